This is an optimization exercise on Yosys and OpenROAD, whose aim is small area, a short achievable clock period and few clock cycles per item, not a production implementation. RTL that was checked went through simulation tests only; none was proved equivalent to the original. Runs are listed by start time; runs that overlapped did not see each other's results, and the first one shown may already differ from the original design. The series may have gaps, and a smaller design here may also do less where the tests do not look. No functional check of the RTL was part of runs 2 to 14, 16, 23, 26, 32, 34 to 38, 54 to 56, 59 to 61, 65, 66, 77, 78 and 80 to 85. The clock port is modelled as an ideal driver; clocking choices that lean on that would not hold on a real chip. Power figures rest on the tool's default switching activity, not on a simulated workload.

`run.sh`:
```
#!/bin/bash
# synth_recipe.tcl (not shown) runs the flow's synth.tcl, then flattens the netlist and writes it again
# the make line also repeats each setting of config.mk as NAME=value (left out here)
make -C /OpenROAD-flow-scripts/flow DESIGN_CONFIG=/design/flow/config.mk WORK_HOME=/design/flow/orfs CLKGATE_MAP_FILE= SYNTH_SCRIPT=/design/flow/synth_recipe.tcl finish
```
`config.mk`:
```
export PLATFORM = sky130hd
export DESIGN_NAME = el2_exu_div_ctl
export DESIGN_NICKNAME = el2_exu_div_ctl
export VERILOG_FILES = /design/flow/design.v
export SDC_FILE = /design/flow/constraint.sdc
export NUM_CORES = 8
export LEC_CHECK = 0
export CAP_MARGIN = 40
export CORE_MARGIN = 2
export CORE_UTILIZATION = 40
export SETUP_SLACK_MARGIN = 1.0
export SLEW_MARGIN = 40
```
`constraint.sdc`:
```
create_clock -name core_clock -period 12.0 [get_ports {clk}]
set_input_delay 2.4000 -clock core_clock [delete_from_list [all_inputs] [get_ports {clk}]]
set_output_delay 2.4000 -clock core_clock [all_outputs]
set_load 0.01 [all_outputs]
```
`design.v`:
```
module rvdff #( parameter WIDTH=1, SHORT=0 )
   (
     input logic [WIDTH-1:0] din,
     input logic           clk,
     input logic                   rst_l,
     output logic [WIDTH-1:0] dout
     );
if (SHORT == 1) begin
   assign dout = din;
end
else begin
   always_ff @(posedge clk or negedge rst_l) begin
      if (rst_l == 0)
        dout[WIDTH-1:0] <= 0;
      else
        dout[WIDTH-1:0] <= din[WIDTH-1:0];
   end
end
endmodule
module rvdffs #( parameter WIDTH=1, SHORT=0 )
   (
     input logic [WIDTH-1:0] din,
     input logic             en,
     input logic           clk,
     input logic                   rst_l,
     output logic [WIDTH-1:0] dout
     );
if (SHORT == 1) begin : genblock
   assign dout = din;
end
else begin : genblock
   rvdff #(WIDTH) dffs (.din((en) ? din[WIDTH-1:0] : dout[WIDTH-1:0]), .*);
end
endmodule
module rvdffe #( parameter WIDTH=1, SHORT=0, OVERRIDE=0 )
   (
     input  logic [WIDTH-1:0] din,
     input  logic           en,
     input  logic           clk,
     input  logic           rst_l,
     input  logic             scan_mode,
     output logic [WIDTH-1:0] dout
     );
   rvdffs #(WIDTH) dff ( .* );
endmodule  
module rvtwoscomp #( parameter WIDTH=32 )
   (
     input logic [WIDTH-1:0] din,
     output logic [WIDTH-1:0] dout
     );
   logic [WIDTH-1:1]          dout_temp;    
   genvar                     i;
   for ( i = 1; i < WIDTH; i++ )  begin : flip_after_first_one
      assign dout_temp[i] = (|din[i-1:0]) ? ~din[i] : din[i];
   end : flip_after_first_one
   assign dout[WIDTH-1:0]  = { dout_temp[WIDTH-1:1], din[0] };
endmodule   
module el2_exu_div_ctl
  (
   input logic           clk,                        
   input logic           rst_l,                      
   input logic           dp_valid,                   
   input logic           dp_unsign,                  
   input logic           dp_rem,                     
   input logic  [31:0]   dividend,                   
   input logic  [31:0]   divisor,                    
   input logic           cancel,                     
   output logic          finish_dly,                 
   output logic [31:0]   out                         
  );
   logic [31:0]          out_raw;
   assign out[31:0] = {32{finish_dly}} & out_raw[31:0];      
        el2_exu_div_new_4bit_fullshortq         i_new_4bit_div_fullshortq       (
            .clk              ( clk                      ),    
            .rst_l            ( rst_l                    ),    
            .scan_mode        ( 1'b0                     ),    
            .cancel           ( cancel                   ),    
            .valid_in         ( dp_valid                 ),    
            .signed_in        (~dp_unsign                ),    
            .rem_in           ( dp_rem                   ),    
            .dividend_in      ( dividend[31:0]           ),    
            .divisor_in       ( divisor[31:0]            ),    
            .valid_out        ( finish_dly               ),    
            .data_out         ( out_raw[31:0]            ));   
endmodule  
module el2_exu_div_new_4bit_fullshortq
  (
   input  logic            clk,                        
   input  logic            rst_l,                      
   input  logic            scan_mode,                  
   input  logic            cancel,                     
   input  logic            valid_in,
   input  logic            signed_in,
   input  logic            rem_in,
   input  logic [31:0]     dividend_in,
   input  logic [31:0]     divisor_in,
   output logic            valid_out,
   output logic [31:0]     data_out
  );
   logic                   valid_ff_in, valid_ff;
   logic                   finish_raw, finish, finish_ff;
   logic                   running_state;
   logic                   misc_enable;
   logic         [2:0]     control_in, control_ff;
   logic                   dividend_sign_ff, divisor_sign_ff, rem_ff;
   logic                   count_enable;
   logic         [6:0]     count_in, count_ff;
   logic                   smallnum_case;
   logic         [3:0]     smallnum;
   logic                   a_enable, a_shift;
   logic        [31:0]     a_in, a_ff;
   logic                   b_enable, b_twos_comp;
   logic        [32:0]     b_in;
   logic        [37:0]     b_ff;
   logic        [31:0]     q_in, q_ff;
   logic                   rq_enable;
   logic                   r_sign_sel;
   logic                   r_restore_sel;
   logic                   r_adder01_sel, r_adder02_sel, r_adder03_sel;
   logic                   r_adder04_sel, r_adder05_sel, r_adder06_sel, r_adder07_sel;
   logic                   r_adder08_sel, r_adder09_sel, r_adder10_sel, r_adder11_sel;
   logic                   r_adder12_sel, r_adder13_sel, r_adder14_sel, r_adder15_sel;
   logic        [32:0]     r_in, r_ff;
   logic                   twos_comp_q_sel, twos_comp_b_sel;
   logic        [31:0]     twos_comp_in, twos_comp_out;
   logic        [15:1]     quotient_raw;
   logic         [3:0]     quotient_new;
   logic        [34:0]     adder01_out;
   logic        [35:0]     adder02_out;
   logic        [36:0]     adder03_out;
   logic        [37:0]     adder04_out;
   logic        [37:0]     adder05_out;
   logic        [37:0]     adder06_out;
   logic        [37:0]     adder07_out;
   logic        [37:0]     adder08_out;
   logic        [37:0]     adder09_out;
   logic        [37:0]     adder10_out;
   logic        [37:0]     adder11_out;
   logic        [37:0]     adder12_out;
   logic        [37:0]     adder13_out;
   logic        [37:0]     adder14_out;
   logic        [37:0]     adder15_out;
   logic        [64:0]     ar_shifted;
   logic         [5:0]     shortq;
   logic         [4:0]     shortq_shift;
   logic         [4:0]     shortq_decode;
   logic         [4:0]     shortq_shift_ff;
   logic                   shortq_enable;
   logic                   shortq_enable_ff;
   logic        [32:0]     shortq_dividend;
   logic                   by_zero_case;
   logic                   by_zero_case_ff;
   rvdffe #(19) i_misc_ff        (.*, .clk(clk), .en(misc_enable),     .din ({valid_ff_in, control_in[2:0], by_zero_case,    shortq_enable,    shortq_shift[4:0],    finish,    count_in[6:0]}),
                                                                       .dout({valid_ff,    control_ff[2:0], by_zero_case_ff, shortq_enable_ff, shortq_shift_ff[4:0], finish_ff, count_ff[6:0]}));
   rvdffe #(32) i_a_ff           (.*, .clk(clk), .en(a_enable),        .din(a_in[31:0]),           .dout(a_ff[31:0]));
   rvdffe #(33) i_b_ff           (.*, .clk(clk), .en(b_enable),        .din(b_in[32:0]),           .dout(b_ff[32:0]));
   rvdffe #(33) i_r_ff           (.*, .clk(clk), .en(rq_enable),       .din(r_in[32:0]),           .dout(r_ff[32:0]));
   rvdffe #(32) i_q_ff           (.*, .clk(clk), .en(rq_enable),       .din(q_in[31:0]),           .dout(q_ff[31:0]));
   assign valid_ff_in            =  valid_in  & ~cancel;
   assign control_in[2]          = (~valid_in & control_ff[2]) | (valid_in & signed_in  & dividend_in[31]);
   assign control_in[1]          = (~valid_in & control_ff[1]) | (valid_in & signed_in  &  divisor_in[31]);
   assign control_in[0]          = (~valid_in & control_ff[0]) | (valid_in & rem_in);
   assign dividend_sign_ff       =  control_ff[2];
   assign divisor_sign_ff        =  control_ff[1];
   assign rem_ff                 =  control_ff[0];
   assign by_zero_case           =  valid_ff & (b_ff[31:0] == 32'b0);
   assign misc_enable            =  valid_in | valid_ff | cancel | running_state | finish_ff;
   assign running_state          = (| count_ff[6:0]) | shortq_enable_ff;
   assign finish_raw             =   smallnum_case      |
                                     by_zero_case       |
                                    (count_ff[6:0] == 7'd32);
   assign finish                 =  finish_raw & ~cancel;
   assign count_enable           = (valid_ff | running_state) & ~finish & ~finish_ff & ~cancel & ~shortq_enable;
   assign count_in[6:0]          = {7{count_enable}} & (count_ff[6:0] + 7'd4 + {2'b0,shortq_shift_ff[4:0]});
   assign a_enable               =  valid_in | running_state;
   assign a_shift                =  running_state & ~shortq_enable_ff;
   assign ar_shifted[64:0]       = { {33{dividend_sign_ff}} , a_ff[31:0]} << {shortq_shift_ff[4:0]};
   assign a_in[31:0]             = ( {32{~a_shift & ~shortq_enable_ff}} &  dividend_in[31:0] ) |
                                   ( {32{ a_shift                    }} & {a_ff[27:0],4'b0}  ) |
                                   ( {32{            shortq_enable_ff}} &  ar_shifted[31:0]  );
   assign b_enable               =    valid_in | b_twos_comp;
   assign b_twos_comp            =    valid_ff & ~(dividend_sign_ff ^ divisor_sign_ff);
   assign b_in[32:0]             = ( {33{~b_twos_comp}} & { (signed_in & divisor_in[31]),divisor_in[31:0] } ) |
                                   ( {33{ b_twos_comp}} & {~divisor_sign_ff,twos_comp_out[31:0] } );
   assign rq_enable              =  valid_in | valid_ff | running_state;
   assign r_sign_sel             =  valid_ff      &  dividend_sign_ff & ~by_zero_case;
   assign r_restore_sel          =  running_state & (quotient_new[3:0] == 4'd00) & ~shortq_enable_ff;
   assign r_adder01_sel          =  running_state & (quotient_new[3:0] == 4'd01) & ~shortq_enable_ff;
   assign r_adder02_sel          =  running_state & (quotient_new[3:0] == 4'd02) & ~shortq_enable_ff;
   assign r_adder03_sel          =  running_state & (quotient_new[3:0] == 4'd03) & ~shortq_enable_ff;
   assign r_adder04_sel          =  running_state & (quotient_new[3:0] == 4'd04) & ~shortq_enable_ff;
   assign r_adder05_sel          =  running_state & (quotient_new[3:0] == 4'd05) & ~shortq_enable_ff;
   assign r_adder06_sel          =  running_state & (quotient_new[3:0] == 4'd06) & ~shortq_enable_ff;
   assign r_adder07_sel          =  running_state & (quotient_new[3:0] == 4'd07) & ~shortq_enable_ff;
   assign r_adder08_sel          =  running_state & (quotient_new[3:0] == 4'd08) & ~shortq_enable_ff;
   assign r_adder09_sel          =  running_state & (quotient_new[3:0] == 4'd09) & ~shortq_enable_ff;
   assign r_adder10_sel          =  running_state & (quotient_new[3:0] == 4'd10) & ~shortq_enable_ff;
   assign r_adder11_sel          =  running_state & (quotient_new[3:0] == 4'd11) & ~shortq_enable_ff;
   assign r_adder12_sel          =  running_state & (quotient_new[3:0] == 4'd12) & ~shortq_enable_ff;
   assign r_adder13_sel          =  running_state & (quotient_new[3:0] == 4'd13) & ~shortq_enable_ff;
   assign r_adder14_sel          =  running_state & (quotient_new[3:0] == 4'd14) & ~shortq_enable_ff;
   assign r_adder15_sel          =  running_state & (quotient_new[3:0] == 4'd15) & ~shortq_enable_ff;
   assign r_in[32:0]             = ( {33{r_sign_sel      }} & {33{1'b1}}               ) |
                                   ( {33{r_restore_sel   }} & {r_ff[28:0],a_ff[31:28]} ) |
                                   ( {33{r_adder01_sel   }} &  adder01_out[32:0]       ) |
                                   ( {33{r_adder02_sel   }} &  adder02_out[32:0]       ) |
                                   ( {33{r_adder03_sel   }} &  adder03_out[32:0]       ) |
                                   ( {33{r_adder04_sel   }} &  adder04_out[32:0]       ) |
                                   ( {33{r_adder05_sel   }} &  adder05_out[32:0]       ) |
                                   ( {33{r_adder06_sel   }} &  adder06_out[32:0]       ) |
                                   ( {33{r_adder07_sel   }} &  adder07_out[32:0]       ) |
                                   ( {33{r_adder08_sel   }} &  adder08_out[32:0]       ) |
                                   ( {33{r_adder09_sel   }} &  adder09_out[32:0]       ) |
                                   ( {33{r_adder10_sel   }} &  adder10_out[32:0]       ) |
                                   ( {33{r_adder11_sel   }} &  adder11_out[32:0]       ) |
                                   ( {33{r_adder12_sel   }} &  adder12_out[32:0]       ) |
                                   ( {33{r_adder13_sel   }} &  adder13_out[32:0]       ) |
                                   ( {33{r_adder14_sel   }} &  adder14_out[32:0]       ) |
                                   ( {33{r_adder15_sel   }} &  adder15_out[32:0]       ) |
                                   ( {33{shortq_enable_ff}} &  ar_shifted[64:32]       ) |
                                   ( {33{by_zero_case    }} & {1'b0,a_ff[31:0]}        );
   assign q_in[31:0]             = ( {32{~valid_ff     }} & {q_ff[27:0], quotient_new[3:0]} ) |
                                   ( {32{ smallnum_case}} & {28'b0     , smallnum[3:0]}     ) |
                                   ( {32{ by_zero_case }} & {32{1'b1}}                      );
   assign b_ff[37:33]            = {b_ff[32],b_ff[32],b_ff[32],b_ff[32],b_ff[32]};
   assign adder01_out[34:0]      = {         r_ff[30:0],a_ff[31:28]}  +                                                                   b_ff[34:0];
   assign adder02_out[35:0]      = {         r_ff[31:0],a_ff[31:28]}  +                                             {b_ff[34:0],1'b0};
   assign adder03_out[36:0]      = {         r_ff[32:0],a_ff[31:28]}  +                                             {b_ff[35:0],1'b0}  +  b_ff[36:0];
   assign adder04_out[37:0]      = {r_ff[32],r_ff[32:0],a_ff[31:28]}  +                       {b_ff[35:0],2'b0};
   assign adder05_out[37:0]      = {r_ff[32],r_ff[32:0],a_ff[31:28]}  +                       {b_ff[35:0],2'b0}  +                        b_ff[37:0];
   assign adder06_out[37:0]      = {r_ff[32],r_ff[32:0],a_ff[31:28]}  +                       {b_ff[35:0],2'b0}  +  {b_ff[36:0],1'b0};
   assign adder07_out[37:0]      = {r_ff[32],r_ff[32:0],a_ff[31:28]}  +                       {b_ff[35:0],2'b0}  +  {b_ff[36:0],1'b0}  +  b_ff[37:0];
   assign adder08_out[37:0]      = {r_ff[32],r_ff[32:0],a_ff[31:28]}  +  {b_ff[34:0],3'b0};
   assign adder09_out[37:0]      = {r_ff[32],r_ff[32:0],a_ff[31:28]}  +  {b_ff[34:0],3'b0} +                                              b_ff[37:0];
   assign adder10_out[37:0]      = {r_ff[32],r_ff[32:0],a_ff[31:28]}  +  {b_ff[34:0],3'b0} +                        {b_ff[36:0],1'b0};
   assign adder11_out[37:0]      = {r_ff[32],r_ff[32:0],a_ff[31:28]}  +  {b_ff[34:0],3'b0} +                        {b_ff[36:0],1'b0}  +  b_ff[37:0];
   assign adder12_out[37:0]      = {r_ff[32],r_ff[32:0],a_ff[31:28]}  +  {b_ff[34:0],3'b0} +  {b_ff[35:0],2'b0};
   assign adder13_out[37:0]      = {r_ff[32],r_ff[32:0],a_ff[31:28]}  +  {b_ff[34:0],3'b0} +  {b_ff[35:0],2'b0}  +                        b_ff[37:0];
   assign adder14_out[37:0]      = {r_ff[32],r_ff[32:0],a_ff[31:28]}  +  {b_ff[34:0],3'b0} +  {b_ff[35:0],2'b0}  +  {b_ff[36:0],1'b0};
   assign adder15_out[37:0]      = {r_ff[32],r_ff[32:0],a_ff[31:28]}  +  {b_ff[34:0],3'b0} +  {b_ff[35:0],2'b0}  +  {b_ff[36:0],1'b0}  +  b_ff[37:0];
   assign quotient_raw[01]       = (~adder01_out[34] ^ dividend_sign_ff) | ( (a_ff[27:0] == 28'b0) & (adder01_out[34:0] == 35'b0) );
   assign quotient_raw[02]       = (~adder02_out[35] ^ dividend_sign_ff) | ( (a_ff[27:0] == 28'b0) & (adder02_out[35:0] == 36'b0) );
   assign quotient_raw[03]       = (~adder03_out[36] ^ dividend_sign_ff) | ( (a_ff[27:0] == 28'b0) & (adder03_out[36:0] == 37'b0) );
   assign quotient_raw[04]       = (~adder04_out[37] ^ dividend_sign_ff) | ( (a_ff[27:0] == 28'b0) & (adder04_out[37:0] == 38'b0) );
   assign quotient_raw[05]       = (~adder05_out[37] ^ dividend_sign_ff) | ( (a_ff[27:0] == 28'b0) & (adder05_out[37:0] == 38'b0) );
   assign quotient_raw[06]       = (~adder06_out[37] ^ dividend_sign_ff) | ( (a_ff[27:0] == 28'b0) & (adder06_out[37:0] == 38'b0) );
   assign quotient_raw[07]       = (~adder07_out[37] ^ dividend_sign_ff) | ( (a_ff[27:0] == 28'b0) & (adder07_out[37:0] == 38'b0) );
   assign quotient_raw[08]       = (~adder08_out[37] ^ dividend_sign_ff) | ( (a_ff[27:0] == 28'b0) & (adder08_out[37:0] == 38'b0) );
   assign quotient_raw[09]       = (~adder09_out[37] ^ dividend_sign_ff) | ( (a_ff[27:0] == 28'b0) & (adder09_out[37:0] == 38'b0) );
   assign quotient_raw[10]       = (~adder10_out[37] ^ dividend_sign_ff) | ( (a_ff[27:0] == 28'b0) & (adder10_out[37:0] == 38'b0) );
   assign quotient_raw[11]       = (~adder11_out[37] ^ dividend_sign_ff) | ( (a_ff[27:0] == 28'b0) & (adder11_out[37:0] == 38'b0) );
   assign quotient_raw[12]       = (~adder12_out[37] ^ dividend_sign_ff) | ( (a_ff[27:0] == 28'b0) & (adder12_out[37:0] == 38'b0) );
   assign quotient_raw[13]       = (~adder13_out[37] ^ dividend_sign_ff) | ( (a_ff[27:0] == 28'b0) & (adder13_out[37:0] == 38'b0) );
   assign quotient_raw[14]       = (~adder14_out[37] ^ dividend_sign_ff) | ( (a_ff[27:0] == 28'b0) & (adder14_out[37:0] == 38'b0) );
   assign quotient_raw[15]       = (~adder15_out[37] ^ dividend_sign_ff) | ( (a_ff[27:0] == 28'b0) & (adder15_out[37:0] == 38'b0) );
   assign quotient_new[0]        = ( quotient_raw[15:01] == 15'b000_0000_0000_0001 ) |   
                                   ( quotient_raw[15:03] == 13'b000_0000_0000_01   ) |   
                                   ( quotient_raw[15:05] == 11'b000_0000_0001      ) |   
                                   ( quotient_raw[15:07] ==  9'b000_0000_01        ) |   
                                   ( quotient_raw[15:09] ==  7'b000_0001           ) |   
                                   ( quotient_raw[15:11] ==  5'b000_01             ) |   
                                   ( quotient_raw[15:13] ==  3'b001                ) |   
                                   ( quotient_raw[   15] ==  1'b1                  );    
   assign quotient_new[1]        = ( quotient_raw[15:02] == 14'b000_0000_0000_001  ) |   
                                   ( quotient_raw[15:03] == 13'b000_0000_0000_01   ) |   
                                   ( quotient_raw[15:06] == 10'b000_0000_001       ) |   
                                   ( quotient_raw[15:07] ==  9'b000_0000_01        ) |   
                                   ( quotient_raw[15:10] ==  6'b000_001            ) |   
                                   ( quotient_raw[15:11] ==  5'b000_01             ) |   
                                   ( quotient_raw[15:14] ==  2'b01                 ) |   
                                   ( quotient_raw[   15] ==  1'b1                  );    
   assign quotient_new[2]        = ( quotient_raw[15:04] == 12'b000_0000_0000_1    ) |   
                                   ( quotient_raw[15:05] == 11'b000_0000_0001      ) |   
                                   ( quotient_raw[15:06] == 10'b000_0000_001       ) |   
                                   ( quotient_raw[15:07] ==  9'b000_0000_01        ) |   
                                   ( quotient_raw[15:12] ==  4'b000_1              ) |   
                                   ( quotient_raw[15:13] ==  3'b001                ) |   
                                   ( quotient_raw[15:14] ==  2'b01                 ) |   
                                   ( quotient_raw[   15] ==  1'b1                  );    
   assign quotient_new[3]        = ( quotient_raw[15:08] ==  8'b000_0000_1         ) |   
                                   ( quotient_raw[15:09] ==  7'b000_0001           ) |   
                                   ( quotient_raw[15:10] ==  6'b000_001            ) |   
                                   ( quotient_raw[15:11] ==  5'b000_01             ) |   
                                   ( quotient_raw[15:12] ==  4'b000_1              ) |   
                                   ( quotient_raw[15:13] ==  3'b001                ) |   
                                   ( quotient_raw[15:14] ==  2'b01                 ) |   
                                   ( quotient_raw[   15] ==  1'b1                  );    
   assign twos_comp_b_sel        =  valid_ff           & ~(dividend_sign_ff ^ divisor_sign_ff);
   assign twos_comp_q_sel        = ~valid_ff & ~rem_ff &  (dividend_sign_ff ^ divisor_sign_ff) & ~by_zero_case_ff;
   assign twos_comp_in[31:0]     = ( {32{twos_comp_q_sel}} & q_ff[31:0] ) |
                                   ( {32{twos_comp_b_sel}} & b_ff[31:0] );
   rvtwoscomp #(32) i_twos_comp  (.din(twos_comp_in[31:0]), .dout(twos_comp_out[31:0]));
   assign valid_out              =  finish_ff & ~cancel;
   assign data_out[31:0]         = ( {32{~rem_ff & ~twos_comp_q_sel}} & q_ff[31:0]          ) |
                                   ( {32{ rem_ff                   }} & r_ff[31:0]          ) |
                                   ( {32{           twos_comp_q_sel}} & twos_comp_out[31:0] );
   assign smallnum_case          = ( (a_ff[31:4]  == 28'b0) & (b_ff[31:4] == 28'b0) & ~by_zero_case & ~rem_ff & valid_ff & ~cancel) |
                                   ( (a_ff[31:0]  == 32'b0) &                         ~by_zero_case & ~rem_ff & valid_ff & ~cancel);
   assign smallnum[3]            = ( a_ff[3] &                                  ~b_ff[3] & ~b_ff[2] & ~b_ff[1]           );
   assign smallnum[2]            = ( a_ff[3] &                                  ~b_ff[3] & ~b_ff[2] &            ~b_ff[0]) |
                                   (            a_ff[2] &                       ~b_ff[3] & ~b_ff[2] & ~b_ff[1]           ) |
                                   ( a_ff[3] &  a_ff[2] &                       ~b_ff[3] & ~b_ff[2]                      );
   assign smallnum[1]            = (            a_ff[2] &                       ~b_ff[3] & ~b_ff[2] &            ~b_ff[0]) |
                                   (                       a_ff[1] &            ~b_ff[3] & ~b_ff[2] & ~b_ff[1]           ) |
                                   ( a_ff[3] &                                  ~b_ff[3] &            ~b_ff[1] & ~b_ff[0]) |
                                   ( a_ff[3] & ~a_ff[2] &                       ~b_ff[3] & ~b_ff[2] &  b_ff[1] &  b_ff[0]) |
                                   (~a_ff[3] &  a_ff[2] &  a_ff[1] &            ~b_ff[3] & ~b_ff[2]                      ) |
                                   ( a_ff[3] &  a_ff[2] &                       ~b_ff[3] &                       ~b_ff[0]) |
                                   ( a_ff[3] &  a_ff[2] &                       ~b_ff[3] &  b_ff[2] & ~b_ff[1]           ) |
                                   ( a_ff[3] &             a_ff[1] &            ~b_ff[3] &            ~b_ff[1]           ) |
                                   ( a_ff[3] &  a_ff[2] &  a_ff[1] &            ~b_ff[3] &  b_ff[2]                      );
   assign smallnum[0]            = (            a_ff[2] &  a_ff[1] &  a_ff[0] & ~b_ff[3] &            ~b_ff[1]           ) |
                                   ( a_ff[3] & ~a_ff[2] &             a_ff[0] & ~b_ff[3] &             b_ff[1] &  b_ff[0]) |
                                   (            a_ff[2] &                       ~b_ff[3] &            ~b_ff[1] & ~b_ff[0]) |
                                   (                       a_ff[1] &            ~b_ff[3] & ~b_ff[2] &            ~b_ff[0]) |
                                   (                                  a_ff[0] & ~b_ff[3] & ~b_ff[2] & ~b_ff[1]           ) |
                                   (~a_ff[3] &  a_ff[2] & ~a_ff[1] &            ~b_ff[3] & ~b_ff[2] &  b_ff[1] &  b_ff[0]) |
                                   (~a_ff[3] &  a_ff[2] &  a_ff[1] &            ~b_ff[3] &                       ~b_ff[0]) |
                                   ( a_ff[3] &                                             ~b_ff[2] & ~b_ff[1] & ~b_ff[0]) |
                                   ( a_ff[3] & ~a_ff[2] &                       ~b_ff[3] &  b_ff[2] &  b_ff[1]           ) |
                                   (~a_ff[3] &  a_ff[2] &  a_ff[1] &            ~b_ff[3] &  b_ff[2] & ~b_ff[1]           ) |
                                   (~a_ff[3] &  a_ff[2] &             a_ff[0] & ~b_ff[3] &            ~b_ff[1]           ) |
                                   ( a_ff[3] & ~a_ff[2] & ~a_ff[1] &            ~b_ff[3] &  b_ff[2] &             b_ff[0]) |
                                   (           ~a_ff[2] &  a_ff[1] &  a_ff[0] & ~b_ff[3] & ~b_ff[2]                      ) |
                                   ( a_ff[3] &  a_ff[2] &                                             ~b_ff[1] & ~b_ff[0]) |
                                   ( a_ff[3] &             a_ff[1] &                       ~b_ff[2] &            ~b_ff[0]) |
                                   (~a_ff[3] &  a_ff[2] &  a_ff[1] &  a_ff[0] & ~b_ff[3] &  b_ff[2]                      ) |
                                   ( a_ff[3] &  a_ff[2] &                        b_ff[3] & ~b_ff[2]                      ) |
                                   ( a_ff[3] &             a_ff[1] &             b_ff[3] & ~b_ff[2] & ~b_ff[1]           ) |
                                   ( a_ff[3] &                        a_ff[0] &            ~b_ff[2] & ~b_ff[1]           ) |
                                   ( a_ff[3] &            ~a_ff[1] &            ~b_ff[3] &  b_ff[2] &  b_ff[1] &  b_ff[0]) |
                                   ( a_ff[3] &  a_ff[2] &  a_ff[1] &             b_ff[3] &                       ~b_ff[0]) |
                                   ( a_ff[3] &  a_ff[2] &  a_ff[1] &             b_ff[3] &            ~b_ff[1]           ) |
                                   ( a_ff[3] &  a_ff[2] &             a_ff[0] &  b_ff[3] &            ~b_ff[1]           ) |
                                   ( a_ff[3] & ~a_ff[2] &  a_ff[1] &            ~b_ff[3] &             b_ff[1]           ) |
                                   ( a_ff[3] &             a_ff[1] &  a_ff[0] &            ~b_ff[2]                      ) |
                                   ( a_ff[3] &  a_ff[2] &  a_ff[1] &  a_ff[0] &  b_ff[3]                                 );
   assign shortq_dividend[32:0]   = {dividend_sign_ff,a_ff[31:0]};
   logic [5:0]  dw_a_enc;
   logic [5:0]  dw_b_enc;
   logic [6:0]  dw_shortq_raw;
   el2_exu_div_cls i_a_cls  (
       .operand  ( shortq_dividend[32:0]  ),
       .cls      ( dw_a_enc[4:0]          ));
   el2_exu_div_cls i_b_cls  (
       .operand  ( b_ff[32:0]             ),
       .cls      ( dw_b_enc[4:0]          ));
   assign dw_a_enc[5]             =  1'b0;
   assign dw_b_enc[5]             =  1'b0;
   assign dw_shortq_raw[6:0]      =  {1'b0,dw_b_enc[5:0]} - {1'b0,dw_a_enc[5:0]} + 7'd1;
   assign shortq[5:0]             =  dw_shortq_raw[6]  ?  6'd0  :  dw_shortq_raw[5:0];
   assign shortq_enable           =  valid_ff & ~shortq[5] & ~(shortq[4:2] ==  3'b111) & ~cancel;
   assign shortq_decode[4:0]      = ( {5{shortq[4:0] == 5'd31}} & 5'd00) |
                                    ( {5{shortq[4:0] == 5'd30}} & 5'd00) |
                                    ( {5{shortq[4:0] == 5'd29}} & 5'd00) |
                                    ( {5{shortq[4:0] == 5'd28}} & 5'd00) |
                                    ( {5{shortq[4:0] == 5'd27}} & 5'd04) |
                                    ( {5{shortq[4:0] == 5'd26}} & 5'd04) |
                                    ( {5{shortq[4:0] == 5'd25}} & 5'd04) |
                                    ( {5{shortq[4:0] == 5'd24}} & 5'd04) |
                                    ( {5{shortq[4:0] == 5'd23}} & 5'd08) |
                                    ( {5{shortq[4:0] == 5'd22}} & 5'd08) |
                                    ( {5{shortq[4:0] == 5'd21}} & 5'd08) |
                                    ( {5{shortq[4:0] == 5'd20}} & 5'd08) |
                                    ( {5{shortq[4:0] == 5'd19}} & 5'd12) |
                                    ( {5{shortq[4:0] == 5'd18}} & 5'd12) |
                                    ( {5{shortq[4:0] == 5'd17}} & 5'd12) |
                                    ( {5{shortq[4:0] == 5'd16}} & 5'd12) |
                                    ( {5{shortq[4:0] == 5'd15}} & 5'd16) |
                                    ( {5{shortq[4:0] == 5'd14}} & 5'd16) |
                                    ( {5{shortq[4:0] == 5'd13}} & 5'd16) |
                                    ( {5{shortq[4:0] == 5'd12}} & 5'd16) |
                                    ( {5{shortq[4:0] == 5'd11}} & 5'd20) |
                                    ( {5{shortq[4:0] == 5'd10}} & 5'd20) |
                                    ( {5{shortq[4:0] == 5'd09}} & 5'd20) |
                                    ( {5{shortq[4:0] == 5'd08}} & 5'd20) |
                                    ( {5{shortq[4:0] == 5'd07}} & 5'd24) |
                                    ( {5{shortq[4:0] == 5'd06}} & 5'd24) |
                                    ( {5{shortq[4:0] == 5'd05}} & 5'd24) |
                                    ( {5{shortq[4:0] == 5'd04}} & 5'd24) |
                                    ( {5{shortq[4:0] == 5'd03}} & 5'd28) |
                                    ( {5{shortq[4:0] == 5'd02}} & 5'd28) |
                                    ( {5{shortq[4:0] == 5'd01}} & 5'd28) |
                                    ( {5{shortq[4:0] == 5'd00}} & 5'd28);
   assign shortq_shift[4:0]       = ~shortq_enable     ?  5'd0  :  shortq_decode[4:0];
endmodule  
module el2_exu_div_cls
  (
   input  logic [32:0] operand,
   output logic [4:0]  cls                   
   );
   logic [4:0]   cls_zeros;
   logic [4:0]   cls_ones;
assign cls_zeros[4:0]             = ({5{operand[31]    ==  {           1'b1} }} & 5'd00) |
                                    ({5{operand[31:30] ==  {{ 1{1'b0}},1'b1} }} & 5'd01) |
                                    ({5{operand[31:29] ==  {{ 2{1'b0}},1'b1} }} & 5'd02) |
                                    ({5{operand[31:28] ==  {{ 3{1'b0}},1'b1} }} & 5'd03) |
                                    ({5{operand[31:27] ==  {{ 4{1'b0}},1'b1} }} & 5'd04) |
                                    ({5{operand[31:26] ==  {{ 5{1'b0}},1'b1} }} & 5'd05) |
                                    ({5{operand[31:25] ==  {{ 6{1'b0}},1'b1} }} & 5'd06) |
                                    ({5{operand[31:24] ==  {{ 7{1'b0}},1'b1} }} & 5'd07) |
                                    ({5{operand[31:23] ==  {{ 8{1'b0}},1'b1} }} & 5'd08) |
                                    ({5{operand[31:22] ==  {{ 9{1'b0}},1'b1} }} & 5'd09) |
                                    ({5{operand[31:21] ==  {{10{1'b0}},1'b1} }} & 5'd10) |
                                    ({5{operand[31:20] ==  {{11{1'b0}},1'b1} }} & 5'd11) |
                                    ({5{operand[31:19] ==  {{12{1'b0}},1'b1} }} & 5'd12) |
                                    ({5{operand[31:18] ==  {{13{1'b0}},1'b1} }} & 5'd13) |
                                    ({5{operand[31:17] ==  {{14{1'b0}},1'b1} }} & 5'd14) |
                                    ({5{operand[31:16] ==  {{15{1'b0}},1'b1} }} & 5'd15) |
                                    ({5{operand[31:15] ==  {{16{1'b0}},1'b1} }} & 5'd16) |
                                    ({5{operand[31:14] ==  {{17{1'b0}},1'b1} }} & 5'd17) |
                                    ({5{operand[31:13] ==  {{18{1'b0}},1'b1} }} & 5'd18) |
                                    ({5{operand[31:12] ==  {{19{1'b0}},1'b1} }} & 5'd19) |
                                    ({5{operand[31:11] ==  {{20{1'b0}},1'b1} }} & 5'd20) |
                                    ({5{operand[31:10] ==  {{21{1'b0}},1'b1} }} & 5'd21) |
                                    ({5{operand[31:09] ==  {{22{1'b0}},1'b1} }} & 5'd22) |
                                    ({5{operand[31:08] ==  {{23{1'b0}},1'b1} }} & 5'd23) |
                                    ({5{operand[31:07] ==  {{24{1'b0}},1'b1} }} & 5'd24) |
                                    ({5{operand[31:06] ==  {{25{1'b0}},1'b1} }} & 5'd25) |
                                    ({5{operand[31:05] ==  {{26{1'b0}},1'b1} }} & 5'd26) |
                                    ({5{operand[31:04] ==  {{27{1'b0}},1'b1} }} & 5'd27) |
                                    ({5{operand[31:03] ==  {{28{1'b0}},1'b1} }} & 5'd28) |
                                    ({5{operand[31:02] ==  {{29{1'b0}},1'b1} }} & 5'd29) |
                                    ({5{operand[31:01] ==  {{30{1'b0}},1'b1} }} & 5'd30) |
                                    ({5{operand[31:00] ==  {{31{1'b0}},1'b1} }} & 5'd31) |
                                    ({5{operand[31:00] ==  {{32{1'b0}}     } }} & 5'd00);     
assign cls_ones[4:0]              = ({5{operand[31:30] ==  {{ 1{1'b1}},1'b0} }} & 5'd00) |
                                    ({5{operand[31:29] ==  {{ 2{1'b1}},1'b0} }} & 5'd01) |
                                    ({5{operand[31:28] ==  {{ 3{1'b1}},1'b0} }} & 5'd02) |
                                    ({5{operand[31:27] ==  {{ 4{1'b1}},1'b0} }} & 5'd03) |
                                    ({5{operand[31:26] ==  {{ 5{1'b1}},1'b0} }} & 5'd04) |
                                    ({5{operand[31:25] ==  {{ 6{1'b1}},1'b0} }} & 5'd05) |
                                    ({5{operand[31:24] ==  {{ 7{1'b1}},1'b0} }} & 5'd06) |
                                    ({5{operand[31:23] ==  {{ 8{1'b1}},1'b0} }} & 5'd07) |
                                    ({5{operand[31:22] ==  {{ 9{1'b1}},1'b0} }} & 5'd08) |
                                    ({5{operand[31:21] ==  {{10{1'b1}},1'b0} }} & 5'd09) |
                                    ({5{operand[31:20] ==  {{11{1'b1}},1'b0} }} & 5'd10) |
                                    ({5{operand[31:19] ==  {{12{1'b1}},1'b0} }} & 5'd11) |
                                    ({5{operand[31:18] ==  {{13{1'b1}},1'b0} }} & 5'd12) |
                                    ({5{operand[31:17] ==  {{14{1'b1}},1'b0} }} & 5'd13) |
                                    ({5{operand[31:16] ==  {{15{1'b1}},1'b0} }} & 5'd14) |
                                    ({5{operand[31:15] ==  {{16{1'b1}},1'b0} }} & 5'd15) |
                                    ({5{operand[31:14] ==  {{17{1'b1}},1'b0} }} & 5'd16) |
                                    ({5{operand[31:13] ==  {{18{1'b1}},1'b0} }} & 5'd17) |
                                    ({5{operand[31:12] ==  {{19{1'b1}},1'b0} }} & 5'd18) |
                                    ({5{operand[31:11] ==  {{20{1'b1}},1'b0} }} & 5'd19) |
                                    ({5{operand[31:10] ==  {{21{1'b1}},1'b0} }} & 5'd20) |
                                    ({5{operand[31:09] ==  {{22{1'b1}},1'b0} }} & 5'd21) |
                                    ({5{operand[31:08] ==  {{23{1'b1}},1'b0} }} & 5'd22) |
                                    ({5{operand[31:07] ==  {{24{1'b1}},1'b0} }} & 5'd23) |
                                    ({5{operand[31:06] ==  {{25{1'b1}},1'b0} }} & 5'd24) |
                                    ({5{operand[31:05] ==  {{26{1'b1}},1'b0} }} & 5'd25) |
                                    ({5{operand[31:04] ==  {{27{1'b1}},1'b0} }} & 5'd26) |
                                    ({5{operand[31:03] ==  {{28{1'b1}},1'b0} }} & 5'd27) |
                                    ({5{operand[31:02] ==  {{29{1'b1}},1'b0} }} & 5'd28) |
                                    ({5{operand[31:01] ==  {{30{1'b1}},1'b0} }} & 5'd29) |
                                    ({5{operand[31:00] ==  {{31{1'b1}},1'b0} }} & 5'd30) |
                                    ({5{operand[31:00] ==  {{32{1'b1}}     } }} & 5'd31);
assign cls[4:0]                   =  operand[32]  ?  cls_ones[4:0]  :  cls_zeros[4:0];
endmodule  
```
==> qor.txt, run 1 <==
=====================================================================================
Met2 Resource Use GR                                                           74.41%
Layout cell share with drive strength beyond 1                                 13.13%
Gate count of the mapped netlist                                                7,489
Core ar.                                                                 127,700 sq um
Shortest period the worst path allows                                        10.93 ns
Total global-route track usage                                                 55.38%
Setup slack of the worst register-to-register path                            1.07 ns
Post-route cell area                                                     59,800 sq um
Post-Synth XOR/XNOR Area                                                       7.008%
Setup Total Neg Slack                                                            0 ns
Mux share of post-synthesis cell area                                          2.884%
Root Buffer Master                                                          clkbuf_16
Remaining Overflow, GRT                                                             0
Global-route wire length before repair                                     512,900 um
Clk buf depth                                                                       2
Number of max-capacitance violations reported                                       0
Pre-CTS setup slack                                                         0.1757 ns
Critical path startpoint category                                                flop
Netlist area before placement                                            51,510 sq um
Die Footprint                                                            131,600 sq um
Number of synthesized flops with an enable pin                                      0
Setup repair after global routing missed its margin                              true
Number of placed I/O pins                                                         103
Share of synthesized registers carrying an async set or reset                  100.0%
TritonCTS Sinks                                                                   147
Average footprint of a synthesized cell                                   6.878 sq um
Result of the run                                            timing/DRC/antenna clean
Worst Setup Slack, final                                                     1.065 ns
Starting density of the core                                                   40.34%
Clock-pin slew of the registers on the worst-case setup and hold paths        0.08 ns
Top Usage Layer GRT                                                              met2
Slew @ Worst Pin                                                             1.052 ns
Sequential-to-total area share from yosys stat                                 7.142%
Via count of the first global-routing pass                                     63.61k
Signal arrival time at the worst endpoint                                    11.32 ns
Average routed wire per standard cell                                        40.15 um
Synth Warn #                                                                        3
DIE HEIGHT                                                                   362.8 um
Std-Cell Rows                                                                     131
Number of antenna violations at the first check in global routing                  79
Clock network latency to the later pin of the worst-skew pair                 0.55 ns
Top_reg_cell synth                                                            dfrtp_1
Estimated wirelength of the detail-placed design                           310,300 um
Slowest CP cell                                                              a222oi_1
Routability congestion estimate                                                 1.240
DP Area                                                                  57,590 sq um
Achievable frequency                                                        91.45 MHz
Max transition margin                                                          28.07%
Final ANT Viol Nets                                                                 0
Depth of the CTS H-tree                                                             4
Layout area overhead                                                           16.10%
Cts bufs inserted                                                                  17
Cts hold-fix bufs                                                                   0
Number of unique standard cell types used by synthesis                            116
TritonCTS clock tree                                                             done
Vias per std cell                                                               7.585
GR Util met3                                                                   24.04%
Number of hold violations in the final report                                       0
Number of cells traversed by the worst register-to-register path                   37
Fraction of the mapped netlist area in adder cells                             14.49%
Flop and latch count out of synthesis                                             147
Path type of the worst setup path                                             reg2reg
Class of the tightest hold or removal check                                   reg2reg
Pin count of the biggest net entering global routing                               67
Number of buffers added on ports                                                  102
Number of DRC violations after detailed-routing iteration 0                    12.42k
Final Max Tran Viols                                                                0
Worst EP required                                                            12.38 ns
GR Util met1                                                                   66.12%
Largest clock skew in the final design                                     0.02963 ns
Hold Crit Depth                                                                     1
Hold Slack                                                                  0.5145 ns
Maximum single-stage delay on the critical path                               0.55 ns
DRC errors left                                                                     0
Main combinational cell family by area after synthesis                   compound AO/OA/AOI/OAI gates
Final wirelength                                                           382,100 um
Final setup fails                                                                   0
CP endpoint kind                                                                 flop
Via total after detailed routing                                               72.17k
Area fraction in compound gates after synthesis                                38.30%
Dominant cell type by count on the critical path                                buf_4
Simple-gate share of the synthesized area                                      25.40%
Number of optimization iterations in the first detailed-route pass                 12
Nets                                                                            8,410
Ratio of final minimum period to clock period                                  91.12%
Largest fanout on the critical path                                                 8
Width of the die                                                             362.8 um
=====================================================================================
==> layout make-up <==
cell class                 instances  area, sq um
multi-input combinational       6705        46730
fill                           12990        67890
clock buffer                      17        425.4
timing repair buffer             679         5653
tap                             1662         2079
clock inverter                    15        202.7
sequential                       147         3704
inverter                         220        825.8
antenna                           70        175.2
==> per-stage QoR <==
step / utilization, % / instances
floorplan: - / 7489
global route: 46.71 / 9451
CTS: 45.81 / 9406
finish: 46.83 / 9515
global placement: 44.83 / 9356
detailed placement: 45.11 / 9369
==> per-layer routing <==
metal,share of wire [%],vias to the layer above
li1,-,29520
met1,35,34180
met2,37,6481
met3,16,1930
met4,11,58
met5,0.17,-
==> layout by cell type (no fill, tap or decap), types with 98 or more instances in the layout <==
cell / n
o21ai_0: 462
nor4_1: 98
a21o_1: 176
nand2_1: 772
a211oi_1: 120
a21oi_1: 734
buf_4: 544
o211ai_1: 118
nand4_1: 136
o21a_1: 117
nand3_1: 174
dfrtp_1: 127
ha_1: 496
xnor2_1: 184
inv_1: 214
a31oi_1: 104
mux2i_1: 116
clkdlybuf4s50_1: 100
nor2_1: 683
xor2_1: 176
nor3_1: 193
==> cell families (layout without fill, tap and decap cells) <==
| logic type | Yosys count | count (layout) |
|---|---|---|
| compound gates | 2907 | 2907 |
| simple gates | 2674 | 2675 |
| buf+inv | 638 | 931 |
| fa+ha+maj | 570 | 570 |
| xor+xnor | 409 | 409 |
| flops | 147 | 147 |
| mux | 144 | 144 |
| other cells | 0 | 70 |
==> sequential cells by signal, indices dropped and copies added (netlist names), named ones only <==
register and count:
i_new_4bit_div_fullshortq.i_a_ff.dff.genblock.dffs.dout 32, i_new_4bit_div_fullshortq.i_b_ff.dff.genblock.dffs.dout 33, i_new_4bit_div_fullshortq.i_misc_ff.dff.genblock.dffs.dout 16, i_new_4bit_div_fullshortq.i_q_ff.dff.genblock.dffs.dout 32, i_new_4bit_div_fullshortq.i_r_ff.dff.genblock.dffs.dout 33
==> worst max-delay path, delay by kind of cell, from the launching register on <==
kind                     cells  cell delay (ns)
multiplexers                 1             0.41
XOR/XNOR                     2             0.49
AO/OA/AOI/OAI               15             4.16
flip-flops                   1             0.49
adder cells (fa/ha/maj)      4             1.74
AND/OR/NAND/NOR             10             2.53
buffers and inverters        5             0.95
==> cells in the mapped netlist (147+ instances only) <==
master / number / area (sq um)
nand2_1: 778 / 2920
o21ai_0: 497 / 2487
a21oi_1: 754 / 3774
dfrtp_1: 147 / 3679
ha_1: 526 / 6581
xnor2_1: 213 / 1866
xor2_1: 194 / 1699
nor3_1: 206 / 1031
inv_1: 217 / 814.5
nor2_1: 693 / 2601
a21o_1: 177 / 1329
nand3_1: 175 / 875.8
clkbuf_1: 346 / 1299
==> repair_timing <==
action,in CTS,in global routing
buffers inserted,4,37
cloned,1,1
setup endpoints to repair,34,35
pin swaps,5,37
gates resized for setup,41,166
==> worst max path at each step <==
| stage | slack [ns] | cells after the start | to | start |
|---|---|---|---|---|
| 3_5_place_dp | 0.18 | 43 | flop | flop |
| 4_1_cts | 1.02 | 44 | flop | flop |
| 5_1_grt | 0.86 | 43 | flop | flop |
| 3_3_place_gp | -0.15 | 42 | flop | flop |
| 6_report | 1.07 | 37 | flop | flop |
| 2_1_floorplan | 2.18 | 42 | flop | flop |
Testbench counts, summed over its fixed seeds: cycles 20,136, items 3,200.
Power of run 1 is not shown: default switching activity piles up to over one toggle a cycle in this logic, so the estimate is an artifact.
==> run 2, diff against run 1 <==
==> design.v (replaced) <==
module el2_exu_div_ctl
  (
   input logic           clk,                        
   input logic           rst_l,                      
   input logic           dp_valid,                   
   input logic           dp_unsign,                  
   input logic           dp_rem,                     
   input logic  [31:0]   dividend,                   
   input logic  [31:0]   divisor,                    
   input logic           cancel,                     
   output logic          finish_dly,                 
   output logic [31:0]   out                         
  );
   function automatic logic [5:0] clz32 (input logic [31:0] x);
      clz32 = 6'd32;
      for (int i = 0; i < 32; i++)
         if (x[i]) clz32 = 31 - i;
   endfunction
   logic        sv_ff;                  
   logic        it_ff;                  
   logic        fin_ff;                 
   logic [3:0]  cnt_ff;                 
   logic        busy;
   logic [31:0] r_ff;                   
   logic [31:0] q_ff;                   
   logic [32:0] b_ff;                   
   logic        rem_ff, negq_ff, negr_ff;
   logic        sa, sb;
   logic [31:0] abs_a, abs_b;
   assign busy  = sv_ff | it_ff;
   assign sa    = ~dp_unsign & dividend[31];
   assign sb    = ~dp_unsign & divisor[31];
   assign abs_a = sa ? -dividend : dividend;
   assign abs_b = sb ? -divisor  : divisor;
   logic [5:0]  clza, clzb;
   logic [6:0]  sdiff;
   logic        bzero, early;
   logic [4:0]  tsh;
   logic [32:0] b_al;
   assign clza  = clz32(r_ff);
   assign clzb  = clz32(b_ff[31:0]);
   assign bzero = clzb[5];
   assign sdiff = {1'b0,clzb} - {1'b0,clza};
   assign early = sdiff[6];                               
   assign tsh   = bzero ? 5'd31 : {sdiff[4:1],1'b1};
   assign b_al  = {1'b0,b_ff[31:0]} << tsh;
   logic [33:0] d1;
   logic [32:0] d2;
   logic        q1, q2;
   logic [31:0] r1, r2;
   assign d1 = {2'b0,r_ff} - {1'b0,b_ff};
   assign q1 = it_ff & ~d1[33];
   assign r1 = q1 ? d1[31:0] : r_ff;
   assign d2 = {1'b0,r1} - {1'b0,b_ff[32:1]};
   assign q2 = it_ff & ~d2[32];
   assign r2 = q2 ? d2[31:0] : r1;
   always_ff @(posedge clk or negedge rst_l) begin
      if (!rst_l) begin
         sv_ff  <= 1'b0;
         it_ff  <= 1'b0;
         fin_ff <= 1'b0;
      end
      else begin
         sv_ff  <= dp_valid & ~cancel;
         it_ff  <= ~cancel & ((sv_ff & ~early) | (it_ff & (cnt_ff != 4'd0)));
         fin_ff <= ~cancel & it_ff & (cnt_ff == 4'd0);
      end
   end
   always_ff @(posedge clk) begin
      cnt_ff <= sv_ff ? tsh[4:1] : cnt_ff - 4'd1;
      q_ff   <= it_ff ? {q_ff[29:0], q1, q2} : 32'b0;
      r_ff   <= busy ? r2 : abs_a;
      b_ff   <= sv_ff ? b_al : it_ff ? {2'b0, b_ff[32:2]} : {1'b0, abs_b};
      if (!busy) begin
         rem_ff  <= dp_rem;
         negr_ff <= sa;
         negq_ff <= sa ^ sb;
      end
      else if (sv_ff & bzero)
         negq_ff <= 1'b0;
   end
   logic [31:0] res;
   logic        negres;
   assign res        = rem_ff ? r_ff : q_ff;
   assign negres     = rem_ff ? negr_ff : negq_ff;
   assign out        = negres ? -res : res;
   assign finish_dly = ~cancel & (fin_ff | (sv_ff & early));
endmodule  
==> run 2 against run 1 <==
Compared with the run above: setup slack better by 3.4 ns; cell count is 79% lower; global-route usage fell by 31 points; final area decreased by 78%; via count fell by 84%; register-to-register slack improved by 3.4 ns; non-clock buffer count shrank 564; still clean; synthesized cell count is 79% lower; routed wire length is 90% lower; flip-flop and latch count down 40; fmax increased by 45%; clock skew fell by 0.012 ns.
==> qor.txt, run 2 <==
==========================================================================
Final ANT Viol Nets                                                      0   unchanged
Pin count of the biggest net entering global routing                    96   was 67
Gate count of the mapped netlist                                     1,552   was 7,489
Path type of the worst setup path                                  reg2reg   unchanged
GR Util met3                                                        3.155%   was 24.04%
Number of unique standard cell types used by synthesis                  91   was 116
Worst EP required                                                 12.29 ns   was 12.38 ns
Width of the die                                                  175.1 um   was 362.8 um
Number of placed I/O pins                                              103   unchanged
Pre-CTS setup slack                                               4.627 ns   was 0.1757 ns
TritonCTS Sinks                                                        107   was 147
Remaining Overflow, GRT                                                  0   unchanged
Non-clock buffer area fraction after layout                         8.478%   was 9.454%
Top Usage Layer GRT                                                   met2   unchanged
Std-Cell Rows                                                           62   was 131
Clock buf/inv share                                                 2.340%   was 1.050%
Via total after detailed routing                                    11.79k   was 72.17k
Number of DRC violations after detailed-routing iteration 0            957   was 12.42k
Number of buffers added on ports                                       102   unchanged
Result of the run                                 timing/DRC/antenna clean   unchanged
Largest cell class by area                                    multi-input gates   unchanged
Final wirelength                                                 37,620 um   was 382,100 um
Achievable frequency                                             133.0 MHz   was 91.45 MHz
==========================================================================
[run 2: cell types whose count changed after synthesis, sizes merged, moves of 143 or more]
cell    before  now
inv        218   74
o21ai      518  113
ha         526   73
a21oi      756  160
nor2       696  156
dfrtp      147    3
nor3       212   41
clkbuf     347   39
a21o       177   29
nand2      778  101
nand3      175   19
xnor2      213   70
[run 2: kinds of logic (layout without fill, tap and decap cells)]
group           Yosys count  count (layout)  synth area share (%)
simple gates            483             483                 20.73
compound gates          505             505                 27.66
mux                      99              99                 9.257
flops                   107             107                 18.69
xor+xnor                140             140                 10.48
buf+inv                 142             206                 4.874
fa+ha+maj                76              76                 8.316
[run 2: worst paths after layout]
| kind | endpoint | slack, ns | depth (start not counted) | startpoint |
|---|---|---|---|---|
| min reg2reg | q_ff[29] | 0.47 | 1 | q_ff[27] |
| max reg2reg | r_ff[26] | 4.48 | 26 | b_ff[1] |
| min | q_ff[29] | 0.47 | 1 | q_ff[27] |
| max | r_ff[26] | 4.48 | 26 | b_ff[1] |
| min in group asynchronous | sv_ff | 2.20 | 1 | rst_l |
| max in group asynchronous | it_ff | 9.65 | 1 | rst_l |
Power of run 2 is left out for the same reason.
==> run 3, diff against run 2 <==
--- a/config.mk
+++ b/config.mk
@@ -8,5 +8,5 @@
 export CAP_MARGIN = 40
 export CORE_MARGIN = 2
 export CORE_UTILIZATION = 40
-export SETUP_SLACK_MARGIN = 1.0
+export SETUP_SLACK_MARGIN = 5
 export SLEW_MARGIN = 40
==> run 3 against run 2 <==
Compared with the run above: highest routed layer unchanged; core utilization rose by 0.57 points; hold slack better by 0.00058 ns; non-clock buffer count rose by 4; routed wire length up 1.5%; cell count is 0.25% higher; largest cell class unchanged; area after synthesis is the same; register-to-register slack improved by 0.83 ns; count of clock-buffer cells in the layout unchanged; critical path depth stayed put.
==> qor.txt, run 3 <==
===================================================================
Result of the run                          timing/DRC/antenna clean   unchanged
Path type of the worst setup path                           reg2reg   unchanged
Total global-route track usage                               24.32%   was 24.29%
Buf/Inv on CP                                                     6   was 5
Post-synth top cells                                   160 x a21oi_1, 155 x nor2_1, 108 x o21ai_0   unchanged
Via count of the first global-routing pass                   10.99k   was 10.98k
Signal arrival time at the worst endpoint                   6.96 ns   was 7.80 ns
Largest area contributor in the synthesized netlist         dfxtp_1   unchanged
Via total after detailed routing                             11.82k   was 11.79k
GR Util met1                                                 33.75%   was 33.76%
Critical path startpoint category                              flop   unchanged
Final non-filler cell total                                   2,005   was 2,000
CP endpoint kind                                               flop   unchanged
Setup Total Neg Slack                                          0 ns   unchanged
Non-clock buffer area fraction after layout                  8.866%   was 8.478%
Cts bufs inserted                                                 9   unchanged
Die Footprint                                          30,650 sq um   unchanged
TritonCTS clock tree                                           done   unchanged
Ratio of final minimum period to clock period                55.73%   was 62.64%
TritonCTS Sinks                                                 107   unchanged
Layout cell share with drive strength beyond 1               7.588%   was 5.941%
Estimated wirelength of the detail-placed design          29,720 um   unchanged
Setup repair after global routing missed its margin           false   unchanged
Non-clock buffer count in the final layout                      119   was 115
Top_reg_cell synth                                          dfxtp_1   unchanged
Netlist area before placement                          11,700 sq um   unchanged
Final wirelength                                          38,190 um   was 37,620 um
Flip-flop and latch share of the layout cell area            16.24%   was 16.37%
Number of placed I/O pins                                       103   unchanged
Startpoint of the lowest-slack hold path                   q_ff[27]   unchanged
Hold Slack                                                0.4679 ns   was 0.4673 ns
Most area-consuming cells after synthesis              dfxtp_1 17%, ha_1 7.8%, a21oi_1 6.8%   unchanged
DRC errors left                                                   0   unchanged
Number of flip-flops under the largest register name             33   unchanged
===================================================================
run 3: cell count changes in the layout (fill, tap and decap cells not counted), moves of 2 or more:
cell / before / now
nor3_1: 41 / 39
dfxtp_2: 0 / 5
mux2i_1: 70 / 68
nor3_2: 0 / 2
a21oi_1: 160 / 157
inv_1: 71 / 69
a21oi_2: 0 / 3
mux2i_2: 0 / 2
dfxtp_1: 101 / 95
run 3: worst max-delay path by stage:
stage / startpoint / to / slack [ns]
floorplan: rem_ff / out[28] / 5.01
global placement: b_ff[2] / r_ff[25] / 4.83
detailed placement: b_ff[2] / r_ff[21] / 4.63
CTS: rem_ff / out[30] / 5.01
global route: b_ff[8] / r_ff[16] / 4.99
finish: b_ff[8] / r_ff[16] / 5.31
run 3: cells by family after synthesis:
group	count (synthesis)	synth area share, %
xor gates and xnor gates	140	10.48
muxes	99	9.257
and+or+nand+nor	483	20.73
DFF	107	18.69
adders and majority gates	76	8.316
AOI/OAI and AO/OA	505	27.66
buffers and inverters	142	4.874
run 3: repair_timing:
item                                    4_1_cts  5_1_grt
setup buffers                                 0        3
endpoints found under the setup margin       22       37
cloned                                        0        2
resized for setup                             9       31
pin swaps                                     0       12
Power of run 3 is left out for the same reason.
==> run 4, diff against run 3 <==
==> flow/run.sh (new file) <==
#!/bin/bash
set -euo pipefail
MARGIN=${MARGIN:-6.5}
sed -E "s/SETUP_SLACK_MARGIN=[^ ]+/SETUP_SLACK_MARGIN=${MARGIN}/" standard.sh > standard_margin.sh
bash standard_margin.sh > flow.log 2>&1
==> standard.sh (new file) <==
#!/bin/bash
# synth_recipe.tcl (not shown) runs the flow's synth.tcl, then flattens the netlist and writes it again
# the make line also repeats each setting of config.mk as NAME=value (left out here)
make -C /OpenROAD-flow-scripts/flow DESIGN_CONFIG=/design/flow/config.mk WORK_HOME=/design/flow/orfs CLKGATE_MAP_FILE= SYNTH_SCRIPT=/design/flow/synth_recipe.tcl "${@:-finish}"
removed: run.sh
==> run 4 against run 3 <==
Compared with the run above: critical path depth fell by 9; flip-flop and latch count did not move; core utilization rose by 6.3 points; die area did not move; setup slack improved by 0.66 ns; count of clock-buffer cells in the layout did not move; first-iteration DRC count rose by 16%; fmax rose by 11%; critical endpoint is now finish_dly; largest cell class unchanged; highest routed layer unchanged.
==> qor.txt, run 4 <==
===========================================================================
Result of the run                                  timing/DRC/antenna clean   unchanged
Multi-input gates                                                     1,304   unchanged
Cts hold-fix bufs                                                         0   unchanged
Met2 Resource Use GR                                                 42.97%   was 39.16%
Via total after detailed routing                                     12.51k   was 11.82k
Depth of the CTS H-tree                                                   3   unchanged
Layout cell share with drive strength beyond 1                       19.58%   was 7.588%
Largest fanout on the critical path                                       3   was 40
Post-Synth XOR/XNOR Area                                             10.48%   unchanged
Number of placed I/O pins                                               103   unchanged
Fillers                                                               2,740   was 2,889
Gate count of the mapped netlist                                      1,552   unchanged
Number of flip-flops under the largest register name                     33   unchanged
Setup Total Neg Slack                                                  0 ns   unchanged
DIE HEIGHT                                                         175.1 um   unchanged
Path type of the worst setup path                                   reg2out   was reg2reg
Fraction of the mapped netlist area in adder cells                   8.316%   unchanged
Average routed wire per standard cell                              19.79 um   was 19.04 um
Nets                                                                  1,847   was 1,762
Simple-gate share of the synthesized area                            20.73%   unchanged
Hold Crit Depth                                                           1   unchanged
Max transition margin                                                34.65%   was 37.03%
Mux share of post-synthesis cell area                                9.257%   unchanged
Slowest CP cell                                                        fa_2   was or4b_1
Worst EP required                                                   9.60 ns   was 12.27 ns
Final wirelength                                                  41,350 um   was 38,190 um
Flop and latch count out of synthesis                                   107   unchanged
Cts bufs inserted                                                         9   unchanged
Biggest regs                                                   b_ff x33, q_ff x32, r_ff x32   unchanged
Library cell with the highest instance count after synthesis        a21oi_1   unchanged
Ratio of final minimum period to clock period                        50.22%   was 55.73%
DRC errors left                                                           0   unchanged
Via count of the first global-routing pass                           11.96k   was 10.99k
Pre-CTS setup slack                                                4.976 ns   was 4.627 ns
===========================================================================
[run 4: cell counts after synthesis]
Identical to the previous run, type by type.
[run 4: final timing paths]
check / startpoint / end / slack [ns]
hold / removal: q_ff[27] / q_ff[29] / 0.47
min in group asynchronous: rst_l / sv_ff / 2.20
hold reg to reg: q_ff[27] / q_ff[29] / 0.47
max in group asynchronous: rst_l / it_ff / 9.64
setup / recovery: r_ff[0] / finish_dly / 5.97
setup reg to reg: b_ff[6] / r_ff[27] / 6.03
[run 4: worst max-delay path: cells and delay by family, from the launching register on]
| family | cells | cell delay, ns |
|---|---|---|
| simple gates | 3 | 0.37 |
| fa+ha+maj | 1 | 0.44 |
| compound gates | 12 | 1.94 |
| buf+inv | 1 | 0.13 |
| flops | 1 | 0.37 |
[run 4: cell families (layout without fill, tap and decap cells)]
logic type / count (synthesis) / count (layout)
AO/OA/AOI/OAI: 505 / 505
AND/OR/NAND/NOR: 483 / 484
buffers and inverters: 142 / 295
XOR/XNOR: 140 / 140
flip-flops: 107 / 107
multiplexers: 99 / 99
adder cells (fa/ha/maj): 76 / 76
Power of run 4 is left out for the same reason.
==> run 5, diff against run 4 <==
==> design.v (replaced) <==
module el2_exu_div_ctl
  (
   input logic           clk,                        
   input logic           rst_l,                      
   input logic           dp_valid,                   
   input logic           dp_unsign,                  
   input logic           dp_rem,                     
   input logic  [31:0]   dividend,                   
   input logic  [31:0]   divisor,                    
   input logic           cancel,                     
   output logic          finish_dly,                 
   output logic [31:0]   out                         
  );
   function automatic logic [5:0] clz32 (input logic [31:0] x);
      clz32 = 6'd32;
      for (int i = 0; i < 32; i++)
         if (x[i]) clz32 = 31 - i;
   endfunction
   logic        sv_ff;                  
   logic        it_ff;                  
   logic        fin_ff;                 
   logic [3:0]  cnt_ff;                 
   logic        busy, ans;
   logic [31:0] r_ff;                   
   logic [31:0] q_ff;                   
   logic [32:0] b_ff;                   
   logic        rem_ff, neg_ff;         
   assign busy  = sv_ff | it_ff;
   assign ans   = sv_ff | fin_ff;       
   logic        sa, sb, bz;
   logic [31:0] neg_in, neg_out;
   logic        neg_s;
   assign sa      = ~dp_unsign & dividend[31];
   assign sb      = ~dp_unsign & divisor[31];
   assign bz      = (divisor == 32'b0);
   assign neg_in  = ans ? (rem_ff ? r_ff : q_ff) : dividend;
   assign neg_s   = ans ? neg_ff : sa;
   assign neg_out = neg_s ? -neg_in : neg_in;
   logic [33:0] d1;
   logic [32:0] d2;
   logic        q1, q2;
   logic [31:0] r1, r2;
   assign d1 = {2'b0,r_ff} - {1'b0,b_ff};
   assign q1 = it_ff & ~d1[33];
   assign r1 = q1 ? d1[31:0] : r_ff;
   assign d2 = {1'b0,r1} - {1'b0,b_ff[32:1]};
   assign q2 = it_ff & ~d2[32];
   assign r2 = q2 ? d2[31:0] : r1;
   logic        early;
   logic [5:0]  clza, clzb;
   logic [5:0]  sdiff;
   logic        bzero;
   logic [3:0]  m;
   logic [4:0]  rot;
   logic [32:0] b_r1, b_rot;
   assign early = d1[33];
   assign clza  = clz32(r_ff);
   assign clzb  = clz32(b_ff[31:0]);
   assign bzero = clzb[5];
   assign sdiff = clzb - clza;                            
   assign m     = (bzero | ~sv_ff) ? 4'hf : sdiff[4:1];
   assign b_r1  = {b_ff[31:0], b_ff[32]};
   assign b_rot = ({b_r1, b_r1} << {m, 1'b0}) >> 33;
   always_ff @(posedge clk or negedge rst_l) begin
      if (!rst_l) begin
         sv_ff  <= 1'b0;
         it_ff  <= 1'b0;
         fin_ff <= 1'b0;
      end
      else begin
         sv_ff  <= dp_valid & ~cancel;
         it_ff  <= ~cancel & ((sv_ff & ~early) | (it_ff & (cnt_ff != 4'd0)));
         fin_ff <= ~cancel & it_ff & (cnt_ff == 4'd0);
      end
   end
   always_ff @(posedge clk) begin
      cnt_ff <= sv_ff ? m : cnt_ff - 4'd1;
      q_ff   <= it_ff ? {q_ff[29:0], q1, q2} : 32'b0;
      r_ff   <= busy ? r2 : neg_out;
      b_ff   <= busy ? b_rot : {1'b0, sb ? -divisor : divisor};
      if (!busy) begin
         rem_ff <= dp_rem;
         neg_ff <= dp_rem ? sa : (sa ^ sb) & ~bz;
      end
   end
   assign out        = neg_out;
   assign finish_dly = ~cancel & (fin_ff | (sv_ff & early));
endmodule  
==> run.sh (new file) <==
#!/bin/bash
# synth_recipe.tcl (not shown) runs the flow's synth.tcl, then flattens the netlist and writes it again
# the make line also repeats each setting of config.mk as NAME=value (left out here)
make -C /OpenROAD-flow-scripts/flow DESIGN_CONFIG=/design/flow/config.mk WORK_HOME=/design/flow/orfs CLKGATE_MAP_FILE= SYNTH_SCRIPT=/design/flow/synth_recipe.tcl finish
removed: flow/run.sh
removed: standard.sh
==> run 5 against run 4 <==
Compared with the run above: still clean on timing, DRC and antenna; cell count decreased by 1.5%; hold slack got worse by 0.013 ns; flip-flop and latch count decreased by 1; setup slack got worse by 0.93 ns; count of clock-buffer cells in the layout unchanged; critical path depth decreased by 9; global-route usage increased by 2.1 points; first-iteration DRC count decreased by 7.6%.
==> qor.txt, run 5 <==
=================================================================================
Slowest CP cell                                                      clkdlybuf4s50_1   was fa_2
Register with the highest flop count                                         b_ff   unchanged
Setup slack of the worst register-to-register path                        5.43 ns   was 6.03 ns
Post-synth top cells                                                 123 x nor2_1, 120 x nand2_1, 114 x a21oi_1   was 160 x a21oi_1, 155 x nor2_1, 108 x o21ai_0
DP Area                                                              13,430 sq um   was 13,150 sq um
Largest clock skew in the final design                                 0.01371 ns   was 0.007423 ns
Number of cells traversed by the worst register-to-register path               21   was 27
Signal arrival time at the worst endpoint                                 4.56 ns   was 3.63 ns
Vias per std cell                                                           6.152   was 5.988
Library cell with the highest instance count after synthesis               nor2_1   was a21oi_1
Buf/Inv on CP                                                                   3   was 1
Share of synthesized registers carrying an async set or reset              2.830%   was 2.804%
Met1 Wirelength                                                         19,710 um   was 18,260 um
Non-clock buffer area fraction after layout                                10.83%   was 14.04%
Pre-CTS setup slack                                                      4.090 ns   was 4.976 ns
CP endpoint kind                                                      output port   unchanged
Worst Setup Slack, final                                                 5.045 ns   was 5.974 ns
Via total after detailed routing                                           12.67k   was 12.51k
DRC errors left                                                                 0   unchanged
Setup repair after global routing missed its margin                         false   was true
Commonest cells after routing, fill and taps aside                   123 x nor2_1, 117 x nand2_1, 114 x a21oi_1, 101 x dfxtp_1, 81 x mux2i_1   was 149 x nor2_1, 134 x a21oi_1, 96 x nand2_1, 85 x clkdlybuf4s50_1, 84 x o21ai_0
Instance count on the critical path                                             8   was 17
Routability congestion estimate                                            0.9955   was 0.9248
Number of buffers added on ports                                              102   unchanged
DIE HEIGHT                                                               178.1 um   was 175.1 um
Met2 wirelength from detailed routing                                   20,940 um   was 19,070 um
Number of antenna violations at the first check in global routing               1   was 0
Number of optimization iterations in the first detailed-route pass              6   unchanged
TritonCTS clock tree                                                         done   unchanged
Die Footprint                                                        31,710 sq um   was 30,650 sq um
Starting density of the core                                               40.79%   was 40.67%
Largest cell class by area                                           multi-input gates   unchanged
Multi-input gates                                                           1,306   was 1,304
Result of the run                                        timing/DRC/antenna clean   unchanged
=================================================================================
-- run 5: changes by cell type in the layout (fill, tap and decap cells not counted), sizes merged, moves of 19 or more --
cell	change
nand2	+19
mux2	+23
nor2	-31
o21ai	-25
mux2i	+28
a31oi	+21
a21oi	-43
buf	-29
xor2	-26
-- run 5: cell families (layout without fill, tap and decap cells) --
group	after synthesis	count (layout)	share of synthesized area [%]
fa+ha+maj	73	73	7.722
compound gates	492	492	27.20
buf+inv	150	257	5.440
flops	106	106	17.80
simple gates	478	478	19.66
xor+xnor	108	108	7.804
mux	155	155	14.38
-- run 5: how the worst max path moves through the flow --
stage | startpoint | end
CTS | dividend[6] | out[27]
detailed placement | dividend[2] | out[27]
global placement | dividend[2] | out[27]
global route | dividend[8] | out[25]
finish | dividend[6] | out[11]
floorplan | dividend[2] | out[27]
-- run 5: timing repair --
item | 4_1_cts | 5_1_grt
hold endpoints to repair | 0 | 0
buffers inserted | 31 | 18
gates resized for setup | 57 | 44
setup endpoints to repair | 39 | 28
pin swaps | 21 | 13
Power of run 5 is not shown: the default activity estimate is doubtful for this run.
==> run 6, diff against run 5 <==
--- a/design.v
+++ b/design.v
@@ -20,22 +20,17 @@
    logic        it_ff;                  
    logic        fin_ff;                 
    logic [3:0]  cnt_ff;                 
-   logic        busy, ans;
+   logic        busy;
    logic [31:0] r_ff;                   
    logic [31:0] q_ff;                   
    logic [32:0] b_ff;                   
    logic        rem_ff, neg_ff;         
    assign busy  = sv_ff | it_ff;
-   assign ans   = sv_ff | fin_ff;       
    logic        sa, sb, bz;
-   logic [31:0] neg_in, neg_out;
-   logic        neg_s;
+   logic [31:0] res;
    assign sa      = ~dp_unsign & dividend[31];
    assign sb      = ~dp_unsign & divisor[31];
    assign bz      = (divisor == 32'b0);
-   assign neg_in  = ans ? (rem_ff ? r_ff : q_ff) : dividend;
-   assign neg_s   = ans ? neg_ff : sa;
-   assign neg_out = neg_s ? -neg_in : neg_in;
    logic [33:0] d1;
    logic [32:0] d2;
    logic        q1, q2;
@@ -76,13 +71,14 @@
    always_ff @(posedge clk) begin
       cnt_ff <= sv_ff ? m : cnt_ff - 4'd1;
       q_ff   <= it_ff ? {q_ff[29:0], q1, q2} : 32'b0;
-      r_ff   <= busy ? r2 : neg_out;
+      r_ff   <= busy ? r2 : (sa ? -dividend : dividend);
       b_ff   <= busy ? b_rot : {1'b0, sb ? -divisor : divisor};
       if (!busy) begin
          rem_ff <= dp_rem;
          neg_ff <= dp_rem ? sa : (sa ^ sb) & ~bz;
       end
    end
-   assign out        = neg_out;
+   assign res        = rem_ff ? r_ff : q_ff;
+   assign out        = neg_ff ? -res : res;
    assign finish_dly = ~cancel & (fin_ff | (sv_ff & early));
 endmodule  
==> run 6 against run 5 <==
Compared with the run above: still clean on timing, DRC and antenna; synthesized cell count up 4.0%; register-to-register slack worse by 0.05 ns; first-iteration DRC count down 8.4%; critical path type is now reg2out; largest cell class unchanged.
==> qor.txt, run 6 <==
=================================================================================
Result of the run                                        timing/DRC/antenna clean   unchanged
Max layer used                                                               met4   unchanged
Routability congestion estimate                                            0.9379   was 0.9955
Number of flip-flops under the largest register name                           33   unchanged
Worst Setup Slack, final                                                 5.228 ns   was 5.045 ns
Destination of the worst hold path                                       q_ff[31]   was q_ff[27]
GR Util met1                                                               32.89%   was 36.17%
Number of hold violations in the final report                                   0   unchanged
Mux share of post-synthesis cell area                                      12.94%   was 14.38%
Slew @ Worst Pin                                                        0.8371 ns   was 0.8537 ns
Number of synthesized flops with an enable pin                                  2   unchanged
Top_reg_cell synth                                                        dfxtp_1   unchanged
Synth Warn #                                                                    1   unchanged
Commonest cells after routing, fill and taps aside                   155 x nor2_1, 142 x a21oi_1, 126 x mux2i_1, 117 x nand2_1, 102 x clkdlybuf4s50_1   was 123 x nor2_1, 117 x nand2_1, 114 x a21oi_1, 101 x dfxtp_1, 81 x mux2i_1
Startpoint of the lowest-slack register-to-register path                  r_ff[1]   was b_ff[19]
Achievable frequency                                                    147.7 MHz   was 143.8 MHz
Total global-route track usage                                             25.15%   was 28.02%
Final ANT Viol Nets                                                             0   unchanged
Hold Crit Depth                                                                 1   unchanged
Reg-to-reg critical path endpoint                                         r_ff[4]   was r_ff[30]
Largest fanout on the critical path                                            41   was 3
Final Max Tran Viols                                                            0   unchanged
Starting density of the core                                               40.32%   was 40.79%
Post CTS Setup Buffer Count                                                     0   was 31
Remaining Overflow, GRT                                                         0   unchanged
Pin count of the biggest net entering global routing                           83   was 57
DIE HEIGHT                                                               179.1 um   was 178.1 um
Path type of the worst setup path                                         reg2out   was in2out
Area fraction in compound gates after synthesis                            25.43%   was 27.20%
Via total after detailed routing                                           12.43k   was 12.67k
Gate count of the mapped netlist                                            1,624   was 1,562
Share of synthesized registers carrying an async set or reset              2.830%   unchanged
Number of optimization iterations in the first detailed-route pass              5   was 6
Shortest period the worst path allows                                    6.772 ns   was 6.955 ns
=================================================================================
-- run 6: cell count changes after synthesis, moves of 9 or more --
cell      change
o22ai_1      -19
a21oi_1      +29
mux2_2       -21
nand3_1       -9
a221oi_1     +26
nor2_1       +33
xor2_1       +21
nor3_1       +19
mux4_2        -9
or3_1        +11
a31oi_1      -20
a221o_1      -11
mux2i_1      +30
-- run 6: worst max-delay path by stage --
stage | start | slack [ns] | end | cells past startpoint
after floorplan | rem_ff | 5.13 | out[30] | 17
after global placement | rem_ff | 5.13 | out[30] | 12
after detailed placement | r_ff[1] | 4.98 | r_ff[30] | 23
after CTS | rem_ff | 4.99 | out[30] | 12
after global routing | rem_ff | 5.00 | out[30] | 12
final | rem_ff | 5.23 | out[31] | 11
-- run 6: cell type report --
| class | count | area share, % |
|---|---|---|
| Clock inverter | 6 | 0.2777 |
| Multi-Input combinational cell | 1372 | 68.41 |
| Sequential cell | 106 | 15.45 |
| Timing Repair inverter | 1 | 0.05375 |
| Inverter | 76 | 2.069 |
| Clock buffer | 10 | 1.711 |
| Timing Repair Buffer | 119 | 8.474 |
| Tap cell | 396 | 3.547 |
Power of run 6 is not shown: the default activity estimate is doubtful for this run.
--- run 7: outline of the changes from run 6 ---
design.v: 84 -> 822 lines; modules unchanged: 0
  el2_exu_div_ctl: edited, 84 -> 822 lines, shown in part
==> module el2_exu_div_ctl as of run 7, first 16 of 822 lines <==
module el2_exu_div_ctl
  (
   input logic           clk,                        
   input logic           rst_l,                      
   input logic           dp_valid,                   
   input logic           dp_unsign,                  
   input logic           dp_rem,                     
   input logic  [31:0]   dividend,                   
   input logic  [31:0]   divisor,                    
   input logic           cancel,                     
   output logic          finish_dly,                 
   output logic [31:0]   out                         
  );
   logic        sv_ff;                  
   logic        it_ff;                  
   logic        fin_ff;                 
removed: run.sh
==> flow/run.sh (new file) <==
#!/bin/bash
set -euo pipefail
MARGIN=${MARGIN:-6.5}
sed -E "s/SETUP_SLACK_MARGIN=[^ ]+/SETUP_SLACK_MARGIN=${MARGIN}/" standard.sh > standard_margin.sh
bash standard_margin.sh > flow.log 2>&1
==> standard.sh (new file) <==
#!/bin/bash
# synth_recipe.tcl (not shown) runs the flow's synth.tcl, then flattens the netlist and writes it again
# the make line also repeats each setting of config.mk as NAME=value (left out here)
make -C /OpenROAD-flow-scripts/flow DESIGN_CONFIG=/design/flow/config.mk WORK_HOME=/design/flow/orfs CLKGATE_MAP_FILE= SYNTH_SCRIPT=/design/flow/synth_recipe.tcl "${@:-finish}"
==> run 7 against run 6 <==
Compared with the run above: critical endpoint unchanged; via count fell by 1.4%; area after synthesis fell by 8.3%; still clean on timing, DRC and antenna; setup slack improved by 0.42 ns; first-iteration DRC count fell by 3.4%.
==> qor.txt, run 7 <==
=================================================================================
Result of the run                                        timing/DRC/antenna clean   unchanged
Number of flip-flops under the largest register name                           33   unchanged
Cts hold-fix bufs                                                               0   unchanged
Number of hold violations in the final report                                   0   unchanged
Met3 wire length                                                          2629 um   was 2245 um
Number of placed I/O pins                                                     103   unchanged
Layout area overhead                                                       33.49%   was 13.85%
Main combinational cell family by area after synthesis               compound AO/OA/AOI/OAI gates   unchanged
Number of DRC violations after detailed-routing iteration 0                   969   was 1,003
Number of gates given a new drive strength after cts                          144   was 2
First element of the critical path                                        q_ff[2]   was rem_ff
Total global-route track usage                                             28.06%   was 25.15%
Area fraction in compound gates after synthesis                            29.46%   was 25.43%
Buf/Inv on CP                                                                   2   unchanged
Via total after detailed routing                                           12.25k   was 12.43k
Average routed wire per standard cell                                    21.50 um   was 19.69 um
Mux share of post-synthesis cell area                                      6.443%   was 12.94%
Pin count of the biggest net entering global routing                           57   was 83
Number of optimization iterations in the first detailed-route pass              5   unchanged
Largest fanout on the critical path                                             5   was 41
Clock network latency to the later pin of the worst-skew pair             0.38 ns   was 0.37 ns
Depth of the CTS H-tree                                                         3   unchanged
Final ANT Viol Nets                                                             0   unchanged
Root Buffer Master                                                      clkbuf_16   unchanged
CP endpoint kind                                                      output port   unchanged
Number of unique standard cell types used by synthesis                         82   was 84
Number of antenna violations at the first check in global routing               0   unchanged
Fraction of the mapped netlist area in adder cells                         9.302%   was 7.731%
Post-Synth XOR/XNOR Area                                                   9.970%   was 9.709%
Most common library cell in the layout ignoring fill and taps              nor2_1   unchanged
Largest clock skew in the final design                                 0.02062 ns   was 0.006562 ns
Ratio of final minimum period to clock period                              52.97%   was 56.44%
Dominant cell type by count on the critical path                            or4_4   was o21ai_1
GR Util met1                                                               36.72%   was 32.89%
=================================================================================
==> run 7: changes by cell type in the layout (fill, tap and decap cells not counted), moves of 16 or more <==
cell,change
inv_2,+19
and2_1,-25
inv_1,-18
mux2i_1,-79
dfxtp_2,+32
nor3_1,-18
ha_1,-22
clkdlybuf4s50_1,-16
dfxtp_1,-35
nor2_1,-37
buf_4,+59
xor2_1,-24
a21oi_1,-44
==> run 7: stage by stage <==
stage	instances	setup slack, ns	hold WS (ns)	utilization (%)	instance area [sq um]
global placement	1906	5.090	0.4826	45.54	12620
global route	2019	5.531	0.5377	54.18	15010
floorplan	1482	6.257	0.4546	-	11290
detailed placement	1907	5.037	0.4822	45.66	12650
finish	2019	5.643	0.4960	54.18	15010
CTS	1982	5.633	0.4975	50.32	13940
==> run 7: area by class of cell <==
type	count	area, sq um	area share (%)
tap	378	473.0	3.151
timing repair buffer	211	2212	14.74
clock inverter	6	57.56	0.3834
sequential	106	2208	14.71
inverter	77	291.5	1.942
multi-input combinational	1231	9539	63.55
clock buffer	10	229.0	1.525
Power of run 7 is not shown: the default activity estimate is doubtful for this run.
## Run 8: large edit since run 7, in outline
design.v: 822 -> 1046 lines; modules unchanged: 0
  el2_exu_div_ctl: edited, 822 -> 1046 lines, not shown
removed: flow/run.sh
removed: standard.sh
==> run.sh (new file) <==
#!/bin/bash
# synth_recipe.tcl (not shown) runs the flow's synth.tcl, then flattens the netlist and writes it again
# the make line also repeats each setting of config.mk as NAME=value (left out here)
make -C /OpenROAD-flow-scripts/flow DESIGN_CONFIG=/design/flow/config.mk WORK_HOME=/design/flow/orfs CLKGATE_MAP_FILE= SYNTH_SCRIPT=/design/flow/synth_recipe.tcl finish
==> run 8 against run 7 <==
Compared with the run above: still clean; die area rose by 2.8%; hold slack barely moved; first-iteration DRC count is 17% lower; final area is 11% lower; area after synthesis rose by 2.9%; clock skew shrank 0.0080 ns; register-to-register slack got worse by 0.92 ns; non-clock buffer count shrank 89; critical path depth is the same; via count down 3.7%; sequential share of layout area up 1.5 points; count of clock-buffer cells in the layout did not move.
==> qor.txt, run 8 <==
=====================================================================================
Number of hold violations in the final report                                       0   unchanged
TritonCTS Sinks                                                                   106   unchanged
Setup slack of the worst register-to-register path                            5.43 ns   was 6.35 ns
Clock network latency to the later pin of the worst-skew pair                 0.37 ns   was 0.38 ns
Slowest CP cell                                                                 or4_4   unchanged
Fillers                                                                         2,898   was 2,592
Final non-filler cell total                                                     1,986   was 2,019
Hold Crit Depth                                                                     1   unchanged
Clock-pin slew of the registers on the worst-case setup and hold paths        0.09 ns   about the same
Ratio of final minimum period to clock period                                  57.10%   was 52.97%
Share of the synthesized area in the top cell type                             17.48%   was 17.98%
Number of max-capacitance violations reported                                       0   unchanged
GR Util met3                                                                   2.450%   was 2.508%
Average routed wire per standard cell                                        19.94 um   was 21.50 um
Layout cell share with drive strength beyond 1                                 7.428%   was 22.12%
Startpoint of the lowest-slack register-to-register path                      b_ff[8]   was b_ff[10]
Area occupied by registers                                                 2157 sq um   was 2208 sq um
Sequential-to-total area share from yosys stat                                 18.65%   was 19.18%
Shortest period the worst path allows                                        6.852 ns   was 6.357 ns
Post-route cell area                                                     13,320 sq um   was 15,010 sq um
Mux share of post-synthesis cell area                                          10.05%   was 6.443%
Final wirelength                                                            39,590 um   was 43,410 um
Cell class contributing the biggest share of worst-path delay            simple AND/OR/NAND/NOR gates   unchanged
Critical path startpoint category                                                flop   unchanged
Result of the run                                            timing/DRC/antenna clean   unchanged
Final Max Tran Viols                                                                0   unchanged
Number of cells traversed by the worst register-to-register path                   21   was 26
Reg-to-reg critical path endpoint                                            q_ff[30]   was q_ff[17]
Via total after detailed routing                                               11.79k   was 12.25k
Estimated wirelength of the detail-placed design                            31,840 um   was 31,550 um
Std-Cell Rows                                                                      62   was 61
Layout area overhead                                                           15.17%   was 33.49%
Gate count of the mapped netlist                                                1,537   was 1,482
Max transition margin                                                          41.66%   was 34.27%
=====================================================================================
## run 8: changes by cell type after synthesis, sizes merged, moves of 14 or more
cell and change:
a21oi +29, xor2 +21, o21ai +14, nor3 -31
mux2 +16, mux4 +15, a221oi -14, nand2 +37
a211oi -27, o22ai +25
## run 8: timing repair
| action | CTS | global route |
|---|---|---|
| pin swaps | 0 | 0 |
| resized for setup | 5 | 6 |
| endpoints found under the setup margin | 4 | 4 |
| setup buffers | 0 | 0 |
## run 8: routing by layer
metal | vias up | share of wire (%)
met2 | 405 | 44
met5 | - | 0
met1 | 5492 | 47
met3 | 61 | 5.5
met4 | 0 | 3.7
li1 | 5835 | -
## run 8: cell families after synthesis
| family | Yosys count |
|---|---|
| AO/OA/AOI/OAI | 514 |
| XOR/XNOR | 143 |
| adder cells (fa/ha/maj) | 71 |
| buffers and inverters | 141 |
| flip-flops | 106 |
| multiplexers | 93 |
| AND/OR/NAND/NOR | 469 |
## run 8: final cells by class
cell class / count / area share, %
clock buffer: 10 / 1.794
clock inverter: 6 / 0.4884
inverter: 68 / 1.916
multi-input combinational: 1290 / 67.19
sequential: 106 / 16.19
tap: 384 / 3.607
timing repair buffer: 122 / 8.811
Power of run 8 is not shown: the default activity estimate is doubtful for this run.
==> run 9, diff against run 8 <==
==> flow/run.sh (new file) <==
#!/bin/bash
set -euo pipefail
MARGIN=${MARGIN:-6.5}
sed -E "s/SETUP_SLACK_MARGIN=[^ ]+/SETUP_SLACK_MARGIN=${MARGIN}/" standard.sh > standard_margin.sh
bash standard_margin.sh > flow.log 2>&1
==> standard.sh (new file) <==
#!/bin/bash
# synth_recipe.tcl (not shown) runs the flow's synth.tcl, then flattens the netlist and writes it again
# the make line also repeats each setting of config.mk as NAME=value (left out here)
make -C /OpenROAD-flow-scripts/flow DESIGN_CONFIG=/design/flow/config.mk WORK_HOME=/design/flow/orfs CLKGATE_MAP_FILE= SYNTH_SCRIPT=/design/flow/synth_recipe.tcl "${@:-finish}"
removed: run.sh
==> run 9 against run 8 <==
Compared with the run above: still clean on timing, DRC and antenna; cell count up 2.0%; global-route usage up 1.1 points; non-clock buffer count grew 40.
==> qor.txt, run 9 <==
===========================================================================
Met3 wire length                                                    2537 um   was 2164 um
Sequential-to-total area share from yosys stat                       18.65%   unchanged
DIE HEIGHT                                                         174.0 um   unchanged
Main combinational cell family by area after synthesis         compound AO/OA/AOI/OAI gates   unchanged
Routability congestion estimate                                      0.9363   was 0.9383
Final wirelength                                                  42,260 um   was 39,590 um
Via total after detailed routing                                     12.15k   was 11.79k
Layout cell share with drive strength beyond 1                       18.21%   was 7.428%
Multi-input gate area                                            9633 sq um   was 8950 sq um
Reg-to-reg critical path endpoint                                   q_ff[9]   was q_ff[30]
Via count of the first global-routing pass                           11.38k   was 11.01k
Number of buffers added on ports                                        102   unchanged
Most area-consuming cells after synthesis                      dfxtp_1 17%, ha_1 7.4%, a21oi_1 6.3%   unchanged
Number of flip-flops under the largest register name                     33   unchanged
Met2 wirelength from detailed routing                             18,990 um   was 17,310 um
Commonest cells after routing, fill and taps aside             152 x nand2_1, 136 x a21oi_1, 124 x nor2_1, 93 x o21ai_0   was 155 x nand2_1, 145 x a21oi_1, 128 x nor2_1, 112 x o21ai_0, 101 x dfxtp_1
GR Util met3                                                         3.325%   was 2.450%
Instance count on the critical path                                      11   unchanged
Timing endpoint of the critical path                                out[31]   was out[30]
Result of the run                                  timing/DRC/antenna clean   unchanged
Max layer used                                                         met4   unchanged
Biggest regs                                                   b_ff x33, q_ff x32, r_ff x32   unchanged
Number of placed instances, taps included                             1,970   unchanged
Slew @ Worst Pin                                                  0.8372 ns   was 0.8671 ns
Met2 Resource Use GR                                                 42.81%   was 41.02%
CP endpoint kind                                                output port   unchanged
Largest fanout on the critical path                                       4   was 8
Die Footprint                                                  30,290 sq um   unchanged
Number of max-capacitance violations reported                             0   unchanged
Max transition margin                                                43.67%   was 41.66%
Worst Setup Slack, final                                           5.214 ns   was 5.148 ns
Library cell with the highest instance count after synthesis        nand2_1   unchanged
Buf/Inv on CP                                                             1   unchanged
Gate count of the mapped netlist                                      1,537   unchanged
===========================================================================
==> run 9: kinds of logic after synthesis <==
kind of cell,count (synthesis)
compound gates,514
xor+xnor,143
fa+ha+maj,71
buf+inv,141
flops,106
mux,93
simple gates,469
==> run 9: repair_timing <==
action,in CTS,in global routing
endpoints found under the setup margin,89,118
pin swaps,22,26
gates resized for setup,158,109
cloned,2,4
buffers inserted,18,16
hold buffers,0,0
endpoints found under the hold margin,0,0
==> run 9: area by class of cell <==
class                      instances  area share [%]
clock buffer                       9           1.565
sequential                       106           15.20
multi-input combinational       1290           66.96
inverter                          68           1.774
clock inverter                     7          0.4523
tap                              384           3.340
timing repair buffer             162           10.71
==> run 9: how the worst min path moves through the flow <==
stage	to	from	slack [ns]
4_1_cts	cnt_ff[0]	cnt_ff[0]	0.50
6_report	cnt_ff[0]	cnt_ff[0]	0.50
3_5_place_dp	cnt_ff[0]	cnt_ff[0]	0.49
2_1_floorplan	cnt_ff[0]	cnt_ff[0]	0.45
3_3_place_gp	cnt_ff[0]	cnt_ff[0]	0.48
5_1_grt	cnt_ff[0]	cnt_ff[0]	0.55
Power of run 9 is not shown: the default activity estimate is doubtful for this run.
--- run 10: outline of the changes from run 9 ---
design.v: 1046 -> 662 lines; modules unchanged: 0
  el2_exu_div_ctl: edited, 1046 -> 76 lines, not shown
  div_cneg_in: new, 113 lines, not shown
  div_cneg_out: new, 113 lines, not shown
  div_step34: new, 143 lines, not shown
  div_step33: new, 140 lines, not shown
  div_clz32: new, 77 lines, not shown
removed: flow/run.sh
removed: standard.sh
==> run.sh (new file) <==
#!/bin/bash
# synth_recipe.tcl (not shown) runs the flow's synth.tcl, then flattens the netlist and writes it again
# the make line also repeats each setting of config.mk as NAME=value (left out here)
make -C /OpenROAD-flow-scripts/flow DESIGN_CONFIG=/design/flow/config.mk WORK_HOME=/design/flow/orfs CLKGATE_MAP_FILE= SYNTH_SCRIPT=/design/flow/synth_recipe.tcl finish
--- a/config.mk
+++ b/config.mk
@@ -10,3 +10,5 @@
 export CORE_UTILIZATION = 40
 export SETUP_SLACK_MARGIN = 5
 export SLEW_MARGIN = 40
+export SYNTH_HIERARCHICAL = 1
+export SYNTH_MINIMUM_KEEP_SIZE = 0
==> run 10 against run 9 <==
Compared with the run above: cell count grew 2.7%; register-to-register slack lost 0.91 ns; setup slack gained 0.44 ns; final area shrank 1.1%; fmax grew 6.9%; flip-flop and latch count is the same.
==> qor.txt, run 10 <==
=============================================================
GR Util met1                                           32.46%   was 35.15%
Number of placed instances, taps included               2,065   was 1,970
Buf/Inv on CP                                               4   was 1
Num sequential                                            106   unchanged
Non-clock buffer count in the final layout                120   was 162
Std-Cell Rows                                              65   was 62
Depth of the CTS H-tree                                     3   unchanged
Nets                                                    1,824   was 1,778
Starting density of the core                           40.38%   was 40.41%
Average routed wire per standard cell                18.87 um   was 20.86 um
Layout area overhead                                   12.27%   was 24.38%
Ratio of final minimum period to clock period          52.88%   was 56.55%
TritonCTS Sinks                                           106   unchanged
Fillers                                                 3,154   was 2,792
Number of hold violations in the final report               0   unchanged
Global-route wire length before repair              62,230 um   was 63,270 um
Remaining Overflow, GRT                                     0   unchanged
Met2 Resource Use GR                                   36.66%   was 42.81%
Synth Warn #                                                7   was 1
Achievable frequency                                157.6 MHz   was 147.4 MHz
Total global-route track usage                         23.33%   was 26.56%
Layout cell share with drive strength beyond 1         10.30%   was 18.21%
Routability congestion estimate                        0.9041   was 0.9363
Width of the die                                     182.0 um   was 174.0 um
Result of the run                    timing/DRC/antenna clean   unchanged
GR Util met3                                           2.507%   was 3.325%
Number of well-tap cells placed                           402   was 384
Max transition margin                                  40.14%   was 43.67%
Nonclk inv count                                          111   was 68
Vias per std cell                                       5.837   was 5.996
Slew @ Worst Pin                                    0.8752 ns   was 0.8372 ns
TritonCTS clock tree                                     done   unchanged
Register with the highest flop count                     b_ff   unchanged
Class of the tightest hold or removal check           reg2reg   unchanged
=============================================================
[run 10: worst paths after layout]
check                      startpoint   endpoint  slack [ns]  cells past startpoint
max in group asynchronous       rst_l      sv_ff        9.64                      1
min reg2reg                 cnt_ff[0]  cnt_ff[0]        0.47                      1
min                         cnt_ff[0]  cnt_ff[0]        0.47                      1
min in group asynchronous       rst_l     fin_ff        2.21                      1
max reg2reg                  b_ff[11]   q_ff[31]        5.65                     26
max                          b_ff[11]   q_ff[31]        5.65                     26
[run 10: layer usage]
metal | wire length (um) | part of all wire (%) | vias to the layer above
met5 | 0 | 0 | -
met4 | 1561 | 4.0 | 0
met3 | 2066 | 5.3 | 74
met2 | 16870 | 43 | 411
met1 | 18770 | 48 | 5634
li1 | - | - | 6028
[run 10: per-stage QoR]
stage	hold slack (ns)	cell area, sq um	setup WS, ns
floorplan	0.4309	12690	6.692
global placement	0.4487	13900	5.668
detailed placement	0.4640	13930	5.508
CTS	0.4754	14220	5.505
global route	0.5236	14230	5.047
finish	0.4692	14230	5.655
Power of run 10 is not shown: the default activity estimate is doubtful for this run.
==> run 11: too many edits to list; what changed since run 10 <==
design.v: 662 -> 886 lines; modules unchanged: 4
  div_step34: edited, 143 -> 259 lines, not shown
  div_step33: edited, 140 -> 248 lines, not shown
removed: run.sh
==> flow/run.sh (new file) <==
#!/bin/bash
set -euo pipefail
MARGIN=${MARGIN:-6.5}
sed -E "s/SETUP_SLACK_MARGIN=[^ ]+/SETUP_SLACK_MARGIN=${MARGIN}/" standard.sh > standard_margin.sh
bash standard_margin.sh > flow.log 2>&1
==> standard.sh (new file) <==
#!/bin/bash
# synth_recipe.tcl (not shown) runs the flow's synth.tcl, then flattens the netlist and writes it again
# the make line also repeats each setting of config.mk as NAME=value (left out here)
make -C /OpenROAD-flow-scripts/flow DESIGN_CONFIG=/design/flow/config.mk WORK_HOME=/design/flow/orfs CLKGATE_MAP_FILE= SYNTH_SCRIPT=/design/flow/synth_recipe.tcl "${@:-finish}"
==> run 11 against run 10 <==
Compared with the run above: register-to-register slack better by 1.0 ns; area after synthesis up 8.4%; fmax up 18%; sequential share of layout area down 1.2 points; hold slack about the same; global-route usage up 2.4 points; count of clock-buffer cells in the layout up 1.
==> qor.txt, run 11 <==
=====================================================================================
Result of the run                                            timing/DRC/antenna clean   unchanged
Root Buffer Master                                                          clkbuf_16   unchanged
Final setup fails                                                                   0   unchanged
Layout cell share with drive strength beyond 1                                 15.59%   was 10.30%
Via count of the first global-routing pass                                     12.97k   was 11.41k
Number of cells traversed by the worst register-to-register path                   25   was 26
Cts hold-fix bufs                                                                   0   unchanged
Final ANT Viol Nets                                                                 0   unchanged
Slowest CP cell                                                                  fa_2   was dfxtp_1
TritonCTS Sinks                                                                   106   unchanged
Vias per std cell                                                               6.008   was 5.837
Max transition margin                                                          47.44%   was 40.14%
Setup Total Neg Slack                                                            0 ns   unchanged
Number of hold violations in the final report                                       0   unchanged
Width of the die                                                             189.4 um   was 182.0 um
Average footprint of a synthesized cell                                   7.709 sq um   was 7.754 sq um
Hold Slack                                                                  0.4695 ns   was 0.4692 ns
Core ar.                                                                 33,700 sq um   was 31,390 sq um
Reg-to-reg critical path endpoint                                            q_ff[25]   was q_ff[31]
Clock-pin slew of the registers on the worst-case setup and hold paths        0.08 ns   was 0.09 ns
Final cell utilization of the core                                             46.83%   was 45.34%
Slew @ Worst Pin                                                            0.7875 ns   was 0.8752 ns
Path type of the worst setup path                                             reg2out   was reg2reg
Via total after detailed routing                                               13.72k   was 12.15k
Estimated wirelength of the detail-placed design                            36,290 um   was 30,160 um
Starting density of the core                                                   40.79%   was 40.38%
Number of DRC violations after detailed-routing iteration 0                     1,234   was 1,013
Number of placed instances, taps included                                       2,256   was 2,065
Synth Warn #                                                                        7   unchanged
Remaining Overflow, GRT                                                             0   unchanged
Total global-route track usage                                                 25.70%   was 23.33%
First element of the critical path                                            r_ff[0]   was b_ff[11]
Met3 wire length                                                              2703 um   was 2066 um
Number of placed I/O pins                                                         103   unchanged
=====================================================================================
==> run 11: how the worst min path moves through the flow <==
stage,start,to,slack (ns),cells past startpoint
2_1_floorplan,cnt_ff[0],cnt_ff[0],0.43,1
3_3_place_gp,cnt_ff[0],cnt_ff[0],0.45,1
3_5_place_dp,cnt_ff[0],cnt_ff[0],0.47,1
4_1_cts,cnt_ff[0],cnt_ff[0],0.47,1
5_1_grt,cnt_ff[0],cnt_ff[0],0.50,1
6_report,cnt_ff[0],cnt_ff[0],0.47,1
==> run 11: final cells by class <==
| type | instances | share of cell area [%] |
|---|---|---|
| Multi-Input combinational cell | 1468 | 69.34 |
| Clock buffer | 11 | 1.673 |
| Timing Repair Buffer | 136 | 8.618 |
| Clock inverter | 5 | 0.2696 |
| Sequential cell | 106 | 13.95 |
| Tap cell | 448 | 3.552 |
| Inverter | 109 | 2.593 |
==> run 11: what timing repair did <==
| action | CTS | global route |
|---|---|---|
| cloned | 0 | 2 |
| pin swaps | 6 | 12 |
| setup endpoints to repair | 65 | 65 |
| endpoints found under the hold margin | 0 | 0 |
| resized for setup | 50 | 35 |
| buffers inserted | 4 | 5 |
Power of run 11 is not shown: the default activity estimate is doubtful for this run.
==> run 12, diff against run 11 <==
==> run.sh (new file) <==
#!/bin/bash
# synth_recipe.tcl (not shown) runs the flow's synth.tcl, then flattens the netlist and writes it again
# the make line also repeats each setting of config.mk as NAME=value (left out here)
make -C /OpenROAD-flow-scripts/flow DESIGN_CONFIG=/design/flow/config.mk WORK_HOME=/design/flow/orfs CLKGATE_MAP_FILE= SYNTH_SCRIPT=/design/flow/synth_recipe.tcl finish
removed: flow/run.sh
removed: standard.sh
==> run 12 against run 11 <==
Compared with the run above: die area unchanged; via count down 0.34%; routed wire length down 2.3%; count of clock-buffer cells in the layout unchanged; critical path depth up 8; global-route usage down 0.13 points; area after synthesis unchanged; register-to-register slack worse by 1.1 ns; core utilization down 1.2 points; non-clock buffer count down 11; clock skew up 0.0045 ns; flip-flop and latch count unchanged.
==> qor.txt, run 12 <==
============================================================================
Result of the run                                   timing/DRC/antenna clean   unchanged
Root Buffer Master                                                 clkbuf_16   unchanged
Gate count of the mapped netlist                                       1,783   unchanged
TritonCTS clock tree                                                    done   unchanged
Setup slack of the worst register-to-register path                   5.56 ns   was 6.70 ns
Via total after detailed routing                                      13.67k   was 13.72k
Final ANT Viol Nets                                                        0   unchanged
Most common library cell in the layout ignoring fill and taps        nand2_1   unchanged
Worst EP required                                                   12.26 ns   was 9.60 ns
Nets                                                                   1,963   was 1,974
Top Usage Layer GRT                                                     met2   unchanged
Cts bufs inserted                                                          9   unchanged
Average routed wire per standard cell                               20.44 um   was 20.81 um
Ratio of final minimum period to clock period                         53.69%   was 44.83%
Clock network latency to the later pin of the worst-skew pair        0.39 ns   was 0.38 ns
DIE HEIGHT                                                          189.4 um   unchanged
Final Max Tran Viols                                                       0   unchanged
Commonest cells after routing, fill and taps aside              259 x nand2_1, 130 x xnor2_1, 109 x inv_1, 102 x clkdlybuf4s50_1, 101 x dfxtp_1   was 259 x nand2_1, 130 x xnor2_1, 108 x inv_1, 100 x clkdlybuf4s50_1, 92 x o21ai_0
First element of the critical path                                   b_ff[1]   was r_ff[0]
Cell class contributing the biggest share of worst-path delay   compound AO/OA/AOI/OAI gates   unchanged
Met2 Resource Use GR                                                  41.45%   was 41.72%
Layout area overhead                                                  11.89%   was 14.81%
Met2 wirelength from detailed routing                              20,990 um   was 21,340 um
Routability congestion estimate                                       0.9597   unchanged
Max layer used                                                          met4   unchanged
Signal arrival time at the worst endpoint                            6.70 ns   was 2.98 ns
Layout cell share with drive strength beyond 1                        12.23%   was 15.59%
Number of gates given a new drive strength after cts                       0   was 50
GR Util met1                                                          35.98%   was 35.83%
Number of buffers added on ports                                         102   unchanged
Number of hold violations in the final report                              0   unchanged
Met1 Wirelength                                                    22,170 um   was 22,520 um
Class of the tightest hold or removal check                          reg2reg   unchanged
TritonCTS Sinks                                                          106   unchanged
============================================================================
run 12: layout make-up:
class,count,area [sq um]
clock buffer,11,264.0
tap,448,560.5
inverter,109,409.1
timing repair buffer,125,1220
clock inverter,5,42.54
sequential,106,2157
multi-input combinational,1468,10730
fill,3395,18320
run 12: worst min path at each step:
stage	cells after the start	end	slack, ns	startpoint
4_1_cts	1	cnt_ff[0]	0.47	cnt_ff[0]
2_1_floorplan	1	cnt_ff[0]	0.43	cnt_ff[0]
5_1_grt	1	cnt_ff[0]	0.50	cnt_ff[0]
6_report	1	cnt_ff[0]	0.47	cnt_ff[0]
3_5_place_dp	1	cnt_ff[0]	0.47	cnt_ff[0]
3_3_place_gp	1	cnt_ff[0]	0.45	cnt_ff[0]
run 12: through the flow:
stage	util, %	setup WS, ns	instance area [sq um]	std cells	hold WS (ns)
6_report	45.64	5.558	15380	2272	0.4747
3_3_place_gp	44.53	5.897	15010	2252	0.4507
4_1_cts	45.64	5.643	15380	2272	0.4726
2_1_floorplan	-	6.956	13760	1787	0.4309
3_5_place_dp	44.73	5.691	15070	2256	0.4662
5_1_grt	45.64	5.018	15380	2272	0.5009
Power of run 12 is not shown: the default activity estimate is doubtful for this run.
==> run 13, diff against run 12 <==
==> design.v: back to that of run 10 <==
==> flow/run.sh (new file) <==
#!/bin/bash
set -euo pipefail
MARGIN=${MARGIN:-6.5}
sed -E "s/SETUP_SLACK_MARGIN=[^ ]+/SETUP_SLACK_MARGIN=${MARGIN}/" standard.sh > standard_margin.sh
bash standard_margin.sh > flow.log 2>&1
==> standard.sh (new file) <==
#!/bin/bash
# synth_recipe.tcl (not shown) runs the flow's synth.tcl, then flattens the netlist and writes it again
# the make line also repeats each setting of config.mk as NAME=value (left out here)
make -C /OpenROAD-flow-scripts/flow DESIGN_CONFIG=/design/flow/config.mk WORK_HOME=/design/flow/orfs CLKGATE_MAP_FILE= SYNTH_SCRIPT=/design/flow/synth_recipe.tcl "${@:-finish}"
removed: run.sh
==> run 13 against run 12 <==
Compared with the run above: die area shrank 7.6%; critical endpoint is now finish_dly; still clean on timing, DRC and antenna; first-iteration DRC count down 4.9%; core utilization grew 2.5 points; fmax increased by 15%; critical path type is now reg2out.
==> qor.txt, run 13 <==
================================================================================
Largest fanout on the critical path                                            3   was 65
Startpoint of the lowest-slack register-to-register path                 r_ff[0]   was b_ff[1]
Most common library cell in the layout ignoring fill and taps            nand2_1   unchanged
Vias per std cell                                                          5.925   was 6.017
Maximum single-stage delay on the critical path                          0.34 ns   was 0.54 ns
Number of antenna violations at the first check in global routing              0   unchanged
Slowest CP cell                                                          dfxtp_2   was dfxtp_1
Starting density of the core                                              40.38%   was 40.79%
Gate count of the mapped netlist                                           1,635   was 1,783
Layout cell share with drive strength beyond 1                            16.61%   was 12.23%
DIE HEIGHT                                                              182.0 um   was 189.4 um
TritonCTS Sinks                                                              106   unchanged
# diodes                                                                       0   unchanged
Achievable frequency                                                   179.0 MHz   was 155.2 MHz
Std-Cell Rows                                                                 65   was 67
Layout area overhead                                                      19.12%   was 11.89%
Number of buffers added on ports                                             102   unchanged
Synth Warn #                                                                   7   unchanged
Commonest cells after routing, fill and taps aside                  264 x nand2_1, 124 x xnor2_1, 110 x inv_1, 101 x clkdlybuf4s50_1, 80 x dfxtp_1   was 259 x nand2_1, 130 x xnor2_1, 109 x inv_1, 102 x clkdlybuf4s50_1, 101 x dfxtp_1
Via total after detailed routing                                          12.59k   was 13.67k
Width of the die                                                        182.0 um   was 189.4 um
Ratio of final minimum period to clock period                             46.56%   was 53.69%
Average footprint of a synthesized cell                              7.754 sq um   was 7.709 sq um
Clock network latency to the later pin of the worst-skew pair            0.37 ns   was 0.39 ns
DRC errors left                                                                0   unchanged
Final cell utilization of the core                                        48.10%   was 45.64%
Register with the highest flop count                                        b_ff   unchanged
Global-route wire length before repair                                 63,710 um   was 73,260 um
Biggest regs                                                        b_ff x33, q_ff x32, r_ff x32   unchanged
Routability congestion estimate                                           0.9041   was 0.9597
Result of the run                                       timing/DRC/antenna clean   unchanged
Signal arrival time at the worst endpoint                                3.19 ns   was 6.70 ns
Core ar.                                                            31,390 sq um   was 33,700 sq um
Slew @ Worst Pin                                                       0.8649 ns   was 0.7953 ns
================================================================================
## run 13: layout make-up
type                    count  area [sq um]
flip-flops and latches    106          2216
fillers                  3097         16290
clock inverters             6         62.56
inverters                 111         416.7
multi-input cells        1326          9961
well taps                 402         503.0
clock buffers              10         229.0
repair buffers            163          1713
## run 13: worst max-delay path by stage
stage	start	endpoint	slack (ns)	depth (start not counted)
4_1_cts	r_ff[0]	finish_dly	6.42	14
3_3_place_gp	b_ff[11]	q_ff[0]	5.67	25
3_5_place_dp	b_ff[11]	q_ff[4]	5.51	25
6_report	r_ff[0]	finish_dly	6.41	15
2_1_floorplan	r_ff[0]	q_ff[22]	6.69	27
5_1_grt	r_ff[0]	finish_dly	6.26	15
## run 13: per-layer routing
metal	vias up	track usage, %	wire length, um
met4	0	10.68	1987
met1	5875	32.82	19020
met3	102	2.367	2353
li1	6117	-	-
met5	-	0	0
met2	491	38.12	19080
## run 13: repair_timing
action | CTS | global route
buffers inserted | 9 | 23
gates resized for setup | 44 | 114
endpoints found under the setup margin | 65 | 65
pin swaps | 14 | 22
gates cloned | 3 | 8
endpoints found under the hold margin | 0 | 0
Power of run 13 is not shown: the default activity estimate is doubtful for this run.
--- run 14: outline of the changes from run 13 ---
design.v: 662 -> 670 lines; modules unchanged: 4
  div_step34: edited, 143 -> 151 lines, not shown
  div_step33: edited, 140 -> 140 lines, not shown
==> run 14 against run 13 <==
Compared with the run above: final area rose by 5.5%; first-iteration DRC count fell by 6.4%; fmax fell by 0.21%; global-route usage rose by 0.22 points; critical endpoint is now q_ff[22]; largest cell class unchanged.
==> qor.txt, run 14 <==
=====================================================================================
TritonCTS clock tree                                                             done   unchanged
Cts bufs inserted                                                                   9   unchanged
Largest fanout on the critical path                                                 8   was 3
Result of the run                                            timing/DRC/antenna clean   unchanged
Worst EP required                                                            12.27 ns   was 9.60 ns
Routability congestion estimate                                                0.9129   was 0.9041
Path type of the worst setup path                                             reg2reg   was reg2out
Average footprint of a synthesized cell                                   8.095 sq um   was 7.754 sq um
Class of the tightest hold or removal check                                   reg2reg   unchanged
Gate count of the mapped netlist                                                1,601   was 1,635
Setup repair after global routing missed its margin                              true   unchanged
Biggest regs                                                             b_ff x33, q_ff x32, r_ff x32   unchanged
Core ar.                                                                 31,720 sq um   was 31,390 sq um
Achievable frequency                                                        178.6 MHz   was 179.0 MHz
Starting density of the core                                                   40.86%   was 40.38%
Number of placed instances, taps included                                       2,035   was 2,065
Global-route wire length before repair                                      64,460 um   was 63,710 um
Shortest period the worst path allows                                        5.599 ns   was 5.587 ns
Signal arrival time at the worst endpoint                                     5.87 ns   was 3.19 ns
Remaining Overflow, GRT                                                             0   unchanged
Pin count of the biggest net entering global routing                               77   unchanged
Maximum single-stage delay on the critical path                               0.43 ns   was 0.34 ns
Via count of the first global-routing pass                                     11.66k   was 11.59k
Via total after detailed routing                                               12.55k   was 12.59k
Cts hold-fix bufs                                                                   0   unchanged
Vias per std cell                                                               5.933   was 5.925
Met3 wire length                                                              2129 um   was 2353 um
Critical path startpoint category                                                flop   unchanged
# diodes                                                                            0   unchanged
Number of max-capacitance violations reported                                       0   unchanged
Worst Setup Slack, final                                                     6.401 ns   was 6.413 ns
Clock-pin slew of the registers on the worst-case setup and hold paths        0.09 ns   was 0.08 ns
Hold Slack                                                                  0.4777 ns   was 0.4736 ns
Number of antenna violations at the first check in global routing                   0   unchanged
=====================================================================================
-- run 14: layer usage --
layer  vias to the layer above  track usage (%)
li1                       6019                -
met1                      6016            33.07
met2                       432            39.18
met3                        82            2.437
met4                         0            9.216
met5                         -                0
-- run 14: worst paths after layout --
path | from | endpoint | slack [ns] | cells after the start
min reg2reg | cnt_ff[0] | cnt_ff[0] | 0.48 | 1
min | cnt_ff[0] | cnt_ff[0] | 0.48 | 1
min in group asynchronous | rst_l | it_ff | 2.21 | 1
max reg2reg | b_ff[17] | q_ff[22] | 6.40 | 24
max in group asynchronous | rst_l | fin_ff | 9.65 | 1
max | b_ff[17] | q_ff[22] | 6.40 | 24
-- run 14: what timing repair did --
item,4_1_cts,5_1_grt
buffers inserted,21,34
pin swaps,15,45
gates cloned,1,8
gates resized for setup,87,146
setup endpoints to repair,65,65
-- run 14: area by class of cell --
class / instances / area (sq um)
Sequential cell: 106 / 2242
Timing Repair Buffer: 185 / 1848
Clock buffer: 10 / 229.0
Multi-Input combinational cell: 1288 / 10600
Fill cell: 3001 / 15780
Clock inverter: 6 / 62.56
Tap cell: 402 / 503.0
Inverter: 118 / 447.9
Power of run 14 is not shown: the default activity estimate is doubtful for this run.
--- run 15: outline of the changes from run 14 ---
design.v: 670 -> 570 lines; modules unchanged: 4
  div_step34: edited, 151 -> 97 lines, not shown
  div_step33: edited, 140 -> 94 lines, not shown
==> run 15 against run 14 <==
Compared with the run above: core utilization fell by 3.6 points; highest routed layer unchanged; setup slack improved by 0.18 ns; global-route usage down 1.2 points; area after synthesis is 0.62% lower; routed wire length shrank 11%; count of clock-buffer cells in the layout decreased by 1; clock skew decreased by 0.0058 ns; via count shrank 5.4%; still clean; hold slack got worse by 0.0043 ns.
==> qor.txt, run 15 <==
=================================================================================
Clock network latency to the later pin of the worst-skew pair             0.36 ns   was 0.38 ns
Vias per std cell                                                           5.801   was 5.933
Number of max-capacitance violations reported                                   0   unchanged
Startpoint of the lowest-slack register-to-register path                  b_ff[3]   was b_ff[17]
Commonest cells after routing, fill and taps aside                   243 x nand2_1, 120 x inv_1, 108 x xnor2_1, 100 x clkdlybuf4s50_1   was 239 x nand2_1, 106 x inv_1, 105 x xnor2_1, 100 x clkdlybuf4s50_1, 73 x mux2i_1
Core ar.                                                             31,640 sq um   was 31,720 sq um
Met2 wirelength from detailed routing                                   17,490 um   was 20,770 um
Number of flip-flops under the largest register name                           33   unchanged
Number of buffers added on ports                                              102   unchanged
Met1 Wirelength                                                         18,710 um   was 19,700 um
Max layer used                                                               met4   unchanged
Gate count of the mapped netlist                                            1,582   was 1,601
Achievable frequency                                                    184.6 MHz   was 178.6 MHz
Nets                                                                        1,812   was 1,880
Result of the run                                        timing/DRC/antenna clean   unchanged
Hold Crit Depth                                                                 1   unchanged
Slew @ Worst Pin                                                        0.8305 ns   was 0.9431 ns
Register with the highest flop count                                         b_ff   unchanged
GR Util met1                                                               32.49%   was 33.07%
Via count of the first global-routing pass                                 11.11k   was 11.66k
Area occupied by registers                                             2198 sq um   was 2242 sq um
Top Usage Layer GRT                                                          met2   unchanged
Class of the tightest hold or removal check                               reg2reg   unchanged
Routability congestion estimate                                            0.8879   was 0.9129
Layout cell share with drive strength beyond 1                             15.63%   was 23.23%
Shortest period the worst path allows                                    5.416 ns   was 5.599 ns
Global-route wire length before repair                                  61,150 um   was 64,460 um
Final setup fails                                                               0   unchanged
Clk buf depth                                                                   2   unchanged
Startpoint of the lowest-slack hold path                                cnt_ff[0]   unchanged
Remaining Overflow, GRT                                                         0   unchanged
Fillers                                                                     3,122   was 3,001
Number of optimization iterations in the first detailed-route pass              5   was 6
Worst Setup Slack, final                                                 6.584 ns   was 6.401 ns
=================================================================================
run 15: worst max path at each step:
stage                 end  slack [ns]  startpoint
3_3_place_gp   finish_dly        6.09      cancel
5_1_grt          q_ff[15]        6.48     b_ff[3]
4_1_cts        finish_dly        6.50     r_ff[0]
3_5_place_dp   finish_dly        6.07      cancel
6_report       finish_dly        6.58      cancel
2_1_floorplan  finish_dly        7.03      cancel
run 15: what timing repair did:
| item | 4_1_cts | 5_1_grt |
|---|---|---|
| hold endpoints to repair | 0 | 0 |
| hold buffers | 0 | 0 |
| resized for setup | 18 | 43 |
| endpoints found under the setup margin | 65 | 65 |
| pin swaps | 3 | 14 |
| buffers inserted | 0 | 16 |
| gates cloned | 1 | 1 |
run 15: cell type report:
| type | count | area share, % |
|---|---|---|
| clock buffer | 9 | 1.528 |
| clock inverter | 6 | 0.3480 |
| inverter | 120 | 3.056 |
| multi-input combinational | 1267 | 67.59 |
| sequential | 106 | 14.91 |
| tap | 402 | 3.412 |
| timing repair buffer | 136 | 9.150 |
run 15: worst max-delay path, cell delays in order:
cell and delay [ns]:
dlygate4sd2_1 0.27, nor2_1 0.11, clkdlybuf4s15_1 0.24
Testbench counts for the RTL of run 15, summed over its fixed seeds: cycles 18,134, items 3,200.
Power of run 15 is not shown: the default activity estimate is doubtful for this run.
==> run 16, diff against run 15 <==
--- a/design.v
+++ b/design.v
@@ -90,98 +90,75 @@
    wire yy_po_l0_25 = x[25] | x[24];
    wire yy_po_l0_27 = x[27] | x[26];
    wire yy_po_l0_29 = x[29] | x[28];
-   wire yy_po_l1_2 = x[2] | yy_po_l0_1;
    wire yy_po_l1_3 = yy_po_l0_3 | yy_po_l0_1;
-   wire yy_po_l1_6 = x[6] | yy_po_l0_5;
    wire yy_po_l1_7 = yy_po_l0_7 | yy_po_l0_5;
-   wire yy_po_l1_10 = x[10] | yy_po_l0_9;
    wire yy_po_l1_11 = yy_po_l0_11 | yy_po_l0_9;
-   wire yy_po_l1_14 = x[14] | yy_po_l0_13;
    wire yy_po_l1_15 = yy_po_l0_15 | yy_po_l0_13;
-   wire yy_po_l1_18 = x[18] | yy_po_l0_17;
    wire yy_po_l1_19 = yy_po_l0_19 | yy_po_l0_17;
-   wire yy_po_l1_22 = x[22] | yy_po_l0_21;
    wire yy_po_l1_23 = yy_po_l0_23 | yy_po_l0_21;
-   wire yy_po_l1_26 = x[26] | yy_po_l0_25;
    wire yy_po_l1_27 = yy_po_l0_27 | yy_po_l0_25;
-   wire yy_po_l1_30 = x[30] | yy_po_l0_29;
-   wire yy_po_l2_4 = x[4] | yy_po_l1_3;
-   wire yy_po_l2_5 = yy_po_l0_5 | yy_po_l1_3;
-   wire yy_po_l2_6 = yy_po_l1_6 | yy_po_l1_3;
    wire yy_po_l2_7 = yy_po_l1_7 | yy_po_l1_3;
-   wire yy_po_l2_12 = x[12] | yy_po_l1_11;
-   wire yy_po_l2_13 = yy_po_l0_13 | yy_po_l1_11;
-   wire yy_po_l2_14 = yy_po_l1_14 | yy_po_l1_11;
    wire yy_po_l2_15 = yy_po_l1_15 | yy_po_l1_11;
-   wire yy_po_l2_20 = x[20] | yy_po_l1_19;
-   wire yy_po_l2_21 = yy_po_l0_21 | yy_po_l1_19;
-   wire yy_po_l2_22 = yy_po_l1_22 | yy_po_l1_19;
    wire yy_po_l2_23 = yy_po_l1_23 | yy_po_l1_19;
-   wire yy_po_l2_28 = x[28] | yy_po_l1_27;
-   wire yy_po_l2_29 = yy_po_l0_29 | yy_po_l1_27;
-   wire yy_po_l2_30 = yy_po_l1_30 | yy_po_l1_27;
-   wire yy_po_l3_8 = x[8] | yy_po_l2_7;
-   wire yy_po_l3_9 = yy_po_l0_9 | yy_po_l2_7;
-   wire yy_po_l3_10 = yy_po_l1_10 | yy_po_l2_7;
-   wire yy_po_l3_11 = yy_po_l1_11 | yy_po_l2_7;
-   wire yy_po_l3_12 = yy_po_l2_12 | yy_po_l2_7;
-   wire yy_po_l3_13 = yy_po_l2_13 | yy_po_l2_7;
-   wire yy_po_l3_14 = yy_po_l2_14 | yy_po_l2_7;
    wire yy_po_l3_15 = yy_po_l2_15 | yy_po_l2_7;
-   wire yy_po_l3_24 = x[24] | yy_po_l2_23;
-   wire yy_po_l3_25 = yy_po_l0_25 | yy_po_l2_23;
-   wire yy_po_l3_26 = yy_po_l1_26 | yy_po_l2_23;
-   wire yy_po_l3_27 = yy_po_l1_27 | yy_po_l2_23;
-   wire yy_po_l3_28 = yy_po_l2_28 | yy_po_l2_23;
-   wire yy_po_l3_29 = yy_po_l2_29 | yy_po_l2_23;
-   wire yy_po_l3_30 = yy_po_l2_30 | yy_po_l2_23;
-   wire yy_po_l4_16 = x[16] | yy_po_l3_15;
-   wire yy_po_l4_17 = yy_po_l0_17 | yy_po_l3_15;
-   wire yy_po_l4_18 = yy_po_l1_18 | yy_po_l3_15;
-   wire yy_po_l4_19 = yy_po_l1_19 | yy_po_l3_15;
-   wire yy_po_l4_20 = yy_po_l2_20 | yy_po_l3_15;
-   wire yy_po_l4_21 = yy_po_l2_21 | yy_po_l3_15;
-   wire yy_po_l4_22 = yy_po_l2_22 | yy_po_l3_15;
-   wire yy_po_l4_23 = yy_po_l2_23 | yy_po_l3_15;
-   wire yy_po_l4_24 = yy_po_l3_24 | yy_po_l3_15;
-   wire yy_po_l4_25 = yy_po_l3_25 | yy_po_l3_15;
-   wire yy_po_l4_26 = yy_po_l3_26 | yy_po_l3_15;
-   wire yy_po_l4_27 = yy_po_l3_27 | yy_po_l3_15;
-   wire yy_po_l4_28 = yy_po_l3_28 | yy_po_l3_15;
-   wire yy_po_l4_29 = yy_po_l3_29 | yy_po_l3_15;
-   wire yy_po_l4_30 = yy_po_l3_30 | yy_po_l3_15;
+   wire yy_po_l5_23 = yy_po_l2_23 | yy_po_l3_15;
+   wire yy_po_l6_11 = yy_po_l1_11 | yy_po_l2_7;
+   wire yy_po_l6_19 = yy_po_l1_19 | yy_po_l3_15;
+   wire yy_po_l6_27 = yy_po_l1_27 | yy_po_l5_23;
+   wire yy_po_l7_5 = yy_po_l0_5 | yy_po_l1_3;
+   wire yy_po_l7_9 = yy_po_l0_9 | yy_po_l2_7;
+   wire yy_po_l7_13 = yy_po_l0_13 | yy_po_l6_11;
+   wire yy_po_l7_17 = yy_po_l0_17 | yy_po_l3_15;
+   wire yy_po_l7_21 = yy_po_l0_21 | yy_po_l6_19;
+   wire yy_po_l7_25 = yy_po_l0_25 | yy_po_l5_23;
+   wire yy_po_l7_29 = yy_po_l0_29 | yy_po_l6_27;
+   wire yy_po_l8_2 = x[2] | yy_po_l0_1;
+   wire yy_po_l8_4 = x[4] | yy_po_l1_3;
+   wire yy_po_l8_6 = x[6] | yy_po_l7_5;
+   wire yy_po_l8_8 = x[8] | yy_po_l2_7;
+   wire yy_po_l8_10 = x[10] | yy_po_l7_9;
+   wire yy_po_l8_12 = x[12] | yy_po_l6_11;
+   wire yy_po_l8_14 = x[14] | yy_po_l7_13;
+   wire yy_po_l8_16 = x[16] | yy_po_l3_15;
+   wire yy_po_l8_18 = x[18] | yy_po_l7_17;
+   wire yy_po_l8_20 = x[20] | yy_po_l6_19;
+   wire yy_po_l8_22 = x[22] | yy_po_l7_21;
+   wire yy_po_l8_24 = x[24] | yy_po_l5_23;
+   wire yy_po_l8_26 = x[26] | yy_po_l7_25;
+   wire yy_po_l8_28 = x[28] | yy_po_l6_27;
+   wire yy_po_l8_30 = x[30] | yy_po_l7_29;
    wire [30:0] yy_po;
    assign yy_po[0] = x[0];
    assign yy_po[1] = yy_po_l0_1;
-   assign yy_po[2] = yy_po_l1_2;
+   assign yy_po[2] = yy_po_l8_2;
    assign yy_po[3] = yy_po_l1_3;
-   assign yy_po[4] = yy_po_l2_4;
-   assign yy_po[5] = yy_po_l2_5;
-   assign yy_po[6] = yy_po_l2_6;
+   assign yy_po[4] = yy_po_l8_4;
+   assign yy_po[5] = yy_po_l7_5;
+   assign yy_po[6] = yy_po_l8_6;
    assign yy_po[7] = yy_po_l2_7;
-   assign yy_po[8] = yy_po_l3_8;
-   assign yy_po[9] = yy_po_l3_9;
-   assign yy_po[10] = yy_po_l3_10;
-   assign yy_po[11] = yy_po_l3_11;
-   assign yy_po[12] = yy_po_l3_12;
-   assign yy_po[13] = yy_po_l3_13;
-   assign yy_po[14] = yy_po_l3_14;
+   assign yy_po[8] = yy_po_l8_8;
+   assign yy_po[9] = yy_po_l7_9;
+   assign yy_po[10] = yy_po_l8_10;
+   assign yy_po[11] = yy_po_l6_11;
+   assign yy_po[12] = yy_po_l8_12;
+   assign yy_po[13] = yy_po_l7_13;
+   assign yy_po[14] = yy_po_l8_14;
    assign yy_po[15] = yy_po_l3_15;
-   assign yy_po[16] = yy_po_l4_16;
-   assign yy_po[17] = yy_po_l4_17;
-   assign yy_po[18] = yy_po_l4_18;
-   assign yy_po[19] = yy_po_l4_19;
-   assign yy_po[20] = yy_po_l4_20;
-   assign yy_po[21] = yy_po_l4_21;
-   assign yy_po[22] = yy_po_l4_22;
-   assign yy_po[23] = yy_po_l4_23;
-   assign yy_po[24] = yy_po_l4_24;
-   assign yy_po[25] = yy_po_l4_25;
-   assign yy_po[26] = yy_po_l4_26;
-   assign yy_po[27] = yy_po_l4_27;
-   assign yy_po[28] = yy_po_l4_28;
-   assign yy_po[29] = yy_po_l4_29;
-   assign yy_po[30] = yy_po_l4_30;
+   assign yy_po[16] = yy_po_l8_16;
+   assign yy_po[17] = yy_po_l7_17;
+   assign yy_po[18] = yy_po_l8_18;
+   assign yy_po[19] = yy_po_l6_19;
+   assign yy_po[20] = yy_po_l8_20;
+   assign yy_po[21] = yy_po_l7_21;
+   assign yy_po[22] = yy_po_l8_22;
+   assign yy_po[23] = yy_po_l5_23;
+   assign yy_po[24] = yy_po_l8_24;
+   assign yy_po[25] = yy_po_l7_25;
+   assign yy_po[26] = yy_po_l8_26;
+   assign yy_po[27] = yy_po_l6_27;
+   assign yy_po[28] = yy_po_l8_28;
+   assign yy_po[29] = yy_po_l7_29;
+   assign yy_po[30] = yy_po_l8_30;
    wire [31:0] yy;
    assign yy[0] = x[0];
    assign yy[31:1] = x[31:1] ^ ({31{s}} & yy_po);
@@ -203,98 +180,75 @@
    wire yy_po_l0_25 = x[25] | x[24];
    wire yy_po_l0_27 = x[27] | x[26];
    wire yy_po_l0_29 = x[29] | x[28];
-   wire yy_po_l1_2 = x[2] | yy_po_l0_1;
    wire yy_po_l1_3 = yy_po_l0_3 | yy_po_l0_1;
-   wire yy_po_l1_6 = x[6] | yy_po_l0_5;
    wire yy_po_l1_7 = yy_po_l0_7 | yy_po_l0_5;
-   wire yy_po_l1_10 = x[10] | yy_po_l0_9;
    wire yy_po_l1_11 = yy_po_l0_11 | yy_po_l0_9;
-   wire yy_po_l1_14 = x[14] | yy_po_l0_13;
    wire yy_po_l1_15 = yy_po_l0_15 | yy_po_l0_13;
-   wire yy_po_l1_18 = x[18] | yy_po_l0_17;
    wire yy_po_l1_19 = yy_po_l0_19 | yy_po_l0_17;
-   wire yy_po_l1_22 = x[22] | yy_po_l0_21;
    wire yy_po_l1_23 = yy_po_l0_23 | yy_po_l0_21;
-   wire yy_po_l1_26 = x[26] | yy_po_l0_25;
    wire yy_po_l1_27 = yy_po_l0_27 | yy_po_l0_25;
-   wire yy_po_l1_30 = x[30] | yy_po_l0_29;
-   wire yy_po_l2_4 = x[4] | yy_po_l1_3;
-   wire yy_po_l2_5 = yy_po_l0_5 | yy_po_l1_3;
-   wire yy_po_l2_6 = yy_po_l1_6 | yy_po_l1_3;
    wire yy_po_l2_7 = yy_po_l1_7 | yy_po_l1_3;
-   wire yy_po_l2_12 = x[12] | yy_po_l1_11;
-   wire yy_po_l2_13 = yy_po_l0_13 | yy_po_l1_11;
-   wire yy_po_l2_14 = yy_po_l1_14 | yy_po_l1_11;
    wire yy_po_l2_15 = yy_po_l1_15 | yy_po_l1_11;
-   wire yy_po_l2_20 = x[20] | yy_po_l1_19;
-   wire yy_po_l2_21 = yy_po_l0_21 | yy_po_l1_19;
-   wire yy_po_l2_22 = yy_po_l1_22 | yy_po_l1_19;
    wire yy_po_l2_23 = yy_po_l1_23 | yy_po_l1_19;
-   wire yy_po_l2_28 = x[28] | yy_po_l1_27;
-   wire yy_po_l2_29 = yy_po_l0_29 | yy_po_l1_27;
-   wire yy_po_l2_30 = yy_po_l1_30 | yy_po_l1_27;
-   wire yy_po_l3_8 = x[8] | yy_po_l2_7;
-   wire yy_po_l3_9 = yy_po_l0_9 | yy_po_l2_7;
-   wire yy_po_l3_10 = yy_po_l1_10 | yy_po_l2_7;
-   wire yy_po_l3_11 = yy_po_l1_11 | yy_po_l2_7;
-   wire yy_po_l3_12 = yy_po_l2_12 | yy_po_l2_7;
-   wire yy_po_l3_13 = yy_po_l2_13 | yy_po_l2_7;
-   wire yy_po_l3_14 = yy_po_l2_14 | yy_po_l2_7;
    wire yy_po_l3_15 = yy_po_l2_15 | yy_po_l2_7;
-   wire yy_po_l3_24 = x[24] | yy_po_l2_23;
-   wire yy_po_l3_25 = yy_po_l0_25 | yy_po_l2_23;
-   wire yy_po_l3_26 = yy_po_l1_26 | yy_po_l2_23;
-   wire yy_po_l3_27 = yy_po_l1_27 | yy_po_l2_23;
-   wire yy_po_l3_28 = yy_po_l2_28 | yy_po_l2_23;
-   wire yy_po_l3_29 = yy_po_l2_29 | yy_po_l2_23;
-   wire yy_po_l3_30 = yy_po_l2_30 | yy_po_l2_23;
-   wire yy_po_l4_16 = x[16] | yy_po_l3_15;
-   wire yy_po_l4_17 = yy_po_l0_17 | yy_po_l3_15;
-   wire yy_po_l4_18 = yy_po_l1_18 | yy_po_l3_15;
-   wire yy_po_l4_19 = yy_po_l1_19 | yy_po_l3_15;
-   wire yy_po_l4_20 = yy_po_l2_20 | yy_po_l3_15;
-   wire yy_po_l4_21 = yy_po_l2_21 | yy_po_l3_15;
-   wire yy_po_l4_22 = yy_po_l2_22 | yy_po_l3_15;
-   wire yy_po_l4_23 = yy_po_l2_23 | yy_po_l3_15;
-   wire yy_po_l4_24 = yy_po_l3_24 | yy_po_l3_15;
-   wire yy_po_l4_25 = yy_po_l3_25 | yy_po_l3_15;
-   wire yy_po_l4_26 = yy_po_l3_26 | yy_po_l3_15;
-   wire yy_po_l4_27 = yy_po_l3_27 | yy_po_l3_15;
-   wire yy_po_l4_28 = yy_po_l3_28 | yy_po_l3_15;
-   wire yy_po_l4_29 = yy_po_l3_29 | yy_po_l3_15;
-   wire yy_po_l4_30 = yy_po_l3_30 | yy_po_l3_15;
+   wire yy_po_l5_23 = yy_po_l2_23 | yy_po_l3_15;
+   wire yy_po_l6_11 = yy_po_l1_11 | yy_po_l2_7;
+   wire yy_po_l6_19 = yy_po_l1_19 | yy_po_l3_15;
+   wire yy_po_l6_27 = yy_po_l1_27 | yy_po_l5_23;
+   wire yy_po_l7_5 = yy_po_l0_5 | yy_po_l1_3;
+   wire yy_po_l7_9 = yy_po_l0_9 | yy_po_l2_7;
+   wire yy_po_l7_13 = yy_po_l0_13 | yy_po_l6_11;
+   wire yy_po_l7_17 = yy_po_l0_17 | yy_po_l3_15;
+   wire yy_po_l7_21 = yy_po_l0_21 | yy_po_l6_19;
+   wire yy_po_l7_25 = yy_po_l0_25 | yy_po_l5_23;
+   wire yy_po_l7_29 = yy_po_l0_29 | yy_po_l6_27;
+   wire yy_po_l8_2 = x[2] | yy_po_l0_1;
+   wire yy_po_l8_4 = x[4] | yy_po_l1_3;
+   wire yy_po_l8_6 = x[6] | yy_po_l7_5;
+   wire yy_po_l8_8 = x[8] | yy_po_l2_7;
+   wire yy_po_l8_10 = x[10] | yy_po_l7_9;
+   wire yy_po_l8_12 = x[12] | yy_po_l6_11;
+   wire yy_po_l8_14 = x[14] | yy_po_l7_13;
+   wire yy_po_l8_16 = x[16] | yy_po_l3_15;
+   wire yy_po_l8_18 = x[18] | yy_po_l7_17;
+   wire yy_po_l8_20 = x[20] | yy_po_l6_19;
+   wire yy_po_l8_22 = x[22] | yy_po_l7_21;
+   wire yy_po_l8_24 = x[24] | yy_po_l5_23;
+   wire yy_po_l8_26 = x[26] | yy_po_l7_25;
+   wire yy_po_l8_28 = x[28] | yy_po_l6_27;
+   wire yy_po_l8_30 = x[30] | yy_po_l7_29;
    wire [30:0] yy_po;
    assign yy_po[0] = x[0];
    assign yy_po[1] = yy_po_l0_1;
-   assign yy_po[2] = yy_po_l1_2;
+   assign yy_po[2] = yy_po_l8_2;
    assign yy_po[3] = yy_po_l1_3;
-   assign yy_po[4] = yy_po_l2_4;
-   assign yy_po[5] = yy_po_l2_5;
-   assign yy_po[6] = yy_po_l2_6;
+   assign yy_po[4] = yy_po_l8_4;
+   assign yy_po[5] = yy_po_l7_5;
+   assign yy_po[6] = yy_po_l8_6;
    assign yy_po[7] = yy_po_l2_7;
-   assign yy_po[8] = yy_po_l3_8;
-   assign yy_po[9] = yy_po_l3_9;
-   assign yy_po[10] = yy_po_l3_10;
-   assign yy_po[11] = yy_po_l3_11;
-   assign yy_po[12] = yy_po_l3_12;
-   assign yy_po[13] = yy_po_l3_13;
-   assign yy_po[14] = yy_po_l3_14;
+   assign yy_po[8] = yy_po_l8_8;
+   assign yy_po[9] = yy_po_l7_9;
+   assign yy_po[10] = yy_po_l8_10;
+   assign yy_po[11] = yy_po_l6_11;
+   assign yy_po[12] = yy_po_l8_12;
+   assign yy_po[13] = yy_po_l7_13;
+   assign yy_po[14] = yy_po_l8_14;
    assign yy_po[15] = yy_po_l3_15;
-   assign yy_po[16] = yy_po_l4_16;
-   assign yy_po[17] = yy_po_l4_17;
-   assign yy_po[18] = yy_po_l4_18;
-   assign yy_po[19] = yy_po_l4_19;
-   assign yy_po[20] = yy_po_l4_20;
-   assign yy_po[21] = yy_po_l4_21;
-   assign yy_po[22] = yy_po_l4_22;
-   assign yy_po[23] = yy_po_l4_23;
-   assign yy_po[24] = yy_po_l4_24;
-   assign yy_po[25] = yy_po_l4_25;
-   assign yy_po[26] = yy_po_l4_26;
-   assign yy_po[27] = yy_po_l4_27;
-   assign yy_po[28] = yy_po_l4_28;
-   assign yy_po[29] = yy_po_l4_29;
-   assign yy_po[30] = yy_po_l4_30;
+   assign yy_po[16] = yy_po_l8_16;
+   assign yy_po[17] = yy_po_l7_17;
+   assign yy_po[18] = yy_po_l8_18;
+   assign yy_po[19] = yy_po_l6_19;
+   assign yy_po[20] = yy_po_l8_20;
+   assign yy_po[21] = yy_po_l7_21;
+   assign yy_po[22] = yy_po_l8_22;
+   assign yy_po[23] = yy_po_l5_23;
+   assign yy_po[24] = yy_po_l8_24;
+   assign yy_po[25] = yy_po_l7_25;
+   assign yy_po[26] = yy_po_l8_26;
+   assign yy_po[27] = yy_po_l6_27;
+   assign yy_po[28] = yy_po_l8_28;
+   assign yy_po[29] = yy_po_l7_29;
+   assign yy_po[30] = yy_po_l8_30;
    wire [31:0] yy;
    assign yy[0] = x[0];
    assign yy[31:1] = x[31:1] ^ ({31{s}} & yy_po);
==> run 16 against run 15 <==
Compared with the run above: area after synthesis up 0.73%; synthesized cell count down 0.38%; critical path type unchanged; via count up 0.88%; still clean on timing, DRC and antenna; largest cell class unchanged; critical path depth unchanged; global-route usage up 0.72 points; final area up 1.1%; clock skew up 0.0074 ns; fmax down 0.36%; non-clock buffer count up 5; count of clock-buffer cells in the layout up 1; sequential share of layout area down 0.098 points.
==> qor.txt, run 16 <==
============================================================================
Result of the run                                   timing/DRC/antenna clean   unchanged
Remaining Overflow, GRT                                                    0   unchanged
Critical path startpoint category                                  input pin   unchanged
Final ANT Viol Nets                                                        0   unchanged
Pre-CTS setup slack                                                 6.015 ns   was 6.074 ns
Via total after detailed routing                                      11.97k   was 11.87k
Class of the tightest hold or removal check                          reg2reg   unchanged
Hold Slack                                                         0.4710 ns   was 0.4734 ns
Commonest cells after routing, fill and taps aside              240 x nand2_1, 120 x inv_1, 109 x xnor2_1, 100 x clkdlybuf4s50_1, 78 x o21ai_0   was 243 x nand2_1, 120 x inv_1, 108 x xnor2_1, 100 x clkdlybuf4s50_1
Dominant cell type by count on the critical path                dlygate4sd2_1
Depth of the CTS H-tree                                                    3   unchanged
Layout area overhead                                                  14.82%   was 14.45%
Die Footprint                                                   33,890 sq um   was 33,650 sq um
Final setup fails                                                          0   unchanged
Most common library cell in the layout ignoring fill and taps        nand2_1   unchanged
Met2 Resource Use GR                                                  37.58%   was 36.30%
Post-route cell area                                            14,900 sq um   was 14,740 sq um
Average footprint of a synthesized cell                          8.232 sq um   was 8.141 sq um
Final wirelength                                                   40,910 um   was 39,310 um
Total global-route track usage                                        23.66%   was 22.93%
Largest fanout on the critical path                                        4   unchanged
Cts bufs inserted                                                          9   unchanged
Layout cell share with drive strength beyond 1                        16.84%   was 15.63%
Met3 wire length                                                     2175 um   was 1817 um
Number of flip-flops under the largest register name                      33   unchanged
Clock network latency to the later pin of the worst-skew pair        0.38 ns   was 0.36 ns
Cts hold-fix bufs                                                          0   unchanged
Setup Total Neg Slack                                                   0 ns   unchanged
DIE HEIGHT                                                          184.1 um   was 183.4 um
Biggest regs                                                    b_ff x33, q_ff x32, r_ff x32   unchanged
Clk buf depth                                                              2   unchanged
Register with the highest flop count                                    b_ff   unchanged
Starting density of the core                                          40.90%   was 40.71%
Worst EP required                                                    9.60 ns   about the same
============================================================================
[run 16: changes by cell type in the layout (fill, tap and decap cells not counted), sizes merged, moves of 6 or more]
cell   delta
buf       +6
nor3      +9
or2       -6
o41ai     -6
or4       -6
nor2      -6
[run 16: final timing paths]
kind / cells after the start / to / slack [ns] / from
setup / recovery: 3 / finish_dly / 6.56 / cancel
setup reg to reg: 24 / q_ff[29] / 6.71 / b_ff[1]
hold reg to reg: 1 / cnt_ff[0] / 0.47 / cnt_ff[0]
hold / removal: 1 / cnt_ff[0] / 0.47 / cnt_ff[0]
max in group asynchronous: 1 / fin_ff / 9.67 / rst_l
min in group asynchronous: 1 / sv_ff / 2.20 / rst_l
[run 16: metrics by stage]
step,cells,utilization [%]
final,2053,46.97
after global routing,2053,46.97
after CTS,2030,46.06
after detailed placement,2013,44.93
after global placement,2011,44.82
after floorplan,1580,-
[run 16: final cells by class]
cell class              count  area (sq um)  share of cell area, %
multi-input cells        1268         10080                  67.69
flip-flops and latches    106          2207                  14.82
repair buffers            141          1351                  9.071
well taps                 402         503.0                  3.376
inverters                 120         450.4                  3.024
clock buffers              10         250.2                  1.680
clock inverters             6         51.30                 0.3444
Power of run 16 is not shown: the default activity estimate is doubtful for this run.
==> run 17, diff against run 16 <==
==> design.v: back to that of run 15 <==
==> flow/run.sh (replaced) <==
#!/bin/bash
set -euo pipefail
MARGIN=${MARGIN:-6.8}
sed -E "s/SETUP_SLACK_MARGIN=[^ ]+/SETUP_SLACK_MARGIN=${MARGIN}/" standard.sh > standard_margin.sh
bash standard_margin.sh > flow.log 2>&1
==> run 17 against run 16 <==
Compared with the run above: flip-flop and latch count is the same; setup slack improved by 0.24 ns; critical endpoint unchanged; area after synthesis fell by 0.72%; non-clock buffer count fell by 5; still clean; clock skew is 0.0071 ns lower.
==> qor.txt, run 17 <==
=================================================================================
Via count of the first global-routing pass                                 11.14k   was 11.50k
Setup slack of the worst register-to-register path                        6.96 ns   was 6.71 ns
Number of placed instances, taps included                                   2,013   unchanged
Area occupied by registers                                             2243 sq um   was 2207 sq um
Signal arrival time at the worst endpoint                                 2.80 ns   was 3.04 ns
Most common library cell in the layout ignoring fill and taps             nand2_1   unchanged
Final non-filler cell total                                                 2,049   was 2,053
Number of optimization iterations in the first detailed-route pass              6   unchanged
First element of the critical path                                       b_ff[12]   was cancel
Root Buffer Master                                                      clkbuf_16   unchanged
Slowest CP cell                                                           dfxtp_2   was dlygate4sd2_1
Via total after detailed routing                                           11.99k   was 11.97k
Nonclk inv count                                                              120   unchanged
CP endpoint kind                                                      output port   unchanged
Biggest regs                                                         b_ff x33, q_ff x32, r_ff x32   unchanged
Num sequential                                                                106   unchanged
Average routed wire per standard cell                                    19.79 um   was 19.93 um
Non-clock buffer area fraction after layout                                9.022%   was 9.071%
Startpoint of the lowest-slack register-to-register path                 b_ff[12]   was b_ff[1]
Path type of the worst setup path                                         reg2out   was in2out
DRC errors left                                                                 0   unchanged
Max transition margin                                                      48.67%   was 45.70%
Result of the run                                        timing/DRC/antenna clean   unchanged
Post CTS Setup Buffer Count                                                     6   was 1
Post-route cell area                                                 14,980 sq um   was 14,900 sq um
Final setup fails                                                               0   unchanged
DIE HEIGHT                                                               183.4 um   was 184.1 um
Cts bufs inserted                                                               9   unchanged
Critical path startpoint category                                            flop   was input pin
Number of flip-flops under the largest register name                           33   unchanged
Remaining Overflow, GRT                                                         0   unchanged
Final Max Tran Viols                                                            0   unchanged
# diodes                                                                        0   unchanged
Clock buf/inv share                                                        1.846%   was 2.024%
=================================================================================
==> run 17: final timing paths <==
kind                              end  cells past startpoint
max in group asynchronous      fin_ff                      1
max                        finish_dly                     13
min                         cnt_ff[0]                      1
min in group asynchronous       sv_ff                      1
max reg2reg                  q_ff[26]                     22
min reg2reg                 cnt_ff[0]                      1
==> run 17: worst register-to-register path, stage by stage (launching register included) <==
cell	delay [ns]
dfxtp_2	0.54
inv_1	0.09
ha_1	0.31
nand4_1	0.15
inv_1	0.07
a21oi_2	0.26
a31oi_4	0.17
o41ai_4	0.31
buf_4	0.18
buf_4	0.10
bufbuf_16	0.31
mux2_4	0.33
ha_1	0.33
and4_2	0.27
a221oi_2	0.38
o21ai_4	0.16
a31oi_2	0.23
fa_1	0.43
inv_1	0.07
nand2_1	0.05
o21ai_1	0.11
nand2_1	0.07
nand2_1	0.07
==> run 17: per-layer routing <==
| metal | track usage, % | vias up | routed length (um) |
|---|---|---|---|
| met3 | 2.318 | 54 | 1771 |
| met5 | 0 | - | 0 |
| met2 | 36.71 | 373 | 18330 |
| li1 | - | 5849 | - |
| met4 | 7.936 | 0 | 1264 |
| met1 | 32.60 | 5714 | 19180 |
Testbench counts for the RTL of run 17, summed over its fixed seeds: cycles 18,134, items 3,200.
Power of run 17 is not shown: the default activity estimate is doubtful for this run.
==> run 18, diff against run 17 <==
==> flow/run.sh (replaced) <==
#!/bin/bash
set -euo pipefail
MARGIN=${MARGIN:-7.0}
sed -E "s/SETUP_SLACK_MARGIN=[^ ]+/SETUP_SLACK_MARGIN=${MARGIN}/" standard.sh > standard_margin.sh
bash standard_margin.sh > flow.log 2>&1
==> run 18 against run 17 <==
Compared with the run above: first-iteration DRC count is 18% higher; critical endpoint unchanged; flip-flop and latch count did not move; fmax grew 1.3%; non-clock buffer count rose by 50; still clean on timing, DRC and antenna; core utilization rose by 3.1 points; die area is the same; largest cell class unchanged; cell count up 2.8%.
==> qor.txt, run 18 <==
==========================================================================
DP Area                                                       14,140 sq um   unchanged
Number of placed I/O pins                                              103   unchanged
Number of placed instances, taps included                            2,013   unchanged
First element of the critical path                                  cancel   was b_ff[12]
DIE HEIGHT                                                        183.4 um   unchanged
Vias per std cell                                                    5.928   was 5.852
Slew @ Worst Pin                                                 0.7879 ns   was 0.7680 ns
Starting density of the core                                        40.71%   unchanged
Biggest regs                                                  b_ff x33, q_ff x32, r_ff x32   unchanged
Die Footprint                                                 33,650 sq um   unchanged
Number of max-capacitance violations reported                            0   unchanged
Signal arrival time at the worst endpoint                          2.73 ns   was 2.80 ns
Via total after detailed routing                                    12.48k   was 11.99k
Layout cell share with drive strength beyond 1                      24.18%   was 17.85%
Via count of the first global-routing pass                          11.39k   was 11.14k
Cts hold-fix bufs                                                        0   unchanged
Achievable frequency                                             195.0 MHz   was 192.5 MHz
DRC errors left                                                          0   unchanged
Register with the highest flop count                                  b_ff   unchanged
Estimated wirelength of the detail-placed design                 29,910 um   unchanged
Largest clock skew in the final design                          0.01046 ns   was 0.01273 ns
Result of the run                                 timing/DRC/antenna clean   unchanged
TritonCTS clock tree                                                  done   unchanged
Worst EP required                                                  9.60 ns   about the same
Hold Slack                                                       0.4714 ns   was 0.4733 ns
Cts bufs inserted                                                        9   unchanged
Number of DRC violations after detailed-routing iteration 0          1,021   was 864
Pre-CTS setup slack                                               6.074 ns   unchanged
Worst Setup Slack, final                                          6.871 ns   was 6.805 ns
Final wirelength                                                 42,850 um   was 40,540 um
Startpoint of the lowest-slack register-to-register path          b_ff[19]   was b_ff[12]
Setup slack of the worst register-to-register path                 7.11 ns   was 6.96 ns
Slowest CP cell                                                      buf_2   was dfxtp_2
Number of buffers added on ports                                       102   unchanged
==========================================================================
run 18: area by class of cell:
| type | instances | share of cell area [%] |
|---|---|---|
| timing repair buffer | 186 | 10.80 |
| tap | 402 | 3.154 |
| clock inverter | 6 | 0.3217 |
| sequential | 106 | 14.30 |
| multi-input combinational | 1277 | 67.19 |
| clock buffer | 9 | 1.412 |
| inverter | 120 | 2.825 |
run 18: worst paths after layout:
check | cells after the start | endpoint
worst max-delay path | 3 | finish_dly
worst min-delay path | 1 | cnt_ff[0]
worst max register to register | 25 | q_ff[24]
worst min register to register | 1 | cnt_ff[0]
max in group asynchronous | 1 | fin_ff
min in group asynchronous | 1 | sv_ff
run 18: routing by layer:
metal	wire, um	vias up	global-route usage, %
li1	-	5979	-
met1	19320	6007	33.39
met2	19730	415	38.31
met3	2172	83	2.338
met4	1629	0	8.480
met5	0	-	0
run 18: timing repair:
| action | CTS | global route |
|---|---|---|
| resized for setup | 110 | 145 |
| hold endpoints to repair | 0 | 0 |
| pin swaps | 23 | 41 |
| endpoints found under the setup margin | 95 | 90 |
| buffers inserted | 14 | 53 |
| cloned | 3 | 8 |
Power of run 18 is not shown: the default activity estimate is doubtful for this run.
==> run 19, diff against run 18 <==
==> flow/run.sh (replaced) <==
#!/bin/bash
set -euo pipefail
MARGIN=${MARGIN:-6.8}
sed -E "s/SETUP_SLACK_MARGIN=[^ ]+/SETUP_SLACK_MARGIN=${MARGIN}/" standard.sh > standard_margin.sh
bash standard_margin.sh > flow.log 2>&1
--- a/config.mk
+++ b/config.mk
@@ -7,7 +7,7 @@
 export LEC_CHECK = 0
 export CAP_MARGIN = 40
 export CORE_MARGIN = 2
-export CORE_UTILIZATION = 40
+export CORE_UTILIZATION = 60
 export SETUP_SLACK_MARGIN = 5
 export SLEW_MARGIN = 40
 export SYNTH_HIERARCHICAL = 1
==> run 19 against run 18 <==
Compared with the run above: clock skew increased by 0.0072 ns; setup slack worse by 0.087 ns; critical endpoint unchanged; still clean on timing, DRC and antenna; highest routed layer unchanged; non-clock buffer count is 52 lower; critical path depth is 11 higher; cell count down 8.8%.
==> qor.txt, run 19 <==
================================================================================
Result of the run                                       timing/DRC/antenna clean   unchanged
Setup Total Neg Slack                                                       0 ns   unchanged
CP endpoint kind                                                     output port   unchanged
Final ANT Viol Nets                                                            0   unchanged
Pin count of the biggest net entering global routing                          77   was 66
Clock network latency to the later pin of the worst-skew pair            0.37 ns   was 0.36 ns
Largest fanout on the critical path                                            3   was 4
Hold Crit Depth                                                                1   unchanged
Number of max-capacitance violations reported                                  0   unchanged
Starting density of the core                                              61.27%   was 40.71%
Core ar.                                                            21,020 sq um   was 31,640 sq um
Cell class contributing the biggest share of worst-path delay       compound AO/OA/AOI/OAI gates   was buffers and inverters
Top Usage Layer GRT                                                         met2   unchanged
Total global-route track usage                                            34.35%   was 23.89%
Startpoint of the lowest-slack register-to-register path                 b_ff[2]   was b_ff[19]
Destination of the worst hold path                                     cnt_ff[0]   unchanged
Layout area overhead                                                      15.12%   was 23.81%
Number of antenna violations at the first check in global routing              1   was 0
Global-route wire length before repair                                 60,860 um   was 63,400 um
Number of placed instances, taps included                                  1,887   was 2,013
Number of DRC violations after detailed-routing iteration 0                1,135   was 1,021
DP Area                                                             13,980 sq um   was 14,140 sq um
Worst EP required                                                        9.60 ns   about the same
Number of buffers added on ports                                             102   unchanged
Startpoint of the lowest-slack hold path                               cnt_ff[0]   unchanged
Register with the highest flop count                                        b_ff   unchanged
Via total after detailed routing                                          12.17k   was 12.48k
Biggest regs                                                        b_ff x33, q_ff x32, r_ff x32   unchanged
Layout cell share with drive strength beyond 1                            17.58%   was 24.18%
DIE HEIGHT                                                              150.5 um   was 183.4 um
Achievable frequency                                                   191.7 MHz   was 195.0 MHz
Synth Warn #                                                                   7   unchanged
Clk buf depth                                                                  2   unchanged
Slew @ Worst Pin                                                       0.7513 ns   was 0.7879 ns
================================================================================
==> run 19: cell count changes in the layout (fill, tap and decap cells not counted), sizes merged <==
cell	delta
clkinv	-1
clkdlybuf4s50	+9
and3	-7
o211ai	-1
dlymetal6s2s	-4
diode	+1
nand4	-1
inv	+1
buf	-53
clkbuf	+2
dlygate4sd2	-5
==> run 19: what timing repair did <==
item	in CTS	in global routing
pin swaps	6	24
resized for setup	55	70
gates cloned	1	1
endpoints found under the hold margin	0	0
setup endpoints to repair	65	80
setup buffers	3	11
==> run 19: layer usage <==
metal  part of all wire (%)  vias to the layer above
met3                    6.5                      107
met4                    5.8                        0
li1                       -                     5821
met2                     46                      501
met5                      0                        -
met1                     42                     5739
==> run 19: final cells by class <==
| class | count | area (sq um) |
|---|---|---|
| antenna | 1 | 2.502 |
| clock buffer | 10 | 239.0 |
| clock inverter | 6 | 47.55 |
| fill | 1720 | 6195 |
| inverter | 120 | 452.9 |
| multi-input combinational | 1268 | 10130 |
| sequential | 106 | 2250 |
| tap | 275 | 344.1 |
| timing repair buffer | 134 | 1356 |
Power of run 19 is not shown: the default activity estimate is doubtful for this run.
==> run 20, diff against run 19 <==
--- a/config.mk
+++ b/config.mk
@@ -7,7 +7,7 @@
 export LEC_CHECK = 0
 export CAP_MARGIN = 40
 export CORE_MARGIN = 2
-export CORE_UTILIZATION = 60
+export CORE_UTILIZATION = 25
 export SETUP_SLACK_MARGIN = 5
 export SLEW_MARGIN = 40
 export SYNTH_HIERARCHICAL = 1
==> run 20 against run 19 <==
Compared with the run above: still clean on timing, DRC and antenna; cell count grew 22%; hold slack lost 0.018 ns; critical path type is now in2out; die area grew 140%; flip-flop and latch count is the same; final area grew 4.3%; core utilization shrank 40 points; clock skew shrank 0.0011 ns; area after synthesis is the same; first-iteration DRC count grew 2.9%; global-route usage shrank 19 points; sequential share of layout area shrank 0.61 points.
==> qor.txt, run 20 <==
============================================================================
Reg-to-reg critical path endpoint                                   q_ff[26]   was q_ff[28]
Path type of the worst setup path                                     in2out   was reg2out
Vias per std cell                                                      5.271   was 6.338
Class of the tightest hold or removal check                          reg2reg   unchanged
# diodes                                                                   0   was 1
Estimated wirelength of the detail-placed design                   33,010 um   was 29,130 um
TritonCTS Sinks                                                          106   unchanged
Achievable frequency                                               192.0 MHz   was 191.7 MHz
Worst EP required                                                    9.60 ns   about the same
Gate count of the mapped netlist                                       1,582   unchanged
Startpoint of the lowest-slack hold path                           cnt_ff[0]   unchanged
Layout cell share with drive strength beyond 1                        19.02%   was 17.58%
Average routed wire per standard cell                               18.82 um   was 20.85 um
Clock network latency to the later pin of the worst-skew pair        0.38 ns   was 0.37 ns
Result of the run                                   timing/DRC/antenna clean   unchanged
Hold Crit Depth                                                            1   unchanged
Cts bufs inserted                                                          9   unchanged
Max layer used                                                          met4   unchanged
Width of the die                                                    231.0 um   was 150.5 um
Signal arrival time at the worst endpoint                            2.81 ns   was 2.82 ns
Number of max-capacitance violations reported                              0   unchanged
Slew @ Worst Pin                                                   0.8729 ns   was 0.7513 ns
Hold Slack                                                         0.4620 ns   was 0.4799 ns
============================================================================
[run 20: per-stage QoR]
step	setup slack [ns]	std cells
after detailed placement	6.082	2290
after global placement	6.088	2289
final	6.791	2336
after CTS	6.776	2312
after global routing	6.684	2336
after floorplan	7.031	1586
[run 20: worst max path at each step]
stage                            end  cells past startpoint  slack (ns)     from
after floorplan           finish_dly                      1        7.03   cancel
after CTS                 finish_dly                      3        6.78   cancel
after global placement    finish_dly                      3        6.09   cancel
after global routing        q_ff[26]                     25        6.68  b_ff[3]
after detailed placement  finish_dly                      3        6.08   cancel
final                     finish_dly                      3        6.79   cancel
[run 20: cell type report]
cell class | count | area (sq um)
clock buffers | 10 | 239.0
clock inverters | 6 | 56.30
fillers | 5425 | 35630
inverters | 120 | 452.9
multi-input cells | 1269 | 10190
flip-flops and latches | 106 | 2252
well taps | 680 | 850.8
repair buffers | 145 | 1428
[run 20: what timing repair did]
item,4_1_cts,5_1_grt
buffers inserted,6,21
resized for setup,60,101
pin swaps,12,20
cloned,0,3
hold buffers,0,0
endpoints found under the setup margin,69,92
[run 20: worst max-delay path, stage by stage]
cell,delay [ns]
clkdlybuf4s15_2,0.21
nor2_2,0.07
buf_2,0.13
Power of run 20 is not shown: the default activity estimate is doubtful for this run.
==> run 21, diff against run 20 <==
==> flow/run.sh (replaced) <==
#!/bin/bash
set -euo pipefail
MARGIN=${MARGIN:-6.8}
PORTBUF=${PORTBUF:-sky130_fd_sc_hd__buf_1}
sed -E -e "s/SETUP_SLACK_MARGIN=[^ ]+/SETUP_SLACK_MARGIN=${MARGIN}/" \
       -e "s/CLKGATE_MAP_FILE= /CLKGATE_MAP_FILE= 'BUFFER_PORTS_ARGS=-buffer_cell ${PORTBUF}' /" \
       standard.sh > standard_mod.sh
grep -q "BUFFER_PORTS_ARGS" standard_mod.sh
bash standard_mod.sh > flow.log 2>&1
--- a/config.mk
+++ b/config.mk
@@ -7,7 +7,7 @@
 export LEC_CHECK = 0
 export CAP_MARGIN = 40
 export CORE_MARGIN = 2
-export CORE_UTILIZATION = 25
+export CORE_UTILIZATION = 40
 export SETUP_SLACK_MARGIN = 5
 export SLEW_MARGIN = 40
 export SYNTH_HIERARCHICAL = 1
==> run 21 against run 20 <==
Compared with the run above: critical path type is now reg2out; cell count fell by 12%; hold slack better by 0.0051 ns; highest routed layer unchanged; setup slack improved by 0.011 ns; still clean; flip-flop and latch count unchanged; die area fell by 37%; clock skew decreased by 0.00067 ns.
==> qor.txt, run 21 <==
================================================================================
Buf/Inv on CP                                                                  4   was 2
Std-Cell Rows                                                                 65   was 83
Nonclk inv count                                                             120   unchanged
Reg-to-reg critical path endpoint                                       q_ff[26]   unchanged
Non-clock buffer area fraction after layout                               5.601%   was 9.230%
Startpoint of the lowest-slack register-to-register path                 r_ff[0]   was b_ff[3]
Layout area overhead                                                      12.21%   was 20.09%
Average routed wire per standard cell                                   19.73 um   was 18.82 um
Number of hold violations in the final report                                  0   unchanged
Die Footprint                                                       33,650 sq um   was 53,350 sq um
Fillers                                                                    3,150   was 5,425
Starting density of the core                                              40.71%   was 25.21%
Path type of the worst setup path                                        reg2out   was in2out
Routability congestion estimate                                           0.8993   was 0.9133
Final cell utilization of the core                                        45.68%   was 30.27%
Gate count of the mapped netlist                                           1,582   unchanged
Number of DRC violations after detailed-routing iteration 0                1,142   was 1,168
Largest clock skew in the final design                                0.01591 ns   was 0.01658 ns
Max transition margin                                                     47.85%   was 41.46%
Final ANT Viol Nets                                                            0   unchanged
Number of buffers added on ports                                             102   unchanged
Number of cells traversed by the worst register-to-register path              24   was 23
Share of cell area taken by multi-input logic gates                       70.30%   was 65.87%
Result of the run                                       timing/DRC/antenna clean   unchanged
Class of the tightest hold or removal check                              reg2reg   unchanged
Clkbuf count                                                                   9   was 10
Vias per std cell                                                          5.902   was 5.271
Number of antenna violations at the first check in global routing              1   was 0
Final Max Tran Viols                                                           0   unchanged
Achievable frequency                                                   192.4 MHz   was 192.0 MHz
Final wirelength                                                       40,710 um   was 43,980 um
Largest cell class by area                                          multi-input gates   unchanged
Root Buffer Master                                                     clkbuf_16   unchanged
# diodes                                                                       0   unchanged
================================================================================
==> run 21: worst max path at each step <==
stage                   from         end  slack, ns  cells past startpoint
global placement    b_ff[27]     q_ff[0]       6.03                     21
CTS                  b_ff[3]    q_ff[27]       6.81                     25
floorplan             cancel  finish_dly       7.03                      1
finish               r_ff[0]  finish_dly       6.80                     14
detailed placement  b_ff[27]    q_ff[27]       6.15                     24
global route         r_ff[0]  finish_dly       6.65                     14
==> run 21: what timing repair did <==
action / in CTS / in global routing
endpoints found under the setup margin: 65 / 66
gates resized for setup: 57 / 62
hold buffers: 0 / 0
cloned: 1 / 2
setup buffers: 18 / 13
pin swaps: 7 / 19
==> run 21: stage by stage <==
step	worst slack (ns)	hold WS [ns]
after floorplan	7.031	0.4309
after global placement	6.029	0.4509
after detailed placement	6.150	0.4555
after CTS	6.808	0.4694
after global routing	6.651	0.4841
final	6.802	0.4671
==> run 21: per-layer routing <==
layer  vias to the layer above  GRT usage, %
li1                       5867             -
met1                      5851         33.56
met2                       400         36.78
met3                        58         2.476
met4                         0         8.192
met5                         -             0
Power of run 21 is not shown: the default activity estimate is doubtful for this run.
==> run 22, diff against run 21 <==
--- a/config.mk
+++ b/config.mk
@@ -5,6 +5,7 @@
 export SDC_FILE = /design/flow/constraint.sdc
 export NUM_CORES = 8
 export LEC_CHECK = 0
+export ABC_AREA = 1
 export CAP_MARGIN = 40
 export CORE_MARGIN = 2
 export CORE_UTILIZATION = 40
==> run 22 against run 21 <==
Compared with the run above: critical path depth down 11; hold slack better by 0.074 ns; non-clock buffer count shrank 32; core utilization decreased by 2.2 points; routed wire length rose by 5.8%; register-to-register slack improved by 0.21 ns; global-route usage up 0.64 points; final area grew 1.4%; synthesized cell count rose by 48%; cell count increased by 37%; area after synthesis grew 6.6%; via count rose by 19%; largest cell class unchanged.
==> qor.txt, run 22 <==
================================================================================
Non-clock buffer area fraction after layout                               3.638%   was 5.601%
Average routed wire per standard cell                                   15.21 um   was 19.73 um
Layout cell share with drive strength beyond 1                            8.770%   was 18.30%
Nonclk inv count                                                             315   was 120
Number of cells traversed by the worst register-to-register path              36   was 24
DP Area                                                             14,190 sq um   was 13,510 sq um
Total global-route track usage                                            24.16%   was 23.52%
Estimated wirelength of the detail-placed design                       33,770 um   was 29,740 um
Largest fanout on the critical path                                            4   was 3
Gate count of the mapped netlist                                           2,343   was 1,582
Number of antenna violations at the first check in global routing              1   unchanged
Die Footprint                                                       35,810 sq um   was 33,650 sq um
Depth of the CTS H-tree                                                        3   unchanged
Post-route cell area                                                14,650 sq um   was 14,450 sq um
Met3 wire length                                                         2480 um   was 1874 um
Multi-input gate area                                                 9886 sq um   was 10,160 sq um
Worst Setup Slack, final                                                6.859 ns   was 6.802 ns
Num sequential                                                               106   unchanged
Clkbuf count                                                                  11   was 9
Result of the run                                       timing/DRC/antenna clean   unchanged
Via count of the first global-routing pass                                13.25k   was 11.40k
Hold Slack                                                             0.5408 ns   was 0.4671 ns
DRC errors left                                                                0   unchanged
================================================================================
run 22: cell count changes in the layout (fill, tap and decap cells not counted), sizes merged, moves of 50 or more:
| cell | delta |
|---|---|
| nor2 | +135 |
| a21oi | +50 |
| xnor2 | -88 |
| nand2 | +647 |
| nand3 | +227 |
| inv | +196 |
| mux2i | -79 |
run 22: worst min-delay path by stage:
stage | startpoint | end | slack, ns | depth (start not counted)
3_3_place_gp | cnt_ff[0] | cnt_ff[0] | 0.51 | 3
2_1_floorplan | cnt_ff[0] | cnt_ff[0] | 0.49 | 3
3_5_place_dp | cnt_ff[0] | cnt_ff[0] | 0.53 | 3
4_1_cts | q_ff[18] | q_ff[20] | 0.55 | 2
5_1_grt | q_ff[3] | q_ff[5] | 0.58 | 2
6_report | q_ff[18] | q_ff[20] | 0.54 | 2
run 22: power groups by stage:
stage	Combinational, mW	Clock (mW)	Sequential [mW]
after floorplan	2.02	0	0.592
after global placement	2.50	0	0.682
after detailed placement	2.52	0	0.683
after CTS	2.56	0.314	0.677
after global routing	2.96	0.328	0.707
final	2.59	0.308	0.687
run 22: critical path: stages:
cell and delay (ns):
clkbuf_2 0.11, nor2_1 0.09, buf_2 0.14
==> run 23, diff against run 22 <==
==> design.v: back to that of run 10 <==
--- a/config.mk
+++ b/config.mk
@@ -5,7 +5,6 @@
 export SDC_FILE = /design/flow/constraint.sdc
 export NUM_CORES = 8
 export LEC_CHECK = 0
-export ABC_AREA = 1
 export CAP_MARGIN = 40
 export CORE_MARGIN = 2
 export CORE_UTILIZATION = 40
==> run 23 against run 22 <==
Compared with the run above: still clean; core utilization increased by 6.3 points; flip-flop and latch count unchanged; setup slack got worse by 0.41 ns; critical endpoint unchanged; critical path type is now reg2out; count of clock-buffer cells in the layout decreased by 1.
==> qor.txt, run 23 <==
=====================================================================================
TritonCTS Sinks                                                                   106   unchanged
Final ANT Viol Nets                                                                 0   unchanged
Slew @ Worst Pin                                                            0.8077 ns   was 0.7786 ns
Via count of the first global-routing pass                                     12.39k   was 13.25k
Core ar.                                                                 31,390 sq um   was 33,700 sq um
Number of DRC violations after detailed-routing iteration 0                     1,179   was 1,312
Total global-route track usage                                                 26.13%   was 24.16%
Signal arrival time at the worst endpoint                                     3.15 ns   was 2.74 ns
Setup Total Neg Slack                                                            0 ns   unchanged
DP Area                                                                  13,300 sq um   was 14,190 sq um
Final wirelength                                                            44,230 um   was 43,060 um
Register with the highest flop count                                             b_ff   unchanged
Critical path startpoint category                                                flop   was input pin
Result of the run                                            timing/DRC/antenna clean   unchanged
Clock network latency to the later pin of the worst-skew pair                 0.38 ns   was 0.37 ns
Number of gates given a new drive strength after cts                              258   was 5
Met3 wire length                                                              2639 um   was 2480 um
Final non-filler cell total                                                     2,159   was 2,831
Root Buffer Master                                                          clkbuf_16   unchanged
First element of the critical path                                            b_ff[0]   was cancel
Timing endpoint of the critical path                                       finish_dly   unchanged
GR Util met3                                                                   2.447%   was 2.391%
Via total after detailed routing                                               12.97k   was 14.45k
Clock-pin slew of the registers on the worst-case setup and hold paths        0.09 ns   was 0.08 ns
Reg-to-reg critical path endpoint                                             q_ff[3]   was q_ff[30]
Setup slack of the worst register-to-register path                            6.50 ns   was 7.17 ns
Worst Setup Slack, final                                                     6.446 ns   was 6.859 ns
Layout cell share with drive strength beyond 1                                 23.28%   was 8.770%
Number of antenna violations at the first check in global routing                   0   was 1
Vias per std cell                                                               6.008   was 5.103
DRC errors left                                                                     0   unchanged
Met2 Resource Use GR                                                           43.48%   was 39.38%
Average routed wire per standard cell                                        20.48 um   was 15.21 um
Setup repair after global routing missed its margin                              true   unchanged
=====================================================================================
[run 23: cell types whose count changed in the layout (fill, tap and decap cells not counted), sizes merged, moves of 25 or more]
cell,previous run,this run
mux2i,0,72
nor4,4,35
inv,318,117
xnor2,22,125
buf,118,197
a21oi,106,64
a32oi,0,32
xor2,48,19
nand3,266,41
o31ai,0,33
nand2,891,267
or2,2,27
nor2,197,65
o221a,0,30
[run 23: area by class of cell]
| type | instances | area, sq um | share of cell area [%] |
|---|---|---|---|
| sequential | 106 | 2211 | 14.14 |
| multi-input combinational | 1326 | 10690 | 68.40 |
| clock inverter | 6 | 55.05 | 0.3521 |
| timing repair buffer | 198 | 1516 | 9.700 |
| tap | 402 | 503.0 | 3.217 |
| clock buffer | 10 | 239.0 | 1.529 |
| inverter | 111 | 416.7 | 2.665 |
[run 23: through the flow]
| step | util, % | hold WS (ns) |
|---|---|---|
| 3_5_place_dp | 42.35 | 0.4628 |
| 5_1_grt | 49.80 | 0.5203 |
| 4_1_cts | 48.38 | 0.4808 |
| 2_1_floorplan | - | 0.4309 |
| 6_report | 49.80 | 0.4807 |
| 3_3_place_gp | 42.24 | 0.4479 |
Power of run 23 is not shown: the default activity estimate is doubtful for this run.
==> run 24, diff against run 23 <==
==> design.v: back to that of run 15 <==
--- a/flow/run.sh
+++ b/flow/run.sh
@@ -1,6 +1,6 @@
 #!/bin/bash
 set -euo pipefail
-MARGIN=${MARGIN:-6.8}
+MARGIN=${MARGIN:-6.6}
 PORTBUF=${PORTBUF:-sky130_fd_sc_hd__buf_1}
 sed -E -e "s/SETUP_SLACK_MARGIN=[^ ]+/SETUP_SLACK_MARGIN=${MARGIN}/" \
        -e "s/CLKGATE_MAP_FILE= /CLKGATE_MAP_FILE= 'BUFFER_PORTS_ARGS=-buffer_cell ${PORTBUF}' /" \
--- a/config.mk
+++ b/config.mk
@@ -5,6 +5,7 @@
 export SDC_FILE = /design/flow/constraint.sdc
 export NUM_CORES = 8
 export LEC_CHECK = 0
+export ABC_AREA = 1
 export CAP_MARGIN = 40
 export CORE_MARGIN = 2
 export CORE_UTILIZATION = 40
==> run 24 against run 23 <==
Compared with the run above: cell count is 31% higher; first-iteration DRC count is 4.0% higher; area after synthesis is 8.3% higher; critical path type is now in2out; critical endpoint unchanged.
==> qor.txt, run 24 <==
================================================================================
TritonCTS clock tree                                                        done   unchanged
Num sequential                                                               106   unchanged
Cts bufs inserted                                                              9   unchanged
Average footprint of a synthesized cell                              5.858 sq um   was 7.754 sq um
TritonCTS Sinks                                                              106   unchanged
Maximum single-stage delay on the critical path                          0.17 ns   was 0.38 ns
Met2 Resource Use GR                                                      38.90%   was 43.48%
Final non-filler cell total                                                2,830   was 2,159
Number of DRC violations after detailed-routing iteration 0                1,226   was 1,179
Std-Cell Rows                                                                 67   was 65
Max layer used                                                              met5   was met4
Slew @ Worst Pin                                                       0.7743 ns   was 0.8077 ns
Number of antenna violations at the first check in global routing              1   was 0
Netlist area before placement                                       13,720 sq um   was 12,680 sq um
Result of the run                                       timing/DRC/antenna clean   unchanged
Routability congestion estimate                                           0.9345   was 0.9437
GR Util met3                                                              2.391%   was 2.447%
Remaining Overflow, GRT                                                        0   unchanged
Number of flip-flops under the largest register name                          33   unchanged
Largest cell class by area                                          multi-input gates   unchanged
Biggest regs                                                        b_ff x33, q_ff x32, r_ff x32   unchanged
Synth Warn #                                                                   7   unchanged
Number of well-tap cells placed                                              448   was 402
Via total after detailed routing                                          14.47k   was 12.97k
Max transition margin                                                     48.26%   was 45.66%
Number of hold violations in the final report                                  0   unchanged
Post-route cell area                                                14,590 sq um   was 15,630 sq um
Most common library cell in the layout ignoring fill and taps            nand2_1   unchanged
Number of buffers added on ports                                             102   unchanged
Setup slack of the worst register-to-register path                       7.08 ns   was 6.50 ns
Non-clock buffer area fraction after layout                               3.446%   was 9.700%
Total global-route track usage                                            23.99%   was 26.13%
Combinational Power                                                      2.58 mW
Critical path startpoint category                                      input pin   was flop
================================================================================
## run 24: cell count changes in the layout (fill, tap and decap cells not counted), moves of 32 or more
cell / change
a21oi_1: +53
nand3_1: +221
inv_1: +188
o31ai_1: -32
xnor2_1: -102
mux2i_1: -71
nand2_2: +35
nand2_1: +603
a32oi_1: -32
nor2_1: +87
buf_4: -51
## run 24: worst paths after layout
kind,cells past startpoint,start,endpoint
max,3,cancel,finish_dly
min,2,q_ff[18],q_ff[20]
max reg2reg,33,r_ff[0],q_ff[2]
min reg2reg,2,q_ff[18],q_ff[20]
max in group asynchronous,1,rst_l,it_ff
min in group asynchronous,1,rst_l,fin_ff
## run 24: through the flow
stage	setup slack (ns)	util (%)
final	6.794	43.31
after CTS	6.628	43.02
after detailed placement	6.614	42.10
after global routing	6.616	43.31
after floorplan	7.031	-
after global placement	6.427	42.09
## run 24: repair_timing
| item | CTS | global route |
|---|---|---|
| pin swaps | 0 | 2 |
| endpoints found under the setup margin | 3 | 65 |
| buffers inserted | 0 | 4 |
| resized for setup | 2 | 12 |
| cloned | 0 | 3 |
Testbench counts for the RTL of run 24, summed over its fixed seeds: cycles 18,134, items 3,200.
==> run 25, diff against run 24 <==
--- a/flow/run.sh
+++ b/flow/run.sh
@@ -1,6 +1,6 @@
 #!/bin/bash
 set -euo pipefail
-MARGIN=${MARGIN:-6.6}
+MARGIN=${MARGIN:-6.4}
 PORTBUF=${PORTBUF:-sky130_fd_sc_hd__buf_1}
 sed -E -e "s/SETUP_SLACK_MARGIN=[^ ]+/SETUP_SLACK_MARGIN=${MARGIN}/" \
        -e "s/CLKGATE_MAP_FILE= /CLKGATE_MAP_FILE= 'BUFFER_PORTS_ARGS=-buffer_cell ${PORTBUF}' /" \
==> run 25 against run 24 <==
Compared with the run above: still clean; cell count fell by 0.21%; first-iteration DRC count increased by 6.0%; routed wire length down 0.83%; non-clock buffer count decreased by 4; sequential power hardly changed.
==> qor.txt, run 25 <==
================================================================================
Result of the run                                       timing/DRC/antenna clean   unchanged
Total sequential power                                                    682 uW   was 683 uW
Netlist area before placement                                       13,720 sq um   unchanged
Cell class contributing the biggest share of worst-path delay       simple AND/OR/NAND/NOR gates   was buffers and inverters
Number of antenna violations at the first check in global routing              1   unchanged
Layout area overhead                                                      5.825%   was 6.336%
Shortest period the worst path allows                                   5.251 ns   was 5.206 ns
Met2 wirelength from detailed routing                                  18,880 um   was 19,220 um
Number of gates given a new drive strength after cts                           0   was 2
Commonest cells after routing, fill and taps aside                  833 x nand2_1, 298 x inv_1, 262 x nand3_1, 151 x nor2_1   unchanged
Nets                                                                       2,543   was 2,549
Hold Crit Depth                                                                2   unchanged
Global-route wire length before repair                                 69,620 um   was 69,630 um
GR Util met3                                                              2.391%   unchanged
Average footprint of a synthesized cell                              5.858 sq um   unchanged
Cts hold-fix bufs                                                              0   unchanged
Slew @ Worst Pin                                                       0.7678 ns   was 0.7743 ns
Remaining Overflow, GRT                                                        0   unchanged
# diodes                                                                       0   unchanged
Critical path startpoint category                                           flop   was input pin
Final ANT Viol Nets                                                            0   unchanged
Achievable frequency                                                   190.4 MHz   was 192.1 MHz
Number of flip-flops under the largest register name                          33   unchanged
Reg-to-reg critical path endpoint                                        q_ff[2]   unchanged
Met2 Resource Use GR                                                      38.87%   was 38.90%
Number of max-capacitance violations reported                                  0   unchanged
Final wirelength                                                       42,890 um   was 43,250 um
Top Usage Layer GRT                                                         met2   unchanged
Largest power group                                                 combinational logic   unchanged
Slowest CP cell                                                          dfxtp_1   was buf_1
Met3 wire length                                                         2455 um   was 2203 um
Signal arrival time at the worst endpoint                                2.85 ns   was 2.81 ns
Cts bufs inserted                                                              9   unchanged
TritonCTS Sinks                                                              106   unchanged
================================================================================
==> run 25: changes by cell type in the layout (fill, tap and decap cells not counted), moves of 3 or more <==
cell,previous run,this run
dfxtp_2,5,0
buf_4,14,10
dfxtp_1,96,101
nand2_4,16,13
==> run 25: area by class of cell <==
cell class / instances / area (sq um) / area share, %
Tap cell: 448 / 560.5 / 3.859
Inverter: 315 / 1191 / 8.201
Clock buffer: 11 / 252.7 / 1.740
Multi-Input combinational cell: 1826 / 9847 / 67.80
Clock inverter: 5 / 43.79 / 0.3015
Sequential cell: 106 / 2160 / 14.87
Timing Repair Buffer: 113 / 469.2 / 3.231
==> run 25: per-stage QoR <==
stage	power [mW]	utilization (%)	hold WS [ns]	setup WS (ns)	cells
3_3_place_gp	3.180	42.09	0.5126	6.427	2807
5_1_grt	3.948	43.10	0.5816	6.484	2824
3_5_place_dp	3.203	42.10	0.5322	6.614	2807
6_report	3.553	43.10	0.5423	6.749	2824
4_1_cts	3.525	42.98	0.5507	6.582	2823
2_1_floorplan	2.609	-	0.4918	7.031	2347
==> run 25: tightest hold or removal path: stages, from the launching register on <==
cell and delay (ns):
dfxtp_1 0.35, nand2_1 0.07, o211ai_1 0.07
==> run 26, diff against run 25 <==
==> design.v: back to that of run 11 <==
--- a/flow/run.sh
+++ b/flow/run.sh
@@ -1,6 +1,6 @@
 #!/bin/bash
 set -euo pipefail
-MARGIN=${MARGIN:-6.4}
+MARGIN=${MARGIN:-6.8}
 PORTBUF=${PORTBUF:-sky130_fd_sc_hd__buf_1}
 sed -E -e "s/SETUP_SLACK_MARGIN=[^ ]+/SETUP_SLACK_MARGIN=${MARGIN}/" \
        -e "s/CLKGATE_MAP_FILE= /CLKGATE_MAP_FILE= 'BUFFER_PORTS_ARGS=-buffer_cell ${PORTBUF}' /" \
==> run 26 against run 25 <==
Compared with the run above: register-to-register slack better by 0.21 ns; critical endpoint unchanged; critical path type is now in2out; setup slack better by 0.13 ns; flip-flop and latch count unchanged; still clean on timing, DRC and antenna; area after synthesis up 15%; count of clock-buffer cells in the layout unchanged; core utilization up 0.51 points; fmax up 2.6%; routed wire length up 44%; via count up 27%; synthesized cell count up 27%; final area up 17%; die area up 15%.
==> qor.txt, run 26 <==
===================================================================
Number of placed I/O pins                                       103   unchanged
Number of flip-flops under the largest register name             33   unchanged
Core ar.                                               38,830 sq um   was 33,700 sq um
Routability congestion estimate                               1.027   was 0.9345
Remaining Overflow, GRT                                           0   unchanged
CP endpoint kind                                        output port   unchanged
Final setup fails                                                 0   unchanged
Critical path startpoint category                         input pin   was flop
Average routed wire per standard cell                      17.43 um   was 15.19 um
DP Area                                                16,450 sq um   was 14,190 sq um
Average footprint of a synthesized cell                 5.323 sq um   was 5.858 sq um
Cts hold-fix bufs                                                 0   unchanged
Final cell utilization of the core                           43.60%   was 43.10%
Number of placed instances, taps included                     3,516   was 2,807
Class of the tightest hold or removal check                 reg2reg   unchanged
Signal arrival time at the worst endpoint                   2.72 ns   was 2.85 ns
Number of max-capacitance violations reported                     0   unchanged
Number of hold violations in the final report                     0   unchanged
Depth of the CTS H-tree                                           3   unchanged
Result of the run                          timing/DRC/antenna clean   unchanged
Die Footprint                                          41,130 sq um   was 35,810 sq um
Via total after detailed routing                             18.54k   was 14.56k
Number of gates given a new drive strength after cts              9   was 0
Vias per std cell                                             5.239   was 5.155
DIE HEIGHT                                                 202.8 um   was 189.2 um
Post CTS Setup Buffer Count                                       0   unchanged
Layout area overhead                                         7.091%   was 5.825%
Largest clock skew in the final design                   0.01491 ns   was 0.01319 ns
Width of the die                                           202.8 um   was 189.2 um
Biggest regs                                           b_ff x33, q_ff x32, r_ff x32   unchanged
Synth Warn #                                                      7   unchanged
Netlist area before placement                          15,810 sq um   was 13,720 sq um
Hold Slack                                                0.5353 ns   was 0.5423 ns
Post-route cell area                                   16,930 sq um   was 14,520 sq um
===================================================================
## run 26: area by class of cell
class / instances / area [sq um]
clock buffers: 11 / 252.7
clock inverters: 5 / 45.04
fillers: 4319 / 21900
inverters: 460 / 1732
multi-input cells: 2310 / 11460
flip-flops and latches: 106 / 2185
well taps: 518 / 648.1
repair buffers: 128 / 611.8
## run 26: path summary, 6_finish.rpt
kind                            slack, ns     start  cells past startpoint          to
min in group asynchronous            1.83     rst_l                      1       sv_ff
worst min register to register       0.54   q_ff[3]                      2     q_ff[5]
worst max-delay path                 6.88    cancel                      3  finish_dly
worst max register to register       7.17  b_ff[17]                     31     q_ff[9]
worst min-delay path                 0.54   q_ff[3]                      2     q_ff[5]
max in group asynchronous           10.01     rst_l                      1       it_ff
## run 26: per-layer routing
metal | vias to the layer above | part of all wire [%] | track usage (%)
li1 | 9273 | - | -
met1 | 8428 | 46 | 41.88
met2 | 738 | 42 | 43.74
met3 | 98 | 9.5 | 6.453
met4 | 0 | 3.1 | 9.046
met5 | - | 0 | 0
## run 26: critical path, stage by stage
cell,delay (ns)
clkbuf_2,0.11
nor2_1,0.08
buf_2,0.13
Power of run 26 is not shown: the default activity estimate is doubtful for this run.
==> run 27: too many edits to list; what changed since run 26 <==
design.v: 886 -> 574 lines; modules unchanged: 3
  el2_exu_div_ctl: edited, 76 -> 73 lines, not shown
  div_step34: edited, 259 -> 97 lines, not shown
  div_step33: edited, 248 -> 94 lines, not shown
  div_rot33: new, 7 lines
==> module div_rot33 as of run 27 <==
module div_rot33 (input logic [32:0] b, input logic [3:0] m, output logic [32:0] y);
   wire [32:0] b_r1  = {b[31:0], b[32]};
   wire [32:0] b_r2  = m[0] ? {b_r1[30:0], b_r1[32:31]} : b_r1;
   wire [32:0] b_r4  = m[1] ? {b_r2[28:0], b_r2[32:29]} : b_r2;
   wire [32:0] b_r8  = m[2] ? {b_r4[24:0], b_r4[32:25]} : b_r4;
   assign y          = m[3] ? {b_r8[16:0], b_r8[32:17]} : b_r8;
endmodule
==> run 27 against run 26 <==
Compared with the run above: still clean on timing, DRC and antenna; hold slack worse by 0.062 ns; core utilization down 0.68 points; fmax down 0.87%; critical path type unchanged; critical endpoint unchanged; largest cell class unchanged; highest routed layer unchanged.
==> qor.txt, run 27 <==
=====================================================================================
Width of the die                                                             190.3 um   was 202.8 um
Signal arrival time at the worst endpoint                                     2.76 ns   was 2.72 ns
Result of the run                                            timing/DRC/antenna clean   unchanged
Root Buffer Master                                                          clkbuf_16   unchanged
Cts hold-fix bufs                                                                   0   unchanged
Average routed wire per standard cell                                        14.13 um   was 17.43 um
Class of the tightest hold or removal check                                   reg2reg   unchanged
Startpoint of the lowest-slack register-to-register path                      r_ff[0]   was b_ff[17]
Cts bufs inserted                                                                   9   unchanged
Fillers                                                                         3,821   was 4,319
Global-route wire length before repair                                      67,390 um   was 93,760 um
Worst EP required                                                             9.60 ns   about the same
Clock-pin slew of the registers on the worst-case setup and hold paths        0.07 ns   was 0.08 ns
Met1 Wirelength                                                             19,790 um   was 28,180 um
Setup Total Neg Slack                                                            0 ns   unchanged
Buf/Inv on CP                                                                       2   unchanged
Gate count of the mapped netlist                                                2,409   was 2,970
Commonest cells after routing, fill and taps aside                       876 x nand2_1, 364 x inv_1, 281 x nand3_1, 166 x nor2_1, 102 x buf_1   was 1,178 x nand2_1, 441 x inv_1, 300 x nand3_1, 207 x nor2_1, 120 x a21oi_1
Shortest period the worst path allows                                        5.162 ns   was 5.117 ns
Clk buf depth                                                                       2   unchanged
Clock network latency to the later pin of the worst-skew pair                 0.38 ns   was 0.37 ns
Startpoint of the lowest-slack hold path                                    cnt_ff[0]   was q_ff[3]
Number of placed I/O pins                                                         103   unchanged
DP Area                                                                  14,360 sq um   was 16,450 sq um
Via total after detailed routing                                               14.17k   was 18.54k
Most common library cell in the layout ignoring fill and taps                 nand2_1   unchanged
Routability congestion estimate                                                0.9560   was 1.027
Largest power group                                                      combinational logic
Number of cells traversed by the worst register-to-register path                   29   was 31
Estimated wirelength of the detail-placed design                            32,410 um   was 50,620 um
Final cell utilization of the core                                             42.92%   was 43.60%
Average footprint of a synthesized cell                                   5.764 sq um   was 5.323 sq um
GR Util met3                                                                   1.619%   was 6.453%
Critical path startpoint category                                           input pin   unchanged
=====================================================================================
[run 27: repair_timing]
item | 4_1_cts | 5_1_grt
pin swaps | 1 | 1
resized for setup | 1 | 20
buffers inserted | 3 | 1
setup endpoints to repair | 2 | 65
cloned | 1 | 0
[run 27: worst max path at each step]
stage | from | end | slack, ns | cells past startpoint
after floorplan | cancel | finish_dly | 7.03 | 1
final | cancel | finish_dly | 6.84 | 3
after global routing | cancel | finish_dly | 6.81 | 3
after detailed placement | b_ff[6] | q_ff[2] | 6.79 | 32
after CTS | cancel | finish_dly | 6.83 | 3
after global placement | cancel | finish_dly | 6.81 | 3
[run 27: stage by stage]
| stage | cells | hold WS, ns |
|---|---|---|
| 2_1_floorplan | 2413 | 0.4356 |
| 3_3_place_gp | 2892 | 0.4714 |
| 3_5_place_dp | 2892 | 0.4648 |
| 4_1_cts | 2912 | 0.4741 |
| 5_1_grt | 2914 | 0.5208 |
| 6_report | 2914 | 0.4731 |
[run 27: layout make-up]
class                      count  area share (%)
sequential                   106           14.74
inverter                     381           9.744
clock buffer                  11           1.577
timing repair buffer         120           3.647
clock inverter                 5          0.2629
tap                          455           3.859
multi-input combinational   1836           66.17
Testbench counts for the RTL of run 27, summed over its fixed seeds: cycles 18,134, items 3,200.
==> run 28, diff against run 27 <==
--- a/config.mk
+++ b/config.mk
@@ -5,10 +5,11 @@
 export SDC_FILE = /design/flow/constraint.sdc
 export NUM_CORES = 8
 export LEC_CHECK = 0
-export ABC_AREA = 1
 export CAP_MARGIN = 40
 export CORE_MARGIN = 2
 export CORE_UTILIZATION = 40
+export CTS_CLUSTER_DIAMETER = 200
+export CTS_CLUSTER_SIZE = 50
 export SETUP_SLACK_MARGIN = 5
 export SLEW_MARGIN = 40
 export SYNTH_HIERARCHICAL = 1
==> run 28 against run 27 <==
Compared with the run above: still clean on timing, DRC and antenna; die area fell by 11%; register-to-register slack got worse by 0.33 ns; via count fell by 27%; global-route usage fell by 1.4 points.
==> qor.txt, run 28 <==
================================================================================
Number of antenna violations at the first check in global routing              0   unchanged
Largest fanout on the critical path                                            3   was 4
DIE HEIGHT                                                              179.8 um   was 190.3 um
Final non-filler cell total                                                1,768   was 2,914
Vias per std cell                                                          5.846   was 4.861
TritonCTS Sinks                                                              106   unchanged
Reg-to-reg critical path endpoint                                       q_ff[26]   was q_ff[2]
Register with the highest flop count                                        b_ff   unchanged
Estimated wirelength of the detail-placed design                       27,160 um   was 32,410 um
Startpoint of the lowest-slack register-to-register path                 r_ff[3]   was r_ff[0]
Final wirelength                                                       35,700 um   was 41,160 um
TritonCTS clock tree                                                        done   unchanged
Pin count of the biggest net entering global routing                          65   was 71
Depth of the CTS H-tree                                                        3   unchanged
Width of the die                                                        179.8 um   was 190.3 um
First element of the critical path                                       r_ff[0]   was cancel
Number of buffers added on ports                                             102   unchanged
Setup slack of the worst register-to-register path                       6.81 ns   was 7.14 ns
Worst Setup Slack, final                                                6.761 ns   was 6.838 ns
Final Max Tran Viols                                                           0   unchanged
Die Footprint                                                       32,310 sq um   was 36,220 sq um
Result of the run                                       timing/DRC/antenna clean   unchanged
Final cell utilization of the core                                        46.10%   was 42.92%
Hold Slack                                                             0.4825 ns   was 0.4731 ns
Critical path startpoint category                                           flop   was input pin
Max layer used                                                              met4   unchanged
Cts bufs inserted                                                              9   unchanged
Max transition margin                                                     42.21%   was 47.61%
Pre-CTS setup slack                                                     5.414 ns   was 6.789 ns
Setup repair after global routing missed its margin                         true   was false
Nets                                                                       1,539   was 2,626
Class of the tightest hold or removal check                              reg2reg   unchanged
Routability congestion estimate                                           0.8847   was 0.9560
Maximum single-stage delay on the critical path                          0.36 ns   was 0.15 ns
================================================================================
## run 28: cell type report
class / count / area [sq um]
Fill cell: 2874 / 16450
Inverter: 118 / 445.4
Clock buffer: 10 / 239.0
Timing Repair Buffer: 151 / 855.8
Clock inverter: 6 / 56.30
Sequential cell: 106 / 2271
Multi-Input combinational cell: 981 / 9701
Tap cell: 396 / 495.5
## run 28: repair_timing
action	CTS	global route
resized for setup	62	87
setup endpoints to repair	76	61
setup buffers	10	26
pin swaps	8	19
endpoints found under the hold margin	0	0
gates cloned	2	0
## run 28: worst min path at each step
| stage | end | slack, ns | depth (start not counted) |
|---|---|---|---|
| floorplan | cnt_ff[0] | 0.44 | 1 |
| global placement | cnt_ff[0] | 0.48 | 1 |
| detailed placement | cnt_ff[0] | 0.46 | 1 |
| CTS | cnt_ff[0] | 0.49 | 1 |
| global route | cnt_ff[0] | 0.51 | 1 |
| finish | cnt_ff[0] | 0.48 | 1 |
## run 28: routing by layer
metal  up-vias  global-route usage [%]
met5         -                       0
met4         0                   6.374
met3        63                   3.768
met2       301                   39.07
met1      5085                   26.68
li1       4887                       -
Power of run 28 is not shown: the default activity estimate is doubtful for this run.
==> run 29, diff against run 28 <==
--- a/config.mk
+++ b/config.mk
@@ -8,8 +8,7 @@
 export CAP_MARGIN = 40
 export CORE_MARGIN = 2
 export CORE_UTILIZATION = 40
-export CTS_CLUSTER_DIAMETER = 200
-export CTS_CLUSTER_SIZE = 50
+export GPL_TIMING_DRIVEN = 1
 export SETUP_SLACK_MARGIN = 5
 export SLEW_MARGIN = 40
 export SYNTH_HIERARCHICAL = 1
==> run 29 against run 28 <==
Compared with the run above: core utilization stayed put; fmax stayed put; setup slack stayed put; die area stayed put; sequential share of layout area stayed put; area after synthesis stayed put; largest cell class unchanged.
==> qor.txt, run 29 <==
=====================================================================================
Result of the run                                            timing/DRC/antenna clean   unchanged
Register with the highest flop count                                             b_ff   unchanged
Estimated wirelength of the detail-placed design                            27,160 um   unchanged
Class of the tightest hold or removal check                                   reg2reg   unchanged
Setup slack of the worst register-to-register path                            6.81 ns   about the same
Layout area overhead                                                           13.82%   unchanged
Average footprint of a synthesized cell                                   9.775 sq um   unchanged
Number of placed instances, taps included                                       1,714   unchanged
Worst EP required                                                             9.60 ns   about the same
Cts bufs inserted                                                                   9   unchanged
Final cell utilization of the core                                             46.10%   unchanged
Most common library cell in the layout ignoring fill and taps                   inv_1   unchanged
Largest clock skew in the final design                                     0.01175 ns   unchanged
DIE HEIGHT                                                                   179.8 um   unchanged
Number of gates given a new drive strength after cts                               62   unchanged
Instance count on the critical path                                                14   unchanged
Starting density of the core                                                   40.50%   unchanged
Area occupied by registers                                                 2271 sq um   unchanged
Slowest CP cell                                                                  fa_2   unchanged
Commonest cells after routing, fill and taps aside                       113 x inv_1, 108 x xnor2_1, 100 x buf_1, 84 x nand2_1, 62 x dfxtp_1   unchanged
TritonCTS clock tree                                                             done   unchanged
Total global-route track usage                                                 21.79%   unchanged
TritonCTS Sinks                                                                   106   unchanged
Depth of the CTS H-tree                                                             3   unchanged
Clk buf depth                                                                       2   unchanged
Routability congestion estimate                                                0.8847   unchanged
Number of flip-flops under the largest register name                               33   unchanged
Worst path cell trace                                                    inv_2, ha_4, fa_2, nand2b_4, a21oi_4, o211ai_1, buf_4, a31oi_4, nor3_2, o21ai_2, inv_1, a21oi_2, nor2_1, buf_2   unchanged
Number of buffers added on ports                                                  102   unchanged
Root Buffer Master                                                          clkbuf_16   unchanged
Multi-input gate area                                                      9701 sq um   unchanged
Destination of the worst hold path                                          cnt_ff[0]   unchanged
Clock-pin slew of the registers on the worst-case setup and hold paths        0.08 ns   about the same
Number of DRC violations after detailed-routing iteration 0                       874   unchanged
=====================================================================================
==> run 29: metal layers <==
layer	vias to the layer above	routed length, um	global-route usage [%]
met4	0	979	6.374
met1	5085	14500	26.68
met2	301	18180	39.07
li1	4887	-	-
met3	63	2037	3.768
met5	-	0	0
==> run 29: per-stage QoR <==
stage | hold slack [ns] | setup slack [ns]
detailed placement | 0.4636 | 5.414
CTS | 0.4881 | 6.801
global route | 0.5119 | 6.618
floorplan | 0.4422 | 6.991
global placement | 0.4758 | 5.507
finish | 0.4825 | 6.761
==> run 29: final cells by class <==
type                            instances  area share (%)
Clock buffer                           10           1.699
Multi-Input combinational cell        981           68.98
Timing Repair Buffer                  151           6.085
Clock inverter                          6          0.4004
Tap cell                              396           3.523
Sequential cell                       106           16.15
Inverter                              118           3.167
==> run 29: worst max path at each step <==
stage / start / to / slack [ns]
after floorplan: b_ff[27] / q_ff[27] / 6.99
after global placement: b_ff[23] / q_ff[3] / 5.51
after detailed placement: b_ff[23] / q_ff[12] / 5.41
after CTS: cancel / finish_dly / 6.80
after global routing: r_ff[0] / q_ff[27] / 6.62
final: r_ff[0] / finish_dly / 6.76
Power of run 29 is not shown: the default activity estimate is doubtful for this run.
==> run 30, diff against run 29 <==
--- a/flow/run.sh
+++ b/flow/run.sh
@@ -1,6 +1,6 @@
 #!/bin/bash
 set -euo pipefail
-MARGIN=${MARGIN:-6.8}
+MARGIN=${MARGIN:-6.7}
 PORTBUF=${PORTBUF:-sky130_fd_sc_hd__buf_1}
 sed -E -e "s/SETUP_SLACK_MARGIN=[^ ]+/SETUP_SLACK_MARGIN=${MARGIN}/" \
        -e "s/CLKGATE_MAP_FILE= /CLKGATE_MAP_FILE= 'BUFFER_PORTS_ARGS=-buffer_cell ${PORTBUF}' /" \
--- a/config.mk
+++ b/config.mk
@@ -8,7 +8,6 @@
 export CAP_MARGIN = 40
 export CORE_MARGIN = 2
 export CORE_UTILIZATION = 40
-export GPL_TIMING_DRIVEN = 1
 export SETUP_SLACK_MARGIN = 5
 export SLEW_MARGIN = 40
 export SYNTH_HIERARCHICAL = 1
==> run 30 against run 29 <==
Compared with the run above: non-clock buffer count rose by 5; via count rose by 0.68%; fmax fell by 0.63%; global-route usage fell by 0.23 points; clock skew barely moved; routed wire length rose by 0.37%; synthesized cell count did not move; critical path type unchanged.
==> qor.txt, run 30 <==
================================================================================
Multi-input gate area                                                 9668 sq um   was 9701 sq um
GR Util met1                                                              26.39%   was 26.68%
Class of the tightest hold or removal check                              reg2reg   unchanged
Met2 wirelength from detailed routing                                  18,460 um   was 18,180 um
Achievable frequency                                                   189.7 MHz   was 190.9 MHz
Power Clock                                                               307 uW
Clock network latency to the later pin of the worst-skew pair            0.37 ns   was 0.38 ns
Worst Setup Slack, final                                                6.728 ns   was 6.761 ns
Multi-input gates                                                            981   unchanged
Number of placed instances, taps included                                  1,714   unchanged
Number of gates given a new drive strength after cts                          50   was 62
Cts bufs inserted                                                              9   unchanged
Depth of the CTS H-tree                                                        3   unchanged
Reg-to-reg critical path endpoint                                       q_ff[30]   was q_ff[26]
Hold Slack                                                             0.4825 ns   about the same
Fillers                                                                    2,869   was 2,874
Root Buffer Master                                                     clkbuf_16   unchanged
Non-clock buffer count in the final layout                                   156   was 151
Non-clock buffer area fraction after layout                               6.342%   was 6.085%
Slew @ Worst Pin                                                       0.8691 ns   was 0.8647 ns
Layout cell share with drive strength beyond 1                            28.10%   was 28.50%
Estimated wirelength of the detail-placed design                       27,160 um   unchanged
Number of buffers added on ports                                             102   unchanged
DRC errors left                                                                0   unchanged
Pin count of the biggest net entering global routing                          65   unchanged
Remaining Overflow, GRT                                                        0   unchanged
DIE HEIGHT                                                              179.8 um   unchanged
Number of antenna violations at the first check in global routing              0   unchanged
Number of cells traversed by the worst register-to-register path              23   unchanged
First element of the critical path                                       r_ff[0]   unchanged
Setup repair after global routing missed its margin                         true   unchanged
Result of the run                                       timing/DRC/antenna clean   unchanged
Final non-filler cell total                                                1,773   was 1,768
Vias per std cell                                                          5.869   was 5.846
================================================================================
[run 30: cell count changes in the layout (fill, tap and decap cells not counted), moves of 2 or more]
cell / change
buf_4: +4
buf_6: +2
a21oi_2: -2
a21oi_1: +2
buf_12: -2
[run 30: critical path, stage by stage (launching register included)]
cell and delay, ns:
dfxtp_2 0.35, inv_2 0.06, ha_4 0.15, fa_2 0.36, nand2b_4 0.17, a21oi_4 0.16
o211ai_1 0.11, buf_4 0.16, a31oi_4 0.21, nor3_1 0.08, o21ai_2 0.26, inv_1 0.07
a21oi_1 0.15, nor2_1 0.06, buf_1 0.13
[run 30: how the worst min path moves through the flow]
stage | from | end | slack [ns] | depth (start not counted)
after detailed placement | cnt_ff[0] | cnt_ff[0] | 0.46 | 1
after global routing | cnt_ff[0] | cnt_ff[0] | 0.51 | 1
after global placement | cnt_ff[0] | cnt_ff[0] | 0.48 | 1
final | cnt_ff[0] | cnt_ff[0] | 0.48 | 1
after floorplan | cnt_ff[0] | cnt_ff[0] | 0.44 | 1
after CTS | cnt_ff[0] | cnt_ff[0] | 0.49 | 1
==> run 31, diff against run 30 <==
--- a/flow/run.sh
+++ b/flow/run.sh
@@ -1,6 +1,6 @@
 #!/bin/bash
 set -euo pipefail
-MARGIN=${MARGIN:-6.7}
+MARGIN=${MARGIN:-6.8}
 PORTBUF=${PORTBUF:-sky130_fd_sc_hd__buf_1}
 sed -E -e "s/SETUP_SLACK_MARGIN=[^ ]+/SETUP_SLACK_MARGIN=${MARGIN}/" \
        -e "s/CLKGATE_MAP_FILE= /CLKGATE_MAP_FILE= 'BUFFER_PORTS_ARGS=-buffer_cell ${PORTBUF}' /" \
==> run 31 against run 30 <==
Compared with the run above: core utilization is essentially flat; non-clock buffer count shrank 5; synthesized cell count is the same; die area is the same; first-iteration DRC count grew 6.1%; count of clock-buffer cells in the layout is the same; still clean; setup slack gained 0.033 ns; register-to-register slack gained 0.06 ns; flip-flop and latch count is the same; clock skew is essentially flat; hold slack is essentially flat; critical path depth is the same.
==> qor.txt, run 31 <==
=====================================================================================
Number of antenna violations at the first check in global routing                   0   unchanged
Result of the run                                            timing/DRC/antenna clean   unchanged
Max transition margin                                                          42.21%   was 41.91%
Number of optimization iterations in the first detailed-route pass                  5   unchanged
Via total after detailed routing                                               10.34k   was 10.41k
Average routed wire per standard cell                                        20.19 um   was 20.21 um
CP endpoint kind                                                          output port   unchanged
Depth of the CTS H-tree                                                             3   unchanged
DIE HEIGHT                                                                   179.8 um   unchanged
Final Max Tran Viols                                                                0   unchanged
DP Area                                                                  12,980 sq um   unchanged
Clock-pin slew of the registers on the worst-case setup and hold paths        0.08 ns   about the same
Largest cell class by area                                               multi-input gates   unchanged
Critical path startpoint category                                                flop   unchanged
Achievable frequency                                                        190.9 MHz   was 189.7 MHz
TritonCTS clock tree                                                             done   unchanged
Nonclk inv count                                                                  118   unchanged
Cts bufs inserted                                                                   9   unchanged
TritonCTS Sinks                                                                   106   unchanged
Maximum single-stage delay on the critical path                               0.36 ns   about the same
Area occupied by registers                                                 2271 sq um   unchanged
Final wirelength                                                            35,700 um   was 35,830 um
Number of placed I/O pins                                                         103   unchanged
Number of placed instances, taps included                                       1,714   unchanged
Cell class contributing the biggest share of worst-path delay            compound AO/OA/AOI/OAI gates   unchanged
Slew @ Worst Pin                                                            0.8647 ns   was 0.8691 ns
Via count of the first global-routing pass                                     10.05k   was 9,954
Final setup fails                                                                   0   unchanged
Worst path cell trace                                                    inv_2, ha_4, fa_2, nand2b_4, a21oi_4, o211ai_1, buf_4, a31oi_4, nor3_2, o21ai_2, inv_1, a21oi_2, nor2_1, buf_2   was inv_2, ha_4, fa_2, nand2b_4, a21oi_4, o211ai_1, buf_4, a31oi_4, nor3_1, o21ai_2, inv_1, a21oi_1, nor2_1, buf_1
Number of buffers added on ports                                                  102   unchanged
Clkbuf count                                                                       10   unchanged
Biggest regs                                                             b_ff x33, q_ff x32, r_ff x32   unchanged
Largest fanout on the critical path                                                 3   unchanged
Width of the die                                                             179.8 um   unchanged
=====================================================================================
run 31: cell count changes in the layout (fill, tap and decap cells not counted), moves of 2 or more:
cell     before  now
buf_12        1    3
buf_6         4    2
a21oi_2      11   13
a21oi_1      37   35
buf_4        43   39
run 31: layer usage:
metal	wire [um]	vias to the layer above	global-route usage, %	share of wire, %
met4	979	0	6.374	2.7
met5	0	-	0	0
met1	14500	5085	26.68	41
li1	-	4887	-	-
met3	2037	63	3.768	5.7
met2	18180	301	39.07	51
run 31: final timing paths:
check	start	endpoint	slack, ns	cells past startpoint
hold / removal	cnt_ff[0]	cnt_ff[0]	0.48	1
hold reg to reg	cnt_ff[0]	cnt_ff[0]	0.48	1
setup / recovery	r_ff[0]	finish_dly	6.76	14
setup reg to reg	r_ff[3]	q_ff[26]	6.81	23
min in group asynchronous	rst_l	it_ff	1.82	1
max in group asynchronous	rst_l	sv_ff	10.02	1
run 31: timing repair:
item | 4_1_cts | 5_1_grt
setup buffers | 10 | 26
resized for setup | 62 | 87
pin swaps | 8 | 19
setup endpoints to repair | 76 | 61
cloned | 2 | 0
Power of run 31 is not shown: the default activity estimate is doubtful for this run.
==> run 32, diff against run 31 <==
--- a/design.v
+++ b/design.v
@@ -72,117 +72,25 @@
    assign finish_dly = ~cancel & (fin_ff | (sv_ff & early));
 endmodule  
 module div_cneg_in (input logic s, input logic [31:0] x, output logic [31:0] y);
-   wire yy_po_l0_1 = x[1] | x[0];
-   wire yy_po_l0_3 = x[3] | x[2];
-   wire yy_po_l0_5 = x[5] | x[4];
-   wire yy_po_l0_7 = x[7] | x[6];
-   wire yy_po_l0_9 = x[9] | x[8];
-   wire yy_po_l0_11 = x[11] | x[10];
-   wire yy_po_l0_13 = x[13] | x[12];
-   wire yy_po_l0_15 = x[15] | x[14];
-   wire yy_po_l0_17 = x[17] | x[16];
-   wire yy_po_l0_19 = x[19] | x[18];
-   wire yy_po_l0_21 = x[21] | x[20];
-   wire yy_po_l0_23 = x[23] | x[22];
-   wire yy_po_l0_25 = x[25] | x[24];
-   wire yy_po_l0_27 = x[27] | x[26];
-   wire yy_po_l0_29 = x[29] | x[28];
-   wire yy_po_l1_2 = x[2] | yy_po_l0_1;
-   wire yy_po_l1_3 = yy_po_l0_3 | yy_po_l0_1;
-   wire yy_po_l1_6 = x[6] | yy_po_l0_5;
-   wire yy_po_l1_7 = yy_po_l0_7 | yy_po_l0_5;
-   wire yy_po_l1_10 = x[10] | yy_po_l0_9;
-   wire yy_po_l1_11 = yy_po_l0_11 | yy_po_l0_9;
-   wire yy_po_l1_14 = x[14] | yy_po_l0_13;
-   wire yy_po_l1_15 = yy_po_l0_15 | yy_po_l0_13;
-   wire yy_po_l1_18 = x[18] | yy_po_l0_17;
-   wire yy_po_l1_19 = yy_po_l0_19 | yy_po_l0_17;
-   wire yy_po_l1_22 = x[22] | yy_po_l0_21;
-   wire yy_po_l1_23 = yy_po_l0_23 | yy_po_l0_21;
-   wire yy_po_l1_26 = x[26] | yy_po_l0_25;
-   wire yy_po_l1_27 = yy_po_l0_27 | yy_po_l0_25;
-   wire yy_po_l1_30 = x[30] | yy_po_l0_29;
-   wire yy_po_l2_4 = x[4] | yy_po_l1_3;
-   wire yy_po_l2_5 = yy_po_l0_5 | yy_po_l1_3;
-   wire yy_po_l2_6 = yy_po_l1_6 | yy_po_l1_3;
-   wire yy_po_l2_7 = yy_po_l1_7 | yy_po_l1_3;
-   wire yy_po_l2_12 = x[12] | yy_po_l1_11;
-   wire yy_po_l2_13 = yy_po_l0_13 | yy_po_l1_11;
-   wire yy_po_l2_14 = yy_po_l1_14 | yy_po_l1_11;
-   wire yy_po_l2_15 = yy_po_l1_15 | yy_po_l1_11;
-   wire yy_po_l2_20 = x[20] | yy_po_l1_19;
-   wire yy_po_l2_21 = yy_po_l0_21 | yy_po_l1_19;
-   wire yy_po_l2_22 = yy_po_l1_22 | yy_po_l1_19;
-   wire yy_po_l2_23 = yy_po_l1_23 | yy_po_l1_19;
-   wire yy_po_l2_28 = x[28] | yy_po_l1_27;
-   wire yy_po_l2_29 = yy_po_l0_29 | yy_po_l1_27;
-   wire yy_po_l2_30 = yy_po_l1_30 | yy_po_l1_27;
-   wire yy_po_l3_8 = x[8] | yy_po_l2_7;
-   wire yy_po_l3_9 = yy_po_l0_9 | yy_po_l2_7;
-   wire yy_po_l3_10 = yy_po_l1_10 | yy_po_l2_7;
-   wire yy_po_l3_11 = yy_po_l1_11 | yy_po_l2_7;
-   wire yy_po_l3_12 = yy_po_l2_12 | yy_po_l2_7;
-   wire yy_po_l3_13 = yy_po_l2_13 | yy_po_l2_7;
-   wire yy_po_l3_14 = yy_po_l2_14 | yy_po_l2_7;
-   wire yy_po_l3_15 = yy_po_l2_15 | yy_po_l2_7;
-   wire yy_po_l3_24 = x[24] | yy_po_l2_23;
-   wire yy_po_l3_25 = yy_po_l0_25 | yy_po_l2_23;
-   wire yy_po_l3_26 = yy_po_l1_26 | yy_po_l2_23;
-   wire yy_po_l3_27 = yy_po_l1_27 | yy_po_l2_23;
-   wire yy_po_l3_28 = yy_po_l2_28 | yy_po_l2_23;
-   wire yy_po_l3_29 = yy_po_l2_29 | yy_po_l2_23;
-   wire yy_po_l3_30 = yy_po_l2_30 | yy_po_l2_23;
-   wire yy_po_l4_16 = x[16] | yy_po_l3_15;
-   wire yy_po_l4_17 = yy_po_l0_17 | yy_po_l3_15;
-   wire yy_po_l4_18 = yy_po_l1_18 | yy_po_l3_15;
-   wire yy_po_l4_19 = yy_po_l1_19 | yy_po_l3_15;
-   wire yy_po_l4_20 = yy_po_l2_20 | yy_po_l3_15;
-   wire yy_po_l4_21 = yy_po_l2_21 | yy_po_l3_15;
-   wire yy_po_l4_22 = yy_po_l2_22 | yy_po_l3_15;
-   wire yy_po_l4_23 = yy_po_l2_23 | yy_po_l3_15;
-   wire yy_po_l4_24 = yy_po_l3_24 | yy_po_l3_15;
-   wire yy_po_l4_25 = yy_po_l3_25 | yy_po_l3_15;
-   wire yy_po_l4_26 = yy_po_l3_26 | yy_po_l3_15;
-   wire yy_po_l4_27 = yy_po_l3_27 | yy_po_l3_15;
-   wire yy_po_l4_28 = yy_po_l3_28 | yy_po_l3_15;
-   wire yy_po_l4_29 = yy_po_l3_29 | yy_po_l3_15;
-   wire yy_po_l4_30 = yy_po_l3_30 | yy_po_l3_15;
-   wire [30:0] yy_po;
-   assign yy_po[0] = x[0];
-   assign yy_po[1] = yy_po_l0_1;
-   assign yy_po[2] = yy_po_l1_2;
-   assign yy_po[3] = yy_po_l1_3;
-   assign yy_po[4] = yy_po_l2_4;
-   assign yy_po[5] = yy_po_l2_5;
-   assign yy_po[6] = yy_po_l2_6;
-   assign yy_po[7] = yy_po_l2_7;
-   assign yy_po[8] = yy_po_l3_8;
-   assign yy_po[9] = yy_po_l3_9;
-   assign yy_po[10] = yy_po_l3_10;
-   assign yy_po[11] = yy_po_l3_11;
-   assign yy_po[12] = yy_po_l3_12;
-   assign yy_po[13] = yy_po_l3_13;
-   assign yy_po[14] = yy_po_l3_14;
-   assign yy_po[15] = yy_po_l3_15;
-   assign yy_po[16] = yy_po_l4_16;
-   assign yy_po[17] = yy_po_l4_17;
-   assign yy_po[18] = yy_po_l4_18;
-   assign yy_po[19] = yy_po_l4_19;
-   assign yy_po[20] = yy_po_l4_20;
-   assign yy_po[21] = yy_po_l4_21;
-   assign yy_po[22] = yy_po_l4_22;
-   assign yy_po[23] = yy_po_l4_23;
-   assign yy_po[24] = yy_po_l4_24;
-   assign yy_po[25] = yy_po_l4_25;
-   assign yy_po[26] = yy_po_l4_26;
-   assign yy_po[27] = yy_po_l4_27;
-   assign yy_po[28] = yy_po_l4_28;
-   assign yy_po[29] = yy_po_l4_29;
-   assign yy_po[30] = yy_po_l4_30;
-   wire [31:0] yy;
-   assign yy[0] = x[0];
-   assign yy[31:1] = x[31:1] ^ ({31{s}} & yy_po);
-   assign y = yy;
+   wire [4:0] p;
+   assign p[0] = 1'b0;
+   div_cneg_in_slice u_0 (.s(s), .pin(p[0]), .x(x[7:0]), .y(y[7:0]), .pout(p[1]));
+   div_cneg_in_slice u_1 (.s(s), .pin(p[1]), .x(x[15:8]), .y(y[15:8]), .pout(p[2]));
+   div_cneg_in_slice u_2 (.s(s), .pin(p[2]), .x(x[23:16]), .y(y[23:16]), .pout(p[3]));
+   div_cneg_in_slice u_3 (.s(s), .pin(p[3]), .x(x[31:24]), .y(y[31:24]), .pout(p[4]));
+endmodule
+module div_cneg_in_slice (input logic s, input logic pin, input logic [7:0] x, output logic [7:0] y, output logic pout);
+   wire [7:0] pre;
+   assign pre[0] = pin;
+   assign pre[1] = pre[0] | x[0];
+   assign pre[2] = pre[1] | x[1];
+   assign pre[3] = pre[2] | x[2];
+   assign pre[4] = pre[3] | x[3];
+   assign pre[5] = pre[4] | x[4];
+   assign pre[6] = pre[5] | x[5];
+   assign pre[7] = pre[6] | x[6];
+   assign y = x ^ ({8{s}} & pre);
+   assign pout = pin | (|x);
 endmodule
 module div_cneg_out (input logic s, input logic [31:0] x, output logic [31:0] y);
    wire yy_po_l0_1 = x[1] | x[0];
==> run 32 against run 31 <==
Compared with the run above: sequential share of layout area down 1.1 points; fmax down 17%; die area down 1.6%; routed wire length up 4.1%; area after synthesis down 1.6%; register-to-register slack worse by 0.06 ns; final area up 7.3%.
==> qor.txt, run 32 <==
=====================================================================================
Result of the run                                            timing/DRC/antenna clean   unchanged
Slowest CP cell                                                                 or4_4   was fa_2
Final cell utilization of the core                                             50.62%   was 46.10%
Worst EP required                                                            12.25 ns   was 9.60 ns
Achievable frequency                                                        158.4 MHz   was 190.9 MHz
DP Area                                                                  12,800 sq um   was 12,980 sq um
Power Clock                                                                    290 uW
DIE HEIGHT                                                                   178.3 um   was 179.8 um
Fillers                                                                         2,673   was 2,874
Clk buf depth                                                                       2   unchanged
Shortest period the worst path allows                                        6.314 ns   was 5.239 ns
Number of placed instances, taps included                                       1,702   was 1,714
Number of placed I/O pins                                                         103   unchanged
Root Buffer Master                                                          clkbuf_16   unchanged
Setup Total Neg Slack                                                            0 ns   unchanged
Worst Setup Slack, final                                                     5.686 ns   was 6.761 ns
Post-route total power                                                       4.356 mW
Total global-route track usage                                                 23.19%   was 21.79%
Vias per std cell                                                               5.829   was 5.846
Post CTS Setup Buffer Count                                                        48   was 10
Cell class contributing the biggest share of worst-path delay            simple AND/OR/NAND/NOR gates   was compound AO/OA/AOI/OAI gates
TritonCTS Sinks                                                                   106   unchanged
Area occupied by registers                                                 2262 sq um   was 2271 sq um
Starting density of the core                                                   40.79%   was 40.50%
Std-Cell Rows                                                                      63   was 64
Signal arrival time at the worst endpoint                                     6.57 ns   was 2.84 ns
Most common library cell in the layout ignoring fill and taps                   inv_1   unchanged
Number of gates given a new drive strength after cts                              177   was 62
Dominant cell type by count on the critical path                                or4_4
Number of DRC violations after detailed-routing iteration 0                       611   was 874
Nets                                                                            1,584   was 1,539
Largest clock skew in the final design                                     0.01025 ns   was 0.01175 ns
Clock-pin slew of the registers on the worst-case setup and hold paths        0.08 ns   about the same
Final wirelength                                                            37,150 um   was 35,700 um
=====================================================================================
[run 32: path summary, 6_finish.rpt]
check / to / cells past startpoint / startpoint / slack, ns
max: q_ff[27] / 14 / dividend[2] / 5.69
min reg2reg: cnt_ff[0] / 1 / cnt_ff[0] / 0.50
max reg2reg: q_ff[30] / 29 / r_ff[0] / 6.75
min: cnt_ff[0] / 1 / cnt_ff[0] / 0.50
min in group asynchronous: sv_ff / 1 / rst_l / 1.83
max in group asynchronous: it_ff / 1 / rst_l / 10.02
[run 32: layout make-up]
cell class | instances | share of cell area [%]
clock buffer | 12 | 1.568
clock inverter | 4 | 0.1825
timing repair buffer | 206 | 10.27
sequential | 106 | 15.00
inverter | 118 | 2.953
multi-input combinational | 971 | 66.79
tap | 390 | 3.235
[run 32: routing by layer]
metal	track usage, %	vias up	share of wire, %	routed length (um)
met5	0	-	0	0
met4	7.656	0	2.6	975
met3	3.922	81	5.6	2081
met2	40.50	343	51	18830
met1	29.01	5189	41	15260
li1	-	4920	-	-
==> run 33, diff against run 32 <==
--- a/design.v
+++ b/design.v
@@ -72,24 +72,24 @@
    assign finish_dly = ~cancel & (fin_ff | (sv_ff & early));
 endmodule  
 module div_cneg_in (input logic s, input logic [31:0] x, output logic [31:0] y);
-   wire [4:0] p;
+   wire [8:0] p;
    assign p[0] = 1'b0;
-   div_cneg_in_slice u_0 (.s(s), .pin(p[0]), .x(x[7:0]), .y(y[7:0]), .pout(p[1]));
-   div_cneg_in_slice u_1 (.s(s), .pin(p[1]), .x(x[15:8]), .y(y[15:8]), .pout(p[2]));
-   div_cneg_in_slice u_2 (.s(s), .pin(p[2]), .x(x[23:16]), .y(y[23:16]), .pout(p[3]));
-   div_cneg_in_slice u_3 (.s(s), .pin(p[3]), .x(x[31:24]), .y(y[31:24]), .pout(p[4]));
+   div_cneg_in_slice u_0 (.s(s), .pin(p[0]), .x(x[3:0]), .y(y[3:0]), .pout(p[1]));
+   div_cneg_in_slice u_1 (.s(s), .pin(p[1]), .x(x[7:4]), .y(y[7:4]), .pout(p[2]));
+   div_cneg_in_slice u_2 (.s(s), .pin(p[2]), .x(x[11:8]), .y(y[11:8]), .pout(p[3]));
+   div_cneg_in_slice u_3 (.s(s), .pin(p[3]), .x(x[15:12]), .y(y[15:12]), .pout(p[4]));
+   div_cneg_in_slice u_4 (.s(s), .pin(p[4]), .x(x[19:16]), .y(y[19:16]), .pout(p[5]));
+   div_cneg_in_slice u_5 (.s(s), .pin(p[5]), .x(x[23:20]), .y(y[23:20]), .pout(p[6]));
+   div_cneg_in_slice u_6 (.s(s), .pin(p[6]), .x(x[27:24]), .y(y[27:24]), .pout(p[7]));
+   div_cneg_in_slice u_7 (.s(s), .pin(p[7]), .x(x[31:28]), .y(y[31:28]), .pout(p[8]));
 endmodule
-module div_cneg_in_slice (input logic s, input logic pin, input logic [7:0] x, output logic [7:0] y, output logic pout);
-   wire [7:0] pre;
+module div_cneg_in_slice (input logic s, input logic pin, input logic [3:0] x, output logic [3:0] y, output logic pout);
+   wire [3:0] pre;
    assign pre[0] = pin;
    assign pre[1] = pre[0] | x[0];
    assign pre[2] = pre[1] | x[1];
    assign pre[3] = pre[2] | x[2];
-   assign pre[4] = pre[3] | x[3];
-   assign pre[5] = pre[4] | x[4];
-   assign pre[6] = pre[5] | x[5];
-   assign pre[7] = pre[6] | x[6];
-   assign y = x ^ ({8{s}} & pre);
+   assign y = x ^ ({4{s}} & pre);
    assign pout = pin | (|x);
 endmodule
 module div_cneg_out (input logic s, input logic [31:0] x, output logic [31:0] y);
==> run 33 against run 32 <==
Compared with the run above: flip-flop and latch count unchanged; total power down 3.3%; clock power is essentially flat; sequential share of layout area rose by 0.80 points; count of clock-buffer cells in the layout stayed put; synthesized cell count grew 0.96%; global-route usage fell by 1.6 points; register-to-register slack improved by 0.07 ns; combinational power decreased by 5%; non-clock buffer count is 21 lower; critical path type is now in2out; critical endpoint is now finish_dly.
==> qor.txt, run 33 <==
===============================================================================
Met3 wire length                                                        1750 um   was 2081 um
Met2 Resource Use GR                                                     37.19%   was 40.50%
Setup Total Neg Slack                                                      0 ns   unchanged
Number of cells traversed by the worst register-to-register path             23   was 29
Clock network latency to the later pin of the worst-skew pair           0.36 ns   was 0.37 ns
Achievable frequency                                                  192.8 MHz   was 158.4 MHz
Worst path cell trace                                              buf_1, nor2_1, buf_1   was buf_8, or4_4, or4_4, or3_4, or4_4, or3_4, or4_4, or3_4, buf_4, o21ai_2, xnor2_1, mux2i_1, o21ai_2, a221o_1
Number of buffers added on ports                                            102   unchanged
Result of the run                                      timing/DRC/antenna clean   unchanged
Number of DRC violations after detailed-routing iteration 0                 722   was 611
Worst EP required                                                       9.60 ns   was 12.25 ns
GR Util met3                                                             3.261%   was 3.922%
Number of max-capacitance violations reported                                 0   unchanged
Core ar.                                                           29,800 sq um   unchanged
Maximum single-stage delay on the critical path                         0.16 ns   was 0.53 ns
Number of flip-flops under the largest register name                         33   unchanged
Top Usage Layer GRT                                                        met2   unchanged
Cts hold-fix bufs                                                             0   unchanged
Synth Warn #                                                                  7   unchanged
Netlist area before placement                                      12,160 sq um   was 12,150 sq um
Register with the highest flop count                                       b_ff   unchanged
Root Buffer Master                                                    clkbuf_16   unchanged
Vias per std cell                                                         5.765   was 5.829
===============================================================================
-- run 33: layout make-up --
class	count	area share [%]
Multi-Input combinational cell	995	67.93
Clock buffer	12	1.716
Timing Repair Buffer	185	7.883
Inverter	118	3.101
Tap cell	390	3.397
Sequential cell	106	15.80
Clock inverter	3	0.1742
-- run 33: worst max-delay path, delay by kind of cell --
| kind | cells | cell delay (ns) |
|---|---|---|
| buf+inv | 2 | 0.28 |
| simple gates | 1 | 0.11 |
-- run 33: how the worst min path moves through the flow --
stage               from        end  slack (ns)  cells after the start
5_1_grt        cnt_ff[0]  cnt_ff[0]        0.55                      1
3_3_place_gp   cnt_ff[0]  cnt_ff[0]        0.47                      1
6_report       cnt_ff[0]  cnt_ff[0]        0.50                      1
2_1_floorplan  cnt_ff[0]  cnt_ff[0]        0.44                      1
4_1_cts        cnt_ff[0]  cnt_ff[0]        0.50                      1
3_5_place_dp   cnt_ff[0]  cnt_ff[0]        0.48                      1
-- run 33: report_power, final --
group,switching (mW),internal [mW]
Sequential,0.299,0.525
Combinational,1.55,1.54
Clock,0.141,0.147
Testbench counts for the RTL of run 33, summed over its fixed seeds: cycles 18,134, items 3,200.
==> run 34, diff against run 33 <==
--- a/design.v
+++ b/design.v
@@ -29,8 +29,9 @@
    div_cneg_in u_nega (.s(sa), .x(dividend), .y(abs_a));
    div_cneg_in u_negb (.s(sb), .x(divisor),  .y(abs_b));
    wire        q1, d1_co, q2, d2_co;
+   wire        en1;
    wire [31:0] r1, d2;
-   div_step34 u_s1 (.en(it_ff), .x({2'b0, r_ff}), .b({1'b0, b_ff}), .q(q1), .co(d1_co), .y(r1));
+   div_step34 u_s1 (.en(en1), .x({2'b0, r_ff}), .b({1'b0, b_ff}), .q(q1), .co(d1_co), .y(r1));
    div_step33 u_s2 (.en(it_ff), .x({1'b0, r1}), .b({1'b0, b_ff[32:1]}), .q(q2), .co(d2_co), .y(d2));
    wire [31:0] r2_n = busy ? r1 : abs_a;
    wire [31:0] r_next = q2 ? d2 : r2_n;
@@ -40,6 +41,8 @@
    div_clz32 u_clzb (.x(b_ff[31:0]), .n(clzb));
    wire [5:0]  sdiff = clzb - clza;                     
    wire        bzero = clzb[5];
+   wire        s0    = sv_ff & ~bzero & (clza == clzb);
+   assign      en1   = it_ff | s0;
    wire [3:0]  m     = (bzero | ~sv_ff) ? 4'hf : sdiff[4:1];
    wire [32:0] b_rot;
    div_rot33 u_rot (.b(b_ff), .m(m), .y(b_rot));
@@ -51,14 +54,14 @@
       end
       else begin
          sv_ff  <= dp_valid & ~cancel;
-         it_ff  <= ~cancel & ((sv_ff & ~early) | (it_ff & (cnt_ff != 4'd0)));
-         fin_ff <= ~cancel & last;
+         it_ff  <= ~cancel & ((sv_ff & ~early & ~s0) | (it_ff & (cnt_ff != 4'd0)));
+         fin_ff <= ~cancel & (last | (s0 & ~early));
       end
    end
    always_ff @(posedge clk) begin
       cnt_ff <= sv_ff ? m : cnt_ff - 4'd1;
       r_ff   <= r_next;
-      q_ff   <= it_ff ? ((last & rem_ff) ? r_next : {q_ff[29:0], q1, q2}) :
+      q_ff   <= (it_ff | s0) ? (((last | s0) & rem_ff) ? r_next : {q_ff[29:0], q1 & it_ff, q2 | s0}) :
                 sv_ff ? 32'b0 : (abs_a & {32{dp_rem}});
       b_ff   <= busy ? b_rot : {1'b0, abs_b};
       if (!busy) begin
@@ -72,25 +75,117 @@
    assign finish_dly = ~cancel & (fin_ff | (sv_ff & early));
 endmodule  
 module div_cneg_in (input logic s, input logic [31:0] x, output logic [31:0] y);
-   wire [8:0] p;
-   assign p[0] = 1'b0;
-   div_cneg_in_slice u_0 (.s(s), .pin(p[0]), .x(x[3:0]), .y(y[3:0]), .pout(p[1]));
-   div_cneg_in_slice u_1 (.s(s), .pin(p[1]), .x(x[7:4]), .y(y[7:4]), .pout(p[2]));
-   div_cneg_in_slice u_2 (.s(s), .pin(p[2]), .x(x[11:8]), .y(y[11:8]), .pout(p[3]));
-   div_cneg_in_slice u_3 (.s(s), .pin(p[3]), .x(x[15:12]), .y(y[15:12]), .pout(p[4]));
-   div_cneg_in_slice u_4 (.s(s), .pin(p[4]), .x(x[19:16]), .y(y[19:16]), .pout(p[5]));
-   div_cneg_in_slice u_5 (.s(s), .pin(p[5]), .x(x[23:20]), .y(y[23:20]), .pout(p[6]));
-   div_cneg_in_slice u_6 (.s(s), .pin(p[6]), .x(x[27:24]), .y(y[27:24]), .pout(p[7]));
-   div_cneg_in_slice u_7 (.s(s), .pin(p[7]), .x(x[31:28]), .y(y[31:28]), .pout(p[8]));
-endmodule
-module div_cneg_in_slice (input logic s, input logic pin, input logic [3:0] x, output logic [3:0] y, output logic pout);
-   wire [3:0] pre;
-   assign pre[0] = pin;
-   assign pre[1] = pre[0] | x[0];
-   assign pre[2] = pre[1] | x[1];
-   assign pre[3] = pre[2] | x[2];
-   assign y = x ^ ({4{s}} & pre);
-   assign pout = pin | (|x);
+   wire yy_po_l0_1 = x[1] | x[0];
+   wire yy_po_l0_3 = x[3] | x[2];
+   wire yy_po_l0_5 = x[5] | x[4];
+   wire yy_po_l0_7 = x[7] | x[6];
+   wire yy_po_l0_9 = x[9] | x[8];
+   wire yy_po_l0_11 = x[11] | x[10];
+   wire yy_po_l0_13 = x[13] | x[12];
+   wire yy_po_l0_15 = x[15] | x[14];
+   wire yy_po_l0_17 = x[17] | x[16];
+   wire yy_po_l0_19 = x[19] | x[18];
+   wire yy_po_l0_21 = x[21] | x[20];
+   wire yy_po_l0_23 = x[23] | x[22];
+   wire yy_po_l0_25 = x[25] | x[24];
+   wire yy_po_l0_27 = x[27] | x[26];
+   wire yy_po_l0_29 = x[29] | x[28];
+   wire yy_po_l1_2 = x[2] | yy_po_l0_1;
+   wire yy_po_l1_3 = yy_po_l0_3 | yy_po_l0_1;
+   wire yy_po_l1_6 = x[6] | yy_po_l0_5;
+   wire yy_po_l1_7 = yy_po_l0_7 | yy_po_l0_5;
+   wire yy_po_l1_10 = x[10] | yy_po_l0_9;
+   wire yy_po_l1_11 = yy_po_l0_11 | yy_po_l0_9;
+   wire yy_po_l1_14 = x[14] | yy_po_l0_13;
+   wire yy_po_l1_15 = yy_po_l0_15 | yy_po_l0_13;
+   wire yy_po_l1_18 = x[18] | yy_po_l0_17;
+   wire yy_po_l1_19 = yy_po_l0_19 | yy_po_l0_17;
+   wire yy_po_l1_22 = x[22] | yy_po_l0_21;
+   wire yy_po_l1_23 = yy_po_l0_23 | yy_po_l0_21;
+   wire yy_po_l1_26 = x[26] | yy_po_l0_25;
+   wire yy_po_l1_27 = yy_po_l0_27 | yy_po_l0_25;
+   wire yy_po_l1_30 = x[30] | yy_po_l0_29;
+   wire yy_po_l2_4 = x[4] | yy_po_l1_3;
+   wire yy_po_l2_5 = yy_po_l0_5 | yy_po_l1_3;
+   wire yy_po_l2_6 = yy_po_l1_6 | yy_po_l1_3;
+   wire yy_po_l2_7 = yy_po_l1_7 | yy_po_l1_3;
+   wire yy_po_l2_12 = x[12] | yy_po_l1_11;
+   wire yy_po_l2_13 = yy_po_l0_13 | yy_po_l1_11;
+   wire yy_po_l2_14 = yy_po_l1_14 | yy_po_l1_11;
+   wire yy_po_l2_15 = yy_po_l1_15 | yy_po_l1_11;
+   wire yy_po_l2_20 = x[20] | yy_po_l1_19;
+   wire yy_po_l2_21 = yy_po_l0_21 | yy_po_l1_19;
+   wire yy_po_l2_22 = yy_po_l1_22 | yy_po_l1_19;
+   wire yy_po_l2_23 = yy_po_l1_23 | yy_po_l1_19;
+   wire yy_po_l2_28 = x[28] | yy_po_l1_27;
+   wire yy_po_l2_29 = yy_po_l0_29 | yy_po_l1_27;
+   wire yy_po_l2_30 = yy_po_l1_30 | yy_po_l1_27;
+   wire yy_po_l3_8 = x[8] | yy_po_l2_7;
+   wire yy_po_l3_9 = yy_po_l0_9 | yy_po_l2_7;
+   wire yy_po_l3_10 = yy_po_l1_10 | yy_po_l2_7;
+   wire yy_po_l3_11 = yy_po_l1_11 | yy_po_l2_7;
+   wire yy_po_l3_12 = yy_po_l2_12 | yy_po_l2_7;
+   wire yy_po_l3_13 = yy_po_l2_13 | yy_po_l2_7;
+   wire yy_po_l3_14 = yy_po_l2_14 | yy_po_l2_7;
+   wire yy_po_l3_15 = yy_po_l2_15 | yy_po_l2_7;
+   wire yy_po_l3_24 = x[24] | yy_po_l2_23;
+   wire yy_po_l3_25 = yy_po_l0_25 | yy_po_l2_23;
+   wire yy_po_l3_26 = yy_po_l1_26 | yy_po_l2_23;
+   wire yy_po_l3_27 = yy_po_l1_27 | yy_po_l2_23;
+   wire yy_po_l3_28 = yy_po_l2_28 | yy_po_l2_23;
+   wire yy_po_l3_29 = yy_po_l2_29 | yy_po_l2_23;
+   wire yy_po_l3_30 = yy_po_l2_30 | yy_po_l2_23;
+   wire yy_po_l4_16 = x[16] | yy_po_l3_15;
+   wire yy_po_l4_17 = yy_po_l0_17 | yy_po_l3_15;
+   wire yy_po_l4_18 = yy_po_l1_18 | yy_po_l3_15;
+   wire yy_po_l4_19 = yy_po_l1_19 | yy_po_l3_15;
+   wire yy_po_l4_20 = yy_po_l2_20 | yy_po_l3_15;
+   wire yy_po_l4_21 = yy_po_l2_21 | yy_po_l3_15;
+   wire yy_po_l4_22 = yy_po_l2_22 | yy_po_l3_15;
+   wire yy_po_l4_23 = yy_po_l2_23 | yy_po_l3_15;
+   wire yy_po_l4_24 = yy_po_l3_24 | yy_po_l3_15;
+   wire yy_po_l4_25 = yy_po_l3_25 | yy_po_l3_15;
+   wire yy_po_l4_26 = yy_po_l3_26 | yy_po_l3_15;
+   wire yy_po_l4_27 = yy_po_l3_27 | yy_po_l3_15;
+   wire yy_po_l4_28 = yy_po_l3_28 | yy_po_l3_15;
+   wire yy_po_l4_29 = yy_po_l3_29 | yy_po_l3_15;
+   wire yy_po_l4_30 = yy_po_l3_30 | yy_po_l3_15;
+   wire [30:0] yy_po;
+   assign yy_po[0] = x[0];
+   assign yy_po[1] = yy_po_l0_1;
+   assign yy_po[2] = yy_po_l1_2;
+   assign yy_po[3] = yy_po_l1_3;
+   assign yy_po[4] = yy_po_l2_4;
+   assign yy_po[5] = yy_po_l2_5;
+   assign yy_po[6] = yy_po_l2_6;
+   assign yy_po[7] = yy_po_l2_7;
+   assign yy_po[8] = yy_po_l3_8;
+   assign yy_po[9] = yy_po_l3_9;
+   assign yy_po[10] = yy_po_l3_10;
+   assign yy_po[11] = yy_po_l3_11;
+   assign yy_po[12] = yy_po_l3_12;
+   assign yy_po[13] = yy_po_l3_13;
+   assign yy_po[14] = yy_po_l3_14;
+   assign yy_po[15] = yy_po_l3_15;
+   assign yy_po[16] = yy_po_l4_16;
+   assign yy_po[17] = yy_po_l4_17;
+   assign yy_po[18] = yy_po_l4_18;
+   assign yy_po[19] = yy_po_l4_19;
+   assign yy_po[20] = yy_po_l4_20;
+   assign yy_po[21] = yy_po_l4_21;
+   assign yy_po[22] = yy_po_l4_22;
+   assign yy_po[23] = yy_po_l4_23;
+   assign yy_po[24] = yy_po_l4_24;
+   assign yy_po[25] = yy_po_l4_25;
+   assign yy_po[26] = yy_po_l4_26;
+   assign yy_po[27] = yy_po_l4_27;
+   assign yy_po[28] = yy_po_l4_28;
+   assign yy_po[29] = yy_po_l4_29;
+   assign yy_po[30] = yy_po_l4_30;
+   wire [31:0] yy;
+   assign yy[0] = x[0];
+   assign yy[31:1] = x[31:1] ^ ({31{s}} & yy_po);
+   assign y = yy;
 endmodule
 module div_cneg_out (input logic s, input logic [31:0] x, output logic [31:0] y);
    wire yy_po_l0_1 = x[1] | x[0];
==> run 34 against run 33 <==
Compared with the run above: hold slack worse by 0.016 ns; flip-flop and latch count stayed put; synthesized cell count is 3.7% higher; final area is 1.5% higher; highest routed layer unchanged; critical path depth is 28 higher.
==> qor.txt, run 34 <==
================================================================================
Result of the run                                       timing/DRC/antenna clean   unchanged
Number of placed I/O pins                                                    103   unchanged
DRC errors left                                                                0   unchanged
Final Max Tran Viols                                                           0   unchanged
Core ar.                                                            30,510 sq um   was 29,800 sq um
Number of antenna violations at the first check in global routing              0   unchanged
Largest clock skew in the final design                                0.01945 ns   was 0.01336 ns
Destination of the worst hold path                                     cnt_ff[0]   unchanged
Register with the highest flop count                                        b_ff   unchanged
Clock network latency to the later pin of the worst-skew pair            0.37 ns   was 0.36 ns
Post-route cell area                                                14,580 sq um   was 14,370 sq um
Number of max-capacitance violations reported                                  0   unchanged
Estimated wirelength of the detail-placed design                       27,490 um   was 25,300 um
Die Footprint                                                       32,350 sq um   was 31,820 sq um
Most common library cell in the layout ignoring fill and taps              inv_1   unchanged
Std-Cell Rows                                                                 64   was 63
Reg-to-reg critical path endpoint                                       q_ff[26]   was q_ff[31]
Netlist area before placement                                       12,370 sq um   was 12,160 sq um
Setup slack of the worst register-to-register path                       5.69 ns   was 6.82 ns
Ratio of final minimum period to clock period                             52.55%   was 43.21%
Depth of the CTS H-tree                                                        3   unchanged
Hold Crit Depth                                                                1   unchanged
Signal arrival time at the worst endpoint                                6.57 ns   was 2.79 ns
Final setup fails                                                              0   unchanged
Nets                                                                       1,600   was 1,587
Max transition margin                                                     46.69%   was 51.43%
Final cell utilization of the core                                        47.77%   was 48.21%
Worst Setup Slack, final                                                5.694 ns   was 6.814 ns
Number of flip-flops under the largest register name                          33   unchanged
Path type of the worst setup path                                        reg2reg   was in2out
Class of the tightest hold or removal check                              reg2reg   unchanged
Maximum single-stage delay on the critical path                          0.54 ns   was 0.16 ns
Dominant cell type by count on the critical path                           inv_2   was buf_1
Synth Warn #                                                                   7   unchanged
================================================================================
[run 34: cell count changes in the layout (fill, tap and decap cells not counted), moves of 11 or more]
| cell | delta |
|---|---|
| nor3_2 | -12 |
| dfxtp_1 | +16 |
| nand2_2 | +11 |
| o21ai_1 | +28 |
| buf_4 | -33 |
| ha_1 | +12 |
| mux2i_1 | +30 |
| a221o_1 | -32 |
| a21oi_2 | -11 |
| dfxtp_4 | -22 |
| and3_1 | -34 |
[run 34: repair_timing]
item                       4_1_cts  5_1_grt
gates resized for setup        101       50
pin swaps                       31       41
setup endpoints to repair       66       76
gates cloned                     9        0
buffers inserted                35        7
[run 34: cell type report]
class / count / area (sq um)
clock buffer: 9 / 225.2
clock inverter: 7 / 91.34
fill: 2841 / 15930
inverter: 121 / 459.2
multi-input combinational: 1022 / 9927
sequential: 106 / 2195
tap: 396 / 495.5
timing repair buffer: 166 / 1182
[run 34: metal layers]
layer	GRT usage (%)	up-vias	wire [um]
li1	-	5007	-
met3	4.072	63	2153
met1	29.13	5267	15490
met2	41.20	356	18920
met4	6.114	0	860
met5	0	-	0
Power of run 34 is not shown: the default activity estimate is doubtful for this run.
==> run 35, diff against run 34 <==
--- a/design.v
+++ b/design.v
@@ -33,7 +33,7 @@
    wire [31:0] r1, d2;
    div_step34 u_s1 (.en(en1), .x({2'b0, r_ff}), .b({1'b0, b_ff}), .q(q1), .co(d1_co), .y(r1));
    div_step33 u_s2 (.en(it_ff), .x({1'b0, r1}), .b({1'b0, b_ff[32:1]}), .q(q2), .co(d2_co), .y(d2));
-   wire [31:0] r2_n = busy ? r1 : abs_a;
+   wire [31:0] r2_n = busy ? ((it_ff | s0) ? r1 : r_ff) : abs_a;
    wire [31:0] r_next = q2 ? d2 : r2_n;
    wire early = ~d1_co;
    wire [5:0] clza, clzb;
@@ -42,7 +42,7 @@
    wire [5:0]  sdiff = clzb - clza;                     
    wire        bzero = clzb[5];
    wire        s0    = sv_ff & ~bzero & (clza == clzb);
-   assign      en1   = it_ff | s0;
+   assign      en1   = busy;    
    wire [3:0]  m     = (bzero | ~sv_ff) ? 4'hf : sdiff[4:1];
    wire [32:0] b_rot;
    div_rot33 u_rot (.b(b_ff), .m(m), .y(b_rot));
==> run 35 against run 34 <==
Compared with the run above: hold slack improved by 0.0072 ns; fmax increased by 21%; cell count increased by 12%; setup slack improved by 1.1 ns; flip-flop and latch count unchanged; via count increased by 15%; first-iteration DRC count increased by 38%; critical path depth decreased by 6; non-clock buffer count increased by 9; area after synthesis increased by 6.5%; die area increased by 6.3%.
==> qor.txt, run 35 <==
=====================================================================================
Result of the run                                            timing/DRC/antenna clean   unchanged
Die Footprint                                                            34,390 sq um   was 32,350 sq um
Starting density of the core                                                   40.57%   was 40.54%
Final setup fails                                                                   0   unchanged
Vias per std cell                                                               6.020   was 5.853
Via count of the first global-routing pass                                     11.66k   was 10.85k
DIE HEIGHT                                                                   185.4 um   was 179.9 um
Ratio of final minimum period to clock period                                  43.55%   was 52.55%
Maximum single-stage delay on the critical path                               0.55 ns   was 0.54 ns
Met1 Wirelength                                                             17,390 um   was 15,490 um
Buf/Inv on CP                                                                       7   was 6
Reg-to-reg critical path endpoint                                            q_ff[26]   unchanged
Most common library cell in the layout ignoring fill and taps                 nand2_1   was inv_1
Number of antenna violations at the first check in global routing                   0   unchanged
Shortest period the worst path allows                                        5.225 ns   was 6.306 ns
Clock network latency to the later pin of the worst-skew pair                 0.37 ns   about the same
Layout cell share with drive strength beyond 1                                 24.70%   was 28.30%
Met3 wire length                                                              2950 um   was 2153 um
Via total after detailed routing                                               12.29k   was 10.69k
Final non-filler cell total                                                     2,041   was 1,827
Estimated wirelength of the detail-placed design                            31,570 um   was 27,490 um
Met2 wirelength from detailed routing                                       21,280 um   was 18,920 um
TritonCTS clock tree                                                             done   unchanged
GR Util met3                                                                   4.050%   was 4.072%
Clk buf depth                                                                       2   unchanged
Destination of the worst hold path                                          cnt_ff[0]   unchanged
Max layer used                                                                   met4   unchanged
Hold Crit Depth                                                                     1   unchanged
Startpoint of the lowest-slack register-to-register path                      r_ff[0]   was r_ff[31]
Number of placed instances, taps included                                       1,965   was 1,760
Clock-pin slew of the registers on the worst-case setup and hold paths        0.08 ns   was 0.09 ns
Slowest CP cell                                                                  fa_2   unchanged
Top Usage Layer GRT                                                              met2   unchanged
Routability congestion estimate                                                0.9635   was 0.9114
=====================================================================================
run 35: final cells by class:
cell class              instances  area share (%)
clock buffers                   9           1.477
clock inverters                 6          0.3282
inverters                     122           3.036
multi-input cells            1181           69.52
flip-flops and latches        106           15.01
well taps                     442           3.627
repair buffers                175           6.999
run 35: how the worst max path moves through the flow:
stage / start / to / slack, ns
after global placement: b_ff[27] / q_ff[30] / 5.98
final: r_ff[0] / q_ff[26] / 6.77
after global routing: b_ff[13] / q_ff[26] / 6.64
after floorplan: b_ff[27] / q_ff[26] / 6.83
after detailed placement: b_ff[27] / q_ff[30] / 5.94
after CTS: r_ff[0] / q_ff[26] / 6.80
run 35: what timing repair did:
item / in CTS / in global routing
pin swaps: 11 / 21
hold buffers: 0 / 0
resized for setup: 83 / 98
buffers inserted: 16 / 42
setup endpoints to repair: 65 / 95
gates cloned: 0 / 3
run 35: metrics by stage:
step | setup slack, ns | util (%)
after floorplan | 6.834 | -
after global placement | 5.977 | 42.30
after detailed placement | 5.942 | 42.45
after CTS | 6.803 | 44.38
after global routing | 6.643 | 46.99
final | 6.775 | 46.99
Power of run 35 is not shown: the default activity estimate is doubtful for this run.
==> run 36, diff against run 35 <==
--- a/design.v
+++ b/design.v
@@ -15,13 +15,12 @@
    logic        it_ff;                  
    logic        fin_ff;                 
    logic [3:0]  cnt_ff;                 
-   logic        busy, last;
    logic [31:0] r_ff;                   
    logic [31:0] q_ff;                   
    logic [32:0] b_ff;                   
    logic        rem_ff, neg_ff;         
-   assign busy = sv_ff | it_ff;
-   assign last = it_ff & (cnt_ff == 4'd0);
+   wire  busy = sv_ff | it_ff;
+   wire  last = it_ff & (cnt_ff == 4'd0);
    wire  sa = ~dp_unsign & dividend[31];
    wire  sb = ~dp_unsign & divisor[31];
    wire  bz = (divisor == 32'b0);
@@ -29,23 +28,29 @@
    div_cneg_in u_nega (.s(sa), .x(dividend), .y(abs_a));
    div_cneg_in u_negb (.s(sb), .x(divisor),  .y(abs_b));
    wire        q1, d1_co, q2, d2_co;
-   wire        en1;
    wire [31:0] r1, d2;
-   div_step34 u_s1 (.en(en1), .x({2'b0, r_ff}), .b({1'b0, b_ff}), .q(q1), .co(d1_co), .y(r1));
+   div_step34 u_s1 (.en(it_ff), .x({2'b0, r_ff}), .b({1'b0, b_ff}), .q(q1), .co(d1_co), .y(r1));
    div_step33 u_s2 (.en(it_ff), .x({1'b0, r1}), .b({1'b0, b_ff[32:1]}), .q(q2), .co(d2_co), .y(d2));
-   wire [31:0] r2_n = busy ? ((it_ff | s0) ? r1 : r_ff) : abs_a;
-   wire [31:0] r_next = q2 ? d2 : r2_n;
-   wire early = ~d1_co;
-   wire [5:0] clza, clzb;
+   wire        early = ~d1_co;
+   wire [5:0]  clza, clzb;
    div_clz32 u_clza (.x(r_ff), .n(clza));
    div_clz32 u_clzb (.x(b_ff[31:0]), .n(clzb));
    wire [5:0]  sdiff = clzb - clza;                     
    wire        bzero = clzb[5];
-   wire        s0    = sv_ff & ~bzero & (clza == clzb);
-   assign      en1   = busy;    
    wire [3:0]  m     = (bzero | ~sv_ff) ? 4'hf : sdiff[4:1];
+   wire        keep1 = 1'b1;
+   wire        go    = it_ff;
+   wire        lastq = last;
+   wire        qb1   = q1;
+   wire        qb2   = q2;
    wire [32:0] b_rot;
    div_rot33 u_rot (.b(b_ff), .m(m), .y(b_rot));
+   wire [31:0] r_next, q_next;
+   wire [32:0] b_next;
+   assign r_next = q2 ? d2 : (busy ? (keep1 ? r1 : r_ff) : abs_a);
+   assign q_next = go ? ((lastq & rem_ff) ? r_next : {q_ff[29:0], qb1, qb2}) :
+                   sv_ff ? 32'b0 : (abs_a & {32{dp_rem}});
+   assign b_next = busy ? b_rot : {1'b0, abs_b};
    always_ff @(posedge clk or negedge rst_l) begin
       if (!rst_l) begin
          sv_ff  <= 1'b0;
@@ -54,16 +59,15 @@
       end
       else begin
          sv_ff  <= dp_valid & ~cancel;
-         it_ff  <= ~cancel & ((sv_ff & ~early & ~s0) | (it_ff & (cnt_ff != 4'd0)));
-         fin_ff <= ~cancel & (last | (s0 & ~early));
+         it_ff  <= ~cancel & ((sv_ff & ~early) | (it_ff & (cnt_ff != 4'd0)));
+         fin_ff <= ~cancel & last;
       end
    end
    always_ff @(posedge clk) begin
       cnt_ff <= sv_ff ? m : cnt_ff - 4'd1;
       r_ff   <= r_next;
-      q_ff   <= (it_ff | s0) ? (((last | s0) & rem_ff) ? r_next : {q_ff[29:0], q1 & it_ff, q2 | s0}) :
-                sv_ff ? 32'b0 : (abs_a & {32{dp_rem}});
-      b_ff   <= busy ? b_rot : {1'b0, abs_b};
+      q_ff   <= q_next;
+      b_ff   <= b_next;
       if (!busy) begin
          rem_ff <= dp_rem;
          neg_ff <= dp_rem ? sa : (sa ^ sb) & ~bz;
==> run 36 against run 35 <==
Compared with the run above: still clean; clock skew rose by 0.0033 ns; critical path depth fell by 11; sequential share of layout area grew 1.1 points; via count decreased by 15%; cell count fell by 13%; synthesized cell count down 15%; area after synthesis is 5.6% lower; routed wire length decreased by 16%; core utilization shrank 0.55 points; final area is 6.9% lower; highest routed layer unchanged.
==> qor.txt, run 36 <==
================================================================================
Routability congestion estimate                                           0.9481   was 0.9635
Vias per std cell                                                          5.876   was 6.020
Number of antenna violations at the first check in global routing              0   unchanged
Layout area overhead                                                      14.27%   was 15.80%
Result of the run                                       timing/DRC/antenna clean   unchanged
Final non-filler cell total                                                1,773   was 2,041
Startpoint of the lowest-slack hold path                               cnt_ff[0]   unchanged
Worst path cell trace                                               inv_4, ha_4, fa_2, nand2b_4, a21oi_4, o211ai_1, buf_4, a31oi_4, nor3_1, o21ai_2, inv_1, a21oi_2, nor2_1, buf_2
Via total after detailed routing                                          10.42k   was 12.29k
Final ANT Viol Nets                                                            0   unchanged
Cell class contributing the biggest share of worst-path delay       compound AO/OA/AOI/OAI gates   unchanged
Final setup fails                                                              0   unchanged
TritonCTS Sinks                                                              106   unchanged
Biggest regs                                                        b_ff x33, q_ff x32, r_ff x32   unchanged
Largest clock skew in the final design                                0.01767 ns   was 0.01441 ns
Buf/Inv on CP                                                                  4   was 7
DRC errors left                                                                0   unchanged
Pin count of the biggest net entering global routing                          66   unchanged
GR Util met3                                                              3.436%   was 4.050%
Ratio of final minimum period to clock period                             43.47%   was 43.55%
GR Util met1                                                              26.23%   was 30.33%
# diodes                                                                       0   unchanged
Die Footprint                                                       32,500 sq um   was 34,390 sq um
================================================================================
run 36: area by class of cell:
| type | count | area [sq um] |
|---|---|---|
| well taps | 396 | 495.5 |
| inverters | 118 | 445.4 |
| repair buffers | 156 | 884.6 |
| clock buffers | 11 | 264.0 |
| fillers | 2888 | 16390 |
| clock inverters | 5 | 65.06 |
| multi-input cells | 981 | 9768 |
| flip-flops and latches | 106 | 2281 |
run 36: through the flow:
stage	cell area, sq um	utilization [%]	hold slack [ns]
6_report	14200	46.43	0.4814
5_1_grt	14200	46.43	0.5563
4_1_cts	13630	44.56	0.4891
3_5_place_dp	12950	42.33	0.4761
3_3_place_gp	12890	42.13	0.4752
2_1_floorplan	12440	-	0.4422
run 36: timing repair:
item | CTS | global route
pin swaps | 10 | 32
resized for setup | 78 | 80
endpoints found under the hold margin | 0 | 0
gates cloned | 1 | 1
setup buffers | 15 | 28
endpoints found under the setup margin | 68 | 80
run 36: worst max path at each step:
stage,slack [ns],cells after the start,endpoint
final,6.78,14,finish_dly
after global routing,6.61,23,q_ff[26]
after CTS,6.80,14,finish_dly
after detailed placement,5.35,21,q_ff[10]
after global placement,5.50,21,q_ff[6]
after floorplan,6.99,23,q_ff[27]
Power of run 36 is not shown: the default activity estimate is doubtful for this run.
==> run 37, diff against run 36 <==
--- a/design.v
+++ b/design.v
@@ -29,7 +29,7 @@
    div_cneg_in u_negb (.s(sb), .x(divisor),  .y(abs_b));
    wire        q1, d1_co, q2, d2_co;
    wire [31:0] r1, d2;
-   div_step34 u_s1 (.en(it_ff), .x({2'b0, r_ff}), .b({1'b0, b_ff}), .q(q1), .co(d1_co), .y(r1));
+   div_step34 u_s1 (.en(busy), .x({2'b0, r_ff}), .b({1'b0, b_ff}), .q(q1), .co(d1_co), .y(r1));
    div_step33 u_s2 (.en(it_ff), .x({1'b0, r1}), .b({1'b0, b_ff[32:1]}), .q(q2), .co(d2_co), .y(d2));
    wire        early = ~d1_co;
    wire [5:0]  clza, clzb;
@@ -38,11 +38,12 @@
    wire [5:0]  sdiff = clzb - clza;                     
    wire        bzero = clzb[5];
    wire [3:0]  m     = (bzero | ~sv_ff) ? 4'hf : sdiff[4:1];
-   wire        keep1 = 1'b1;
-   wire        go    = it_ff;
-   wire        lastq = last;
-   wire        qb1   = q1;
-   wire        qb2   = q2;
+   wire        s0    = sv_ff & ~bzero & (clza == clzb);
+   wire        keep1 = it_ff | s0;                      
+   wire        go    = it_ff | s0;                      
+   wire        lastq = last | s0;                       
+   wire        qb1   = q1 & it_ff;
+   wire        qb2   = q2 | s0;
    wire [32:0] b_rot;
    div_rot33 u_rot (.b(b_ff), .m(m), .y(b_rot));
    wire [31:0] r_next, q_next;
@@ -59,8 +60,8 @@
       end
       else begin
          sv_ff  <= dp_valid & ~cancel;
-         it_ff  <= ~cancel & ((sv_ff & ~early) | (it_ff & (cnt_ff != 4'd0)));
-         fin_ff <= ~cancel & last;
+         it_ff  <= ~cancel & ((sv_ff & ~early & ~s0) | (it_ff & (cnt_ff != 4'd0)));
+         fin_ff <= ~cancel & (last | (s0 & ~early));
       end
    end
    always_ff @(posedge clk) begin
==> run 37 against run 36 <==
Compared with the run above: final area is 9.0% higher; flip-flop and latch count stayed put; die area is 4.8% higher; largest cell class unchanged; core utilization is 1.5 points higher; clock skew is 0.0030 ns lower; still clean; cell count is 9.8% higher.
==> qor.txt, run 37 <==
=====================================================================================
GR Util met3                                                                   4.288%   was 3.436%
Met2 wirelength from detailed routing                                       20,320 um   was 18,210 um
Root Buffer Master                                                          clkbuf_16   unchanged
Met1 Wirelength                                                             17,880 um   was 14,930 um
Number of gates given a new drive strength after cts                              121   was 78
Slew @ Worst Pin                                                            0.7698 ns   was 0.8347 ns
Multi-input gates                                                               1,092   was 981
TritonCTS Sinks                                                                   106   unchanged
Result of the run                                            timing/DRC/antenna clean   unchanged
Worst EP required                                                            12.25 ns   was 9.60 ns
Clock-pin slew of the registers on the worst-case setup and hold paths        0.08 ns   was 0.07 ns
Clock buf/inv share                                                            1.858%   was 2.317%
Layout cell share with drive strength beyond 1                                 32.71%   was 28.98%
Core ar.                                                                 32,290 sq um   was 30,590 sq um
Multi-input gate area                                                    10,800 sq um   was 9768 sq um
Slowest CP cell                                                               dfxtp_1   was dfxtp_2
Number of cells traversed by the worst register-to-register path                   27   was 24
Cell class contributing the biggest share of worst-path delay            compound AO/OA/AOI/OAI gates   unchanged
Number of hold violations in the final report                                       0   unchanged
Instance count on the critical path                                                27   was 14
Nets                                                                            1,673   was 1,544
DIE HEIGHT                                                                   184.5 um   was 180.3 um
Max layer used                                                                   met5   was met4
Clk buf depth                                                                       2   unchanged
Number of well-tap cells placed                                                   442   was 396
Register with the highest flop count                                             b_ff   unchanged
Depth of the CTS H-tree                                                             3   unchanged
Routability congestion estimate                                                0.8936   was 0.9481
Startpoint of the lowest-slack register-to-register path                      r_ff[1]   was b_ff[9]
Signal arrival time at the worst endpoint                                     5.50 ns   was 2.82 ns
Commonest cells after routing, fill and taps aside                       113 x inv_1, 108 x xnor2_1, 108 x nand2_1, 101 x buf_1, 69 x a21oi_1   was 113 x inv_1, 110 x xnor2_1, 100 x buf_1, 84 x nand2_1, 62 x dfxtp_1
Std-Cell Rows                                                                      66   was 64
Number of optimization iterations in the first detailed-route pass                  7   was 5
Final setup fails                                                                   0   unchanged
=====================================================================================
## run 37: cell count changes in the layout (fill, tap and decap cells not counted), sizes merged, moves of 30 or more
| cell | change |
|---|---|
| a211oi | +37 |
| a21oi | +34 |
| a221o | -31 |
| mux2i | -38 |
| nand2 | +32 |
| nor3 | +30 |
| o21ai | -33 |
| o221a | +30 |
| o221ai | +32 |
## run 37: how the worst min path moves through the flow
stage	cells after the start	from	to	slack (ns)
3_3_place_gp	1	cnt_ff[0]	cnt_ff[0]	0.48
4_1_cts	1	cnt_ff[0]	cnt_ff[0]	0.50
2_1_floorplan	1	cnt_ff[0]	cnt_ff[0]	0.44
6_report	1	cnt_ff[0]	cnt_ff[0]	0.50
5_1_grt	1	cnt_ff[0]	cnt_ff[0]	0.53
3_5_place_dp	1	cnt_ff[0]	cnt_ff[0]	0.48
## run 37: through the flow
step	hold WS, ns	area, sq um	std cells	util [%]
floorplan	0.4410	13080	1398	-
global placement	0.4779	13650	1875	42.26
detailed placement	0.4817	13690	1877	42.40
CTS	0.5040	14710	1923	45.56
global route	0.5286	15490	1946	47.97
finish	0.4988	15490	1946	47.97
Power of run 37 is not shown: the default activity estimate is doubtful for this run.
==> run 38, diff against run 37 <==
--- a/design.v
+++ b/design.v
@@ -29,7 +29,7 @@
    div_cneg_in u_negb (.s(sb), .x(divisor),  .y(abs_b));
    wire        q1, d1_co, q2, d2_co;
    wire [31:0] r1, d2;
-   div_step34 u_s1 (.en(busy), .x({2'b0, r_ff}), .b({1'b0, b_ff}), .q(q1), .co(d1_co), .y(r1));
+   div_step34 u_s1 (.en(it_ff), .x({2'b0, r_ff}), .b({1'b0, b_ff}), .q(q1), .co(d1_co), .y(r1));
    div_step33 u_s2 (.en(it_ff), .x({1'b0, r1}), .b({1'b0, b_ff[32:1]}), .q(q2), .co(d2_co), .y(d2));
    wire        early = ~d1_co;
    wire [5:0]  clza, clzb;
@@ -38,20 +38,19 @@
    wire [5:0]  sdiff = clzb - clza;                     
    wire        bzero = clzb[5];
    wire [3:0]  m     = (bzero | ~sv_ff) ? 4'hf : sdiff[4:1];
-   wire        s0    = sv_ff & ~bzero & (clza == clzb);
-   wire        keep1 = it_ff | s0;                      
-   wire        go    = it_ff | s0;                      
-   wire        lastq = last | s0;                       
-   wire        qb1   = q1 & it_ff;
-   wire        qb2   = q2 | s0;
+   wire        keep1 = 1'b1;
+   wire        go    = it_ff;
+   wire        lastq = last;
+   wire        qb1   = q1;
+   wire        qb2   = q2;
    wire [32:0] b_rot;
    div_rot33 u_rot (.b(b_ff), .m(m), .y(b_rot));
    wire [31:0] r_next, q_next;
    wire [32:0] b_next;
-   assign r_next = q2 ? d2 : (busy ? (keep1 ? r1 : r_ff) : abs_a);
-   assign q_next = go ? ((lastq & rem_ff) ? r_next : {q_ff[29:0], qb1, qb2}) :
-                   sv_ff ? 32'b0 : (abs_a & {32{dp_rem}});
-   assign b_next = busy ? b_rot : {1'b0, abs_b};
+   div_rnext u_rn (.busy(busy), .keep1(keep1), .q2(q2), .d2(d2), .r1(r1), .r(r_ff), .abs_a(abs_a), .y(r_next));
+   div_qnext u_qn (.go(go), .lastq(lastq), .rem(rem_ff), .sv(sv_ff), .dp_rem(dp_rem), .qb1(qb1), .qb2(qb2),
+                   .r_next(r_next), .q(q_ff), .abs_a(abs_a), .y(q_next));
+   div_bnext u_bn (.busy(busy), .b_rot(b_rot), .abs_b(abs_b), .y(b_next));
    always_ff @(posedge clk or negedge rst_l) begin
       if (!rst_l) begin
          sv_ff  <= 1'b0;
@@ -60,8 +59,8 @@
       end
       else begin
          sv_ff  <= dp_valid & ~cancel;
-         it_ff  <= ~cancel & ((sv_ff & ~early & ~s0) | (it_ff & (cnt_ff != 4'd0)));
-         fin_ff <= ~cancel & (last | (s0 & ~early));
+         it_ff  <= ~cancel & ((sv_ff & ~early) | (it_ff & (cnt_ff != 4'd0)));
+         fin_ff <= ~cancel & last;
       end
    end
    always_ff @(posedge clk) begin
@@ -580,3 +579,16 @@
    wire [32:0] b_r8  = m[2] ? {b_r4[24:0], b_r4[32:25]} : b_r4;
    assign y          = m[3] ? {b_r8[16:0], b_r8[32:17]} : b_r8;
 endmodule
+module div_rnext (input logic busy, input logic keep1, input logic q2, input logic [31:0] d2,
+                  input logic [31:0] r1, input logic [31:0] r, input logic [31:0] abs_a, output logic [31:0] y);
+   assign y = q2 ? d2 : (busy ? (keep1 ? r1 : r) : abs_a);
+endmodule
+module div_qnext (input logic go, input logic lastq, input logic rem, input logic sv, input logic dp_rem,
+                  input logic qb1, input logic qb2, input logic [31:0] r_next, input logic [31:0] q,
+                  input logic [31:0] abs_a, output logic [31:0] y);
+   assign y = go ? ((lastq & rem) ? r_next : {q[29:0], qb1, qb2}) :
+              sv ? 32'b0 : (abs_a & {32{dp_rem}});
+endmodule
+module div_bnext (input logic busy, input logic [32:0] b_rot, input logic [31:0] abs_b, output logic [32:0] y);
+   assign y = busy ? b_rot : {1'b0, abs_b};
+endmodule
==> run 38 against run 37 <==
Compared with the run above: flip-flop and latch count stayed put; non-clock buffer count is 20 higher; critical path depth is 1 lower; hold slack worse by 0.014 ns; setup slack worse by 0.017 ns; routed wire length is 1.2% lower; area after synthesis is 2.3% higher; count of clock-buffer cells in the layout is 1 lower; critical path type unchanged; highest routed layer is now met4.
==> qor.txt, run 38 <==
=====================================================================================
Result of the run                                            timing/DRC/antenna clean   unchanged
Proportion of power drawn by the clock network                                   7.2%
Multi-input gate area                                                    10,740 sq um   was 10,800 sq um
Critical path startpoint category                                                flop   unchanged
Clock-pin slew of the registers on the worst-case setup and hold paths        0.09 ns   was 0.08 ns
First element of the critical path                                            b_ff[0]   was r_ff[1]
Dominant cell type by count on the critical path                               a21o_1   was a21oi_4
Non-clock buffer area fraction after layout                                    7.878%   was 6.826%
Number of buffers added on ports                                                  102   unchanged
Largest fanout on the critical path                                                 7   was 8
Num sequential                                                                    106   unchanged
Class of the tightest hold or removal check                                   reg2reg   unchanged
Signal arrival time at the worst endpoint                                     5.59 ns   was 5.50 ns
Achievable frequency                                                        189.9 MHz   was 190.5 MHz
Worst EP required                                                            12.33 ns   was 12.25 ns
Largest power group                                                      combinational logic
Setup slack of the worst register-to-register path                            6.73 ns   was 6.75 ns
Pin count of the biggest net entering global routing                               98   was 64
Final non-filler cell total                                                     1,919   was 1,946
CP endpoint kind                                                                 flop   unchanged
Estimated wirelength of the detail-placed design                            29,440 um   was 29,770 um
Width of the die                                                             186.6 um   was 184.5 um
Total global-route track usage                                                 23.41%   was 24.01%
Flip-flop and latch share of the layout cell area                              14.55%   was 14.57%
DRC errors left                                                                     0   unchanged
Commonest cells after routing, fill and taps aside                       147 x inv_1, 110 x xnor2_1, 101 x buf_1, 76 x nand2_1, 66 x buf_4   was 113 x inv_1, 108 x xnor2_1, 108 x nand2_1, 101 x buf_1, 69 x a21oi_1
Final setup fails                                                                   0   unchanged
Destination of the worst hold path                                          cnt_ff[0]   unchanged
Slew @ Worst Pin                                                            0.7621 ns   was 0.7698 ns
Cts bufs inserted                                                                   9   unchanged
Switching power                                                              2.011 mW
Die Footprint                                                            34,820 sq um   was 34,050 sq um
Final wirelength                                                            41,590 um   was 42,090 um
Synth Warn #                                                                        7   unchanged
=====================================================================================
[run 38: worst register-to-register path, delay by kind of cell, from the launching register on]
| family | cells | cell delay (ns) |
|---|---|---|
| compound gates | 11 | 1.73 |
| xor+xnor | 1 | 0.13 |
| fa+ha+maj | 4 | 1.10 |
| buf+inv | 4 | 0.60 |
| flops | 1 | 0.38 |
| mux | 1 | 0.30 |
| simple gates | 5 | 0.98 |
[run 38: timing repair]
| action | 4_1_cts | 5_1_grt |
|---|---|---|
| setup endpoints to repair | 65 | 66 |
| endpoints found under the hold margin | 0 | 0 |
| pin swaps | 33 | 22 |
| gates resized for setup | 145 | 50 |
| buffers inserted | 41 | 23 |
| cloned | 5 | 1 |
[run 38: metal layers]
layer | global-route usage (%) | up-vias | part of all wire [%]
met4 | 8.822 | 0 | 3.5
met5 | 0 | - | 0
met3 | 3.404 | 105 | 5.6
met2 | 41.32 | 451 | 49
li1 | - | 5286 | -
met1 | 28.86 | 5673 | 42
[run 38: stage by stage]
stage                     utilization [%]  cell area, sq um
after floorplan                         -             13360
after global placement              42.34             13850
after detailed placement            42.48             13890
after CTS                           46.43             15180
after global routing                47.89             15660
final                               47.89             15660
==> run 39, diff against run 38 <==
==> design.v: back to that of run 27 <==
==> flow/run.sh (replaced) <==
#!/bin/bash
# The standard layout (standard.sh), with these changes in how the layout is made:
#  - every input and output port still gets its own buffer, but a plain buf_1
#    (OpenROAD's buffer_ports -buffer_cell) instead of the default delay buffer;
#    the resizer upsizes it where timing needs;
#  - any further ORFS variables listed in flow/extra_vars (one NAME=value per line).
# make's output goes to flow.log; ORFS keeps each step's own log under orfs/logs.
set -euo pipefail
MARGIN=${MARGIN:-6.8}
PORTBUF=${PORTBUF:-sky130_fd_sc_hd__buf_1}
EXTRA="'BUFFER_PORTS_ARGS=-buffer_cell ${PORTBUF}'"
if [[ -f flow/extra_vars ]]; then
  while read -r line; do
    [[ -z "$line" || "$line" == \#* ]] && continue
    EXTRA="$EXTRA '$line'"
  done < flow/extra_vars
fi
sed -E -e "s/SETUP_SLACK_MARGIN=[^ ]+/SETUP_SLACK_MARGIN=${MARGIN}/" \
       -e "s|CLKGATE_MAP_FILE= |CLKGATE_MAP_FILE= ${EXTRA} |" \
       standard.sh > standard_mod.sh
grep -q "BUFFER_PORTS_ARGS" standard_mod.sh
bash standard_mod.sh > flow.log 2>&1
==> run 39 against run 38 <==
Compared with the run above: sequential share of layout area up 1.6 points; clock skew down 0.0072 ns; global-route usage down 1.6 points; via count down 10%; critical path depth down 12; final area down 10%; flip-flop and latch count unchanged; register-to-register slack better by 0.08 ns; first-iteration DRC count up 20%; critical path type is now reg2out.
==> qor.txt, run 39 <==
=====================================================================================
Result of the run                                            timing/DRC/antenna clean   unchanged
Remaining Overflow, GRT                                                             0   unchanged
Final wirelength                                                            35,700 um   was 41,590 um
Setup repair after global routing missed its margin                              true   unchanged
DRC errors left                                                                     0   unchanged
Global-route wire length before repair                                      56,230 um   was 65,320 um
Register with the highest flop count                                             b_ff   unchanged
Clock-pin slew of the registers on the worst-case setup and hold paths        0.08 ns   was 0.09 ns
Average routed wire per standard cell                                        20.19 um   was 21.67 um
Area occupied by registers                                                 2271 sq um   was 2278 sq um
Total global-route track usage                                                 21.79%   was 23.41%
Largest clock skew in the final design                                     0.01175 ns   was 0.01891 ns
Hold Slack                                                                  0.4825 ns   was 0.4852 ns
Signal arrival time at the worst endpoint                                     2.84 ns   was 5.59 ns
Path type of the worst setup path                                             reg2out   was reg2reg
Max transition margin                                                          42.21%   was 49.01%
Top Usage Layer GRT                                                              met2   unchanged
Clk buf depth                                                                       2   unchanged
Setup slack of the worst register-to-register path                            6.81 ns   was 6.73 ns
Final setup fails                                                                   0   unchanged
TritonCTS Sinks                                                                   106   unchanged
TritonCTS clock tree                                                             done   unchanged
Cts bufs inserted                                                                   9   unchanged
Slowest CP cell                                                                  fa_2   was dfxtp_4
Final non-filler cell total                                                     1,768   was 1,919
Final cell utilization of the core                                             46.10%   was 47.89%
Fillers                                                                         2,874   was 3,030
Slew @ Worst Pin                                                            0.8647 ns   was 0.7621 ns
GR Util met1                                                                   26.68%   was 28.86%
Largest fanout on the critical path                                                 3   was 7
Post-route cell area                                                     14,060 sq um   was 15,660 sq um
Pre-CTS setup slack                                                          5.414 ns   was 5.550 ns
Class of the tightest hold or removal check                                   reg2reg   unchanged
Estimated wirelength of the detail-placed design                            27,160 um   was 29,440 um
=====================================================================================
## run 39: layout make-up
cell class / count / share of cell area (%)
multi-input cells: 981 / 68.98
inverters: 118 / 3.167
well taps: 396 / 3.523
repair buffers: 151 / 6.085
flip-flops and latches: 106 / 16.15
clock inverters: 6 / 0.4004
clock buffers: 10 / 1.699
## run 39: layer usage
metal	vias to the layer above	share of wire, %
met2	301	51
li1	4887	-
met5	-	0
met4	0	2.7
met1	5085	41
met3	63	5.7
## run 39: worst min-delay path by stage
stage / startpoint / to / slack (ns) / depth (start not counted)
final: cnt_ff[0] / cnt_ff[0] / 0.48 / 1
after global routing: cnt_ff[0] / cnt_ff[0] / 0.51 / 1
after CTS: cnt_ff[0] / cnt_ff[0] / 0.49 / 1
after detailed placement: cnt_ff[0] / cnt_ff[0] / 0.46 / 1
after global placement: cnt_ff[0] / cnt_ff[0] / 0.48 / 1
after floorplan: cnt_ff[0] / cnt_ff[0] / 0.44 / 1
## run 39: repair_timing
action,CTS,global route
gates cloned,2,0
endpoints found under the hold margin,0,0
endpoints found under the setup margin,76,61
hold buffers,0,0
pin swaps,8,19
buffers inserted,10,26
resized for setup,62,87
Testbench counts for the RTL of run 39, summed over its fixed seeds: cycles 18,134, items 3,200.
Power of run 39 is not shown: the default activity estimate is doubtful for this run.
==> run 40, diff against run 39 <==
==> flow/extra_vars (new file) <==
SKIP_LAST_GASP=1
==> run 40 against run 39 <==
Compared with the run above: first-iteration DRC count unchanged; core utilization unchanged; critical path depth unchanged; clock skew unchanged; register-to-register slack about the same.
==> qor.txt, run 40 <==
=====================================================================================
Result of the run                                            timing/DRC/antenna clean   unchanged
Clock network latency to the later pin of the worst-skew pair                 0.38 ns   about the same
Gate count of the mapped netlist                                                1,264   unchanged
Core ar.                                                                 30,510 sq um   unchanged
Buf/Inv on CP                                                                       4   unchanged
Multi-input gate area                                                      9701 sq um   unchanged
Largest clock skew in the final design                                     0.01175 ns   unchanged
Via total after detailed routing                                               10.34k   unchanged
Number of placed I/O pins                                                         103   unchanged
Cts hold-fix bufs                                                                   0   unchanged
Layout cell share with drive strength beyond 1                                 28.50%   unchanged
Post CTS Setup Buffer Count                                                        10   unchanged
Estimated wirelength of the detail-placed design                            27,160 um   unchanged
Max transition margin                                                          42.21%   unchanged
Flip-flop and latch share of the layout cell area                              16.15%   unchanged
Clock buf/inv share                                                            2.100%   unchanged
DIE HEIGHT                                                                   179.8 um   unchanged
Final wirelength                                                            35,700 um   unchanged
Setup repair after global routing missed its margin                              true   unchanged
Setup slack of the worst register-to-register path                            6.81 ns   about the same
Biggest regs                                                             b_ff x33, q_ff x32, r_ff x32   unchanged
Via count of the first global-routing pass                                     10.05k   unchanged
Non-clock buffer area fraction after layout                                    6.085%   unchanged
Maximum single-stage delay on the critical path                               0.36 ns   about the same
Share of cell area taken by multi-input logic gates                            68.98%   unchanged
Number of cells traversed by the worst register-to-register path                   23   unchanged
Number of hold violations in the final report                                       0   unchanged
Startpoint of the lowest-slack hold path                                    cnt_ff[0]   unchanged
Clock-pin slew of the registers on the worst-case setup and hold paths        0.08 ns   about the same
Cell class contributing the biggest share of worst-path delay            compound AO/OA/AOI/OAI gates   unchanged
Number of buffers added on ports                                                  102   unchanged
Setup Total Neg Slack                                                            0 ns   unchanged
Worst EP required                                                             9.60 ns   about the same
Destination of the worst hold path                                          cnt_ff[0]   unchanged
=====================================================================================
-- run 40: stage by stage --
step	instances	utilization, %	worst slack (ns)	area [sq um]
3_3_place_gp	1709	42.22	5.507	12880
2_1_floorplan	1268	-	6.991	12370
6_report	1768	46.10	6.761	14060
5_1_grt	1768	46.10	6.618	14060
4_1_cts	1742	44.39	6.801	13540
3_5_place_dp	1714	42.53	5.414	12980
-- run 40: per-layer routing --
layer  up-vias  global-route usage [%]  wire length (um)
li1       4887                       -                 -
met1      5085                   26.68             14500
met2       301                   39.07             18180
met3        63                   3.768              2037
met4         0                   6.374               979
met5         -                       0                 0
-- run 40: worst max-delay path by stage --
| stage | from | end | slack [ns] | cells after the start |
|---|---|---|---|---|
| CTS | cancel | finish_dly | 6.80 | 3 |
| global route | r_ff[0] | q_ff[27] | 6.62 | 25 |
| detailed placement | b_ff[23] | q_ff[12] | 5.41 | 21 |
| global placement | b_ff[23] | q_ff[3] | 5.51 | 21 |
| finish | r_ff[0] | finish_dly | 6.76 | 14 |
| floorplan | b_ff[27] | q_ff[27] | 6.99 | 23 |
Power of run 40 is not shown: the default activity estimate is doubtful for this run.
==> run 41, diff against run 40 <==
--- a/flow/run.sh
+++ b/flow/run.sh
@@ -6,7 +6,7 @@
 #  - any further ORFS variables listed in flow/extra_vars (one NAME=value per line).
 # make's output goes to flow.log; ORFS keeps each step's own log under orfs/logs.
 set -euo pipefail
-MARGIN=${MARGIN:-6.8}
+MARGIN=${MARGIN:-7.0}
 PORTBUF=${PORTBUF:-sky130_fd_sc_hd__buf_1}
 EXTRA="'BUFFER_PORTS_ARGS=-buffer_cell ${PORTBUF}'"
 if [[ -f flow/extra_vars ]]; then
==> flow/extra_vars (replaced) <==
SKIP_INCREMENTAL_REPAIR=1
==> run 41 against run 40 <==
Compared with the run above: sequential share of layout area grew 0.19 points; first-iteration DRC count is 15% lower; clock skew rose by 0.0012 ns; fmax is 1.6% higher; non-clock buffer count decreased by 4; global-route usage rose by 0.71 points; flip-flop and latch count stayed put; still clean; register-to-register slack better by 0.03 ns; cell count fell by 0.28%; hold slack better by 0.0059 ns; highest routed layer unchanged; setup slack improved by 0.082 ns.
==> qor.txt, run 41 <==
=====================================================================================
Area occupied by registers                                                 2282 sq um   was 2271 sq um
Clock network latency to the later pin of the worst-skew pair                 0.37 ns   was 0.38 ns
Switching power                                                              1.991 mW
Largest fanout on the critical path                                                 6   was 3
Achievable frequency                                                        193.9 MHz   was 190.9 MHz
Result of the run                                            timing/DRC/antenna clean   unchanged
Number of placed I/O pins                                                         103   unchanged
Internal power consumption                                                   2.163 mW
Clk buf depth                                                                       2   unchanged
TritonCTS Sinks                                                                   106   unchanged
Post CTS Setup Buffer Count                                                        33   was 10
Final non-filler cell total                                                     1,763   was 1,768
Depth of the CTS H-tree                                                             3   unchanged
Vias per std cell                                                               5.900   was 5.846
Layout area overhead                                                           13.03%   was 13.82%
Clock-pin slew of the registers on the worst-case setup and hold paths        0.08 ns   about the same
Met3 wire length                                                              1880 um   was 2037 um
Total sequential power                                                         780 uW
Remaining Overflow, GRT                                                             0   unchanged
Largest power group                                                      combinational logic
Commonest cells after routing, fill and taps aside                       118 x inv_1, 110 x xnor2_1, 99 x buf_1, 85 x nand2_1, 61 x mux4_2   was 113 x inv_1, 108 x xnor2_1, 100 x buf_1, 84 x nand2_1, 62 x dfxtp_1
Final wirelength                                                            36,790 um   was 35,700 um
GR Util met3                                                                   3.100%   was 3.768%
DRC errors left                                                                     0   unchanged
Num sequential                                                                    106   unchanged
Number of DRC violations after detailed-routing iteration 0                       744   was 874
Critical path startpoint category                                                flop   unchanged
Met1 Wirelength                                                             15,010 um   was 14,500 um
Top Usage Layer GRT                                                              met2   unchanged
Multi-input gates                                                                 980   was 981
Number of optimization iterations in the first detailed-route pass                  5   unchanged
Signal arrival time at the worst endpoint                                     5.41 ns   was 2.84 ns
Final setup fails                                                                   0   unchanged
Proportion of power drawn by the clock network                                   7.7%
=====================================================================================
[run 41: path summary, 6_finish.rpt]
| check | startpoint | endpoint | slack, ns | cells past startpoint |
|---|---|---|---|---|
| setup / recovery | b_ff[3] | q_ff[26] | 6.84 | 25 |
| hold / removal | cnt_ff[0] | cnt_ff[0] | 0.49 | 1 |
| setup reg to reg | b_ff[3] | q_ff[26] | 6.84 | 25 |
| hold reg to reg | cnt_ff[0] | cnt_ff[0] | 0.49 | 1 |
| max in group asynchronous | rst_l | it_ff | 10.01 | 1 |
| min in group asynchronous | rst_l | fin_ff | 1.83 | 1 |
[run 41: worst max-delay path: stages, from the launching register on]
cell       delay [ns]
dfxtp_4          0.36
inv_1            0.06
ha_4             0.25
o211ai_1         0.26
a21oi_4          0.06
o211ai_1         0.17
buf_4            0.17
a31oi_4          0.08
buf_4            0.15
o41ai_4          0.31
buf_12           0.17
mux2i_2          0.24
inv_1            0.08
ha_1             0.20
fa_2             0.34
nand2b_4         0.16
a21oi_4          0.16
o2111ai_2        0.15
o211a_4          0.31
o21ai_4          0.21
a31oi_2          0.12
fa_2             0.53
inv_1            0.04
nand2_1          0.07
o21ai_2          0.07
a221o_1          0.29
==> run 42, diff against run 41 <==
--- a/flow/run.sh
+++ b/flow/run.sh
@@ -6,7 +6,7 @@
 #  - any further ORFS variables listed in flow/extra_vars (one NAME=value per line).
 # make's output goes to flow.log; ORFS keeps each step's own log under orfs/logs.
 set -euo pipefail
-MARGIN=${MARGIN:-7.0}
+MARGIN=${MARGIN:-6.8}
 PORTBUF=${PORTBUF:-sky130_fd_sc_hd__buf_1}
 EXTRA="'BUFFER_PORTS_ARGS=-buffer_cell ${PORTBUF}'"
 if [[ -f flow/extra_vars ]]; then
--- a/config.mk
+++ b/config.mk
@@ -12,3 +12,4 @@
 export SLEW_MARGIN = 40
 export SYNTH_HIERARCHICAL = 1
 export SYNTH_MINIMUM_KEEP_SIZE = 0
+export TNS_END_PERCENT = 5
==> run 42 against run 41 <==
Compared with the run above: total power fell by 5.5%; die area stayed put; combinational power shrank 9.2%; area after synthesis unchanged.
==> qor.txt, run 42 <==
================================================================================
Shortest period the worst path allows                                   5.344 ns   was 5.157 ns
Slew @ Worst Pin                                                       0.9177 ns   was 0.9958 ns
Largest fanout on the critical path                                           13   was 6
Ratio of final minimum period to clock period                             44.53%   was 42.98%
Startpoint of the lowest-slack register-to-register path                b_ff[19]   was b_ff[3]
Cts bufs inserted                                                              9   unchanged
Final ANT Viol Nets                                                            0   unchanged
Starting density of the core                                              40.50%   unchanged
Setup Total Neg Slack                                                       0 ns   unchanged
Remaining Overflow, GRT                                                        0   unchanged
Met3 wire length                                                         2027 um   was 1880 um
Final Max Tran Viols                                                           0   unchanged
Clock network latency to the later pin of the worst-skew pair            0.38 ns   was 0.37 ns
Proportion of power drawn by the clock network                              7.8%   was 7.7%
Critical path startpoint category                                           flop   unchanged
Via count of the first global-routing pass                                10.03k   was 10.38k
Width of the die                                                        179.8 um   unchanged
Biggest regs                                                        b_ff x33, q_ff x32, r_ff x32   unchanged
Via total after detailed routing                                          10.16k   was 10.40k
Setup slack of the worst register-to-register path                       6.66 ns   was 6.84 ns
TritonCTS Sinks                                                              106   unchanged
Multi-input gate area                                                 9438 sq um   was 9600 sq um
Number of antenna violations at the first check in global routing              0   unchanged
Switching power                                                         1.926 mW   was 1.991 mW
Result of the run                                       timing/DRC/antenna clean   unchanged
GR Util met3                                                              3.707%   was 3.100%
Signal arrival time at the worst endpoint                                5.61 ns   was 5.41 ns
# diodes                                                                       0   unchanged
Number of placed I/O pins                                                    103   unchanged
Final setup fails                                                              0   unchanged
Number of max-capacitance violations reported                                  0   unchanged
Root Buffer Master                                                     clkbuf_16   unchanged
Final wirelength                                                       35,030 um   was 36,790 um
Sequential fraction of design power                                        21.5%   was 18.8%
================================================================================
-- run 42: per-stage QoR --
step | cell area (sq um) | utilization [%] | setup slack, ns
global placement | 12880 | 42.22 | 5.507
finish | 13480 | 44.20 | 6.656
global route | 13480 | 44.20 | 6.369
detailed placement | 12980 | 42.53 | 5.414
floorplan | 12370 | - | 6.991
CTS | 13480 | 44.20 | 6.715
-- run 42: cell type report --
cell class / instances / share of cell area (%)
tap: 396 / 3.674
sequential: 106 / 16.38
multi-input combinational: 981 / 69.99
timing repair buffer: 119 / 4.482
clock buffer: 10 / 1.772
clock inverter: 6 / 0.4176
inverter: 118 / 3.285
-- run 42: worst max-delay path, cell delays in order (launching register included) --
cell and delay [ns]:
dfxtp_2 0.50, inv_1 0.08, ha_1 0.37, a21oi_2 0.15
o21ai_2 0.08, a211oi_2 0.22, nor3_2 0.10, o41ai_4 0.43
buf_12 0.21, mux2i_1 0.23, inv_1 0.06, ha_1 0.19
fa_1 0.37, nand2b_1 0.19, a21oi_2 0.18, o2111ai_2 0.19
o211a_4 0.33, o21ai_4 0.21, a21oi_1 0.12, fa_1 0.49
inv_1 0.05, nand2_1 0.05, o21ai_1 0.10, a221o_1 0.32
==> run 43, diff against run 42 <==
==> flow/extra_vars (replaced) <==
SKIP_INCREMENTAL_REPAIR=1
SKIP_CTS_REPAIR_TIMING=1
--- a/config.mk
+++ b/config.mk
@@ -12,4 +12,3 @@
 export SLEW_MARGIN = 40
 export SYNTH_HIERARCHICAL = 1
 export SYNTH_MINIMUM_KEEP_SIZE = 0
-export TNS_END_PERCENT = 5
==> run 43 against run 42 <==
Compared with the run above: setup slack got worse by 1.4 ns; die area did not move; still clean on timing, DRC and antenna; sequential share of layout area fell by 0.12 points; fmax fell by 20%; largest power group unchanged; synthesized cell count unchanged; routed wire length fell by 1.6%; via count is 0.92% lower; clock power about the same; count of clock-buffer cells in the layout unchanged; global-route usage fell by 0.29 points; core utilization down 0.70 points.
==> qor.txt, run 43 <==
==========================================================================
Result of the run                                 timing/DRC/antenna clean   unchanged
Width of the die                                                  179.8 um   unchanged
Largest clock skew in the final design                          0.01175 ns   was 0.01135 ns
Register with the highest flop count                                  b_ff   unchanged
Final setup fails                                                        0   unchanged
Proportion of power drawn by the clock network                        8.0%   was 7.8%
Biggest regs                                                  b_ff x33, q_ff x32, r_ff x32   unchanged
Commonest cells after routing, fill and taps aside            118 x inv_1, 110 x xnor2_1, 101 x dfxtp_1, 101 x buf_1, 86 x nand2_1   was 118 x inv_1, 110 x xnor2_1, 101 x buf_1, 86 x nand2_1, 72 x dfxtp_1
Number of DRC violations after detailed-routing iteration 0            787   was 829
Nets                                                                 1,501   was 1,507
Cts bufs inserted                                                        9   unchanged
Number of buffers added on ports                                       102   unchanged
Number of placed instances, taps included                            1,714   unchanged
DP Area                                                       12,980 sq um   unchanged
Die Footprint                                                 32,310 sq um   unchanged
Part of the power in combinational logic                             70.7%   about the same
TritonCTS clock tree                                                  done   unchanged
Total global-route track usage                                      21.40%   was 21.70%
Global-route wire length before repair                           55,360 um   was 56,040 um
Hold Slack                                                       0.4834 ns   was 0.4846 ns
Routability congestion estimate                                     0.8847   unchanged
Slew @ Worst Pin                                                 0.8702 ns   was 0.9177 ns
Combinational Power                                                2.73 mW   was 2.77 mW
Final non-filler cell total                                          1,730   was 1,736
Std-Cell Rows                                                           64   unchanged
Startpoint of the lowest-slack hold path                         cnt_ff[0]   unchanged
DIE HEIGHT                                                        179.8 um   unchanged
Reg-to-reg critical path endpoint                                 q_ff[12]   was q_ff[30]
Largest fanout on the critical path                                     45   was 13
Pin count of the biggest net entering global routing                    65   unchanged
Vias per std cell                                                    5.816   was 5.850
Post-route total power                                            3.855 mW   was 3.925 mW
Via total after detailed routing                                    10.06k   was 10.16k
Largest power group                                           combinational logic   unchanged
==========================================================================
## run 43: area by class of cell
class	instances	area, sq um	area share, %
inverter	118	442.9	3.337
tap	396	495.5	3.733
multi-input combinational	980	9364	70.56
clock inverter	6	56.30	0.4242
clock buffer	10	239.0	1.801
sequential	106	2157	16.25
timing repair buffer	114	516.7	3.894
## run 43: critical path, stage by stage (launching register included)
cell	delay, ns
dfxtp_1	0.69
inv_1	0.10
ha_1	0.36
a21oi_1	0.13
o21ai_1	0.11
a211oi_2	0.23
nor3_2	0.10
o41ai_4	0.84
buf_4	0.53
mux2i_1	0.28
inv_1	0.06
ha_1	0.19
fa_1	0.37
nand2b_1	0.19
a21oi_2	0.18
o2111ai_2	0.19
o211a_4	0.32
o211ai_2	0.13
and3_2	0.50
buf_4	0.57
o21ai_2	0.15
a221o_1	0.31
## run 43: per-layer routing
metal | global-route usage, % | wire [um] | part of all wire, % | vias to the layer above
met4 | 5.593 | 742 | 2.2 | 0
met2 | 38.74 | 17710 | 51 | 242
met3 | 3.586 | 1920 | 5.6 | 52
li1 | - | - | - | 4819
met5 | 0 | 0 | 0 | -
met1 | 26.23 | 14090 | 41 | 4949
==> run 44, diff against run 43 <==
--- a/flow/run.sh
+++ b/flow/run.sh
@@ -6,7 +6,7 @@
 #  - any further ORFS variables listed in flow/extra_vars (one NAME=value per line).
 # make's output goes to flow.log; ORFS keeps each step's own log under orfs/logs.
 set -euo pipefail
-MARGIN=${MARGIN:-6.8}
+MARGIN=${MARGIN:-6.9}
 PORTBUF=${PORTBUF:-sky130_fd_sc_hd__buf_1}
 EXTRA="'BUFFER_PORTS_ARGS=-buffer_cell ${PORTBUF}'"
 if [[ -f flow/extra_vars ]]; then
==> flow/extra_vars (replaced) <==
SKIP_INCREMENTAL_REPAIR=1
==> run 44 against run 43 <==
Compared with the run above: still clean; clock power about the same; flip-flop and latch count unchanged; total power up 5.6%; die area unchanged; combinational power up 8.8%; sequential share of layout area up 0.093 points; first-iteration DRC count up 2.0%; final area up 4.1%; register-to-register slack better by 1.6 ns.
==> qor.txt, run 44 <==
=================================================================
Num sequential                                                106   unchanged
Vias per std cell                                           5.832   was 5.816
# diodes                                                        0   unchanged
DIE HEIGHT                                               179.8 um   unchanged
TritonCTS clock tree                                         done   unchanged
Synth Warn #                                                    7   unchanged
Startpoint of the lowest-slack hold path                cnt_ff[0]   unchanged
Layout cell share with drive strength beyond 1             25.74%   was 19.34%
Total sequential power                                     793 uW   was 821 uW
Final wirelength                                        35,560 um   was 34,460 um
Nonclk inv count                                              118   unchanged
Fillers                                                     2,885   was 2,950
Gate count of the mapped netlist                            1,264   unchanged
Layout area overhead                                       11.82%   was 7.413%
Post-route total power                                   4.070 mW   was 3.855 mW
Multi-input gates                                             981   was 980
Via count of the first global-routing pass                 10.19k   was 9,913
Area occupied by registers                             2258 sq um   was 2157 sq um
Average routed wire per standard cell                    20.25 um   was 19.92 um
Commonest cells after routing, fill and taps aside   117 x inv_1, 110 x xnor2_1, 99 x buf_1, 86 x nand2_1, 65 x ha_1   was 118 x inv_1, 110 x xnor2_1, 101 x dfxtp_1, 101 x buf_1, 86 x nand2_1
Number of placed I/O pins                                     103   unchanged
Average footprint of a synthesized cell               9.775 sq um   unchanged
Class of the tightest hold or removal check               reg2reg   unchanged
Met1 Wirelength                                         14,420 um   was 14,090 um
Cts bufs inserted                                               9   unchanged
Total global-route track usage                             22.10%   was 21.40%
Via total after detailed routing                           10.24k   was 10.06k
Slew @ Worst Pin                                        0.8629 ns   was 0.8702 ns
Register with the highest flop count                         b_ff   unchanged
Starting density of the core                               40.50%   unchanged
Clkbuf count                                                   10   unchanged
Width of the die                                         179.8 um   unchanged
Result of the run                        timing/DRC/antenna clean   unchanged
Ratio of final minimum period to clock period              43.01%   was 55.79%
=================================================================
run 44: metrics by stage:
stage / std cells / cell area (sq um)
6_report: 1756 / 13820
5_1_grt: 1756 / 13820
4_1_cts: 1756 / 13820
3_5_place_dp: 1714 / 12980
3_3_place_gp: 1709 / 12880
2_1_floorplan: 1268 / 12370
run 44: worst max-delay path, cell delays in order, from the launching register on:
cell	delay (ns)
dfxtp_2	0.35
inv_2	0.05
ha_4	0.15
fa_2	0.36
nand2b_4	0.17
a21oi_4	0.16
o211ai_1	0.09
buf_4	0.17
a31oi_4	0.17
nor3_2	0.07
o21ai_2	0.23
inv_1	0.08
a21oi_2	0.13
nor2_2	0.05
buf_2	0.13
run 44: how the worst max path moves through the flow:
stage | start | end | slack, ns | depth (start not counted)
2_1_floorplan | b_ff[27] | q_ff[27] | 6.99 | 23
3_3_place_gp | b_ff[23] | q_ff[3] | 5.51 | 21
3_5_place_dp | b_ff[23] | q_ff[12] | 5.41 | 21
4_1_cts | r_ff[0] | finish_dly | 6.85 | 14
5_1_grt | b_ff[11] | q_ff[26] | 6.55 | 23
6_report | r_ff[0] | finish_dly | 6.84 | 14
==> run 45, diff against run 44 <==
--- a/flow/run.sh
+++ b/flow/run.sh
@@ -6,7 +6,7 @@
 #  - any further ORFS variables listed in flow/extra_vars (one NAME=value per line).
 # make's output goes to flow.log; ORFS keeps each step's own log under orfs/logs.
 set -euo pipefail
-MARGIN=${MARGIN:-6.9}
+MARGIN=${MARGIN:-6.6}
 PORTBUF=${PORTBUF:-sky130_fd_sc_hd__buf_1}
 EXTRA="'BUFFER_PORTS_ARGS=-buffer_cell ${PORTBUF}'"
 if [[ -f flow/extra_vars ]]; then
==> run 45 against run 44 <==
Compared with the run above: still clean on timing, DRC and antenna; synthesized cell count unchanged; non-clock buffer count decreased by 23; cell count down 1.4%; area after synthesis unchanged; count of clock-buffer cells in the layout is the same; sequential power grew 5.7%; clock skew grew 0.00056 ns; core utilization decreased by 1.4 points; critical path type is now reg2reg.
==> qor.txt, run 45 <==
=====================================================================================
Post-route cell area                                                     13,400 sq um   was 13,820 sq um
Ratio of final minimum period to clock period                                  45.36%   was 43.01%
Number of DRC violations after detailed-routing iteration 0                       780   was 803
Number of optimization iterations in the first detailed-route pass                  6   was 5
Layout area overhead                                                           8.415%   was 11.82%
Slew @ Worst Pin                                                            0.8744 ns   was 0.8629 ns
Setup Total Neg Slack                                                            0 ns   unchanged
Worst Setup Slack, final                                                     6.556 ns   was 6.839 ns
Shortest period the worst path allows                                        5.444 ns   was 5.161 ns
Starting density of the core                                                   40.50%   unchanged
Register with the highest flop count                                             b_ff   unchanged
Final non-filler cell total                                                     1,732   was 1,756
Pin count of the biggest net entering global routing                               65   unchanged
Multi-input gate area                                                      9385 sq um   was 9553 sq um
Result of the run                                            timing/DRC/antenna clean   unchanged
Most common library cell in the layout ignoring fill and taps                   inv_1   unchanged
Width of the die                                                             179.8 um   unchanged
DRC errors left                                                                     0   unchanged
Final cell utilization of the core                                             43.91%   was 45.28%
Average routed wire per standard cell                                        19.98 um   was 20.25 um
Gate count of the mapped netlist                                                1,264   unchanged
Fillers                                                                         2,937   was 2,885
Estimated wirelength of the detail-placed design                            27,160 um   unchanged
Clock-pin slew of the registers on the worst-case setup and hold paths        0.08 ns   about the same
TritonCTS Sinks                                                                   106   unchanged
Area occupied by registers                                                 2200 sq um   was 2258 sq um
Buf/Inv on CP                                                                       2   was 4
Class of the tightest hold or removal check                                   reg2reg   unchanged
Path type of the worst setup path                                             reg2reg   was reg2out
# diodes                                                                            0   unchanged
Final ANT Viol Nets                                                                 0   unchanged
DIE HEIGHT                                                                   179.8 um   unchanged
Achievable frequency                                                        183.7 MHz   was 193.8 MHz
Number of flip-flops under the largest register name                               33   unchanged
=====================================================================================
==> run 45: layout make-up <==
type	count	area share, %
timing repair buffer	116	4.306
sequential	106	16.42
clock inverter	6	0.4203
tap	396	3.699
clock buffer	10	1.784
inverter	118	3.307
multi-input combinational	980	70.06
==> run 45: path summary, 6_finish.rpt <==
| check | from | endpoint | slack (ns) | cells past startpoint |
|---|---|---|---|---|
| hold reg to reg | cnt_ff[0] | cnt_ff[0] | 0.48 | 1 |
| setup reg to reg | b_ff[7] | q_ff[13] | 6.56 | 21 |
| min in group asynchronous | rst_l | it_ff | 1.82 | 1 |
| setup / recovery | b_ff[7] | q_ff[13] | 6.56 | 21 |
| max in group asynchronous | rst_l | sv_ff | 10.02 | 1 |
| hold / removal | cnt_ff[0] | cnt_ff[0] | 0.48 | 1 |
==> run 45: layer usage <==
layer  part of all wire, %  vias up  GRT usage, %
li1                      -     4823             -
met4                   1.9        0         5.496
met5                     0        -             0
met1                    41     4993         26.38
met3                   5.2       48         3.626
met2                    52      261         38.99
==> run 45: where the power goes <==
group / internal (mW) / switching, mW
Sequential: 0.504 / 0.334
Clock: 0.151 / 0.155
Combinational: 1.33 / 1.41
==> run 46, diff against run 45 <==
--- a/flow/run.sh
+++ b/flow/run.sh
@@ -6,7 +6,7 @@
 #  - any further ORFS variables listed in flow/extra_vars (one NAME=value per line).
 # make's output goes to flow.log; ORFS keeps each step's own log under orfs/logs.
 set -euo pipefail
-MARGIN=${MARGIN:-6.6}
+MARGIN=${MARGIN:-6.8}
 PORTBUF=${PORTBUF:-sky130_fd_sc_hd__buf_1}
 EXTRA="'BUFFER_PORTS_ARGS=-buffer_cell ${PORTBUF}'"
 if [[ -f flow/extra_vars ]]; then
==> flow/extra_vars (replaced) <==
SKIP_INCREMENTAL_REPAIR=1
SKIP_LAST_GASP=1
==> run 46 against run 45 <==
Compared with the run above: count of clock-buffer cells in the layout unchanged; final area increased by 1.1%; cell count increased by 0.58%; sequential share of layout area about the same; hold slack about the same; area after synthesis unchanged; setup slack improved by 0.22 ns; largest power group unchanged; fmax increased by 4.2%; die area unchanged.
==> qor.txt, run 46 <==
=====================================================================================
Fillers                                                                         2,920   was 2,937
Nonclk inv count                                                                  118   unchanged
Clkbuf count                                                                       10   unchanged
Clock-pin slew of the registers on the worst-case setup and hold paths        0.08 ns   about the same
Number of hold violations in the final report                                       0   unchanged
Global-route wire length before repair                                      56,230 um   was 55,590 um
Achievable frequency                                                        191.4 MHz   was 183.7 MHz
Remaining Overflow, GRT                                                             0   unchanged
Maximum single-stage delay on the critical path                               0.50 ns   was 0.46 ns
Core ar.                                                                 30,510 sq um   unchanged
Number of cells traversed by the worst register-to-register path                   22   was 21
Critical path startpoint category                                                flop   unchanged
Startpoint of the lowest-slack register-to-register path                     b_ff[29]   was b_ff[7]
Pin count of the biggest net entering global routing                               65   unchanged
Register with the highest flop count                                             b_ff   unchanged
Final Max Tran Viols                                                                0   unchanged
Signal arrival time at the worst endpoint                                     5.49 ns   was 5.70 ns
Top Usage Layer GRT                                                              met2   unchanged
Clock network latency to the later pin of the worst-skew pair                 0.37 ns   about the same
Buf/Inv on CP                                                                       3   was 2
Met2 Resource Use GR                                                           39.07%   was 38.99%
Number of well-tap cells placed                                                   396   unchanged
Met1 Wirelength                                                             14,330 um   about the same
Pre-CTS setup slack                                                          5.414 ns   unchanged
Setup slack of the worst register-to-register path                            6.77 ns   was 6.56 ns
Number of optimization iterations in the first detailed-route pass                  5   was 6
# diodes                                                                            0   unchanged
Biggest regs                                                             b_ff x33, q_ff x32, r_ff x32   unchanged
Result of the run                                            timing/DRC/antenna clean   unchanged
Estimated wirelength of the detail-placed design                            27,160 um   unchanged
TritonCTS Sinks                                                                   106   unchanged
Area occupied by registers                                                 2217 sq um   was 2200 sq um
Largest cell class by area                                               multi-input gates   unchanged
Largest fanout on the critical path                                                10   was 45
=====================================================================================
## run 46: worst min path at each step
stage              start  slack, ns   endpoint  cells past startpoint
2_1_floorplan  cnt_ff[0]       0.44  cnt_ff[0]                      1
3_3_place_gp   cnt_ff[0]       0.48  cnt_ff[0]                      1
3_5_place_dp   cnt_ff[0]       0.46  cnt_ff[0]                      1
4_1_cts        cnt_ff[0]       0.49  cnt_ff[0]                      1
5_1_grt        cnt_ff[0]       0.51  cnt_ff[0]                      1
6_report       cnt_ff[0]       0.48  cnt_ff[0]                      1
## run 46: where the power goes
group	total (mW)	switching, mW	internal [mW]
clock network	0.308	0.157	0.151
logic	2.81	1.46	1.36
registers	0.827	0.318	0.509
total	3.95	1.93	2.02
## run 46: per-stage QoR
stage | cells | instance area [sq um] | utilization [%] | power [mW]
2_1_floorplan | 1268 | 12370 | - | 2.855
3_3_place_gp | 1709 | 12880 | 42.22 | 3.474
3_5_place_dp | 1714 | 12980 | 42.53 | 3.533
4_1_cts | 1742 | 13540 | 44.39 | 3.942
5_1_grt | 1742 | 13540 | 44.39 | 4.290
6_report | 1742 | 13540 | 44.39 | 3.949
==> run 47, diff against run 46 <==
==> flow/extra_vars (replaced) <==
SKIP_INCREMENTAL_REPAIR=1
==> run 47 against run 46 <==
Compared with the run above: still clean on timing, DRC and antenna; global-route usage stayed put; critical path depth stayed put; fmax stayed put; area after synthesis stayed put; total power stayed put; sequential share of layout area stayed put; clock power hardly changed; synthesized cell count stayed put; critical path type unchanged.
==> qor.txt, run 47 <==
============================================================================
Critical path startpoint category                                       flop   unchanged
Number of flip-flops under the largest register name                      33   unchanged
Shortest period the worst path allows                               5.226 ns   unchanged
Layout area overhead                                                  9.600%   unchanged
Clock network latency to the later pin of the worst-skew pair        0.37 ns   about the same
Buf/Inv on CP                                                              3   unchanged
Biggest regs                                                    b_ff x33, q_ff x32, r_ff x32   unchanged
Number of placed I/O pins                                                103   unchanged
# diodes                                                                   0   unchanged
Number of placed instances, taps included                              1,714   unchanged
TritonCTS Sinks                                                          106   unchanged
Root Buffer Master                                                 clkbuf_16   unchanged
Largest fanout on the critical path                                       10   unchanged
DIE HEIGHT                                                          179.8 um   unchanged
Number of DRC violations after detailed-routing iteration 0              811   unchanged
Total global-route track usage                                        21.79%   unchanged
Result of the run                                   timing/DRC/antenna clean   unchanged
Area occupied by registers                                        2217 sq um   unchanged
Number of hold violations in the final report                              0   unchanged
Worst path cell trace                                           inv_1, ha_1, a21o_1, a21o_1, a21o_1, o41ai_4, buf_12, mux2i_1, inv_1, ha_1, fa_1, nand2b_1, a21oi_2, o2111ai_2, o211a_4, o21ai_4, a21boi_1, fa_1, xnor2_1, nand2_1, o21ai_2, a221o_1   unchanged
Synth Warn #                                                               7   unchanged
Most common library cell in the layout ignoring fill and taps          inv_1   unchanged
Estimated wirelength of the detail-placed design                   27,160 um   unchanged
Final setup fails                                                          0   unchanged
Fillers                                                                2,920   unchanged
Worst Setup Slack, final                                            6.774 ns   unchanged
Multi-input gate area                                             9440 sq um   unchanged
Global-route wire length before repair                             56,230 um   unchanged
CP endpoint kind                                                        flop   unchanged
Number of gates given a new drive strength after cts                      62   unchanged
Worst EP required                                                   12.26 ns   about the same
Core ar.                                                        30,510 sq um   unchanged
Setup Total Neg Slack                                                   0 ns   unchanged
DP Area                                                         12,980 sq um   unchanged
============================================================================
-- run 47: worst paths after layout --
check,slack (ns),from,cells after the start,to
worst max-delay path,6.77,b_ff[29],22,q_ff[29]
worst min-delay path,0.48,cnt_ff[0],1,cnt_ff[0]
worst max register to register,6.77,b_ff[29],22,q_ff[29]
worst min register to register,0.48,cnt_ff[0],1,cnt_ff[0]
max in group asynchronous,10.02,rst_l,1,sv_ff
min in group asynchronous,1.82,rst_l,1,it_ff
-- run 47: final cells by class --
class	instances	area share (%)
Clock inverter	6	0.4158
Timing Repair Buffer	125	4.805
Clock buffer	10	1.765
Inverter	118	3.271
Sequential cell	106	16.37
Multi-Input combinational cell	981	69.71
Tap cell	396	3.659
-- run 47: metal layers --
metal	part of all wire, %	wire length (um)	vias to the layer above	GRT usage, %
li1	-	-	4845	-
met1	41	14330	4955	26.68
met2	51	17790	282	39.07
met3	5.8	2017	62	3.768
met4	2.6	916	0	6.374
met5	0	0	-	0
-- run 47: report_power, final --
group	total, mW	switching [mW]	internal (mW)
logic	2.81	1.46	1.36
registers	0.827	0.318	0.509
clock network	0.308	0.157	0.151
total	3.95	1.93	2.02
==> run 48, diff against run 47 <==
==> flow/extra_vars (replaced) <==
SKIP_INCREMENTAL_REPAIR=1
RECOVER_POWER=100
==> run 48 against run 47 <==
Compared with the run above: the layout now fails its checks (max-capacitance violations, max-slew violations); combinational power is 2% lower; clock power about the same; sequential power hardly changed; setup slack got worse by 2.0 ns; die area unchanged; hold slack better by 0.0051 ns; register-to-register slack worse by 2.0 ns; critical endpoint is now q_ff[12]; largest power group unchanged.
==> qor.txt, run 48 <==
============================================================================
Number of max-capacitance violations reported                              4   was 0
Commonest cells after routing, fill and taps aside              118 x inv_1, 110 x xnor2_1, 100 x buf_1, 86 x nand2_1, 84 x o21ai_0   was 118 x inv_1, 110 x xnor2_1, 100 x buf_1, 86 x nand2_1, 71 x dfxtp_1
Area occupied by registers                                        2216 sq um   was 2217 sq um
Number of hold violations in the final report                              0   unchanged
# diodes                                                                   0   unchanged
Cts hold-fix bufs                                                          0   unchanged
Total sequential power                                                824 uW   was 827 uW
Combinational Power                                                  2.75 mW   was 2.81 mW
Netlist area before placement                                   12,360 sq um   unchanged
Root Buffer Master                                                 clkbuf_16   unchanged
Number of DRC violations after detailed-routing iteration 0              787   was 811
Most common library cell in the layout ignoring fill and taps          inv_1   unchanged
Final non-filler cell total                                            1,742   unchanged
Path type of the worst setup path                                    reg2reg   unchanged
Final Max Tran Viols                                                     151   was 0
Cell class contributing the biggest share of worst-path delay   compound AO/OA/AOI/OAI gates   unchanged
Clk buf depth                                                              2   unchanged
Gate count of the mapped netlist                                       1,264   unchanged
Proportion of power drawn by the clock network                          7.9%   was 7.8%
DP Area                                                         12,980 sq um   unchanged
Result of the run                                               complete, but fails checks   was timing/DRC/antenna clean
Part of the power in combinational logic                               70.8%   was 71.3%
Multi-input gate area                                             9159 sq um   was 9440 sq um
Instance count on the critical path                                       20   was 22
Worst EP required                                                   12.26 ns   about the same
Starting density of the core                                          40.50%   unchanged
Global-route wire length before repair                             56,230 um   unchanged
Violated checks                                                 max-capacitance violations, max-slew violations
Fillers                                                                3,002   was 2,920
Cts bufs inserted                                                          9   unchanged
Die Footprint                                                   32,310 sq um   unchanged
Nets                                                                   1,513   unchanged
CP endpoint kind                                                        flop   unchanged
TritonCTS clock tree                                                    done   unchanged
============================================================================
## run 48: path summary, 6_finish.rpt
check	end	from	slack, ns
setup / recovery	q_ff[12]	b_ff[24]	4.79
hold / removal	cnt_ff[0]	cnt_ff[0]	0.49
setup reg to reg	q_ff[12]	b_ff[24]	4.79
hold reg to reg	cnt_ff[0]	cnt_ff[0]	0.49
max in group asynchronous	sv_ff	rst_l	10.02
min in group asynchronous	it_ff	rst_l	1.82
## run 48: final cells by class
type                    instances  share of cell area, %
well taps                     396                  3.749
inverters                     118                  3.351
multi-input cells             981                  69.30
clock buffers                  10                  1.808
flip-flops and latches        106                  16.77
clock inverters                 6                 0.4260
repair buffers                125                  4.601
## run 48: routing by layer
layer | up-vias | global-route usage, % | share of wire, %
met5 | - | 0 | 0
met4 | 0 | 6.374 | 2.7
met3 | 68 | 3.768 | 5.6
met2 | 289 | 39.07 | 50
met1 | 4959 | 26.68 | 41
li1 | 4832 | - | -
==> run 49, diff against run 48 <==
==> flow/extra_vars (replaced) <==
SKIP_INCREMENTAL_REPAIR=1
--- a/config.mk
+++ b/config.mk
@@ -5,10 +5,10 @@
 export SDC_FILE = /design/flow/constraint.sdc
 export NUM_CORES = 8
 export LEC_CHECK = 0
-export CAP_MARGIN = 40
+export CAP_MARGIN = 5
 export CORE_MARGIN = 2
 export CORE_UTILIZATION = 40
 export SETUP_SLACK_MARGIN = 5
-export SLEW_MARGIN = 40
+export SLEW_MARGIN = 5
 export SYNTH_HIERARCHICAL = 1
 export SYNTH_MINIMUM_KEEP_SIZE = 0
==> run 49 against run 48 <==
Compared with the run above: the run now finishes clean; flip-flop and latch count did not move; final area increased by 2.0%; sequential power increased by 2%; non-clock buffer count down 4; register-to-register slack gained 1.9 ns; setup slack improved by 1.9 ns; clock power is 3% lower; synthesized cell count did not move; cell count shrank 0.23%; critical endpoint is now q_ff[27]; highest routed layer unchanged.
==> qor.txt, run 49 <==
=====================================================================================
Average routed wire per standard cell                                        20.19 um   was 20.24 um
Largest power group                                                      combinational logic   unchanged
Number of optimization iterations in the first detailed-route pass                  4   was 6
Die Footprint                                                            32,310 sq um   unchanged
# diodes                                                                            0   unchanged
Layout cell share with drive strength beyond 1                                 23.03%   was 18.87%
Post CTS Setup Buffer Count                                                        11   was 10
Class of the tightest hold or removal check                                   reg2reg   unchanged
Estimated wirelength of the detail-placed design                            27,040 um   was 27,160 um
Internal power consumption                                                   2.029 mW   was 1.986 mW
Total sequential power                                                         841 uW   was 824 uW
Slowest CP cell                                                               dfxtp_1   was clkbuf_1
TritonCTS Sinks                                                                   106   unchanged
Remaining Overflow, GRT                                                             0   unchanged
Number of hold violations in the final report                                       0   unchanged
Pin count of the biggest net entering global routing                               65   unchanged
Switching power                                                              1.929 mW   was 1.892 mW
Total global-route track usage                                                 21.82%   was 21.79%
Number of DRC violations after detailed-routing iteration 0                       750   was 787
Number of flip-flops under the largest register name                               33   unchanged
Result of the run                                            timing/DRC/antenna clean   was complete, but fails checks
Startpoint of the lowest-slack hold path                                    cnt_ff[0]   unchanged
DIE HEIGHT                                                                   179.8 um   unchanged
Power Clock                                                                    299 uW   was 308 uW
Shortest period the worst path allows                                        5.269 ns   was 7.213 ns
Achievable frequency                                                        189.8 MHz   was 138.6 MHz
Clock-pin slew of the registers on the worst-case setup and hold paths        0.08 ns   about the same
Via count of the first global-routing pass                                     10.16k   was 10.05k
Sequential fraction of design power                                             21.2%   was 21.3%
Layout area overhead                                                           9.063%   was 6.967%
Instance count on the critical path                                                23   was 20
Commonest cells after routing, fill and taps aside                       118 x inv_1, 110 x xnor2_1, 100 x buf_1, 86 x nand2_1, 71 x dfxtp_1   was 118 x inv_1, 110 x xnor2_1, 100 x buf_1, 86 x nand2_1, 84 x o21ai_0
Width of the die                                                             179.8 um   unchanged
Cts hold-fix bufs                                                                   0   unchanged
=====================================================================================
==> run 49: cell type report <==
type,instances,area (sq um),share of cell area (%)
Clock inverter,4,31.28,0.2321
Clock buffer,12,256.5,1.903
Sequential cell,106,2227,16.53
Inverter,118,442.9,3.287
Multi-Input combinational cell,981,9444,70.08
Timing Repair Buffer,121,578.1,4.290
Tap cell,396,495.5,3.677
==> run 49: metal layers <==
| metal | vias to the layer above | wire length (um) | GRT usage [%] |
|---|---|---|---|
| li1 | 4819 | - | - |
| met4 | 0 | 746 | 6.016 |
| met3 | 51 | 1705 | 2.816 |
| met1 | 4993 | 14650 | 26.90 |
| met2 | 275 | 17990 | 39.79 |
| met5 | - | 0 | 0 |
==> run 49: metrics by stage <==
stage | setup slack, ns | hold WS, ns | total power, mW | cells
2_1_floorplan | 6.991 | 0.4422 | 2.855 | 1268
3_3_place_gp | 5.507 | 0.4758 | 3.474 | 1709
3_5_place_dp | 5.417 | 0.4700 | 3.520 | 1709
4_1_cts | 6.798 | 0.4868 | 3.945 | 1738
5_1_grt | 6.443 | 0.5104 | 4.304 | 1738
6_report | 6.731 | 0.4841 | 3.959 | 1738
==> run 50, diff against run 49 <==
--- a/config.mk
+++ b/config.mk
@@ -5,10 +5,10 @@
 export SDC_FILE = /design/flow/constraint.sdc
 export NUM_CORES = 8
 export LEC_CHECK = 0
-export CAP_MARGIN = 5
+export CAP_MARGIN = 20
 export CORE_MARGIN = 2
 export CORE_UTILIZATION = 40
 export SETUP_SLACK_MARGIN = 5
-export SLEW_MARGIN = 5
+export SLEW_MARGIN = 20
 export SYNTH_HIERARCHICAL = 1
 export SYNTH_MINIMUM_KEEP_SIZE = 0
==> run 50 against run 49 <==
Compared with the run above: still clean on timing, DRC and antenna; final area stayed put; die area stayed put; setup slack stayed put; fmax stayed put; critical endpoint unchanged; largest power group unchanged; highest routed layer unchanged.
==> qor.txt, run 50 <==
=================================================================================
Result of the run                                        timing/DRC/antenna clean   unchanged
Max transition margin                                                      18.51%   unchanged
Width of the die                                                         179.8 um   unchanged
Internal power consumption                                               2.029 mW   unchanged
Largest power group                                                  combinational logic   unchanged
Largest clock skew in the final design                                 0.01337 ns   unchanged
Synth Warn #                                                                    7   unchanged
Pin count of the biggest net entering global routing                           65   unchanged
First element of the critical path                                        r_ff[3]   unchanged
Final setup fails                                                               0   unchanged
Non-clock buffer area fraction after layout                                4.290%   unchanged
Final wirelength                                                        35,090 um   unchanged
TritonCTS clock tree                                                         done   unchanged
CP endpoint kind                                                             flop   unchanged
Shortest period the worst path allows                                    5.269 ns   unchanged
DRC errors left                                                                 0   unchanged
Register with the highest flop count                                         b_ff   unchanged
Cts bufs inserted                                                               9   unchanged
Top Usage Layer GRT                                                          met2   unchanged
Power Clock                                                                299 uW   about the same
Estimated wirelength of the detail-placed design                        27,040 um   unchanged
Multi-input gate area                                                  9444 sq um   unchanged
Class of the tightest hold or removal check                               reg2reg   unchanged
Signal arrival time at the worst endpoint                                 5.53 ns   about the same
Number of optimization iterations in the first detailed-route pass              4   unchanged
Biggest regs                                                         b_ff x33, q_ff x32, r_ff x32   unchanged
Final cell utilization of the core                                         44.17%   unchanged
Pre-CTS setup slack                                                      5.417 ns   unchanged
Via total after detailed routing                                           10.14k   unchanged
Final ANT Viol Nets                                                             0   unchanged
Nonclk inv count                                                              118   unchanged
Number of well-tap cells placed                                               396   unchanged
Clock network latency to the later pin of the worst-skew pair             0.37 ns   about the same
GR Util met1                                                               26.90%   unchanged
=================================================================================
==> run 50: worst max-delay path, cell delays in order, from the launching register on <==
cell and delay, ns:
dfxtp_1 0.47, ha_1 0.32, o211ai_1 0.28, a21oi_4 0.06
o211ai_1 0.16, buf_4 0.17, a31oi_4 0.09, o41ai_4 0.32
buf_12 0.17, mux2i_2 0.23, inv_1 0.06, ha_1 0.19
fa_1 0.38, nand2b_1 0.19, a21oi_2 0.19, o2111ai_2 0.18
o211a_4 0.30, o21ai_4 0.24, a31oi_1 0.14, fa_1 0.40
xnor2_1 0.14, nand2_1 0.08, o21ai_2 0.08, a221o_1 0.30
==> run 50: how the worst min path moves through the flow <==
stage               depth (start not counted)  startpoint         to  slack [ns]
finish                                      1   cnt_ff[0]  cnt_ff[0]        0.48
global route                                1   cnt_ff[0]  cnt_ff[0]        0.51
CTS                                         1   cnt_ff[0]  cnt_ff[0]        0.49
detailed placement                          1   cnt_ff[0]  cnt_ff[0]        0.47
global placement                            1   cnt_ff[0]  cnt_ff[0]        0.48
floorplan                                   1   cnt_ff[0]  cnt_ff[0]        0.44
==> run 51, diff against run 50 <==
==> flow/extra_vars (replaced) <==
SKIP_INCREMENTAL_REPAIR=1
SKIP_GATE_CLONING=1
--- a/config.mk
+++ b/config.mk
@@ -5,10 +5,10 @@
 export SDC_FILE = /design/flow/constraint.sdc
 export NUM_CORES = 8
 export LEC_CHECK = 0
-export CAP_MARGIN = 20
+export CAP_MARGIN = 40
 export CORE_MARGIN = 2
 export CORE_UTILIZATION = 40
 export SETUP_SLACK_MARGIN = 5
-export SLEW_MARGIN = 20
+export SLEW_MARGIN = 40
 export SYNTH_HIERARCHICAL = 1
 export SYNTH_MINIMUM_KEEP_SIZE = 0
==> run 51 against run 50 <==
Compared with the run above: clock skew fell by 0.0020 ns; setup slack improved by 0.017 ns; clock power rose by 2%; register-to-register slack improved by 0.02 ns; routed wire length fell by 0.59%.
==> qor.txt, run 51 <==
=================================================================================
Nets                                                                        1,510   was 1,509
Cts hold-fix bufs                                                               0   unchanged
DIE HEIGHT                                                               179.8 um   unchanged
Gate count of the mapped netlist                                            1,264   unchanged
Setup slack of the worst register-to-register path                        6.75 ns   was 6.73 ns
Number of placed I/O pins                                                     103   unchanged
Post-route total power                                                   3.934 mW   was 3.959 mW
Netlist area before placement                                        12,360 sq um   unchanged
Number of optimization iterations in the first detailed-route pass              4   unchanged
Most common library cell in the layout ignoring fill and taps               inv_1   unchanged
Post CTS Setup Buffer Count                                                     9   was 11
Area occupied by registers                                             2215 sq um   was 2227 sq um
Die Footprint                                                        32,310 sq um   unchanged
Final non-filler cell total                                                 1,739   was 1,738
Global-route wire length before repair                                  55,970 um   was 56,590 um
Final cell utilization of the core                                         44.23%   was 44.17%
Critical path startpoint category                                            flop   unchanged
Synth Warn #                                                                    7   unchanged
Fillers                                                                     2,920   was 2,918
Register with the highest flop count                                         b_ff   unchanged
Clock network latency to the later pin of the worst-skew pair             0.37 ns   about the same
Signal arrival time at the worst endpoint                                 5.51 ns   was 5.53 ns
Remaining Overflow, GRT                                                         0   unchanged
Estimated wirelength of the detail-placed design                        27,160 um   was 27,040 um
Biggest regs                                                         b_ff x33, q_ff x32, r_ff x32   unchanged
Startpoint of the lowest-slack register-to-register path                 b_ff[13]   was r_ff[3]
Number of gates given a new drive strength after cts                           60   was 70
Number of placed instances, taps included                                   1,714   was 1,709
Shortest period the worst path allows                                    5.251 ns   was 5.269 ns
Result of the run                                        timing/DRC/antenna clean   unchanged
Post-route cell area                                                 13,500 sq um   was 13,480 sq um
Ratio of final minimum period to clock period                              43.76%   was 43.91%
Number of antenna violations at the first check in global routing               0   unchanged
Average routed wire per standard cell                                    20.06 um   was 20.19 um
=================================================================================
-- run 51: area by class of cell --
type                       instances  share of cell area, %
tap                              396                  3.671
timing repair buffer             123                  4.580
multi-input combinational        980                  69.87
clock inverter                     6                 0.4172
clock buffer                      10                  1.771
sequential                       106                  16.41
inverter                         118                  3.282
-- run 51: critical path, delay by kind of cell (launching register included) --
family / cells / cell delay [ns]
muxes: 1 / 0.22
xor gates and xnor gates: 1 / 0.14
DFF: 1 / 0.48
buffers and inverters: 3 / 0.29
AOI/OAI and AO/OA: 11 / 2.33
adders and majority gates: 4 / 1.32
and+or+nand+nor: 3 / 0.34
-- run 51: power breakdown --
group          leakage, nW  total [mW]  switching (mW)  internal [mW]
combinational         4.50        2.80            1.45           1.35
sequential           0.911       0.831           0.322          0.508
clock                0.137       0.306           0.155          0.151
total                 5.55        3.93            1.92           2.01
-- run 51: routing by layer --
layer	share of wire (%)	wire, um	vias to the layer above
met5	0	0	-
met3	6.0	2088	49
met2	51	17920	304
met4	1.9	654	0
met1	41	14220	4986
li1	-	-	4835
==> run 52, diff against run 51 <==
==> flow/extra_vars (replaced) <==
SKIP_INCREMENTAL_REPAIR=1
SETUP_MOVE_SEQUENCE=unbuffer,sizeup,swap
==> run 52 against run 51 <==
Compared with the run above: still clean; global-route usage barely moved; final area rose by 1.1%; non-clock buffer count is 9 lower; sequential power grew 4.3%; area after synthesis is the same; synthesized cell count did not move; register-to-register slack got worse by 0.45 ns; setup slack got worse by 0.45 ns; critical path depth grew 1; first-iteration DRC count is 5.1% lower; die area unchanged; largest cell class unchanged; highest routed layer unchanged.
==> qor.txt, run 52 <==
=====================================================================================
Number of gates given a new drive strength after cts                              108   was 60
DIE HEIGHT                                                                   179.8 um   unchanged
Max transition margin                                                          37.70%   was 41.43%
Pin count of the biggest net entering global routing                               65   unchanged
Number of hold violations in the final report                                       0   unchanged
Number of placed I/O pins                                                         103   unchanged
Most common library cell in the layout ignoring fill and taps                   inv_1   unchanged
Sequential fraction of design power                                             21.4%   was 21.1%
GR Util met3                                                                   3.525%   was 3.788%
Layout area overhead                                                           10.39%   was 9.225%
Number of placed instances, taps included                                       1,714   unchanged
TritonCTS Sinks                                                                   106   unchanged
Class of the tightest hold or removal check                                   reg2reg   unchanged
Width of the die                                                             179.8 um   unchanged
Fillers                                                                         2,909   was 2,920
Power Clock                                                                    305 uW   was 306 uW
Met3 wire length                                                              1918 um   was 2088 um
Clk buf depth                                                                       2   unchanged
Average routed wire per standard cell                                        20.13 um   was 20.06 um
Combinational Power                                                           2.87 mW   was 2.80 mW
Die Footprint                                                            32,310 sq um   unchanged
DRC errors left                                                                     0   unchanged
Largest power group                                                      combinational logic   unchanged
Final wirelength                                                            34,830 um   was 34,880 um
Gate count of the mapped netlist                                                1,264   unchanged
DP Area                                                                  12,980 sq um   unchanged
Signal arrival time at the worst endpoint                                     5.97 ns   was 5.51 ns
Clock-pin slew of the registers on the worst-case setup and hold paths        0.08 ns   about the same
Depth of the CTS H-tree                                                             3   unchanged
Number of optimization iterations in the first detailed-route pass                  5   was 4
Average footprint of a synthesized cell                                   9.775 sq um   unchanged
Met1 Wirelength                                                             14,180 um   was 14,220 um
Result of the run                                            timing/DRC/antenna clean   unchanged
Core ar.                                                                 30,510 sq um   unchanged
=====================================================================================
==> run 52: final cells by class <==
class	count	area [sq um]	area share, %
timing repair buffer	114	538.0	3.945
tap	396	495.5	3.633
multi-input combinational	980	9608	70.44
clock buffer	10	239.0	1.752
inverter	118	442.9	3.247
clock inverter	6	56.30	0.4128
sequential	106	2260	16.57
==> run 52: worst min-delay path by stage <==
stage / slack, ns / to / startpoint / cells after the start
floorplan: 0.44 / cnt_ff[0] / cnt_ff[0] / 1
global placement: 0.48 / cnt_ff[0] / cnt_ff[0] / 1
detailed placement: 0.46 / cnt_ff[0] / cnt_ff[0] / 1
CTS: 0.49 / cnt_ff[0] / cnt_ff[0] / 1
global route: 0.51 / cnt_ff[0] / cnt_ff[0] / 1
finish: 0.48 / cnt_ff[0] / cnt_ff[0] / 1
==> run 52: stage by stage <==
stage,total power [mW],utilization (%)
final,4.043,44.71
after global routing,4.392,44.71
after CTS,4.036,44.71
after detailed placement,3.533,42.53
after global placement,3.474,42.22
after floorplan,2.855,-
==> run 53, diff against run 52 <==
==> flow/extra_vars (replaced) <==
SKIP_INCREMENTAL_REPAIR=1
SETUP_MOVE_SEQUENCE=unbuffer,sizeup,swap,buffer
==> run 53 against run 52 <==
Compared with the run above: still clean; clock skew is 0.0015 ns higher; non-clock buffer count increased by 12; register-to-register slack better by 0.43 ns; final area down 0.37%; critical path depth is 1 lower; total power is 1.3% lower; routed wire length grew 0.61%; sequential power down 5.5%; first-iteration DRC count grew 11%; cell count grew 0.69%; flip-flop and latch count unchanged; via count is 0.12% higher; critical path type unchanged.
==> qor.txt, run 53 <==
=============================================================
Result of the run                    timing/DRC/antenna clean   unchanged
DP Area                                          12,980 sq um   unchanged
Number of hold violations in the final report               0   unchanged
Sequential fraction of design power                     20.5%   was 21.4%
Met3 wire length                                      1918 um   unchanged
Routability congestion estimate                        0.8847   unchanged
Final cell utilization of the core                     44.54%   was 44.71%
Slew @ Worst Pin                                    0.8537 ns   was 0.9313 ns
Std-Cell Rows                                              64   unchanged
Final wirelength                                    35,040 um   was 34,830 um
Post-route cell area                             13,590 sq um   was 13,640 sq um
Depth of the CTS H-tree                                     3   unchanged
TritonCTS Sinks                                           106   unchanged
# diodes                                                    0   unchanged
Proportion of power drawn by the clock network           7.7%   was 7.5%
Worst path cell trace                            inv_1, ha_1, a21oi_1, o21ai_0, a21oi_2, a31oi_4, o41ai_4, buf_12, mux2i_2, inv_1, ha_1, fa_1, nand2b_4, a21oi_2, o2111ai_2, o211a_4, o21ai_4, a31oi_1, fa_1, xnor2_1, nand2_1, o21ai_2, a221o_1   was inv_1, ha_1, fa_1, nand2b_4, a21oi_2, o211ai_1, a31oi_2, o41ai_4, buf_12, mux2i_2, inv_1, ha_2, fa_2, nand2b_4, a21oi_4, o2111ai_2, o211a_4, o21ai_4, a31oi_1, fa_2, inv_2, nand2_2, o21ai_2, a221o_1
Average footprint of a synthesized cell           9.775 sq um   unchanged
Pre-CTS setup slack                                  5.414 ns   unchanged
Via total after detailed routing                       10.13k   was 10.12k
Number of max-capacitance violations reported               0   unchanged
Die Footprint                                    32,310 sq um   unchanged
Buf/Inv on CP                                               3   was 4
Met2 wirelength from detailed routing               18,100 um   was 17,980 um
=============================================================
-- run 53: path summary, 6_finish.rpt --
| path | endpoint | start | cells after the start | slack (ns) |
|---|---|---|---|---|
| setup / recovery | q_ff[27] | b_ff[11] | 23 | 6.73 |
| hold / removal | cnt_ff[0] | cnt_ff[0] | 1 | 0.48 |
| setup reg to reg | q_ff[27] | b_ff[11] | 23 | 6.73 |
| hold reg to reg | cnt_ff[0] | cnt_ff[0] | 1 | 0.48 |
| max in group asynchronous | sv_ff | rst_l | 1 | 10.02 |
| min in group asynchronous | it_ff | rst_l | 1 | 1.82 |
-- run 53: area by class of cell --
cell class,instances,share of cell area [%]
repair buffers,126,4.622
clock buffers,10,1.759
flip-flops and latches,106,16.55
multi-input cells,980,69.74
inverters,118,3.259
well taps,396,3.646
clock inverters,6,0.4143
-- run 53: worst register-to-register path, delay by kind of cell (launching register included) --
family                   cells  cell delay, ns
AND/OR/NAND/NOR              2            0.25
AO/OA/AOI/OAI               12            2.37
buffers and inverters        3            0.40
flip-flops                   1            0.44
adder cells (fa/ha/maj)      4            1.30
multiplexers                 1            0.27
XOR/XNOR                     1            0.14
==> run 54, diff against run 53 <==
--- a/design.v
+++ b/design.v
@@ -15,13 +15,12 @@
    logic        it_ff;                  
    logic        fin_ff;                 
    logic [3:0]  cnt_ff;                 
-   logic        busy, last;
    logic [31:0] r_ff;                   
    logic [31:0] q_ff;                   
    logic [32:0] b_ff;                   
    logic        rem_ff, neg_ff;         
-   assign busy = sv_ff | it_ff;
-   assign last = it_ff & (cnt_ff == 4'd0);
+   wire  busy = sv_ff | it_ff;
+   wire  last = it_ff & (cnt_ff == 4'd0);
    wire  sa = ~dp_unsign & dividend[31];
    wire  sb = ~dp_unsign & divisor[31];
    wire  bz = (divisor == 32'b0);
@@ -32,17 +31,25 @@
    wire [31:0] r1, d2;
    div_step34 u_s1 (.en(it_ff), .x({2'b0, r_ff}), .b({1'b0, b_ff}), .q(q1), .co(d1_co), .y(r1));
    div_step33 u_s2 (.en(it_ff), .x({1'b0, r1}), .b({1'b0, b_ff[32:1]}), .q(q2), .co(d2_co), .y(d2));
-   wire [31:0] r2_n = busy ? r1 : abs_a;
-   wire [31:0] r_next = q2 ? d2 : r2_n;
-   wire early = ~d1_co;
-   wire [5:0] clza, clzb;
+   wire        early = ~d1_co;
+   wire [5:0]  clza, clzb;
    div_clz32 u_clza (.x(r_ff), .n(clza));
    div_clz32 u_clzb (.x(b_ff[31:0]), .n(clzb));
    wire [5:0]  sdiff = clzb - clza;                     
    wire        bzero = clzb[5];
    wire [3:0]  m     = (bzero | ~sv_ff) ? 4'hf : sdiff[4:1];
+   wire        keep1 = 1'b1;
+   wire        go    = it_ff;
+   wire        lastq = last;
+   wire        qb1   = q1;
+   wire        qb2   = q2;
    wire [32:0] b_rot;
    div_rot33 u_rot (.b(b_ff), .m(m), .y(b_rot));
+   wire [31:0] r_next, q_next;
+   wire [32:0] b_next;
+   assign r_next = q2 ? d2 : (busy ? r1 : abs_a);
+   assign q_next = {32{it_ff}} & {q_ff[29:0], q1, q2};
+   assign b_next = busy ? b_rot : {1'b0, abs_b};
    always_ff @(posedge clk or negedge rst_l) begin
       if (!rst_l) begin
          sv_ff  <= 1'b0;
@@ -58,16 +65,15 @@
    always_ff @(posedge clk) begin
       cnt_ff <= sv_ff ? m : cnt_ff - 4'd1;
       r_ff   <= r_next;
-      q_ff   <= it_ff ? ((last & rem_ff) ? r_next : {q_ff[29:0], q1, q2}) :
-                sv_ff ? 32'b0 : (abs_a & {32{dp_rem}});
-      b_ff   <= busy ? b_rot : {1'b0, abs_b};
+      q_ff   <= q_next;
+      b_ff   <= b_next;
       if (!busy) begin
          rem_ff <= dp_rem;
          neg_ff <= dp_rem ? sa : (sa ^ sb) & ~bz;
       end
    end
    wire [31:0] ans;
-   div_cneg_out u_nego (.s(neg_ff), .x(q_ff), .y(ans));
+   div_cneg_out u_nego (.s(neg_ff), .x(rem_ff ? r_ff : q_ff), .y(ans));
    assign out        = ans;
    assign finish_dly = ~cancel & (fin_ff | (sv_ff & early));
 endmodule  
--- a/flow/run.sh
+++ b/flow/run.sh
@@ -6,7 +6,7 @@
 #  - any further ORFS variables listed in flow/extra_vars (one NAME=value per line).
 # make's output goes to flow.log; ORFS keeps each step's own log under orfs/logs.
 set -euo pipefail
-MARGIN=${MARGIN:-6.8}
+MARGIN=${MARGIN:-6.9}
 PORTBUF=${PORTBUF:-sky130_fd_sc_hd__buf_1}
 EXTRA="'BUFFER_PORTS_ARGS=-buffer_cell ${PORTBUF}'"
 if [[ -f flow/extra_vars ]]; then
==> flow/extra_vars (replaced) <==
SKIP_INCREMENTAL_REPAIR=1
==> run 54 against run 53 <==
Compared with the run above: still clean on timing, DRC and antenna; hold slack worse by 0.036 ns; fmax down 2.5%; critical path depth down 11; sequential share of layout area down 0.40 points; setup slack worse by 0.14 ns; global-route usage up 0.081 points; via count down 2.1%; critical path type is now reg2out; largest cell class unchanged; highest routed layer unchanged.
==> qor.txt, run 54 <==
================================================================================
Hold Crit Depth                                                                1   unchanged
Final setup fails                                                              0   unchanged
Vias per std cell                                                          5.685   was 5.815
Class of the tightest hold or removal check                              reg2reg   unchanged
Final Max Tran Viols                                                           0   unchanged
Startpoint of the lowest-slack register-to-register path                b_ff[11]   unchanged
Cts hold-fix bufs                                                              0   unchanged
Most common library cell in the layout ignoring fill and taps              inv_1   unchanged
Number of max-capacitance violations reported                                  0   unchanged
Die Footprint                                                       31,960 sq um   was 32,310 sq um
Timing endpoint of the critical path                                     out[18]   was q_ff[27]
Width of the die                                                        178.8 um   was 179.8 um
Netlist area before placement                                       12,220 sq um   was 12,360 sq um
Layout area overhead                                                      12.73%   was 9.985%
Signal arrival time at the worst endpoint                                3.01 ns   was 5.54 ns
Destination of the worst hold path                                      q_ff[12]   was cnt_ff[0]
Final non-filler cell total                                                1,745   was 1,742
Estimated wirelength of the detail-placed design                       25,760 um   was 27,160 um
Slew @ Worst Pin                                                       0.8850 ns   was 0.8537 ns
Nets                                                                       1,522   was 1,513
Total global-route track usage                                            21.92%   was 21.84%
CP endpoint kind                                                     output port   was flop
Largest fanout on the critical path                                           14   was 25
Result of the run                                       timing/DRC/antenna clean   unchanged
Ratio of final minimum period to clock period                             45.06%   was 43.92%
First element of the critical path                                        rem_ff   was b_ff[11]
Average footprint of a synthesized cell                              9.736 sq um   was 9.775 sq um
Final ANT Viol Nets                                                            0   unchanged
Shortest period the worst path allows                                   5.408 ns   was 5.271 ns
Routability congestion estimate                                           0.9265   was 0.8847
TritonCTS Sinks                                                              106   unchanged
Met2 Resource Use GR                                                      35.75%   was 39.63%
Post-route cell area                                                13,770 sq um   was 13,590 sq um
Number of antenna violations at the first check in global routing              0   unchanged
================================================================================
[run 54: critical path, stage by stage (launching register included)]
cell	delay, ns
edfxtp_1	0.42
buf_12	0.17
buf_4	0.15
buf_16	0.14
mux2_4	0.32
nor4_4	0.26
buf_4	0.18
nand4_4	0.11
buf_12	0.19
buf_4	0.15
o31ai_2	0.22
xnor2_1	0.17
buf_2	0.16
[run 54: area by class of cell]
| class | instances | area [sq um] |
|---|---|---|
| inverter | 118 | 442.9 |
| timing repair buffer | 138 | 838.3 |
| sequential | 106 | 2226 |
| fill | 2775 | 16100 |
| clock inverter | 7 | 60.06 |
| tap | 390 | 488.0 |
| clock buffer | 9 | 225.2 |
| multi-input combinational | 977 | 9494 |
[run 54: routing by layer]
layer | up-vias | wire, um
met5 | - | 0
met4 | 0 | 1111
met3 | 55 | 1721
met2 | 317 | 15820
met1 | 4792 | 15370
li1 | 4756 | -
Power of run 54 is not shown: the default activity estimate is doubtful for this run.
==> run 55, diff against run 54 <==
--- a/flow/run.sh
+++ b/flow/run.sh
@@ -6,7 +6,7 @@
 #  - any further ORFS variables listed in flow/extra_vars (one NAME=value per line).
 # make's output goes to flow.log; ORFS keeps each step's own log under orfs/logs.
 set -euo pipefail
-MARGIN=${MARGIN:-6.9}
+MARGIN=${MARGIN:-6.8}
 PORTBUF=${PORTBUF:-sky130_fd_sc_hd__buf_1}
 EXTRA="'BUFFER_PORTS_ARGS=-buffer_cell ${PORTBUF}'"
 if [[ -f flow/extra_vars ]]; then
removed: flow/extra_vars
==> run 55 against run 54 <==
Compared with the run above: sequential share of layout area fell by 0.28 points; synthesized cell count did not move; area after synthesis is the same; routed wire length is 3.8% higher; flip-flop and latch count is the same; global-route usage decreased by 0.18 points; first-iteration DRC count shrank 4.2%.
==> qor.txt, run 55 <==
=================================================================================
Number of buffers added on ports                                              102   unchanged
Cts bufs inserted                                                               9   unchanged
Multi-input gate area                                                  9697 sq um   was 9494 sq um
Netlist area before placement                                        12,220 sq um   unchanged
Core ar.                                                             29,870 sq um   unchanged
Global-route wire length before repair                                  53,790 um   was 54,210 um
Starting density of the core                                               40.90%   unchanged
Largest cell class by area                                           multi-input gates   unchanged
Gate count of the mapped netlist                                            1,255   unchanged
DIE HEIGHT                                                               178.8 um   unchanged
Pre-CTS setup slack                                                      6.415 ns   unchanged
Worst Setup Slack, final                                                 6.588 ns   was 6.592 ns
Clkbuf count                                                                    9   unchanged
Share of cell area taken by multi-input logic gates                        68.91%   was 68.93%
Number of antenna violations at the first check in global routing               0   unchanged
Met1 Wirelength                                                         15,910 um   was 15,370 um
Root Buffer Master                                                      clkbuf_16   unchanged
Nets                                                                        1,533   was 1,522
Ratio of final minimum period to clock period                              45.10%   was 45.06%
Depth of the CTS H-tree                                                         3   unchanged
Average footprint of a synthesized cell                               9.736 sq um   unchanged
Biggest regs                                                         b_ff x33, q_ff x32, r_ff x32   unchanged
Setup Total Neg Slack                                                        0 ns   unchanged
Path type of the worst setup path                                         reg2out   unchanged
Result of the run                                        timing/DRC/antenna clean   unchanged
Register with the highest flop count                                         b_ff   unchanged
Final non-filler cell total                                                 1,756   was 1,745
Commonest cells after routing, fill and taps aside                   118 x inv_1, 109 x xnor2_1, 86 x nand2_1, 83 x buf_1, 67 x ha_1   was 118 x inv_1, 110 x xnor2_1, 86 x nand2_1, 84 x buf_1, 68 x ha_1
Number of optimization iterations in the first detailed-route pass              5   unchanged
Flip-flop and latch share of the layout cell area                          15.88%   was 16.16%
Multi-input gates                                                             980   was 977
Die Footprint                                                        31,960 sq um   unchanged
Setup slack of the worst register-to-register path                        6.92 ns   was 6.82 ns
Number of hold violations in the final report                                   0   unchanged
=================================================================================
run 55: worst paths after layout:
path / startpoint / to / cells past startpoint
worst min-delay path: q_ff[10] / q_ff[12] / 1
worst max-delay path: rem_ff / out[31] / 8
max in group asynchronous: rst_l / sv_ff / 1
worst max register to register: r_ff[21] / r_ff[26] / 20
min in group asynchronous: rst_l / it_ff / 1
worst min register to register: q_ff[10] / q_ff[12] / 1
run 55: critical path: cells and delay by family, from the launching register on:
family	cells	cell delay (ns)
XOR/XNOR	1	0.18
multiplexers	1	0.32
AO/OA/AOI/OAI	1	0.24
AND/OR/NAND/NOR	2	0.97
flip-flops	1	0.42
buffers and inverters	3	0.50
run 55: timing repair:
action | in CTS | in global routing
hold buffers | 0 | 0
cloned | 3 | 4
setup buffers | 15 | 15
setup endpoints to repair | 74 | 68
resized for setup | 84 | 83
pin swaps | 17 | 20
run 55: layer usage:
metal / up-vias / GRT usage, %
met4: 0 / 8.130
met3: 58 / 2.799
met1: 4904 / 29.77
met5: - / 0
met2: 330 / 34.97
li1: 4779 / -
Power of run 55 is not shown: the default activity estimate is doubtful for this run.
==> run 56, diff against run 55 <==
==> flow/extra_vars (new file) <==
SKIP_INCREMENTAL_REPAIR=1
==> run 56 against run 55 <==
Compared with the run above: sequential share of layout area rose by 0.22 points; setup slack better by 0.034 ns; non-clock buffer count decreased by 16; synthesized cell count unchanged; core utilization decreased by 1.4 points; cell count down 1.1%; area after synthesis stayed put.
==> qor.txt, run 56 <==
=====================================================================================
Largest fanout on the critical path                                                 8   unchanged
Hold Slack                                                                  0.4495 ns   was 0.4476 ns
Via count of the first global-routing pass                                      9,507   unchanged
Average routed wire per standard cell                                        19.46 um   was 20.12 um
Result of the run                                            timing/DRC/antenna clean   unchanged
Number of DRC violations after detailed-routing iteration 0                       653   was 690
Clk buf depth                                                                       2   unchanged
Layout cell share with drive strength beyond 1                                 24.42%   was 28.99%
Std-Cell Rows                                                                      63   unchanged
Total global-route track usage                                                 21.74%   unchanged
GR Util met3                                                                   2.799%   unchanged
Number of flip-flops under the largest register name                               33   unchanged
Clock-pin slew of the registers on the worst-case setup and hold paths        0.08 ns   about the same
Slew @ Worst Pin                                                            0.8820 ns   was 0.8920 ns
GR Util met1                                                                   29.77%   unchanged
Worst EP required                                                             9.60 ns   about the same
Nets                                                                            1,514   was 1,533
Cts hold-fix bufs                                                                   0   unchanged
Number of antenna violations at the first check in global routing                   0   unchanged
Post-route cell area                                                     13,640 sq um   was 14,070 sq um
Routability congestion estimate                                                0.9265   unchanged
Setup Total Neg Slack                                                            0 ns   unchanged
Via total after detailed routing                                                9,876   was 10.07k
Number of buffers added on ports                                                  102   unchanged
Width of the die                                                             178.8 um   unchanged
Max transition margin                                                          40.84%   was 40.18%
Gate count of the mapped netlist                                                1,255   unchanged
CP endpoint kind                                                          output port   unchanged
Core ar.                                                                 29,870 sq um   unchanged
Clock network latency to the later pin of the worst-skew pair                 0.37 ns   about the same
Remaining Overflow, GRT                                                             0   unchanged
Vias per std cell                                                               5.686   was 5.735
Worst Setup Slack, final                                                     6.623 ns   was 6.588 ns
Met2 Resource Use GR                                                           34.97%   unchanged
=====================================================================================
-- run 56: worst paths after layout --
check,from,slack (ns),depth (start not counted),to
min reg2reg,q_ff[11],0.45,1,q_ff[13]
max in group asynchronous,rst_l,10.03,1,sv_ff
max reg2reg,r_ff[30],6.78,15,b_ff[7]
max,rem_ff,6.62,8,out[31]
min in group asynchronous,rst_l,1.82,1,it_ff
min,q_ff[11],0.45,1,q_ff[13]
-- run 56: worst max-delay path: stages (launching register included) --
cell and delay, ns:
edfxtp_1 0.42, buf_12 0.17, buf_16 0.15, mux2_4 0.32, or4_4 0.55, or3_4 0.45
o41ai_4 0.23, xnor2_1 0.16, buf_2 0.16
-- run 56: area by class of cell --
class / count / area (sq um) / share of cell area [%]
well taps: 390 / 488.0 / 3.577
clock inverters: 7 / 60.06 / 0.4402
multi-input cells: 977 / 9460 / 69.35
repair buffers: 130 / 769.5 / 5.641
flip-flops and latches: 106 / 2196 / 16.10
clock buffers: 9 / 225.2 / 1.651
inverters: 118 / 442.9 / 3.247
-- run 56: layer usage --
layer  share of wire [%]  wire length [um]
met1                  45             15320
met2                  46             15610
met3                 5.1              1732
met4                 3.4              1141
met5                   0                 0
Power of run 56 is not shown: the default activity estimate is doubtful for this run.
==> run 57, diff against run 56 <==
==> design.v: back to that of run 27 <==
--- a/config.mk
+++ b/config.mk
@@ -8,6 +8,8 @@
 export CAP_MARGIN = 40
 export CORE_MARGIN = 2
 export CORE_UTILIZATION = 40
+export CTS_CLUSTER_DIAMETER = 150
+export CTS_CLUSTER_SIZE = 40
 export SETUP_SLACK_MARGIN = 5
 export SLEW_MARGIN = 40
 export SYNTH_HIERARCHICAL = 1
==> run 57 against run 56 <==
Compared with the run above: still clean on timing, DRC and antenna; clock skew increased by 0.0042 ns; setup slack improved by 0.15 ns; hold slack improved by 0.035 ns; register-to-register slack about the same; final area decreased by 0.73%; critical path type is now reg2reg; cell count increased by 0.29%; global-route usage increased by 0.051 points.
==> qor.txt, run 57 <==
=================================================================================
Buf/Inv on CP                                                                   3   unchanged
Number of gates given a new drive strength after cts                           62   was 84
Power Clock                                                                308 uW
Timing endpoint of the critical path                                     q_ff[29]   was out[31]
Number of optimization iterations in the first detailed-route pass              5   unchanged
Startpoint of the lowest-slack register-to-register path                 b_ff[29]   was r_ff[30]
Reg-to-reg critical path endpoint                                        q_ff[29]   was b_ff[7]
Proportion of power drawn by the clock network                               7.8%
Layout cell share with drive strength beyond 1                             23.11%   was 24.42%
Num sequential                                                                106   unchanged
Root Buffer Master                                                      clkbuf_16   unchanged
Part of the power in combinational logic                                    71.3%
Sequential fraction of design power                                         20.9%
Number of placed instances, taps included                                   1,714   was 1,703
Result of the run                                        timing/DRC/antenna clean   unchanged
Number of placed I/O pins                                                     103   unchanged
Register with the highest flop count                                         b_ff   unchanged
Clock network latency to the later pin of the worst-skew pair             0.37 ns   about the same
Die Footprint                                                        32,310 sq um   was 31,960 sq um
Achievable frequency                                                    191.4 MHz   was 186.0 MHz
Final ANT Viol Nets                                                             0   unchanged
Pre-CTS setup slack                                                      5.414 ns   was 6.415 ns
Core ar.                                                             30,510 sq um   was 29,870 sq um
Dominant cell type by count on the critical path                           a21o_1
Number of hold violations in the final report                                   0   unchanged
Largest power group                                                  combinational logic
Hold Crit Depth                                                                 1   unchanged
Number of DRC violations after detailed-routing iteration 0                   811   was 653
Slowest CP cell                                                           dfxtp_2   was or4_4
Net switching fraction of the power                                        48.95%
Hold Slack                                                              0.4846 ns   was 0.4495 ns
Final cell utilization of the core                                         44.39%   was 45.66%
Internal power consumption                                               2.016 mW
Depth of the CTS H-tree                                                         3   unchanged
=================================================================================
-- run 57: cell types whose count changed in the layout (fill, tap and decap cells not counted), moves of 4 or more --
cell | previous run | this run
mux2_4 | 30 | 21
and3_1 | 2 | 35
buf_1 | 91 | 100
mux2_2 | 56 | 35
o31ai_1 | 23 | 29
dfxtp_4 | 2 | 9
o21ai_1 | 35 | 5
dfxtp_2 | 25 | 21
and2_1 | 33 | 1
o31ai_2 | 4 | 0
o21ai_2 | 7 | 35
a221o_1 | 0 | 32
buf_2 | 11 | 1
-- run 57: worst min-delay path by stage --
stage / start / endpoint / slack [ns]
after CTS: cnt_ff[0] / cnt_ff[0] / 0.49
after global placement: cnt_ff[0] / cnt_ff[0] / 0.48
final: cnt_ff[0] / cnt_ff[0] / 0.48
after floorplan: cnt_ff[0] / cnt_ff[0] / 0.44
after detailed placement: cnt_ff[0] / cnt_ff[0] / 0.46
after global routing: cnt_ff[0] / cnt_ff[0] / 0.51
-- run 57: per-layer routing --
metal	track usage, %	vias to the layer above
met1	26.68	4955
met5	0	-
met2	39.07	282
met4	6.374	0
met3	3.768	62
li1	-	4845
Testbench counts for the RTL of run 57, summed over its fixed seeds: cycles 18,134, items 3,200.
==> run 58, diff against run 57 <==
--- a/config.mk
+++ b/config.mk
@@ -8,8 +8,9 @@
 export CAP_MARGIN = 40
 export CORE_MARGIN = 2
 export CORE_UTILIZATION = 40
-export CTS_CLUSTER_DIAMETER = 150
-export CTS_CLUSTER_SIZE = 40
+export CTS_BUF_LIST = sky130_fd_sc_hd__clkbuf_8
+export CTS_CLUSTER_DIAMETER = 200
+export CTS_CLUSTER_SIZE = 60
 export SETUP_SLACK_MARGIN = 5
 export SLEW_MARGIN = 40
 export SYNTH_HIERARCHICAL = 1
==> run 58 against run 57 <==
Compared with the run above: cell count up 0.17%; largest power group unchanged; critical endpoint is now finish_dly; combinational power about the same; fmax down 0.12%; flip-flop and latch count unchanged; setup slack worse by 0.0062 ns; sequential power about the same.
==> qor.txt, run 58 <==
=================================================================================
Result of the run                                        timing/DRC/antenna clean   unchanged
Worst Setup Slack, final                                                 6.768 ns   was 6.774 ns
Internal power consumption                                               1.968 mW   was 2.016 mW
Layout cell share with drive strength beyond 1                             23.65%   was 23.11%
Max transition margin                                                      42.91%   was 44.40%
Setup Total Neg Slack                                                        0 ns   unchanged
Nets                                                                        1,516   was 1,513
Number of gates given a new drive strength after cts                           77   was 62
Gate count of the mapped netlist                                            1,264   unchanged
Hold Crit Depth                                                                 1   unchanged
Layout area overhead                                                       9.367%   was 9.600%
Estimated wirelength of the detail-placed design                        27,160 um   unchanged
Final Max Tran Viols                                                            0   unchanged
Commonest cells after routing, fill and taps aside                   118 x inv_1, 110 x xnor2_1, 100 x buf_1, 86 x nand2_1   was 118 x inv_1, 110 x xnor2_1, 100 x buf_1, 86 x nand2_1, 71 x dfxtp_1
Netlist area before placement                                        12,360 sq um   unchanged
Ratio of final minimum period to clock period                              43.60%   was 43.55%
Part of the power in combinational logic                                    72.9%   was 71.3%
DRC errors left                                                                 0   unchanged
Flip-flop and latch share of the layout cell area                          16.57%   was 16.37%
Number of buffers added on ports                                              102   unchanged
Timing endpoint of the critical path                                   finish_dly   was q_ff[29]
Final wirelength                                                        35,030 um   was 35,060 um
Largest fanout on the critical path                                             3   was 10
Core ar.                                                             30,510 sq um   unchanged
Number of hold violations in the final report                                   0   unchanged
Number of optimization iterations in the first detailed-route pass              5   unchanged
Critical path startpoint category                                            flop   unchanged
Hold Slack                                                              0.4843 ns   was 0.4846 ns
Net switching fraction of the power                                        49.54%   was 48.95%
Proportion of power drawn by the clock network                               6.0%   was 7.8%
Post CTS Setup Buffer Count                                                    13   was 10
Final ANT Viol Nets                                                             0   unchanged
Clkbuf count                                                                   10   unchanged
Slew @ Worst Pin                                                        0.8542 ns   was 0.8340 ns
=================================================================================
-- run 58: changes by cell type in the layout (fill, tap and decap cells not counted), sizes merged --
cell / before / now
buf: 123 / 126
-- run 58: worst max-delay path: cells and delay by family (launching register included) --
family / cells / cell delay [ns]
buffers and inverters: 4 / 0.42
AND/OR/NAND/NOR: 3 / 0.29
AO/OA/AOI/OAI: 5 / 0.80
adder cells (fa/ha/maj): 2 / 0.54
flip-flops: 1 / 0.36
-- run 58: power groups by stage --
stage	Clock, mW	Sequential [mW]	Combinational (mW)
floorplan	0	0.665	2.19
global placement	0	0.827	2.65
detailed placement	0	0.823	2.71
CTS	0.237	0.817	2.84
global route	0.249	0.845	3.15
finish	0.233	0.824	2.84
-- run 58: per-layer routing --
metal  track usage [%]  share of wire [%]  up-vias  wire length, um
met5                 0                  0        -                0
met4             6.407                2.2        0              782
met3             3.485                5.1       48             1792
met2             38.88                 51      274            17870
met1             27.00                 42     4968            14580
li1                  -                  -     4844                -
## Run 59: large edit since run 58, in outline
design.v: 574 -> 528 lines; modules unchanged: 5
  div_cneg_in: edited, 113 -> 90 lines, not shown
  div_cneg_out: edited, 113 -> 90 lines, not shown
--- a/config.mk
+++ b/config.mk
@@ -8,9 +8,6 @@
 export CAP_MARGIN = 40
 export CORE_MARGIN = 2
 export CORE_UTILIZATION = 40
-export CTS_BUF_LIST = sky130_fd_sc_hd__clkbuf_8
-export CTS_CLUSTER_DIAMETER = 200
-export CTS_CLUSTER_SIZE = 60
 export SETUP_SLACK_MARGIN = 5
 export SLEW_MARGIN = 40
 export SYNTH_HIERARCHICAL = 1
==> run 59 against run 58 <==
Compared with the run above: setup slack lost 0.041 ns; sequential power grew 2.5%; critical endpoint is now q_ff[27]; sequential share of layout area shrank 0.36 points; largest cell class unchanged; hold slack lost 0.0052 ns; critical path depth grew 8; die area grew 0.75%; flip-flop and latch count is the same; cell count is the same; combinational power is essentially flat.
==> qor.txt, run 59 <==
================================================================================
Result of the run                                       timing/DRC/antenna clean   unchanged
Biggest regs                                                        b_ff x33, q_ff x32, r_ff x32   unchanged
Pre-CTS setup slack                                                     5.817 ns   was 5.414 ns
Via count of the first global-routing pass                                10.36k   was 10.05k
Layout cell share with drive strength beyond 1                            24.76%   was 23.65%
Share of cell area taken by multi-input logic gates                       69.89%   was 70.01%
Fillers                                                                    2,936   was 2,913
Std-Cell Rows                                                                 64   unchanged
Number of well-tap cells placed                                              396   unchanged
Startpoint of the lowest-slack hold path                               cnt_ff[0]   unchanged
Shortest period the worst path allows                                   5.273 ns   was 5.232 ns
Clock network latency to the later pin of the worst-skew pair            0.37 ns   was 0.42 ns
Netlist area before placement                                       12,450 sq um   was 12,360 sq um
Number of antenna violations at the first check in global routing              0   was 1
Startpoint of the lowest-slack register-to-register path                r_ff[13]   was r_ff[22]
Multi-input gates                                                            980   was 981
Largest cell class by area                                          multi-input gates   unchanged
Width of the die                                                        180.4 um   was 179.8 um
Estimated wirelength of the detail-placed design                       28,350 um   was 27,160 um
Destination of the worst hold path                                     cnt_ff[0]   unchanged
Maximum single-stage delay on the critical path                          0.49 ns   was 0.36 ns
Commonest cells after routing, fill and taps aside                  118 x inv_1, 110 x xnor2_1, 101 x buf_1, 83 x nand2_1, 70 x dfxtp_1   was 118 x inv_1, 110 x xnor2_1, 100 x buf_1, 86 x nand2_1
CP endpoint kind                                                            flop   was output port
Cts hold-fix bufs                                                              0   unchanged
Global-route wire length before repair                                 58,930 um   was 56,280 um
Number of hold violations in the final report                                  0   unchanged
Slew @ Worst Pin                                                       0.9445 ns   was 0.8542 ns
Number of gates given a new drive strength after cts                          73   was 77
Max transition margin                                                     35.40%   was 42.91%
Number of buffers added on ports                                             102   unchanged
DP Area                                                             13,060 sq um   was 12,980 sq um
Depth of the CTS H-tree                                                        3   unchanged
Reg-to-reg critical path endpoint                                       q_ff[27]   was b_ff[2]
Flip-flop and latch share of the layout cell area                         16.21%   was 16.57%
================================================================================
[run 59: how the worst max path moves through the flow]
stage	start	to
finish	r_ff[13]	q_ff[27]
global route	r_ff[13]	q_ff[19]
CTS	r_ff[13]	q_ff[27]
detailed placement	b_ff[13]	q_ff[30]
global placement	b_ff[13]	q_ff[30]
floorplan	b_ff[27]	q_ff[27]
[run 59: where the power goes]
group | total [mW] | internal [mW] | leakage (nW) | switching (mW)
Clock | 0.330 | 0.169 | 0.157 | 0.161
Sequential | 0.845 | 0.511 | 0.912 | 0.334
Combinational | 2.85 | 1.38 | 4.52 | 1.47
Total | 4.03 | 2.06 | 5.59 | 1.97
[run 59: per-layer routing]
metal  global-route usage [%]  share of wire, %  vias to the layer above
li1                         -                 -                     4858
met1                    30.64                43                     5146
met2                    37.77                47                      392
met3                    3.739               6.8                       70
met4                    6.710               2.4                        0
met5                        0                 0                        -
[run 59: worst max-delay path: cells and delay by family (launching register included)]
kind	cells	cell delay, ns
compound gates	11	2.41
fa+ha+maj	4	1.32
flops	1	0.49
simple gates	3	0.33
buf+inv	2	0.24
mux	1	0.22
xor+xnor	1	0.14
==> run 60: too many edits to list; what changed since run 59 <==
design.v: 528 -> 674 lines; modules unchanged: 3
  div_cneg_in: edited, 90 -> 113 lines, not shown
  div_cneg_out: edited, 90 -> 113 lines, not shown
  div_step34: edited, 97 -> 151 lines, not shown
  div_step33: edited, 94 -> 140 lines, not shown
==> run 60 against run 59 <==
Compared with the run above: largest cell class unchanged; critical path depth is 2 higher; clock power decreased by 2%; sequential share of layout area shrank 0.41 points; combinational power increased by 2%; first-iteration DRC count down 33%; synthesized cell count up 2.4%; largest power group unchanged; routed wire length decreased by 1.7%.
==> qor.txt, run 60 <==
=====================================================================================
Average footprint of a synthesized cell                                   9.612 sq um   was 9.896 sq um
Number of antenna violations at the first check in global routing                   0   unchanged
Number of gates given a new drive strength after cts                               87   was 73
Netlist area before placement                                            12,380 sq um   was 12,450 sq um
Achievable frequency                                                        186.3 MHz   was 189.6 MHz
Die Footprint                                                            32,370 sq um   was 32,550 sq um
Path type of the worst setup path                                             reg2reg   unchanged
Met2 Resource Use GR                                                           40.25%   was 37.77%
Hold Slack                                                                  0.4836 ns   was 0.4791 ns
Post-route total power                                                       4.090 mW   was 4.029 mW
Estimated wirelength of the detail-placed design                            27,470 um   was 28,350 um
Startpoint of the lowest-slack register-to-register path                      r_ff[0]   was r_ff[13]
Switching power                                                              2.002 mW   was 1.969 mW
Number of placed I/O pins                                                         103   unchanged
Clk buf depth                                                                       2   unchanged
Dominant cell type by count on the critical path                                buf_4
Slowest CP cell                                                                  fa_1   was dfxtp_1
Maximum single-stage delay on the critical path                               0.44 ns   was 0.49 ns
Final setup fails                                                                   0   unchanged
Pre-CTS setup slack                                                          6.094 ns   was 5.817 ns
GR Util met1                                                                   26.97%   was 30.64%
Most common library cell in the layout ignoring fill and taps                   inv_1   unchanged
Layout cell share with drive strength beyond 1                                 24.68%   was 24.76%
Final wirelength                                                            36,470 um   was 37,120 um
# diodes                                                                            0   unchanged
Setup Total Neg Slack                                                            0 ns   unchanged
Multi-input gate area                                                      9641 sq um   was 9583 sq um
Clock-pin slew of the registers on the worst-case setup and hold paths        0.08 ns   about the same
Result of the run                                            timing/DRC/antenna clean   unchanged
Final ANT Viol Nets                                                                 0   unchanged
Met3 wire length                                                              2221 um   was 2510 um
DIE HEIGHT                                                                   179.9 um   was 180.4 um
Power Clock                                                                    325 uW   was 330 uW
Final cell utilization of the core                                             45.59%   was 44.83%
=====================================================================================
-- run 60: path summary, 6_finish.rpt --
| kind | to | slack, ns | depth (start not counted) |
|---|---|---|---|
| max | q_ff[30] | 6.63 | 24 |
| min | cnt_ff[0] | 0.48 | 1 |
| max reg2reg | q_ff[30] | 6.63 | 24 |
| min reg2reg | cnt_ff[0] | 0.48 | 1 |
| max in group asynchronous | it_ff | 10.01 | 1 |
| min in group asynchronous | sv_ff | 1.83 | 1 |
-- run 60: worst register-to-register path: cells and delay by family, from the launching register on --
| kind | cells | cell delay (ns) |
|---|---|---|
| AOI/OAI and AO/OA | 10 | 2.22 |
| DFF | 1 | 0.34 |
| and+or+nand+nor | 3 | 0.25 |
| adders and majority gates | 4 | 1.28 |
| muxes | 1 | 0.37 |
| buffers and inverters | 6 | 0.85 |
-- run 60: cell type report --
| cell class | instances | area share, % |
|---|---|---|
| Multi-Input combinational cell | 1004 | 69.31 |
| Timing Repair Buffer | 142 | 5.919 |
| Tap cell | 396 | 3.562 |
| Inverter | 118 | 3.184 |
| Sequential cell | 106 | 15.80 |
| Clock buffer | 9 | 1.619 |
| Clock inverter | 7 | 0.6027 |
==> run 61: too many edits to list; what changed since run 60 <==
design.v: 674 -> 666 lines; modules unchanged: 5
  div_step34: edited, 151 -> 143 lines, not shown
  div_step33: edited, 140 -> 140 lines, not shown
==> run 61 against run 60 <==
Compared with the run above: global-route usage shrank 0.17 points; first-iteration DRC count rose by 9.2%; fmax shrank 6.2%; total power shrank 3.6%; final area shrank 4.3%; cell count decreased by 0.11%; area after synthesis shrank 1.8%; synthesized cell count rose by 2.3%; die area is 1.8% lower; flip-flop and latch count is the same; largest power group unchanged; highest routed layer unchanged.
==> qor.txt, run 61 <==
=====================================================================================
Number of optimization iterations in the first detailed-route pass                  5   was 6
Number of cells traversed by the worst register-to-register path                   26   was 24
First element of the critical path                                           b_ff[11]   was r_ff[0]
Result of the run                                            timing/DRC/antenna clean   unchanged
Hold Slack                                                                  0.4843 ns   was 0.4836 ns
Setup slack of the worst register-to-register path                            6.28 ns   was 6.63 ns
Most common library cell in the layout ignoring fill and taps                 xnor2_1   was inv_1
Clock-pin slew of the registers on the worst-case setup and hold paths        0.08 ns   about the same
Remaining Overflow, GRT                                                             0   unchanged
Max transition margin                                                          46.79%   was 48.29%
Buf/Inv on CP                                                                       5   was 6
Number of flip-flops under the largest register name                               33   unchanged
Largest clock skew in the final design                                     0.01598 ns   was 0.01975 ns
Number of max-capacitance violations reported                                       0   unchanged
TritonCTS clock tree                                                             done   unchanged
Final Max Tran Viols                                                                0   unchanged
Signal arrival time at the worst endpoint                                     6.04 ns   was 5.69 ns
Final setup fails                                                                   0   unchanged
Startpoint of the lowest-slack hold path                                    cnt_ff[0]   unchanged
Final ANT Viol Nets                                                                 0   unchanged
Number of buffers added on ports                                                  102   unchanged
Critical path startpoint category                                                flop   unchanged
Largest fanout on the critical path                                                61   was 16
Estimated wirelength of the detail-placed design                            26,970 um   was 27,470 um
Root Buffer Master                                                          clkbuf_16   unchanged
Hold Crit Depth                                                                     1   unchanged
Pin count of the biggest net entering global routing                               62   was 56
Post CTS Setup Buffer Count                                                         6   was 24
Achievable frequency                                                        174.8 MHz   was 186.3 MHz
Cts hold-fix bufs                                                                   0   unchanged
Ratio of final minimum period to clock period                                  47.66%   was 44.73%
Average footprint of a synthesized cell                                   9.228 sq um   was 9.612 sq um
DRC errors left                                                                     0   unchanged
Register with the highest flop count                                             b_ff   unchanged
=====================================================================================
==> run 61: layer usage <==
metal	global-route usage [%]	wire, um	vias up
met2	40.20	18260	294
met4	6.064	761	0
met3	3.836	1788	48
met5	0	0	-
met1	27.70	14620	5158
li1	-	-	5062
==> run 61: power by group <==
part	switching, mW	internal [mW]
Combinational	1.48	1.36
Clock	0.156	0.147
Sequential	0.317	0.491
==> run 61: through the flow <==
step	utilization, %	power [mW]	cell area [sq um]	cells
6_report	44.68	3.945	13310	1780
5_1_grt	44.68	4.256	13310	1780
4_1_cts	44.68	3.924	13310	1780
3_5_place_dp	42.74	3.496	12740	1756
3_3_place_gp	42.62	3.462	12700	1755
2_1_floorplan	-	2.850	12190	1321
==> run 61: cell type report <==
class	instances	area share [%]
clock buffer	9	1.692
multi-input combinational	1039	70.06
clock inverter	7	0.5452
timing repair buffer	120	4.634
tap	390	3.666
inverter	109	3.074
sequential	106	16.33
==> run 62, diff against run 61 <==
==> design.v: back to that of run 27 <==
--- a/config.mk
+++ b/config.mk
@@ -8,6 +8,7 @@
 export CAP_MARGIN = 40
 export CORE_MARGIN = 2
 export CORE_UTILIZATION = 40
+export PLACE_DENSITY = 0.7
 export SETUP_SLACK_MARGIN = 5
 export SLEW_MARGIN = 40
 export SYNTH_HIERARCHICAL = 1
==> run 62 against run 61 <==
Compared with the run above: hold slack better by 0.0047 ns; non-clock buffer count did not move; fmax is 8.5% higher; still clean on timing, DRC and antenna; largest power group unchanged; final area up 1.1%; first-iteration DRC count up 22%; area after synthesis grew 1.7%; via count down 1.8%; synthesized cell count shrank 4.0%; largest cell class unchanged; total power shrank 0.87%.
==> qor.txt, run 62 <==
=====================================================================================
Combinational Power                                                           2.77 mW   was 2.83 mW
Largest power group                                                      combinational logic   unchanged
Result of the run                                            timing/DRC/antenna clean   unchanged
Width of the die                                                             179.8 um   was 178.3 um
Top Usage Layer GRT                                                              met2   unchanged
Number of hold violations in the final report                                       0   unchanged
Via total after detailed routing                                               10.37k   was 10.56k
# diodes                                                                            0   unchanged
Part of the power in combinational logic                                        70.9%   was 71.8%
Estimated wirelength of the detail-placed design                            26,440 um   was 26,970 um
Final Max Tran Viols                                                                0   unchanged
Met2 wirelength from detailed routing                                       17,390 um   was 18,260 um
Pin count of the biggest net entering global routing                               67   was 62
Clock-pin slew of the registers on the worst-case setup and hold paths        0.08 ns   about the same
Power Clock                                                                    299 uW   was 303 uW
Layout cell share with drive strength beyond 1                                 22.76%   was 19.28%
Shortest period the worst path allows                                        5.273 ns   was 5.719 ns
Max layer used                                                                   met4   unchanged
Hold Crit Depth                                                                     1   unchanged
Number of flip-flops under the largest register name                               33   unchanged
Number of max-capacitance violations reported                                       0   unchanged
Max transition margin                                                          38.60%   was 46.79%
Number of cells traversed by the worst register-to-register path                   24   was 26
Number of optimization iterations in the first detailed-route pass                  5   unchanged
Setup slack of the worst register-to-register path                            6.73 ns   was 6.28 ns
Final cell utilization of the core                                             44.09%   was 44.68%
Cts hold-fix bufs                                                                   0   unchanged
Proportion of power drawn by the clock network                                   7.6%   was 7.7%
Number of placed I/O pins                                                         103   unchanged
Layout area overhead                                                           8.871%   was 9.533%
Cts bufs inserted                                                                   9   unchanged
Most common library cell in the layout ignoring fill and taps                   inv_1   was xnor2_1
Std-Cell Rows                                                                      64   was 63
Depth of the CTS H-tree                                                             3   unchanged
=====================================================================================
==> run 62: cell type report <==
class	count	area, sq um
flip-flops and latches	106	2210
repair buffers	120	585.6
fillers	2888	17060
clock inverters	6	58.81
well taps	396	495.5
inverters	118	442.9
multi-input cells	980	9430
clock buffers	10	229.0
==> run 62: critical path, delay by kind of cell (launching register included) <==
kind	cells	cell delay (ns)
compound gates	12	2.33
fa+ha+maj	4	1.38
buf+inv	5	0.55
flops	1	0.43
mux	1	0.23
simple gates	2	0.22
==> run 62: worst max-delay path by stage <==
stage / from / endpoint / slack [ns] / cells past startpoint
after floorplan: b_ff[27] / q_ff[27] / 6.99 / 23
after global placement: b_ff[27] / q_ff[1] / 5.61 / 21
after detailed placement: b_ff[23] / q_ff[8] / 5.49 / 21
after CTS: b_ff[3] / q_ff[30] / 6.77 / 24
after global routing: b_ff[3] / q_ff[30] / 6.40 / 24
final: b_ff[3] / q_ff[30] / 6.73 / 24
==> run 62: stage by stage <==
step           hold WS (ns)  cell area (sq um)
6_report             0.4890              13450
5_1_grt              0.5217              13450
4_1_cts              0.4923              13450
3_5_place_dp         0.4829              12930
3_3_place_gp         0.4723              12890
2_1_floorplan        0.4422              12370
Testbench counts for the RTL of run 62, summed over its fixed seeds: cycles 18,134, items 3,200.
==> run 63, diff against run 62 <==
--- a/config.mk
+++ b/config.mk
@@ -7,8 +7,7 @@
 export LEC_CHECK = 0
 export CAP_MARGIN = 40
 export CORE_MARGIN = 2
-export CORE_UTILIZATION = 40
-export PLACE_DENSITY = 0.7
+export CORE_UTILIZATION = 55
 export SETUP_SLACK_MARGIN = 5
 export SLEW_MARGIN = 40
 export SYNTH_HIERARCHICAL = 1
==> run 63 against run 62 <==
Compared with the run above: clock power grew 3%; critical endpoint unchanged; first-iteration DRC count fell by 25%; still clean on timing, DRC and antenna; synthesized cell count unchanged; combinational power is 3% higher; global-route usage up 9.2 points.
==> qor.txt, run 63 <==
=====================================================================================
Result of the run                                            timing/DRC/antenna clean   unchanged
Routability congestion estimate                                                0.9155   was 0.9436
Commonest cells after routing, fill and taps aside                       118 x inv_1, 110 x xnor2_1, 101 x buf_1, 86 x nand2_1   was 118 x inv_1, 110 x xnor2_1, 100 x buf_1, 87 x nand2_1, 71 x dfxtp_1
Depth of the CTS H-tree                                                             3   unchanged
Startpoint of the lowest-slack hold path                                    cnt_ff[0]   unchanged
Average routed wire per standard cell                                        21.49 um   was 19.63 um
Number of antenna violations at the first check in global routing                   0   unchanged
Via count of the first global-routing pass                                     10.03k   was 10.47k
Number of gates given a new drive strength after cts                               77   was 63
Number of buffers added on ports                                                  102   unchanged
Die Footprint                                                            23,680 sq um   was 32,310 sq um
Vias per std cell                                                               6.264   was 5.974
Gate count of the mapped netlist                                                1,264   unchanged
DP Area                                                                  12,800 sq um   was 12,930 sq um
Total global-route track usage                                                 30.31%   was 21.06%
Internal power consumption                                                   2.053 mW   was 1.995 mW
Clock-pin slew of the registers on the worst-case setup and hold paths        0.08 ns   about the same
Via total after detailed routing                                               10.19k   was 10.37k
Signal arrival time at the worst endpoint                                     5.52 ns   was 5.53 ns
Clock network latency to the later pin of the worst-skew pair                 0.37 ns   about the same
Largest power group                                                      combinational logic   unchanged
Instance count on the critical path                                                23   was 24
Max transition margin                                                          37.32%   was 38.60%
Estimated wirelength of the detail-placed design                            26,910 um   was 26,440 um
Number of flip-flops under the largest register name                               33   unchanged
Starting density of the core                                                   56.27%   was 40.50%
Number of cells traversed by the worst register-to-register path                   23   was 24
Achievable frequency                                                        189.9 MHz   was 189.7 MHz
Destination of the worst hold path                                          cnt_ff[0]   unchanged
Hold Crit Depth                                                                     1   unchanged
Root Buffer Master                                                          clkbuf_16   unchanged
Reg-to-reg critical path endpoint                                            q_ff[30]   unchanged
Synth Warn #                                                                        7   unchanged
Remaining Overflow, GRT                                                             0   unchanged
=====================================================================================
==> run 63: layer usage <==
layer,GRT usage (%),vias up,wire length (um)
met3,5.327,36,1597
li1,-,4844,-
met4,6.854,0,641
met2,50.92,229,16870
met1,41.06,5083,15850
met5,0,-,0
==> run 63: layout make-up <==
| class | instances | area, sq um | share of cell area [%] |
|---|---|---|---|
| inverter | 118 | 442.9 | 3.302 |
| tap | 280 | 350.3 | 2.612 |
| timing repair buffer | 127 | 640.6 | 4.776 |
| multi-input combinational | 980 | 9450 | 70.45 |
| sequential | 106 | 2240 | 16.70 |
| clock inverter | 4 | 53.80 | 0.4011 |
| clock buffer | 12 | 236.5 | 1.763 |
==> run 63: metrics by stage <==
step	utilization [%]	setup WS, ns	std cells	total power, mW
detailed placement	58.27	5.461	1597	3.532
finish	61.09	6.735	1627	3.989
global route	61.09	6.473	1627	4.322
global placement	58.03	5.549	1594	3.505
CTS	61.09	6.797	1627	3.971
floorplan	-	6.991	1268	2.855
==> run 64, diff against run 63 <==
--- a/config.mk
+++ b/config.mk
@@ -7,7 +7,8 @@
 export LEC_CHECK = 0
 export CAP_MARGIN = 40
 export CORE_MARGIN = 2
-export CORE_UTILIZATION = 55
+export CORE_UTILIZATION = 40
+export PLACE_DENSITY = 0.45
 export SETUP_SLACK_MARGIN = 5
 export SLEW_MARGIN = 40
 export SYNTH_HIERARCHICAL = 1
==> run 64 against run 63 <==
Compared with the run above: area after synthesis is the same; final area grew 2.0%; clock power shrank 5%; sequential share of layout area shrank 0.30 points; cell count grew 7.5%; sequential power is essentially flat; combinational power grew 2%; register-to-register slack is essentially flat.
==> qor.txt, run 64 <==
============================================================================
Layout area overhead                                                  10.70%   was 8.567%
Number of max-capacitance violations reported                              0   unchanged
Result of the run                                   timing/DRC/antenna clean   unchanged
Routability congestion estimate                                       0.8704   was 0.9155
Reg-to-reg critical path endpoint                                   q_ff[26]   was q_ff[30]
Final wirelength                                                   37,790 um   was 34,960 um
DP Area                                                         12,930 sq um   was 12,800 sq um
Largest fanout on the critical path                                        5   was 8
Cts bufs inserted                                                          9   unchanged
Met2 wirelength from detailed routing                              18,660 um   was 16,870 um
Number of gates given a new drive strength after cts                      89   was 77
Max transition margin                                                 39.95%   was 37.32%
Clock network latency to the later pin of the worst-skew pair        0.37 ns   about the same
Vias per std cell                                                      5.774   was 6.264
Met1 Wirelength                                                    17,100 um   was 15,850 um
Instance count on the critical path                                       23   unchanged
Destination of the worst hold path                                 cnt_ff[0]   unchanged
Average routed wire per standard cell                               21.61 um   was 21.49 um
Total global-route track usage                                        23.90%   was 30.31%
Number of placed instances, taps included                              1,714   was 1,597
First element of the critical path                                   r_ff[3]   was b_ff[9]
Netlist area before placement                                   12,360 sq um   unchanged
Global-route wire length before repair                             60,310 um   was 56,090 um
============================================================================
[run 64: cell types whose count changed in the layout (fill, tap and decap cells not counted), sizes merged]
cell and delta:
buf +7, bufinv -1, clkbuf -1, clkinv +2, clkinvlp -2, diode +1
[run 64: metrics by stage]
step                      utilization, %  hold WS [ns]
after floorplan                        -        0.4422
after global placement             42.27        0.4778
final                              44.83        0.5053
after detailed placement           42.39        0.4785
after global routing               44.82        0.5367
after CTS                          44.82        0.4960
[run 64: where the power goes]
part	total [mW]	switching [mW]	internal (mW)	leakage [nW]
Clock	0.293	0.141	0.152	0.139
Sequential	0.836	0.319	0.517	0.914
Combinational	2.92	1.52	1.41	4.55
[run 64: final cells by class]
| type | count | area (sq um) | area share [%] |
|---|---|---|---|
| Timing Repair Buffer | 133 | 685.7 | 5.013 |
| Clock buffer | 12 | 256.5 | 1.875 |
| Clock inverter | 3 | 23.77 | 0.1738 |
| Inverter | 118 | 442.9 | 3.238 |
| Tap cell | 396 | 495.5 | 3.622 |
| Multi-Input combinational cell | 980 | 9529 | 69.67 |
| Sequential cell | 106 | 2242 | 16.39 |
| Antenna cell | 1 | 2.502 | 0.01829 |
==> run 65, diff against run 64 <==
--- a/design.v
+++ b/design.v
@@ -200,98 +200,75 @@
    wire yy_po_l0_25 = x[25] | x[24];
    wire yy_po_l0_27 = x[27] | x[26];
    wire yy_po_l0_29 = x[29] | x[28];
-   wire yy_po_l1_2 = x[2] | yy_po_l0_1;
    wire yy_po_l1_3 = yy_po_l0_3 | yy_po_l0_1;
-   wire yy_po_l1_6 = x[6] | yy_po_l0_5;
    wire yy_po_l1_7 = yy_po_l0_7 | yy_po_l0_5;
-   wire yy_po_l1_10 = x[10] | yy_po_l0_9;
    wire yy_po_l1_11 = yy_po_l0_11 | yy_po_l0_9;
-   wire yy_po_l1_14 = x[14] | yy_po_l0_13;
    wire yy_po_l1_15 = yy_po_l0_15 | yy_po_l0_13;
-   wire yy_po_l1_18 = x[18] | yy_po_l0_17;
    wire yy_po_l1_19 = yy_po_l0_19 | yy_po_l0_17;
-   wire yy_po_l1_22 = x[22] | yy_po_l0_21;
    wire yy_po_l1_23 = yy_po_l0_23 | yy_po_l0_21;
-   wire yy_po_l1_26 = x[26] | yy_po_l0_25;
    wire yy_po_l1_27 = yy_po_l0_27 | yy_po_l0_25;
-   wire yy_po_l1_30 = x[30] | yy_po_l0_29;
-   wire yy_po_l2_4 = x[4] | yy_po_l1_3;
-   wire yy_po_l2_5 = yy_po_l0_5 | yy_po_l1_3;
-   wire yy_po_l2_6 = yy_po_l1_6 | yy_po_l1_3;
    wire yy_po_l2_7 = yy_po_l1_7 | yy_po_l1_3;
-   wire yy_po_l2_12 = x[12] | yy_po_l1_11;
-   wire yy_po_l2_13 = yy_po_l0_13 | yy_po_l1_11;
-   wire yy_po_l2_14 = yy_po_l1_14 | yy_po_l1_11;
    wire yy_po_l2_15 = yy_po_l1_15 | yy_po_l1_11;
-   wire yy_po_l2_20 = x[20] | yy_po_l1_19;
-   wire yy_po_l2_21 = yy_po_l0_21 | yy_po_l1_19;
-   wire yy_po_l2_22 = yy_po_l1_22 | yy_po_l1_19;
    wire yy_po_l2_23 = yy_po_l1_23 | yy_po_l1_19;
-   wire yy_po_l2_28 = x[28] | yy_po_l1_27;
-   wire yy_po_l2_29 = yy_po_l0_29 | yy_po_l1_27;
-   wire yy_po_l2_30 = yy_po_l1_30 | yy_po_l1_27;
-   wire yy_po_l3_8 = x[8] | yy_po_l2_7;
-   wire yy_po_l3_9 = yy_po_l0_9 | yy_po_l2_7;
-   wire yy_po_l3_10 = yy_po_l1_10 | yy_po_l2_7;
-   wire yy_po_l3_11 = yy_po_l1_11 | yy_po_l2_7;
-   wire yy_po_l3_12 = yy_po_l2_12 | yy_po_l2_7;
-   wire yy_po_l3_13 = yy_po_l2_13 | yy_po_l2_7;
-   wire yy_po_l3_14 = yy_po_l2_14 | yy_po_l2_7;
    wire yy_po_l3_15 = yy_po_l2_15 | yy_po_l2_7;
-   wire yy_po_l3_24 = x[24] | yy_po_l2_23;
-   wire yy_po_l3_25 = yy_po_l0_25 | yy_po_l2_23;
-   wire yy_po_l3_26 = yy_po_l1_26 | yy_po_l2_23;
-   wire yy_po_l3_27 = yy_po_l1_27 | yy_po_l2_23;
-   wire yy_po_l3_28 = yy_po_l2_28 | yy_po_l2_23;
-   wire yy_po_l3_29 = yy_po_l2_29 | yy_po_l2_23;
-   wire yy_po_l3_30 = yy_po_l2_30 | yy_po_l2_23;
-   wire yy_po_l4_16 = x[16] | yy_po_l3_15;
-   wire yy_po_l4_17 = yy_po_l0_17 | yy_po_l3_15;
-   wire yy_po_l4_18 = yy_po_l1_18 | yy_po_l3_15;
-   wire yy_po_l4_19 = yy_po_l1_19 | yy_po_l3_15;
-   wire yy_po_l4_20 = yy_po_l2_20 | yy_po_l3_15;
-   wire yy_po_l4_21 = yy_po_l2_21 | yy_po_l3_15;
-   wire yy_po_l4_22 = yy_po_l2_22 | yy_po_l3_15;
-   wire yy_po_l4_23 = yy_po_l2_23 | yy_po_l3_15;
-   wire yy_po_l4_24 = yy_po_l3_24 | yy_po_l3_15;
-   wire yy_po_l4_25 = yy_po_l3_25 | yy_po_l3_15;
-   wire yy_po_l4_26 = yy_po_l3_26 | yy_po_l3_15;
-   wire yy_po_l4_27 = yy_po_l3_27 | yy_po_l3_15;
-   wire yy_po_l4_28 = yy_po_l3_28 | yy_po_l3_15;
-   wire yy_po_l4_29 = yy_po_l3_29 | yy_po_l3_15;
-   wire yy_po_l4_30 = yy_po_l3_30 | yy_po_l3_15;
+   wire yy_po_l5_23 = yy_po_l2_23 | yy_po_l3_15;
+   wire yy_po_l6_11 = yy_po_l1_11 | yy_po_l2_7;
+   wire yy_po_l6_19 = yy_po_l1_19 | yy_po_l3_15;
+   wire yy_po_l6_27 = yy_po_l1_27 | yy_po_l5_23;
+   wire yy_po_l7_5 = yy_po_l0_5 | yy_po_l1_3;
+   wire yy_po_l7_9 = yy_po_l0_9 | yy_po_l2_7;
+   wire yy_po_l7_13 = yy_po_l0_13 | yy_po_l6_11;
+   wire yy_po_l7_17 = yy_po_l0_17 | yy_po_l3_15;
+   wire yy_po_l7_21 = yy_po_l0_21 | yy_po_l6_19;
+   wire yy_po_l7_25 = yy_po_l0_25 | yy_po_l5_23;
+   wire yy_po_l7_29 = yy_po_l0_29 | yy_po_l6_27;
+   wire yy_po_l8_2 = x[2] | yy_po_l0_1;
+   wire yy_po_l8_4 = x[4] | yy_po_l1_3;
+   wire yy_po_l8_6 = x[6] | yy_po_l7_5;
+   wire yy_po_l8_8 = x[8] | yy_po_l2_7;
+   wire yy_po_l8_10 = x[10] | yy_po_l7_9;
+   wire yy_po_l8_12 = x[12] | yy_po_l6_11;
+   wire yy_po_l8_14 = x[14] | yy_po_l7_13;
+   wire yy_po_l8_16 = x[16] | yy_po_l3_15;
+   wire yy_po_l8_18 = x[18] | yy_po_l7_17;
+   wire yy_po_l8_20 = x[20] | yy_po_l6_19;
+   wire yy_po_l8_22 = x[22] | yy_po_l7_21;
+   wire yy_po_l8_24 = x[24] | yy_po_l5_23;
+   wire yy_po_l8_26 = x[26] | yy_po_l7_25;
+   wire yy_po_l8_28 = x[28] | yy_po_l6_27;
+   wire yy_po_l8_30 = x[30] | yy_po_l7_29;
    wire [30:0] yy_po;
    assign yy_po[0] = x[0];
    assign yy_po[1] = yy_po_l0_1;
-   assign yy_po[2] = yy_po_l1_2;
+   assign yy_po[2] = yy_po_l8_2;
    assign yy_po[3] = yy_po_l1_3;
-   assign yy_po[4] = yy_po_l2_4;
-   assign yy_po[5] = yy_po_l2_5;
-   assign yy_po[6] = yy_po_l2_6;
+   assign yy_po[4] = yy_po_l8_4;
+   assign yy_po[5] = yy_po_l7_5;
+   assign yy_po[6] = yy_po_l8_6;
    assign yy_po[7] = yy_po_l2_7;
-   assign yy_po[8] = yy_po_l3_8;
-   assign yy_po[9] = yy_po_l3_9;
-   assign yy_po[10] = yy_po_l3_10;
-   assign yy_po[11] = yy_po_l3_11;
-   assign yy_po[12] = yy_po_l3_12;
-   assign yy_po[13] = yy_po_l3_13;
-   assign yy_po[14] = yy_po_l3_14;
+   assign yy_po[8] = yy_po_l8_8;
+   assign yy_po[9] = yy_po_l7_9;
+   assign yy_po[10] = yy_po_l8_10;
+   assign yy_po[11] = yy_po_l6_11;
+   assign yy_po[12] = yy_po_l8_12;
+   assign yy_po[13] = yy_po_l7_13;
+   assign yy_po[14] = yy_po_l8_14;
    assign yy_po[15] = yy_po_l3_15;
-   assign yy_po[16] = yy_po_l4_16;
-   assign yy_po[17] = yy_po_l4_17;
-   assign yy_po[18] = yy_po_l4_18;
-   assign yy_po[19] = yy_po_l4_19;
-   assign yy_po[20] = yy_po_l4_20;
-   assign yy_po[21] = yy_po_l4_21;
-   assign yy_po[22] = yy_po_l4_22;
-   assign yy_po[23] = yy_po_l4_23;
-   assign yy_po[24] = yy_po_l4_24;
-   assign yy_po[25] = yy_po_l4_25;
-   assign yy_po[26] = yy_po_l4_26;
-   assign yy_po[27] = yy_po_l4_27;
-   assign yy_po[28] = yy_po_l4_28;
-   assign yy_po[29] = yy_po_l4_29;
-   assign yy_po[30] = yy_po_l4_30;
+   assign yy_po[16] = yy_po_l8_16;
+   assign yy_po[17] = yy_po_l7_17;
+   assign yy_po[18] = yy_po_l8_18;
+   assign yy_po[19] = yy_po_l6_19;
+   assign yy_po[20] = yy_po_l8_20;
+   assign yy_po[21] = yy_po_l7_21;
+   assign yy_po[22] = yy_po_l8_22;
+   assign yy_po[23] = yy_po_l5_23;
+   assign yy_po[24] = yy_po_l8_24;
+   assign yy_po[25] = yy_po_l7_25;
+   assign yy_po[26] = yy_po_l8_26;
+   assign yy_po[27] = yy_po_l6_27;
+   assign yy_po[28] = yy_po_l8_28;
+   assign yy_po[29] = yy_po_l7_29;
+   assign yy_po[30] = yy_po_l8_30;
    wire [31:0] yy;
    assign yy[0] = x[0];
    assign yy[31:1] = x[31:1] ^ ({31{s}} & yy_po);
--- a/config.mk
+++ b/config.mk
@@ -8,7 +8,6 @@
 export CAP_MARGIN = 40
 export CORE_MARGIN = 2
 export CORE_UTILIZATION = 40
-export PLACE_DENSITY = 0.45
 export SETUP_SLACK_MARGIN = 5
 export SLEW_MARGIN = 40
 export SYNTH_HIERARCHICAL = 1
==> run 65 against run 64 <==
Compared with the run above: hold slack got worse by 0.015 ns; via count rose by 0.67%; clock skew rose by 0.0091 ns; combinational power decreased by 5%; highest routed layer unchanged; flip-flop and latch count unchanged; critical path type unchanged; first-iteration DRC count rose by 50%; still clean; fmax barely moved; critical endpoint is now q_ff[2]; clock power up 6%.
==> qor.txt, run 65 <==
=====================================================================================
Estimated wirelength of the detail-placed design                            27,340 um   was 29,410 um
Pin count of the biggest net entering global routing                               66   was 58
Non-clock buffer count in the final layout                                        119   was 133
Number of DRC violations after detailed-routing iteration 0                       727   was 484
Slew @ Worst Pin                                                            0.8267 ns   was 0.8926 ns
Commonest cells after routing, fill and taps aside                       117 x inv_1, 110 x xnor2_1, 101 x buf_1, 85 x nand2_1, 67 x ha_1   was 118 x inv_1, 110 x xnor2_1, 102 x buf_1, 85 x nand2_1, 67 x dfxtp_1
Final cell utilization of the core                                             44.50%   was 44.83%
TritonCTS clock tree                                                             done   unchanged
Biggest regs                                                             b_ff x33, q_ff x32, r_ff x32   unchanged
Cell class contributing the biggest share of worst-path delay            compound AO/OA/AOI/OAI gates   unchanged
Final non-filler cell total                                                     1,735   was 1,749
Part of the power in combinational logic                                        70.5%   was 72.1%
Proportion of power drawn by the clock network                                   7.9%   was 7.2%
Clock-pin slew of the registers on the worst-case setup and hold paths        0.09 ns   was 0.07 ns
Number of antenna violations at the first check in global routing                   0   unchanged
Root Buffer Master                                                          clkbuf_16   unchanged
Non-clock buffer area fraction after layout                                    4.341%   was 5.013%
Cts bufs inserted                                                                   9   unchanged
Die Footprint                                                            32,390 sq um   was 32,310 sq um
Result of the run                                            timing/DRC/antenna clean   unchanged
Final Max Tran Viols                                                                0   unchanged
DRC errors left                                                                     0   unchanged
Max transition margin                                                          43.46%   was 39.95%
=====================================================================================
-- run 65: power groups by stage --
stage | logic, mW | clock network, mW | registers, mW
2_1_floorplan | 2.19 | 0 | 0.669
3_3_place_gp | 2.64 | 0 | 0.833
3_5_place_dp | 2.68 | 0 | 0.830
4_1_cts | 2.77 | 0.313 | 0.847
5_1_grt | 3.10 | 0.327 | 0.874
6_report | 2.78 | 0.310 | 0.855
-- run 65: final timing paths --
kind | start | to | slack, ns
worst max register to register | b_ff[5] | q_ff[2] | 6.75
worst min-delay path | cnt_ff[0] | cnt_ff[0] | 0.49
min in group asynchronous | rst_l | fin_ff | 1.84
max in group asynchronous | rst_l | it_ff | 10.00
worst min register to register | cnt_ff[0] | cnt_ff[0] | 0.49
worst max-delay path | b_ff[5] | q_ff[2] | 6.75
-- run 65: routing by layer --
layer	up-vias	global-route usage (%)	share of wire, %
li1	4837	-	-
met2	277	38.84	51
met3	39	3.586	5.0
met4	0	5.691	2.0
met1	5013	26.86	43
met5	-	0	0
==> run 66, diff against run 65 <==
--- a/design.v
+++ b/design.v
@@ -73,6 +73,168 @@
 endmodule  
 module div_cneg_in (input logic s, input logic [31:0] x, output logic [31:0] y);
    wire yy_po_l0_1 = x[1] | x[0];
+   wire yy_po_l0_2 = x[2] | x[1];
+   wire yy_po_l0_3 = x[3] | x[2];
+   wire yy_po_l0_4 = x[4] | x[3];
+   wire yy_po_l0_5 = x[5] | x[4];
+   wire yy_po_l0_6 = x[6] | x[5];
+   wire yy_po_l0_7 = x[7] | x[6];
+   wire yy_po_l0_8 = x[8] | x[7];
+   wire yy_po_l0_9 = x[9] | x[8];
+   wire yy_po_l0_10 = x[10] | x[9];
+   wire yy_po_l0_11 = x[11] | x[10];
+   wire yy_po_l0_12 = x[12] | x[11];
+   wire yy_po_l0_13 = x[13] | x[12];
+   wire yy_po_l0_14 = x[14] | x[13];
+   wire yy_po_l0_15 = x[15] | x[14];
+   wire yy_po_l0_16 = x[16] | x[15];
+   wire yy_po_l0_17 = x[17] | x[16];
+   wire yy_po_l0_18 = x[18] | x[17];
+   wire yy_po_l0_19 = x[19] | x[18];
+   wire yy_po_l0_20 = x[20] | x[19];
+   wire yy_po_l0_21 = x[21] | x[20];
+   wire yy_po_l0_22 = x[22] | x[21];
+   wire yy_po_l0_23 = x[23] | x[22];
+   wire yy_po_l0_24 = x[24] | x[23];
+   wire yy_po_l0_25 = x[25] | x[24];
+   wire yy_po_l0_26 = x[26] | x[25];
+   wire yy_po_l0_27 = x[27] | x[26];
+   wire yy_po_l0_28 = x[28] | x[27];
+   wire yy_po_l0_29 = x[29] | x[28];
+   wire yy_po_l0_30 = x[30] | x[29];
+   wire yy_po_l1_2 = yy_po_l0_2 | x[0];
+   wire yy_po_l1_3 = yy_po_l0_3 | yy_po_l0_1;
+   wire yy_po_l1_4 = yy_po_l0_4 | yy_po_l0_2;
+   wire yy_po_l1_5 = yy_po_l0_5 | yy_po_l0_3;
+   wire yy_po_l1_6 = yy_po_l0_6 | yy_po_l0_4;
+   wire yy_po_l1_7 = yy_po_l0_7 | yy_po_l0_5;
+   wire yy_po_l1_8 = yy_po_l0_8 | yy_po_l0_6;
+   wire yy_po_l1_9 = yy_po_l0_9 | yy_po_l0_7;
+   wire yy_po_l1_10 = yy_po_l0_10 | yy_po_l0_8;
+   wire yy_po_l1_11 = yy_po_l0_11 | yy_po_l0_9;
+   wire yy_po_l1_12 = yy_po_l0_12 | yy_po_l0_10;
+   wire yy_po_l1_13 = yy_po_l0_13 | yy_po_l0_11;
+   wire yy_po_l1_14 = yy_po_l0_14 | yy_po_l0_12;
+   wire yy_po_l1_15 = yy_po_l0_15 | yy_po_l0_13;
+   wire yy_po_l1_16 = yy_po_l0_16 | yy_po_l0_14;
+   wire yy_po_l1_17 = yy_po_l0_17 | yy_po_l0_15;
+   wire yy_po_l1_18 = yy_po_l0_18 | yy_po_l0_16;
+   wire yy_po_l1_19 = yy_po_l0_19 | yy_po_l0_17;
+   wire yy_po_l1_20 = yy_po_l0_20 | yy_po_l0_18;
+   wire yy_po_l1_21 = yy_po_l0_21 | yy_po_l0_19;
+   wire yy_po_l1_22 = yy_po_l0_22 | yy_po_l0_20;
+   wire yy_po_l1_23 = yy_po_l0_23 | yy_po_l0_21;
+   wire yy_po_l1_24 = yy_po_l0_24 | yy_po_l0_22;
+   wire yy_po_l1_25 = yy_po_l0_25 | yy_po_l0_23;
+   wire yy_po_l1_26 = yy_po_l0_26 | yy_po_l0_24;
+   wire yy_po_l1_27 = yy_po_l0_27 | yy_po_l0_25;
+   wire yy_po_l1_28 = yy_po_l0_28 | yy_po_l0_26;
+   wire yy_po_l1_29 = yy_po_l0_29 | yy_po_l0_27;
+   wire yy_po_l1_30 = yy_po_l0_30 | yy_po_l0_28;
+   wire yy_po_l2_4 = yy_po_l1_4 | x[0];
+   wire yy_po_l2_5 = yy_po_l1_5 | yy_po_l0_1;
+   wire yy_po_l2_6 = yy_po_l1_6 | yy_po_l1_2;
+   wire yy_po_l2_7 = yy_po_l1_7 | yy_po_l1_3;
+   wire yy_po_l2_8 = yy_po_l1_8 | yy_po_l1_4;
+   wire yy_po_l2_9 = yy_po_l1_9 | yy_po_l1_5;
+   wire yy_po_l2_10 = yy_po_l1_10 | yy_po_l1_6;
+   wire yy_po_l2_11 = yy_po_l1_11 | yy_po_l1_7;
+   wire yy_po_l2_12 = yy_po_l1_12 | yy_po_l1_8;
+   wire yy_po_l2_13 = yy_po_l1_13 | yy_po_l1_9;
+   wire yy_po_l2_14 = yy_po_l1_14 | yy_po_l1_10;
+   wire yy_po_l2_15 = yy_po_l1_15 | yy_po_l1_11;
+   wire yy_po_l2_16 = yy_po_l1_16 | yy_po_l1_12;
+   wire yy_po_l2_17 = yy_po_l1_17 | yy_po_l1_13;
+   wire yy_po_l2_18 = yy_po_l1_18 | yy_po_l1_14;
+   wire yy_po_l2_19 = yy_po_l1_19 | yy_po_l1_15;
+   wire yy_po_l2_20 = yy_po_l1_20 | yy_po_l1_16;
+   wire yy_po_l2_21 = yy_po_l1_21 | yy_po_l1_17;
+   wire yy_po_l2_22 = yy_po_l1_22 | yy_po_l1_18;
+   wire yy_po_l2_23 = yy_po_l1_23 | yy_po_l1_19;
+   wire yy_po_l2_24 = yy_po_l1_24 | yy_po_l1_20;
+   wire yy_po_l2_25 = yy_po_l1_25 | yy_po_l1_21;
+   wire yy_po_l2_26 = yy_po_l1_26 | yy_po_l1_22;
+   wire yy_po_l2_27 = yy_po_l1_27 | yy_po_l1_23;
+   wire yy_po_l2_28 = yy_po_l1_28 | yy_po_l1_24;
+   wire yy_po_l2_29 = yy_po_l1_29 | yy_po_l1_25;
+   wire yy_po_l2_30 = yy_po_l1_30 | yy_po_l1_26;
+   wire yy_po_l3_8 = yy_po_l2_8 | x[0];
+   wire yy_po_l3_9 = yy_po_l2_9 | yy_po_l0_1;
+   wire yy_po_l3_10 = yy_po_l2_10 | yy_po_l1_2;
+   wire yy_po_l3_11 = yy_po_l2_11 | yy_po_l1_3;
+   wire yy_po_l3_12 = yy_po_l2_12 | yy_po_l2_4;
+   wire yy_po_l3_13 = yy_po_l2_13 | yy_po_l2_5;
+   wire yy_po_l3_14 = yy_po_l2_14 | yy_po_l2_6;
+   wire yy_po_l3_15 = yy_po_l2_15 | yy_po_l2_7;
+   wire yy_po_l3_16 = yy_po_l2_16 | yy_po_l2_8;
+   wire yy_po_l3_17 = yy_po_l2_17 | yy_po_l2_9;
+   wire yy_po_l3_18 = yy_po_l2_18 | yy_po_l2_10;
+   wire yy_po_l3_19 = yy_po_l2_19 | yy_po_l2_11;
+   wire yy_po_l3_20 = yy_po_l2_20 | yy_po_l2_12;
+   wire yy_po_l3_21 = yy_po_l2_21 | yy_po_l2_13;
+   wire yy_po_l3_22 = yy_po_l2_22 | yy_po_l2_14;
+   wire yy_po_l3_23 = yy_po_l2_23 | yy_po_l2_15;
+   wire yy_po_l3_24 = yy_po_l2_24 | yy_po_l2_16;
+   wire yy_po_l3_25 = yy_po_l2_25 | yy_po_l2_17;
+   wire yy_po_l3_26 = yy_po_l2_26 | yy_po_l2_18;
+   wire yy_po_l3_27 = yy_po_l2_27 | yy_po_l2_19;
+   wire yy_po_l3_28 = yy_po_l2_28 | yy_po_l2_20;
+   wire yy_po_l3_29 = yy_po_l2_29 | yy_po_l2_21;
+   wire yy_po_l3_30 = yy_po_l2_30 | yy_po_l2_22;
+   wire yy_po_l4_16 = yy_po_l3_16 | x[0];
+   wire yy_po_l4_17 = yy_po_l3_17 | yy_po_l0_1;
+   wire yy_po_l4_18 = yy_po_l3_18 | yy_po_l1_2;
+   wire yy_po_l4_19 = yy_po_l3_19 | yy_po_l1_3;
+   wire yy_po_l4_20 = yy_po_l3_20 | yy_po_l2_4;
+   wire yy_po_l4_21 = yy_po_l3_21 | yy_po_l2_5;
+   wire yy_po_l4_22 = yy_po_l3_22 | yy_po_l2_6;
+   wire yy_po_l4_23 = yy_po_l3_23 | yy_po_l2_7;
+   wire yy_po_l4_24 = yy_po_l3_24 | yy_po_l3_8;
+   wire yy_po_l4_25 = yy_po_l3_25 | yy_po_l3_9;
+   wire yy_po_l4_26 = yy_po_l3_26 | yy_po_l3_10;
+   wire yy_po_l4_27 = yy_po_l3_27 | yy_po_l3_11;
+   wire yy_po_l4_28 = yy_po_l3_28 | yy_po_l3_12;
+   wire yy_po_l4_29 = yy_po_l3_29 | yy_po_l3_13;
+   wire yy_po_l4_30 = yy_po_l3_30 | yy_po_l3_14;
+   wire [30:0] yy_po;
+   assign yy_po[0] = x[0];
+   assign yy_po[1] = yy_po_l0_1;
+   assign yy_po[2] = yy_po_l1_2;
+   assign yy_po[3] = yy_po_l1_3;
+   assign yy_po[4] = yy_po_l2_4;
+   assign yy_po[5] = yy_po_l2_5;
+   assign yy_po[6] = yy_po_l2_6;
+   assign yy_po[7] = yy_po_l2_7;
+   assign yy_po[8] = yy_po_l3_8;
+   assign yy_po[9] = yy_po_l3_9;
+   assign yy_po[10] = yy_po_l3_10;
+   assign yy_po[11] = yy_po_l3_11;
+   assign yy_po[12] = yy_po_l3_12;
+   assign yy_po[13] = yy_po_l3_13;
+   assign yy_po[14] = yy_po_l3_14;
+   assign yy_po[15] = yy_po_l3_15;
+   assign yy_po[16] = yy_po_l4_16;
+   assign yy_po[17] = yy_po_l4_17;
+   assign yy_po[18] = yy_po_l4_18;
+   assign yy_po[19] = yy_po_l4_19;
+   assign yy_po[20] = yy_po_l4_20;
+   assign yy_po[21] = yy_po_l4_21;
+   assign yy_po[22] = yy_po_l4_22;
+   assign yy_po[23] = yy_po_l4_23;
+   assign yy_po[24] = yy_po_l4_24;
+   assign yy_po[25] = yy_po_l4_25;
+   assign yy_po[26] = yy_po_l4_26;
+   assign yy_po[27] = yy_po_l4_27;
+   assign yy_po[28] = yy_po_l4_28;
+   assign yy_po[29] = yy_po_l4_29;
+   assign yy_po[30] = yy_po_l4_30;
+   wire [31:0] yy;
+   assign yy[0] = x[0];
+   assign yy[31:1] = x[31:1] ^ ({31{s}} & yy_po);
+   assign y = yy;
+endmodule
+module div_cneg_out (input logic s, input logic [31:0] x, output logic [31:0] y);
+   wire yy_po_l0_1 = x[1] | x[0];
    wire yy_po_l0_3 = x[3] | x[2];
    wire yy_po_l0_5 = x[5] | x[4];
    wire yy_po_l0_7 = x[7] | x[6];
@@ -182,96 +344,6 @@
    wire [31:0] yy;
    assign yy[0] = x[0];
    assign yy[31:1] = x[31:1] ^ ({31{s}} & yy_po);
-   assign y = yy;
-endmodule
-module div_cneg_out (input logic s, input logic [31:0] x, output logic [31:0] y);
-   wire yy_po_l0_1 = x[1] | x[0];
-   wire yy_po_l0_3 = x[3] | x[2];
-   wire yy_po_l0_5 = x[5] | x[4];
-   wire yy_po_l0_7 = x[7] | x[6];
-   wire yy_po_l0_9 = x[9] | x[8];
-   wire yy_po_l0_11 = x[11] | x[10];
-   wire yy_po_l0_13 = x[13] | x[12];
-   wire yy_po_l0_15 = x[15] | x[14];
-   wire yy_po_l0_17 = x[17] | x[16];
-   wire yy_po_l0_19 = x[19] | x[18];
-   wire yy_po_l0_21 = x[21] | x[20];
-   wire yy_po_l0_23 = x[23] | x[22];
-   wire yy_po_l0_25 = x[25] | x[24];
-   wire yy_po_l0_27 = x[27] | x[26];
-   wire yy_po_l0_29 = x[29] | x[28];
-   wire yy_po_l1_3 = yy_po_l0_3 | yy_po_l0_1;
-   wire yy_po_l1_7 = yy_po_l0_7 | yy_po_l0_5;
-   wire yy_po_l1_11 = yy_po_l0_11 | yy_po_l0_9;
-   wire yy_po_l1_15 = yy_po_l0_15 | yy_po_l0_13;
-   wire yy_po_l1_19 = yy_po_l0_19 | yy_po_l0_17;
-   wire yy_po_l1_23 = yy_po_l0_23 | yy_po_l0_21;
-   wire yy_po_l1_27 = yy_po_l0_27 | yy_po_l0_25;
-   wire yy_po_l2_7 = yy_po_l1_7 | yy_po_l1_3;
-   wire yy_po_l2_15 = yy_po_l1_15 | yy_po_l1_11;
-   wire yy_po_l2_23 = yy_po_l1_23 | yy_po_l1_19;
-   wire yy_po_l3_15 = yy_po_l2_15 | yy_po_l2_7;
-   wire yy_po_l5_23 = yy_po_l2_23 | yy_po_l3_15;
-   wire yy_po_l6_11 = yy_po_l1_11 | yy_po_l2_7;
-   wire yy_po_l6_19 = yy_po_l1_19 | yy_po_l3_15;
-   wire yy_po_l6_27 = yy_po_l1_27 | yy_po_l5_23;
-   wire yy_po_l7_5 = yy_po_l0_5 | yy_po_l1_3;
-   wire yy_po_l7_9 = yy_po_l0_9 | yy_po_l2_7;
-   wire yy_po_l7_13 = yy_po_l0_13 | yy_po_l6_11;
-   wire yy_po_l7_17 = yy_po_l0_17 | yy_po_l3_15;
-   wire yy_po_l7_21 = yy_po_l0_21 | yy_po_l6_19;
-   wire yy_po_l7_25 = yy_po_l0_25 | yy_po_l5_23;
-   wire yy_po_l7_29 = yy_po_l0_29 | yy_po_l6_27;
-   wire yy_po_l8_2 = x[2] | yy_po_l0_1;
-   wire yy_po_l8_4 = x[4] | yy_po_l1_3;
-   wire yy_po_l8_6 = x[6] | yy_po_l7_5;
-   wire yy_po_l8_8 = x[8] | yy_po_l2_7;
-   wire yy_po_l8_10 = x[10] | yy_po_l7_9;
-   wire yy_po_l8_12 = x[12] | yy_po_l6_11;
-   wire yy_po_l8_14 = x[14] | yy_po_l7_13;
-   wire yy_po_l8_16 = x[16] | yy_po_l3_15;
-   wire yy_po_l8_18 = x[18] | yy_po_l7_17;
-   wire yy_po_l8_20 = x[20] | yy_po_l6_19;
-   wire yy_po_l8_22 = x[22] | yy_po_l7_21;
-   wire yy_po_l8_24 = x[24] | yy_po_l5_23;
-   wire yy_po_l8_26 = x[26] | yy_po_l7_25;
-   wire yy_po_l8_28 = x[28] | yy_po_l6_27;
-   wire yy_po_l8_30 = x[30] | yy_po_l7_29;
-   wire [30:0] yy_po;
-   assign yy_po[0] = x[0];
-   assign yy_po[1] = yy_po_l0_1;
-   assign yy_po[2] = yy_po_l8_2;
-   assign yy_po[3] = yy_po_l1_3;
-   assign yy_po[4] = yy_po_l8_4;
-   assign yy_po[5] = yy_po_l7_5;
-   assign yy_po[6] = yy_po_l8_6;
-   assign yy_po[7] = yy_po_l2_7;
-   assign yy_po[8] = yy_po_l8_8;
-   assign yy_po[9] = yy_po_l7_9;
-   assign yy_po[10] = yy_po_l8_10;
-   assign yy_po[11] = yy_po_l6_11;
-   assign yy_po[12] = yy_po_l8_12;
-   assign yy_po[13] = yy_po_l7_13;
-   assign yy_po[14] = yy_po_l8_14;
-   assign yy_po[15] = yy_po_l3_15;
-   assign yy_po[16] = yy_po_l8_16;
-   assign yy_po[17] = yy_po_l7_17;
-   assign yy_po[18] = yy_po_l8_18;
-   assign yy_po[19] = yy_po_l6_19;
-   assign yy_po[20] = yy_po_l8_20;
-   assign yy_po[21] = yy_po_l7_21;
-   assign yy_po[22] = yy_po_l8_22;
-   assign yy_po[23] = yy_po_l5_23;
-   assign yy_po[24] = yy_po_l8_24;
-   assign yy_po[25] = yy_po_l7_25;
-   assign yy_po[26] = yy_po_l8_26;
-   assign yy_po[27] = yy_po_l6_27;
-   assign yy_po[28] = yy_po_l8_28;
-   assign yy_po[29] = yy_po_l7_29;
-   assign yy_po[30] = yy_po_l8_30;
-   wire [31:0] yy;
-   assign yy[0] = x[0];
-   assign yy[31:1] = x[31:1] ^ ({31{s}} & yy_po);
    assign y = yy;
 endmodule
 module div_step34 (input logic en, input logic [33:0] x, input logic [33:0] b, output logic q, output logic co, output logic [31:0] y);
==> run 66 against run 65 <==
Compared with the run above: still clean on timing, DRC and antenna; critical path depth grew 3; sequential share of layout area is 0.25 points lower; synthesized cell count up 2.4%; register-to-register slack about the same; combinational power fell by 1%; setup slack lost 0.012 ns; total power fell by 0.70%; largest cell class unchanged.
==> qor.txt, run 66 <==
=====================================================================================
Hold Slack                                                                  0.4823 ns   was 0.4905 ns
Maximum single-stage delay on the critical path                               0.49 ns   was 0.45 ns
Final cell utilization of the core                                             44.57%   was 44.50%
Max layer used                                                                   met4   unchanged
Estimated wirelength of the detail-placed design                            28,190 um   was 27,340 um
Post-route total power                                                       3.917 mW   was 3.945 mW
Layout area overhead                                                           9.497%   was 9.596%
Top Usage Layer GRT                                                              met2   unchanged
Synth Warn #                                                                        7   unchanged
Largest fanout on the critical path                                                 9   was 45
Clock-pin slew of the registers on the worst-case setup and hold paths        0.08 ns   was 0.09 ns
Most common library cell in the layout ignoring fill and taps                   inv_1   unchanged
Startpoint of the lowest-slack register-to-register path                      b_ff[3]   was b_ff[5]
Worst EP required                                                            12.26 ns   about the same
Starting density of the core                                                   40.70%   was 40.60%
Layout cell share with drive strength beyond 1                                 22.12%   was 24.05%
Average routed wire per standard cell                                        20.41 um   was 20.28 um
Global-route wire length before repair                                      57,700 um   was 56,640 um
Result of the run                                            timing/DRC/antenna clean   unchanged
Final wirelength                                                            36,050 um   was 35,190 um
Critical path startpoint category                                                flop   unchanged
TritonCTS Sinks                                                                   106   unchanged
Total global-route track usage                                                 22.18%   was 21.66%
Power Clock                                                                    331 uW   was 310 uW
Ratio of final minimum period to clock period                                  43.89%   was 43.79%
GR Util met3                                                                   4.224%   was 3.586%
Met2 Resource Use GR                                                           38.95%   was 38.84%
Post-route cell area                                                     13,630 sq um   was 13,580 sq um
Part of the power in combinational logic                                        70.0%   was 70.5%
Gate count of the mapped netlist                                                1,292   was 1,262
Number of antenna violations at the first check in global routing                   0   unchanged
Clock network latency to the later pin of the worst-skew pair                 0.38 ns   about the same
Number of DRC violations after detailed-routing iteration 0                       743   was 727
Slowest CP cell                                                                  fa_1   was a221oi_2
=====================================================================================
[run 66: cell count changes in the layout (fill, tap and decap cells not counted), sizes merged, moves of 4 or more]
cell | before | now
nand2b | 13 | 17
or2 | 6 | 10
nor3 | 16 | 21
o21ai | 90 | 85
nand2 | 87 | 91
nand4b | 0 | 4
[run 66: how the worst max path moves through the flow]
stage / startpoint / to / slack [ns] / depth (start not counted)
3_3_place_gp: b_ff[25] / q_ff[30] / 5.60 / 21
4_1_cts: b_ff[3] / q_ff[30] / 6.79 / 24
2_1_floorplan: b_ff[27] / q_ff[27] / 6.99 / 23
3_5_place_dp: b_ff[25] / q_ff[30] / 5.49 / 21
6_report: b_ff[3] / q_ff[30] / 6.73 / 24
5_1_grt: b_ff[3] / q_ff[22] / 6.38 / 23
[run 66: layout make-up]
cell class	count	area, sq um
Clock buffer	10	229.0
Clock inverter	6	87.58
Fill cell	2967	16960
Inverter	120	450.4
Multi-Input combinational cell	1006	9527
Sequential cell	106	2215
Tap cell	396	495.5
Timing Repair Buffer	122	629.4
==> run 67, diff against run 66 <==
==> design.v: back to that of run 27 <==
--- a/config.mk
+++ b/config.mk
@@ -8,6 +8,7 @@
 export CAP_MARGIN = 40
 export CORE_MARGIN = 2
 export CORE_UTILIZATION = 40
+export CTS_BUF_LIST = sky130_fd_sc_hd__clkbuf_8
 export SETUP_SLACK_MARGIN = 5
 export SLEW_MARGIN = 40
 export SYNTH_HIERARCHICAL = 1
==> run 67 against run 66 <==
Compared with the run above: area after synthesis is 0.76% lower; final area is 0.88% lower; hold slack better by 0.0020 ns; routed wire length is 2.8% lower; highest routed layer unchanged; core utilization is 0.28 points lower; cell count is 1.2% lower; flip-flop and latch count stayed put; still clean on timing, DRC and antenna; critical endpoint is now finish_dly; via count is 2.3% lower.
==> qor.txt, run 67 <==
============================================================================
Result of the run                                   timing/DRC/antenna clean   unchanged
Startpoint of the lowest-slack hold path                           cnt_ff[0]   unchanged
Path type of the worst setup path                                    reg2out   was reg2reg
Met3 wire length                                                     1792 um   was 2300 um
Number of hold violations in the final report                              0   unchanged
Starting density of the core                                          40.50%   was 40.70%
Largest clock skew in the final design                            0.01771 ns   was 0.01540 ns
Reg-to-reg critical path endpoint                                    b_ff[2]   was q_ff[30]
Post-route cell area                                            13,510 sq um   was 13,630 sq um
Instance count on the critical path                                       14   was 24
Number of placed I/O pins                                                103   unchanged
Average routed wire per standard cell                               20.07 um   was 20.41 um
Shortest period the worst path allows                               5.232 ns   was 5.266 ns
Die Footprint                                                   32,310 sq um   was 32,550 sq um
Part of the power in combinational logic                               72.9%   was 70.0%
Buf/Inv on CP                                                              4   was 5
Final ANT Viol Nets                                                        0   unchanged
CP endpoint kind                                                 output port   was flop
Clk buf depth                                                              2   unchanged
Core ar.                                                        30,510 sq um   was 30,590 sq um
Slew @ Worst Pin                                                   0.8542 ns   was 0.8494 ns
Setup slack of the worst register-to-register path                   6.79 ns   was 6.73 ns
Number of DRC violations after detailed-routing iteration 0              823   was 743
Achievable frequency                                               191.1 MHz   was 189.9 MHz
Startpoint of the lowest-slack register-to-register path            r_ff[22]   was b_ff[3]
Total global-route track usage                                        21.79%   was 22.18%
Post-route total power                                              3.901 mW   was 3.917 mW
Vias per std cell                                                      5.807   was 5.874
TritonCTS clock tree                                                    done   unchanged
Std-Cell Rows                                                             64   unchanged
# diodes                                                                   0   unchanged
Number of max-capacitance violations reported                              0   unchanged
Most common library cell in the layout ignoring fill and taps          inv_1   unchanged
Proportion of power drawn by the clock network                          6.0%   was 8.4%
============================================================================
## run 67: cell type report
type	instances	area (sq um)
Clock buffer	10	137.6
Clock inverter	6	56.30
Fill cell	2913	17000
Inverter	118	442.9
Multi-Input combinational cell	981	9460
Sequential cell	106	2240
Tap cell	396	495.5
Timing Repair Buffer	128	680.7
## run 67: metrics by stage
step	setup slack, ns	util (%)	std cells
final	6.768	44.29	1745
after global routing	6.479	44.29	1745
after CTS	6.801	44.29	1745
after detailed placement	5.414	42.53	1714
after global placement	5.507	42.22	1709
after floorplan	6.991	-	1268
## run 67: worst min path at each step
| stage | to | slack, ns | cells past startpoint |
|---|---|---|---|
| after global placement | cnt_ff[0] | 0.48 | 1 |
| after floorplan | cnt_ff[0] | 0.44 | 1 |
| after detailed placement | cnt_ff[0] | 0.46 | 1 |
| after global routing | cnt_ff[0] | 0.52 | 1 |
| after CTS | cnt_ff[0] | 0.49 | 1 |
| final | cnt_ff[0] | 0.48 | 1 |
Testbench counts for the RTL of run 67, summed over its fixed seeds: cycles 18,134, items 3,200.
==> run 68, diff against run 67 <==
==> design.v: back to that of run 33 <==
--- a/config.mk
+++ b/config.mk
@@ -9,6 +9,8 @@
 export CORE_MARGIN = 2
 export CORE_UTILIZATION = 40
 export CTS_BUF_LIST = sky130_fd_sc_hd__clkbuf_8
+export CTS_CLUSTER_DIAMETER = 200
+export CTS_CLUSTER_SIZE = 60
 export SETUP_SLACK_MARGIN = 5
 export SLEW_MARGIN = 40
 export SYNTH_HIERARCHICAL = 1
==> run 68 against run 67 <==
Compared with the run above: still clean on timing, DRC and antenna; die area decreased by 1.5%; global-route usage down 0.28 points; cell count grew 0.40%; routed wire length shrank 5.5%; core utilization increased by 0.43 points; clock power is 9.0% lower; setup slack lost 0.025 ns; hold slack gained 0.020 ns; critical path type is now in2reg; largest cell class unchanged; highest routed layer unchanged.
==> qor.txt, run 68 <==
=====================================================================================
Routability congestion estimate                                                0.9285   was 0.8847
# diodes                                                                            0   unchanged
Area occupied by registers                                                 2226 sq um   was 2240 sq um
Layout cell share with drive strength beyond 1                                 22.61%   was 23.65%
Most common library cell in the layout ignoring fill and taps                   inv_1   unchanged
Largest fanout on the critical path                                                 5   was 3
Nets                                                                            1,530   was 1,516
GR Util met1                                                                   28.04%   was 27.00%
Signal arrival time at the worst endpoint                                     5.55 ns   was 2.83 ns
Clock-pin slew of the registers on the worst-case setup and hold paths        0.10 ns   was 0.12 ns
DIE HEIGHT                                                                   178.4 um   was 179.8 um
Final setup fails                                                                   0   unchanged
Gate count of the mapped netlist                                                1,259   was 1,264
Number of gates given a new drive strength after cts                               79   was 77
Shortest period the worst path allows                                        5.257 ns   was 5.232 ns
Reg-to-reg critical path endpoint                                            q_ff[26]   was b_ff[2]
Path type of the worst setup path                                              in2reg   was reg2out
CP endpoint kind                                                                 flop   was output port
Pin count of the biggest net entering global routing                               66   was 65
Slew @ Worst Pin                                                            0.6767 ns   was 0.8542 ns
Netlist area before placement                                            12,160 sq um   was 12,360 sq um
Std-Cell Rows                                                                      63   was 64
Met2 Resource Use GR                                                           37.50%   was 38.88%
Clock network latency to the later pin of the worst-skew pair                 0.39 ns   was 0.42 ns
Number of hold violations in the final report                                       0   unchanged
Vias per std cell                                                               5.696   was 5.807
Top Usage Layer GRT                                                              met2   unchanged
Max transition margin                                                          53.72%   was 42.91%
Destination of the worst hold path                                          cnt_ff[0]   unchanged
Proportion of power drawn by the clock network                                   5.6%   was 6.0%
Met2 wirelength from detailed routing                                       16,250 um   was 17,870 um
Root Buffer Master                                                           clkbuf_8   unchanged
Die Footprint                                                            31,820 sq um   was 32,310 sq um
Result of the run                                            timing/DRC/antenna clean   unchanged
=====================================================================================
==> run 68: worst max-delay path: cells and delay by family <==
kind | cells | cell delay, ns
xor+xnor | 1 | 0.12
compound gates | 3 | 0.76
mux | 1 | 0.14
simple gates | 14 | 1.97
buf+inv | 1 | 0.15
==> run 68: power groups by stage <==
stage	combinational (mW)	sequential (mW)	clock, mW
after floorplan	2.16	0.664	0
after global placement	2.59	0.830	0
after detailed placement	2.64	0.824	0
after CTS	2.71	0.841	0.219
after global routing	3.04	0.867	0.230
final	2.71	0.847	0.212
==> run 68: worst max path at each step <==
stage,startpoint,end,slack (ns),cells after the start
after global routing,divisor[0],b_ff[31],6.34,18
after floorplan,dividend[0],q_ff[30],6.80,19
after CTS,dividend[0],q_ff[31],6.77,20
final,dividend[0],q_ff[31],6.74,20
after detailed placement,b_ff[23],q_ff[31],5.82,21
after global placement,b_ff[25],q_ff[31],5.93,21
==> run 68: layout make-up <==
type | instances | share of cell area (%)
clock buffers | 10 | 1.033
inverters | 118 | 3.324
multi-input cells | 995 | 70.31
flip-flops and latches | 106 | 16.71
well taps | 390 | 3.662
repair buffers | 128 | 4.723
clock inverters | 5 | 0.2442
Testbench counts for the RTL of run 68, summed over its fixed seeds: cycles 18,134, items 3,200.
==> run 69, diff against run 68 <==
--- a/config.mk
+++ b/config.mk
@@ -9,8 +9,6 @@
 export CORE_MARGIN = 2
 export CORE_UTILIZATION = 40
 export CTS_BUF_LIST = sky130_fd_sc_hd__clkbuf_8
-export CTS_CLUSTER_DIAMETER = 200
-export CTS_CLUSTER_SIZE = 60
 export SETUP_SLACK_MARGIN = 5
 export SLEW_MARGIN = 40
 export SYNTH_HIERARCHICAL = 1
==> run 69 against run 68 <==
Compared with the run above: still clean; fmax did not move; total power did not move; critical path depth did not move; cell count did not move; count of clock-buffer cells in the layout did not move; sequential share of layout area did not move; critical path type unchanged; largest cell class unchanged.
==> qor.txt, run 69 <==
=====================================================================================
Result of the run                                            timing/DRC/antenna clean   unchanged
Switching power                                                              1.844 mW   unchanged
Destination of the worst hold path                                          cnt_ff[0]   unchanged
Sequential fraction of design power                                             22.5%   about the same
Power Clock                                                                    212 uW   about the same
Number of cells traversed by the worst register-to-register path                   23   unchanged
Clock-pin slew of the registers on the worst-case setup and hold paths        0.10 ns   about the same
Setup slack of the worst register-to-register path                            6.80 ns   about the same
Post CTS Setup Buffer Count                                                        11   unchanged
Number of flip-flops under the largest register name                               33   unchanged
Proportion of power drawn by the clock network                                   5.6%   about the same
DRC errors left                                                                     0   unchanged
Die Footprint                                                            31,820 sq um   unchanged
GR Util met3                                                                   2.920%   unchanged
Worst path cell trace                                                    buf_1, nor3_2, nand2_1, nor3_1, nand2_1, nor3_1, nand2_1, nor3_2, nand2_1, nor3_2, nand2_2, nor3_2, nand2_2, nor3_1, nand2_1, o41ai_2, xnor2_1, mux2i_1, o21ai_1, a221o_1   unchanged
Number of antenna violations at the first check in global routing                   0   unchanged
Total global-route track usage                                                 21.51%   unchanged
Number of DRC violations after detailed-routing iteration 0                       607   unchanged
Clock network latency to the later pin of the worst-skew pair                 0.39 ns   about the same
Commonest cells after routing, fill and taps aside                       119 x inv_1, 112 x xnor2_1, 103 x nand2_1, 101 x buf_1, 72 x dfxtp_1   unchanged
Via total after detailed routing                                                9,979   unchanged
Width of the die                                                             178.4 um   unchanged
Net switching fraction of the power                                            48.92%   unchanged
Number of gates given a new drive strength after cts                               79   unchanged
Pin count of the biggest net entering global routing                               66   unchanged
Clk buf depth                                                                       2   unchanged
Cell class contributing the biggest share of worst-path delay            simple AND/OR/NAND/NOR gates   unchanged
Starting density of the core                                                   40.82%   unchanged
Setup Total Neg Slack                                                            0 ns   unchanged
Routability congestion estimate                                                0.9285   unchanged
Largest power group                                                      combinational logic   unchanged
Gate count of the mapped netlist                                                1,259   unchanged
Signal arrival time at the worst endpoint                                     5.55 ns   about the same
Layout cell share with drive strength beyond 1                                 22.61%   unchanged
=====================================================================================
## run 69: worst max-delay path by stage
stage	start	end	slack [ns]	cells past startpoint
after floorplan	dividend[0]	q_ff[30]	6.80	19
after global placement	b_ff[25]	q_ff[31]	5.93	21
after detailed placement	b_ff[23]	q_ff[31]	5.82	21
after CTS	dividend[0]	q_ff[31]	6.77	20
after global routing	divisor[0]	b_ff[31]	6.34	18
final	dividend[0]	q_ff[31]	6.74	20
## run 69: cell type report
cell class	instances	share of cell area, %
multi-input combinational	995	70.31
timing repair buffer	128	4.723
clock inverter	5	0.2442
tap	390	3.662
inverter	118	3.324
clock buffer	10	1.033
sequential	106	16.71
## run 69: through the flow
stage | util (%) | std cells | cell area [sq um]
floorplan | - | 1271 | 12210
global placement | 43.03 | 1725 | 12820
detailed placement | 43.04 | 1725 | 12820
CTS | 44.72 | 1752 | 13320
global route | 44.72 | 1752 | 13320
finish | 44.72 | 1752 | 13320
## run 69: routing by layer
| layer | vias to the layer above | part of all wire [%] |
|---|---|---|
| met5 | - | 0 |
| met1 | 4827 | 44 |
| li1 | 4829 | - |
| met4 | 0 | 1.7 |
| met2 | 281 | 49 |
| met3 | 42 | 5.4 |
==> run 70, diff against run 69 <==
--- a/flow/run.sh
+++ b/flow/run.sh
@@ -6,7 +6,7 @@
 #  - any further ORFS variables listed in flow/extra_vars (one NAME=value per line).
 # make's output goes to flow.log; ORFS keeps each step's own log under orfs/logs.
 set -euo pipefail
-MARGIN=${MARGIN:-6.8}
+MARGIN=${MARGIN:-7.0}
 PORTBUF=${PORTBUF:-sky130_fd_sc_hd__buf_1}
 EXTRA="'BUFFER_PORTS_ARGS=-buffer_cell ${PORTBUF}'"
 if [[ -f flow/extra_vars ]]; then
==> run 70 against run 69 <==
Compared with the run above: still clean on timing, DRC and antenna; sequential share of layout area shrank 0.34 points; hold slack lost 0.0082 ns; via count grew 2.8%; area after synthesis is the same; critical path type is now reg2reg.
==> qor.txt, run 70 <==
=================================================================================
Width of the die                                                         178.4 um   unchanged
Clock network latency to the later pin of the worst-skew pair             0.40 ns   was 0.39 ns
Met1 Wirelength                                                         14,880 um   was 14,490 um
Shortest period the worst path allows                                    5.263 ns   was 5.257 ns
Average routed wire per standard cell                                    19.46 um   was 18.88 um
Worst EP required                                                        12.29 ns   about the same
Estimated wirelength of the detail-placed design                        25,270 um   was 25,300 um
Nets                                                                        1,565   was 1,530
Final wirelength                                                        34,790 um   was 33,080 um
Number of flip-flops under the largest register name                           33   unchanged
Layout cell share with drive strength beyond 1                             26.75%   was 22.61%
Global-route wire length before repair                                  55,700 um   was 53,830 um
Ratio of final minimum period to clock period                              43.85%   was 43.81%
Pin count of the biggest net entering global routing                           51   was 66
Most common library cell in the layout ignoring fill and taps               inv_1   unchanged
First element of the critical path                                        b_ff[5]   was dividend[0]
Result of the run                                        timing/DRC/antenna clean   unchanged
Class of the tightest hold or removal check                               reg2reg   unchanged
Setup slack of the worst register-to-register path                        6.74 ns   was 6.80 ns
Startpoint of the lowest-slack hold path                                cnt_ff[0]   unchanged
Number of max-capacitance violations reported                                   0   unchanged
Vias per std cell                                                           5.737   was 5.696
GR Util met1                                                               28.77%   was 28.04%
Instance count on the critical path                                            27   was 20
Destination of the worst hold path                                      cnt_ff[0]   unchanged
TritonCTS Sinks                                                               106   unchanged
Largest clock skew in the final design                                 0.01389 ns   was 0.01563 ns
Number of DRC violations after detailed-routing iteration 0                   720   was 607
# diodes                                                                        0   unchanged
Number of hold violations in the final report                                   0   unchanged
Register with the highest flop count                                         b_ff   unchanged
CP endpoint kind                                                             flop   unchanged
Number of optimization iterations in the first detailed-route pass              7   was 5
Reg-to-reg critical path endpoint                                        q_ff[30]   was q_ff[26]
=================================================================================
==> run 70: area by class of cell <==
type | count | area (sq um)
clock inverter | 7 | 73.82
fill | 2817 | 15880
clock buffer | 9 | 123.9
tap | 390 | 488.0
multi-input combinational | 995 | 9527
inverter | 118 | 442.9
sequential | 106 | 2277
timing repair buffer | 163 | 985.9
==> run 70: where the power goes <==
| part | switching (mW) | internal, mW | total (mW) |
|---|---|---|---|
| Clock | 0.137 | 0.0981 | 0.235 |
| Combinational | 1.55 | 1.45 | 3.00 |
| Sequential | 0.268 | 0.526 | 0.793 |
==> run 70: metrics by stage <==
stage	setup WS [ns]	instance area (sq um)	hold WS [ns]	std cells	utilization, %
after CTS	6.852	13920	0.5041	1788	46.71
after detailed placement	5.798	12830	0.4783	1726	43.07
after global placement	5.337	12810	0.4763	1724	43.01
after global routing	6.438	13920	0.5233	1788	46.71
after floorplan	6.798	12220	0.4422	1271	-
final	6.737	13920	0.4962	1788	46.71
==> run 71, diff against run 70 <==
--- a/flow/run.sh
+++ b/flow/run.sh
@@ -3,12 +3,15 @@
 #  - every input and output port still gets its own buffer, but a plain buf_1
 #    (OpenROAD's buffer_ports -buffer_cell) instead of the default delay buffer;
 #    the resizer upsizes it where timing needs;
+#  - after clock-tree synthesis, flow/post_cts.tcl recovers area on paths that
+#    keep the setup margin (if RECOVER_PCT is set in flow/extra_vars);
 #  - any further ORFS variables listed in flow/extra_vars (one NAME=value per line).
 # make's output goes to flow.log; ORFS keeps each step's own log under orfs/logs.
 set -euo pipefail
-MARGIN=${MARGIN:-7.0}
+MARGIN=${MARGIN:-6.8}
 PORTBUF=${PORTBUF:-sky130_fd_sc_hd__buf_1}
 EXTRA="'BUFFER_PORTS_ARGS=-buffer_cell ${PORTBUF}'"
+EXTRA="$EXTRA 'POST_CTS_TCL=$PWD/flow/post_cts.tcl'"
 if [[ -f flow/extra_vars ]]; then
   while read -r line; do
     [[ -z "$line" || "$line" == \#* ]] && continue
==> flow/extra_vars (replaced) <==
SKIP_INCREMENTAL_REPAIR=1
RECOVER_PCT=100
==> flow/post_cts.tcl (new file) <==
# Area recovery after clock-tree synthesis and its timing repair: downsize cells
# on paths that keep at least the repair's setup margin (the SDC is unchanged).
if {[info exists ::env(RECOVER_PCT)] && $::env(RECOVER_PCT) > 0} {
  puts "post-CTS area recovery: $::env(RECOVER_PCT)% of paths, setup margin $::env(SETUP_SLACK_MARGIN)"
  report_design_area
  repair_timing -recover_power $::env(RECOVER_PCT) -setup_margin $::env(SETUP_SLACK_MARGIN) -verbose
  detailed_placement
  check_placement -verbose
  report_design_area
  report_worst_slack -max
}
==> run 71 against run 70 <==
Compared with the run above: now fails the layout checks on max-capacitance violations, max-slew violations; clock skew rose by 0.0024 ns; via count shrank 2.9%; count of clock-buffer cells in the layout grew 1; die area is the same; total power down 7.5%; clock power decreased by 9.8%; first-iteration DRC count decreased by 14%; area after synthesis is the same; global-route usage shrank 0.83 points; highest routed layer unchanged.
==> qor.txt, run 71 <==
=====================================================================================
Result of the run                                                        complete, but fails checks   was timing/DRC/antenna clean
Violated checks                                                          max-capacitance violations, max-slew violations
Clock network latency to the later pin of the worst-skew pair                 0.40 ns   about the same
Startpoint of the lowest-slack hold path                                    cnt_ff[0]   unchanged
Number of hold violations in the final report                                       0   unchanged
Signal arrival time at the worst endpoint                                     7.76 ns   was 5.55 ns
Nonclk inv count                                                                  118   unchanged
Flip-flop and latch share of the layout cell area                              17.01%   was 16.36%
Vias per std cell                                                               5.688   was 5.737
Std-Cell Rows                                                                      63   unchanged
Slew @ Worst Pin                                                             2.923 ns   was 0.6796 ns
Pre-CTS setup slack                                                          5.824 ns   was 5.798 ns
Final Max Tran Viols                                                              304   was 0
Area occupied by registers                                                 2225 sq um   was 2277 sq um
Startpoint of the lowest-slack register-to-register path                      r_ff[0]   was b_ff[5]
TritonCTS Sinks                                                                   106   unchanged
DIE HEIGHT                                                                   178.4 um   unchanged
Timing endpoint of the critical path                                          q_ff[2]   was q_ff[30]
Multi-input gate area                                                      9165 sq um   was 9527 sq um
Gate count of the mapped netlist                                                1,259   unchanged
Number of max-capacitance violations reported                                       7   was 0
Clock-pin slew of the registers on the worst-case setup and hold paths        0.10 ns   was 0.11 ns
Routability congestion estimate                                                0.9285   was 0.9243
Final ANT Viol Nets                                                                 0   unchanged
Worst Setup Slack, final                                                     4.535 ns   was 6.737 ns
Reg-to-reg critical path endpoint                                             q_ff[2]   was q_ff[30]
Estimated wirelength of the detail-placed design                            25,300 um   was 25,270 um
Final setup fails                                                                   0   unchanged
Destination of the worst hold path                                          cnt_ff[0]   unchanged
Layout area overhead                                                           7.551%   was 14.43%
Non-clock buffer area fraction after layout                                    4.515%   was 7.084%
Number of antenna violations at the first check in global routing                   0   unchanged
First element of the critical path                                            r_ff[0]   was b_ff[5]
Num sequential                                                                    106   unchanged
=====================================================================================
[run 71: per-stage QoR]
step	util, %	hold slack, ns	instances
2_1_floorplan	-	0.4422	1271
3_3_place_gp	43.03	0.4735	1725
3_5_place_dp	43.04	0.4809	1725
5_1_grt	43.90	0.5578	1752
6_report	43.90	0.5101	1752
[run 71: power breakdown]
| part | internal [mW] | switching (mW) |
|---|---|---|
| Combinational | 1.31 | 1.36 |
| Sequential | 0.511 | 0.333 |
| Clock | 0.0804 | 0.131 |
| Total | 1.91 | 1.82 |
[run 71: layer usage]
metal / global-route usage, % / vias up
met4: 5.691 / 0
met3: 2.899 / 42
met1: 28.21 / 4863
met5: 0 / -
li1: - / 4804
met2: 37.40 / 256
[run 71: critical path, delay by kind of cell (launching register included)]
kind / cells / cell delay [ns]
xor+xnor: 1 / 0.13
buf+inv: 3 / 2.08
compound gates: 10 / 2.42
flops: 1 / 0.34
simple gates: 3 / 0.62
mux: 1 / 0.32
fa+ha+maj: 4 / 1.41
==> run 72, diff against run 71 <==
==> flow/extra_vars (replaced) <==
SKIP_INCREMENTAL_REPAIR=1
RECOVER_PCT=50
==> run 72 against run 71 <==
Compared with the run above: still fails the layout checks on max-capacitance violations, max-slew violations; flip-flop and latch count unchanged; first-iteration DRC count fell by 0.16%; total power increased by 0.64%; largest power group unchanged.
==> qor.txt, run 72 <==
================================================================================
CP endpoint kind                                                            flop   unchanged
Violated checks                                                     max-capacitance violations, max-slew violations   unchanged
Biggest regs                                                        b_ff x33, q_ff x32, r_ff x32   unchanged
Multi-input gate area                                                 9245 sq um   was 9165 sq um
Final Max Tran Viols                                                         270   was 304
Shortest period the worst path allows                                   7.273 ns   was 7.465 ns
Layout cell share with drive strength beyond 1                            20.12%   was 18.72%
Met1 Wirelength                                                        14,650 um   was 14,700 um
Final cell utilization of the core                                        44.20%   was 43.90%
Slowest CP cell                                                         clkbuf_1   unchanged
Most common library cell in the layout ignoring fill and taps              inv_1   unchanged
Ratio of final minimum period to clock period                             60.61%   was 62.21%
Starting density of the core                                              40.82%   unchanged
Achievable frequency                                                   137.5 MHz   was 134.0 MHz
Post-route total power                                                  3.751 mW   was 3.727 mW
Path type of the worst setup path                                        reg2reg   unchanged
Estimated wirelength of the detail-placed design                       25,300 um   unchanged
Met2 wirelength from detailed routing                                  16,400 um   was 16,340 um
Global-route wire length before repair                                 54,010 um   was 54,030 um
Fillers                                                                    2,976   was 2,991
Vias per std cell                                                          5.714   was 5.688
Result of the run                                                   complete, but fails checks   unchanged
Number of antenna violations at the first check in global routing              0   unchanged
Slew @ Worst Pin                                                        2.900 ns   was 2.923 ns
Number of placed I/O pins                                                    103   unchanged
Instance count on the critical path                                           19   was 22
Hold Crit Depth                                                                1   unchanged
Reg-to-reg critical path endpoint                                        q_ff[2]   unchanged
Number of max-capacitance violations reported                                  6   was 7
Signal arrival time at the worst endpoint                                7.56 ns   was 7.76 ns
Pin count of the biggest net entering global routing                          66   unchanged
Largest clock skew in the final design                                0.01380 ns   was 0.01626 ns
DIE HEIGHT                                                              178.4 um   unchanged
Destination of the worst hold path                                     cnt_ff[0]   unchanged
================================================================================
run 72: final cells by class:
type | instances | area share (%)
multi-input cells | 995 | 70.20
clock buffers | 10 | 1.045
flip-flops and latches | 106 | 16.90
repair buffers | 128 | 4.541
well taps | 390 | 3.705
inverters | 118 | 3.363
clock inverters | 5 | 0.2470
run 72: through the flow:
step	cell area [sq um]	std cells	hold WS (ns)	setup slack, ns
floorplan	12210	1271	0.4422	6.795
global placement	12820	1725	0.4735	5.927
detailed placement	12820	1725	0.4809	5.824
global route	13170	1752	0.5578	4.072
finish	13170	1752	0.5101	4.727
run 72: where the power goes:
group / switching (mW) / internal [mW]
sequential: 0.335 / 0.511
combinational: 1.37 / 1.33
clock: 0.132 / 0.0804
total: 1.83 / 1.92
run 72: routing by layer:
metal / up-vias / global-route usage [%]
li1: 4813 / -
met1: 4910 / 28.20
met2: 252 / 37.50
met3: 36 / 2.877
met4: 0 / 5.522
met5: - / 0
==> run 73, diff against run 72 <==
==> flow/extra_vars (replaced) <==
SKIP_INCREMENTAL_REPAIR=1
RECOVER_PCT=100
--- a/flow/post_cts.tcl
+++ b/flow/post_cts.tcl
@@ -3,7 +3,7 @@
 if {[info exists ::env(RECOVER_PCT)] && $::env(RECOVER_PCT) > 0} {
   puts "post-CTS area recovery: $::env(RECOVER_PCT)% of paths, setup margin $::env(SETUP_SLACK_MARGIN)"
   report_design_area
-  repair_timing -recover_power $::env(RECOVER_PCT) -setup_margin $::env(SETUP_SLACK_MARGIN) -verbose
+  repair_timing -recover_power $::env(RECOVER_PCT) -setup_margin $::env(SETUP_SLACK_MARGIN) -slack_margin $::env(SETUP_SLACK_MARGIN) -verbose
   detailed_placement
   check_placement -verbose
   report_design_area
==> run 73 against run 72 <==
Compared with the run above: the layout still fails its checks (max-capacitance violations, max-slew violations); flip-flop and latch count stayed put; setup slack worse by 0.19 ns; total power is 0.64% lower; count of clock-buffer cells in the layout stayed put; critical endpoint unchanged.
==> qor.txt, run 73 <==
===============================================================
Netlist area before placement                      12,160 sq um   unchanged
Violated checks                                    max-capacitance violations, max-slew violations   unchanged
Net switching fraction of the power                      48.85%   was 48.86%
Global-route wire length before repair                54,030 um   was 54,010 um
Result of the run                                  complete, but fails checks   unchanged
Final ANT Viol Nets                                           0   unchanged
Final Max Tran Viols                                        304   was 270
Register with the highest flop count                       b_ff   unchanged
Largest clock skew in the final design               0.01626 ns   was 0.01380 ns
Vias per std cell                                         5.688   was 5.714
Width of the die                                       178.4 um   unchanged
Gate count of the mapped netlist                          1,259   unchanged
Nets                                                      1,530   unchanged
Number of max-capacitance violations reported                 7   was 6
Proportion of power drawn by the clock network             5.7%   about the same
Layout cell share with drive strength beyond 1           18.72%   was 20.12%
Achievable frequency                                  134.0 MHz   was 137.5 MHz
Critical path startpoint category                          flop   unchanged
Biggest regs                                       b_ff x33, q_ff x32, r_ff x32   unchanged
GR Util met1                                             28.21%   was 28.20%
Average footprint of a synthesized cell             9.661 sq um   unchanged
Pre-CTS setup slack                                    5.824 ns   unchanged
Dominant cell type by count on the critical path        a21oi_1   unchanged
===============================================================
## run 73: cell type report
| class | instances | area (sq um) | share of cell area [%] |
|---|---|---|---|
| repair buffers | 128 | 590.6 | 4.515 |
| well taps | 390 | 488.0 | 3.730 |
| multi-input cells | 995 | 9165 | 70.06 |
| inverters | 118 | 442.9 | 3.386 |
| clock buffers | 10 | 137.6 | 1.052 |
| clock inverters | 5 | 32.53 | 0.2487 |
| flip-flops and latches | 106 | 2225 | 17.01 |
## run 73: power by group through the flow
stage / registers (mW) / logic [mW] / clock network [mW]
3_3_place_gp: 0.830 / 2.59 / 0
6_report: 0.844 / 2.67 / 0.212
2_1_floorplan: 0.664 / 2.16 / 0
5_1_grt: 0.865 / 3.00 / 0.230
3_5_place_dp: 0.824 / 2.64 / 0
## run 73: final timing paths
kind                            from   endpoint  slack (ns)  cells past startpoint
min                        cnt_ff[0]  cnt_ff[0]        0.51                      1
max in group asynchronous      rst_l      it_ff       10.03                      1
max                          r_ff[0]    q_ff[2]        4.53                     22
min reg2reg                cnt_ff[0]  cnt_ff[0]        0.51                      1
max reg2reg                  r_ff[0]    q_ff[2]        4.53                     22
min in group asynchronous      rst_l      sv_ff        1.80                      1
==> run 74, diff against run 73 <==
==> flow/post_cts.tcl (replaced) <==
# Area recovery after clock-tree synthesis and its timing repair: downsize cells
# (repair_timing -recover_power), then repair setup timing again to the same
# margin, so only cells off the critical paths stay smaller (the SDC is unchanged).
if {[info exists ::env(RECOVER_PCT)] && $::env(RECOVER_PCT) > 0} {
  puts "post-CTS area recovery: $::env(RECOVER_PCT)% of paths, setup margin $::env(SETUP_SLACK_MARGIN)"
  report_design_area
  repair_timing -recover_power $::env(RECOVER_PCT) -verbose
  report_design_area
  report_worst_slack -max
  repair_timing -setup -setup_margin $::env(SETUP_SLACK_MARGIN) -verbose
  detailed_placement
  check_placement -verbose
  report_design_area
  report_worst_slack -max
}
==> run 74 against run 73 <==
Compared with the run above: the layout still fails its checks (max-capacitance violations, max-slew violations); largest cell class unchanged; global-route usage up 0.52 points; cell count up 0.91%; largest power group unchanged; routed wire length up 2.3%; area after synthesis unchanged; first-iteration DRC count down 0.16%; highest routed layer unchanged; core utilization up 1.1 points; total power up 4.3%; clock skew up 0.0012 ns; clock power about the same.
==> qor.txt, run 74 <==
=================================================================
Met2 Resource Use GR                                       38.29%   was 37.40%
Reg-to-reg critical path endpoint                        q_ff[15]   was q_ff[2]
Layout area overhead                                       10.20%   was 7.551%
Violated checks                                      max-capacitance violations, max-slew violations   unchanged
Met1 Wirelength                                         14,680 um   was 14,700 um
Number of placed instances, taps included                   1,725   unchanged
Max layer used                                               met4   unchanged
Max transition margin                                     -95.20%   was -94.88%
Result of the run                                    complete, but fails checks   unchanged
Shortest period the worst path allows                    5.309 ns   was 7.465 ns
Final Max Tran Viols                                          169   was 304
CP endpoint kind                                             flop   unchanged
Ratio of final minimum period to clock period              44.24%   was 62.21%
Commonest cells after routing, fill and taps aside   120 x inv_1, 112 x xnor2_1, 101 x nand2_1, 101 x buf_1, 73 x o21ai_0   was 120 x inv_1, 112 x xnor2_1, 103 x nand2_1, 101 x buf_1, 77 x o21ai_0
Average footprint of a synthesized cell               9.661 sq um   unchanged
Worst EP required                                        12.28 ns   was 12.29 ns
Signal arrival time at the worst endpoint                 5.59 ns   was 7.76 ns
Setup slack of the worst register-to-register path        6.69 ns   was 4.53 ns
DRC errors left                                                 0   unchanged
Largest fanout on the critical path                             5   was 65
Final wirelength                                        34,010 um   was 33,240 um
Critical path startpoint category                            flop   unchanged
Average routed wire per standard cell                    19.23 um   was 18.97 um
Via total after detailed routing                           10.16k   was 9,965
Synth Warn #                                                    7   unchanged
Final ANT Viol Nets                                             0   unchanged
Path type of the worst setup path                         reg2reg   unchanged
Core ar.                                             29,800 sq um   unchanged
Post-route cell area                                 13,400 sq um   was 13,080 sq um
Final non-filler cell total                                 1,768   was 1,752
DP Area                                              12,820 sq um   unchanged
Number of max-capacitance violations reported                   4   was 7
Largest clock skew in the final design                 0.01749 ns   was 0.01626 ns
Startpoint of the lowest-slack hold path                cnt_ff[0]   unchanged
=================================================================
[run 74: power breakdown]
group          total (mW)  internal [mW]  switching, mW
clock               0.213         0.0804          0.132
sequential          0.833          0.519          0.314
combinational        2.84           1.39           1.45
[run 74: critical path, delay by kind of cell, from the launching register on]
kind	cells	cell delay [ns]
and+or+nand+nor	4	0.41
buffers and inverters	5	0.70
xor gates and xnor gates	1	0.15
AOI/OAI and AO/OA	10	2.12
DFF	1	0.38
adders and majority gates	3	1.10
muxes	1	0.33
[run 74: area by class of cell]
class                      count  area (sq um)
tap                          390         488.0
timing repair buffer         144         755.7
multi-input combinational    995          9294
clock inverter                 5         32.53
fill                        2964         16390
inverter                     118         442.9
sequential                   106          2253
clock buffer                  10         137.6
[run 74: worst max path at each step]
stage,cells past startpoint,slack [ns],end,startpoint
after floorplan,19,6.80,q_ff[30],dividend[0]
after global placement,21,5.93,q_ff[31],b_ff[25]
after detailed placement,21,5.82,q_ff[31],b_ff[23]
after global routing,18,6.33,b_ff[31],divisor[0]
final,24,6.69,q_ff[15],b_ff[7]
==> run 75, diff against run 74 <==
==> flow/extra_vars (replaced) <==
SKIP_INCREMENTAL_REPAIR=1
RECOVER_PCT=30
==> run 75 against run 74 <==
Compared with the run above: routed wire length decreased by 2.3%; first-iteration DRC count shrank 13%; the layout still fails its checks (max-capacitance violations, max-slew violations); die area unchanged.
==> qor.txt, run 75 <==
=====================================================================================
Number of DRC violations after detailed-routing iteration 0                       536   was 616
Violated checks                                                          max-capacitance violations, max-slew violations   unchanged
# diodes                                                                            0   unchanged
Clock-pin slew of the registers on the worst-case setup and hold paths        0.11 ns   was 0.10 ns
Sequential fraction of design power                                             22.4%   was 21.5%
Ratio of final minimum period to clock period                                  43.85%   was 44.24%
Commonest cells after routing, fill and taps aside                       119 x inv_1, 112 x xnor2_1, 102 x nand2_1, 101 x buf_1, 72 x dfxtp_1   was 120 x inv_1, 112 x xnor2_1, 101 x nand2_1, 101 x buf_1, 73 x o21ai_0
Max transition margin                                                         -93.61%   was -95.20%
Number of max-capacitance violations reported                                       4   unchanged
Final Max Tran Viols                                                              169   unchanged
Die Footprint                                                            31,820 sq um   unchanged
GR Util met3                                                                   2.899%   unchanged
Number of placed I/O pins                                                         103   unchanged
DP Area                                                                  12,820 sq um   unchanged
Register with the highest flop count                                             b_ff   unchanged
Most common library cell in the layout ignoring fill and taps                   inv_1   unchanged
Total sequential power                                                         847 uW   was 833 uW
Vias per std cell                                                               5.719   was 5.747
Result of the run                                                        complete, but fails checks   unchanged
Number of buffers added on ports                                                  102   unchanged
Largest power group                                                      combinational logic   unchanged
Max layer used                                                                   met4   unchanged
Netlist area before placement                                            12,160 sq um   unchanged
TritonCTS clock tree                                                             done   unchanged
Routability congestion estimate                                                0.9285   unchanged
Layout cell share with drive strength beyond 1                                 22.30%   was 22.13%
Net switching fraction of the power                                            48.83%   was 48.72%
Maximum single-stage delay on the critical path                               0.28 ns   was 0.40 ns
Core ar.                                                                 29,800 sq um   unchanged
Combinational Power                                                           2.72 mW   was 2.84 mW
Layout area overhead                                                           9.433%   was 10.20%
Width of the die                                                             178.4 um   unchanged
Final wirelength                                                            33,230 um   was 34,010 um
Largest fanout on the critical path                                                 6   was 5
=====================================================================================
## run 75: per-stage QoR
stage          utilization, %  hold WS (ns)  std cells  total power [mW]  setup WS, ns
2_1_floorplan               -        0.4422       1271             2.829         6.795
3_3_place_gp            43.03        0.4735       1725             3.416         5.927
3_5_place_dp            43.04        0.4809       1725             3.460         5.824
5_1_grt                 44.67        0.5530       1753             4.151         6.329
6_report                44.67        0.5090       1753             3.782         6.738
## run 75: cell type report
| class | count | share of cell area [%] |
|---|---|---|
| multi-input combinational | 995 | 70.11 |
| sequential | 106 | 16.72 |
| timing repair buffer | 129 | 4.898 |
| tap | 390 | 3.666 |
| inverter | 118 | 3.328 |
| clock buffer | 10 | 1.034 |
| clock inverter | 5 | 0.2444 |
## run 75: worst paths after layout
check                           start         to  slack (ns)  depth (start not counted)
max                        divisor[0]   b_ff[31]        6.74                         18
min                         cnt_ff[0]  cnt_ff[0]        0.51                          1
max reg2reg                  r_ff[30]    b_ff[2]        6.76                         15
min reg2reg                 cnt_ff[0]  cnt_ff[0]        0.51                          1
max in group asynchronous       rst_l      it_ff       10.03                          1
min in group asynchronous       rst_l      sv_ff        1.81                          1
==> run 76, diff against run 75 <==
--- a/flow/run.sh
+++ b/flow/run.sh
@@ -3,15 +3,12 @@
 #  - every input and output port still gets its own buffer, but a plain buf_1
 #    (OpenROAD's buffer_ports -buffer_cell) instead of the default delay buffer;
 #    the resizer upsizes it where timing needs;
-#  - after clock-tree synthesis, flow/post_cts.tcl recovers area on paths that
-#    keep the setup margin (if RECOVER_PCT is set in flow/extra_vars);
 #  - any further ORFS variables listed in flow/extra_vars (one NAME=value per line).
 # make's output goes to flow.log; ORFS keeps each step's own log under orfs/logs.
 set -euo pipefail
-MARGIN=${MARGIN:-6.8}
+MARGIN=${MARGIN:-6.9}
 PORTBUF=${PORTBUF:-sky130_fd_sc_hd__buf_1}
 EXTRA="'BUFFER_PORTS_ARGS=-buffer_cell ${PORTBUF}'"
-EXTRA="$EXTRA 'POST_CTS_TCL=$PWD/flow/post_cts.tcl'"
 if [[ -f flow/extra_vars ]]; then
   while read -r line; do
     [[ -z "$line" || "$line" == \#* ]] && continue
==> flow/extra_vars (replaced) <==
SKIP_INCREMENTAL_REPAIR=1
removed: flow/post_cts.tcl
==> run 76 against run 75 <==
Compared with the run above: now clean on timing, DRC and antenna; final area rose by 1.2%; global-route usage is essentially flat; flip-flop and latch count is the same; critical path type is now reg2reg; fmax is 1.3% higher; setup slack better by 0.066 ns; via count increased by 0.40%; largest cell class unchanged; routed wire length grew 0.68%.
==> qor.txt, run 76 <==
============================================================================
Result of the run                                   timing/DRC/antenna clean   was complete, but fails checks
Netlist area before placement                                   12,160 sq um   unchanged
Slowest CP cell                                                         fa_1   was mux2_2
Cts hold-fix bufs                                                          0
Signal arrival time at the worst endpoint                            5.51 ns   was 5.55 ns
Register with the highest flop count                                    b_ff   unchanged
Internal power consumption                                          1.962 mW   was 1.936 mW
Largest clock skew in the final design                            0.01540 ns   was 0.01513 ns
Clk buf depth                                                              2
Synth Warn #                                                               7   unchanged
Worst path cell trace                                           ha_1, a21oi_1, nand2_1, o211ai_1, buf_4, a31oi_4, o41ai_4, buf_12, mux2i_2, inv_1, ha_1, fa_1, nand2b_1, a21oi_2, o2111ai_2, o21ai_4, a211o_1, a31oi_1, fa_1, inv_1, nand2_1, o21ai_1, a221o_1   was buf_1, nor3_1, nand2_1, nor3_1, nand2_1, nor3_1, nand2_1, nor3_1, nand2_1, nor3_1, nand2_1, nor3_1, nand2_1, nor3_1, nand2_1, o41ai_2, xnor2_1, mux2_2
Final setup fails                                                          0   unchanged
DIE HEIGHT                                                          178.4 um   unchanged
Post CTS Setup Buffer Count                                               20
Biggest regs                                                    b_ff x33, q_ff x32, r_ff x32   unchanged
Nets                                                                   1,540   was 1,531
Max transition margin                                                 51.92%   was -93.61%
Estimated wirelength of the detail-placed design                   25,480 um   was 25,300 um
Number of placed I/O pins                                                103   unchanged
Remaining Overflow, GRT                                                    0   unchanged
Most common library cell in the layout ignoring fill and taps          inv_1   unchanged
Slew @ Worst Pin                                                   0.7030 ns   was 2.904 ns
Worst EP required                                                   12.31 ns   was 12.28 ns
============================================================================
-- run 76: layout make-up --
class,count,area share [%]
inverter,118,3.288
timing repair buffer,138,5.257
multi-input combinational,995,69.87
tap,390,3.622
clock buffer,10,1.022
clock inverter,6,0.2508
sequential,106,16.69
-- run 76: worst paths after layout --
| kind | startpoint | to | cells past startpoint |
|---|---|---|---|
| worst max-delay path | r_ff[7] | q_ff[30] | 23 |
| worst min-delay path | cnt_ff[0] | cnt_ff[0] | 1 |
| worst max register to register | r_ff[7] | q_ff[30] | 23 |
| worst min register to register | cnt_ff[0] | cnt_ff[0] | 1 |
| max in group asynchronous | rst_l | fin_ff | 1 |
| min in group asynchronous | rst_l | sv_ff | 1 |
-- run 76: layer usage --
metal	GRT usage, %	part of all wire (%)	vias up
met4	5.081	1.6	0
met1	27.56	43	4903
met5	0	0	-
met3	4.092	5.4	44
li1	-	-	4841
met2	37.69	50	277
-- run 76: power groups by stage --
stage,Clock [mW],Combinational [mW],Sequential (mW)
floorplan,0,2.16,0.664
global placement,0,2.61,0.828
detailed placement,0,2.64,0.824
CTS,0.223,2.80,0.811
global route,0.234,3.12,0.831
finish,0.216,2.81,0.814
==> run 77: too many edits to list; what changed since run 76 <==
design.v: 482 -> 582 lines; modules unchanged: 3
  el2_exu_div_ctl: edited, 73 -> 79 lines, not shown
  div_cneg_in: edited, 12 -> 113 lines, not shown
  div_iter: new, 193 lines, shown in part
  removed: div_cneg_in_slice, div_step34, div_step33
==> module div_iter as of run 77, first 9 of 193 lines <==
module div_iter (input logic it, input logic busy, input logic [31:0] r, input logic [32:0] b, input logic [31:0] abs_a,
                 output logic q1, output logic co1, output logic q2, output logic [31:0] r_next);
   wire [33:0] s1_x = {2'b0, r};
   wire [33:0] s1_b = {1'b0, b};
   wire [33:0] d1_p0 = s1_x ^ ~s1_b;
   wire [33:0] d1_g0 = s1_x & ~s1_b;
   wire d1_g1_1 = d1_g0[1] | (d1_p0[1] & (d1_g0[0] | d1_p0[0]));
   wire d1_g1_3 = d1_g0[3] | (d1_p0[3] & d1_g0[2]);
   wire d1_p1_3 = d1_p0[3] & d1_p0[2];
--- a/flow/run.sh
+++ b/flow/run.sh
@@ -6,7 +6,7 @@
 #  - any further ORFS variables listed in flow/extra_vars (one NAME=value per line).
 # make's output goes to flow.log; ORFS keeps each step's own log under orfs/logs.
 set -euo pipefail
-MARGIN=${MARGIN:-6.9}
+MARGIN=${MARGIN:-6.8}
 PORTBUF=${PORTBUF:-sky130_fd_sc_hd__buf_1}
 EXTRA="'BUFFER_PORTS_ARGS=-buffer_cell ${PORTBUF}'"
 if [[ -f flow/extra_vars ]]; then
--- a/config.mk
+++ b/config.mk
@@ -8,7 +8,6 @@
 export CAP_MARGIN = 40
 export CORE_MARGIN = 2
 export CORE_UTILIZATION = 40
-export CTS_BUF_LIST = sky130_fd_sc_hd__clkbuf_8
 export SETUP_SLACK_MARGIN = 5
 export SLEW_MARGIN = 40
 export SYNTH_HIERARCHICAL = 1
==> run 77 against run 76 <==
Compared with the run above: flip-flop and latch count unchanged; first-iteration DRC count up 83%; cell count increased by 1.4%; final area rose by 4.9%; still clean; sequential share of layout area is 0.98 points lower; setup slack got worse by 0.65 ns; area after synthesis decreased by 0.14%.
==> qor.txt, run 77 <==
=====================================================================================
Startpoint of the lowest-slack register-to-register path                      r_ff[0]   was r_ff[7]
Number of flip-flops under the largest register name                               33   unchanged
DRC errors left                                                                     0   unchanged
Final setup fails                                                                   0   unchanged
Gate count of the mapped netlist                                                1,285   was 1,259
Remaining Overflow, GRT                                                             0   unchanged
Result of the run                                            timing/DRC/antenna clean   unchanged
Total global-route track usage                                                 25.67%   was 21.61%
Achievable frequency                                                        171.2 MHz   was 192.5 MHz
Final Max Tran Viols                                                                0   unchanged
Startpoint of the lowest-slack hold path                                    cnt_ff[0]   unchanged
Fillers                                                                         2,850   was 2,889
TritonCTS Sinks                                                                   106   unchanged
Number of antenna violations at the first check in global routing                   0   unchanged
Clock network latency to the later pin of the worst-skew pair                 0.37 ns   was 0.41 ns
Clock-pin slew of the registers on the worst-case setup and hold paths        0.09 ns   was 0.11 ns
Commonest cells after routing, fill and taps aside                       121 x xnor2_1, 101 x buf_1, 88 x inv_1, 75 x dfxtp_1   was 119 x inv_1, 112 x xnor2_1, 101 x nand2_1, 100 x buf_1
Met2 wirelength from detailed routing                                       19,660 um   was 16,610 um
Via count of the first global-routing pass                                     10.94k   was 9,879
Max transition margin                                                          40.94%   was 51.92%
Biggest regs                                                             b_ff x33, q_ff x32, r_ff x32   unchanged
Met3 wire length                                                              2706 um   was 1818 um
Die Footprint                                                            31,770 sq um   was 31,820 sq um
Reg-to-reg critical path endpoint                                            q_ff[25]   was q_ff[30]
Max layer used                                                                   met4   unchanged
GR Util met1                                                                   33.08%   was 27.56%
Maximum single-stage delay on the critical path                               0.45 ns   was 0.51 ns
Number of DRC violations after detailed-routing iteration 0                       995   was 545
Number of placed I/O pins                                                         103   unchanged
Via total after detailed routing                                               11.32k   was 10.07k
Number of gates given a new drive strength after cts                              131   was 101
Post CTS Setup Buffer Count                                                        55   was 20
Pin count of the biggest net entering global routing                               44   was 66
Final wirelength                                                            40,770 um   was 33,450 um
=====================================================================================
-- run 77: area by class of cell --
class	count	area, sq um	share of cell area, %
clock buffer	9	225.2	1.594
clock inverter	7	81.33	0.5755
inverter	94	359.1	2.541
multi-input combinational	1010	9641	68.22
sequential	106	2220	15.71
tap	390	488.0	3.453
timing repair buffer	171	1111	7.862
timing repair inverter	1	7.507	0.05312
-- run 77: worst min path at each step --
stage / endpoint / slack [ns] / depth (start not counted)
finish: cnt_ff[0] / 0.49 / 1
CTS: cnt_ff[0] / 0.49 / 1
detailed placement: cnt_ff[0] / 0.48 / 1
global placement: cnt_ff[0] / 0.47 / 1
global route: cnt_ff[0] / 0.50 / 1
floorplan: cnt_ff[0] / 0.44 / 1
-- run 77: stage by stage --
stage | setup slack [ns] | util (%) | std cells | instance area (sq um) | hold WS (ns)
detailed placement | 5.188 | 42.80 | 1712 | 12750 | 0.4779
finish | 6.158 | 47.43 | 1788 | 14130 | 0.4873
CTS | 6.300 | 47.43 | 1788 | 14130 | 0.4899
global route | 5.871 | 47.43 | 1788 | 14130 | 0.5042
global placement | 5.291 | 42.52 | 1708 | 12670 | 0.4748
floorplan | 6.801 | - | 1285 | 12180 | 0.4410
Power of run 77 is not shown: the default activity estimate is doubtful for this run.
==> run 78, diff against run 77 <==
removed: flow/extra_vars
==> run 78 against run 77 <==
Compared with the run above: cell count grew 1.5%; register-to-register slack better by 0.15 ns; clock skew is 0.0023 ns higher; highest routed layer unchanged.
==> qor.txt, run 78 <==
================================================================================
Nets                                                                       1,588   was 1,562
Post-route cell area                                                14,690 sq um   was 14,130 sq um
Most common library cell in the layout ignoring fill and taps            xnor2_1   unchanged
Result of the run                                       timing/DRC/antenna clean   unchanged
Setup repair after global routing missed its margin                         true
Critical path startpoint category                                           flop   unchanged
TritonCTS clock tree                                                        done   unchanged
Achievable frequency                                                   175.6 MHz   was 171.2 MHz
Cts bufs inserted                                                              9   unchanged
Width of the die                                                        178.3 um   unchanged
DIE HEIGHT                                                              178.3 um   unchanged
Signal arrival time at the worst endpoint                                5.97 ns   was 6.10 ns
Netlist area before placement                                       12,150 sq um   unchanged
Final wirelength                                                       42,270 um   was 40,770 um
Number of buffers added on ports                                             102   unchanged
Shortest period the worst path allows                                   5.696 ns   was 5.842 ns
Met3 wire length                                                         3031 um   was 2706 um
Number of gates given a new drive strength after cts                         131   unchanged
Biggest regs                                                        b_ff x33, q_ff x32, r_ff x32   unchanged
Post CTS Setup Buffer Count                                                   55   unchanged
First element of the critical path                                       r_ff[0]   unchanged
Layout area overhead                                                      20.92%   was 16.36%
Starting density of the core                                              40.76%   unchanged
DP Area                                                             12,750 sq um   unchanged
Met2 Resource Use GR                                                      42.81%   unchanged
Clock network latency to the later pin of the worst-skew pair            0.38 ns   was 0.37 ns
Core ar.                                                            29,800 sq um   unchanged
Via total after detailed routing                                          11.57k   was 11.32k
Number of antenna violations at the first check in global routing              0   unchanged
Met1 Wirelength                                                        17,350 um   was 16,860 um
Total global-route track usage                                            25.67%   unchanged
Slew @ Worst Pin                                                       0.8401 ns   was 0.8778 ns
TritonCTS Sinks                                                              106   unchanged
Pin count of the biggest net entering global routing                          44   unchanged
================================================================================
[run 78: cell type report]
class | count | area [sq um] | area share [%]
clock buffers | 9 | 225.2 | 1.533
clock inverters | 7 | 81.33 | 0.5538
inverters | 94 | 361.6 | 2.462
multi-input cells | 1010 | 9894 | 67.37
flip-flops and latches | 106 | 2232 | 15.20
well taps | 390 | 488.0 | 3.323
repair buffers | 197 | 1396 | 9.508
repair inverters | 1 | 7.507 | 0.05112
[run 78: path summary, 6_finish.rpt]
check                            end  cells after the start
setup / recovery            q_ff[26]                     28
hold / removal             cnt_ff[0]                      1
setup reg to reg            q_ff[26]                     28
hold reg to reg            cnt_ff[0]                      1
max in group asynchronous      it_ff                      1
min in group asynchronous     fin_ff                      1
[run 78: worst max-delay path, delay by kind of cell, from the launching register on]
| family | cells | cell delay, ns |
|---|---|---|
| and+or+nand+nor | 4 | 0.62 |
| adders and majority gates | 5 | 1.58 |
| buffers and inverters | 3 | 0.21 |
| DFF | 1 | 0.37 |
| AOI/OAI and AO/OA | 15 | 2.58 |
| xor gates and xnor gates | 1 | 0.20 |
Power of run 78 is not shown: the default activity estimate is doubtful for this run.
==> run 79, diff against run 78 <==
==> design.v: back to that of run 33 <==
==> flow/extra_vars (new file) <==
SKIP_INCREMENTAL_REPAIR=1
==> run 79 against run 78 <==
Compared with the run above: synthesized cell count decreased by 2.0%; hold slack improved by 0.012 ns; count of clock-buffer cells in the layout increased by 3; core utilization decreased by 4.3 points; area after synthesis increased by 0.14%; still clean; fmax increased by 8.4%; critical path depth decreased by 8; register-to-register slack improved by 0.47 ns; clock skew decreased by 0.0036 ns.
==> qor.txt, run 79 <==
==========================================================================
Reg-to-reg critical path endpoint                                  q_ff[4]   was q_ff[26]
Result of the run                                 timing/DRC/antenna clean   unchanged
Largest fanout on the critical path                                      5   was 3
TritonCTS Sinks                                                        106   unchanged
Global-route wire length before repair                           53,920 um   was 62,660 um
Layout cell share with drive strength beyond 1                      22.27%   was 28.51%
Largest power group                                           combinational logic
Ratio of final minimum period to clock period                       43.78%   was 47.47%
Met3 wire length                                                   1928 um   was 3031 um
Proportion of power drawn by the clock network                        7.4%
Hold Slack                                                       0.4995 ns   was 0.4873 ns
Number of placed instances, taps included                            1,725   was 1,712
Root Buffer Master                                               clkbuf_16   unchanged
Met1 Wirelength                                                  14,380 um   was 17,350 um
Final Max Tran Viols                                                     0   unchanged
Worst path cell trace                                         buf_1, nor3_2, nand2_1, nor3_2, nand2_1, nor3_1, nand2_1, nor3_2, nand2_1, nor3_2, nand2_2, nor3_2, nand2_2, nor3_1, nand2_1, o41ai_2, xnor2_1, mux2i_1, o21ai_1, a221o_1
Clkbuf count                                                            12   was 9
Via count of the first global-routing pass                           9,994   was 10.94k
Remaining Overflow, GRT                                                  0   unchanged
Post CTS Setup Buffer Count                                             14   was 55
Cts bufs inserted                                                        9   unchanged
Average routed wire per standard cell                             18.91 um   was 23.30 um
Vias per std cell                                                    5.693   was 6.377
Fillers                                                              2,919   was 2,769
Startpoint of the lowest-slack register-to-register path           r_ff[0]   unchanged
Total sequential power                                              846 uW
TritonCTS clock tree                                                  done   unchanged
Estimated wirelength of the detail-placed design                 25,300 um   was 30,340 um
Number of DRC violations after detailed-routing iteration 0            545   was 1,135
Core ar.                                                      29,800 sq um   unchanged
Timing endpoint of the critical path                              q_ff[31]   was q_ff[26]
Clock buf/inv share                                                 2.024%   was 2.087%
Starting density of the core                                        40.82%   was 40.76%
Slowest CP cell                                                    o41ai_2   was fa_2
==========================================================================
run 79: changes by cell type in the layout (fill, tap and decap cells not counted), moves of 14 or more:
cell and change:
o21a_1 -14, o21ai_0 -14, mux2_4 +17, conb_1 +15, a21o_1 -19, buf_4 -29, mux2i_1 +40, nand2_1 +44
inv_1 +32, o21ai_2 +24, o211ai_1 -20, o21ai_1 -14, buf_6 -25
run 79: worst reg2reg max path, cell delays in order, from the launching register on:
cell	delay, ns
dfxtp_1	0.33
inv_1	0.05
ha_1	0.20
fa_2	0.35
nand2b_1	0.18
a21oi_2	0.18
o211ai_1	0.10
buf_4	0.17
nand3_2	0.13
a21o_1	0.18
a21oi_1	0.11
fa_1	0.40
xnor2_1	0.14
mux2_4	0.28
ha_1	0.36
a21o_1	0.15
a21oi_1	0.07
o21ai_0	0.44
a21oi_1	0.19
nor3b_4	0.26
buf_12	0.32
o21ai_2	0.21
a221o_1	0.31
run 79: metrics by stage:
step                setup slack [ns]  area, sq um
floorplan                      6.795        12210
global placement               5.927        12820
detailed placement             5.824        12820
CTS                            6.762        13420
global route                   6.373        13420
finish                         6.747        13420
Testbench counts for the RTL of run 79, summed over its fixed seeds: cycles 18,134, items 3,200.
==> run 80, diff against run 79 <==
--- a/design.v
+++ b/design.v
@@ -72,25 +72,38 @@
    assign finish_dly = ~cancel & (fin_ff | (sv_ff & early));
 endmodule  
 module div_cneg_in (input logic s, input logic [31:0] x, output logic [31:0] y);
-   wire [8:0] p;
-   assign p[0] = 1'b0;
-   div_cneg_in_slice u_0 (.s(s), .pin(p[0]), .x(x[3:0]), .y(y[3:0]), .pout(p[1]));
-   div_cneg_in_slice u_1 (.s(s), .pin(p[1]), .x(x[7:4]), .y(y[7:4]), .pout(p[2]));
-   div_cneg_in_slice u_2 (.s(s), .pin(p[2]), .x(x[11:8]), .y(y[11:8]), .pout(p[3]));
-   div_cneg_in_slice u_3 (.s(s), .pin(p[3]), .x(x[15:12]), .y(y[15:12]), .pout(p[4]));
-   div_cneg_in_slice u_4 (.s(s), .pin(p[4]), .x(x[19:16]), .y(y[19:16]), .pout(p[5]));
-   div_cneg_in_slice u_5 (.s(s), .pin(p[5]), .x(x[23:20]), .y(y[23:20]), .pout(p[6]));
-   div_cneg_in_slice u_6 (.s(s), .pin(p[6]), .x(x[27:24]), .y(y[27:24]), .pout(p[7]));
-   div_cneg_in_slice u_7 (.s(s), .pin(p[7]), .x(x[31:28]), .y(y[31:28]), .pout(p[8]));
+   wire [3:0] o;         
+   wire [3:0] po;        
+   div_cneg_in_pfx u_p (.o(o), .po(po));
+   div_cneg_in_slice u_0 (.s(s), .pin(1'b0), .x(x[7:0]), .y(y[7:0]), .o(o[0]));
+   div_cneg_in_slice u_1 (.s(s), .pin(po[0]), .x(x[15:8]), .y(y[15:8]), .o(o[1]));
+   div_cneg_in_slice u_2 (.s(s), .pin(po[1]), .x(x[23:16]), .y(y[23:16]), .o(o[2]));
+   div_cneg_in_slice u_3 (.s(s), .pin(po[2]), .x(x[31:24]), .y(y[31:24]), .o(o[3]));
 endmodule
-module div_cneg_in_slice (input logic s, input logic pin, input logic [3:0] x, output logic [3:0] y, output logic pout);
-   wire [3:0] pre;
+module div_cneg_in_pfx (input logic [3:0] o, output logic [3:0] po);
+   wire pp_l0_1 = o[1] | o[0];
+   wire pp_l0_3 = o[3] | o[2];
+   wire pp_l1_3 = pp_l0_3 | pp_l0_1;
+   wire pp_l2_2 = o[2] | pp_l0_1;
+   wire [3:0] pp;
+   assign pp[0] = o[0];
+   assign pp[1] = pp_l0_1;
+   assign pp[2] = pp_l2_2;
+   assign pp[3] = pp_l1_3;
+   assign po = pp;
+endmodule
+module div_cneg_in_slice (input logic s, input logic pin, input logic [7:0] x, output logic [7:0] y, output logic o);
+   wire [7:0] pre;
    assign pre[0] = pin;
    assign pre[1] = pre[0] | x[0];
    assign pre[2] = pre[1] | x[1];
    assign pre[3] = pre[2] | x[2];
-   assign y = x ^ ({4{s}} & pre);
-   assign pout = pin | (|x);
+   assign pre[4] = pre[3] | x[3];
+   assign pre[5] = pre[4] | x[4];
+   assign pre[6] = pre[5] | x[5];
+   assign pre[7] = pre[6] | x[6];
+   assign y = x ^ ({8{s}} & pre);
+   assign o = |x;
 endmodule
 module div_cneg_out (input logic s, input logic [31:0] x, output logic [31:0] y);
    wire yy_po_l0_1 = x[1] | x[0];
==> run 80 against run 79 <==
Compared with the run above: via count up 1.9%; clock power grew 24%; hold slack is essentially flat; core utilization rose by 0.059 points; sequential power shrank 1%; flip-flop and latch count is the same; die area up 0.24%; critical path type is now reg2reg; critical endpoint is now q_ff[27]; largest power group unchanged; highest routed layer unchanged.
==> qor.txt, run 80 <==
=================================================================================
Remaining Overflow, GRT                                                         0   unchanged
Total sequential power                                                     835 uW   was 846 uW
Total global-route track usage                                             21.64%   was 21.57%
Top Usage Layer GRT                                                          met2   unchanged
Met2 Resource Use GR                                                       37.40%   was 37.19%
Max transition margin                                                      46.12%   was 52.10%
Post-route cell area                                                 13,430 sq um   was 13,420 sq um
Largest power group                                                  combinational logic   unchanged
Global-route wire length before repair                                  53,950 um   was 53,920 um
Via total after detailed routing                                           10.18k   was 9,991
Layout area overhead                                                       10.18%   was 10.31%
Nets                                                                        1,514   was 1,533
Timing endpoint of the critical path                                     q_ff[27]   was q_ff[31]
Proportion of power drawn by the clock network                               9.0%   was 7.4%
Synth Warn #                                                                    7   unchanged
Clk buf depth                                                                   2   unchanged
Routability congestion estimate                                            0.9191   was 0.9285
Number of cells traversed by the worst register-to-register path               23   was 22
Biggest regs                                                         b_ff x33, q_ff x32, r_ff x32   unchanged
Register with the highest flop count                                         b_ff   unchanged
Final wirelength                                                        33,640 um   was 33,180 um
Hold Crit Depth                                                                 1   unchanged
Cts hold-fix bufs                                                               0   unchanged
Part of the power in combinational logic                                    69.8%   was 70.5%
Pre-CTS setup slack                                                      5.385 ns   was 5.824 ns
# diodes                                                                        0   unchanged
Power Clock                                                                356 uW   was 286 uW
Result of the run                                        timing/DRC/antenna clean   unchanged
GR Util met3                                                               3.474%   was 3.261%
Destination of the worst hold path                                      cnt_ff[0]   unchanged
Class of the tightest hold or removal check                               reg2reg   unchanged
Path type of the worst setup path                                         reg2reg   was in2reg
Final setup fails                                                               0   unchanged
Number of optimization iterations in the first detailed-route pass              5   unchanged
=================================================================================
==> run 80: critical path, cell delays in order, from the launching register on <==
cell	delay, ns
dfxtp_4	0.40
inv_1	0.05
ha_1	0.33
o211ai_1	0.22
a21oi_2	0.08
o211ai_1	0.34
a31oi_2	0.20
o41ai_4	0.32
buf_12	0.17
mux2i_2	0.24
inv_1	0.07
ha_1	0.19
fa_1	0.38
nand2b_1	0.20
a21oi_2	0.21
o2111ai_2	0.18
o21ai_4	0.26
a21o_4	0.19
a41oi_2	0.14
fa_1	0.41
xnor2_1	0.16
nand2_1	0.09
o21ai_2	0.06
a221o_1	0.29
==> run 80: layout make-up <==
type | instances | area [sq um]
clock buffer | 9 | 225.2
sequential | 106 | 2223
inverter | 118 | 442.9
multi-input combinational | 983 | 9304
fill | 2874 | 16360
tap | 390 | 488.0
clock inverter | 7 | 123.9
timing repair buffer | 124 | 626.9
==> run 80: per-stage QoR <==
step           hold slack [ns]  total power, mW
5_1_grt                 0.5425            4.283
6_report                0.4994            3.940
3_5_place_dp            0.4777            3.469
4_1_cts                 0.4970            3.931
3_3_place_gp            0.4727            3.424
2_1_floorplan           0.4422            2.828
==> run 81, diff against run 80 <==
--- a/design.v
+++ b/design.v
@@ -72,37 +72,48 @@
    assign finish_dly = ~cancel & (fin_ff | (sv_ff & early));
 endmodule  
 module div_cneg_in (input logic s, input logic [31:0] x, output logic [31:0] y);
-   wire [3:0] o;         
-   wire [3:0] po;        
+   wire [7:0] o;         
+   wire [7:0] po;        
    div_cneg_in_pfx u_p (.o(o), .po(po));
-   div_cneg_in_slice u_0 (.s(s), .pin(1'b0), .x(x[7:0]), .y(y[7:0]), .o(o[0]));
-   div_cneg_in_slice u_1 (.s(s), .pin(po[0]), .x(x[15:8]), .y(y[15:8]), .o(o[1]));
-   div_cneg_in_slice u_2 (.s(s), .pin(po[1]), .x(x[23:16]), .y(y[23:16]), .o(o[2]));
-   div_cneg_in_slice u_3 (.s(s), .pin(po[2]), .x(x[31:24]), .y(y[31:24]), .o(o[3]));
+   div_cneg_in_slice u_0 (.s(s), .pin(1'b0), .x(x[3:0]), .y(y[3:0]), .o(o[0]));
+   div_cneg_in_slice u_1 (.s(s), .pin(po[0]), .x(x[7:4]), .y(y[7:4]), .o(o[1]));
+   div_cneg_in_slice u_2 (.s(s), .pin(po[1]), .x(x[11:8]), .y(y[11:8]), .o(o[2]));
+   div_cneg_in_slice u_3 (.s(s), .pin(po[2]), .x(x[15:12]), .y(y[15:12]), .o(o[3]));
+   div_cneg_in_slice u_4 (.s(s), .pin(po[3]), .x(x[19:16]), .y(y[19:16]), .o(o[4]));
+   div_cneg_in_slice u_5 (.s(s), .pin(po[4]), .x(x[23:20]), .y(y[23:20]), .o(o[5]));
+   div_cneg_in_slice u_6 (.s(s), .pin(po[5]), .x(x[27:24]), .y(y[27:24]), .o(o[6]));
+   div_cneg_in_slice u_7 (.s(s), .pin(po[6]), .x(x[31:28]), .y(y[31:28]), .o(o[7]));
 endmodule
-module div_cneg_in_pfx (input logic [3:0] o, output logic [3:0] po);
+module div_cneg_in_pfx (input logic [7:0] o, output logic [7:0] po);
    wire pp_l0_1 = o[1] | o[0];
    wire pp_l0_3 = o[3] | o[2];
+   wire pp_l0_5 = o[5] | o[4];
+   wire pp_l0_7 = o[7] | o[6];
    wire pp_l1_3 = pp_l0_3 | pp_l0_1;
-   wire pp_l2_2 = o[2] | pp_l0_1;
-   wire [3:0] pp;
+   wire pp_l1_7 = pp_l0_7 | pp_l0_5;
+   wire pp_l2_7 = pp_l1_7 | pp_l1_3;
+   wire pp_l3_5 = pp_l0_5 | pp_l1_3;
+   wire pp_l4_2 = o[2] | pp_l0_1;
+   wire pp_l4_4 = o[4] | pp_l1_3;
+   wire pp_l4_6 = o[6] | pp_l3_5;
+   wire [7:0] pp;
    assign pp[0] = o[0];
    assign pp[1] = pp_l0_1;
-   assign pp[2] = pp_l2_2;
+   assign pp[2] = pp_l4_2;
    assign pp[3] = pp_l1_3;
+   assign pp[4] = pp_l4_4;
+   assign pp[5] = pp_l3_5;
+   assign pp[6] = pp_l4_6;
+   assign pp[7] = pp_l2_7;
    assign po = pp;
 endmodule
-module div_cneg_in_slice (input logic s, input logic pin, input logic [7:0] x, output logic [7:0] y, output logic o);
-   wire [7:0] pre;
+module div_cneg_in_slice (input logic s, input logic pin, input logic [3:0] x, output logic [3:0] y, output logic o);
+   wire [3:0] pre;
    assign pre[0] = pin;
    assign pre[1] = pre[0] | x[0];
    assign pre[2] = pre[1] | x[1];
    assign pre[3] = pre[2] | x[2];
-   assign pre[4] = pre[3] | x[3];
-   assign pre[5] = pre[4] | x[4];
-   assign pre[6] = pre[5] | x[5];
-   assign pre[7] = pre[6] | x[6];
-   assign y = x ^ ({8{s}} & pre);
+   assign y = x ^ ({4{s}} & pre);
    assign o = |x;
 endmodule
 module div_cneg_out (input logic s, input logic [31:0] x, output logic [31:0] y);
==> run 81 against run 80 <==
Compared with the run above: routed wire length up 2.1%; die area increased by 1.0%; final area up 1.2%; sequential share of layout area fell by 0.10 points; via count decreased by 0.21%; core utilization is 0.42 points lower; register-to-register slack improved by 0.04 ns; synthesized cell count up 0.64%; count of clock-buffer cells in the layout stayed put.
==> qor.txt, run 81 <==
===============================================================================
Startpoint of the lowest-slack register-to-register path               b_ff[20]   was b_ff[3]
GR Util met1                                                             27.97%   was 27.81%
Core ar.                                                           30,430 sq um   was 29,800 sq um
Class of the tightest hold or removal check                             reg2reg   unchanged
Register with the highest flop count                                       b_ff   unchanged
Final ANT Viol Nets                                                           0   unchanged
Timing endpoint of the critical path                                   q_ff[26]   was q_ff[27]
Reg-to-reg critical path endpoint                                      q_ff[26]   was q_ff[27]
Achievable frequency                                                  190.0 MHz   was 188.5 MHz
Ratio of final minimum period to clock period                            43.85%   was 44.21%
Met2 Resource Use GR                                                     37.41%   was 37.40%
Worst Setup Slack, final                                               6.738 ns   was 6.695 ns
Biggest regs                                                       b_ff x33, q_ff x32, r_ff x32   unchanged
DRC errors left                                                               0   unchanged
# diodes                                                                      0   unchanged
Post CTS Setup Buffer Count                                                   8   was 6
Remaining Overflow, GRT                                                       0   unchanged
Pre-CTS setup slack                                                    6.000 ns   was 5.385 ns
Layout area overhead                                                     10.32%   was 10.18%
Nets                                                                      1,517   was 1,514
Critical path startpoint category                                          flop   unchanged
Slowest CP cell                                                            fa_1   unchanged
Number of cells traversed by the worst register-to-register path             23   unchanged
Pin count of the biggest net entering global routing                         57   was 66
Final wirelength                                                      34,360 um   was 33,640 um
Hold Crit Depth                                                               1   unchanged
Buf/Inv on CP                                                                 4   was 3
Number of max-capacitance violations reported                                 0   unchanged
Routability congestion estimate                                          0.9177   was 0.9191
CP endpoint kind                                                           flop   unchanged
Max layer used                                                             met4   unchanged
Most common library cell in the layout ignoring fill and taps             inv_1   unchanged
Result of the run                                      timing/DRC/antenna clean   unchanged
Estimated wirelength of the detail-placed design                      25,880 um   was 26,030 um
===============================================================================
-- run 81: cell types whose count changed in the layout (fill, tap and decap cells not counted), sizes merged, moves of 4 or more --
| cell | previous run | this run |
|---|---|---|
| o21ai | 94 | 86 |
| o41ai | 16 | 24 |
| nand2 | 91 | 95 |
| nand2b | 19 | 15 |
| nor4 | 32 | 28 |
-- run 81: report_power, final --
| group | internal, mW | switching, mW |
|---|---|---|
| Combinational | 1.37 | 1.43 |
| Clock | 0.185 | 0.149 |
| Sequential | 0.514 | 0.319 |
-- run 81: layout make-up --
| class | instances | area, sq um | share of cell area (%) |
|---|---|---|---|
| clock buffer | 9 | 225.2 | 1.657 |
| multi-input combinational | 981 | 9384 | 69.04 |
| tap | 396 | 495.5 | 3.645 |
| timing repair buffer | 127 | 700.7 | 5.155 |
| inverter | 120 | 450.4 | 3.314 |
| clock inverter | 7 | 100.1 | 0.7364 |
| sequential | 106 | 2236 | 16.45 |
-- run 81: stage by stage --
step | hold WS [ns] | power [mW]
floorplan | 0.4422 | 2.829
global placement | 0.4756 | 3.420
detailed placement | 0.4784 | 3.464
CTS | 0.4983 | 3.947
global route | 0.5373 | 4.316
finish | 0.4980 | 3.962
==> run 82, diff against run 81 <==
--- a/design.v
+++ b/design.v
@@ -117,117 +117,49 @@
    assign o = |x;
 endmodule
 module div_cneg_out (input logic s, input logic [31:0] x, output logic [31:0] y);
-   wire yy_po_l0_1 = x[1] | x[0];
-   wire yy_po_l0_3 = x[3] | x[2];
-   wire yy_po_l0_5 = x[5] | x[4];
-   wire yy_po_l0_7 = x[7] | x[6];
-   wire yy_po_l0_9 = x[9] | x[8];
-   wire yy_po_l0_11 = x[11] | x[10];
-   wire yy_po_l0_13 = x[13] | x[12];
-   wire yy_po_l0_15 = x[15] | x[14];
-   wire yy_po_l0_17 = x[17] | x[16];
-   wire yy_po_l0_19 = x[19] | x[18];
-   wire yy_po_l0_21 = x[21] | x[20];
-   wire yy_po_l0_23 = x[23] | x[22];
-   wire yy_po_l0_25 = x[25] | x[24];
-   wire yy_po_l0_27 = x[27] | x[26];
-   wire yy_po_l0_29 = x[29] | x[28];
-   wire yy_po_l1_2 = x[2] | yy_po_l0_1;
-   wire yy_po_l1_3 = yy_po_l0_3 | yy_po_l0_1;
-   wire yy_po_l1_6 = x[6] | yy_po_l0_5;
-   wire yy_po_l1_7 = yy_po_l0_7 | yy_po_l0_5;
-   wire yy_po_l1_10 = x[10] | yy_po_l0_9;
-   wire yy_po_l1_11 = yy_po_l0_11 | yy_po_l0_9;
-   wire yy_po_l1_14 = x[14] | yy_po_l0_13;
-   wire yy_po_l1_15 = yy_po_l0_15 | yy_po_l0_13;
-   wire yy_po_l1_18 = x[18] | yy_po_l0_17;
-   wire yy_po_l1_19 = yy_po_l0_19 | yy_po_l0_17;
-   wire yy_po_l1_22 = x[22] | yy_po_l0_21;
-   wire yy_po_l1_23 = yy_po_l0_23 | yy_po_l0_21;
-   wire yy_po_l1_26 = x[26] | yy_po_l0_25;
-   wire yy_po_l1_27 = yy_po_l0_27 | yy_po_l0_25;
-   wire yy_po_l1_30 = x[30] | yy_po_l0_29;
-   wire yy_po_l2_4 = x[4] | yy_po_l1_3;
-   wire yy_po_l2_5 = yy_po_l0_5 | yy_po_l1_3;
-   wire yy_po_l2_6 = yy_po_l1_6 | yy_po_l1_3;
-   wire yy_po_l2_7 = yy_po_l1_7 | yy_po_l1_3;
-   wire yy_po_l2_12 = x[12] | yy_po_l1_11;
-   wire yy_po_l2_13 = yy_po_l0_13 | yy_po_l1_11;
-   wire yy_po_l2_14 = yy_po_l1_14 | yy_po_l1_11;
-   wire yy_po_l2_15 = yy_po_l1_15 | yy_po_l1_11;
-   wire yy_po_l2_20 = x[20] | yy_po_l1_19;
-   wire yy_po_l2_21 = yy_po_l0_21 | yy_po_l1_19;
-   wire yy_po_l2_22 = yy_po_l1_22 | yy_po_l1_19;
-   wire yy_po_l2_23 = yy_po_l1_23 | yy_po_l1_19;
-   wire yy_po_l2_28 = x[28] | yy_po_l1_27;
-   wire yy_po_l2_29 = yy_po_l0_29 | yy_po_l1_27;
-   wire yy_po_l2_30 = yy_po_l1_30 | yy_po_l1_27;
-   wire yy_po_l3_8 = x[8] | yy_po_l2_7;
-   wire yy_po_l3_9 = yy_po_l0_9 | yy_po_l2_7;
-   wire yy_po_l3_10 = yy_po_l1_10 | yy_po_l2_7;
-   wire yy_po_l3_11 = yy_po_l1_11 | yy_po_l2_7;
-   wire yy_po_l3_12 = yy_po_l2_12 | yy_po_l2_7;
-   wire yy_po_l3_13 = yy_po_l2_13 | yy_po_l2_7;
-   wire yy_po_l3_14 = yy_po_l2_14 | yy_po_l2_7;
-   wire yy_po_l3_15 = yy_po_l2_15 | yy_po_l2_7;
-   wire yy_po_l3_24 = x[24] | yy_po_l2_23;
-   wire yy_po_l3_25 = yy_po_l0_25 | yy_po_l2_23;
-   wire yy_po_l3_26 = yy_po_l1_26 | yy_po_l2_23;
-   wire yy_po_l3_27 = yy_po_l1_27 | yy_po_l2_23;
-   wire yy_po_l3_28 = yy_po_l2_28 | yy_po_l2_23;
-   wire yy_po_l3_29 = yy_po_l2_29 | yy_po_l2_23;
-   wire yy_po_l3_30 = yy_po_l2_30 | yy_po_l2_23;
-   wire yy_po_l4_16 = x[16] | yy_po_l3_15;
-   wire yy_po_l4_17 = yy_po_l0_17 | yy_po_l3_15;
-   wire yy_po_l4_18 = yy_po_l1_18 | yy_po_l3_15;
-   wire yy_po_l4_19 = yy_po_l1_19 | yy_po_l3_15;
-   wire yy_po_l4_20 = yy_po_l2_20 | yy_po_l3_15;
-   wire yy_po_l4_21 = yy_po_l2_21 | yy_po_l3_15;
-   wire yy_po_l4_22 = yy_po_l2_22 | yy_po_l3_15;
-   wire yy_po_l4_23 = yy_po_l2_23 | yy_po_l3_15;
-   wire yy_po_l4_24 = yy_po_l3_24 | yy_po_l3_15;
-   wire yy_po_l4_25 = yy_po_l3_25 | yy_po_l3_15;
-   wire yy_po_l4_26 = yy_po_l3_26 | yy_po_l3_15;
-   wire yy_po_l4_27 = yy_po_l3_27 | yy_po_l3_15;
-   wire yy_po_l4_28 = yy_po_l3_28 | yy_po_l3_15;
-   wire yy_po_l4_29 = yy_po_l3_29 | yy_po_l3_15;
-   wire yy_po_l4_30 = yy_po_l3_30 | yy_po_l3_15;
-   wire [30:0] yy_po;
-   assign yy_po[0] = x[0];
-   assign yy_po[1] = yy_po_l0_1;
-   assign yy_po[2] = yy_po_l1_2;
-   assign yy_po[3] = yy_po_l1_3;
-   assign yy_po[4] = yy_po_l2_4;
-   assign yy_po[5] = yy_po_l2_5;
-   assign yy_po[6] = yy_po_l2_6;
-   assign yy_po[7] = yy_po_l2_7;
-   assign yy_po[8] = yy_po_l3_8;
-   assign yy_po[9] = yy_po_l3_9;
-   assign yy_po[10] = yy_po_l3_10;
-   assign yy_po[11] = yy_po_l3_11;
-   assign yy_po[12] = yy_po_l3_12;
-   assign yy_po[13] = yy_po_l3_13;
-   assign yy_po[14] = yy_po_l3_14;
-   assign yy_po[15] = yy_po_l3_15;
-   assign yy_po[16] = yy_po_l4_16;
-   assign yy_po[17] = yy_po_l4_17;
-   assign yy_po[18] = yy_po_l4_18;
-   assign yy_po[19] = yy_po_l4_19;
-   assign yy_po[20] = yy_po_l4_20;
-   assign yy_po[21] = yy_po_l4_21;
-   assign yy_po[22] = yy_po_l4_22;
-   assign yy_po[23] = yy_po_l4_23;
-   assign yy_po[24] = yy_po_l4_24;
-   assign yy_po[25] = yy_po_l4_25;
-   assign yy_po[26] = yy_po_l4_26;
-   assign yy_po[27] = yy_po_l4_27;
-   assign yy_po[28] = yy_po_l4_28;
-   assign yy_po[29] = yy_po_l4_29;
-   assign yy_po[30] = yy_po_l4_30;
-   wire [31:0] yy;
-   assign yy[0] = x[0];
-   assign yy[31:1] = x[31:1] ^ ({31{s}} & yy_po);
-   assign y = yy;
+   wire [7:0] o;         
+   wire [7:0] po;        
+   div_cneg_out_pfx u_p (.o(o), .po(po));
+   div_cneg_out_slice u_0 (.s(s), .pin(1'b0), .x(x[3:0]), .y(y[3:0]), .o(o[0]));
+   div_cneg_out_slice u_1 (.s(s), .pin(po[0]), .x(x[7:4]), .y(y[7:4]), .o(o[1]));
+   div_cneg_out_slice u_2 (.s(s), .pin(po[1]), .x(x[11:8]), .y(y[11:8]), .o(o[2]));
+   div_cneg_out_slice u_3 (.s(s), .pin(po[2]), .x(x[15:12]), .y(y[15:12]), .o(o[3]));
+   div_cneg_out_slice u_4 (.s(s), .pin(po[3]), .x(x[19:16]), .y(y[19:16]), .o(o[4]));
+   div_cneg_out_slice u_5 (.s(s), .pin(po[4]), .x(x[23:20]), .y(y[23:20]), .o(o[5]));
+   div_cneg_out_slice u_6 (.s(s), .pin(po[5]), .x(x[27:24]), .y(y[27:24]), .o(o[6]));
+   div_cneg_out_slice u_7 (.s(s), .pin(po[6]), .x(x[31:28]), .y(y[31:28]), .o(o[7]));
+endmodule
+module div_cneg_out_pfx (input logic [7:0] o, output logic [7:0] po);
+   wire pp_l0_1 = o[1] | o[0];
+   wire pp_l0_3 = o[3] | o[2];
+   wire pp_l0_5 = o[5] | o[4];
+   wire pp_l0_7 = o[7] | o[6];
+   wire pp_l1_3 = pp_l0_3 | pp_l0_1;
+   wire pp_l1_7 = pp_l0_7 | pp_l0_5;
+   wire pp_l2_7 = pp_l1_7 | pp_l1_3;
+   wire pp_l3_5 = pp_l0_5 | pp_l1_3;
+   wire pp_l4_2 = o[2] | pp_l0_1;
+   wire pp_l4_4 = o[4] | pp_l1_3;
+   wire pp_l4_6 = o[6] | pp_l3_5;
+   wire [7:0] pp;
+   assign pp[0] = o[0];
+   assign pp[1] = pp_l0_1;
+   assign pp[2] = pp_l4_2;
+   assign pp[3] = pp_l1_3;
+   assign pp[4] = pp_l4_4;
+   assign pp[5] = pp_l3_5;
+   assign pp[6] = pp_l4_6;
+   assign pp[7] = pp_l2_7;
+   assign po = pp;
+endmodule
+module div_cneg_out_slice (input logic s, input logic pin, input logic [3:0] x, output logic [3:0] y, output logic o);
+   wire [3:0] pre;
+   assign pre[0] = pin;
+   assign pre[1] = pre[0] | x[0];
+   assign pre[2] = pre[1] | x[1];
+   assign pre[3] = pre[2] | x[2];
+   assign y = x ^ ({4{s}} & pre);
+   assign o = |x;
 endmodule
 module div_step34 (input logic en, input logic [33:0] x, input logic [33:0] b, output logic q, output logic co, output logic [31:0] y);
    wire [33:0] d_p0 = x ^ ~b;
==> run 82 against run 81 <==
Compared with the run above: flip-flop and latch count is the same; via count down 1.1%; count of clock-buffer cells in the layout unchanged; final area shrank 1.2%; global-route usage shrank 1.1 points; area after synthesis about the same; first-iteration DRC count is 8.4% lower; clock skew is 0.0015 ns higher; routed wire length decreased by 3.0%; critical path type unchanged; largest power group unchanged; highest routed layer unchanged.
==> qor.txt, run 82 <==
============================================================================
Remaining Overflow, GRT                                                    0   unchanged
Final setup fails                                                          0   unchanged
Power Clock                                                           343 uW   was 334 uW
TritonCTS clock tree                                                    done   unchanged
Average footprint of a synthesized cell                          9.745 sq um   was 9.755 sq um
Final Max Tran Viols                                                       0   unchanged
Critical path startpoint category                                       flop   unchanged
Core ar.                                                        30,430 sq um   unchanged
Result of the run                                   timing/DRC/antenna clean   unchanged
Startpoint of the lowest-slack register-to-register path            b_ff[21]   was b_ff[20]
Biggest regs                                                    b_ff x33, q_ff x32, r_ff x32   unchanged
Synth Warn #                                                               7   unchanged
Achievable frequency                                               185.4 MHz   was 190.0 MHz
Timing endpoint of the critical path                                q_ff[30]   was q_ff[26]
Std-Cell Rows                                                             64   unchanged
# diodes                                                                   0   unchanged
Gate count of the mapped netlist                                       1,264   was 1,263
Total global-route track usage                                        20.66%   was 21.73%
Worst EP required                                                   12.26 ns   about the same
Max transition margin                                                 42.30%   was 45.81%
Clock network latency to the later pin of the worst-skew pair        0.37 ns   about the same
Clk buf depth                                                              2   unchanged
GR Util met1                                                          26.75%   was 27.97%
============================================================================
run 82: cell count changes in the layout (fill, tap and decap cells not counted), sizes merged, moves of 2 or more:
cell    delta
buf        -4
or4        +4
or3        -3
nand4      -2
nor4       -3
conb       +4
inv        +3
clkinv     -2
nand2      +3
run 82: area by class of cell:
class	instances	share of cell area, %
clock buffer	9	1.677
clock inverter	7	0.8014
inverter	121	3.383
multi-input combinational	983	69.54
sequential	106	16.36
tap	396	3.690
timing repair buffer	122	4.548
run 82: routing by layer:
metal  part of all wire [%]  vias to the layer above  wire length [um]
met5                      0                        -                 0
met4                    1.7                        0               551
met3                    5.8                       44              1921
met2                     49                      327             16410
met1                     43                     4882             14450
li1                       -                     4798                 -
run 82: stage by stage:
stage          util [%]  cell area, sq um  cells  setup slack [ns]  total power [mW]
2_1_floorplan         -             12370   1277             6.965             2.823
3_3_place_gp      42.16             12830   1719             5.532             3.412
3_5_place_dp      42.33             12880   1721             5.393             3.448
4_1_cts           44.12             13430   1744             6.655             3.875
5_1_grt           44.12             13430   1744             6.240             4.232
6_report          44.12             13430   1744             6.608             3.884
==> run 83: too many edits to list; what changed since run 82 <==
design.v: 438 -> 620 lines; modules unchanged: 4
  div_cneg_in: edited, 13 -> 113 lines, not shown
  div_cneg_out: edited, 13 -> 113 lines, not shown
  div_step33: edited, 94 -> 140 lines, not shown
  removed: div_cneg_in_pfx, div_cneg_in_slice, div_cneg_out_pfx, div_cneg_out_slice
==> run 83 against run 82 <==
Compared with the run above: total power up 6.8%; sequential share of layout area down 0.29 points; setup slack better by 0.12 ns; sequential power up 1%; area after synthesis up 0.76%; hold slack better by 0.0062 ns; via count up 5.5%; die area up 0.74%; largest power group unchanged.
==> qor.txt, run 83 <==
=================================================================================
Result of the run                                        timing/DRC/antenna clean   unchanged
Number of optimization iterations in the first detailed-route pass              5   unchanged
Startpoint of the lowest-slack register-to-register path                  b_ff[9]   was b_ff[21]
Max transition margin                                                      35.18%   was 42.30%
Met2 Resource Use GR                                                       38.93%   was 36.14%
Root Buffer Master                                                      clkbuf_16   unchanged
GR Util met1                                                               28.29%   was 26.75%
Layout area overhead                                                       11.46%   was 8.999%
Total global-route track usage                                             22.58%   was 20.66%
Register with the highest flop count                                         b_ff   unchanged
Achievable frequency                                                    189.6 MHz   was 185.4 MHz
Post-route cell area                                                 13,830 sq um   was 13,430 sq um
Setup slack of the worst register-to-register path                        6.73 ns   was 6.61 ns
Number of max-capacitance violations reported                                   0   unchanged
Cts hold-fix bufs                                                               0   unchanged
Pin count of the biggest net entering global routing                           67   was 66
TritonCTS clock tree                                                         done   unchanged
Final setup fails                                                               0   unchanged
Multi-input gate area                                                  9624 sq um   was 9336 sq um
Final cell utilization of the core                                         45.23%   was 44.12%
Shortest period the worst path allows                                    5.273 ns   was 5.392 ns
Ratio of final minimum period to clock period                              43.94%   was 44.94%
Class of the tightest hold or removal check                               reg2reg   unchanged
=================================================================================
[run 83: layout make-up]
| type | count | share of cell area [%] |
|---|---|---|
| tap | 396 | 3.581 |
| sequential | 106 | 16.07 |
| inverter | 115 | 3.120 |
| multi-input combinational | 1012 | 69.57 |
| clock buffer | 9 | 1.628 |
| clock inverter | 7 | 0.8501 |
| timing repair buffer | 128 | 5.182 |
[run 83: critical path, delay by kind of cell, from the launching register on]
| kind | cells | cell delay, ns |
|---|---|---|
| and+or+nand+nor | 5 | 0.85 |
| adders and majority gates | 3 | 1.09 |
| buffers and inverters | 3 | 0.40 |
| DFF | 1 | 0.42 |
| AOI/OAI and AO/OA | 10 | 2.08 |
| muxes | 1 | 0.31 |
[run 83: power breakdown]
| part | leakage, nW | switching, mW | total [mW] | internal, mW |
|---|---|---|---|---|
| Sequential | 0.912 | 0.331 | 0.841 | 0.510 |
| Combinational | 4.56 | 1.51 | 2.97 | 1.45 |
| Clock | 0.164 | 0.152 | 0.341 | 0.189 |
## Run 84: large edit since run 83, in outline
design.v: 620 -> 736 lines; modules unchanged: 5
  div_step34: edited, 97 -> 259 lines, not shown
  div_step33: edited, 140 -> 94 lines, not shown
==> run 84 against run 83 <==
Compared with the run above: still clean; sequential share of layout area decreased by 0.37 points; global-route usage increased by 0.63 points; routed wire length increased by 5.7%; synthesized cell count increased by 5.8%; count of clock-buffer cells in the layout unchanged; fmax decreased by 2.4%; clock skew increased by 0.0044 ns; hold slack got worse by 0.0092 ns; critical path depth increased by 5; final area increased by 1.9%; critical endpoint unchanged.
==> qor.txt, run 84 <==
=====================================================================================
Result of the run                                            timing/DRC/antenna clean   unchanged
Clk buf depth                                                                       2   unchanged
Cts hold-fix bufs                                                                   0   unchanged
Vias per std cell                                                               6.006   was 5.980
Average footprint of a synthesized cell                                   9.300 sq um   was 9.599 sq um
Biggest regs                                                             b_ff x33, q_ff x32, r_ff x32   unchanged
Class of the tightest hold or removal check                                   reg2reg   unchanged
Path type of the worst setup path                                             reg2reg   unchanged
Fillers                                                                         3,032   was 2,910
Via count of the first global-routing pass                                     11.13k   was 10.48k
Number of max-capacitance violations reported                                       0   unchanged
Max transition margin                                                          43.81%   was 35.18%
Worst Setup Slack, final                                                     6.600 ns   was 6.727 ns
Most common library cell in the layout ignoring fill and taps                 xnor2_1   unchanged
Signal arrival time at the worst endpoint                                     5.65 ns   was 5.53 ns
Die Footprint                                                            33,250 sq um   was 32,450 sq um
Number of antenna violations at the first check in global routing                   0   unchanged
DIE HEIGHT                                                                   182.3 um   was 180.2 um
TritonCTS clock tree                                                             done   unchanged
Final setup fails                                                                   0   unchanged
Netlist area before placement                                            12,720 sq um   was 12,410 sq um
Clock-pin slew of the registers on the worst-case setup and hold paths        0.10 ns   was 0.08 ns
TritonCTS Sinks                                                                   106   unchanged
Std-Cell Rows                                                                      65   was 64
Largest fanout on the critical path                                                 4   was 32
Number of flip-flops under the largest register name                               33   unchanged
Average routed wire per standard cell                                        20.62 um   was 20.38 um
Cell class contributing the biggest share of worst-path delay            compound AO/OA/AOI/OAI gates   unchanged
CP endpoint kind                                                                 flop   unchanged
Nets                                                                            1,604   was 1,533
Synth Warn #                                                                        7   unchanged
Root Buffer Master                                                          clkbuf_16   unchanged
Maximum single-stage delay on the critical path                               0.53 ns   was 0.47 ns
Commonest cells after routing, fill and taps aside                       120 x xnor2_1, 114 x inv_1, 101 x buf_1, 94 x nand2_1, 75 x dfxtp_1   was 120 x xnor2_1, 115 x inv_1, 101 x buf_1, 86 x nand2_1, 70 x dfxtp_1
=====================================================================================
run 84: path summary, 6_finish.rpt:
path,startpoint,to,cells after the start
setup reg to reg,r_ff[0],q_ff[30],27
max in group asynchronous,rst_l,fin_ff,1
min in group asynchronous,rst_l,sv_ff,1
setup / recovery,r_ff[0],q_ff[30],27
hold reg to reg,cnt_ff[0],cnt_ff[0],1
hold / removal,cnt_ff[0],cnt_ff[0],1
run 84: final cells by class:
class	count	area, sq um	share of cell area (%)
clock buffers	9	225.2	1.598
clock inverters	7	70.07	0.4972
inverters	117	441.7	3.134
multi-input cells	1080	9912	70.34
flip-flops and latches	106	2212	15.70
well taps	402	503.0	3.570
repair buffers	132	726.9	5.159
run 84: through the flow:
step	area, sq um	utilization (%)
finish	14090	44.77
global placement	13240	42.06
global route	14090	44.77
detailed placement	13270	42.17
CTS	14090	44.77
floorplan	12740	-
run 84: layer usage:
| metal | part of all wire (%) | GRT usage [%] |
|---|---|---|
| met5 | 0 | 0 |
| met2 | 51 | 41.91 |
| met4 | 2.1 | 6.677 |
| met1 | 41 | 28.71 |
| met3 | 5.2 | 3.313 |
Power of run 84 is not shown: the default activity estimate is doubtful for this run.
--- run 85: outline of the changes from run 84 ---
design.v: 736 -> 728 lines; modules unchanged: 5
  div_step34: edited, 259 -> 97 lines, not shown
  div_step33: edited, 94 -> 248 lines, not shown
==> run 85 against run 84 <==
Compared with the run above: still clean; routed wire length about the same; critical path depth is 5 lower; final area fell by 0.88%; critical path type unchanged; critical endpoint is now q_ff[16]; highest routed layer unchanged.
==> qor.txt, run 85 <==
=================================================================================
DRC errors left                                                                 0   unchanged
Die Footprint                                                        33,590 sq um   was 33,250 sq um
Ratio of final minimum period to clock period                              44.50%   was 45.00%
Slew @ Worst Pin                                                        0.9141 ns   was 0.8217 ns
Final non-filler cell total                                                 1,831   was 1,853
Pin count of the biggest net entering global routing                           67   was 61
Gate count of the mapped netlist                                            1,361   was 1,368
Remaining Overflow, GRT                                                         0   unchanged
Cts hold-fix bufs                                                               0   unchanged
Starting density of the core                                               40.63%   was 40.42%
Final cell utilization of the core                                         44.15%   was 44.77%
Final ANT Viol Nets                                                             0   unchanged
TritonCTS clock tree                                                         done   unchanged
Register with the highest flop count                                         b_ff   unchanged
Number of optimization iterations in the first detailed-route pass              5   was 9
Cell class contributing the biggest share of worst-path delay        compound AO/OA/AOI/OAI gates   unchanged
Worst Setup Slack, final                                                 6.660 ns   was 6.600 ns
Clock network latency to the later pin of the worst-skew pair             0.38 ns   was 0.37 ns
Largest clock skew in the final design                                 0.01375 ns   was 0.01971 ns
Synth Warn #                                                                    7   unchanged
Number of placed instances, taps included                                   1,810   was 1,818
Via total after detailed routing                                           11.05k   was 11.13k
Estimated wirelength of the detail-placed design                        29,910 um   was 28,840 um
Result of the run                                        timing/DRC/antenna clean   unchanged
Post-route cell area                                                 13,970 sq um   was 14,090 sq um
Achievable frequency                                                    187.3 MHz   was 185.2 MHz
Width of the die                                                         183.3 um   was 182.3 um
Number of antenna violations at the first check in global routing               0   unchanged
Worst path cell trace                                                inv_1, ha_1, a21oi_2, o21ai_2, a211oi_2, nor3_2, o41ai_4, buf_12, mux2i_2, inv_1, ha_1, fa_1, nor2b_1, o31ai_2, a21oi_2, a41oi_2, o21ai_1, a21boi_0, xnor2_1, nand2_1, o21ai_2, a221o_1
Final Max Tran Viols                                                            0   unchanged
Most common library cell in the layout ignoring fill and taps             xnor2_1   unchanged
Commonest cells after routing, fill and taps aside                   121 x xnor2_1, 108 x inv_1, 102 x buf_1, 93 x nand2_1, 71 x dfxtp_1   was 120 x xnor2_1, 114 x inv_1, 101 x buf_1, 94 x nand2_1, 75 x dfxtp_1
Core ar.                                                             31,640 sq um   was 31,470 sq um
Clk buf depth                                                                   2   unchanged
=================================================================================
[run 85: area by class of cell]
class	count	area (sq um)
fill	3090	17670
multi-input combinational	1081	9958
sequential	106	2197
timing repair buffer	118	593.1
tap	402	503.0
inverter	108	405.4
clock buffer	9	225.2
clock inverter	7	85.08
[run 85: path summary, 6_finish.rpt]
path / start / endpoint / slack, ns / cells past startpoint
min: cnt_ff[0] / cnt_ff[0] / 0.48 / 1
max: b_ff[16] / q_ff[16] / 6.66 / 22
min reg2reg: cnt_ff[0] / cnt_ff[0] / 0.48 / 1
max reg2reg: b_ff[16] / q_ff[16] / 6.66 / 22
max in group asynchronous: rst_l / it_ff / 10.02 / 1
min in group asynchronous: rst_l / sv_ff / 1.82 / 1
[run 85: layer usage]
layer | track usage, % | routed length (um) | up-vias | share of wire [%]
li1 | - | - | 5249 | -
met1 | 28.56 | 16010 | 5382 | 42
met2 | 40.06 | 18950 | 344 | 50
met3 | 4.130 | 2168 | 72 | 5.7
met4 | 7.776 | 1113 | 0 | 2.9
met5 | 0 | 0 | - | 0
Power of run 85 is not shown: the default activity estimate is doubtful for this run.

-- re-timing with driven ports --
The results above use ideal ports. As a check the final layouts listed here were re-extracted and re-timed, cells and wires unchanged. Step 1 assumes that a clkbuf_16 drives the clock port and a buf_2 every other input. Step 2 times the ports against the registers' clock, not the clock port: input delays grow and output delays shrink by t, the midpoint of the rising clock arrivals with the driver on. Slacks: ideal ports / drivers / drivers and shift; pairs: ideal ports / drivers.
run	shift t [ns]	setup slack, ns	clock arrival spread, ns	pins driven straight from the clock port
run 1	0.603	1.065 / 1.065 / 1.065	0.030 / 0.029	1
run 2	0.422	4.483 / 4.483 / 4.483	0.017 / 0.018	1
run 3	0.422	5.313 / 5.280 / 5.313	0.017 / 0.017	1
run 4	0.419	5.974 / 5.923 / 6.021	0.009 / 0.009	1
run 5	0.413	5.045 / 5.019 / 5.019	0.013 / 0.013	1
run 6	0.411	5.228 / 5.179 / 5.376	0.010 / 0.009	1
run 7	0.421	5.643 / 5.588 / 6.009	0.020 / 0.021	1
run 8	0.414	5.148 / 5.098 / 5.364	0.012 / 0.012	1
run 9	0.411	5.214 / 5.166 / 5.577	0.013 / 0.014	1
run 10	0.408	5.655 / 5.655 / 5.655	0.016 / 0.017	1
run 11	0.423	6.620 / 6.569 / 6.671	0.019 / 0.020	1
run 12	0.427	5.558 / 5.558 / 5.558	0.024 / 0.024	1
run 13	0.409	6.413 / 6.366 / 6.469	0.015 / 0.015	1
run 14	0.420	6.401 / 6.401 / 6.401	0.019 / 0.018	1
run 15	0.402	6.584 / 6.566 / 6.566	0.012 / 0.012	1
run 16	0.417	6.564 / 6.547 / 6.547	0.020 / 0.019	1
run 17	0.407	6.805 / 6.757 / 6.835	0.012 / 0.013	1
run 18	0.407	6.871 / 6.851 / 6.851	0.010 / 0.010	1
run 19	0.410	6.784 / 6.734 / 6.853	0.018 / 0.017	1
run 20	0.422	6.791 / 6.769 / 6.769	0.017 / 0.017	1
run 21	0.399	6.802 / 6.755 / 6.809	0.016 / 0.016	1
run 22	0.413	6.859 / 6.837 / 6.837	0.012 / 0.012	1
run 23	0.415	6.446 / 6.397 / 6.500	0.020 / 0.020	1
run 24	0.414	6.794 / 6.773 / 6.773	0.012 / 0.012	1
run 25	0.411	6.749 / 6.697 / 6.764	0.013 / 0.013	1
run 26	0.410	6.883 / 6.861 / 6.861	0.015 / 0.015	1
run 27	0.426	6.838 / 6.817 / 6.817	0.018 / 0.018	1
run 28	0.418	6.761 / 6.712 / 6.777	0.012 / 0.012	1
run 29	0.418	6.761 / 6.712 / 6.777	0.012 / 0.012	1
run 30	0.417	6.728 / 6.678 / 6.754	0.012 / 0.012	1
run 31	0.418	6.761 / 6.712 / 6.777	0.012 / 0.012	1
run 32	0.416	5.686 / 5.698 / 5.282	0.011 / 0.010	1
run 33	0.403	6.814 / 6.783 / 6.623	0.014 / 0.013	1
run 34	0.407	5.694 / 5.694 / 5.694	0.019 / 0.019	1
run 35	0.409	6.775 / 6.725 / 6.775	0.015 / 0.015	1
run 36	0.412	6.784 / 6.738 / 6.811	0.018 / 0.018	1
run 37	0.408	6.750 / 6.750 / 6.750	0.014 / 0.014	1
run 38	0.420	6.733 / 6.711 / 6.733	0.019 / 0.019	1
run 39	0.418	6.761 / 6.712 / 6.777	0.012 / 0.012	1
run 40	0.418	6.761 / 6.712 / 6.777	0.012 / 0.012	1
run 41	0.409	6.843 / 6.843 / 6.843	0.013 / 0.013	1
run 42	0.419	6.656 / 6.640 / 6.656	0.011 / 0.012	1
run 43	0.421	5.305 / 5.305 / 5.305	0.012 / 0.012	1
run 44	0.413	6.839 / 6.793 / 6.851	0.011 / 0.011	1
run 45	0.417	6.556 / 6.536 / 6.556	0.012 / 0.012	1
run 46	0.418	6.774 / 6.740 / 6.770	0.012 / 0.012	1
run 47	0.418	6.774 / 6.740 / 6.770	0.012 / 0.012	1
run 48	0.419	4.787 / 4.787 / 4.787	0.012 / 0.012	1
run 49	0.412	6.731 / 6.731 / 6.731	0.013 / 0.014	1
run 50	0.412	6.731 / 6.731 / 6.731	0.013 / 0.014	1
run 51	0.417	6.749 / 6.721 / 6.749	0.011 / 0.011	1
run 52	0.416	6.299 / 6.299 / 6.299	0.011 / 0.010	1
run 53	0.419	6.729 / 6.698 / 6.729	0.012 / 0.012	1
run 54	0.420	6.592 / 6.540 / 6.803	0.007 / 0.008	1
run 55	0.417	6.588 / 6.536 / 6.823	0.007 / 0.007	1
run 56	0.418	6.623 / 6.571 / 6.775	0.008 / 0.008	1
run 57	0.418	6.774 / 6.740 / 6.770	0.012 / 0.012	1
run 58	0.452	6.768 / 6.726 / 6.769	0.018 / 0.018	1
run 59	0.413	6.727 / 6.727 / 6.727	0.014 / 0.013	1
run 60	0.420	6.632 / 6.632 / 6.632	0.019 / 0.019	1
run 61	0.410	6.281 / 6.281 / 6.281	0.016 / 0.016	1
run 62	0.410	6.727 / 6.727 / 6.727	0.017 / 0.017	1
run 63	0.412	6.735 / 6.735 / 6.735	0.014 / 0.014	1
run 64	0.414	6.746 / 6.722 / 6.746	0.011 / 0.011	1
run 65	0.414	6.745 / 6.702 / 6.745	0.021 / 0.020	1
run 66	0.421	6.734 / 6.732 / 6.734	0.016 / 0.016	1
run 67	0.452	6.768 / 6.726 / 6.769	0.018 / 0.018	1
run 68	0.428	6.743 / 6.764 / 6.336	0.016 / 0.016	1
run 69	0.428	6.743 / 6.764 / 6.336	0.016 / 0.016	1
run 70	0.438	6.737 / 6.737 / 6.514	0.014 / 0.013	1
run 71	0.432	4.535 / 4.535 / 4.535	0.016 / 0.016	1
run 72	0.430	4.727 / 4.727 / 4.727	0.014 / 0.014	1
run 73	0.432	4.535 / 4.535 / 4.535	0.016 / 0.016	1
run 74	0.432	6.691 / 6.691 / 6.332	0.017 / 0.017	1
run 75	0.429	6.738 / 6.757 / 6.331	0.015 / 0.015	1
run 76	0.444	6.804 / 6.790 / 6.452	0.016 / 0.015	1
run 77	0.421	6.158 / 6.158 / 6.158	0.011 / 0.010	1
run 78	0.424	6.304 / 6.304 / 6.304	0.013 / 0.013	1
run 79	0.402	6.747 / 6.749 / 6.372	0.009 / 0.010	1
run 80	0.408	6.695 / 6.695 / 6.426	0.007 / 0.007	1
run 81	0.410	6.738 / 6.696 / 6.660	0.012 / 0.012	1
run 82	0.415	6.608 / 6.599 / 6.586	0.013 / 0.013	1
run 83	0.411	6.727 / 6.727 / 6.727	0.015 / 0.015	1
run 84	0.411	6.600 / 6.600 / 6.600	0.020 / 0.020	1
run 85	0.420	6.660 / 6.660 / 6.660	0.014 / 0.013	1
